What follows belongs to an exercise in optimizing a design on an open flow for small area and a short achievable clock period; a production flow would make more cautious choices.
Where RTL was checked, it was by simulation tests only, not by an equivalence proof against the original.
Runs are listed by start time; runs that overlapped did not see each other's results, and the first one shown may already differ from the original design.
Some runs may be left out. An edit can pass the tests and still lose a function that they never use.
The RTL of runs 2 and 3 was laid out without a check of its function.

**flow/design.v**
```verilog
module fpu_adder
(
	input clk, rst,
	input [31:0] a,
	input [31:0] b,
	input sub,			 
	output [31:0] s
);
	wire exchange = ({1'b0, b[30:0]} > {1'b0, a[30:0]});
	wire [31:0] fp_large = exchange? b : a;
	wire [31:0] fp_small = exchange? a : b;
	wire fp_large_hidden_bit = |fp_large[30:23];
	wire fp_small_hidden_bit = |fp_small[30:23];
	wire [23:0] large_frac24 = {fp_large_hidden_bit,fp_large[22:0]};
	wire [23:0] small_frac24 = {fp_small_hidden_bit,fp_small[22:0]};
	wire [7:0] temp_exp = fp_large[30:23];
	wire sign = exchange? sub^b[31] : a[31];
	wire op_sub = sub^fp_large[31]^fp_small[31];
	wire fp_large_expo_is_ff = &fp_large[30:23];
	wire fp_small_expo_is_ff = &fp_small[30:23];
	wire fp_large_frac_is_00 = ~|fp_large[22:0];
	wire fp_small_frac_is_00 = ~|fp_small[22:0];
	wire fp_large_is_inf = fp_large_expo_is_ff & fp_large_frac_is_00;
	wire fp_small_is_inf = fp_small_expo_is_ff & fp_small_frac_is_00;
	wire fp_large_is_nan = fp_large_expo_is_ff & ~fp_large_frac_is_00;
	wire fp_small_is_nan = fp_small_expo_is_ff & ~fp_small_frac_is_00;
	wire s_is_inf = fp_large_is_inf | fp_small_is_inf;
	wire s_is_nan = fp_large_is_nan | fp_small_is_nan | ((sub^fp_small[31]^fp_large[31]) & fp_large_is_inf & fp_small_is_inf);
	wire [22:0] nan_frac = ({1'b0, a[22:0]} > {1'b0, b[22:0]}) ? {1'b1, a[21:0]} : {1'b1, b[21:0]};
	wire [22:0] inf_nan_frac = s_is_nan ? nan_frac : 23'h0;
	wire [7:0] exp_diff = fp_large[30:23] - fp_small[30:23];
	wire small_den_only = (fp_large[30:23] != 0) & (fp_small[30:23] == 0);
	wire [7:0] shift_amount = small_den_only ? exp_diff - 8'h1 : exp_diff;
	wire [49:0] small_frac50 = (shift_amount >= 26) ? {26'h0, small_frac24} : {small_frac24, 26'h0} >> shift_amount;
	wire [26:0] small_frac27 = {small_frac50[49:24], |small_frac50[23:0]};
	wire [27:0] aligned_large_frac = {1'b0, large_frac24, 3'b000};
	wire [27:0] aligned_small_frac = {1'b0, small_frac27};
	wire [27:0] cal_frac = op_sub ? aligned_large_frac - aligned_small_frac : aligned_large_frac + aligned_small_frac;
	wire [26:0] f4, f3, f2, f1, f0;
	wire [4:0] zeros;
	assign zeros[4] = ~|cal_frac[26:11];
	assign f4 = zeros[4] ? {cal_frac[10:0], 16'b0} : cal_frac[26:0];
	assign zeros[3] = ~|f4[26:19];
	assign f3 = zeros[3] ? {f4[18:0], 8'b0} : f4;
	assign zeros[2] = ~|f3[26:23];
	assign f2 = zeros[2] ? {f3[22:0], 4'b0} : f3;
	assign zeros[1] = ~|f2[26:25];
	assign f1 = zeros[1] ? {f2[24:0], 2'b0} : f2;
	assign zeros[0] = ~f1[26];
	assign f0 = zeros[0] ? {f1[25:0], 1'b0} : f1;
	reg [7:0] exp0;
	reg [26:0] frac0;
	always @(*) begin
		if (cal_frac[27]) begin  
			frac0 = cal_frac[27:1];  
			exp0 = temp_exp + 8'h1;
		end else begin
			if ((temp_exp > zeros) && (f0[26])) begin  
				exp0 = temp_exp - zeros;
				frac0 = f0;                
			end else begin                 
				exp0 = 0;
				if (temp_exp != 0)         
				frac0 = cal_frac[26:0] << (temp_exp - 8'h1);
				else frac0 = cal_frac[26:0]; 
			end
		end
	end
	wire frac_plus_1 = frac0[2] & (frac0[1] | frac0[0]) | frac0[2] & frac0[1] & frac0[0] & frac0[3] | (frac0[2] | frac0[1] | frac0[0]) & sign;
	wire [24:0] frac_round = {1'b0, frac0[26:3]} + frac_plus_1;
	wire [7:0] exponent = frac_round[24]? exp0 + 8'h1 : exp0;
	wire overflow = &exp0 | &exponent;
	reg [31:0] res;
	always @(posedge clk) begin
		if (rst) begin
			res <= 0;
		end else begin
			res <= final_result(overflow, sign, s_is_nan, s_is_inf, exponent, frac_round[22:0], inf_nan_frac);
		end
	end
	assign s = res;
	function [31:0] final_result;
		input overflow;
		input sign;
		input is_nan;
		input is_inf;
		input [7:0] exponent;
		input [22:0] fraction, inf_nan_frac;
		casex({overflow, sign, is_nan, is_inf})
			4'b1_x_0_x : final_result = {sign, 8'hff, 23'h000000};  
			4'b0_x_0_0 : final_result = {sign, exponent, fraction};  
			4'bx_x_1_x : final_result = {1'b1, 8'hff, inf_nan_frac};  
			4'bx_x_0_1 : final_result = {sign, 8'hff, inf_nan_frac};  
			default : final_result = {sign, 8'h00, 23'h000000};  
		endcase
	endfunction
endmodule
module pipelined_fpu_mul_eff
(
	input clk, rst,
	input [31:0] a, b,
	output [31:0] s
);
	wire a_expo_is_00 = ~|a[30:23];
	wire a_expo_is_ff = &a[30:23];
	wire a_frac_is_00 = ~|a[22:0];
	wire a_is_inf = a_expo_is_ff & a_frac_is_00;
	wire a_is_nan = a_expo_is_ff & ~a_frac_is_00;
	wire a_is_0 = a_expo_is_00 & a_frac_is_00;
	wire b_expo_is_00 = ~|b[30:23];
	wire b_expo_is_ff = &b[30:23];
	wire b_frac_is_00 = ~|b[22:0];
	wire b_is_inf = b_expo_is_ff & b_frac_is_00;
	wire b_is_nan = b_expo_is_ff & ~b_frac_is_00;
	wire b_is_0 = b_expo_is_00 & b_frac_is_00;
	wire [22:0] nan_frac = (a[21:0] > b[21:0]) ? {1'b1, a[21:0]} : {1'b1, b[21:0]};
	wire is_nan = a_is_nan | b_is_nan | (a_is_inf & b_is_0) | (b_is_inf & a_is_0);
	wire [23:0] a_frac24 = {~a_expo_is_00, a[22:0]};
	wire [23:0] b_frac24 = {~b_expo_is_00, b[22:0]};
	wire [35:0] pp1 = a_frac24 * b_frac24[11:0];
	reg sign_str, s_is_nan_str, s_is_inf_str;
	reg [9:0] exp10_str;
	reg [22:0] inf_nan_frac_str;
	reg [23:0] a_frac24_str;
	reg [11:0] b_frac24_msb_str;
	reg [35:0] pp1_str;
	always @(posedge clk) begin
		if (rst) begin
			sign_str <= 0;
			s_is_nan_str <= 0;
			s_is_inf_str <= 0;
			exp10_str <= 0;
			inf_nan_frac_str <= 0;
			a_frac24_str <= 0;
			b_frac24_msb_str <= 0;
			pp1_str <= 0;
		end else begin
			sign_str <= a[31] ^ b[31];
			s_is_nan_str <= is_nan;
			s_is_inf_str <= a_is_inf | b_is_inf;
			exp10_str <= {2'h0, a[30:23]} + {2'h0, b[30:23]} - 10'h7f + a_expo_is_00 + b_expo_is_00;
			inf_nan_frac_str <= is_nan ? nan_frac : 23'h0;
			a_frac24_str <= a_frac24;
			b_frac24_msb_str <= b_frac24[23:12];
			pp1_str <= pp1;
		end
	end
	wire [35:0] pp2 = a_frac24_str * b_frac24_msb_str;
	wire [87:0] full_z = pp1_str + {pp2, 12'h000};
	reg sign, s_is_nan, s_is_inf;
	reg [9:0] exp10;
	reg [22:0] inf_nan_frac;
	reg [47:8] z_sum, z_carry;
	reg [7:0] z_7_0;
	always @(posedge clk) begin
		if (rst) begin
			sign <= 0;
			s_is_nan <= 0;
			s_is_inf <= 0;
			exp10 <= 0;
			inf_nan_frac <= 0;
			z_carry <= 0;
			z_sum <= 0;
			z_7_0 <= 0;
		end else begin
			sign <= sign_str;
			s_is_nan <= s_is_nan_str;
			s_is_inf <= s_is_inf_str;
			exp10 <= exp10_str;
			inf_nan_frac <= inf_nan_frac_str;
			z_carry <= full_z[87:48];
			z_sum <= full_z[47:8];
			z_7_0 <= full_z[7:0];
		end
	end
	wire [47:8] z_47_8 = {1'b0, z_sum} + z_carry;
	wire [47:0] z = {z_47_8, z_7_0};
	wire [46:0] z5, z4, z3, z2, z1, z0;
	wire [5:0] zeros;
	assign zeros[5] = ~|z[46:15];
	assign z5 = zeros[5] ? {z[14:0], 32'b0} : z[46:0];
	assign zeros[4] = ~|z5[46:31];
	assign z4 = zeros[4] ? {z5[30:0], 16'b0} : z5;
	assign zeros[3] = ~|z4[46:39];
	assign z3 = zeros[3] ? {z4[38:0], 8'b0} : z4;
	assign zeros[2] = ~|z3[46:43];
	assign z2 = zeros[2] ? {z3[42:0], 4'b0} : z3;
	assign zeros[1] = ~|z2[46:45];
	assign z1 = zeros[1] ? {z2[44:0], 2'b0} : z2;
	assign zeros[0] = ~z1[46];
	assign z0 = zeros[0] ? {z1[45:0], 1'b0} : z1;
	reg [46:0] frac0;
	reg [9:0] exp0;
	always @(*) begin
		if (z[47]) begin
			exp0 = exp10 + 10'h1;
			frac0 = z[47:1];
		end else begin
			if (!exp10[9] && (exp10[8:0] > zeros) && z0[46]) begin
				exp0 = exp10 - zeros;
				frac0 = z0;
			end else begin
				exp0 = 0;
				if (!exp10[9] && (exp10 != 0))
					frac0 = z[46:0] << (exp10 - 10'h1);
				else
					frac0 = z[46:0] >> (10'h1 - exp10);
			end
		end
	end
	wire [26:0] frac = {frac0[46:21], |frac0[20:0]};
	wire frac_plus_1 = frac0[2] & (frac0[1] | frac0[0]) | frac0[2] & ~frac0[1] & ~frac0[0] & frac0[3];
	wire [24:0] frac_round = {1'b0, frac[26:3]} + frac_plus_1;
	wire [9:0] exp1 = frac_round[24] ? exp0 + 10'h1 : exp0;
	wire overflow = (exp0 >= 10'h0ff) | (exp1 >= 10'h0ff);
	reg [31:0] prod;
	always @(posedge clk) begin
		if (rst) begin
			prod <= 0;
		end else begin
			prod <= final_result(overflow, sign, s_is_inf, s_is_nan, exp1[7:0], frac_round[22:0], inf_nan_frac);
		end
	end 
	assign s = prod;
	function [31:0] final_result;
		input overflow;
		input sign, s_is_inf, s_is_nan;
		input [7:0] exponent;
		input [22:0] fraction, inf_nan_frac;
		casex({overflow, sign, s_is_nan, s_is_inf})
			4'b1_x_0_x : final_result = {sign, 8'hff, 23'h000000};
			4'b0_x_0_0 : final_result = {sign, exponent, fraction};
			4'bx_x_1_x : final_result = {1'b1, 8'hff, inf_nan_frac};
			4'bx_x_0_1 : final_result = {sign, 8'hff, inf_nan_frac};
			default : final_result = {sign, 8'h00, 23'h000000};
		endcase
	endfunction
endmodule
module complex_multiplier
(
	input clk, rst,
	input in_valid,
	input [31:0] x_real, x_imag, y_real, y_imag,
	output out_valid,
	output [31:0] xy_real, xy_imag
);
	wire [31:0] rr, ri, ir, ii;
	reg [3:0] valid_pipe;
	always @(posedge clk) begin
		if (rst)
			valid_pipe <= 4'b0;
		else
			valid_pipe <= {valid_pipe[2:0], in_valid};
	end
	assign out_valid = valid_pipe[3];
	pipelined_fpu_mul_eff mrr(
		.clk(clk),
		.rst(rst),
		.a(x_real),
		.b(y_real),
		.s(rr)
	);
	pipelined_fpu_mul_eff mri(
		.clk(clk),
		.rst(rst),
		.a(x_real),
		.b(y_imag),
		.s(ri)
	);
	pipelined_fpu_mul_eff mir(
		.clk(clk),
		.rst(rst),
		.a(x_imag),
		.b(y_real),
		.s(ir)
	);
	pipelined_fpu_mul_eff mii(
		.clk(clk),
		.rst(rst),
		.a(x_imag),
		.b(y_imag),
		.s(ii)
	);
	fpu_adder realpart(
		.clk(clk),
		.rst(rst),
		.a(rr),
		.b(ii),
		.sub(1'b1),
		.s(xy_real)
	);
	fpu_adder imagpart(
		.clk(clk),
		.rst(rst),
		.a(ri),
		.b(ir),
		.sub(1'b0),
		.s(xy_imag)
	);
endmodule
```
**flow/constraint.sdc**
```tcl
create_clock -name core_clock -period 21.0 [get_ports {clk}]
set_input_delay 4.2000 -clock core_clock [delete_from_list [all_inputs] [get_ports {clk}]]
set_output_delay 4.2000 -clock core_clock [all_outputs]
set_load 0.01 [all_outputs]
```
**flow/run.sh**
```bash
#!/bin/bash
# synth_recipe.tcl (not shown) runs the flow's synth.tcl, then flattens the netlist and writes it again
# the make line also repeats each setting of config.mk as NAME=value (left out here)
make -C /OpenROAD-flow-scripts/flow DESIGN_CONFIG=/design/flow/config.mk WORK_HOME=/design/flow/orfs CLKGATE_MAP_FILE= SYNTH_SCRIPT=/design/flow/synth_recipe.tcl finish
```
**flow/config.mk**
```make
export PLATFORM = sky130hd
export DESIGN_NAME = complex_multiplier
export DESIGN_NICKNAME = complex_multiplier
export VERILOG_FILES = /design/flow/design.v
export SDC_FILE = /design/flow/constraint.sdc
export NUM_CORES = 8
export LEC_CHECK = 0
export CAP_MARGIN = 20
export CORE_MARGIN = 2
export CORE_UTILIZATION = 40
export SLEW_MARGIN = 20
```
==> metrics.cfg, run 1 <==
[cts]
htree_num_levels = 3
hold_buffers = 0
cts_resized = 0
clk_pin_slew_ps = 60
cts_root_buf = clkbuf_16
cts_num_sinks = 896
ctsLongestPathBuffers = 4
cts_inserted_buffers = 115
clk_latency_ps = 960
cts_setup_buffers = 0
cts_tree = yes

[logic_synthesis]
ys_ff_latch = 896
yosys.area.top_type_share_pct = 20.92
netlist_area_mm2 = 0.1703
yosys.area_share.adder_pct = 29.56
syn_avg_cell_area_um2 = 7.605
postSynthCellCount = 22400
syn_nets = 25480
synth_compound_area_share_pct = 17.82
synth_top_family_by_area = adder cells
synth_edf_count = 0
synth-simple-area-share_pct = 21.51
ys_warn_count = 3
ys_types = 132
synthXorXnorAreaFrac_pct = 5.140
async_flop_share_pct = 0
synth.area.mux_share_pct = 6.406
synth.area.top_cells = fa_1, dfxtp_1, ha_1
synth_top_area_cell = fa_1
synth-seq-area-share_pct = 10.53
synth_flop_cell = dfxtp_1

[run_status]
status = finished clean

[setup_path]
crit_type = register to register
max_stage_delay_ps = 780
cp_common_cell = a21oi_1
cp_max_fo = 43
worstPathArrival_ps = 19550
cp_top_family = simple AND/OR/NAND/NOR gates
cp-start-kind = register
crit_buf_inv = 6
end_kind = register
slowest_stage = ha_2
cp.required_ps = 21800

[hold_path]
min_path_type = register to register

[finish]
final_common_cell = nand2_1
post-route-util_pct = 43.26
final_cell_mix = nand2_1, inv_1, nor2_1
fill_cells = 43550
drive_gt1_share_pct = 7.067
fin_nets = 24950
instances_no_fill = 27720
area_delta_synth_final_pct = 7.694

[global_route]
grt_pass1_wl_um = 1112000
grt_usage_pct = 34.35
first_global_vias = 161800
grt_start_max_net_pins = 157
grt_overflow_total = 0
antenna_found_initial = 60

[route]
drtAntennaViolNets = 0
wirelength_um = 761300
vias = 166700
drt-initial-drc-count = 18600
firstDrtPassIters = 8
drcViolationCount = 0
wl_per_cell_um = 27.46
viasPerCell = 6.014

[placed_design]
dp.final_hpwl_um = 592400
numPortBuffers = 195
place.gp.congestion = 1.019
place_inst = 27410

[timing]
max_slew_margin_pct = 13.54
min_period_ps = 18750
setup_viol = 0
finalSetupTns_ps = 0
whs_ps = 414.0
slew_violations = 0
fin_worst_skew_ps = 99.00
worst_pin_slew_ps = 1283
hold_violations = 0
rsz0062_at_grt = no
fin_crit_sh_pct = 89.27
timing.fmax_mhz = 53.35

[floorplanning]
die_h_um = 656.6
dieArea_mm2 = 0.4311
initial_core_util_pct = 40.17
die_w_um = 656.6
num_io_pins = 196
fp.coreArea_mm2 = 0.4240
rows = 239

[flow_run]
cap_violations = 0

synth_stat cells (426+ instances only):
cell / n
a21oi_1: 1381
and2_1: 682
clkbuf_1: 1261
dfxtp_1: 896
fa_1: 1780
ha_1: 1174
inv_1: 2458
mux2i_1: 662
nand2_1: 3016
nand3_1: 426
nor2_1: 1861
nor3_1: 532
o21ai_0: 993
xnor2_1: 661
final timing paths:
kind / start / end / slack, ps / depth (start not counted)
worst max-delay path: mii.prod[10]$_SDFF_PP0_ / realpart.res[22]$_SDFF_PP0_ / 2250 / 57
worst min-delay path: mrr.inf_nan_frac_str[6]$_SDFF_PP0_ / mrr.inf_nan_frac[6]$_SDFF_PP0_ / 410 / 1
worst max register to register: mii.prod[10]$_SDFF_PP0_ / realpart.res[22]$_SDFF_PP0_ / 2250 / 57
worst min register to register: mrr.inf_nan_frac_str[6]$_SDFF_PP0_ / mrr.inf_nan_frac[6]$_SDFF_PP0_ / 410 / 1
logic make-up (layout without fill, tap and decap cells):
family                     Yosys count  count (layout)
other                                0              98
buffers and inverters             4024            3586
xor gates and xnor gates           991             991
AOI/OAI and AO/OA                 4711            4711
DFF                                896             896
and+or+nand+nor                   7901            7901
adders and majority gates         2957            2957
muxes                              918             918
final cells by class:
cell class / count / area, um2 / share of cell area, %
well taps: 5663 / 7086 / 3.862
inverters: 2487 / 9335 / 5.089
diodes: 98 / 245.2 / 0.1337
clock buffers: 137 / 3134 / 1.708
repair buffers: 887 / 6865 / 3.742
multi-input cells: 17480 / 137700 / 75.07
flip-flops and latches: 896 / 18000 / 9.812
clock inverters: 75 / 1061 / 0.5784
stage by stage:
step,worst slack (ps),instance area [um2]
2_1_floorplan,4028,170300
3_3_place_gp,3021,178900
6_report,2254,183500
4_1_cts,2759,183200
3_5_place_dp,2798,179000
5_1_grt,1220,183400
flip-flops by register name (all words and copies together) (netlist names), 24 cells and up:
name	flops
imagpart.res	32
mii.a_frac24_str	24
mir.z_sum	40
mrr.pp1_str	36
mii.pp1_str	36
mri.z_sum	40
mii.z_sum	40
mir.prod	32
mri.a_frac24_str	24
mii.prod	32
mrr.prod	32
mri.pp1_str	36
mir.pp1_str	36
mrr.z_sum	40
realpart.res	32
mri.prod	32
layer usage:
metal	part of all wire (%)	global-route usage [%]
met1	41	45.19
met2	42	51.53
met3	9.6	7.407
met4	7.2	20.72
met5	0.028	0
Power of run 1 is left out: the tool's default activity adds up to more than one toggle a clock period on the data nets, which glitch-free logic cannot reach.
==> inputs of run 2 (changes only) <==
==> flow/design.v (replaced) <==
module fpu_adder
(
	input clk,
	input [31:0] a,
	input [31:0] b,
	input sub,			 
	output [31:0] s
);
	wire exchange = (b[30:0] > a[30:0]);
	wire [31:0] fp_large = exchange ? b : a;
	wire [31:0] fp_small = exchange ? a : b;
	wire [23:0] large_frac24 = {|fp_large[30:23], fp_large[22:0]};
	wire [23:0] small_frac24 = {|fp_small[30:23], fp_small[22:0]};
	wire [7:0] temp_exp = fp_large[30:23];
	wire sign = exchange ? sub ^ b[31] : a[31];
	wire op_sub = sub ^ a[31] ^ b[31];
	wire a_expo_is_ff = &a[30:23];
	wire b_expo_is_ff = &b[30:23];
	wire a_frac_is_00 = ~|a[22:0];
	wire b_frac_is_00 = ~|b[22:0];
	wire a_is_inf = a_expo_is_ff & a_frac_is_00;
	wire b_is_inf = b_expo_is_ff & b_frac_is_00;
	wire a_is_nan = a_expo_is_ff & ~a_frac_is_00;
	wire b_is_nan = b_expo_is_ff & ~b_frac_is_00;
	wire s_is_inf = a_is_inf | b_is_inf;
	wire s_is_nan = a_is_nan | b_is_nan | (op_sub & a_is_inf & b_is_inf);
	wire [21:0] nan_frac = (a[22:0] > b[22:0]) ? a[21:0] : b[21:0];
	wire [7:0] dab = a[30:23] - b[30:23];
	wire [7:0] dba = b[30:23] - a[30:23];
	wire [7:0] exp_diff = exchange ? dba : dab;
	wire small_den_only = (|fp_large[30:23]) & ~(|fp_small[30:23]);
	wire [7:0] shift_amount = exp_diff - small_den_only;
	wire [49:0] small_frac50 = (shift_amount >= 26) ? {26'h0, small_frac24} : {small_frac24, 26'h0} >> shift_amount;
	wire [26:0] small_frac27 = {small_frac50[49:24], |small_frac50[23:0]};
	wire [27:0] aligned_large_frac = {1'b0, large_frac24, 3'b000};
	wire [27:0] aligned_small_frac = {1'b0, small_frac27};
	wire [27:0] cal_frac = op_sub ? aligned_large_frac - aligned_small_frac : aligned_large_frac + aligned_small_frac;
	reg [27:0] cal_q;
	reg [7:0] te_q;
	reg sign_q, nan_q, inf_q;
	always @(posedge clk) begin
		cal_q <= {cal_frac[27:22], s_is_nan ? nan_frac : cal_frac[21:0]};
		te_q <= temp_exp;
		sign_q <= sign;
		nan_q <= s_is_nan;
		inf_q <= s_is_inf;
	end
	wire [4:0] zeros = lzc27(cal_q[26:0]);
	wire [7:0] lim = (te_q == 8'h0) ? 8'h0 : te_q - 8'h1;
	wire [4:0] sh = ({3'h0, zeros} < lim) ? zeros : lim[4:0];
	wire [26:0] f0 = cal_q[26:0] << sh;
	wire [26:0] frac0 = cal_q[27] ? cal_q[27:1] : f0;
	wire [7:0] exp0 = cal_q[27] ? te_q + 8'h1 : f0[26] ? te_q - sh : 8'h0;
	wire frac_plus_1 = frac0[2] & (frac0[1] | frac0[0]) | (frac0[2] | frac0[1] | frac0[0]) & sign_q;
	wire [24:0] frac_round = {1'b0, frac0[26:3]} + frac_plus_1;
	wire [7:0] exponent = frac_round[24] ? exp0 + 8'h1 : exp0;
	wire overflow = &exp0 | &exponent;
	reg [31:0] res;
	always @(posedge clk) begin
		if (nan_q)
			res <= {1'b1, 8'hff, 1'b1, cal_q[21:0]};
		else if (overflow | inf_q)
			res <= {sign_q, 8'hff, 23'h0};
		else
			res <= {sign_q, exponent, frac_round[22:0]};
	end
	assign s = res;
	function [4:0] lzc27;
		input [26:0] v;
		integer i;
		begin
			lzc27 = 5'd31;
			for (i = 0; i < 27; i = i + 1)
				if (v[i]) lzc27 = 26 - i;
		end
	endfunction
endmodule
module pipelined_fpu_mul_eff
(
	input clk,
	input [31:0] a, b,
	output [31:0] s
);
	wire [7:0] ea = a[30:23];
	wire [7:0] eb = b[30:23];
	wire a_expo_is_00 = ~|ea;
	wire b_expo_is_00 = ~|eb;
	wire a_expo_is_ff = &ea;
	wire b_expo_is_ff = &eb;
	wire a_frac_is_00 = ~|a[22:0];
	wire b_frac_is_00 = ~|b[22:0];
	wire a_is_inf = a_expo_is_ff & a_frac_is_00;
	wire a_is_nan = a_expo_is_ff & ~a_frac_is_00;
	wire a_is_0 = a_expo_is_00 & a_frac_is_00;
	wire b_is_inf = b_expo_is_ff & b_frac_is_00;
	wire b_is_nan = b_expo_is_ff & ~b_frac_is_00;
	wire b_is_0 = b_expo_is_00 & b_frac_is_00;
	wire is_nan = a_is_nan | b_is_nan | (a_is_inf & b_is_0) | (b_is_inf & a_is_0);
	wire is_inf = a_is_inf | b_is_inf;
	wire [21:0] nan_frac = (a[21:0] > b[21:0]) ? a[21:0] : b[21:0];
	wire [23:0] a_frac24 = {~a_expo_is_00, a[22:0]};
	wire [23:0] b_frac24 = {~b_expo_is_00, b[22:0]};
	wire [47:0] z;
	mant_mul24 mm(.x(a_frac24), .y(b_frac24), .z(z));
	wire [9:0] E = {2'h0, ea} + {2'h0, eb} - 10'h7f + a_expo_is_00 + b_expo_is_00;
	wire [4:0] lza = lzc24(a_frac24);
	wire [4:0] lzb = lzc24(b_frac24);
	wire [5:0] L = lza + lzb;
	wire signed [10:0] Es = {E[9], E};
	wire signed [10:0] Ls = {5'h0, L};
	wire signed [10:0] Em1 = Es - 11'sd1;
	wire signed [10:0] s0 = (Em1 < Ls) ? Em1 : Ls;
	wire signed [10:0] r0 = 11'sd46 - s0;
	wire [6:0] r = (r0 > 11'sd127) ? 7'd127 : r0[6:0];
	wire signed [10:0] EmL = Es - Ls;
	wire [8:0] Eb = (EmL < 11'sd1) ? 9'd1 : EmL[8:0];
	wire L0 = (L == 6'd0);
	wire fA1 = L0 & (E == 10'h3ff);
	wire fA2 = L0 & E[9] & (E != 10'h3ff);
	reg [47:0] z_q;
	reg [6:0] r_q;
	reg [8:0] Eb_q;
	reg fA1_q, fA2_q, sign_q, nan_q, inf_q;
	always @(posedge clk) begin
		z_q <= {z[47:22], is_nan ? nan_frac : z[21:0]};
		r_q <= r;
		Eb_q <= Eb;
		fA1_q <= fA1;
		fA2_q <= fA2;
		sign_q <= a[31] ^ b[31];
		nan_q <= is_nan;
		inf_q <= is_inf;
	end
	wire [93:0] zz = {z_q, 46'h0} >> r_q;
	wire [47:0] y = zz[47:0];
	wire zA = fA1_q & z_q[47];
	wire [46:0] frac0 = zA ? z_q[47:1] : y[47] ? y[47:1] : y[46:0];
	wire frac_plus_1 = frac0[2] & (frac0[1] | frac0[0] | frac0[3]);
	wire [24:0] frac_round = {1'b0, frac0[46:23]} + frac_plus_1;
	wire [9:0] exp0 = zA ? 10'h0 : (y[47] | y[46]) ? {1'b0, Eb_q} + y[47] : 10'h0;
	wire [9:0] exp1 = frac_round[24] ? exp0 + 10'h1 : exp0;
	wire overflow = (exp0 >= 10'h0ff) | (exp1 >= 10'h0ff) | (fA2_q & z_q[47]);
	reg [31:0] prod;
	always @(posedge clk) begin
		if (nan_q)
			prod <= {1'b1, 8'hff, 1'b1, z_q[21:0]};
		else if (overflow | inf_q)
			prod <= {sign_q, 8'hff, 23'h0};
		else
			prod <= {sign_q, exp1[7:0], frac_round[22:0]};
	end
	assign s = prod;
	function [4:0] lzc24;
		input [23:0] v;
		integer i;
		begin
			lzc24 = 5'd24;
			for (i = 0; i < 24; i = i + 1)
				if (v[i]) lzc24 = 23 - i;
		end
	endfunction
endmodule
module mant_mul24(input [23:0] x, input [23:0] y, output [47:0] z);
wire bo1;
wire bt2;
wire bn3;
wire pp4;
wire pp5;
wire pp6;
wire pp7;
wire pp8;
wire pp9;
wire pp10;
wire pp11;
wire pp12;
wire pp13;
wire pp14;
wire pp15;
wire pp16;
wire pp17;
wire pp18;
wire pp19;
wire pp20;
wire pp21;
wire pp22;
wire pp23;
wire pp24;
wire pp25;
wire pp26;
wire pp27;
wire pp28;
wire nn29;
wire bo30;
wire bt31;
wire bn32;
wire pp33;
wire pp34;
wire pp35;
wire pp36;
wire pp37;
wire pp38;
wire pp39;
wire pp40;
wire pp41;
wire pp42;
wire pp43;
wire pp44;
wire pp45;
wire pp46;
wire pp47;
wire pp48;
wire pp49;
wire pp50;
wire pp51;
wire pp52;
wire pp53;
wire pp54;
wire pp55;
wire pp56;
wire pp57;
wire nn58;
wire bo59;
wire bt60;
wire bn61;
wire pp62;
wire pp63;
wire pp64;
wire pp65;
wire pp66;
wire pp67;
wire pp68;
wire pp69;
wire pp70;
wire pp71;
wire pp72;
wire pp73;
wire pp74;
wire pp75;
wire pp76;
wire pp77;
wire pp78;
wire pp79;
wire pp80;
wire pp81;
wire pp82;
wire pp83;
wire pp84;
wire pp85;
wire pp86;
wire nn87;
wire bo88;
wire bt89;
wire bn90;
wire pp91;
wire pp92;
wire pp93;
wire pp94;
wire pp95;
wire pp96;
wire pp97;
wire pp98;
wire pp99;
wire pp100;
wire pp101;
wire pp102;
wire pp103;
wire pp104;
wire pp105;
wire pp106;
wire pp107;
wire pp108;
wire pp109;
wire pp110;
wire pp111;
wire pp112;
wire pp113;
wire pp114;
wire pp115;
wire nn116;
wire bo117;
wire bt118;
wire bn119;
wire pp120;
wire pp121;
wire pp122;
wire pp123;
wire pp124;
wire pp125;
wire pp126;
wire pp127;
wire pp128;
wire pp129;
wire pp130;
wire pp131;
wire pp132;
wire pp133;
wire pp134;
wire pp135;
wire pp136;
wire pp137;
wire pp138;
wire pp139;
wire pp140;
wire pp141;
wire pp142;
wire pp143;
wire pp144;
wire nn145;
wire bo146;
wire bt147;
wire bn148;
wire pp149;
wire pp150;
wire pp151;
wire pp152;
wire pp153;
wire pp154;
wire pp155;
wire pp156;
wire pp157;
wire pp158;
wire pp159;
wire pp160;
wire pp161;
wire pp162;
wire pp163;
wire pp164;
wire pp165;
wire pp166;
wire pp167;
wire pp168;
wire pp169;
wire pp170;
wire pp171;
wire pp172;
wire pp173;
wire nn174;
wire bo175;
wire bt176;
wire bn177;
wire pp178;
wire pp179;
wire pp180;
wire pp181;
wire pp182;
wire pp183;
wire pp184;
wire pp185;
wire pp186;
wire pp187;
wire pp188;
wire pp189;
wire pp190;
wire pp191;
wire pp192;
wire pp193;
wire pp194;
wire pp195;
wire pp196;
wire pp197;
wire pp198;
wire pp199;
wire pp200;
wire pp201;
wire pp202;
wire nn203;
wire bo204;
wire bt205;
wire bn206;
wire pp207;
wire pp208;
wire pp209;
wire pp210;
wire pp211;
wire pp212;
wire pp213;
wire pp214;
wire pp215;
wire pp216;
wire pp217;
wire pp218;
wire pp219;
wire pp220;
wire pp221;
wire pp222;
wire pp223;
wire pp224;
wire pp225;
wire pp226;
wire pp227;
wire pp228;
wire pp229;
wire pp230;
wire pp231;
wire nn232;
wire bo233;
wire bt234;
wire bn235;
wire pp236;
wire pp237;
wire pp238;
wire pp239;
wire pp240;
wire pp241;
wire pp242;
wire pp243;
wire pp244;
wire pp245;
wire pp246;
wire pp247;
wire pp248;
wire pp249;
wire pp250;
wire pp251;
wire pp252;
wire pp253;
wire pp254;
wire pp255;
wire pp256;
wire pp257;
wire pp258;
wire pp259;
wire pp260;
wire nn261;
wire bo262;
wire bt263;
wire bn264;
wire pp265;
wire pp266;
wire pp267;
wire pp268;
wire pp269;
wire pp270;
wire pp271;
wire pp272;
wire pp273;
wire pp274;
wire pp275;
wire pp276;
wire pp277;
wire pp278;
wire pp279;
wire pp280;
wire pp281;
wire pp282;
wire pp283;
wire pp284;
wire pp285;
wire pp286;
wire pp287;
wire pp288;
wire pp289;
wire nn290;
wire bo291;
wire bt292;
wire bn293;
wire pp294;
wire pp295;
wire pp296;
wire pp297;
wire pp298;
wire pp299;
wire pp300;
wire pp301;
wire pp302;
wire pp303;
wire pp304;
wire pp305;
wire pp306;
wire pp307;
wire pp308;
wire pp309;
wire pp310;
wire pp311;
wire pp312;
wire pp313;
wire pp314;
wire pp315;
wire pp316;
wire pp317;
wire pp318;
wire nn319;
wire bo320;
wire bt321;
wire bn322;
wire pp323;
wire pp324;
wire pp325;
wire pp326;
wire pp327;
wire pp328;
wire pp329;
wire pp330;
wire pp331;
wire pp332;
wire pp333;
wire pp334;
wire pp335;
wire pp336;
wire pp337;
wire pp338;
wire pp339;
wire pp340;
wire pp341;
wire pp342;
wire pp343;
wire pp344;
wire pp345;
wire pp346;
wire pp347;
wire nn348;
wire bo349;
wire bt350;
wire bn351;
wire pp352;
wire pp353;
wire pp354;
wire pp355;
wire pp356;
wire pp357;
wire pp358;
wire pp359;
wire pp360;
wire pp361;
wire pp362;
wire pp363;
wire pp364;
wire pp365;
wire pp366;
wire pp367;
wire pp368;
wire pp369;
wire pp370;
wire pp371;
wire pp372;
wire pp373;
wire pp374;
wire pp375;
wire s376;
wire c377;
wire s378;
wire c379;
wire s380;
wire c381;
wire s382;
wire c383;
wire s384;
wire c385;
wire s386;
wire c387;
wire s388;
wire c389;
wire s390;
wire c391;
wire s392;
wire c393;
wire s394;
wire c395;
wire s396;
wire c397;
wire s398;
wire c399;
wire s400;
wire c401;
wire s402;
wire c403;
wire s404;
wire c405;
wire s406;
wire c407;
wire s408;
wire c409;
wire s410;
wire c411;
wire s412;
wire c413;
wire s414;
wire c415;
wire s416;
wire c417;
wire s418;
wire c419;
wire s420;
wire c421;
wire s422;
wire c423;
wire s424;
wire c425;
wire s426;
wire c427;
wire s428;
wire c429;
wire s430;
wire c431;
wire s432;
wire c433;
wire s434;
wire c435;
wire s436;
wire c437;
wire s438;
wire c439;
wire s440;
wire c441;
wire s442;
wire c443;
wire s444;
wire c445;
wire s446;
wire c447;
wire s448;
wire c449;
wire s450;
wire c451;
wire s452;
wire c453;
wire s454;
wire c455;
wire s456;
wire c457;
wire s458;
wire c459;
wire s460;
wire c461;
wire s462;
wire c463;
wire s464;
wire c465;
wire s466;
wire c467;
wire s468;
wire c469;
wire s470;
wire c471;
wire s472;
wire c473;
wire s474;
wire c475;
wire s476;
wire c477;
wire s478;
wire c479;
wire s480;
wire c481;
wire s482;
wire c483;
wire s484;
wire c485;
wire s486;
wire c487;
wire s488;
wire c489;
wire s490;
wire c491;
wire s492;
wire c493;
wire s494;
wire c495;
wire s496;
wire c497;
wire s498;
wire c499;
wire s500;
wire c501;
wire s502;
wire c503;
wire s504;
wire c505;
wire s506;
wire c507;
wire s508;
wire c509;
wire s510;
wire c511;
wire s512;
wire c513;
wire s514;
wire c515;
wire s516;
wire c517;
wire s518;
wire c519;
wire s520;
wire c521;
wire s522;
wire c523;
wire s524;
wire c525;
wire s526;
wire c527;
wire s528;
wire c529;
wire s530;
wire c531;
wire s532;
wire c533;
wire s534;
wire c535;
wire s536;
wire c537;
wire s538;
wire c539;
wire s540;
wire c541;
wire s542;
wire c543;
wire s544;
wire c545;
wire s546;
wire c547;
wire s548;
wire c549;
wire s550;
wire c551;
wire s552;
wire c553;
wire s554;
wire c555;
wire s556;
wire c557;
wire s558;
wire c559;
wire s560;
wire c561;
wire s562;
wire c563;
wire s564;
wire c565;
wire s566;
wire c567;
wire s568;
wire c569;
wire s570;
wire c571;
wire s572;
wire c573;
wire s574;
wire c575;
wire s576;
wire c577;
wire s578;
wire c579;
wire s580;
wire c581;
wire s582;
wire c583;
wire s584;
wire c585;
wire s586;
wire c587;
wire s588;
wire c589;
wire s590;
wire c591;
wire s592;
wire c593;
wire s594;
wire c595;
wire s596;
wire c597;
wire s598;
wire c599;
wire s600;
wire c601;
wire s602;
wire c603;
wire s604;
wire c605;
wire s606;
wire c607;
wire s608;
wire c609;
wire s610;
wire c611;
wire s612;
wire c613;
wire s614;
wire c615;
wire s616;
wire c617;
wire s618;
wire c619;
wire s620;
wire c621;
wire s622;
wire c623;
wire s624;
wire c625;
wire s626;
wire c627;
wire s628;
wire c629;
wire s630;
wire c631;
wire s632;
wire c633;
wire s634;
wire c635;
wire s636;
wire c637;
wire s638;
wire c639;
wire s640;
wire c641;
wire s642;
wire c643;
wire s644;
wire c645;
wire s646;
wire c647;
wire s648;
wire c649;
wire s650;
wire c651;
wire s652;
wire c653;
wire s654;
wire c655;
wire s656;
wire c657;
wire s658;
wire c659;
wire s660;
wire c661;
wire s662;
wire c663;
wire s664;
wire c665;
wire s666;
wire c667;
wire s668;
wire c669;
wire s670;
wire c671;
wire s672;
wire c673;
wire s674;
wire c675;
wire s676;
wire c677;
wire s678;
wire c679;
wire s680;
wire c681;
wire s682;
wire c683;
wire s684;
wire c685;
wire s686;
wire c687;
wire s688;
wire c689;
wire s690;
wire c691;
wire s692;
wire c693;
wire s694;
wire c695;
wire s696;
wire c697;
wire s698;
wire c699;
wire s700;
wire c701;
wire s702;
wire c703;
wire s704;
wire c705;
wire s706;
wire c707;
wire s708;
wire c709;
wire s710;
wire c711;
wire s712;
wire c713;
wire s714;
wire c715;
wire s716;
wire c717;
wire s718;
wire c719;
wire s720;
wire c721;
wire s722;
wire c723;
wire s724;
wire c725;
wire s726;
wire c727;
wire s728;
wire c729;
wire s730;
wire c731;
wire s732;
wire c733;
wire s734;
wire c735;
wire s736;
wire c737;
wire s738;
wire c739;
wire s740;
wire c741;
wire s742;
wire c743;
wire s744;
wire c745;
wire s746;
wire c747;
wire s748;
wire c749;
wire s750;
wire c751;
wire s752;
wire c753;
wire s754;
wire c755;
wire s756;
wire c757;
wire s758;
wire c759;
wire s760;
wire c761;
wire s762;
wire c763;
wire s764;
wire c765;
wire s766;
wire c767;
wire s768;
wire c769;
wire s770;
wire c771;
wire s772;
wire c773;
wire s774;
wire c775;
wire s776;
wire c777;
wire s778;
wire c779;
wire s780;
wire c781;
wire s782;
wire c783;
wire s784;
wire c785;
wire s786;
wire c787;
wire s788;
wire c789;
wire s790;
wire c791;
wire s792;
wire c793;
wire s794;
wire c795;
wire s796;
wire c797;
wire s798;
wire c799;
wire s800;
wire c801;
wire s802;
wire c803;
wire s804;
wire c805;
wire s806;
wire c807;
wire s808;
wire c809;
wire s810;
wire c811;
wire s812;
wire c813;
wire s814;
wire c815;
wire s816;
wire c817;
wire s818;
wire c819;
wire s820;
wire c821;
wire s822;
wire c823;
wire s824;
wire c825;
wire s826;
wire c827;
wire s828;
wire c829;
wire s830;
wire c831;
wire s832;
wire c833;
wire s834;
wire c835;
wire s836;
wire c837;
wire s838;
wire c839;
wire s840;
wire c841;
wire s842;
wire c843;
wire s844;
wire c845;
wire s846;
wire c847;
wire s848;
wire c849;
wire s850;
wire c851;
wire s852;
wire c853;
wire s854;
wire c855;
wire s856;
wire c857;
wire s858;
wire c859;
wire s860;
wire c861;
wire s862;
wire c863;
wire s864;
wire c865;
wire s866;
wire c867;
wire s868;
wire c869;
wire s870;
wire c871;
wire s872;
wire c873;
wire s874;
wire c875;
wire s876;
wire c877;
wire s878;
wire c879;
wire s880;
wire c881;
wire s882;
wire c883;
wire s884;
wire c885;
wire s886;
wire c887;
wire s888;
wire c889;
wire s890;
wire c891;
wire s892;
wire c893;
wire s894;
wire c895;
wire s896;
wire c897;
wire s898;
wire c899;
wire s900;
wire c901;
wire s902;
wire c903;
wire s904;
wire c905;
wire s906;
wire c907;
wire s908;
wire c909;
wire s910;
wire c911;
wire s912;
wire c913;
wire s914;
wire c915;
wire s916;
wire c917;
wire s918;
wire c919;
wire s920;
wire c921;
wire s922;
wire c923;
wire s924;
wire c925;
wire s926;
wire c927;
wire s928;
wire c929;
wire s930;
wire c931;
wire s932;
wire c933;
wire s934;
wire c935;
wire s936;
wire c937;
wire s938;
wire c939;
wire s940;
wire c941;
wire s942;
wire c943;
wire s944;
wire c945;
wire s946;
wire c947;
wire s948;
wire c949;
wire s950;
wire c951;
wire s952;
wire c953;
wire s954;
wire c955;
wire s956;
wire c957;
wire s958;
wire c959;
wire s960;
wire c961;
wire s962;
wire c963;
wire s964;
wire c965;
wire s966;
wire c967;
assign bo1 = y[0] ^ 1'b0;
assign bt2 = (y[1] & ~y[0] & ~1'b0) | (~y[1] & y[0] & 1'b0);
assign bn3 = y[1];
assign pp4 = ((bo1 & x[0])) ^ bn3;
assign pp5 = ((bo1 & x[1]) | (bt2 & x[0])) ^ bn3;
assign pp6 = ((bo1 & x[2]) | (bt2 & x[1])) ^ bn3;
assign pp7 = ((bo1 & x[3]) | (bt2 & x[2])) ^ bn3;
assign pp8 = ((bo1 & x[4]) | (bt2 & x[3])) ^ bn3;
assign pp9 = ((bo1 & x[5]) | (bt2 & x[4])) ^ bn3;
assign pp10 = ((bo1 & x[6]) | (bt2 & x[5])) ^ bn3;
assign pp11 = ((bo1 & x[7]) | (bt2 & x[6])) ^ bn3;
assign pp12 = ((bo1 & x[8]) | (bt2 & x[7])) ^ bn3;
assign pp13 = ((bo1 & x[9]) | (bt2 & x[8])) ^ bn3;
assign pp14 = ((bo1 & x[10]) | (bt2 & x[9])) ^ bn3;
assign pp15 = ((bo1 & x[11]) | (bt2 & x[10])) ^ bn3;
assign pp16 = ((bo1 & x[12]) | (bt2 & x[11])) ^ bn3;
assign pp17 = ((bo1 & x[13]) | (bt2 & x[12])) ^ bn3;
assign pp18 = ((bo1 & x[14]) | (bt2 & x[13])) ^ bn3;
assign pp19 = ((bo1 & x[15]) | (bt2 & x[14])) ^ bn3;
assign pp20 = ((bo1 & x[16]) | (bt2 & x[15])) ^ bn3;
assign pp21 = ((bo1 & x[17]) | (bt2 & x[16])) ^ bn3;
assign pp22 = ((bo1 & x[18]) | (bt2 & x[17])) ^ bn3;
assign pp23 = ((bo1 & x[19]) | (bt2 & x[18])) ^ bn3;
assign pp24 = ((bo1 & x[20]) | (bt2 & x[19])) ^ bn3;
assign pp25 = ((bo1 & x[21]) | (bt2 & x[20])) ^ bn3;
assign pp26 = ((bo1 & x[22]) | (bt2 & x[21])) ^ bn3;
assign pp27 = ((bo1 & x[23]) | (bt2 & x[22])) ^ bn3;
assign pp28 = ((bt2 & x[23])) ^ bn3;
assign nn29 = ~bn3;
assign bo30 = y[2] ^ y[1];
assign bt31 = (y[3] & ~y[2] & ~y[1]) | (~y[3] & y[2] & y[1]);
assign bn32 = y[3];
assign pp33 = ((bo30 & x[0])) ^ bn32;
assign pp34 = ((bo30 & x[1]) | (bt31 & x[0])) ^ bn32;
assign pp35 = ((bo30 & x[2]) | (bt31 & x[1])) ^ bn32;
assign pp36 = ((bo30 & x[3]) | (bt31 & x[2])) ^ bn32;
assign pp37 = ((bo30 & x[4]) | (bt31 & x[3])) ^ bn32;
assign pp38 = ((bo30 & x[5]) | (bt31 & x[4])) ^ bn32;
assign pp39 = ((bo30 & x[6]) | (bt31 & x[5])) ^ bn32;
assign pp40 = ((bo30 & x[7]) | (bt31 & x[6])) ^ bn32;
assign pp41 = ((bo30 & x[8]) | (bt31 & x[7])) ^ bn32;
assign pp42 = ((bo30 & x[9]) | (bt31 & x[8])) ^ bn32;
assign pp43 = ((bo30 & x[10]) | (bt31 & x[9])) ^ bn32;
assign pp44 = ((bo30 & x[11]) | (bt31 & x[10])) ^ bn32;
assign pp45 = ((bo30 & x[12]) | (bt31 & x[11])) ^ bn32;
assign pp46 = ((bo30 & x[13]) | (bt31 & x[12])) ^ bn32;
assign pp47 = ((bo30 & x[14]) | (bt31 & x[13])) ^ bn32;
assign pp48 = ((bo30 & x[15]) | (bt31 & x[14])) ^ bn32;
assign pp49 = ((bo30 & x[16]) | (bt31 & x[15])) ^ bn32;
assign pp50 = ((bo30 & x[17]) | (bt31 & x[16])) ^ bn32;
assign pp51 = ((bo30 & x[18]) | (bt31 & x[17])) ^ bn32;
assign pp52 = ((bo30 & x[19]) | (bt31 & x[18])) ^ bn32;
assign pp53 = ((bo30 & x[20]) | (bt31 & x[19])) ^ bn32;
assign pp54 = ((bo30 & x[21]) | (bt31 & x[20])) ^ bn32;
assign pp55 = ((bo30 & x[22]) | (bt31 & x[21])) ^ bn32;
assign pp56 = ((bo30 & x[23]) | (bt31 & x[22])) ^ bn32;
assign pp57 = ((bt31 & x[23])) ^ bn32;
assign nn58 = ~bn32;
assign bo59 = y[4] ^ y[3];
assign bt60 = (y[5] & ~y[4] & ~y[3]) | (~y[5] & y[4] & y[3]);
assign bn61 = y[5];
assign pp62 = ((bo59 & x[0])) ^ bn61;
assign pp63 = ((bo59 & x[1]) | (bt60 & x[0])) ^ bn61;
assign pp64 = ((bo59 & x[2]) | (bt60 & x[1])) ^ bn61;
assign pp65 = ((bo59 & x[3]) | (bt60 & x[2])) ^ bn61;
assign pp66 = ((bo59 & x[4]) | (bt60 & x[3])) ^ bn61;
assign pp67 = ((bo59 & x[5]) | (bt60 & x[4])) ^ bn61;
assign pp68 = ((bo59 & x[6]) | (bt60 & x[5])) ^ bn61;
assign pp69 = ((bo59 & x[7]) | (bt60 & x[6])) ^ bn61;
assign pp70 = ((bo59 & x[8]) | (bt60 & x[7])) ^ bn61;
assign pp71 = ((bo59 & x[9]) | (bt60 & x[8])) ^ bn61;
assign pp72 = ((bo59 & x[10]) | (bt60 & x[9])) ^ bn61;
assign pp73 = ((bo59 & x[11]) | (bt60 & x[10])) ^ bn61;
assign pp74 = ((bo59 & x[12]) | (bt60 & x[11])) ^ bn61;
assign pp75 = ((bo59 & x[13]) | (bt60 & x[12])) ^ bn61;
assign pp76 = ((bo59 & x[14]) | (bt60 & x[13])) ^ bn61;
assign pp77 = ((bo59 & x[15]) | (bt60 & x[14])) ^ bn61;
assign pp78 = ((bo59 & x[16]) | (bt60 & x[15])) ^ bn61;
assign pp79 = ((bo59 & x[17]) | (bt60 & x[16])) ^ bn61;
assign pp80 = ((bo59 & x[18]) | (bt60 & x[17])) ^ bn61;
assign pp81 = ((bo59 & x[19]) | (bt60 & x[18])) ^ bn61;
assign pp82 = ((bo59 & x[20]) | (bt60 & x[19])) ^ bn61;
assign pp83 = ((bo59 & x[21]) | (bt60 & x[20])) ^ bn61;
assign pp84 = ((bo59 & x[22]) | (bt60 & x[21])) ^ bn61;
assign pp85 = ((bo59 & x[23]) | (bt60 & x[22])) ^ bn61;
assign pp86 = ((bt60 & x[23])) ^ bn61;
assign nn87 = ~bn61;
assign bo88 = y[6] ^ y[5];
assign bt89 = (y[7] & ~y[6] & ~y[5]) | (~y[7] & y[6] & y[5]);
assign bn90 = y[7];
assign pp91 = ((bo88 & x[0])) ^ bn90;
assign pp92 = ((bo88 & x[1]) | (bt89 & x[0])) ^ bn90;
assign pp93 = ((bo88 & x[2]) | (bt89 & x[1])) ^ bn90;
assign pp94 = ((bo88 & x[3]) | (bt89 & x[2])) ^ bn90;
assign pp95 = ((bo88 & x[4]) | (bt89 & x[3])) ^ bn90;
assign pp96 = ((bo88 & x[5]) | (bt89 & x[4])) ^ bn90;
assign pp97 = ((bo88 & x[6]) | (bt89 & x[5])) ^ bn90;
assign pp98 = ((bo88 & x[7]) | (bt89 & x[6])) ^ bn90;
assign pp99 = ((bo88 & x[8]) | (bt89 & x[7])) ^ bn90;
assign pp100 = ((bo88 & x[9]) | (bt89 & x[8])) ^ bn90;
assign pp101 = ((bo88 & x[10]) | (bt89 & x[9])) ^ bn90;
assign pp102 = ((bo88 & x[11]) | (bt89 & x[10])) ^ bn90;
assign pp103 = ((bo88 & x[12]) | (bt89 & x[11])) ^ bn90;
assign pp104 = ((bo88 & x[13]) | (bt89 & x[12])) ^ bn90;
assign pp105 = ((bo88 & x[14]) | (bt89 & x[13])) ^ bn90;
assign pp106 = ((bo88 & x[15]) | (bt89 & x[14])) ^ bn90;
assign pp107 = ((bo88 & x[16]) | (bt89 & x[15])) ^ bn90;
assign pp108 = ((bo88 & x[17]) | (bt89 & x[16])) ^ bn90;
assign pp109 = ((bo88 & x[18]) | (bt89 & x[17])) ^ bn90;
assign pp110 = ((bo88 & x[19]) | (bt89 & x[18])) ^ bn90;
assign pp111 = ((bo88 & x[20]) | (bt89 & x[19])) ^ bn90;
assign pp112 = ((bo88 & x[21]) | (bt89 & x[20])) ^ bn90;
assign pp113 = ((bo88 & x[22]) | (bt89 & x[21])) ^ bn90;
assign pp114 = ((bo88 & x[23]) | (bt89 & x[22])) ^ bn90;
assign pp115 = ((bt89 & x[23])) ^ bn90;
assign nn116 = ~bn90;
assign bo117 = y[8] ^ y[7];
assign bt118 = (y[9] & ~y[8] & ~y[7]) | (~y[9] & y[8] & y[7]);
assign bn119 = y[9];
assign pp120 = ((bo117 & x[0])) ^ bn119;
assign pp121 = ((bo117 & x[1]) | (bt118 & x[0])) ^ bn119;
assign pp122 = ((bo117 & x[2]) | (bt118 & x[1])) ^ bn119;
assign pp123 = ((bo117 & x[3]) | (bt118 & x[2])) ^ bn119;
assign pp124 = ((bo117 & x[4]) | (bt118 & x[3])) ^ bn119;
assign pp125 = ((bo117 & x[5]) | (bt118 & x[4])) ^ bn119;
assign pp126 = ((bo117 & x[6]) | (bt118 & x[5])) ^ bn119;
assign pp127 = ((bo117 & x[7]) | (bt118 & x[6])) ^ bn119;
assign pp128 = ((bo117 & x[8]) | (bt118 & x[7])) ^ bn119;
assign pp129 = ((bo117 & x[9]) | (bt118 & x[8])) ^ bn119;
assign pp130 = ((bo117 & x[10]) | (bt118 & x[9])) ^ bn119;
assign pp131 = ((bo117 & x[11]) | (bt118 & x[10])) ^ bn119;
assign pp132 = ((bo117 & x[12]) | (bt118 & x[11])) ^ bn119;
assign pp133 = ((bo117 & x[13]) | (bt118 & x[12])) ^ bn119;
assign pp134 = ((bo117 & x[14]) | (bt118 & x[13])) ^ bn119;
assign pp135 = ((bo117 & x[15]) | (bt118 & x[14])) ^ bn119;
assign pp136 = ((bo117 & x[16]) | (bt118 & x[15])) ^ bn119;
assign pp137 = ((bo117 & x[17]) | (bt118 & x[16])) ^ bn119;
assign pp138 = ((bo117 & x[18]) | (bt118 & x[17])) ^ bn119;
assign pp139 = ((bo117 & x[19]) | (bt118 & x[18])) ^ bn119;
assign pp140 = ((bo117 & x[20]) | (bt118 & x[19])) ^ bn119;
assign pp141 = ((bo117 & x[21]) | (bt118 & x[20])) ^ bn119;
assign pp142 = ((bo117 & x[22]) | (bt118 & x[21])) ^ bn119;
assign pp143 = ((bo117 & x[23]) | (bt118 & x[22])) ^ bn119;
assign pp144 = ((bt118 & x[23])) ^ bn119;
assign nn145 = ~bn119;
assign bo146 = y[10] ^ y[9];
assign bt147 = (y[11] & ~y[10] & ~y[9]) | (~y[11] & y[10] & y[9]);
assign bn148 = y[11];
assign pp149 = ((bo146 & x[0])) ^ bn148;
assign pp150 = ((bo146 & x[1]) | (bt147 & x[0])) ^ bn148;
assign pp151 = ((bo146 & x[2]) | (bt147 & x[1])) ^ bn148;
assign pp152 = ((bo146 & x[3]) | (bt147 & x[2])) ^ bn148;
assign pp153 = ((bo146 & x[4]) | (bt147 & x[3])) ^ bn148;
assign pp154 = ((bo146 & x[5]) | (bt147 & x[4])) ^ bn148;
assign pp155 = ((bo146 & x[6]) | (bt147 & x[5])) ^ bn148;
assign pp156 = ((bo146 & x[7]) | (bt147 & x[6])) ^ bn148;
assign pp157 = ((bo146 & x[8]) | (bt147 & x[7])) ^ bn148;
assign pp158 = ((bo146 & x[9]) | (bt147 & x[8])) ^ bn148;
assign pp159 = ((bo146 & x[10]) | (bt147 & x[9])) ^ bn148;
assign pp160 = ((bo146 & x[11]) | (bt147 & x[10])) ^ bn148;
assign pp161 = ((bo146 & x[12]) | (bt147 & x[11])) ^ bn148;
assign pp162 = ((bo146 & x[13]) | (bt147 & x[12])) ^ bn148;
assign pp163 = ((bo146 & x[14]) | (bt147 & x[13])) ^ bn148;
assign pp164 = ((bo146 & x[15]) | (bt147 & x[14])) ^ bn148;
assign pp165 = ((bo146 & x[16]) | (bt147 & x[15])) ^ bn148;
assign pp166 = ((bo146 & x[17]) | (bt147 & x[16])) ^ bn148;
assign pp167 = ((bo146 & x[18]) | (bt147 & x[17])) ^ bn148;
assign pp168 = ((bo146 & x[19]) | (bt147 & x[18])) ^ bn148;
assign pp169 = ((bo146 & x[20]) | (bt147 & x[19])) ^ bn148;
assign pp170 = ((bo146 & x[21]) | (bt147 & x[20])) ^ bn148;
assign pp171 = ((bo146 & x[22]) | (bt147 & x[21])) ^ bn148;
assign pp172 = ((bo146 & x[23]) | (bt147 & x[22])) ^ bn148;
assign pp173 = ((bt147 & x[23])) ^ bn148;
assign nn174 = ~bn148;
assign bo175 = y[12] ^ y[11];
assign bt176 = (y[13] & ~y[12] & ~y[11]) | (~y[13] & y[12] & y[11]);
assign bn177 = y[13];
assign pp178 = ((bo175 & x[0])) ^ bn177;
assign pp179 = ((bo175 & x[1]) | (bt176 & x[0])) ^ bn177;
assign pp180 = ((bo175 & x[2]) | (bt176 & x[1])) ^ bn177;
assign pp181 = ((bo175 & x[3]) | (bt176 & x[2])) ^ bn177;
assign pp182 = ((bo175 & x[4]) | (bt176 & x[3])) ^ bn177;
assign pp183 = ((bo175 & x[5]) | (bt176 & x[4])) ^ bn177;
assign pp184 = ((bo175 & x[6]) | (bt176 & x[5])) ^ bn177;
assign pp185 = ((bo175 & x[7]) | (bt176 & x[6])) ^ bn177;
assign pp186 = ((bo175 & x[8]) | (bt176 & x[7])) ^ bn177;
assign pp187 = ((bo175 & x[9]) | (bt176 & x[8])) ^ bn177;
assign pp188 = ((bo175 & x[10]) | (bt176 & x[9])) ^ bn177;
assign pp189 = ((bo175 & x[11]) | (bt176 & x[10])) ^ bn177;
assign pp190 = ((bo175 & x[12]) | (bt176 & x[11])) ^ bn177;
assign pp191 = ((bo175 & x[13]) | (bt176 & x[12])) ^ bn177;
assign pp192 = ((bo175 & x[14]) | (bt176 & x[13])) ^ bn177;
assign pp193 = ((bo175 & x[15]) | (bt176 & x[14])) ^ bn177;
assign pp194 = ((bo175 & x[16]) | (bt176 & x[15])) ^ bn177;
assign pp195 = ((bo175 & x[17]) | (bt176 & x[16])) ^ bn177;
assign pp196 = ((bo175 & x[18]) | (bt176 & x[17])) ^ bn177;
assign pp197 = ((bo175 & x[19]) | (bt176 & x[18])) ^ bn177;
assign pp198 = ((bo175 & x[20]) | (bt176 & x[19])) ^ bn177;
assign pp199 = ((bo175 & x[21]) | (bt176 & x[20])) ^ bn177;
assign pp200 = ((bo175 & x[22]) | (bt176 & x[21])) ^ bn177;
assign pp201 = ((bo175 & x[23]) | (bt176 & x[22])) ^ bn177;
assign pp202 = ((bt176 & x[23])) ^ bn177;
assign nn203 = ~bn177;
assign bo204 = y[14] ^ y[13];
assign bt205 = (y[15] & ~y[14] & ~y[13]) | (~y[15] & y[14] & y[13]);
assign bn206 = y[15];
assign pp207 = ((bo204 & x[0])) ^ bn206;
assign pp208 = ((bo204 & x[1]) | (bt205 & x[0])) ^ bn206;
assign pp209 = ((bo204 & x[2]) | (bt205 & x[1])) ^ bn206;
assign pp210 = ((bo204 & x[3]) | (bt205 & x[2])) ^ bn206;
assign pp211 = ((bo204 & x[4]) | (bt205 & x[3])) ^ bn206;
assign pp212 = ((bo204 & x[5]) | (bt205 & x[4])) ^ bn206;
assign pp213 = ((bo204 & x[6]) | (bt205 & x[5])) ^ bn206;
assign pp214 = ((bo204 & x[7]) | (bt205 & x[6])) ^ bn206;
assign pp215 = ((bo204 & x[8]) | (bt205 & x[7])) ^ bn206;
assign pp216 = ((bo204 & x[9]) | (bt205 & x[8])) ^ bn206;
assign pp217 = ((bo204 & x[10]) | (bt205 & x[9])) ^ bn206;
assign pp218 = ((bo204 & x[11]) | (bt205 & x[10])) ^ bn206;
assign pp219 = ((bo204 & x[12]) | (bt205 & x[11])) ^ bn206;
assign pp220 = ((bo204 & x[13]) | (bt205 & x[12])) ^ bn206;
assign pp221 = ((bo204 & x[14]) | (bt205 & x[13])) ^ bn206;
assign pp222 = ((bo204 & x[15]) | (bt205 & x[14])) ^ bn206;
assign pp223 = ((bo204 & x[16]) | (bt205 & x[15])) ^ bn206;
assign pp224 = ((bo204 & x[17]) | (bt205 & x[16])) ^ bn206;
assign pp225 = ((bo204 & x[18]) | (bt205 & x[17])) ^ bn206;
assign pp226 = ((bo204 & x[19]) | (bt205 & x[18])) ^ bn206;
assign pp227 = ((bo204 & x[20]) | (bt205 & x[19])) ^ bn206;
assign pp228 = ((bo204 & x[21]) | (bt205 & x[20])) ^ bn206;
assign pp229 = ((bo204 & x[22]) | (bt205 & x[21])) ^ bn206;
assign pp230 = ((bo204 & x[23]) | (bt205 & x[22])) ^ bn206;
assign pp231 = ((bt205 & x[23])) ^ bn206;
assign nn232 = ~bn206;
assign bo233 = y[16] ^ y[15];
assign bt234 = (y[17] & ~y[16] & ~y[15]) | (~y[17] & y[16] & y[15]);
assign bn235 = y[17];
assign pp236 = ((bo233 & x[0])) ^ bn235;
assign pp237 = ((bo233 & x[1]) | (bt234 & x[0])) ^ bn235;
assign pp238 = ((bo233 & x[2]) | (bt234 & x[1])) ^ bn235;
assign pp239 = ((bo233 & x[3]) | (bt234 & x[2])) ^ bn235;
assign pp240 = ((bo233 & x[4]) | (bt234 & x[3])) ^ bn235;
assign pp241 = ((bo233 & x[5]) | (bt234 & x[4])) ^ bn235;
assign pp242 = ((bo233 & x[6]) | (bt234 & x[5])) ^ bn235;
assign pp243 = ((bo233 & x[7]) | (bt234 & x[6])) ^ bn235;
assign pp244 = ((bo233 & x[8]) | (bt234 & x[7])) ^ bn235;
assign pp245 = ((bo233 & x[9]) | (bt234 & x[8])) ^ bn235;
assign pp246 = ((bo233 & x[10]) | (bt234 & x[9])) ^ bn235;
assign pp247 = ((bo233 & x[11]) | (bt234 & x[10])) ^ bn235;
assign pp248 = ((bo233 & x[12]) | (bt234 & x[11])) ^ bn235;
assign pp249 = ((bo233 & x[13]) | (bt234 & x[12])) ^ bn235;
assign pp250 = ((bo233 & x[14]) | (bt234 & x[13])) ^ bn235;
assign pp251 = ((bo233 & x[15]) | (bt234 & x[14])) ^ bn235;
assign pp252 = ((bo233 & x[16]) | (bt234 & x[15])) ^ bn235;
assign pp253 = ((bo233 & x[17]) | (bt234 & x[16])) ^ bn235;
assign pp254 = ((bo233 & x[18]) | (bt234 & x[17])) ^ bn235;
assign pp255 = ((bo233 & x[19]) | (bt234 & x[18])) ^ bn235;
assign pp256 = ((bo233 & x[20]) | (bt234 & x[19])) ^ bn235;
assign pp257 = ((bo233 & x[21]) | (bt234 & x[20])) ^ bn235;
assign pp258 = ((bo233 & x[22]) | (bt234 & x[21])) ^ bn235;
assign pp259 = ((bo233 & x[23]) | (bt234 & x[22])) ^ bn235;
assign pp260 = ((bt234 & x[23])) ^ bn235;
assign nn261 = ~bn235;
assign bo262 = y[18] ^ y[17];
assign bt263 = (y[19] & ~y[18] & ~y[17]) | (~y[19] & y[18] & y[17]);
assign bn264 = y[19];
assign pp265 = ((bo262 & x[0])) ^ bn264;
assign pp266 = ((bo262 & x[1]) | (bt263 & x[0])) ^ bn264;
assign pp267 = ((bo262 & x[2]) | (bt263 & x[1])) ^ bn264;
assign pp268 = ((bo262 & x[3]) | (bt263 & x[2])) ^ bn264;
assign pp269 = ((bo262 & x[4]) | (bt263 & x[3])) ^ bn264;
assign pp270 = ((bo262 & x[5]) | (bt263 & x[4])) ^ bn264;
assign pp271 = ((bo262 & x[6]) | (bt263 & x[5])) ^ bn264;
assign pp272 = ((bo262 & x[7]) | (bt263 & x[6])) ^ bn264;
assign pp273 = ((bo262 & x[8]) | (bt263 & x[7])) ^ bn264;
assign pp274 = ((bo262 & x[9]) | (bt263 & x[8])) ^ bn264;
assign pp275 = ((bo262 & x[10]) | (bt263 & x[9])) ^ bn264;
assign pp276 = ((bo262 & x[11]) | (bt263 & x[10])) ^ bn264;
assign pp277 = ((bo262 & x[12]) | (bt263 & x[11])) ^ bn264;
assign pp278 = ((bo262 & x[13]) | (bt263 & x[12])) ^ bn264;
assign pp279 = ((bo262 & x[14]) | (bt263 & x[13])) ^ bn264;
assign pp280 = ((bo262 & x[15]) | (bt263 & x[14])) ^ bn264;
assign pp281 = ((bo262 & x[16]) | (bt263 & x[15])) ^ bn264;
assign pp282 = ((bo262 & x[17]) | (bt263 & x[16])) ^ bn264;
assign pp283 = ((bo262 & x[18]) | (bt263 & x[17])) ^ bn264;
assign pp284 = ((bo262 & x[19]) | (bt263 & x[18])) ^ bn264;
assign pp285 = ((bo262 & x[20]) | (bt263 & x[19])) ^ bn264;
assign pp286 = ((bo262 & x[21]) | (bt263 & x[20])) ^ bn264;
assign pp287 = ((bo262 & x[22]) | (bt263 & x[21])) ^ bn264;
assign pp288 = ((bo262 & x[23]) | (bt263 & x[22])) ^ bn264;
assign pp289 = ((bt263 & x[23])) ^ bn264;
assign nn290 = ~bn264;
assign bo291 = y[20] ^ y[19];
assign bt292 = (y[21] & ~y[20] & ~y[19]) | (~y[21] & y[20] & y[19]);
assign bn293 = y[21];
assign pp294 = ((bo291 & x[0])) ^ bn293;
assign pp295 = ((bo291 & x[1]) | (bt292 & x[0])) ^ bn293;
assign pp296 = ((bo291 & x[2]) | (bt292 & x[1])) ^ bn293;
assign pp297 = ((bo291 & x[3]) | (bt292 & x[2])) ^ bn293;
assign pp298 = ((bo291 & x[4]) | (bt292 & x[3])) ^ bn293;
assign pp299 = ((bo291 & x[5]) | (bt292 & x[4])) ^ bn293;
assign pp300 = ((bo291 & x[6]) | (bt292 & x[5])) ^ bn293;
assign pp301 = ((bo291 & x[7]) | (bt292 & x[6])) ^ bn293;
assign pp302 = ((bo291 & x[8]) | (bt292 & x[7])) ^ bn293;
assign pp303 = ((bo291 & x[9]) | (bt292 & x[8])) ^ bn293;
assign pp304 = ((bo291 & x[10]) | (bt292 & x[9])) ^ bn293;
assign pp305 = ((bo291 & x[11]) | (bt292 & x[10])) ^ bn293;
assign pp306 = ((bo291 & x[12]) | (bt292 & x[11])) ^ bn293;
assign pp307 = ((bo291 & x[13]) | (bt292 & x[12])) ^ bn293;
assign pp308 = ((bo291 & x[14]) | (bt292 & x[13])) ^ bn293;
assign pp309 = ((bo291 & x[15]) | (bt292 & x[14])) ^ bn293;
assign pp310 = ((bo291 & x[16]) | (bt292 & x[15])) ^ bn293;
assign pp311 = ((bo291 & x[17]) | (bt292 & x[16])) ^ bn293;
assign pp312 = ((bo291 & x[18]) | (bt292 & x[17])) ^ bn293;
assign pp313 = ((bo291 & x[19]) | (bt292 & x[18])) ^ bn293;
assign pp314 = ((bo291 & x[20]) | (bt292 & x[19])) ^ bn293;
assign pp315 = ((bo291 & x[21]) | (bt292 & x[20])) ^ bn293;
assign pp316 = ((bo291 & x[22]) | (bt292 & x[21])) ^ bn293;
assign pp317 = ((bo291 & x[23]) | (bt292 & x[22])) ^ bn293;
assign pp318 = ((bt292 & x[23])) ^ bn293;
assign nn319 = ~bn293;
assign bo320 = y[22] ^ y[21];
assign bt321 = (y[23] & ~y[22] & ~y[21]) | (~y[23] & y[22] & y[21]);
assign bn322 = y[23];
assign pp323 = ((bo320 & x[0])) ^ bn322;
assign pp324 = ((bo320 & x[1]) | (bt321 & x[0])) ^ bn322;
assign pp325 = ((bo320 & x[2]) | (bt321 & x[1])) ^ bn322;
assign pp326 = ((bo320 & x[3]) | (bt321 & x[2])) ^ bn322;
assign pp327 = ((bo320 & x[4]) | (bt321 & x[3])) ^ bn322;
assign pp328 = ((bo320 & x[5]) | (bt321 & x[4])) ^ bn322;
assign pp329 = ((bo320 & x[6]) | (bt321 & x[5])) ^ bn322;
assign pp330 = ((bo320 & x[7]) | (bt321 & x[6])) ^ bn322;
assign pp331 = ((bo320 & x[8]) | (bt321 & x[7])) ^ bn322;
assign pp332 = ((bo320 & x[9]) | (bt321 & x[8])) ^ bn322;
assign pp333 = ((bo320 & x[10]) | (bt321 & x[9])) ^ bn322;
assign pp334 = ((bo320 & x[11]) | (bt321 & x[10])) ^ bn322;
assign pp335 = ((bo320 & x[12]) | (bt321 & x[11])) ^ bn322;
assign pp336 = ((bo320 & x[13]) | (bt321 & x[12])) ^ bn322;
assign pp337 = ((bo320 & x[14]) | (bt321 & x[13])) ^ bn322;
assign pp338 = ((bo320 & x[15]) | (bt321 & x[14])) ^ bn322;
assign pp339 = ((bo320 & x[16]) | (bt321 & x[15])) ^ bn322;
assign pp340 = ((bo320 & x[17]) | (bt321 & x[16])) ^ bn322;
assign pp341 = ((bo320 & x[18]) | (bt321 & x[17])) ^ bn322;
assign pp342 = ((bo320 & x[19]) | (bt321 & x[18])) ^ bn322;
assign pp343 = ((bo320 & x[20]) | (bt321 & x[19])) ^ bn322;
assign pp344 = ((bo320 & x[21]) | (bt321 & x[20])) ^ bn322;
assign pp345 = ((bo320 & x[22]) | (bt321 & x[21])) ^ bn322;
assign pp346 = ((bo320 & x[23]) | (bt321 & x[22])) ^ bn322;
assign pp347 = ((bt321 & x[23])) ^ bn322;
assign nn348 = ~bn322;
assign bo349 = 1'b0 ^ y[23];
assign bt350 = (1'b0 & ~1'b0 & ~y[23]) | (~1'b0 & 1'b0 & y[23]);
assign bn351 = 1'b0;
assign pp352 = (bo349 & x[0]);
assign pp353 = (bo349 & x[1]) | (bt350 & x[0]);
assign pp354 = (bo349 & x[2]) | (bt350 & x[1]);
assign pp355 = (bo349 & x[3]) | (bt350 & x[2]);
assign pp356 = (bo349 & x[4]) | (bt350 & x[3]);
assign pp357 = (bo349 & x[5]) | (bt350 & x[4]);
assign pp358 = (bo349 & x[6]) | (bt350 & x[5]);
assign pp359 = (bo349 & x[7]) | (bt350 & x[6]);
assign pp360 = (bo349 & x[8]) | (bt350 & x[7]);
assign pp361 = (bo349 & x[9]) | (bt350 & x[8]);
assign pp362 = (bo349 & x[10]) | (bt350 & x[9]);
assign pp363 = (bo349 & x[11]) | (bt350 & x[10]);
assign pp364 = (bo349 & x[12]) | (bt350 & x[11]);
assign pp365 = (bo349 & x[13]) | (bt350 & x[12]);
assign pp366 = (bo349 & x[14]) | (bt350 & x[13]);
assign pp367 = (bo349 & x[15]) | (bt350 & x[14]);
assign pp368 = (bo349 & x[16]) | (bt350 & x[15]);
assign pp369 = (bo349 & x[17]) | (bt350 & x[16]);
assign pp370 = (bo349 & x[18]) | (bt350 & x[17]);
assign pp371 = (bo349 & x[19]) | (bt350 & x[18]);
assign pp372 = (bo349 & x[20]) | (bt350 & x[19]);
assign pp373 = (bo349 & x[21]) | (bt350 & x[20]);
assign pp374 = (bo349 & x[22]) | (bt350 & x[21]);
assign pp375 = (bo349 & x[23]) | (bt350 & x[22]);
assign s376 = pp20 ^ pp47;
assign c377 = pp20 & pp47;
assign s378 = pp21 ^ pp48;
assign c379 = pp21 & pp48;
assign s380 = pp22 ^ pp49 ^ pp76;
assign c381 = (pp22 & pp49) | (pp22 & pp76) | (pp49 & pp76);
assign s382 = pp103 ^ pp130;
assign c383 = pp103 & pp130;
assign s384 = pp23 ^ pp50 ^ pp77;
assign c385 = (pp23 & pp50) | (pp23 & pp77) | (pp50 & pp77);
assign s386 = pp104 ^ pp131;
assign c387 = pp104 & pp131;
assign s388 = pp24 ^ pp51 ^ pp78;
assign c389 = (pp24 & pp51) | (pp24 & pp78) | (pp51 & pp78);
assign s390 = pp105 ^ pp132 ^ pp159;
assign c391 = (pp105 & pp132) | (pp105 & pp159) | (pp132 & pp159);
assign s392 = pp186 ^ pp213;
assign c393 = pp186 & pp213;
assign s394 = pp25 ^ pp52 ^ pp79;
assign c395 = (pp25 & pp52) | (pp25 & pp79) | (pp52 & pp79);
assign s396 = pp106 ^ pp133 ^ pp160;
assign c397 = (pp106 & pp133) | (pp106 & pp160) | (pp133 & pp160);
assign s398 = pp187 ^ pp214;
assign c399 = pp187 & pp214;
assign s400 = pp26 ^ pp53 ^ pp80;
assign c401 = (pp26 & pp53) | (pp26 & pp80) | (pp53 & pp80);
assign s402 = pp107 ^ pp134 ^ pp161;
assign c403 = (pp107 & pp134) | (pp107 & pp161) | (pp134 & pp161);
assign s404 = pp188 ^ pp215 ^ pp242;
assign c405 = (pp188 & pp215) | (pp188 & pp242) | (pp215 & pp242);
assign s406 = pp269 ^ pp296;
assign c407 = pp269 & pp296;
assign s408 = pp27 ^ pp54 ^ pp81;
assign c409 = (pp27 & pp54) | (pp27 & pp81) | (pp54 & pp81);
assign s410 = pp108 ^ pp135 ^ pp162;
assign c411 = (pp108 & pp135) | (pp108 & pp162) | (pp135 & pp162);
assign s412 = pp189 ^ pp216 ^ pp243;
assign c413 = (pp189 & pp216) | (pp189 & pp243) | (pp216 & pp243);
assign s414 = pp270 ^ pp297;
assign c415 = pp270 & pp297;
assign s416 = pp28 ^ pp55 ^ pp82;
assign c417 = (pp28 & pp55) | (pp28 & pp82) | (pp55 & pp82);
assign s418 = pp109 ^ pp136 ^ pp163;
assign c419 = (pp109 & pp136) | (pp109 & pp163) | (pp136 & pp163);
assign s420 = pp190 ^ pp217 ^ pp244;
assign c421 = (pp190 & pp217) | (pp190 & pp244) | (pp217 & pp244);
assign s422 = pp271 ^ pp298 ^ pp325;
assign c423 = (pp271 & pp298) | (pp271 & pp325) | (pp298 & pp325);
assign s424 = pp56 ^ pp83 ^ pp110;
assign c425 = (pp56 & pp83) | (pp56 & pp110) | (pp83 & pp110);
assign s426 = pp137 ^ pp164 ^ pp191;
assign c427 = (pp137 & pp164) | (pp137 & pp191) | (pp164 & pp191);
assign s428 = pp218 ^ pp245 ^ pp272;
assign c429 = (pp218 & pp245) | (pp218 & pp272) | (pp245 & pp272);
assign s430 = pp299 ^ pp326 ^ pp353;
assign c431 = (pp299 & pp326) | (pp299 & pp353) | (pp326 & pp353);
assign s432 = pp57 ^ pp84 ^ pp111;
assign c433 = (pp57 & pp84) | (pp57 & pp111) | (pp84 & pp111);
assign s434 = pp138 ^ pp165 ^ pp192;
assign c435 = (pp138 & pp165) | (pp138 & pp192) | (pp165 & pp192);
assign s436 = pp219 ^ pp246 ^ pp273;
assign c437 = (pp219 & pp246) | (pp219 & pp273) | (pp246 & pp273);
assign s438 = pp300 ^ pp327 ^ pp354;
assign c439 = (pp300 & pp327) | (pp300 & pp354) | (pp327 & pp354);
assign s440 = nn58 ^ pp85 ^ pp112;
assign c441 = (nn58 & pp85) | (nn58 & pp112) | (pp85 & pp112);
assign s442 = pp139 ^ pp166 ^ pp193;
assign c443 = (pp139 & pp166) | (pp139 & pp193) | (pp166 & pp193);
assign s444 = pp220 ^ pp247 ^ pp274;
assign c445 = (pp220 & pp247) | (pp220 & pp274) | (pp247 & pp274);
assign s446 = pp301 ^ pp328 ^ pp355;
assign c447 = (pp301 & pp328) | (pp301 & pp355) | (pp328 & pp355);
assign s448 = pp86 ^ pp113 ^ pp140;
assign c449 = (pp86 & pp113) | (pp86 & pp140) | (pp113 & pp140);
assign s450 = pp167 ^ pp194 ^ pp221;
assign c451 = (pp167 & pp194) | (pp167 & pp221) | (pp194 & pp221);
assign s452 = pp248 ^ pp275 ^ pp302;
assign c453 = (pp248 & pp275) | (pp248 & pp302) | (pp275 & pp302);
assign s454 = pp329 ^ pp356;
assign c455 = pp329 & pp356;
assign s456 = nn87 ^ pp114 ^ pp141;
assign c457 = (nn87 & pp114) | (nn87 & pp141) | (pp114 & pp141);
assign s458 = pp168 ^ pp195 ^ pp222;
assign c459 = (pp168 & pp195) | (pp168 & pp222) | (pp195 & pp222);
assign s460 = pp249 ^ pp276 ^ pp303;
assign c461 = (pp249 & pp276) | (pp249 & pp303) | (pp276 & pp303);
assign s462 = pp115 ^ pp142 ^ pp169;
assign c463 = (pp115 & pp142) | (pp115 & pp169) | (pp142 & pp169);
assign s464 = pp196 ^ pp223 ^ pp250;
assign c465 = (pp196 & pp223) | (pp196 & pp250) | (pp223 & pp250);
assign s466 = pp277 ^ pp304;
assign c467 = pp277 & pp304;
assign s468 = nn116 ^ pp143 ^ pp170;
assign c469 = (nn116 & pp143) | (nn116 & pp170) | (pp143 & pp170);
assign s470 = pp197 ^ pp224 ^ pp251;
assign c471 = (pp197 & pp224) | (pp197 & pp251) | (pp224 & pp251);
assign s472 = pp144 ^ pp171 ^ pp198;
assign c473 = (pp144 & pp171) | (pp144 & pp198) | (pp171 & pp198);
assign s474 = pp225 ^ pp252;
assign c475 = pp225 & pp252;
assign s476 = nn145 ^ pp172 ^ pp199;
assign c477 = (nn145 & pp172) | (nn145 & pp199) | (pp172 & pp199);
assign s478 = pp173 ^ pp200;
assign c479 = pp173 & pp200;
assign s480 = pp14 ^ pp41;
assign c481 = pp14 & pp41;
assign s482 = pp15 ^ pp42;
assign c483 = pp15 & pp42;
assign s484 = pp16 ^ pp43 ^ pp70;
assign c485 = (pp16 & pp43) | (pp16 & pp70) | (pp43 & pp70);
assign s486 = pp97 ^ pp124;
assign c487 = pp97 & pp124;
assign s488 = pp17 ^ pp44 ^ pp71;
assign c489 = (pp17 & pp44) | (pp17 & pp71) | (pp44 & pp71);
assign s490 = pp98 ^ pp125;
assign c491 = pp98 & pp125;
assign s492 = pp18 ^ pp45 ^ pp72;
assign c493 = (pp18 & pp45) | (pp18 & pp72) | (pp45 & pp72);
assign s494 = pp99 ^ pp126 ^ pp153;
assign c495 = (pp99 & pp126) | (pp99 & pp153) | (pp126 & pp153);
assign s496 = pp180 ^ pp207;
assign c497 = pp180 & pp207;
assign s498 = pp19 ^ pp46 ^ pp73;
assign c499 = (pp19 & pp46) | (pp19 & pp73) | (pp46 & pp73);
assign s500 = pp100 ^ pp127 ^ pp154;
assign c501 = (pp100 & pp127) | (pp100 & pp154) | (pp127 & pp154);
assign s502 = pp181 ^ pp208;
assign c503 = pp181 & pp208;
assign s504 = pp74 ^ pp101 ^ pp128;
assign c505 = (pp74 & pp101) | (pp74 & pp128) | (pp101 & pp128);
assign s506 = pp155 ^ pp182 ^ pp209;
assign c507 = (pp155 & pp182) | (pp155 & pp209) | (pp182 & pp209);
assign s508 = pp236 ^ bn235 ^ s376;
assign c509 = (pp236 & bn235) | (pp236 & s376) | (bn235 & s376);
assign s510 = pp75 ^ pp102 ^ pp129;
assign c511 = (pp75 & pp102) | (pp75 & pp129) | (pp102 & pp129);
assign s512 = pp156 ^ pp183 ^ pp210;
assign c513 = (pp156 & pp183) | (pp156 & pp210) | (pp183 & pp210);
assign s514 = pp237 ^ c377 ^ s378;
assign c515 = (pp237 & c377) | (pp237 & s378) | (c377 & s378);
assign s516 = pp157 ^ pp184 ^ pp211;
assign c517 = (pp157 & pp184) | (pp157 & pp211) | (pp184 & pp211);
assign s518 = pp238 ^ pp265 ^ bn264;
assign c519 = (pp238 & pp265) | (pp238 & bn264) | (pp265 & bn264);
assign s520 = c379 ^ s382 ^ s380;
assign c521 = (c379 & s382) | (c379 & s380) | (s382 & s380);
assign s522 = pp158 ^ pp185 ^ pp212;
assign c523 = (pp158 & pp185) | (pp158 & pp212) | (pp185 & pp212);
assign s524 = pp239 ^ pp266 ^ c383;
assign c525 = (pp239 & pp266) | (pp239 & c383) | (pp266 & c383);
assign s526 = s386 ^ c381 ^ s384;
assign c527 = (s386 & c381) | (s386 & s384) | (c381 & s384);
assign s528 = pp240 ^ pp267 ^ pp294;
assign c529 = (pp240 & pp267) | (pp240 & pp294) | (pp267 & pp294);
assign s530 = bn293 ^ c387 ^ s392;
assign c531 = (bn293 & c387) | (bn293 & s392) | (c387 & s392);
assign s532 = c385 ^ s388 ^ s390;
assign c533 = (c385 & s388) | (c385 & s390) | (s388 & s390);
assign s534 = pp241 ^ pp268 ^ pp295;
assign c535 = (pp241 & pp268) | (pp241 & pp295) | (pp268 & pp295);
assign s536 = c393 ^ s398 ^ c389;
assign c537 = (c393 & s398) | (c393 & c389) | (s398 & c389);
assign s538 = c391 ^ s394 ^ s396;
assign c539 = (c391 & s394) | (c391 & s396) | (s394 & s396);
assign s540 = pp323 ^ bn322 ^ c399;
assign c541 = (pp323 & bn322) | (pp323 & c399) | (bn322 & c399);
assign s542 = s406 ^ c395 ^ c397;
assign c543 = (s406 & c395) | (s406 & c397) | (c395 & c397);
assign s544 = s400 ^ s402 ^ s404;
assign c545 = (s400 & s402) | (s400 & s404) | (s402 & s404);
assign s546 = pp324 ^ c407 ^ s414;
assign c547 = (pp324 & c407) | (pp324 & s414) | (c407 & s414);
assign s548 = c401 ^ c403 ^ c405;
assign c549 = (c401 & c403) | (c401 & c405) | (c403 & c405);
assign s550 = s408 ^ s410 ^ s412;
assign c551 = (s408 & s410) | (s408 & s412) | (s410 & s412);
assign s552 = pp352 ^ c415 ^ c409;
assign c553 = (pp352 & c415) | (pp352 & c409) | (c415 & c409);
assign s554 = c411 ^ c413 ^ s416;
assign c555 = (c411 & c413) | (c411 & s416) | (c413 & s416);
assign s556 = s418 ^ s420 ^ s422;
assign c557 = (s418 & s420) | (s418 & s422) | (s420 & s422);
assign s558 = bn3 ^ c417 ^ c419;
assign c559 = (bn3 & c417) | (bn3 & c419) | (c417 & c419);
assign s560 = c421 ^ c423 ^ s424;
assign c561 = (c421 & c423) | (c421 & s424) | (c423 & s424);
assign s562 = s426 ^ s428 ^ s430;
assign c563 = (s426 & s428) | (s426 & s430) | (s428 & s430);
assign s564 = bn3 ^ c425 ^ c427;
assign c565 = (bn3 & c425) | (bn3 & c427) | (c425 & c427);
assign s566 = c429 ^ c431 ^ s432;
assign c567 = (c429 & c431) | (c429 & s432) | (c431 & s432);
assign s568 = s434 ^ s436 ^ s438;
assign c569 = (s434 & s436) | (s434 & s438) | (s436 & s438);
assign s570 = nn29 ^ c433 ^ c435;
assign c571 = (nn29 & c433) | (nn29 & c435) | (c433 & c435);
assign s572 = c437 ^ c439 ^ s440;
assign c573 = (c437 & c439) | (c437 & s440) | (c439 & s440);
assign s574 = s442 ^ s444 ^ s446;
assign c575 = (s442 & s444) | (s442 & s446) | (s444 & s446);
assign s576 = 1'b1 ^ s454 ^ c441;
assign c577 = (1'b1 & s454) | (1'b1 & c441) | (s454 & c441);
assign s578 = c443 ^ c445 ^ c447;
assign c579 = (c443 & c445) | (c443 & c447) | (c445 & c447);
assign s580 = s448 ^ s450 ^ s452;
assign c581 = (s448 & s450) | (s448 & s452) | (s450 & s452);
assign s582 = pp330 ^ pp357 ^ c455;
assign c583 = (pp330 & pp357) | (pp330 & c455) | (pp357 & c455);
assign s584 = c449 ^ c451 ^ c453;
assign c585 = (c449 & c451) | (c449 & c453) | (c451 & c453);
assign s586 = s456 ^ s458 ^ s460;
assign c587 = (s456 & s458) | (s456 & s460) | (s458 & s460);
assign s588 = pp331 ^ pp358 ^ 1'b1;
assign c589 = (pp331 & pp358) | (pp331 & 1'b1) | (pp358 & 1'b1);
assign s590 = s466 ^ c457 ^ c459;
assign c591 = (s466 & c457) | (s466 & c459) | (c457 & c459);
assign s592 = c461 ^ s462 ^ s464;
assign c593 = (c461 & s462) | (c461 & s464) | (s462 & s464);
assign s594 = pp278 ^ pp305 ^ pp332;
assign c595 = (pp278 & pp305) | (pp278 & pp332) | (pp305 & pp332);
assign s596 = pp359 ^ c467 ^ c463;
assign c597 = (pp359 & c467) | (pp359 & c463) | (c467 & c463);
assign s598 = c465 ^ s468 ^ s470;
assign c599 = (c465 & s468) | (c465 & s470) | (s468 & s470);
assign s600 = pp279 ^ pp306 ^ pp333;
assign c601 = (pp279 & pp306) | (pp279 & pp333) | (pp306 & pp333);
assign s602 = pp360 ^ 1'b1 ^ s474;
assign c603 = (pp360 & 1'b1) | (pp360 & s474) | (1'b1 & s474);
assign s604 = c469 ^ c471 ^ s472;
assign c605 = (c469 & c471) | (c469 & s472) | (c471 & s472);
assign s606 = pp226 ^ pp253 ^ pp280;
assign c607 = (pp226 & pp253) | (pp226 & pp280) | (pp253 & pp280);
assign s608 = pp307 ^ pp334 ^ pp361;
assign c609 = (pp307 & pp334) | (pp307 & pp361) | (pp334 & pp361);
assign s610 = c475 ^ c473 ^ s476;
assign c611 = (c475 & c473) | (c475 & s476) | (c473 & s476);
assign s612 = pp227 ^ pp254 ^ pp281;
assign c613 = (pp227 & pp254) | (pp227 & pp281) | (pp254 & pp281);
assign s614 = pp308 ^ pp335 ^ pp362;
assign c615 = (pp308 & pp335) | (pp308 & pp362) | (pp335 & pp362);
assign s616 = 1'b1 ^ s478 ^ c477;
assign c617 = (1'b1 & s478) | (1'b1 & c477) | (s478 & c477);
assign s618 = nn174 ^ pp201 ^ pp228;
assign c619 = (nn174 & pp201) | (nn174 & pp228) | (pp201 & pp228);
assign s620 = pp255 ^ pp282 ^ pp309;
assign c621 = (pp255 & pp282) | (pp255 & pp309) | (pp282 & pp309);
assign s622 = pp336 ^ pp363 ^ c479;
assign c623 = (pp336 & pp363) | (pp336 & c479) | (pp363 & c479);
assign s624 = pp202 ^ pp229 ^ pp256;
assign c625 = (pp202 & pp229) | (pp202 & pp256) | (pp229 & pp256);
assign s626 = pp283 ^ pp310 ^ pp337;
assign c627 = (pp283 & pp310) | (pp283 & pp337) | (pp310 & pp337);
assign s628 = pp364 ^ 1'b1;
assign c629 = pp364 & 1'b1;
assign s630 = nn203 ^ pp230 ^ pp257;
assign c631 = (nn203 & pp230) | (nn203 & pp257) | (pp230 & pp257);
assign s632 = pp284 ^ pp311 ^ pp338;
assign c633 = (pp284 & pp311) | (pp284 & pp338) | (pp311 & pp338);
assign s634 = pp231 ^ pp258 ^ pp285;
assign c635 = (pp231 & pp258) | (pp231 & pp285) | (pp258 & pp285);
assign s636 = pp312 ^ pp339;
assign c637 = pp312 & pp339;
assign s638 = nn232 ^ pp259 ^ pp286;
assign c639 = (nn232 & pp259) | (nn232 & pp286) | (pp259 & pp286);
assign s640 = pp260 ^ pp287;
assign c641 = pp260 & pp287;
assign s642 = pp10 ^ pp37;
assign c643 = pp10 & pp37;
assign s644 = pp11 ^ pp38;
assign c645 = pp11 & pp38;
assign s646 = pp12 ^ pp39 ^ pp66;
assign c647 = (pp12 & pp39) | (pp12 & pp66) | (pp39 & pp66);
assign s648 = pp93 ^ pp120;
assign c649 = pp93 & pp120;
assign s650 = pp13 ^ pp40 ^ pp67;
assign c651 = (pp13 & pp40) | (pp13 & pp67) | (pp40 & pp67);
assign s652 = pp94 ^ pp121;
assign c653 = pp94 & pp121;
assign s654 = pp68 ^ pp95 ^ pp122;
assign c655 = (pp68 & pp95) | (pp68 & pp122) | (pp95 & pp122);
assign s656 = pp149 ^ bn148 ^ s480;
assign c657 = (pp149 & bn148) | (pp149 & s480) | (bn148 & s480);
assign s658 = pp69 ^ pp96 ^ pp123;
assign c659 = (pp69 & pp96) | (pp69 & pp123) | (pp96 & pp123);
assign s660 = pp150 ^ c481 ^ s482;
assign c661 = (pp150 & c481) | (pp150 & s482) | (c481 & s482);
assign s662 = pp151 ^ pp178 ^ bn177;
assign c663 = (pp151 & pp178) | (pp151 & bn177) | (pp178 & bn177);
assign s664 = c483 ^ s486 ^ s484;
assign c665 = (c483 & s486) | (c483 & s484) | (s486 & s484);
assign s666 = pp152 ^ pp179 ^ c487;
assign c667 = (pp152 & pp179) | (pp152 & c487) | (pp179 & c487);
assign s668 = s490 ^ c485 ^ s488;
assign c669 = (s490 & c485) | (s490 & s488) | (c485 & s488);
assign s670 = bn206 ^ c491 ^ s496;
assign c671 = (bn206 & c491) | (bn206 & s496) | (c491 & s496);
assign s672 = c489 ^ s492 ^ s494;
assign c673 = (c489 & s492) | (c489 & s494) | (s492 & s494);
assign s674 = c497 ^ s502 ^ c493;
assign c675 = (c497 & s502) | (c497 & c493) | (s502 & c493);
assign s676 = c495 ^ s498 ^ s500;
assign c677 = (c495 & s498) | (c495 & s500) | (s498 & s500);
assign s678 = c503 ^ c499 ^ c501;
assign c679 = (c503 & c499) | (c503 & c501) | (c499 & c501);
assign s680 = s504 ^ s506 ^ s508;
assign c681 = (s504 & s506) | (s504 & s508) | (s506 & s508);
assign s682 = c505 ^ c507 ^ s510;
assign c683 = (c505 & c507) | (c505 & s510) | (c507 & s510);
assign s684 = s512 ^ c509 ^ s514;
assign c685 = (s512 & c509) | (s512 & s514) | (c509 & s514);
assign s686 = c511 ^ c513 ^ s516;
assign c687 = (c511 & c513) | (c511 & s516) | (c513 & s516);
assign s688 = s518 ^ c515 ^ s520;
assign c689 = (s518 & c515) | (s518 & s520) | (c515 & s520);
assign s690 = c517 ^ c519 ^ s522;
assign c691 = (c517 & c519) | (c517 & s522) | (c519 & s522);
assign s692 = s524 ^ c521 ^ s526;
assign c693 = (s524 & c521) | (s524 & s526) | (c521 & s526);
assign s694 = c523 ^ s528 ^ c525;
assign c695 = (c523 & s528) | (c523 & c525) | (s528 & c525);
assign s696 = s530 ^ c527 ^ s532;
assign c697 = (s530 & c527) | (s530 & s532) | (c527 & s532);
assign s698 = c529 ^ s534 ^ c531;
assign c699 = (c529 & s534) | (c529 & c531) | (s534 & c531);
assign s700 = c533 ^ s536 ^ s538;
assign c701 = (c533 & s536) | (c533 & s538) | (s536 & s538);
assign s702 = c535 ^ s540 ^ c537;
assign c703 = (c535 & s540) | (c535 & c537) | (s540 & c537);
assign s704 = c539 ^ s542 ^ s544;
assign c705 = (c539 & s542) | (c539 & s544) | (s542 & s544);
assign s706 = c541 ^ c543 ^ s546;
assign c707 = (c541 & c543) | (c541 & s546) | (c543 & s546);
assign s708 = c545 ^ s548 ^ s550;
assign c709 = (c545 & s548) | (c545 & s550) | (s548 & s550);
assign s710 = c547 ^ c549 ^ c551;
assign c711 = (c547 & c549) | (c547 & c551) | (c549 & c551);
assign s712 = s552 ^ s554 ^ s556;
assign c713 = (s552 & s554) | (s552 & s556) | (s554 & s556);
assign s714 = c553 ^ c555 ^ c557;
assign c715 = (c553 & c555) | (c553 & c557) | (c555 & c557);
assign s716 = s558 ^ s560 ^ s562;
assign c717 = (s558 & s560) | (s558 & s562) | (s560 & s562);
assign s718 = c559 ^ c561 ^ c563;
assign c719 = (c559 & c561) | (c559 & c563) | (c561 & c563);
assign s720 = s564 ^ s566 ^ s568;
assign c721 = (s564 & s566) | (s564 & s568) | (s566 & s568);
assign s722 = c565 ^ c567 ^ c569;
assign c723 = (c565 & c567) | (c565 & c569) | (c567 & c569);
assign s724 = s570 ^ s572 ^ s574;
assign c725 = (s570 & s572) | (s570 & s574) | (s572 & s574);
assign s726 = c571 ^ c573 ^ c575;
assign c727 = (c571 & c573) | (c571 & c575) | (c573 & c575);
assign s728 = s576 ^ s578 ^ s580;
assign c729 = (s576 & s578) | (s576 & s580) | (s578 & s580);
assign s730 = s582 ^ c577 ^ c579;
assign c731 = (s582 & c577) | (s582 & c579) | (c577 & c579);
assign s732 = c581 ^ s584 ^ s586;
assign c733 = (c581 & s584) | (c581 & s586) | (s584 & s586);
assign s734 = s588 ^ c583 ^ c585;
assign c735 = (s588 & c583) | (s588 & c585) | (c583 & c585);
assign s736 = c587 ^ s590 ^ s592;
assign c737 = (c587 & s590) | (c587 & s592) | (s590 & s592);
assign s738 = c589 ^ s594 ^ c591;
assign c739 = (c589 & s594) | (c589 & c591) | (s594 & c591);
assign s740 = c593 ^ s596 ^ s598;
assign c741 = (c593 & s596) | (c593 & s598) | (s596 & s598);
assign s742 = c595 ^ s600 ^ c597;
assign c743 = (c595 & s600) | (c595 & c597) | (s600 & c597);
assign s744 = s602 ^ c599 ^ s604;
assign c745 = (s602 & c599) | (s602 & s604) | (c599 & s604);
assign s746 = c601 ^ s606 ^ s608;
assign c747 = (c601 & s606) | (c601 & s608) | (s606 & s608);
assign s748 = c603 ^ c605 ^ s610;
assign c749 = (c603 & c605) | (c603 & s610) | (c605 & s610);
assign s750 = c607 ^ c609 ^ s612;
assign c751 = (c607 & c609) | (c607 & s612) | (c609 & s612);
assign s752 = s614 ^ c611 ^ s616;
assign c753 = (s614 & c611) | (s614 & s616) | (c611 & s616);
assign s754 = c613 ^ c615 ^ s618;
assign c755 = (c613 & c615) | (c613 & s618) | (c615 & s618);
assign s756 = s620 ^ s622 ^ c617;
assign c757 = (s620 & s622) | (s620 & c617) | (s622 & c617);
assign s758 = s628 ^ c619 ^ c621;
assign c759 = (s628 & c619) | (s628 & c621) | (c619 & c621);
assign s760 = s624 ^ s626 ^ c623;
assign c761 = (s624 & s626) | (s624 & c623) | (s626 & c623);
assign s762 = pp365 ^ c629 ^ c625;
assign c763 = (pp365 & c629) | (pp365 & c625) | (c629 & c625);
assign s764 = c627 ^ s630 ^ s632;
assign c765 = (c627 & s630) | (c627 & s632) | (s630 & s632);
assign s766 = pp366 ^ 1'b1 ^ s636;
assign c767 = (pp366 & 1'b1) | (pp366 & s636) | (1'b1 & s636);
assign s768 = c631 ^ c633 ^ s634;
assign c769 = (c631 & c633) | (c631 & s634) | (c633 & s634);
assign s770 = pp313 ^ pp340 ^ pp367;
assign c771 = (pp313 & pp340) | (pp313 & pp367) | (pp340 & pp367);
assign s772 = c637 ^ c635 ^ s638;
assign c773 = (c637 & c635) | (c637 & s638) | (c635 & s638);
assign s774 = pp314 ^ pp341 ^ pp368;
assign c775 = (pp314 & pp341) | (pp314 & pp368) | (pp341 & pp368);
assign s776 = 1'b1 ^ s640 ^ c639;
assign c777 = (1'b1 & s640) | (1'b1 & c639) | (s640 & c639);
assign s778 = nn261 ^ pp288 ^ pp315;
assign c779 = (nn261 & pp288) | (nn261 & pp315) | (pp288 & pp315);
assign s780 = pp342 ^ pp369 ^ c641;
assign c781 = (pp342 & pp369) | (pp342 & c641) | (pp369 & c641);
assign s782 = pp289 ^ pp316 ^ pp343;
assign c783 = (pp289 & pp316) | (pp289 & pp343) | (pp316 & pp343);
assign s784 = pp370 ^ 1'b1;
assign c785 = pp370 & 1'b1;
assign s786 = nn290 ^ pp317 ^ pp344;
assign c787 = (nn290 & pp317) | (nn290 & pp344) | (pp317 & pp344);
assign s788 = pp318 ^ pp345;
assign c789 = pp318 & pp345;
assign s790 = pp8 ^ pp35;
assign c791 = pp8 & pp35;
assign s792 = pp9 ^ pp36;
assign c793 = pp9 & pp36;
assign s794 = pp64 ^ pp91 ^ bn90;
assign c795 = (pp64 & pp91) | (pp64 & bn90) | (pp91 & bn90);
assign s796 = pp65 ^ pp92 ^ c643;
assign c797 = (pp65 & pp92) | (pp65 & c643) | (pp92 & c643);
assign s798 = bn119 ^ c645 ^ s648;
assign c799 = (bn119 & c645) | (bn119 & s648) | (c645 & s648);
assign s800 = c649 ^ s652 ^ c647;
assign c801 = (c649 & s652) | (c649 & c647) | (s652 & c647);
assign s802 = c653 ^ c651 ^ s654;
assign c803 = (c653 & c651) | (c653 & s654) | (c651 & s654);
assign s804 = c655 ^ s658 ^ c657;
assign c805 = (c655 & s658) | (c655 & c657) | (s658 & c657);
assign s806 = c659 ^ s662 ^ c661;
assign c807 = (c659 & s662) | (c659 & c661) | (s662 & c661);
assign s808 = c663 ^ s666 ^ c665;
assign c809 = (c663 & s666) | (c663 & c665) | (s666 & c665);
assign s810 = c667 ^ s670 ^ c669;
assign c811 = (c667 & s670) | (c667 & c669) | (s670 & c669);
assign s812 = c671 ^ c673 ^ s674;
assign c813 = (c671 & c673) | (c671 & s674) | (c673 & s674);
assign s814 = c675 ^ c677 ^ s678;
assign c815 = (c675 & c677) | (c675 & s678) | (c677 & s678);
assign s816 = c679 ^ s682 ^ c681;
assign c817 = (c679 & s682) | (c679 & c681) | (s682 & c681);
assign s818 = c683 ^ s686 ^ c685;
assign c819 = (c683 & s686) | (c683 & c685) | (s686 & c685);
assign s820 = c687 ^ s690 ^ c689;
assign c821 = (c687 & s690) | (c687 & c689) | (s690 & c689);
assign s822 = c691 ^ s694 ^ c693;
assign c823 = (c691 & s694) | (c691 & c693) | (s694 & c693);
assign s824 = c695 ^ s698 ^ c697;
assign c825 = (c695 & s698) | (c695 & c697) | (s698 & c697);
assign s826 = c699 ^ s702 ^ c701;
assign c827 = (c699 & s702) | (c699 & c701) | (s702 & c701);
assign s828 = c703 ^ s706 ^ c705;
assign c829 = (c703 & s706) | (c703 & c705) | (s706 & c705);
assign s830 = c707 ^ c709 ^ s710;
assign c831 = (c707 & c709) | (c707 & s710) | (c709 & s710);
assign s832 = c711 ^ c713 ^ s714;
assign c833 = (c711 & c713) | (c711 & s714) | (c713 & s714);
assign s834 = c715 ^ c717 ^ s718;
assign c835 = (c715 & c717) | (c715 & s718) | (c717 & s718);
assign s836 = c719 ^ c721 ^ s722;
assign c837 = (c719 & c721) | (c719 & s722) | (c721 & s722);
assign s838 = c723 ^ c725 ^ s726;
assign c839 = (c723 & c725) | (c723 & s726) | (c725 & s726);
assign s840 = c727 ^ s730 ^ c729;
assign c841 = (c727 & s730) | (c727 & c729) | (s730 & c729);
assign s842 = c731 ^ s734 ^ c733;
assign c843 = (c731 & s734) | (c731 & c733) | (s734 & c733);
assign s844 = c735 ^ s738 ^ c737;
assign c845 = (c735 & s738) | (c735 & c737) | (s738 & c737);
assign s846 = c739 ^ s742 ^ c741;
assign c847 = (c739 & s742) | (c739 & c741) | (s742 & c741);
assign s848 = s746 ^ c743 ^ c745;
assign c849 = (s746 & c743) | (s746 & c745) | (c743 & c745);
assign s850 = c747 ^ s750 ^ c749;
assign c851 = (c747 & s750) | (c747 & c749) | (s750 & c749);
assign s852 = c751 ^ s754 ^ c753;
assign c853 = (c751 & s754) | (c751 & c753) | (s754 & c753);
assign s854 = c755 ^ s758 ^ s760;
assign c855 = (c755 & s758) | (c755 & s760) | (s758 & s760);
assign s856 = c759 ^ s762 ^ s764;
assign c857 = (c759 & s762) | (c759 & s764) | (s762 & s764);
assign s858 = c763 ^ s766 ^ c765;
assign c859 = (c763 & s766) | (c763 & c765) | (s766 & c765);
assign s860 = s770 ^ c767 ^ c769;
assign c861 = (s770 & c767) | (s770 & c769) | (c767 & c769);
assign s862 = c771 ^ s774 ^ c773;
assign c863 = (c771 & s774) | (c771 & c773) | (s774 & c773);
assign s864 = c775 ^ s778 ^ s780;
assign c865 = (c775 & s778) | (c775 & s780) | (s778 & s780);
assign s866 = s784 ^ c779 ^ s782;
assign c867 = (s784 & c779) | (s784 & s782) | (c779 & s782);
assign s868 = pp371 ^ c785 ^ c783;
assign c869 = (pp371 & c785) | (pp371 & c783) | (c785 & c783);
assign s870 = pp372 ^ 1'b1 ^ s788;
assign c871 = (pp372 & 1'b1) | (pp372 & s788) | (1'b1 & s788);
assign s872 = nn319 ^ pp346 ^ pp373;
assign c873 = (nn319 & pp346) | (nn319 & pp373) | (pp346 & pp373);
assign s874 = pp347 ^ pp374;
assign c875 = pp347 & pp374;
assign s876 = pp6 ^ pp33;
assign c877 = pp6 & pp33;
assign s878 = pp7 ^ pp34;
assign c879 = pp7 & pp34;
assign s880 = pp62 ^ bn61 ^ s790;
assign c881 = (pp62 & bn61) | (pp62 & s790) | (bn61 & s790);
assign s882 = pp63 ^ c791 ^ s792;
assign c883 = (pp63 & c791) | (pp63 & s792) | (c791 & s792);
assign s884 = c793 ^ s642 ^ s794;
assign c885 = (c793 & s642) | (c793 & s794) | (s642 & s794);
assign s886 = s644 ^ c795 ^ s796;
assign c887 = (s644 & c795) | (s644 & s796) | (c795 & s796);
assign s888 = s646 ^ c797 ^ s798;
assign c889 = (s646 & c797) | (s646 & s798) | (c797 & s798);
assign s890 = s650 ^ c799 ^ s800;
assign c891 = (s650 & c799) | (s650 & s800) | (c799 & s800);
assign s892 = c801 ^ s656 ^ s802;
assign c893 = (c801 & s656) | (c801 & s802) | (s656 & s802);
assign s894 = s660 ^ c803 ^ s804;
assign c895 = (s660 & c803) | (s660 & s804) | (c803 & s804);
assign s896 = s664 ^ c805 ^ s806;
assign c897 = (s664 & c805) | (s664 & s806) | (c805 & s806);
assign s898 = s668 ^ c807 ^ s808;
assign c899 = (s668 & c807) | (s668 & s808) | (c807 & s808);
assign s900 = s672 ^ c809 ^ s810;
assign c901 = (s672 & c809) | (s672 & s810) | (c809 & s810);
assign s902 = s676 ^ c811 ^ s812;
assign c903 = (s676 & c811) | (s676 & s812) | (c811 & s812);
assign s904 = c813 ^ s680 ^ s814;
assign c905 = (c813 & s680) | (c813 & s814) | (s680 & s814);
assign s906 = c815 ^ s684 ^ s816;
assign c907 = (c815 & s684) | (c815 & s816) | (s684 & s816);
assign s908 = s688 ^ c817 ^ s818;
assign c909 = (s688 & c817) | (s688 & s818) | (c817 & s818);
assign s910 = s692 ^ c819 ^ s820;
assign c911 = (s692 & c819) | (s692 & s820) | (c819 & s820);
assign s912 = s696 ^ c821 ^ s822;
assign c913 = (s696 & c821) | (s696 & s822) | (c821 & s822);
assign s914 = s700 ^ c823 ^ s824;
assign c915 = (s700 & c823) | (s700 & s824) | (c823 & s824);
assign s916 = s704 ^ c825 ^ s826;
assign c917 = (s704 & c825) | (s704 & s826) | (c825 & s826);
assign s918 = s708 ^ c827 ^ s828;
assign c919 = (s708 & c827) | (s708 & s828) | (c827 & s828);
assign s920 = s712 ^ c829 ^ s830;
assign c921 = (s712 & c829) | (s712 & s830) | (c829 & s830);
assign s922 = s716 ^ c831 ^ s832;
assign c923 = (s716 & c831) | (s716 & s832) | (c831 & s832);
assign s924 = s720 ^ c833 ^ s834;
assign c925 = (s720 & c833) | (s720 & s834) | (c833 & s834);
assign s926 = s724 ^ c835 ^ s836;
assign c927 = (s724 & c835) | (s724 & s836) | (c835 & s836);
assign s928 = s728 ^ c837 ^ s838;
assign c929 = (s728 & c837) | (s728 & s838) | (c837 & s838);
assign s930 = s732 ^ c839 ^ s840;
assign c931 = (s732 & c839) | (s732 & s840) | (c839 & s840);
assign s932 = s736 ^ c841 ^ s842;
assign c933 = (s736 & c841) | (s736 & s842) | (c841 & s842);
assign s934 = s740 ^ c843 ^ s844;
assign c935 = (s740 & c843) | (s740 & s844) | (c843 & s844);
assign s936 = s744 ^ c845 ^ s846;
assign c937 = (s744 & c845) | (s744 & s846) | (c845 & s846);
assign s938 = s748 ^ c847 ^ s848;
assign c939 = (s748 & c847) | (s748 & s848) | (c847 & s848);
assign s940 = s752 ^ c849 ^ s850;
assign c941 = (s752 & c849) | (s752 & s850) | (c849 & s850);
assign s942 = s756 ^ c851 ^ s852;
assign c943 = (s756 & c851) | (s756 & s852) | (c851 & s852);
assign s944 = c757 ^ s854 ^ c853;
assign c945 = (c757 & s854) | (c757 & c853) | (s854 & c853);
assign s946 = c761 ^ s856 ^ c855;
assign c947 = (c761 & s856) | (c761 & c855) | (s856 & c855);
assign s948 = s768 ^ c857 ^ s858;
assign c949 = (s768 & c857) | (s768 & s858) | (c857 & s858);
assign s950 = s772 ^ c859 ^ s860;
assign c951 = (s772 & c859) | (s772 & s860) | (c859 & s860);
assign s952 = s776 ^ c861 ^ s862;
assign c953 = (s776 & c861) | (s776 & s862) | (c861 & s862);
assign s954 = c777 ^ s864 ^ c863;
assign c955 = (c777 & s864) | (c777 & c863) | (s864 & c863);
assign s956 = c781 ^ s866 ^ c865;
assign c957 = (c781 & s866) | (c781 & c865) | (s866 & c865);
assign s958 = s786 ^ c867 ^ s868;
assign c959 = (s786 & c867) | (s786 & s868) | (c867 & s868);
assign s960 = c787 ^ c869 ^ s870;
assign c961 = (c787 & c869) | (c787 & s870) | (c869 & s870);
assign s962 = c789 ^ s872 ^ c871;
assign c963 = (c789 & s872) | (c789 & c871) | (s872 & c871);
assign s964 = 1'b1 ^ s874 ^ c873;
assign c965 = (1'b1 & s874) | (1'b1 & c873) | (s874 & c873);
assign s966 = nn348 ^ pp375 ^ c875;
assign c967 = (nn348 & pp375) | (nn348 & c875) | (pp375 & c875);
wire [47:0] ra = {c965, c963, c961, c959, c957, c955, c953, c951, c949, c947, c945, c943, c941, c939, c937, c935, c933, c931, c929, c927, c925, c923, c921, c919, c917, c915, c913, c911, c909, c907, c905, c903, c901, c899, c897, c895, c893, c891, c889, c887, c885, c883, c881, c879, c877, s876, pp5, pp4};
wire [47:0] rb = {s966, s964, s962, s960, s958, s956, s954, s952, s950, s948, s946, s944, s942, s940, s938, s936, s934, s932, s930, s928, s926, s924, s922, s920, s918, s916, s914, s912, s910, s908, s906, s904, s902, s900, s898, s896, s894, s892, s890, s888, s886, s884, s882, s880, s878, bn32, 1'b0, bn3};
assign z = ra + rb;
endmodule
module complex_multiplier
(
	input clk, rst,
	input in_valid,
	input [31:0] x_real, x_imag, y_real, y_imag,
	output out_valid,
	output [31:0] xy_real, xy_imag
);
	reg [4:0] valid_pipe;
	always @(posedge clk) begin
		if (rst)
			valid_pipe <= 5'b0;
		else
			valid_pipe <= {valid_pipe[3:0], in_valid};
	end
	assign out_valid = valid_pipe[4];
	reg [31:0] xr, xi, yr, yi;
	always @(posedge clk) begin
		xr <= x_real;
		xi <= x_imag;
		yr <= y_real;
		yi <= y_imag;
	end
	wire [31:0] rr, ri, ir, ii;
	pipelined_fpu_mul_eff mrr(.clk(clk), .a(xr), .b(yr), .s(rr));
	pipelined_fpu_mul_eff mri(.clk(clk), .a(xr), .b(yi), .s(ri));
	pipelined_fpu_mul_eff mir(.clk(clk), .a(xi), .b(yr), .s(ir));
	pipelined_fpu_mul_eff mii(.clk(clk), .a(xi), .b(yi), .s(ii));
	fpu_adder realpart(.clk(clk), .a(rr), .b(ii), .sub(1'b1), .s(xy_real));
	fpu_adder imagpart(.clk(clk), .a(ri), .b(ir), .sub(1'b0), .s(xy_imag));
endmodule
--- a/flow/config.mk
+++ b/flow/config.mk
@@ -5,6 +5,7 @@
 export SDC_FILE = /design/flow/constraint.sdc
 export NUM_CORES = 8
 export LEC_CHECK = 0
+export ABC_AREA = 1
 export CAP_MARGIN = 20
 export CORE_MARGIN = 2
 export CORE_UTILIZATION = 40
==> metrics.cfg, run 2 <==
[cts]
clk_latency_ps = 880
hold_buffers = 0
ctsLongestPathBuffers = 4
cts_resized = 0
cts_inserted_buffers = 99
htree_num_levels = 3
clk_pin_slew_ps = 60
cts_setup_buffers = 0
cts_root_buf = clkbuf_16
cts_num_sinks = 679
cts_tree = yes

[placed_design]
dp_slack_ps = 12060
dp.final_hpwl_um = 413100
numPortBuffers = 195
place.gp.congestion = 1.045
place_inst = 21510

[logic_synthesis]
synthTopCellsByCount = nand2_1, inv_1, xor2_1
ys_types = 100
synth_top_area_cell = fa_1
ys_warn_count = 3
synth_edf_count = 0
syn_avg_cell_area_um2 = 6.886
async_flop_share_pct = 0
synth.area.top_cells = fa_1, dfxtp_1, xor2_1
synth_most_common_cell = nand2_1
postSynthCellCount = 17940
synth_flop_cell = dfxtp_1
ys_ff_latch = 679
netlist_area_mm2 = 0.1235
syn_nets = 19930
synth-seq-area-share_pct = 11.01
yosys.area.top_type_share_pct = 16.47

[timing]
fin_crit_sh_pct = 44.17
hold_violations = 0
setup_viol = 0
fin_worst_skew_ps = 115.6
max_slew_margin_pct = 20.03
worst_pin_slew_ps = 1191
slew_violations = 0
timing.fmax_mhz = 107.8
timing.final.ws_setup_ps = 11720
finalSetupTns_ps = 0
min_period_ps = 9276
rsz0062_at_grt = no

[finish]
fin_nets = 19480
drive_gt1_share_pct = 5.208
final_cell_mix = nand2_1, inv_1, xor2_1
area_delta_synth_final_pct = 7.146
final_common_cell = nand2_1
instances_no_fill = 21720

[hold_path]
min-delay-start = valid_pipe[3]$_SDFF_PP0_
min_path_type = register to register
hold_path_end = valid_pipe[4]$_SDFF_PP0_
hold_depth = 2

[setup_path]
slowest_stage = fa_1
r2r_start = yr[3]$_DFF_P_
crit_type = register to register
cp_common_cell = inv_1
worstPathArrival_ps = 10020
cp_max_fo = 32
cp_top_family = adder cells
crit_buf_inv = 9
cp.required_ps = 21740
cp-start-kind = register
max_stage_delay_ps = 550
regToRegEndpoint = mir.z_q[46]$_DFF_P_
reg2reg_depth = 38
end_kind = register
r2r_setup_slack_ps = 11720

[floorplanning]
rows = 204
die_w_um = 559.7
initial_core_util_pct = 40.09
fp.coreArea_mm2 = 0.3081
dieArea_mm2 = 0.3132
num_io_pins = 196
die_h_um = 559.7

[route]
drt-initial-drc-count = 14960
drcViolationCount = 0
wl_per_cell_um = 25.21
viasPerCell = 5.836
drtAntennaViolNets = 0
wirelength_um = 547500
vias = 126800
firstDrtPassIters = 6

[flow_run]
cap_violations = 0

[global_route]
grt_usage_pct = 33.65
antenna_found_initial = 49
grt_start_max_net_pins = 102
grt_overflow_total = 0
grt_pass1_wl_um = 800500
first_global_vias = 120000

[run_status]
status = finished clean

[run 2: cell count changes in the layout (fill, tap and decap cells not counted), sizes merged, moves of 541 or more]
cell / change
nand3: +541
nor2: -643
and2: -668
fa: -764
a21oi: -597
o22ai: +1130
xor2: +1145
[run 2: layer usage]
| layer | vias up | wire length [um] | share of wire, % | track usage, % |
|---|---|---|---|---|
| li1 | 57980 | - | - | - |
| met1 | 59860 | 223300 | 41 | 44.44 |
| met2 | 7359 | 224900 | 41 | 49.28 |
| met3 | 1550 | 62220 | 11 | 9.057 |
| met4 | 28 | 36790 | 6.7 | 19.05 |
| met5 | - | 226 | 0.041 | 0 |
[run 2: cell families after synthesis]
family                     count (synthesis)  synth area share (%)
xor gates and xnor gates                1618                 11.49
buffers and inverters                   3845                 12.19
adders and majority gates               1860                 25.02
DFF                                      679                 11.01
muxes                                    203                 1.647
and+or+nand+nor                         5905                 20.47
AOI/OAI and AO/OA                       3825                 18.18
[run 2: area by class of cell]
cell class                 count  area, um2
fill                       32340     175700
multi-input combinational  13410      95200
sequential                   679      13620
inverter                    2791      10510
tap                         4120       5155
timing repair buffer         508       4302
clock buffer                 121       2713
clock inverter                59      757.0
antenna                       31      77.57
[run 2: through the flow]
| step | hold WS [ps] | utilization (%) | cell area (um2) |
|---|---|---|---|
| detailed placement | 392.8 | 41.80 | 128800 |
| CTS | 407.8 | 42.93 | 132200 |
| global placement | 390.8 | 41.80 | 128800 |
| floorplan | 388.3 | - | 123500 |
| finish | 404.3 | 42.95 | 132300 |
| global route | 417.5 | 42.95 | 132300 |
[run 2: how the worst max path moves through the flow]
stage / start / endpoint / cells past startpoint
6_report: yr[3]$_DFF_P_ / mir.z_q[46]$_DFF_P_ / 38
5_1_grt: yr[0]$_DFF_P_ / mir.r_q[1]$_SDFF_PN1_ / 41
4_1_cts: mrr.prod[23]$_SDFF_PP1_ / realpart.cal_q[25]$_DFF_P_ / 45
3_5_place_dp: mrr.prod[23]$_SDFF_PP1_ / realpart.cal_q[25]$_DFF_P_ / 45
3_3_place_gp: mrr.prod[23]$_SDFF_PP1_ / realpart.cal_q[25]$_DFF_P_ / 45
2_1_floorplan: mii.prod[13]$_DFF_P_ / realpart.cal_q[26]$_DFF_P_ / 52
[run 2: worst min-delay path: cells and delay by family (launching register included)]
| family | cells | cell delay [ps] |
|---|---|---|
| DFF | 1 | 300 |
| and+or+nand+nor | 1 | 30 |
| buffers and inverters | 1 | 40 |
Power of run 2 is left out for the same reason.
==> inputs of run 3 (changes only) <==
--- a/flow/config.mk
+++ b/flow/config.mk
@@ -5,7 +5,7 @@
 export SDC_FILE = /design/flow/constraint.sdc
 export NUM_CORES = 8
 export LEC_CHECK = 0
-export ABC_AREA = 1
+export ABC_AREA = 0
 export CAP_MARGIN = 20
 export CORE_MARGIN = 2
 export CORE_UTILIZATION = 40
==> metrics.cfg, run 3 <==
[logic_synthesis]
ys_ff_latch = 679
async_flop_share_pct = 0
netlist_area_mm2 = 0.1482
syn_nets = 23050
synth_top_area_cell = fa_1
yosys.area.top_type_share_pct = 13.72
synth_flop_cell = dfxtp_1
synth_most_common_cell = a21oi_1
synth-seq-area-share_pct = 9.172
syn_avg_cell_area_um2 = 7.038
ys_types = 125
synthTopCellsByCount = a21oi_1, nand2_1, o21ai_0
postSynthCellCount = 21060
synth.area.top_cells = fa_1, dfxtp_1, a21oi_1
synth_edf_count = 0
ys_warn_count = 3

[floorplanning]
initial_core_util_pct = 40.18
die_h_um = 612.7
die_w_um = 612.7
dieArea_mm2 = 0.3754
num_io_pins = 196
rows = 223
fp.coreArea_mm2 = 0.3689

[timing]
hold_violations = 0
rsz0062_at_grt = no
setup_viol = 0
slew_violations = 0
finalSetupTns_ps = 0
timing.final.ws_setup_ps = 9717
timing.fmax_mhz = 88.63
min_period_ps = 11280
fin_worst_skew_ps = 80.49
worst_pin_slew_ps = 1261
fin_crit_sh_pct = 53.73
max_slew_margin_pct = 15.35

[placed_design]
dp.final_hpwl_um = 500700
dp_slack_ps = 9798
numPortBuffers = 195
place_inst = 24470
place.gp.congestion = 1.028

[global_route]
grt_start_max_net_pins = 167
grt_pass1_wl_um = 1026000
grt_overflow_total = 0
first_global_vias = 149000
antenna_found_initial = 50
grt_usage_pct = 36.16

[setup_path]
cp_top_family = compound AO/OA/AOI/OAI gates
cp-start-kind = register
worstPathArrival_ps = 12080
r2r_start = mii.prod[21]$_DFF_P_
r2r_setup_slack_ps = 9720
crit_buf_inv = 3
slowest_stage = nor4_2
cp.required_ps = 21790
end_kind = register
max_stage_delay_ps = 700
regToRegEndpoint = realpart.cal_q[26]$_DFF_P_
cp_common_cell = a21oi_1
crit_type = register to register
cp_max_fo = 51
reg2reg_depth = 48

[route]
drtAntennaViolNets = 0
wirelength_um = 709200
drcViolationCount = 0
viasPerCell = 6.633
wl_per_cell_um = 28.73
firstDrtPassIters = 12
drt-initial-drc-count = 23960
vias = 163700

[cts]
cts_tree = yes
cts_root_buf = clkbuf_16
clk_latency_ps = 890
cts_inserted_buffers = 93
hold_buffers = 0
cts_num_sinks = 679
cts_resized = 0
cts_setup_buffers = 0
htree_num_levels = 3
ctsLongestPathBuffers = 4
clk_pin_slew_ps = 70

[flow_run]
cap_violations = 0

[finish]
area_delta_synth_final_pct = 4.823
final-seq-area_mm2 = 0.01391
fill_cells = 38220
final_cell_mix = a21oi_1, nand2_1, o21ai_0
multi_input_area_mm2 = 0.1199
instances_no_fill = 24680
drive_gt1_share_pct = 6.679
post-route-util_pct = 42.12
final_common_cell = a21oi_1
fin_nets = 21610

[hold_path]
min-delay-start = valid_pipe[0]$_SDFF_PP0_
hold_path_end = valid_pipe[1]$_SDFF_PP0_
min_path_type = register to register
hold_depth = 1

[run_status]
status = finished clean

run 3: worst max path at each step:
stage          slack [ps]  cells past startpoint                  from                         end
3_5_place_dp         9800                     48  mii.prod[14]$_DFF_P_  realpart.cal_q[26]$_DFF_P_
5_1_grt              8630                     48  mii.prod[14]$_DFF_P_  realpart.cal_q[26]$_DFF_P_
6_report             9720                     48  mii.prod[21]$_DFF_P_  realpart.cal_q[26]$_DFF_P_
3_3_place_gp         9640                     48  mii.prod[14]$_DFF_P_  realpart.cal_q[26]$_DFF_P_
2_1_floorplan       10580                     54   mii.prod[5]$_DFF_P_  realpart.cal_q[26]$_DFF_P_
4_1_cts              9770                     48  mii.prod[14]$_DFF_P_  realpart.cal_q[26]$_DFF_P_
run 3: cells by family (layout without fill, tap and decap cells):
kind of cell / count (synthesis) / in the layout / synth area share [%]
adders and majority gates: 1914 / 1914 / 21.21
AOI/OAI and AO/OA: 7754 / 7754 / 32.34
muxes: 805 / 805 / 7.149
DFF: 679 / 679 / 9.172
buffers and inverters: 3927 / 2559 / 10.23
xor gates and xnor gates: 660 / 660 / 3.924
and+or+nand+nor: 5318 / 5318 / 15.98
other: 0 / 44 / 0
run 3: stage by stage:
stage | hold WS (ps) | area [um2]
after floorplan | 389.5 | 148200
after global placement | 416.0 | 152000
after detailed placement | 429.4 | 152000
after CTS | 443.8 | 155200
after global routing | 459.2 | 155300
final | 440.7 | 155300
run 3: layer usage:
metal  part of all wire, %  up-vias  GRT usage, %  wire length (um)
li1                      -    72020             -                 -
met1                    39    77680         47.33            278000
met2                    41    11280         52.61            290300
met3                    13     2699         11.27             93470
met4                   6.6       42         19.72             47020
met5                 0.065        -        0.1679               460
run 3: layout make-up:
cell class | instances | area share [%]
Tap cell | 4950 | 3.987
Timing Repair Buffer | 663 | 3.550
Inverter | 1728 | 4.183
Multi-Input combinational cell | 16450 | 77.20
Clock inverter | 57 | 0.4518
Sequential cell | 679 | 8.955
Clock buffer | 111 | 1.608
Antenna cell | 44 | 0.07088
Power of run 3 is left out for the same reason.
==> inputs of run 4 (changes only) <==
==> flow/design.v (replaced) <==
module fpu_adder
(
	input clk,
	input [31:0] a_d,		 
	input [31:0] b_d,
	input sub,			 
	output [31:0] s
);
	wire exchange_d = (b_d[30:0] > a_d[30:0]);
	wire [7:0] ea1 = {a_d[30:24], a_d[23] | ~|a_d[30:23]};
	wire [7:0] eb1 = {b_d[30:24], b_d[23] | ~|b_d[30:23]};
	wire [7:0] dab = ea1 - eb1;
	wire [7:0] dba = eb1 - ea1;
	wire [7:0] shift_amount_d = exchange_d ? dba : dab;
	wire nan_a_d = (a_d[22:0] > b_d[22:0]);
	reg [31:0] fp_large, fp_small;
	reg exchange, nan_small, big_shift;
	reg [4:0] sh5;
	always @(posedge clk) begin
		fp_large <= exchange_d ? b_d : a_d;
		fp_small <= exchange_d ? a_d : b_d;
		exchange <= exchange_d;
		nan_small <= ~(nan_a_d ^ exchange_d);
		big_shift <= (shift_amount_d >= 8'd26);
		sh5 <= shift_amount_d[4:0];
	end
	wire [23:0] large_frac24 = {|fp_large[30:23], fp_large[22:0]};
	wire [23:0] small_frac24 = {|fp_small[30:23], fp_small[22:0]};
	wire [7:0] temp_exp = fp_large[30:23];
	wire sign = fp_large[31] ^ (exchange & sub);
	wire op_sub = sub ^ fp_large[31] ^ fp_small[31];
	wire l_expo_is_ff = &fp_large[30:23];
	wire s_expo_is_ff = &fp_small[30:23];
	wire l_frac_is_00 = ~|fp_large[22:0];
	wire s_frac_is_00 = ~|fp_small[22:0];
	wire l_is_inf = l_expo_is_ff & l_frac_is_00;
	wire s_is_inf_ = s_expo_is_ff & s_frac_is_00;
	wire l_is_nan = l_expo_is_ff & ~l_frac_is_00;
	wire s_is_nan_ = s_expo_is_ff & ~s_frac_is_00;
	wire s_is_inf = l_is_inf | s_is_inf_;
	wire s_is_nan = l_is_nan | s_is_nan_ | (op_sub & l_is_inf & s_is_inf_);
	wire [21:0] nan_frac = nan_small ? fp_small[21:0] : fp_large[21:0];
	wire [25:0] small_hi = big_shift ? 26'h0 : {small_frac24, 2'b00} >> sh5;
	wire [23:0] below = big_shift ? 24'hffffff : ~(24'hffffff << (sh5 - 5'd2)) & {24{sh5 >= 5'd3}};
	wire sticky = |(small_frac24 & below);
	wire [27:0] aligned_large_frac = s_is_nan ? {2'b10, nan_frac, 4'h0} : {1'b0, large_frac24, 3'b000};
	wire [27:0] aligned_small_frac = s_is_nan ? 28'h0 : {1'b0, small_hi, sticky};
	wire [27:0] cal_frac = aligned_large_frac + (aligned_small_frac ^ {28{op_sub}}) + op_sub;
	reg [27:0] cal_q;
	reg [7:0] te_q;
	reg sign_q, nan_q, inf_q;
	always @(posedge clk) begin
		cal_q <= cal_frac;
		te_q <= temp_exp;
		sign_q <= sign;
		nan_q <= s_is_nan;
		inf_q <= s_is_inf;
	end
	wire [4:0] zeros = lzc27(cal_q[26:0]);
	wire [7:0] lim = (te_q == 8'h0) ? 8'h0 : te_q - 8'h1;
	wire [4:0] sh = ({3'h0, zeros} < lim) ? zeros : lim[4:0];
	wire [26:0] f0 = cal_q[26:0] << sh;
	wire [26:0] frac0 = cal_q[27] ? cal_q[27:1] : f0;
	wire [7:0] exp0 = cal_q[27] ? te_q + 8'h1 : f0[26] ? te_q - sh : 8'h0;
	wire frac_plus_1 = frac0[2] & (frac0[1] | frac0[0]) | (frac0[2] | frac0[1] | frac0[0]) & sign_q;
	reg [23:0] fh_q;
	reg [7:0] e0_q;
	reg p1_q, sign_q2, nan_q2, inf_q2;
	always @(posedge clk) begin
		fh_q <= frac0[26:3];
		p1_q <= frac_plus_1;
		e0_q <= exp0;
		sign_q2 <= sign_q;
		nan_q2 <= nan_q;
		inf_q2 <= inf_q;
	end
	wire [24:0] frac_round = {1'b0, fh_q} + p1_q;
	wire [7:0] exponent = frac_round[24] ? e0_q + 8'h1 : e0_q;
	wire overflow = &e0_q | &exponent;
	reg [31:0] res;
	always @(posedge clk) begin
		if (nan_q2)
			res <= {1'b1, 8'hff, 1'b1, frac_round[21:0]};
		else if (overflow | inf_q2)
			res <= {sign_q2, 8'hff, 23'h0};
		else
			res <= {sign_q2, exponent, frac_round[22:0]};
	end
	assign s = res;
	function [4:0] lzc27;
		input [26:0] v;
		integer i;
		begin
			lzc27 = 5'd31;
			for (i = 0; i < 27; i = i + 1)
				if (v[i]) lzc27 = 26 - i;
		end
	endfunction
endmodule
module pipelined_fpu_mul_eff
(
	input clk,
	input [31:0] a, b,
	input [12:0] b_one, b_two,
	output [31:0] s
);
	wire [7:0] ea = a[30:23];
	wire [7:0] eb = b[30:23];
	wire a_expo_is_00 = ~|ea;
	wire b_expo_is_00 = ~|eb;
	wire a_expo_is_ff = &ea;
	wire b_expo_is_ff = &eb;
	wire a_frac_is_00 = ~|a[22:0];
	wire b_frac_is_00 = ~|b[22:0];
	wire a_is_inf = a_expo_is_ff & a_frac_is_00;
	wire a_is_nan = a_expo_is_ff & ~a_frac_is_00;
	wire a_is_0 = a_expo_is_00 & a_frac_is_00;
	wire b_is_inf = b_expo_is_ff & b_frac_is_00;
	wire b_is_nan = b_expo_is_ff & ~b_frac_is_00;
	wire b_is_0 = b_expo_is_00 & b_frac_is_00;
	wire is_nan = a_is_nan | b_is_nan | (a_is_inf & b_is_0) | (b_is_inf & a_is_0);
	wire is_inf = a_is_inf | b_is_inf;
	wire [21:0] nan_frac = (a[21:0] > b[21:0]) ? a[21:0] : b[21:0];
	wire [23:0] a_frac24 = {~a_expo_is_00, a[22:0]};
	wire [23:0] b_frac24 = {~b_expo_is_00, b[22:0]};
	wire [12:0] b_neg = {1'b0, b_frac24[23], b_frac24[21], b_frac24[19], b_frac24[17], b_frac24[15],
		b_frac24[13], b_frac24[11], b_frac24[9], b_frac24[7], b_frac24[5], b_frac24[3], b_frac24[1]};
	wire [47:0] ra, rb;
	mant_mul24 mm(.x(a_frac24), .one(b_one), .two(b_two), .neg(b_neg), .ra(ra), .rb(rb));
	wire [8:0] S = {1'b0, ea[7:1], ea[0] | a_expo_is_00} + {1'b0, eb[7:1], eb[0] | b_expo_is_00};
	wire [5:0] lzs = lzc24(a_frac24) + lzc24(b_frac24);
	reg [47:0] ra_q, rb_q;
	reg [8:0] S_q;
	reg [5:0] lzs_q;
	reg sign_q, nan_q, inf_q;
	always @(posedge clk) begin
		ra_q <= {ra[47:22], is_nan ? nan_frac : ra[21:0]};
		rb_q <= {rb[47:22], is_nan ? 22'h0 : rb[21:0]};
		S_q <= S;
		lzs_q <= lzs;
		sign_q <= a[31] ^ b[31];
		nan_q <= is_nan;
		inf_q <= is_inf;
	end
	wire [47:0] z = ra_q + rb_q;
	wire [9:0] rA = 10'd535 - lzs_q;
	wire [9:0] rB = 10'd663 - S_q;
	wire [9:0] rM = (rA > rB) ? rA : rB;
	wire [6:0] r = ~rM[9] ? 7'd0 : (rM[8:7] != 2'b00) ? 7'd127 : rM[6:0];
	wire [9:0] EmL = {1'b0, S_q} + 10'd385 - lzs_q;
	wire [8:0] Eb = (EmL < 10'd513) ? 9'd1 : EmL[8:0];
	wire L0 = (lzs_q == 6'd0);
	wire fA1 = L0 & (S_q == 9'd126);
	wire fA2 = L0 & (S_q < 9'd126);
	reg [47:0] z_q;
	reg [6:0] r_q;
	reg [8:0] Eb_q;
	reg fA1_q, fA2_q, sign_q2, nan_q2, inf_q2;
	always @(posedge clk) begin
		z_q <= z;
		r_q <= r;
		Eb_q <= Eb;
		fA1_q <= fA1;
		fA2_q <= fA2;
		sign_q2 <= sign_q;
		nan_q2 <= nan_q;
		inf_q2 <= inf_q;
	end
	wire [70:0] zz = {z_q, 23'h0} >> r_q;
	wire [47:0] y = zz[47:0];
	wire zA = fA1_q & z_q[47];
	wire [46:0] frac0 = zA ? z_q[47:1] : y[47] ? y[47:1] : y[46:0];
	wire frac_plus_1 = frac0[2] & (frac0[1] | frac0[0] | frac0[3]);
	wire [9:0] exp0 = zA ? 10'h0 : (y[47] | y[46]) ? {1'b0, Eb_q} + y[47] : 10'h0;
	reg [23:0] fh_q;
	reg [9:0] e0_q;
	reg p1_q, sign_q3, nan_q3, inf_q3, ovfA_q3;
	always @(posedge clk) begin
		fh_q <= nan_q2 ? {2'b00, z_q[21:0]} : frac0[46:23];
		p1_q <= frac_plus_1 & ~nan_q2;
		e0_q <= exp0;
		sign_q3 <= sign_q2;
		nan_q3 <= nan_q2;
		inf_q3 <= inf_q2;
		ovfA_q3 <= fA2_q & z_q[47];
	end
	wire [24:0] frac_round = {1'b0, fh_q} + p1_q;
	wire [9:0] exp1 = frac_round[24] ? e0_q + 10'h1 : e0_q;
	wire overflow = (e0_q >= 10'h0ff) | (exp1 >= 10'h0ff) | ovfA_q3;
	reg [31:0] prod;
	always @(posedge clk) begin
		if (nan_q3)
			prod <= {1'b1, 8'hff, 1'b1, frac_round[21:0]};
		else if (overflow | inf_q3)
			prod <= {sign_q3, 8'hff, 23'h0};
		else
			prod <= {sign_q3, exp1[7:0], frac_round[22:0]};
	end
	assign s = prod;
	function [4:0] lzc24;
		input [23:0] v;
		reg [31:0] w;
		reg [15:0] z1;
		reg [15:0] c1;
		reg [7:0] z2;
		reg [15:0] c2;
		reg [3:0] z3;
		reg [11:0] c3;
		reg [1:0] z4;
		reg [7:0] c4;
		integer g;
		begin
			w = {v, 8'hff};
			for (g = 0; g < 16; g = g + 1) begin
				z1[g] = ~(w[2*g+1] | w[2*g]);
				c1[g] = ~w[2*g+1];
			end
			for (g = 0; g < 8; g = g + 1) begin
				z2[g] = z1[2*g+1] & z1[2*g];
				c2[2*g +: 2] = z1[2*g+1] ? {1'b1, c1[2*g]} : {1'b0, c1[2*g+1]};
			end
			for (g = 0; g < 4; g = g + 1) begin
				z3[g] = z2[2*g+1] & z2[2*g];
				c3[3*g +: 3] = z2[2*g+1] ? {1'b1, c2[2*(2*g) +: 2]} : {1'b0, c2[2*(2*g+1) +: 2]};
			end
			for (g = 0; g < 2; g = g + 1) begin
				z4[g] = z3[2*g+1] & z3[2*g];
				c4[4*g +: 4] = z3[2*g+1] ? {1'b1, c3[3*(2*g) +: 3]} : {1'b0, c3[3*(2*g+1) +: 3]};
			end
			lzc24 = z4[1] ? {1'b1, c4[3:0]} : {1'b0, c4[7:4]};
		end
	endfunction
endmodule
module mant_mul24(input [23:0] x, input [12:0] one, input [12:0] two, input [12:0] neg, output [47:0] ra, output [47:0] rb);
wire pp1;
wire pp2;
wire pp3;
wire pp4;
wire pp5;
wire pp6;
wire pp7;
wire pp8;
wire pp9;
wire pp10;
wire pp11;
wire pp12;
wire pp13;
wire pp14;
wire pp15;
wire pp16;
wire pp17;
wire pp18;
wire pp19;
wire pp20;
wire pp21;
wire pp22;
wire pp23;
wire pp24;
wire pp25;
wire nn26;
wire pp27;
wire pp28;
wire pp29;
wire pp30;
wire pp31;
wire pp32;
wire pp33;
wire pp34;
wire pp35;
wire pp36;
wire pp37;
wire pp38;
wire pp39;
wire pp40;
wire pp41;
wire pp42;
wire pp43;
wire pp44;
wire pp45;
wire pp46;
wire pp47;
wire pp48;
wire pp49;
wire pp50;
wire pp51;
wire nn52;
wire pp53;
wire pp54;
wire pp55;
wire pp56;
wire pp57;
wire pp58;
wire pp59;
wire pp60;
wire pp61;
wire pp62;
wire pp63;
wire pp64;
wire pp65;
wire pp66;
wire pp67;
wire pp68;
wire pp69;
wire pp70;
wire pp71;
wire pp72;
wire pp73;
wire pp74;
wire pp75;
wire pp76;
wire pp77;
wire nn78;
wire pp79;
wire pp80;
wire pp81;
wire pp82;
wire pp83;
wire pp84;
wire pp85;
wire pp86;
wire pp87;
wire pp88;
wire pp89;
wire pp90;
wire pp91;
wire pp92;
wire pp93;
wire pp94;
wire pp95;
wire pp96;
wire pp97;
wire pp98;
wire pp99;
wire pp100;
wire pp101;
wire pp102;
wire pp103;
wire nn104;
wire pp105;
wire pp106;
wire pp107;
wire pp108;
wire pp109;
wire pp110;
wire pp111;
wire pp112;
wire pp113;
wire pp114;
wire pp115;
wire pp116;
wire pp117;
wire pp118;
wire pp119;
wire pp120;
wire pp121;
wire pp122;
wire pp123;
wire pp124;
wire pp125;
wire pp126;
wire pp127;
wire pp128;
wire pp129;
wire nn130;
wire pp131;
wire pp132;
wire pp133;
wire pp134;
wire pp135;
wire pp136;
wire pp137;
wire pp138;
wire pp139;
wire pp140;
wire pp141;
wire pp142;
wire pp143;
wire pp144;
wire pp145;
wire pp146;
wire pp147;
wire pp148;
wire pp149;
wire pp150;
wire pp151;
wire pp152;
wire pp153;
wire pp154;
wire pp155;
wire nn156;
wire pp157;
wire pp158;
wire pp159;
wire pp160;
wire pp161;
wire pp162;
wire pp163;
wire pp164;
wire pp165;
wire pp166;
wire pp167;
wire pp168;
wire pp169;
wire pp170;
wire pp171;
wire pp172;
wire pp173;
wire pp174;
wire pp175;
wire pp176;
wire pp177;
wire pp178;
wire pp179;
wire pp180;
wire pp181;
wire nn182;
wire pp183;
wire pp184;
wire pp185;
wire pp186;
wire pp187;
wire pp188;
wire pp189;
wire pp190;
wire pp191;
wire pp192;
wire pp193;
wire pp194;
wire pp195;
wire pp196;
wire pp197;
wire pp198;
wire pp199;
wire pp200;
wire pp201;
wire pp202;
wire pp203;
wire pp204;
wire pp205;
wire pp206;
wire pp207;
wire nn208;
wire pp209;
wire pp210;
wire pp211;
wire pp212;
wire pp213;
wire pp214;
wire pp215;
wire pp216;
wire pp217;
wire pp218;
wire pp219;
wire pp220;
wire pp221;
wire pp222;
wire pp223;
wire pp224;
wire pp225;
wire pp226;
wire pp227;
wire pp228;
wire pp229;
wire pp230;
wire pp231;
wire pp232;
wire pp233;
wire nn234;
wire pp235;
wire pp236;
wire pp237;
wire pp238;
wire pp239;
wire pp240;
wire pp241;
wire pp242;
wire pp243;
wire pp244;
wire pp245;
wire pp246;
wire pp247;
wire pp248;
wire pp249;
wire pp250;
wire pp251;
wire pp252;
wire pp253;
wire pp254;
wire pp255;
wire pp256;
wire pp257;
wire pp258;
wire pp259;
wire nn260;
wire pp261;
wire pp262;
wire pp263;
wire pp264;
wire pp265;
wire pp266;
wire pp267;
wire pp268;
wire pp269;
wire pp270;
wire pp271;
wire pp272;
wire pp273;
wire pp274;
wire pp275;
wire pp276;
wire pp277;
wire pp278;
wire pp279;
wire pp280;
wire pp281;
wire pp282;
wire pp283;
wire pp284;
wire pp285;
wire nn286;
wire pp287;
wire pp288;
wire pp289;
wire pp290;
wire pp291;
wire pp292;
wire pp293;
wire pp294;
wire pp295;
wire pp296;
wire pp297;
wire pp298;
wire pp299;
wire pp300;
wire pp301;
wire pp302;
wire pp303;
wire pp304;
wire pp305;
wire pp306;
wire pp307;
wire pp308;
wire pp309;
wire pp310;
wire pp311;
wire nn312;
wire pp313;
wire pp314;
wire pp315;
wire pp316;
wire pp317;
wire pp318;
wire pp319;
wire pp320;
wire pp321;
wire pp322;
wire pp323;
wire pp324;
wire pp325;
wire pp326;
wire pp327;
wire pp328;
wire pp329;
wire pp330;
wire pp331;
wire pp332;
wire pp333;
wire pp334;
wire pp335;
wire pp336;
wire s337;
wire c338;
wire s339;
wire c340;
wire s341;
wire c342;
wire t343;
wire s344;
wire c345;
wire s346;
wire c347;
wire t348;
wire s349;
wire c350;
wire s351;
wire c352;
wire t353;
wire s354;
wire c355;
wire t356;
wire s357;
wire c358;
wire s359;
wire c360;
wire t361;
wire s362;
wire c363;
wire t364;
wire s365;
wire c366;
wire s367;
wire c368;
wire t369;
wire s370;
wire c371;
wire t372;
wire s373;
wire c374;
wire t375;
wire s376;
wire c377;
wire s378;
wire c379;
wire t380;
wire s381;
wire c382;
wire t383;
wire s384;
wire c385;
wire t386;
wire s387;
wire c388;
wire s389;
wire c390;
wire t391;
wire s392;
wire c393;
wire t394;
wire s395;
wire c396;
wire t397;
wire s398;
wire c399;
wire t400;
wire s401;
wire c402;
wire t403;
wire s404;
wire c405;
wire t406;
wire s407;
wire c408;
wire t409;
wire s410;
wire c411;
wire t412;
wire s413;
wire c414;
wire t415;
wire s416;
wire c417;
wire t418;
wire s419;
wire c420;
wire t421;
wire s422;
wire c423;
wire t424;
wire s425;
wire c426;
wire t427;
wire s428;
wire c429;
wire t430;
wire s431;
wire c432;
wire t433;
wire s434;
wire c435;
wire t436;
wire s437;
wire c438;
wire t439;
wire s440;
wire c441;
wire t442;
wire s443;
wire c444;
wire t445;
wire s446;
wire c447;
wire s448;
wire c449;
wire t450;
wire s451;
wire c452;
wire t453;
wire s454;
wire c455;
wire t456;
wire s457;
wire c458;
wire t459;
wire s460;
wire c461;
wire t462;
wire s463;
wire c464;
wire s465;
wire c466;
wire t467;
wire s468;
wire c469;
wire t470;
wire s471;
wire c472;
wire t473;
wire s474;
wire c475;
wire s476;
wire c477;
wire t478;
wire s479;
wire c480;
wire s481;
wire c482;
wire s483;
wire c484;
wire s485;
wire c486;
wire t487;
wire s488;
wire c489;
wire s490;
wire c491;
wire t492;
wire s493;
wire c494;
wire s495;
wire c496;
wire t497;
wire s498;
wire c499;
wire t500;
wire s501;
wire c502;
wire s503;
wire c504;
wire t505;
wire s506;
wire c507;
wire t508;
wire s509;
wire c510;
wire s511;
wire c512;
wire t513;
wire s514;
wire c515;
wire t516;
wire s517;
wire c518;
wire t519;
wire s520;
wire c521;
wire t522;
wire s523;
wire c524;
wire t525;
wire s526;
wire c527;
wire t528;
wire s529;
wire c530;
wire t531;
wire s532;
wire c533;
wire t534;
wire s535;
wire c536;
wire t537;
wire s538;
wire c539;
wire t540;
wire s541;
wire c542;
wire t543;
wire s544;
wire c545;
wire t546;
wire s547;
wire c548;
wire t549;
wire s550;
wire c551;
wire t552;
wire s553;
wire c554;
wire t555;
wire s556;
wire c557;
wire t558;
wire s559;
wire c560;
wire t561;
wire s562;
wire c563;
wire t564;
wire s565;
wire c566;
wire t567;
wire s568;
wire c569;
wire t570;
wire s571;
wire c572;
wire t573;
wire s574;
wire c575;
wire t576;
wire s577;
wire c578;
wire t579;
wire s580;
wire c581;
wire t582;
wire s583;
wire c584;
wire t585;
wire s586;
wire c587;
wire t588;
wire s589;
wire c590;
wire t591;
wire s592;
wire c593;
wire t594;
wire s595;
wire c596;
wire t597;
wire s598;
wire c599;
wire t600;
wire s601;
wire c602;
wire t603;
wire s604;
wire c605;
wire t606;
wire s607;
wire c608;
wire t609;
wire s610;
wire c611;
wire t612;
wire s613;
wire c614;
wire t615;
wire s616;
wire c617;
wire t618;
wire s619;
wire c620;
wire t621;
wire s622;
wire c623;
wire t624;
wire s625;
wire c626;
wire t627;
wire s628;
wire c629;
wire t630;
wire s631;
wire c632;
wire t633;
wire s634;
wire c635;
wire t636;
wire s637;
wire c638;
wire t639;
wire s640;
wire c641;
wire t642;
wire s643;
wire c644;
wire t645;
wire s646;
wire c647;
wire t648;
wire s649;
wire c650;
wire t651;
wire s652;
wire c653;
wire t654;
wire s655;
wire c656;
wire t657;
wire s658;
wire c659;
wire t660;
wire s661;
wire c662;
wire t663;
wire s664;
wire c665;
wire t666;
wire s667;
wire c668;
wire t669;
wire s670;
wire c671;
wire t672;
wire s673;
wire c674;
wire t675;
wire s676;
wire c677;
wire t678;
wire s679;
wire c680;
wire t681;
wire s682;
wire c683;
wire t684;
wire s685;
wire c686;
wire t687;
wire s688;
wire c689;
wire t690;
wire s691;
wire c692;
wire t693;
wire s694;
wire c695;
wire t696;
wire s697;
wire c698;
wire s699;
wire c700;
wire t701;
wire s702;
wire c703;
wire t704;
wire s705;
wire c706;
wire t707;
wire s708;
wire c709;
wire s710;
wire c711;
wire t712;
wire s713;
wire c714;
wire s715;
wire c716;
wire s717;
wire c718;
wire s719;
wire c720;
wire t721;
wire s722;
wire c723;
wire s724;
wire c725;
wire t726;
wire s727;
wire c728;
wire s729;
wire c730;
wire t731;
wire s732;
wire c733;
wire t734;
wire s735;
wire c736;
wire t737;
wire s738;
wire c739;
wire t740;
wire s741;
wire c742;
wire t743;
wire s744;
wire c745;
wire t746;
wire s747;
wire c748;
wire t749;
wire s750;
wire c751;
wire t752;
wire s753;
wire c754;
wire t755;
wire s756;
wire c757;
wire t758;
wire s759;
wire c760;
wire t761;
wire s762;
wire c763;
wire t764;
wire s765;
wire c766;
wire t767;
wire s768;
wire c769;
wire t770;
wire s771;
wire c772;
wire t773;
wire s774;
wire c775;
wire t776;
wire s777;
wire c778;
wire t779;
wire s780;
wire c781;
wire t782;
wire s783;
wire c784;
wire t785;
wire s786;
wire c787;
wire t788;
wire s789;
wire c790;
wire t791;
wire s792;
wire c793;
wire t794;
wire s795;
wire c796;
wire t797;
wire s798;
wire c799;
wire t800;
wire s801;
wire c802;
wire t803;
wire s804;
wire c805;
wire t806;
wire s807;
wire c808;
wire t809;
wire s810;
wire c811;
wire t812;
wire s813;
wire c814;
wire t815;
wire s816;
wire c817;
wire t818;
wire s819;
wire c820;
wire t821;
wire s822;
wire c823;
wire t824;
wire s825;
wire c826;
wire t827;
wire s828;
wire c829;
wire t830;
wire s831;
wire c832;
wire t833;
wire s834;
wire c835;
wire t836;
wire s837;
wire c838;
wire t839;
wire s840;
wire c841;
wire t842;
wire s843;
wire c844;
wire t845;
wire s846;
wire c847;
wire t848;
wire s849;
wire c850;
wire t851;
wire s852;
wire c853;
wire t854;
wire s855;
wire c856;
wire t857;
wire s858;
wire c859;
wire t860;
wire s861;
wire c862;
wire t863;
wire s864;
wire c865;
wire t866;
wire s867;
wire c868;
wire t869;
wire s870;
wire c871;
wire t872;
wire s873;
wire c874;
wire t875;
wire s876;
wire c877;
wire t878;
wire s879;
wire c880;
wire t881;
wire s882;
wire c883;
wire t884;
wire s885;
wire c886;
wire t887;
wire s888;
wire c889;
wire t890;
wire s891;
wire c892;
wire t893;
wire s894;
wire c895;
wire t896;
wire s897;
wire c898;
wire t899;
wire s900;
wire c901;
wire t902;
wire s903;
wire c904;
wire t905;
wire s906;
wire c907;
wire t908;
wire s909;
wire c910;
wire t911;
wire s912;
wire c913;
wire t914;
wire s915;
wire c916;
wire t917;
wire s918;
wire c919;
wire t920;
wire s921;
wire c922;
wire t923;
wire s924;
wire c925;
wire s926;
wire c927;
wire t928;
wire s929;
wire c930;
wire s931;
wire c932;
wire s933;
wire c934;
wire s935;
wire c936;
wire t937;
wire s938;
wire c939;
wire t940;
wire s941;
wire c942;
wire t943;
wire s944;
wire c945;
wire t946;
wire s947;
wire c948;
wire t949;
wire s950;
wire c951;
wire t952;
wire s953;
wire c954;
wire t955;
wire s956;
wire c957;
wire t958;
wire s959;
wire c960;
wire t961;
wire s962;
wire c963;
wire t964;
wire s965;
wire c966;
wire t967;
wire s968;
wire c969;
wire t970;
wire s971;
wire c972;
wire t973;
wire s974;
wire c975;
wire t976;
wire s977;
wire c978;
wire t979;
wire s980;
wire c981;
wire t982;
wire s983;
wire c984;
wire t985;
wire s986;
wire c987;
wire t988;
wire s989;
wire c990;
wire t991;
wire s992;
wire c993;
wire t994;
wire s995;
wire c996;
wire t997;
wire s998;
wire c999;
wire t1000;
wire s1001;
wire c1002;
wire t1003;
wire s1004;
wire c1005;
wire t1006;
wire s1007;
wire c1008;
wire t1009;
wire s1010;
wire c1011;
wire t1012;
wire s1013;
wire c1014;
wire t1015;
wire s1016;
wire c1017;
wire t1018;
wire s1019;
wire c1020;
wire t1021;
wire s1022;
wire c1023;
wire t1024;
wire s1025;
wire c1026;
wire t1027;
wire s1028;
wire c1029;
wire t1030;
wire s1031;
wire c1032;
wire t1033;
wire s1034;
wire c1035;
wire t1036;
wire s1037;
wire c1038;
wire t1039;
wire s1040;
wire c1041;
wire t1042;
wire s1043;
wire c1044;
wire t1045;
wire s1046;
wire c1047;
wire t1048;
wire s1049;
wire c1050;
wire t1051;
wire s1052;
wire c1053;
wire t1054;
wire s1055;
wire c1056;
wire s1057;
wire c1058;
wire s1059;
wire c1060;
wire s1061;
wire c1062;
wire t1063;
wire s1064;
wire c1065;
wire t1066;
wire s1067;
wire c1068;
wire t1069;
wire s1070;
wire c1071;
wire t1072;
wire s1073;
wire c1074;
wire t1075;
wire s1076;
wire c1077;
wire t1078;
wire s1079;
wire c1080;
wire t1081;
wire s1082;
wire c1083;
wire t1084;
wire s1085;
wire c1086;
wire t1087;
wire s1088;
wire c1089;
wire t1090;
wire s1091;
wire c1092;
wire t1093;
wire s1094;
wire c1095;
wire t1096;
wire s1097;
wire c1098;
wire t1099;
wire s1100;
wire c1101;
wire t1102;
wire s1103;
wire c1104;
wire t1105;
wire s1106;
wire c1107;
wire t1108;
wire s1109;
wire c1110;
wire t1111;
wire s1112;
wire c1113;
wire t1114;
wire s1115;
wire c1116;
wire t1117;
wire s1118;
wire c1119;
wire t1120;
wire s1121;
wire c1122;
wire t1123;
wire s1124;
wire c1125;
wire t1126;
wire s1127;
wire c1128;
wire t1129;
wire s1130;
wire c1131;
wire t1132;
wire s1133;
wire c1134;
wire t1135;
wire s1136;
wire c1137;
wire t1138;
wire s1139;
wire c1140;
wire t1141;
wire s1142;
wire c1143;
wire t1144;
wire s1145;
wire c1146;
wire t1147;
wire s1148;
wire c1149;
wire t1150;
wire s1151;
wire c1152;
wire t1153;
wire s1154;
wire c1155;
wire t1156;
wire s1157;
wire c1158;
wire t1159;
wire s1160;
wire c1161;
wire t1162;
wire s1163;
wire c1164;
wire t1165;
wire s1166;
wire c1167;
wire t1168;
wire s1169;
wire c1170;
wire t1171;
wire s1172;
wire c1173;
wire t1174;
wire s1175;
wire c1176;
wire t1177;
wire s1178;
wire c1179;
wire t1180;
wire s1181;
wire c1182;
wire t1183;
wire s1184;
wire c1185;
wire t1186;
wire s1187;
wire c1188;
wire t1189;
wire s1190;
wire c1191;
wire t1192;
assign pp1 = ((one[0] & x[0])) ^ neg[0];
assign pp2 = ((one[0] & x[1]) | (two[0] & x[0])) ^ neg[0];
assign pp3 = ((one[0] & x[2]) | (two[0] & x[1])) ^ neg[0];
assign pp4 = ((one[0] & x[3]) | (two[0] & x[2])) ^ neg[0];
assign pp5 = ((one[0] & x[4]) | (two[0] & x[3])) ^ neg[0];
assign pp6 = ((one[0] & x[5]) | (two[0] & x[4])) ^ neg[0];
assign pp7 = ((one[0] & x[6]) | (two[0] & x[5])) ^ neg[0];
assign pp8 = ((one[0] & x[7]) | (two[0] & x[6])) ^ neg[0];
assign pp9 = ((one[0] & x[8]) | (two[0] & x[7])) ^ neg[0];
assign pp10 = ((one[0] & x[9]) | (two[0] & x[8])) ^ neg[0];
assign pp11 = ((one[0] & x[10]) | (two[0] & x[9])) ^ neg[0];
assign pp12 = ((one[0] & x[11]) | (two[0] & x[10])) ^ neg[0];
assign pp13 = ((one[0] & x[12]) | (two[0] & x[11])) ^ neg[0];
assign pp14 = ((one[0] & x[13]) | (two[0] & x[12])) ^ neg[0];
assign pp15 = ((one[0] & x[14]) | (two[0] & x[13])) ^ neg[0];
assign pp16 = ((one[0] & x[15]) | (two[0] & x[14])) ^ neg[0];
assign pp17 = ((one[0] & x[16]) | (two[0] & x[15])) ^ neg[0];
assign pp18 = ((one[0] & x[17]) | (two[0] & x[16])) ^ neg[0];
assign pp19 = ((one[0] & x[18]) | (two[0] & x[17])) ^ neg[0];
assign pp20 = ((one[0] & x[19]) | (two[0] & x[18])) ^ neg[0];
assign pp21 = ((one[0] & x[20]) | (two[0] & x[19])) ^ neg[0];
assign pp22 = ((one[0] & x[21]) | (two[0] & x[20])) ^ neg[0];
assign pp23 = ((one[0] & x[22]) | (two[0] & x[21])) ^ neg[0];
assign pp24 = ((one[0] & x[23]) | (two[0] & x[22])) ^ neg[0];
assign pp25 = ((two[0] & x[23])) ^ neg[0];
assign nn26 = ~neg[0];
assign pp27 = ((one[1] & x[0])) ^ neg[1];
assign pp28 = ((one[1] & x[1]) | (two[1] & x[0])) ^ neg[1];
assign pp29 = ((one[1] & x[2]) | (two[1] & x[1])) ^ neg[1];
assign pp30 = ((one[1] & x[3]) | (two[1] & x[2])) ^ neg[1];
assign pp31 = ((one[1] & x[4]) | (two[1] & x[3])) ^ neg[1];
assign pp32 = ((one[1] & x[5]) | (two[1] & x[4])) ^ neg[1];
assign pp33 = ((one[1] & x[6]) | (two[1] & x[5])) ^ neg[1];
assign pp34 = ((one[1] & x[7]) | (two[1] & x[6])) ^ neg[1];
assign pp35 = ((one[1] & x[8]) | (two[1] & x[7])) ^ neg[1];
assign pp36 = ((one[1] & x[9]) | (two[1] & x[8])) ^ neg[1];
assign pp37 = ((one[1] & x[10]) | (two[1] & x[9])) ^ neg[1];
assign pp38 = ((one[1] & x[11]) | (two[1] & x[10])) ^ neg[1];
assign pp39 = ((one[1] & x[12]) | (two[1] & x[11])) ^ neg[1];
assign pp40 = ((one[1] & x[13]) | (two[1] & x[12])) ^ neg[1];
assign pp41 = ((one[1] & x[14]) | (two[1] & x[13])) ^ neg[1];
assign pp42 = ((one[1] & x[15]) | (two[1] & x[14])) ^ neg[1];
assign pp43 = ((one[1] & x[16]) | (two[1] & x[15])) ^ neg[1];
assign pp44 = ((one[1] & x[17]) | (two[1] & x[16])) ^ neg[1];
assign pp45 = ((one[1] & x[18]) | (two[1] & x[17])) ^ neg[1];
assign pp46 = ((one[1] & x[19]) | (two[1] & x[18])) ^ neg[1];
assign pp47 = ((one[1] & x[20]) | (two[1] & x[19])) ^ neg[1];
assign pp48 = ((one[1] & x[21]) | (two[1] & x[20])) ^ neg[1];
assign pp49 = ((one[1] & x[22]) | (two[1] & x[21])) ^ neg[1];
assign pp50 = ((one[1] & x[23]) | (two[1] & x[22])) ^ neg[1];
assign pp51 = ((two[1] & x[23])) ^ neg[1];
assign nn52 = ~neg[1];
assign pp53 = ((one[2] & x[0])) ^ neg[2];
assign pp54 = ((one[2] & x[1]) | (two[2] & x[0])) ^ neg[2];
assign pp55 = ((one[2] & x[2]) | (two[2] & x[1])) ^ neg[2];
assign pp56 = ((one[2] & x[3]) | (two[2] & x[2])) ^ neg[2];
assign pp57 = ((one[2] & x[4]) | (two[2] & x[3])) ^ neg[2];
assign pp58 = ((one[2] & x[5]) | (two[2] & x[4])) ^ neg[2];
assign pp59 = ((one[2] & x[6]) | (two[2] & x[5])) ^ neg[2];
assign pp60 = ((one[2] & x[7]) | (two[2] & x[6])) ^ neg[2];
assign pp61 = ((one[2] & x[8]) | (two[2] & x[7])) ^ neg[2];
assign pp62 = ((one[2] & x[9]) | (two[2] & x[8])) ^ neg[2];
assign pp63 = ((one[2] & x[10]) | (two[2] & x[9])) ^ neg[2];
assign pp64 = ((one[2] & x[11]) | (two[2] & x[10])) ^ neg[2];
assign pp65 = ((one[2] & x[12]) | (two[2] & x[11])) ^ neg[2];
assign pp66 = ((one[2] & x[13]) | (two[2] & x[12])) ^ neg[2];
assign pp67 = ((one[2] & x[14]) | (two[2] & x[13])) ^ neg[2];
assign pp68 = ((one[2] & x[15]) | (two[2] & x[14])) ^ neg[2];
assign pp69 = ((one[2] & x[16]) | (two[2] & x[15])) ^ neg[2];
assign pp70 = ((one[2] & x[17]) | (two[2] & x[16])) ^ neg[2];
assign pp71 = ((one[2] & x[18]) | (two[2] & x[17])) ^ neg[2];
assign pp72 = ((one[2] & x[19]) | (two[2] & x[18])) ^ neg[2];
assign pp73 = ((one[2] & x[20]) | (two[2] & x[19])) ^ neg[2];
assign pp74 = ((one[2] & x[21]) | (two[2] & x[20])) ^ neg[2];
assign pp75 = ((one[2] & x[22]) | (two[2] & x[21])) ^ neg[2];
assign pp76 = ((one[2] & x[23]) | (two[2] & x[22])) ^ neg[2];
assign pp77 = ((two[2] & x[23])) ^ neg[2];
assign nn78 = ~neg[2];
assign pp79 = ((one[3] & x[0])) ^ neg[3];
assign pp80 = ((one[3] & x[1]) | (two[3] & x[0])) ^ neg[3];
assign pp81 = ((one[3] & x[2]) | (two[3] & x[1])) ^ neg[3];
assign pp82 = ((one[3] & x[3]) | (two[3] & x[2])) ^ neg[3];
assign pp83 = ((one[3] & x[4]) | (two[3] & x[3])) ^ neg[3];
assign pp84 = ((one[3] & x[5]) | (two[3] & x[4])) ^ neg[3];
assign pp85 = ((one[3] & x[6]) | (two[3] & x[5])) ^ neg[3];
assign pp86 = ((one[3] & x[7]) | (two[3] & x[6])) ^ neg[3];
assign pp87 = ((one[3] & x[8]) | (two[3] & x[7])) ^ neg[3];
assign pp88 = ((one[3] & x[9]) | (two[3] & x[8])) ^ neg[3];
assign pp89 = ((one[3] & x[10]) | (two[3] & x[9])) ^ neg[3];
assign pp90 = ((one[3] & x[11]) | (two[3] & x[10])) ^ neg[3];
assign pp91 = ((one[3] & x[12]) | (two[3] & x[11])) ^ neg[3];
assign pp92 = ((one[3] & x[13]) | (two[3] & x[12])) ^ neg[3];
assign pp93 = ((one[3] & x[14]) | (two[3] & x[13])) ^ neg[3];
assign pp94 = ((one[3] & x[15]) | (two[3] & x[14])) ^ neg[3];
assign pp95 = ((one[3] & x[16]) | (two[3] & x[15])) ^ neg[3];
assign pp96 = ((one[3] & x[17]) | (two[3] & x[16])) ^ neg[3];
assign pp97 = ((one[3] & x[18]) | (two[3] & x[17])) ^ neg[3];
assign pp98 = ((one[3] & x[19]) | (two[3] & x[18])) ^ neg[3];
assign pp99 = ((one[3] & x[20]) | (two[3] & x[19])) ^ neg[3];
assign pp100 = ((one[3] & x[21]) | (two[3] & x[20])) ^ neg[3];
assign pp101 = ((one[3] & x[22]) | (two[3] & x[21])) ^ neg[3];
assign pp102 = ((one[3] & x[23]) | (two[3] & x[22])) ^ neg[3];
assign pp103 = ((two[3] & x[23])) ^ neg[3];
assign nn104 = ~neg[3];
assign pp105 = ((one[4] & x[0])) ^ neg[4];
assign pp106 = ((one[4] & x[1]) | (two[4] & x[0])) ^ neg[4];
assign pp107 = ((one[4] & x[2]) | (two[4] & x[1])) ^ neg[4];
assign pp108 = ((one[4] & x[3]) | (two[4] & x[2])) ^ neg[4];
assign pp109 = ((one[4] & x[4]) | (two[4] & x[3])) ^ neg[4];
assign pp110 = ((one[4] & x[5]) | (two[4] & x[4])) ^ neg[4];
assign pp111 = ((one[4] & x[6]) | (two[4] & x[5])) ^ neg[4];
assign pp112 = ((one[4] & x[7]) | (two[4] & x[6])) ^ neg[4];
assign pp113 = ((one[4] & x[8]) | (two[4] & x[7])) ^ neg[4];
assign pp114 = ((one[4] & x[9]) | (two[4] & x[8])) ^ neg[4];
assign pp115 = ((one[4] & x[10]) | (two[4] & x[9])) ^ neg[4];
assign pp116 = ((one[4] & x[11]) | (two[4] & x[10])) ^ neg[4];
assign pp117 = ((one[4] & x[12]) | (two[4] & x[11])) ^ neg[4];
assign pp118 = ((one[4] & x[13]) | (two[4] & x[12])) ^ neg[4];
assign pp119 = ((one[4] & x[14]) | (two[4] & x[13])) ^ neg[4];
assign pp120 = ((one[4] & x[15]) | (two[4] & x[14])) ^ neg[4];
assign pp121 = ((one[4] & x[16]) | (two[4] & x[15])) ^ neg[4];
assign pp122 = ((one[4] & x[17]) | (two[4] & x[16])) ^ neg[4];
assign pp123 = ((one[4] & x[18]) | (two[4] & x[17])) ^ neg[4];
assign pp124 = ((one[4] & x[19]) | (two[4] & x[18])) ^ neg[4];
assign pp125 = ((one[4] & x[20]) | (two[4] & x[19])) ^ neg[4];
assign pp126 = ((one[4] & x[21]) | (two[4] & x[20])) ^ neg[4];
assign pp127 = ((one[4] & x[22]) | (two[4] & x[21])) ^ neg[4];
assign pp128 = ((one[4] & x[23]) | (two[4] & x[22])) ^ neg[4];
assign pp129 = ((two[4] & x[23])) ^ neg[4];
assign nn130 = ~neg[4];
assign pp131 = ((one[5] & x[0])) ^ neg[5];
assign pp132 = ((one[5] & x[1]) | (two[5] & x[0])) ^ neg[5];
assign pp133 = ((one[5] & x[2]) | (two[5] & x[1])) ^ neg[5];
assign pp134 = ((one[5] & x[3]) | (two[5] & x[2])) ^ neg[5];
assign pp135 = ((one[5] & x[4]) | (two[5] & x[3])) ^ neg[5];
assign pp136 = ((one[5] & x[5]) | (two[5] & x[4])) ^ neg[5];
assign pp137 = ((one[5] & x[6]) | (two[5] & x[5])) ^ neg[5];
assign pp138 = ((one[5] & x[7]) | (two[5] & x[6])) ^ neg[5];
assign pp139 = ((one[5] & x[8]) | (two[5] & x[7])) ^ neg[5];
assign pp140 = ((one[5] & x[9]) | (two[5] & x[8])) ^ neg[5];
assign pp141 = ((one[5] & x[10]) | (two[5] & x[9])) ^ neg[5];
assign pp142 = ((one[5] & x[11]) | (two[5] & x[10])) ^ neg[5];
assign pp143 = ((one[5] & x[12]) | (two[5] & x[11])) ^ neg[5];
assign pp144 = ((one[5] & x[13]) | (two[5] & x[12])) ^ neg[5];
assign pp145 = ((one[5] & x[14]) | (two[5] & x[13])) ^ neg[5];
assign pp146 = ((one[5] & x[15]) | (two[5] & x[14])) ^ neg[5];
assign pp147 = ((one[5] & x[16]) | (two[5] & x[15])) ^ neg[5];
assign pp148 = ((one[5] & x[17]) | (two[5] & x[16])) ^ neg[5];
assign pp149 = ((one[5] & x[18]) | (two[5] & x[17])) ^ neg[5];
assign pp150 = ((one[5] & x[19]) | (two[5] & x[18])) ^ neg[5];
assign pp151 = ((one[5] & x[20]) | (two[5] & x[19])) ^ neg[5];
assign pp152 = ((one[5] & x[21]) | (two[5] & x[20])) ^ neg[5];
assign pp153 = ((one[5] & x[22]) | (two[5] & x[21])) ^ neg[5];
assign pp154 = ((one[5] & x[23]) | (two[5] & x[22])) ^ neg[5];
assign pp155 = ((two[5] & x[23])) ^ neg[5];
assign nn156 = ~neg[5];
assign pp157 = ((one[6] & x[0])) ^ neg[6];
assign pp158 = ((one[6] & x[1]) | (two[6] & x[0])) ^ neg[6];
assign pp159 = ((one[6] & x[2]) | (two[6] & x[1])) ^ neg[6];
assign pp160 = ((one[6] & x[3]) | (two[6] & x[2])) ^ neg[6];
assign pp161 = ((one[6] & x[4]) | (two[6] & x[3])) ^ neg[6];
assign pp162 = ((one[6] & x[5]) | (two[6] & x[4])) ^ neg[6];
assign pp163 = ((one[6] & x[6]) | (two[6] & x[5])) ^ neg[6];
assign pp164 = ((one[6] & x[7]) | (two[6] & x[6])) ^ neg[6];
assign pp165 = ((one[6] & x[8]) | (two[6] & x[7])) ^ neg[6];
assign pp166 = ((one[6] & x[9]) | (two[6] & x[8])) ^ neg[6];
assign pp167 = ((one[6] & x[10]) | (two[6] & x[9])) ^ neg[6];
assign pp168 = ((one[6] & x[11]) | (two[6] & x[10])) ^ neg[6];
assign pp169 = ((one[6] & x[12]) | (two[6] & x[11])) ^ neg[6];
assign pp170 = ((one[6] & x[13]) | (two[6] & x[12])) ^ neg[6];
assign pp171 = ((one[6] & x[14]) | (two[6] & x[13])) ^ neg[6];
assign pp172 = ((one[6] & x[15]) | (two[6] & x[14])) ^ neg[6];
assign pp173 = ((one[6] & x[16]) | (two[6] & x[15])) ^ neg[6];
assign pp174 = ((one[6] & x[17]) | (two[6] & x[16])) ^ neg[6];
assign pp175 = ((one[6] & x[18]) | (two[6] & x[17])) ^ neg[6];
assign pp176 = ((one[6] & x[19]) | (two[6] & x[18])) ^ neg[6];
assign pp177 = ((one[6] & x[20]) | (two[6] & x[19])) ^ neg[6];
assign pp178 = ((one[6] & x[21]) | (two[6] & x[20])) ^ neg[6];
assign pp179 = ((one[6] & x[22]) | (two[6] & x[21])) ^ neg[6];
assign pp180 = ((one[6] & x[23]) | (two[6] & x[22])) ^ neg[6];
assign pp181 = ((two[6] & x[23])) ^ neg[6];
assign nn182 = ~neg[6];
assign pp183 = ((one[7] & x[0])) ^ neg[7];
assign pp184 = ((one[7] & x[1]) | (two[7] & x[0])) ^ neg[7];
assign pp185 = ((one[7] & x[2]) | (two[7] & x[1])) ^ neg[7];
assign pp186 = ((one[7] & x[3]) | (two[7] & x[2])) ^ neg[7];
assign pp187 = ((one[7] & x[4]) | (two[7] & x[3])) ^ neg[7];
assign pp188 = ((one[7] & x[5]) | (two[7] & x[4])) ^ neg[7];
assign pp189 = ((one[7] & x[6]) | (two[7] & x[5])) ^ neg[7];
assign pp190 = ((one[7] & x[7]) | (two[7] & x[6])) ^ neg[7];
assign pp191 = ((one[7] & x[8]) | (two[7] & x[7])) ^ neg[7];
assign pp192 = ((one[7] & x[9]) | (two[7] & x[8])) ^ neg[7];
assign pp193 = ((one[7] & x[10]) | (two[7] & x[9])) ^ neg[7];
assign pp194 = ((one[7] & x[11]) | (two[7] & x[10])) ^ neg[7];
assign pp195 = ((one[7] & x[12]) | (two[7] & x[11])) ^ neg[7];
assign pp196 = ((one[7] & x[13]) | (two[7] & x[12])) ^ neg[7];
assign pp197 = ((one[7] & x[14]) | (two[7] & x[13])) ^ neg[7];
assign pp198 = ((one[7] & x[15]) | (two[7] & x[14])) ^ neg[7];
assign pp199 = ((one[7] & x[16]) | (two[7] & x[15])) ^ neg[7];
assign pp200 = ((one[7] & x[17]) | (two[7] & x[16])) ^ neg[7];
assign pp201 = ((one[7] & x[18]) | (two[7] & x[17])) ^ neg[7];
assign pp202 = ((one[7] & x[19]) | (two[7] & x[18])) ^ neg[7];
assign pp203 = ((one[7] & x[20]) | (two[7] & x[19])) ^ neg[7];
assign pp204 = ((one[7] & x[21]) | (two[7] & x[20])) ^ neg[7];
assign pp205 = ((one[7] & x[22]) | (two[7] & x[21])) ^ neg[7];
assign pp206 = ((one[7] & x[23]) | (two[7] & x[22])) ^ neg[7];
assign pp207 = ((two[7] & x[23])) ^ neg[7];
assign nn208 = ~neg[7];
assign pp209 = ((one[8] & x[0])) ^ neg[8];
assign pp210 = ((one[8] & x[1]) | (two[8] & x[0])) ^ neg[8];
assign pp211 = ((one[8] & x[2]) | (two[8] & x[1])) ^ neg[8];
assign pp212 = ((one[8] & x[3]) | (two[8] & x[2])) ^ neg[8];
assign pp213 = ((one[8] & x[4]) | (two[8] & x[3])) ^ neg[8];
assign pp214 = ((one[8] & x[5]) | (two[8] & x[4])) ^ neg[8];
assign pp215 = ((one[8] & x[6]) | (two[8] & x[5])) ^ neg[8];
assign pp216 = ((one[8] & x[7]) | (two[8] & x[6])) ^ neg[8];
assign pp217 = ((one[8] & x[8]) | (two[8] & x[7])) ^ neg[8];
assign pp218 = ((one[8] & x[9]) | (two[8] & x[8])) ^ neg[8];
assign pp219 = ((one[8] & x[10]) | (two[8] & x[9])) ^ neg[8];
assign pp220 = ((one[8] & x[11]) | (two[8] & x[10])) ^ neg[8];
assign pp221 = ((one[8] & x[12]) | (two[8] & x[11])) ^ neg[8];
assign pp222 = ((one[8] & x[13]) | (two[8] & x[12])) ^ neg[8];
assign pp223 = ((one[8] & x[14]) | (two[8] & x[13])) ^ neg[8];
assign pp224 = ((one[8] & x[15]) | (two[8] & x[14])) ^ neg[8];
assign pp225 = ((one[8] & x[16]) | (two[8] & x[15])) ^ neg[8];
assign pp226 = ((one[8] & x[17]) | (two[8] & x[16])) ^ neg[8];
assign pp227 = ((one[8] & x[18]) | (two[8] & x[17])) ^ neg[8];
assign pp228 = ((one[8] & x[19]) | (two[8] & x[18])) ^ neg[8];
assign pp229 = ((one[8] & x[20]) | (two[8] & x[19])) ^ neg[8];
assign pp230 = ((one[8] & x[21]) | (two[8] & x[20])) ^ neg[8];
assign pp231 = ((one[8] & x[22]) | (two[8] & x[21])) ^ neg[8];
assign pp232 = ((one[8] & x[23]) | (two[8] & x[22])) ^ neg[8];
assign pp233 = ((two[8] & x[23])) ^ neg[8];
assign nn234 = ~neg[8];
assign pp235 = ((one[9] & x[0])) ^ neg[9];
assign pp236 = ((one[9] & x[1]) | (two[9] & x[0])) ^ neg[9];
assign pp237 = ((one[9] & x[2]) | (two[9] & x[1])) ^ neg[9];
assign pp238 = ((one[9] & x[3]) | (two[9] & x[2])) ^ neg[9];
assign pp239 = ((one[9] & x[4]) | (two[9] & x[3])) ^ neg[9];
assign pp240 = ((one[9] & x[5]) | (two[9] & x[4])) ^ neg[9];
assign pp241 = ((one[9] & x[6]) | (two[9] & x[5])) ^ neg[9];
assign pp242 = ((one[9] & x[7]) | (two[9] & x[6])) ^ neg[9];
assign pp243 = ((one[9] & x[8]) | (two[9] & x[7])) ^ neg[9];
assign pp244 = ((one[9] & x[9]) | (two[9] & x[8])) ^ neg[9];
assign pp245 = ((one[9] & x[10]) | (two[9] & x[9])) ^ neg[9];
assign pp246 = ((one[9] & x[11]) | (two[9] & x[10])) ^ neg[9];
assign pp247 = ((one[9] & x[12]) | (two[9] & x[11])) ^ neg[9];
assign pp248 = ((one[9] & x[13]) | (two[9] & x[12])) ^ neg[9];
assign pp249 = ((one[9] & x[14]) | (two[9] & x[13])) ^ neg[9];
assign pp250 = ((one[9] & x[15]) | (two[9] & x[14])) ^ neg[9];
assign pp251 = ((one[9] & x[16]) | (two[9] & x[15])) ^ neg[9];
assign pp252 = ((one[9] & x[17]) | (two[9] & x[16])) ^ neg[9];
assign pp253 = ((one[9] & x[18]) | (two[9] & x[17])) ^ neg[9];
assign pp254 = ((one[9] & x[19]) | (two[9] & x[18])) ^ neg[9];
assign pp255 = ((one[9] & x[20]) | (two[9] & x[19])) ^ neg[9];
assign pp256 = ((one[9] & x[21]) | (two[9] & x[20])) ^ neg[9];
assign pp257 = ((one[9] & x[22]) | (two[9] & x[21])) ^ neg[9];
assign pp258 = ((one[9] & x[23]) | (two[9] & x[22])) ^ neg[9];
assign pp259 = ((two[9] & x[23])) ^ neg[9];
assign nn260 = ~neg[9];
assign pp261 = ((one[10] & x[0])) ^ neg[10];
assign pp262 = ((one[10] & x[1]) | (two[10] & x[0])) ^ neg[10];
assign pp263 = ((one[10] & x[2]) | (two[10] & x[1])) ^ neg[10];
assign pp264 = ((one[10] & x[3]) | (two[10] & x[2])) ^ neg[10];
assign pp265 = ((one[10] & x[4]) | (two[10] & x[3])) ^ neg[10];
assign pp266 = ((one[10] & x[5]) | (two[10] & x[4])) ^ neg[10];
assign pp267 = ((one[10] & x[6]) | (two[10] & x[5])) ^ neg[10];
assign pp268 = ((one[10] & x[7]) | (two[10] & x[6])) ^ neg[10];
assign pp269 = ((one[10] & x[8]) | (two[10] & x[7])) ^ neg[10];
assign pp270 = ((one[10] & x[9]) | (two[10] & x[8])) ^ neg[10];
assign pp271 = ((one[10] & x[10]) | (two[10] & x[9])) ^ neg[10];
assign pp272 = ((one[10] & x[11]) | (two[10] & x[10])) ^ neg[10];
assign pp273 = ((one[10] & x[12]) | (two[10] & x[11])) ^ neg[10];
assign pp274 = ((one[10] & x[13]) | (two[10] & x[12])) ^ neg[10];
assign pp275 = ((one[10] & x[14]) | (two[10] & x[13])) ^ neg[10];
assign pp276 = ((one[10] & x[15]) | (two[10] & x[14])) ^ neg[10];
assign pp277 = ((one[10] & x[16]) | (two[10] & x[15])) ^ neg[10];
assign pp278 = ((one[10] & x[17]) | (two[10] & x[16])) ^ neg[10];
assign pp279 = ((one[10] & x[18]) | (two[10] & x[17])) ^ neg[10];
assign pp280 = ((one[10] & x[19]) | (two[10] & x[18])) ^ neg[10];
assign pp281 = ((one[10] & x[20]) | (two[10] & x[19])) ^ neg[10];
assign pp282 = ((one[10] & x[21]) | (two[10] & x[20])) ^ neg[10];
assign pp283 = ((one[10] & x[22]) | (two[10] & x[21])) ^ neg[10];
assign pp284 = ((one[10] & x[23]) | (two[10] & x[22])) ^ neg[10];
assign pp285 = ((two[10] & x[23])) ^ neg[10];
assign nn286 = ~neg[10];
assign pp287 = ((one[11] & x[0])) ^ neg[11];
assign pp288 = ((one[11] & x[1]) | (two[11] & x[0])) ^ neg[11];
assign pp289 = ((one[11] & x[2]) | (two[11] & x[1])) ^ neg[11];
assign pp290 = ((one[11] & x[3]) | (two[11] & x[2])) ^ neg[11];
assign pp291 = ((one[11] & x[4]) | (two[11] & x[3])) ^ neg[11];
assign pp292 = ((one[11] & x[5]) | (two[11] & x[4])) ^ neg[11];
assign pp293 = ((one[11] & x[6]) | (two[11] & x[5])) ^ neg[11];
assign pp294 = ((one[11] & x[7]) | (two[11] & x[6])) ^ neg[11];
assign pp295 = ((one[11] & x[8]) | (two[11] & x[7])) ^ neg[11];
assign pp296 = ((one[11] & x[9]) | (two[11] & x[8])) ^ neg[11];
assign pp297 = ((one[11] & x[10]) | (two[11] & x[9])) ^ neg[11];
assign pp298 = ((one[11] & x[11]) | (two[11] & x[10])) ^ neg[11];
assign pp299 = ((one[11] & x[12]) | (two[11] & x[11])) ^ neg[11];
assign pp300 = ((one[11] & x[13]) | (two[11] & x[12])) ^ neg[11];
assign pp301 = ((one[11] & x[14]) | (two[11] & x[13])) ^ neg[11];
assign pp302 = ((one[11] & x[15]) | (two[11] & x[14])) ^ neg[11];
assign pp303 = ((one[11] & x[16]) | (two[11] & x[15])) ^ neg[11];
assign pp304 = ((one[11] & x[17]) | (two[11] & x[16])) ^ neg[11];
assign pp305 = ((one[11] & x[18]) | (two[11] & x[17])) ^ neg[11];
assign pp306 = ((one[11] & x[19]) | (two[11] & x[18])) ^ neg[11];
assign pp307 = ((one[11] & x[20]) | (two[11] & x[19])) ^ neg[11];
assign pp308 = ((one[11] & x[21]) | (two[11] & x[20])) ^ neg[11];
assign pp309 = ((one[11] & x[22]) | (two[11] & x[21])) ^ neg[11];
assign pp310 = ((one[11] & x[23]) | (two[11] & x[22])) ^ neg[11];
assign pp311 = ((two[11] & x[23])) ^ neg[11];
assign nn312 = ~neg[11];
assign pp313 = (one[12] & x[0]);
assign pp314 = (one[12] & x[1]) | (two[12] & x[0]);
assign pp315 = (one[12] & x[2]) | (two[12] & x[1]);
assign pp316 = (one[12] & x[3]) | (two[12] & x[2]);
assign pp317 = (one[12] & x[4]) | (two[12] & x[3]);
assign pp318 = (one[12] & x[5]) | (two[12] & x[4]);
assign pp319 = (one[12] & x[6]) | (two[12] & x[5]);
assign pp320 = (one[12] & x[7]) | (two[12] & x[6]);
assign pp321 = (one[12] & x[8]) | (two[12] & x[7]);
assign pp322 = (one[12] & x[9]) | (two[12] & x[8]);
assign pp323 = (one[12] & x[10]) | (two[12] & x[9]);
assign pp324 = (one[12] & x[11]) | (two[12] & x[10]);
assign pp325 = (one[12] & x[12]) | (two[12] & x[11]);
assign pp326 = (one[12] & x[13]) | (two[12] & x[12]);
assign pp327 = (one[12] & x[14]) | (two[12] & x[13]);
assign pp328 = (one[12] & x[15]) | (two[12] & x[14]);
assign pp329 = (one[12] & x[16]) | (two[12] & x[15]);
assign pp330 = (one[12] & x[17]) | (two[12] & x[16]);
assign pp331 = (one[12] & x[18]) | (two[12] & x[17]);
assign pp332 = (one[12] & x[19]) | (two[12] & x[18]);
assign pp333 = (one[12] & x[20]) | (two[12] & x[19]);
assign pp334 = (one[12] & x[21]) | (two[12] & x[20]);
assign pp335 = (one[12] & x[22]) | (two[12] & x[21]);
assign pp336 = (one[12] & x[23]) | (two[12] & x[22]);
assign s337 = pp17 ^ pp41;
assign c338 = pp17 & pp41;
assign s339 = pp18 ^ pp42;
assign c340 = pp18 & pp42;
assign t343 = pp19 ^ pp43;
assign s341 = t343 ^ pp67;
assign c342 = (pp19 & pp43) | (t343 & pp67);
assign s344 = pp91 ^ pp115;
assign c345 = pp91 & pp115;
assign t348 = pp20 ^ pp44;
assign s346 = t348 ^ pp68;
assign c347 = (pp20 & pp44) | (t348 & pp68);
assign s349 = pp92 ^ pp116;
assign c350 = pp92 & pp116;
assign t353 = pp21 ^ pp45;
assign s351 = t353 ^ pp69;
assign c352 = (pp21 & pp45) | (t353 & pp69);
assign t356 = pp93 ^ pp117;
assign s354 = t356 ^ pp141;
assign c355 = (pp93 & pp117) | (t356 & pp141);
assign s357 = pp165 ^ pp189;
assign c358 = pp165 & pp189;
assign t361 = pp22 ^ pp46;
assign s359 = t361 ^ pp70;
assign c360 = (pp22 & pp46) | (t361 & pp70);
assign t364 = pp94 ^ pp118;
assign s362 = t364 ^ pp142;
assign c363 = (pp94 & pp118) | (t364 & pp142);
assign s365 = pp166 ^ pp190;
assign c366 = pp166 & pp190;
assign t369 = pp23 ^ pp47;
assign s367 = t369 ^ pp71;
assign c368 = (pp23 & pp47) | (t369 & pp71);
assign t372 = pp95 ^ pp119;
assign s370 = t372 ^ pp143;
assign c371 = (pp95 & pp119) | (t372 & pp143);
assign t375 = pp167 ^ pp191;
assign s373 = t375 ^ pp215;
assign c374 = (pp167 & pp191) | (t375 & pp215);
assign s376 = pp239 ^ pp263;
assign c377 = pp239 & pp263;
assign t380 = pp24 ^ pp48;
assign s378 = t380 ^ pp72;
assign c379 = (pp24 & pp48) | (t380 & pp72);
assign t383 = pp96 ^ pp120;
assign s381 = t383 ^ pp144;
assign c382 = (pp96 & pp120) | (t383 & pp144);
assign t386 = pp168 ^ pp192;
assign s384 = t386 ^ pp216;
assign c385 = (pp168 & pp192) | (t386 & pp216);
assign s387 = pp240 ^ pp264;
assign c388 = pp240 & pp264;
assign t391 = pp25 ^ pp49;
assign s389 = t391 ^ pp73;
assign c390 = (pp25 & pp49) | (t391 & pp73);
assign t394 = pp97 ^ pp121;
assign s392 = t394 ^ pp145;
assign c393 = (pp97 & pp121) | (t394 & pp145);
assign t397 = pp169 ^ pp193;
assign s395 = t397 ^ pp217;
assign c396 = (pp169 & pp193) | (t397 & pp217);
assign t400 = pp241 ^ pp265;
assign s398 = t400 ^ pp289;
assign c399 = (pp241 & pp265) | (t400 & pp289);
assign t403 = pp50 ^ pp74;
assign s401 = t403 ^ pp98;
assign c402 = (pp50 & pp74) | (t403 & pp98);
assign t406 = pp122 ^ pp146;
assign s404 = t406 ^ pp170;
assign c405 = (pp122 & pp146) | (t406 & pp170);
assign t409 = pp194 ^ pp218;
assign s407 = t409 ^ pp242;
assign c408 = (pp194 & pp218) | (t409 & pp242);
assign t412 = pp266 ^ pp290;
assign s410 = t412 ^ pp314;
assign c411 = (pp266 & pp290) | (t412 & pp314);
assign t415 = pp51 ^ pp75;
assign s413 = t415 ^ pp99;
assign c414 = (pp51 & pp75) | (t415 & pp99);
assign t418 = pp123 ^ pp147;
assign s416 = t418 ^ pp171;
assign c417 = (pp123 & pp147) | (t418 & pp171);
assign t421 = pp195 ^ pp219;
assign s419 = t421 ^ pp243;
assign c420 = (pp195 & pp219) | (t421 & pp243);
assign t424 = pp267 ^ pp291;
assign s422 = t424 ^ pp315;
assign c423 = (pp267 & pp291) | (t424 & pp315);
assign t427 = nn52 ^ pp76;
assign s425 = t427 ^ pp100;
assign c426 = (nn52 & pp76) | (t427 & pp100);
assign t430 = pp124 ^ pp148;
assign s428 = t430 ^ pp172;
assign c429 = (pp124 & pp148) | (t430 & pp172);
assign t433 = pp196 ^ pp220;
assign s431 = t433 ^ pp244;
assign c432 = (pp196 & pp220) | (t433 & pp244);
assign t436 = pp268 ^ pp292;
assign s434 = t436 ^ pp316;
assign c435 = (pp268 & pp292) | (t436 & pp316);
assign t439 = pp77 ^ pp101;
assign s437 = t439 ^ pp125;
assign c438 = (pp77 & pp101) | (t439 & pp125);
assign t442 = pp149 ^ pp173;
assign s440 = t442 ^ pp197;
assign c441 = (pp149 & pp173) | (t442 & pp197);
assign t445 = pp221 ^ pp245;
assign s443 = t445 ^ pp269;
assign c444 = (pp221 & pp245) | (t445 & pp269);
assign s446 = pp293 ^ pp317;
assign c447 = pp293 & pp317;
assign t450 = nn78 ^ pp102;
assign s448 = t450 ^ pp126;
assign c449 = (nn78 & pp102) | (t450 & pp126);
assign t453 = pp150 ^ pp174;
assign s451 = t453 ^ pp198;
assign c452 = (pp150 & pp174) | (t453 & pp198);
assign t456 = pp222 ^ pp246;
assign s454 = t456 ^ pp270;
assign c455 = (pp222 & pp246) | (t456 & pp270);
assign t459 = pp103 ^ pp127;
assign s457 = t459 ^ pp151;
assign c458 = (pp103 & pp127) | (t459 & pp151);
assign t462 = pp175 ^ pp199;
assign s460 = t462 ^ pp223;
assign c461 = (pp175 & pp199) | (t462 & pp223);
assign s463 = pp247 ^ pp271;
assign c464 = pp247 & pp271;
assign t467 = nn104 ^ pp128;
assign s465 = t467 ^ pp152;
assign c466 = (nn104 & pp128) | (t467 & pp152);
assign t470 = pp176 ^ pp200;
assign s468 = t470 ^ pp224;
assign c469 = (pp176 & pp200) | (t470 & pp224);
assign t473 = pp129 ^ pp153;
assign s471 = t473 ^ pp177;
assign c472 = (pp129 & pp153) | (t473 & pp177);
assign s474 = pp201 ^ pp225;
assign c475 = pp201 & pp225;
assign t478 = nn130 ^ pp154;
assign s476 = t478 ^ pp178;
assign c477 = (nn130 & pp154) | (t478 & pp178);
assign s479 = pp155 ^ pp179;
assign c480 = pp155 & pp179;
assign s481 = pp11 ^ pp35;
assign c482 = pp11 & pp35;
assign s483 = pp12 ^ pp36;
assign c484 = pp12 & pp36;
assign t487 = pp13 ^ pp37;
assign s485 = t487 ^ pp61;
assign c486 = (pp13 & pp37) | (t487 & pp61);
assign s488 = pp85 ^ pp109;
assign c489 = pp85 & pp109;
assign t492 = pp14 ^ pp38;
assign s490 = t492 ^ pp62;
assign c491 = (pp14 & pp38) | (t492 & pp62);
assign s493 = pp86 ^ pp110;
assign c494 = pp86 & pp110;
assign t497 = pp15 ^ pp39;
assign s495 = t497 ^ pp63;
assign c496 = (pp15 & pp39) | (t497 & pp63);
assign t500 = pp87 ^ pp111;
assign s498 = t500 ^ pp135;
assign c499 = (pp87 & pp111) | (t500 & pp135);
assign s501 = pp159 ^ pp183;
assign c502 = pp159 & pp183;
assign t505 = pp16 ^ pp40;
assign s503 = t505 ^ pp64;
assign c504 = (pp16 & pp40) | (t505 & pp64);
assign t508 = pp88 ^ pp112;
assign s506 = t508 ^ pp136;
assign c507 = (pp88 & pp112) | (t508 & pp136);
assign s509 = pp160 ^ pp184;
assign c510 = pp160 & pp184;
assign t513 = pp65 ^ pp89;
assign s511 = t513 ^ pp113;
assign c512 = (pp65 & pp89) | (t513 & pp113);
assign t516 = pp137 ^ pp161;
assign s514 = t516 ^ pp185;
assign c515 = (pp137 & pp161) | (t516 & pp185);
assign t519 = pp209 ^ neg[8];
assign s517 = t519 ^ s337;
assign c518 = (pp209 & neg[8]) | (t519 & s337);
assign t522 = pp66 ^ pp90;
assign s520 = t522 ^ pp114;
assign c521 = (pp66 & pp90) | (t522 & pp114);
assign t525 = pp138 ^ pp162;
assign s523 = t525 ^ pp186;
assign c524 = (pp138 & pp162) | (t525 & pp186);
assign t528 = pp210 ^ c338;
assign s526 = t528 ^ s339;
assign c527 = (pp210 & c338) | (t528 & s339);
assign t531 = pp139 ^ pp163;
assign s529 = t531 ^ pp187;
assign c530 = (pp139 & pp163) | (t531 & pp187);
assign t534 = pp211 ^ pp235;
assign s532 = t534 ^ neg[9];
assign c533 = (pp211 & pp235) | (t534 & neg[9]);
assign t537 = c340 ^ s344;
assign s535 = t537 ^ s341;
assign c536 = (c340 & s344) | (t537 & s341);
assign t540 = pp140 ^ pp164;
assign s538 = t540 ^ pp188;
assign c539 = (pp140 & pp164) | (t540 & pp188);
assign t543 = pp212 ^ pp236;
assign s541 = t543 ^ c345;
assign c542 = (pp212 & pp236) | (t543 & c345);
assign t546 = s349 ^ c342;
assign s544 = t546 ^ s346;
assign c545 = (s349 & c342) | (t546 & s346);
assign t549 = pp213 ^ pp237;
assign s547 = t549 ^ pp261;
assign c548 = (pp213 & pp237) | (t549 & pp261);
assign t552 = neg[10] ^ c350;
assign s550 = t552 ^ s357;
assign c551 = (neg[10] & c350) | (t552 & s357);
assign t555 = c347 ^ s351;
assign s553 = t555 ^ s354;
assign c554 = (c347 & s351) | (t555 & s354);
assign t558 = pp214 ^ pp238;
assign s556 = t558 ^ pp262;
assign c557 = (pp214 & pp238) | (t558 & pp262);
assign t561 = c358 ^ s365;
assign s559 = t561 ^ c352;
assign c560 = (c358 & s365) | (t561 & c352);
assign t564 = c355 ^ s359;
assign s562 = t564 ^ s362;
assign c563 = (c355 & s359) | (t564 & s362);
assign t567 = pp287 ^ neg[11];
assign s565 = t567 ^ c366;
assign c566 = (pp287 & neg[11]) | (t567 & c366);
assign t570 = s376 ^ c360;
assign s568 = t570 ^ c363;
assign c569 = (s376 & c360) | (t570 & c363);
assign t573 = s367 ^ s370;
assign s571 = t573 ^ s373;
assign c572 = (s367 & s370) | (t573 & s373);
assign t576 = pp288 ^ c377;
assign s574 = t576 ^ s387;
assign c575 = (pp288 & c377) | (t576 & s387);
assign t579 = c368 ^ c371;
assign s577 = t579 ^ c374;
assign c578 = (c368 & c371) | (t579 & c374);
assign t582 = s378 ^ s381;
assign s580 = t582 ^ s384;
assign c581 = (s378 & s381) | (t582 & s384);
assign t585 = pp313 ^ c388;
assign s583 = t585 ^ c379;
assign c584 = (pp313 & c388) | (t585 & c379);
assign t588 = c382 ^ c385;
assign s586 = t588 ^ s389;
assign c587 = (c382 & c385) | (t588 & s389);
assign t591 = s392 ^ s395;
assign s589 = t591 ^ s398;
assign c590 = (s392 & s395) | (t591 & s398);
assign t594 = neg[0] ^ c390;
assign s592 = t594 ^ c393;
assign c593 = (neg[0] & c390) | (t594 & c393);
assign t597 = c396 ^ c399;
assign s595 = t597 ^ s401;
assign c596 = (c396 & c399) | (t597 & s401);
assign t600 = s404 ^ s407;
assign s598 = t600 ^ s410;
assign c599 = (s404 & s407) | (t600 & s410);
assign t603 = neg[0] ^ c402;
assign s601 = t603 ^ c405;
assign c602 = (neg[0] & c402) | (t603 & c405);
assign t606 = c408 ^ c411;
assign s604 = t606 ^ s413;
assign c605 = (c408 & c411) | (t606 & s413);
assign t609 = s416 ^ s419;
assign s607 = t609 ^ s422;
assign c608 = (s416 & s419) | (t609 & s422);
assign t612 = nn26 ^ c414;
assign s610 = t612 ^ c417;
assign c611 = (nn26 & c414) | (t612 & c417);
assign t615 = c420 ^ c423;
assign s613 = t615 ^ s425;
assign c614 = (c420 & c423) | (t615 & s425);
assign t618 = s428 ^ s431;
assign s616 = t618 ^ s434;
assign c617 = (s428 & s431) | (t618 & s434);
assign t621 = 1'b1 ^ s446;
assign s619 = t621 ^ c426;
assign c620 = (1'b1 & s446) | (t621 & c426);
assign t624 = c429 ^ c432;
assign s622 = t624 ^ c435;
assign c623 = (c429 & c432) | (t624 & c435);
assign t627 = s437 ^ s440;
assign s625 = t627 ^ s443;
assign c626 = (s437 & s440) | (t627 & s443);
assign t630 = pp294 ^ pp318;
assign s628 = t630 ^ c447;
assign c629 = (pp294 & pp318) | (t630 & c447);
assign t633 = c438 ^ c441;
assign s631 = t633 ^ c444;
assign c632 = (c438 & c441) | (t633 & c444);
assign t636 = s448 ^ s451;
assign s634 = t636 ^ s454;
assign c635 = (s448 & s451) | (t636 & s454);
assign t639 = pp295 ^ pp319;
assign s637 = t639 ^ 1'b1;
assign c638 = (pp295 & pp319) | (t639 & 1'b1);
assign t642 = s463 ^ c449;
assign s640 = t642 ^ c452;
assign c641 = (s463 & c449) | (t642 & c452);
assign t645 = c455 ^ s457;
assign s643 = t645 ^ s460;
assign c644 = (c455 & s457) | (t645 & s460);
assign t648 = pp248 ^ pp272;
assign s646 = t648 ^ pp296;
assign c647 = (pp248 & pp272) | (t648 & pp296);
assign t651 = pp320 ^ c464;
assign s649 = t651 ^ c458;
assign c650 = (pp320 & c464) | (t651 & c458);
assign t654 = c461 ^ s465;
assign s652 = t654 ^ s468;
assign c653 = (c461 & s465) | (t654 & s468);
assign t657 = pp249 ^ pp273;
assign s655 = t657 ^ pp297;
assign c656 = (pp249 & pp273) | (t657 & pp297);
assign t660 = pp321 ^ 1'b1;
assign s658 = t660 ^ s474;
assign c659 = (pp321 & 1'b1) | (t660 & s474);
assign t663 = c466 ^ c469;
assign s661 = t663 ^ s471;
assign c662 = (c466 & c469) | (t663 & s471);
assign t666 = pp202 ^ pp226;
assign s664 = t666 ^ pp250;
assign c665 = (pp202 & pp226) | (t666 & pp250);
assign t669 = pp274 ^ pp298;
assign s667 = t669 ^ pp322;
assign c668 = (pp274 & pp298) | (t669 & pp322);
assign t672 = c475 ^ c472;
assign s670 = t672 ^ s476;
assign c671 = (c475 & c472) | (t672 & s476);
assign t675 = pp203 ^ pp227;
assign s673 = t675 ^ pp251;
assign c674 = (pp203 & pp227) | (t675 & pp251);
assign t678 = pp275 ^ pp299;
assign s676 = t678 ^ pp323;
assign c677 = (pp275 & pp299) | (t678 & pp323);
assign t681 = 1'b1 ^ s479;
assign s679 = t681 ^ c477;
assign c680 = (1'b1 & s479) | (t681 & c477);
assign t684 = nn156 ^ pp180;
assign s682 = t684 ^ pp204;
assign c683 = (nn156 & pp180) | (t684 & pp204);
assign t687 = pp228 ^ pp252;
assign s685 = t687 ^ pp276;
assign c686 = (pp228 & pp252) | (t687 & pp276);
assign t690 = pp300 ^ pp324;
assign s688 = t690 ^ c480;
assign c689 = (pp300 & pp324) | (t690 & c480);
assign t693 = pp181 ^ pp205;
assign s691 = t693 ^ pp229;
assign c692 = (pp181 & pp205) | (t693 & pp229);
assign t696 = pp253 ^ pp277;
assign s694 = t696 ^ pp301;
assign c695 = (pp253 & pp277) | (t696 & pp301);
assign s697 = pp325 ^ 1'b1;
assign c698 = pp325 & 1'b1;
assign t701 = nn182 ^ pp206;
assign s699 = t701 ^ pp230;
assign c700 = (nn182 & pp206) | (t701 & pp230);
assign t704 = pp254 ^ pp278;
assign s702 = t704 ^ pp302;
assign c703 = (pp254 & pp278) | (t704 & pp302);
assign t707 = pp207 ^ pp231;
assign s705 = t707 ^ pp255;
assign c706 = (pp207 & pp231) | (t707 & pp255);
assign s708 = pp279 ^ pp303;
assign c709 = pp279 & pp303;
assign t712 = nn208 ^ pp232;
assign s710 = t712 ^ pp256;
assign c711 = (nn208 & pp232) | (t712 & pp256);
assign s713 = pp233 ^ pp257;
assign c714 = pp233 & pp257;
assign s715 = pp7 ^ pp31;
assign c716 = pp7 & pp31;
assign s717 = pp8 ^ pp32;
assign c718 = pp8 & pp32;
assign t721 = pp9 ^ pp33;
assign s719 = t721 ^ pp57;
assign c720 = (pp9 & pp33) | (t721 & pp57);
assign s722 = pp81 ^ pp105;
assign c723 = pp81 & pp105;
assign t726 = pp10 ^ pp34;
assign s724 = t726 ^ pp58;
assign c725 = (pp10 & pp34) | (t726 & pp58);
assign s727 = pp82 ^ pp106;
assign c728 = pp82 & pp106;
assign t731 = pp59 ^ pp83;
assign s729 = t731 ^ pp107;
assign c730 = (pp59 & pp83) | (t731 & pp107);
assign t734 = pp131 ^ neg[5];
assign s732 = t734 ^ s481;
assign c733 = (pp131 & neg[5]) | (t734 & s481);
assign t737 = pp60 ^ pp84;
assign s735 = t737 ^ pp108;
assign c736 = (pp60 & pp84) | (t737 & pp108);
assign t740 = pp132 ^ c482;
assign s738 = t740 ^ s483;
assign c739 = (pp132 & c482) | (t740 & s483);
assign t743 = pp133 ^ pp157;
assign s741 = t743 ^ neg[6];
assign c742 = (pp133 & pp157) | (t743 & neg[6]);
assign t746 = c484 ^ s488;
assign s744 = t746 ^ s485;
assign c745 = (c484 & s488) | (t746 & s485);
assign t749 = pp134 ^ pp158;
assign s747 = t749 ^ c489;
assign c748 = (pp134 & pp158) | (t749 & c489);
assign t752 = s493 ^ c486;
assign s750 = t752 ^ s490;
assign c751 = (s493 & c486) | (t752 & s490);
assign t755 = neg[7] ^ c494;
assign s753 = t755 ^ s501;
assign c754 = (neg[7] & c494) | (t755 & s501);
assign t758 = c491 ^ s495;
assign s756 = t758 ^ s498;
assign c757 = (c491 & s495) | (t758 & s498);
assign t761 = c502 ^ s509;
assign s759 = t761 ^ c496;
assign c760 = (c502 & s509) | (t761 & c496);
assign t764 = c499 ^ s503;
assign s762 = t764 ^ s506;
assign c763 = (c499 & s503) | (t764 & s506);
assign t767 = c510 ^ c504;
assign s765 = t767 ^ c507;
assign c766 = (c510 & c504) | (t767 & c507);
assign t770 = s511 ^ s514;
assign s768 = t770 ^ s517;
assign c769 = (s511 & s514) | (t770 & s517);
assign t773 = c512 ^ c515;
assign s771 = t773 ^ s520;
assign c772 = (c512 & c515) | (t773 & s520);
assign t776 = s523 ^ c518;
assign s774 = t776 ^ s526;
assign c775 = (s523 & c518) | (t776 & s526);
assign t779 = c521 ^ c524;
assign s777 = t779 ^ s529;
assign c778 = (c521 & c524) | (t779 & s529);
assign t782 = s532 ^ c527;
assign s780 = t782 ^ s535;
assign c781 = (s532 & c527) | (t782 & s535);
assign t785 = c530 ^ c533;
assign s783 = t785 ^ s538;
assign c784 = (c530 & c533) | (t785 & s538);
assign t788 = s541 ^ c536;
assign s786 = t788 ^ s544;
assign c787 = (s541 & c536) | (t788 & s544);
assign t791 = c539 ^ s547;
assign s789 = t791 ^ c542;
assign c790 = (c539 & s547) | (t791 & c542);
assign t794 = s550 ^ c545;
assign s792 = t794 ^ s553;
assign c793 = (s550 & c545) | (t794 & s553);
assign t797 = c548 ^ s556;
assign s795 = t797 ^ c551;
assign c796 = (c548 & s556) | (t797 & c551);
assign t800 = c554 ^ s559;
assign s798 = t800 ^ s562;
assign c799 = (c554 & s559) | (t800 & s562);
assign t803 = c557 ^ s565;
assign s801 = t803 ^ c560;
assign c802 = (c557 & s565) | (t803 & c560);
assign t806 = c563 ^ s568;
assign s804 = t806 ^ s571;
assign c805 = (c563 & s568) | (t806 & s571);
assign t809 = c566 ^ c569;
assign s807 = t809 ^ s574;
assign c808 = (c566 & c569) | (t809 & s574);
assign t812 = c572 ^ s577;
assign s810 = t812 ^ s580;
assign c811 = (c572 & s577) | (t812 & s580);
assign t815 = c575 ^ c578;
assign s813 = t815 ^ c581;
assign c814 = (c575 & c578) | (t815 & c581);
assign t818 = s583 ^ s586;
assign s816 = t818 ^ s589;
assign c817 = (s583 & s586) | (t818 & s589);
assign t821 = c584 ^ c587;
assign s819 = t821 ^ c590;
assign c820 = (c584 & c587) | (t821 & c590);
assign t824 = s592 ^ s595;
assign s822 = t824 ^ s598;
assign c823 = (s592 & s595) | (t824 & s598);
assign t827 = c593 ^ c596;
assign s825 = t827 ^ c599;
assign c826 = (c593 & c596) | (t827 & c599);
assign t830 = s601 ^ s604;
assign s828 = t830 ^ s607;
assign c829 = (s601 & s604) | (t830 & s607);
assign t833 = c602 ^ c605;
assign s831 = t833 ^ c608;
assign c832 = (c602 & c605) | (t833 & c608);
assign t836 = s610 ^ s613;
assign s834 = t836 ^ s616;
assign c835 = (s610 & s613) | (t836 & s616);
assign t839 = c611 ^ c614;
assign s837 = t839 ^ c617;
assign c838 = (c611 & c614) | (t839 & c617);
assign t842 = s619 ^ s622;
assign s840 = t842 ^ s625;
assign c841 = (s619 & s622) | (t842 & s625);
assign t845 = s628 ^ c620;
assign s843 = t845 ^ c623;
assign c844 = (s628 & c620) | (t845 & c623);
assign t848 = c626 ^ s631;
assign s846 = t848 ^ s634;
assign c847 = (c626 & s631) | (t848 & s634);
assign t851 = s637 ^ c629;
assign s849 = t851 ^ c632;
assign c850 = (s637 & c629) | (t851 & c632);
assign t854 = c635 ^ s640;
assign s852 = t854 ^ s643;
assign c853 = (c635 & s640) | (t854 & s643);
assign t857 = c638 ^ s646;
assign s855 = t857 ^ c641;
assign c856 = (c638 & s646) | (t857 & c641);
assign t860 = c644 ^ s649;
assign s858 = t860 ^ s652;
assign c859 = (c644 & s649) | (t860 & s652);
assign t863 = c647 ^ s655;
assign s861 = t863 ^ c650;
assign c862 = (c647 & s655) | (t863 & c650);
assign t866 = s658 ^ c653;
assign s864 = t866 ^ s661;
assign c865 = (s658 & c653) | (t866 & s661);
assign t869 = c656 ^ s664;
assign s867 = t869 ^ s667;
assign c868 = (c656 & s664) | (t869 & s667);
assign t872 = c659 ^ c662;
assign s870 = t872 ^ s670;
assign c871 = (c659 & c662) | (t872 & s670);
assign t875 = c665 ^ c668;
assign s873 = t875 ^ s673;
assign c874 = (c665 & c668) | (t875 & s673);
assign t878 = s676 ^ c671;
assign s876 = t878 ^ s679;
assign c877 = (s676 & c671) | (t878 & s679);
assign t881 = c674 ^ c677;
assign s879 = t881 ^ s682;
assign c880 = (c674 & c677) | (t881 & s682);
assign t884 = s685 ^ s688;
assign s882 = t884 ^ c680;
assign c883 = (s685 & s688) | (t884 & c680);
assign t887 = s697 ^ c683;
assign s885 = t887 ^ c686;
assign c886 = (s697 & c683) | (t887 & c686);
assign t890 = s691 ^ s694;
assign s888 = t890 ^ c689;
assign c889 = (s691 & s694) | (t890 & c689);
assign t893 = pp326 ^ c698;
assign s891 = t893 ^ c692;
assign c892 = (pp326 & c698) | (t893 & c692);
assign t896 = c695 ^ s699;
assign s894 = t896 ^ s702;
assign c895 = (c695 & s699) | (t896 & s702);
assign t899 = pp327 ^ 1'b1;
assign s897 = t899 ^ s708;
assign c898 = (pp327 & 1'b1) | (t899 & s708);
assign t902 = c700 ^ c703;
assign s900 = t902 ^ s705;
assign c901 = (c700 & c703) | (t902 & s705);
assign t905 = pp280 ^ pp304;
assign s903 = t905 ^ pp328;
assign c904 = (pp280 & pp304) | (t905 & pp328);
assign t908 = c709 ^ c706;
assign s906 = t908 ^ s710;
assign c907 = (c709 & c706) | (t908 & s710);
assign t911 = pp281 ^ pp305;
assign s909 = t911 ^ pp329;
assign c910 = (pp281 & pp305) | (t911 & pp329);
assign t914 = 1'b1 ^ s713;
assign s912 = t914 ^ c711;
assign c913 = (1'b1 & s713) | (t914 & c711);
assign t917 = nn234 ^ pp258;
assign s915 = t917 ^ pp282;
assign c916 = (nn234 & pp258) | (t917 & pp282);
assign t920 = pp306 ^ pp330;
assign s918 = t920 ^ c714;
assign c919 = (pp306 & pp330) | (t920 & c714);
assign t923 = pp259 ^ pp283;
assign s921 = t923 ^ pp307;
assign c922 = (pp259 & pp283) | (t923 & pp307);
assign s924 = pp331 ^ 1'b1;
assign c925 = pp331 & 1'b1;
assign t928 = nn260 ^ pp284;
assign s926 = t928 ^ pp308;
assign c927 = (nn260 & pp284) | (t928 & pp308);
assign s929 = pp285 ^ pp309;
assign c930 = pp285 & pp309;
assign s931 = pp5 ^ pp29;
assign c932 = pp5 & pp29;
assign s933 = pp6 ^ pp30;
assign c934 = pp6 & pp30;
assign t937 = pp55 ^ pp79;
assign s935 = t937 ^ neg[3];
assign c936 = (pp55 & pp79) | (t937 & neg[3]);
assign t940 = pp56 ^ pp80;
assign s938 = t940 ^ c716;
assign c939 = (pp56 & pp80) | (t940 & c716);
assign t943 = neg[4] ^ c718;
assign s941 = t943 ^ s722;
assign c942 = (neg[4] & c718) | (t943 & s722);
assign t946 = c723 ^ s727;
assign s944 = t946 ^ c720;
assign c945 = (c723 & s727) | (t946 & c720);
assign t949 = c728 ^ c725;
assign s947 = t949 ^ s729;
assign c948 = (c728 & c725) | (t949 & s729);
assign t952 = c730 ^ s735;
assign s950 = t952 ^ c733;
assign c951 = (c730 & s735) | (t952 & c733);
assign t955 = c736 ^ s741;
assign s953 = t955 ^ c739;
assign c954 = (c736 & s741) | (t955 & c739);
assign t958 = c742 ^ s747;
assign s956 = t958 ^ c745;
assign c957 = (c742 & s747) | (t958 & c745);
assign t961 = c748 ^ s753;
assign s959 = t961 ^ c751;
assign c960 = (c748 & s753) | (t961 & c751);
assign t964 = c754 ^ c757;
assign s962 = t964 ^ s759;
assign c963 = (c754 & c757) | (t964 & s759);
assign t967 = c760 ^ c763;
assign s965 = t967 ^ s765;
assign c966 = (c760 & c763) | (t967 & s765);
assign t970 = c766 ^ s771;
assign s968 = t970 ^ c769;
assign c969 = (c766 & s771) | (t970 & c769);
assign t973 = c772 ^ s777;
assign s971 = t973 ^ c775;
assign c972 = (c772 & s777) | (t973 & c775);
assign t976 = c778 ^ s783;
assign s974 = t976 ^ c781;
assign c975 = (c778 & s783) | (t976 & c781);
assign t979 = c784 ^ s789;
assign s977 = t979 ^ c787;
assign c978 = (c784 & s789) | (t979 & c787);
assign t982 = c790 ^ s795;
assign s980 = t982 ^ c793;
assign c981 = (c790 & s795) | (t982 & c793);
assign t985 = c796 ^ s801;
assign s983 = t985 ^ c799;
assign c984 = (c796 & s801) | (t985 & c799);
assign t988 = c802 ^ s807;
assign s986 = t988 ^ c805;
assign c987 = (c802 & s807) | (t988 & c805);
assign t991 = c808 ^ c811;
assign s989 = t991 ^ s813;
assign c990 = (c808 & c811) | (t991 & s813);
assign t994 = c814 ^ c817;
assign s992 = t994 ^ s819;
assign c993 = (c814 & c817) | (t994 & s819);
assign t997 = c820 ^ c823;
assign s995 = t997 ^ s825;
assign c996 = (c820 & c823) | (t997 & s825);
assign t1000 = c826 ^ c829;
assign s998 = t1000 ^ s831;
assign c999 = (c826 & c829) | (t1000 & s831);
assign t1003 = c832 ^ c835;
assign s1001 = t1003 ^ s837;
assign c1002 = (c832 & c835) | (t1003 & s837);
assign t1006 = c838 ^ s843;
assign s1004 = t1006 ^ c841;
assign c1005 = (c838 & s843) | (t1006 & c841);
assign t1009 = c844 ^ s849;
assign s1007 = t1009 ^ c847;
assign c1008 = (c844 & s849) | (t1009 & c847);
assign t1012 = c850 ^ s855;
assign s1010 = t1012 ^ c853;
assign c1011 = (c850 & s855) | (t1012 & c853);
assign t1015 = c856 ^ s861;
assign s1013 = t1015 ^ c859;
assign c1014 = (c856 & s861) | (t1015 & c859);
assign t1018 = s867 ^ c862;
assign s1016 = t1018 ^ c865;
assign c1017 = (s867 & c862) | (t1018 & c865);
assign t1021 = c868 ^ s873;
assign s1019 = t1021 ^ c871;
assign c1020 = (c868 & s873) | (t1021 & c871);
assign t1024 = c874 ^ s879;
assign s1022 = t1024 ^ c877;
assign c1023 = (c874 & s879) | (t1024 & c877);
assign t1027 = c880 ^ s885;
assign s1025 = t1027 ^ s888;
assign c1026 = (c880 & s885) | (t1027 & s888);
assign t1030 = c886 ^ s891;
assign s1028 = t1030 ^ s894;
assign c1029 = (c886 & s891) | (t1030 & s894);
assign t1033 = c892 ^ s897;
assign s1031 = t1033 ^ c895;
assign c1032 = (c892 & s897) | (t1033 & c895);
assign t1036 = s903 ^ c898;
assign s1034 = t1036 ^ c901;
assign c1035 = (s903 & c898) | (t1036 & c901);
assign t1039 = c904 ^ s909;
assign s1037 = t1039 ^ c907;
assign c1038 = (c904 & s909) | (t1039 & c907);
assign t1042 = c910 ^ s915;
assign s1040 = t1042 ^ s918;
assign c1041 = (c910 & s915) | (t1042 & s918);
assign t1045 = s924 ^ c916;
assign s1043 = t1045 ^ s921;
assign c1044 = (s924 & c916) | (t1045 & s921);
assign t1048 = pp332 ^ c925;
assign s1046 = t1048 ^ c922;
assign c1047 = (pp332 & c925) | (t1048 & c922);
assign t1051 = pp333 ^ 1'b1;
assign s1049 = t1051 ^ s929;
assign c1050 = (pp333 & 1'b1) | (t1051 & s929);
assign t1054 = nn286 ^ pp310;
assign s1052 = t1054 ^ pp334;
assign c1053 = (nn286 & pp310) | (t1054 & pp334);
assign s1055 = pp311 ^ pp335;
assign c1056 = pp311 & pp335;
assign s1057 = pp3 ^ pp27;
assign c1058 = pp3 & pp27;
assign s1059 = pp4 ^ pp28;
assign c1060 = pp4 & pp28;
assign t1063 = pp53 ^ neg[2];
assign s1061 = t1063 ^ s931;
assign c1062 = (pp53 & neg[2]) | (t1063 & s931);
assign t1066 = pp54 ^ c932;
assign s1064 = t1066 ^ s933;
assign c1065 = (pp54 & c932) | (t1066 & s933);
assign t1069 = c934 ^ s715;
assign s1067 = t1069 ^ s935;
assign c1068 = (c934 & s715) | (t1069 & s935);
assign t1072 = s717 ^ c936;
assign s1070 = t1072 ^ s938;
assign c1071 = (s717 & c936) | (t1072 & s938);
assign t1075 = s719 ^ c939;
assign s1073 = t1075 ^ s941;
assign c1074 = (s719 & c939) | (t1075 & s941);
assign t1078 = s724 ^ c942;
assign s1076 = t1078 ^ s944;
assign c1077 = (s724 & c942) | (t1078 & s944);
assign t1081 = c945 ^ s732;
assign s1079 = t1081 ^ s947;
assign c1080 = (c945 & s732) | (t1081 & s947);
assign t1084 = s738 ^ c948;
assign s1082 = t1084 ^ s950;
assign c1083 = (s738 & c948) | (t1084 & s950);
assign t1087 = s744 ^ c951;
assign s1085 = t1087 ^ s953;
assign c1086 = (s744 & c951) | (t1087 & s953);
assign t1090 = s750 ^ c954;
assign s1088 = t1090 ^ s956;
assign c1089 = (s750 & c954) | (t1090 & s956);
assign t1093 = s756 ^ c957;
assign s1091 = t1093 ^ s959;
assign c1092 = (s756 & c957) | (t1093 & s959);
assign t1096 = s762 ^ c960;
assign s1094 = t1096 ^ s962;
assign c1095 = (s762 & c960) | (t1096 & s962);
assign t1099 = c963 ^ s768;
assign s1097 = t1099 ^ s965;
assign c1098 = (c963 & s768) | (t1099 & s965);
assign t1102 = c966 ^ s774;
assign s1100 = t1102 ^ s968;
assign c1101 = (c966 & s774) | (t1102 & s968);
assign t1105 = s780 ^ c969;
assign s1103 = t1105 ^ s971;
assign c1104 = (s780 & c969) | (t1105 & s971);
assign t1108 = s786 ^ c972;
assign s1106 = t1108 ^ s974;
assign c1107 = (s786 & c972) | (t1108 & s974);
assign t1111 = s792 ^ c975;
assign s1109 = t1111 ^ s977;
assign c1110 = (s792 & c975) | (t1111 & s977);
assign t1114 = s798 ^ c978;
assign s1112 = t1114 ^ s980;
assign c1113 = (s798 & c978) | (t1114 & s980);
assign t1117 = s804 ^ c981;
assign s1115 = t1117 ^ s983;
assign c1116 = (s804 & c981) | (t1117 & s983);
assign t1120 = s810 ^ c984;
assign s1118 = t1120 ^ s986;
assign c1119 = (s810 & c984) | (t1120 & s986);
assign t1123 = s816 ^ c987;
assign s1121 = t1123 ^ s989;
assign c1122 = (s816 & c987) | (t1123 & s989);
assign t1126 = s822 ^ c990;
assign s1124 = t1126 ^ s992;
assign c1125 = (s822 & c990) | (t1126 & s992);
assign t1129 = s828 ^ c993;
assign s1127 = t1129 ^ s995;
assign c1128 = (s828 & c993) | (t1129 & s995);
assign t1132 = s834 ^ c996;
assign s1130 = t1132 ^ s998;
assign c1131 = (s834 & c996) | (t1132 & s998);
assign t1135 = s840 ^ c999;
assign s1133 = t1135 ^ s1001;
assign c1134 = (s840 & c999) | (t1135 & s1001);
assign t1138 = s846 ^ c1002;
assign s1136 = t1138 ^ s1004;
assign c1137 = (s846 & c1002) | (t1138 & s1004);
assign t1141 = s852 ^ c1005;
assign s1139 = t1141 ^ s1007;
assign c1140 = (s852 & c1005) | (t1141 & s1007);
assign t1144 = s858 ^ c1008;
assign s1142 = t1144 ^ s1010;
assign c1143 = (s858 & c1008) | (t1144 & s1010);
assign t1147 = s864 ^ c1011;
assign s1145 = t1147 ^ s1013;
assign c1146 = (s864 & c1011) | (t1147 & s1013);
assign t1150 = s870 ^ c1014;
assign s1148 = t1150 ^ s1016;
assign c1149 = (s870 & c1014) | (t1150 & s1016);
assign t1153 = s876 ^ c1017;
assign s1151 = t1153 ^ s1019;
assign c1152 = (s876 & c1017) | (t1153 & s1019);
assign t1156 = s882 ^ c1020;
assign s1154 = t1156 ^ s1022;
assign c1155 = (s882 & c1020) | (t1156 & s1022);
assign t1159 = c883 ^ s1025;
assign s1157 = t1159 ^ c1023;
assign c1158 = (c883 & s1025) | (t1159 & c1023);
assign t1162 = c889 ^ s1028;
assign s1160 = t1162 ^ c1026;
assign c1161 = (c889 & s1028) | (t1162 & c1026);
assign t1165 = s900 ^ c1029;
assign s1163 = t1165 ^ s1031;
assign c1164 = (s900 & c1029) | (t1165 & s1031);
assign t1168 = s906 ^ c1032;
assign s1166 = t1168 ^ s1034;
assign c1167 = (s906 & c1032) | (t1168 & s1034);
assign t1171 = s912 ^ c1035;
assign s1169 = t1171 ^ s1037;
assign c1170 = (s912 & c1035) | (t1171 & s1037);
assign t1174 = c913 ^ s1040;
assign s1172 = t1174 ^ c1038;
assign c1173 = (c913 & s1040) | (t1174 & c1038);
assign t1177 = c919 ^ s1043;
assign s1175 = t1177 ^ c1041;
assign c1176 = (c919 & s1043) | (t1177 & c1041);
assign t1180 = s926 ^ c1044;
assign s1178 = t1180 ^ s1046;
assign c1179 = (s926 & c1044) | (t1180 & s1046);
assign t1183 = c927 ^ c1047;
assign s1181 = t1183 ^ s1049;
assign c1182 = (c927 & c1047) | (t1183 & s1049);
assign t1186 = c930 ^ s1052;
assign s1184 = t1186 ^ c1050;
assign c1185 = (c930 & s1052) | (t1186 & c1050);
assign t1189 = 1'b1 ^ s1055;
assign s1187 = t1189 ^ c1053;
assign c1188 = (1'b1 & s1055) | (t1189 & c1053);
assign t1192 = nn312 ^ pp336;
assign s1190 = t1192 ^ c1056;
assign c1191 = (nn312 & pp336) | (t1192 & c1056);
assign ra = {c1188, c1185, c1182, c1179, c1176, c1173, c1170, c1167, c1164, c1161, c1158, c1155, c1152, c1149, c1146, c1143, c1140, c1137, c1134, c1131, c1128, c1125, c1122, c1119, c1116, c1113, c1110, c1107, c1104, c1101, c1098, c1095, c1092, c1089, c1086, c1083, c1080, c1077, c1074, c1071, c1068, c1065, c1062, c1060, c1058, s1057, pp2, pp1};
assign rb = {s1190, s1187, s1184, s1181, s1178, s1175, s1172, s1169, s1166, s1163, s1160, s1157, s1154, s1151, s1148, s1145, s1142, s1139, s1136, s1133, s1130, s1127, s1124, s1121, s1118, s1115, s1112, s1109, s1106, s1103, s1100, s1097, s1094, s1091, s1088, s1085, s1082, s1079, s1076, s1073, s1070, s1067, s1064, s1061, s1059, neg[1], 1'b0, neg[0]};
endmodule
module complex_multiplier
(
	input clk, rst,
	input in_valid,
	input [31:0] x_real, x_imag, y_real, y_imag,
	output out_valid,
	output [31:0] xy_real, xy_imag
);
	reg [8:0] valid_pipe;
	always @(posedge clk) begin
		if (rst)
			valid_pipe <= 9'b0;
		else
			valid_pipe <= {valid_pipe[7:0], in_valid};
	end
	assign out_valid = valid_pipe[8];
	reg [31:0] xr, xi, yr, yi;
	reg [12:0] yr_one, yr_two, yi_one, yi_two;
	always @(posedge clk) begin
		xr <= x_real;
		xi <= x_imag;
		yr <= y_real;
		yi <= y_imag;
		yr_one <= booth_one(y_real);
		yr_two <= booth_two(y_real);
		yi_one <= booth_one(y_imag);
		yi_two <= booth_two(y_imag);
	end
	wire [31:0] rr, ri, ir, ii;
	pipelined_fpu_mul_eff mrr(.clk(clk), .a(xr), .b(yr), .b_one(yr_one), .b_two(yr_two), .s(rr));
	pipelined_fpu_mul_eff mri(.clk(clk), .a(xr), .b(yi), .b_one(yi_one), .b_two(yi_two), .s(ri));
	pipelined_fpu_mul_eff mir(.clk(clk), .a(xi), .b(yr), .b_one(yr_one), .b_two(yr_two), .s(ir));
	pipelined_fpu_mul_eff mii(.clk(clk), .a(xi), .b(yi), .b_one(yi_one), .b_two(yi_two), .s(ii));
	fpu_adder realpart(.clk(clk), .a_d(rr), .b_d(ii), .sub(1'b1), .s(xy_real));
	fpu_adder imagpart(.clk(clk), .a_d(ri), .b_d(ir), .sub(1'b0), .s(xy_imag));
	function [25:0] booth_digits;
		input [31:0] f;
		reg [26:0] m;
		integer i;
		begin
			m = {2'b00, |f[30:23], f[22:0], 1'b0};
			for (i = 0; i < 13; i = i + 1) begin
				booth_digits[i] = m[2*i+1] ^ m[2*i];
				booth_digits[13+i] = (m[2*i+2] & ~m[2*i+1] & ~m[2*i]) | (~m[2*i+2] & m[2*i+1] & m[2*i]);
			end
		end
	endfunction
	function [12:0] booth_one;
		input [31:0] f;
		booth_one = booth_digits(f) >> 0;
	endfunction
	function [12:0] booth_two;
		input [31:0] f;
		booth_two = booth_digits(f) >> 13;
	endfunction
endmodule
--- a/flow/config.mk
+++ b/flow/config.mk
@@ -5,8 +5,8 @@
 export SDC_FILE = /design/flow/constraint.sdc
 export NUM_CORES = 8
 export LEC_CHECK = 0
-export ABC_AREA = 0
+export ABC_AREA = 1
 export CAP_MARGIN = 20
 export CORE_MARGIN = 2
-export CORE_UTILIZATION = 40
+export CORE_UTILIZATION = 55
 export SLEW_MARGIN = 20
==> metrics.cfg, run 4 <==
[logic_synthesis]
ys_types = 81
synth.area.top_cells = dfxtp_1, fa_1, xor2_1
synth_top_area_cell = dfxtp_1
async_flop_share_pct = 0
syn_avg_cell_area_um2 = 7.746
synthTopCellsByCount = nand2_1, inv_1, dfxtp_1
synth_flop_cell = dfxtp_1
postSynthCellCount = 17080
syn_nets = 19040
ys_ff_latch = 1554
synth_edf_count = 0
yosys.area.top_type_share_pct = 23.51
ys_warn_count = 3
netlist_area_mm2 = 0.1323
synth_most_common_cell = nand2_1
synth-seq-area-share_pct = 23.51

[timing]
slew_violations = 0
timing.fmax_mhz = 168.9
worst_pin_slew_ps = 1261
finalSetupTns_ps = 0
hold_violations = 0
fin_crit_sh_pct = 28.19
rsz0062_at_grt = no
min_period_ps = 5920
setup_viol = 0
fin_worst_skew_ps = 59.99
max_slew_margin_pct = 15.81

[floorplanning]
initial_core_util_pct = 55.16
dieArea_mm2 = 0.2445
rows = 180
fp.coreArea_mm2 = 0.2399
die_w_um = 494.5
die_h_um = 494.5
num_io_pins = 196

[route]
wirelength_um = 499100
drt-initial-drc-count = 13720
wl_per_cell_um = 24.84
firstDrtPassIters = 9
drcViolationCount = 0
viasPerCell = 6.054
vias = 121700
drtAntennaViolNets = 0

[placed_design]
place.gp.congestion = 1.018
place_area_mm2 = 0.1365
numPortBuffers = 195
dp.final_hpwl_um = 359500

[finish]
final_common_cell = nand2_1
fin_nets = 18680
fin_area_mm2 = 0.1427
area_delta_synth_final_pct = 7.832
post-route-util_pct = 59.48
final_cell_mix = nand2_1, inv_1, dfxtp_1
drive_gt1_share_pct = 4.975

[cts]
cts_inserted_buffers = 174
cts_root_buf = clkbuf_16
cts_tree = yes
cts_setup_buffers = 0
clk_latency_ps = 880
cts_num_sinks = 1554
cts_resized = 0
htree_num_levels = 4
clk_pin_slew_ps = 60
ctsLongestPathBuffers = 3
hold_buffers = 0

[setup_path]
cp-start-kind = register
crit_buf_inv = 1
max_stage_delay_ps = 540
r2r_setup_slack_ps = 15400
slowest_stage = clkdlybuf4s50_1
cp_top_family = buffers and inverters
critical_path.cell_chain = clkdlybuf4s50_1
cp_max_fo = 1
crit_type = register to output port
end_kind = output port
worstPathArrival_ps = 1720
cp.required_ps = 16800

[run_status]
status = finished clean

[hold_path]
min_path_type = register to register

[global_route]
grt_overflow_total = 0
first_global_vias = 115000
grt_start_max_net_pins = 94
grt_pass1_wl_um = 735800
grt_usage_pct = 39.93
antenna_found_initial = 63

[flow_run]
cap_violations = 0

==> run 4: layout make-up <==
type,instances,area [um2]
multi-input cells,12360,89280
diodes,46,115.1
repair buffers,464,3971
fillers,22620,97180
flip-flops and latches,1554,31130
clock inverters,100,1236
clock buffers,219,4816
inverters,2167,8137
well taps,3185,3985
==> run 4: final timing paths <==
check                         startpoint                         end  cells past startpoint
max reg2reg      imagpart.sh5[1]$_DFF_P_  imagpart.cal_q[22]$_DFF_P_                     27
min                   mii.inf_q2$_DFF_P_          mii.inf_q3$_DFF_P_                      0
max          realpart.res[28]$_SDFF_PP1_                 xy_real[28]                      1
min reg2reg           mii.inf_q2$_DFF_P_          mii.inf_q3$_DFF_P_                      0
==> run 4: through the flow <==
stage          hold slack [ps]  setup WS, ps  instances
2_1_floorplan            309.6         16190      17080
3_3_place_gp             310.7         14950      19730
3_5_place_dp             312.1         14980      19730
4_1_cts                  307.7         15010      20050
5_1_grt                  327.6         14850      20070
6_report                 318.7         15080      20100
==> run 4: kinds of logic (layout without fill, tap and decap cells) <==
kind of cell,Yosys count,after routing,synth area share [%]
muxes,101,101,0.7849
other,0,46,0
DFF,1554,1554,23.51
AOI/OAI and AO/OA,3880,3880,17.10
and+or+nand+nor,4836,4836,15.12
adders and majority gates,1830,1830,23.06
buffers and inverters,3166,2950,9.069
xor gates and xnor gates,1714,1714,11.36
==> run 4: metal layers <==
metal  vias up  GRT usage, %  wire, um
li1      55650             -         -
met1     57170         51.86    198200
met2      7152         58.16    207000
met3      1653         12.15     59070
met4        26         24.07     34670
met5         -             0       190
Power of run 4 is not shown: the default activity estimate is doubtful for this run.
==> inputs of run 5 (changes only) <==
--- a/flow/design.v
+++ b/flow/design.v
@@ -11,40 +11,49 @@
 	wire [7:0] eb1 = {b_d[30:24], b_d[23] | ~|b_d[30:23]};
 	wire [7:0] dab = ea1 - eb1;
 	wire [7:0] dba = eb1 - ea1;
-	wire [7:0] shift_amount_d = exchange_d ? dba : dab;
-	wire nan_a_d = (a_d[22:0] > b_d[22:0]);
+	wire [4:0] tza = tzc24({|a_d[30:23], a_d[22:0]});
+	wire [4:0] tzb = tzc24({|b_d[30:23], b_d[22:0]});
+	wire big_ab = (dab >= 8'd26);
+	wire big_ba = (dba >= 8'd26);
+	wire [5:0] shc_ab = big_ab ? 6'd26 : {1'b0, dab[4:0]};
+	wire [5:0] shc_ba = big_ba ? 6'd26 : {1'b0, dba[4:0]};
+	wire sticky_ab = ({1'b0, tzb} + 6'd3 <= shc_ab);
+	wire sticky_ba = ({1'b0, tza} + 6'd3 <= shc_ba);
+	wire big_shift_d = exchange_d ? big_ba : big_ab;
+	wire [4:0] sh5_d = exchange_d ? dba[4:0] : dab[4:0];
+	wire sticky_d = exchange_d ? sticky_ba : sticky_ab;
+	wire a_expo_is_ff = &a_d[30:23];
+	wire b_expo_is_ff = &b_d[30:23];
+	wire a_frac_is_00 = ~|a_d[22:0];
+	wire b_frac_is_00 = ~|b_d[22:0];
+	wire a_is_inf = a_expo_is_ff & a_frac_is_00;
+	wire b_is_inf = b_expo_is_ff & b_frac_is_00;
+	wire a_is_nan = a_expo_is_ff & ~a_frac_is_00;
+	wire b_is_nan = b_expo_is_ff & ~b_frac_is_00;
+	wire s_is_inf_d = a_is_inf | b_is_inf;
+	wire s_is_nan_d = a_is_nan | b_is_nan | ((sub ^ a_d[31] ^ b_d[31]) & a_is_inf & b_is_inf);
+	wire [21:0] nan_frac = (a_d[22:0] > b_d[22:0]) ? a_d[21:0] : b_d[21:0];
 	reg [31:0] fp_large, fp_small;
-	reg exchange, nan_small, big_shift;
+	reg exchange, big_shift, sticky, nan_q0, inf_q0;
 	reg [4:0] sh5;
 	always @(posedge clk) begin
-		fp_large <= exchange_d ? b_d : a_d;
-		fp_small <= exchange_d ? a_d : b_d;
+		fp_large <= s_is_nan_d ? {9'h0ff, 1'b0, nan_frac} : exchange_d ? b_d : a_d;
+		fp_small <= s_is_nan_d ? 32'h0 : exchange_d ? a_d : b_d;
 		exchange <= exchange_d;
-		nan_small <= ~(nan_a_d ^ exchange_d);
-		big_shift <= (shift_amount_d >= 8'd26);
-		sh5 <= shift_amount_d[4:0];
+		big_shift <= big_shift_d;
+		sh5 <= sh5_d;
+		sticky <= sticky_d & ~s_is_nan_d;
+		nan_q0 <= s_is_nan_d;
+		inf_q0 <= s_is_inf_d;
 	end
 	wire [23:0] large_frac24 = {|fp_large[30:23], fp_large[22:0]};
 	wire [23:0] small_frac24 = {|fp_small[30:23], fp_small[22:0]};
 	wire [7:0] temp_exp = fp_large[30:23];
 	wire sign = fp_large[31] ^ (exchange & sub);
 	wire op_sub = sub ^ fp_large[31] ^ fp_small[31];
-	wire l_expo_is_ff = &fp_large[30:23];
-	wire s_expo_is_ff = &fp_small[30:23];
-	wire l_frac_is_00 = ~|fp_large[22:0];
-	wire s_frac_is_00 = ~|fp_small[22:0];
-	wire l_is_inf = l_expo_is_ff & l_frac_is_00;
-	wire s_is_inf_ = s_expo_is_ff & s_frac_is_00;
-	wire l_is_nan = l_expo_is_ff & ~l_frac_is_00;
-	wire s_is_nan_ = s_expo_is_ff & ~s_frac_is_00;
-	wire s_is_inf = l_is_inf | s_is_inf_;
-	wire s_is_nan = l_is_nan | s_is_nan_ | (op_sub & l_is_inf & s_is_inf_);
-	wire [21:0] nan_frac = nan_small ? fp_small[21:0] : fp_large[21:0];
 	wire [25:0] small_hi = big_shift ? 26'h0 : {small_frac24, 2'b00} >> sh5;
-	wire [23:0] below = big_shift ? 24'hffffff : ~(24'hffffff << (sh5 - 5'd2)) & {24{sh5 >= 5'd3}};
-	wire sticky = |(small_frac24 & below);
-	wire [27:0] aligned_large_frac = s_is_nan ? {2'b10, nan_frac, 4'h0} : {1'b0, large_frac24, 3'b000};
-	wire [27:0] aligned_small_frac = s_is_nan ? 28'h0 : {1'b0, small_hi, sticky};
+	wire [27:0] aligned_large_frac = {1'b0, large_frac24, 3'b000};
+	wire [27:0] aligned_small_frac = {1'b0, small_hi, sticky};
 	wire [27:0] cal_frac = aligned_large_frac + (aligned_small_frac ^ {28{op_sub}}) + op_sub;
 	reg [27:0] cal_q;
 	reg [7:0] te_q;
@@ -53,8 +62,8 @@
 		cal_q <= cal_frac;
 		te_q <= temp_exp;
 		sign_q <= sign;
-		nan_q <= s_is_nan;
-		inf_q <= s_is_inf;
+		nan_q <= nan_q0;
+		inf_q <= inf_q0;
 	end
 	wire [4:0] zeros = lzc27(cal_q[26:0]);
 	wire [7:0] lim = (te_q == 8'h0) ? 8'h0 : te_q - 8'h1;
@@ -87,6 +96,39 @@
 			res <= {sign_q2, exponent, frac_round[22:0]};
 	end
 	assign s = res;
+	function [4:0] tzc24;
+		input [23:0] v;
+		reg [31:0] w;
+		reg [15:0] z1;
+		reg [15:0] c1;
+		reg [7:0] z2;
+		reg [15:0] c2;
+		reg [3:0] z3;
+		reg [11:0] c3;
+		reg [1:0] z4;
+		reg [7:0] c4;
+		integer g;
+		begin
+			w = {8'hff, v};
+			for (g = 0; g < 16; g = g + 1) begin
+				z1[g] = ~(w[2*g+1] | w[2*g]);
+				c1[g] = ~w[2*g];
+			end
+			for (g = 0; g < 8; g = g + 1) begin
+				z2[g] = z1[2*g+1] & z1[2*g];
+				c2[2*g +: 2] = z1[2*g] ? {1'b1, c1[2*g+1]} : {1'b0, c1[2*g]};
+			end
+			for (g = 0; g < 4; g = g + 1) begin
+				z3[g] = z2[2*g+1] & z2[2*g];
+				c3[3*g +: 3] = z2[2*g] ? {1'b1, c2[2*(2*g+1) +: 2]} : {1'b0, c2[2*(2*g) +: 2]};
+			end
+			for (g = 0; g < 2; g = g + 1) begin
+				z4[g] = z3[2*g+1] & z3[2*g];
+				c4[4*g +: 4] = z3[2*g] ? {1'b1, c3[3*(2*g+1) +: 3]} : {1'b0, c3[3*(2*g) +: 3]};
+			end
+			tzc24 = z4[0] ? {1'b1, c4[7:4]} : {1'b0, c4[3:0]};
+		end
+	endfunction
 	function [4:0] lzc27;
 		input [26:0] v;
 		integer i;
@@ -142,7 +184,8 @@
 		nan_q <= is_nan;
 		inf_q <= is_inf;
 	end
-	wire [47:0] z = ra_q + rb_q;
+	wire [47:0] z;
+	add48 cpa(.a(ra_q), .b(rb_q), .s(z));
 	wire [9:0] rA = 10'd535 - lzs_q;
 	wire [9:0] rB = 10'd663 - S_q;
 	wire [9:0] rM = (rA > rB) ? rA : rB;
@@ -2619,6 +2662,361 @@
 assign ra = {c1188, c1185, c1182, c1179, c1176, c1173, c1170, c1167, c1164, c1161, c1158, c1155, c1152, c1149, c1146, c1143, c1140, c1137, c1134, c1131, c1128, c1125, c1122, c1119, c1116, c1113, c1110, c1107, c1104, c1101, c1098, c1095, c1092, c1089, c1086, c1083, c1080, c1077, c1074, c1071, c1068, c1065, c1062, c1060, c1058, s1057, pp2, pp1};
 assign rb = {s1190, s1187, s1184, s1181, s1178, s1175, s1172, s1169, s1166, s1163, s1160, s1157, s1154, s1151, s1148, s1145, s1142, s1139, s1136, s1133, s1130, s1127, s1124, s1121, s1118, s1115, s1112, s1109, s1106, s1103, s1100, s1097, s1094, s1091, s1088, s1085, s1082, s1079, s1076, s1073, s1070, s1067, s1064, s1061, s1059, neg[1], 1'b0, neg[0]};
 endmodule
+module add48(input [47:0] a, input [47:0] b, output [47:0] s);
+wire ag0 = a[0] & b[0];
+wire ap0 = a[0] ^ b[0];
+wire ag1 = a[1] & b[1];
+wire ap1 = a[1] ^ b[1];
+wire ag2 = a[2] & b[2];
+wire ap2 = a[2] ^ b[2];
+wire ag3 = a[3] & b[3];
+wire ap3 = a[3] ^ b[3];
+wire ag4 = a[4] & b[4];
+wire ap4 = a[4] ^ b[4];
+wire ag5 = a[5] & b[5];
+wire ap5 = a[5] ^ b[5];
+wire ag6 = a[6] & b[6];
+wire ap6 = a[6] ^ b[6];
+wire ag7 = a[7] & b[7];
+wire ap7 = a[7] ^ b[7];
+wire ag8 = a[8] & b[8];
+wire ap8 = a[8] ^ b[8];
+wire ag9 = a[9] & b[9];
+wire ap9 = a[9] ^ b[9];
+wire ag10 = a[10] & b[10];
+wire ap10 = a[10] ^ b[10];
+wire ag11 = a[11] & b[11];
+wire ap11 = a[11] ^ b[11];
+wire ag12 = a[12] & b[12];
+wire ap12 = a[12] ^ b[12];
+wire ag13 = a[13] & b[13];
+wire ap13 = a[13] ^ b[13];
+wire ag14 = a[14] & b[14];
+wire ap14 = a[14] ^ b[14];
+wire ag15 = a[15] & b[15];
+wire ap15 = a[15] ^ b[15];
+wire ag16 = a[16] & b[16];
+wire ap16 = a[16] ^ b[16];
+wire ag17 = a[17] & b[17];
+wire ap17 = a[17] ^ b[17];
+wire ag18 = a[18] & b[18];
+wire ap18 = a[18] ^ b[18];
+wire ag19 = a[19] & b[19];
+wire ap19 = a[19] ^ b[19];
+wire ag20 = a[20] & b[20];
+wire ap20 = a[20] ^ b[20];
+wire ag21 = a[21] & b[21];
+wire ap21 = a[21] ^ b[21];
+wire ag22 = a[22] & b[22];
+wire ap22 = a[22] ^ b[22];
+wire ag23 = a[23] & b[23];
+wire ap23 = a[23] ^ b[23];
+wire ag24 = a[24] & b[24];
+wire ap24 = a[24] ^ b[24];
+wire ag25 = a[25] & b[25];
+wire ap25 = a[25] ^ b[25];
+wire ag26 = a[26] & b[26];
+wire ap26 = a[26] ^ b[26];
+wire ag27 = a[27] & b[27];
+wire ap27 = a[27] ^ b[27];
+wire ag28 = a[28] & b[28];
+wire ap28 = a[28] ^ b[28];
+wire ag29 = a[29] & b[29];
+wire ap29 = a[29] ^ b[29];
+wire ag30 = a[30] & b[30];
+wire ap30 = a[30] ^ b[30];
+wire ag31 = a[31] & b[31];
+wire ap31 = a[31] ^ b[31];
+wire ag32 = a[32] & b[32];
+wire ap32 = a[32] ^ b[32];
+wire ag33 = a[33] & b[33];
+wire ap33 = a[33] ^ b[33];
+wire ag34 = a[34] & b[34];
+wire ap34 = a[34] ^ b[34];
+wire ag35 = a[35] & b[35];
+wire ap35 = a[35] ^ b[35];
+wire ag36 = a[36] & b[36];
+wire ap36 = a[36] ^ b[36];
+wire ag37 = a[37] & b[37];
+wire ap37 = a[37] ^ b[37];
+wire ag38 = a[38] & b[38];
+wire ap38 = a[38] ^ b[38];
+wire ag39 = a[39] & b[39];
+wire ap39 = a[39] ^ b[39];
+wire ag40 = a[40] & b[40];
+wire ap40 = a[40] ^ b[40];
+wire ag41 = a[41] & b[41];
+wire ap41 = a[41] ^ b[41];
+wire ag42 = a[42] & b[42];
+wire ap42 = a[42] ^ b[42];
+wire ag43 = a[43] & b[43];
+wire ap43 = a[43] ^ b[43];
+wire ag44 = a[44] & b[44];
+wire ap44 = a[44] ^ b[44];
+wire ag45 = a[45] & b[45];
+wire ap45 = a[45] ^ b[45];
+wire ag46 = a[46] & b[46];
+wire ap46 = a[46] ^ b[46];
+wire ag47 = a[47] & b[47];
+wire ap47 = a[47] ^ b[47];
+wire aG1 = ag1 | (ap1 & ag0);
+wire aP1 = ap1 & ap0;
+wire aG2 = ag3 | (ap3 & ag2);
+wire aP2 = ap3 & ap2;
+wire aG3 = ag5 | (ap5 & ag4);
+wire aP3 = ap5 & ap4;
+wire aG4 = ag7 | (ap7 & ag6);
+wire aP4 = ap7 & ap6;
+wire aG5 = ag9 | (ap9 & ag8);
+wire aP5 = ap9 & ap8;
+wire aG6 = ag11 | (ap11 & ag10);
+wire aP6 = ap11 & ap10;
+wire aG7 = ag13 | (ap13 & ag12);
+wire aP7 = ap13 & ap12;
+wire aG8 = ag15 | (ap15 & ag14);
+wire aP8 = ap15 & ap14;
+wire aG9 = ag17 | (ap17 & ag16);
+wire aP9 = ap17 & ap16;
+wire aG10 = ag19 | (ap19 & ag18);
+wire aP10 = ap19 & ap18;
+wire aG11 = ag21 | (ap21 & ag20);
+wire aP11 = ap21 & ap20;
+wire aG12 = ag23 | (ap23 & ag22);
+wire aP12 = ap23 & ap22;
+wire aG13 = ag25 | (ap25 & ag24);
+wire aP13 = ap25 & ap24;
+wire aG14 = ag27 | (ap27 & ag26);
+wire aP14 = ap27 & ap26;
+wire aG15 = ag29 | (ap29 & ag28);
+wire aP15 = ap29 & ap28;
+wire aG16 = ag31 | (ap31 & ag30);
+wire aP16 = ap31 & ap30;
+wire aG17 = ag33 | (ap33 & ag32);
+wire aP17 = ap33 & ap32;
+wire aG18 = ag35 | (ap35 & ag34);
+wire aP18 = ap35 & ap34;
+wire aG19 = ag37 | (ap37 & ag36);
+wire aP19 = ap37 & ap36;
+wire aG20 = ag39 | (ap39 & ag38);
+wire aP20 = ap39 & ap38;
+wire aG21 = ag41 | (ap41 & ag40);
+wire aP21 = ap41 & ap40;
+wire aG22 = ag43 | (ap43 & ag42);
+wire aP22 = ap43 & ap42;
+wire aG23 = ag45 | (ap45 & ag44);
+wire aP23 = ap45 & ap44;
+wire aG24 = ag47 | (ap47 & ag46);
+wire aP24 = ap47 & ap46;
+wire aG25 = ag2 | (ap2 & aG1);
+wire aP25 = ap2 & aP1;
+wire aG26 = aG2 | (aP2 & aG1);
+wire aP26 = aP2 & aP1;
+wire aG27 = ag6 | (ap6 & aG3);
+wire aP27 = ap6 & aP3;
+wire aG28 = aG4 | (aP4 & aG3);
+wire aP28 = aP4 & aP3;
+wire aG29 = ag10 | (ap10 & aG5);
+wire aP29 = ap10 & aP5;
+wire aG30 = aG6 | (aP6 & aG5);
+wire aP30 = aP6 & aP5;
+wire aG31 = ag14 | (ap14 & aG7);
+wire aP31 = ap14 & aP7;
+wire aG32 = aG8 | (aP8 & aG7);
+wire aP32 = aP8 & aP7;
+wire aG33 = ag18 | (ap18 & aG9);
+wire aP33 = ap18 & aP9;
+wire aG34 = aG10 | (aP10 & aG9);
+wire aP34 = aP10 & aP9;
+wire aG35 = ag22 | (ap22 & aG11);
+wire aP35 = ap22 & aP11;
+wire aG36 = aG12 | (aP12 & aG11);
+wire aP36 = aP12 & aP11;
+wire aG37 = ag26 | (ap26 & aG13);
+wire aP37 = ap26 & aP13;
+wire aG38 = aG14 | (aP14 & aG13);
+wire aP38 = aP14 & aP13;
+wire aG39 = ag30 | (ap30 & aG15);
+wire aP39 = ap30 & aP15;
+wire aG40 = aG16 | (aP16 & aG15);
+wire aP40 = aP16 & aP15;
+wire aG41 = ag34 | (ap34 & aG17);
+wire aP41 = ap34 & aP17;
+wire aG42 = aG18 | (aP18 & aG17);
+wire aP42 = aP18 & aP17;
+wire aG43 = ag38 | (ap38 & aG19);
+wire aP43 = ap38 & aP19;
+wire aG44 = aG20 | (aP20 & aG19);
+wire aP44 = aP20 & aP19;
+wire aG45 = ag42 | (ap42 & aG21);
+wire aP45 = ap42 & aP21;
+wire aG46 = aG22 | (aP22 & aG21);
+wire aP46 = aP22 & aP21;
+wire aG47 = ag46 | (ap46 & aG23);
+wire aP47 = ap46 & aP23;
+wire aG48 = aG24 | (aP24 & aG23);
+wire aP48 = aP24 & aP23;
+wire aG49 = ag4 | (ap4 & aG26);
+wire aP49 = ap4 & aP26;
+wire aG50 = aG3 | (aP3 & aG26);
+wire aP50 = aP3 & aP26;
+wire aG51 = aG27 | (aP27 & aG26);
+wire aP51 = aP27 & aP26;
+wire aG52 = aG28 | (aP28 & aG26);
+wire aP52 = aP28 & aP26;
+wire aG53 = ag12 | (ap12 & aG30);
+wire aP53 = ap12 & aP30;
+wire aG54 = aG7 | (aP7 & aG30);
+wire aP54 = aP7 & aP30;
+wire aG55 = aG31 | (aP31 & aG30);
+wire aP55 = aP31 & aP30;
+wire aG56 = aG32 | (aP32 & aG30);
+wire aP56 = aP32 & aP30;
+wire aG57 = ag20 | (ap20 & aG34);
+wire aP57 = ap20 & aP34;
+wire aG58 = aG11 | (aP11 & aG34);
+wire aP58 = aP11 & aP34;
+wire aG59 = aG35 | (aP35 & aG34);
+wire aP59 = aP35 & aP34;
+wire aG60 = aG36 | (aP36 & aG34);
+wire aP60 = aP36 & aP34;
+wire aG61 = ag28 | (ap28 & aG38);
+wire aP61 = ap28 & aP38;
+wire aG62 = aG15 | (aP15 & aG38);
+wire aP62 = aP15 & aP38;
+wire aG63 = aG39 | (aP39 & aG38);
+wire aP63 = aP39 & aP38;
+wire aG64 = aG40 | (aP40 & aG38);
+wire aP64 = aP40 & aP38;
+wire aG65 = ag36 | (ap36 & aG42);
+wire aP65 = ap36 & aP42;
+wire aG66 = aG19 | (aP19 & aG42);
+wire aP66 = aP19 & aP42;
+wire aG67 = aG43 | (aP43 & aG42);
+wire aP67 = aP43 & aP42;
+wire aG68 = aG44 | (aP44 & aG42);
+wire aP68 = aP44 & aP42;
+wire aG69 = ag44 | (ap44 & aG46);
+wire aP69 = ap44 & aP46;
+wire aG70 = aG23 | (aP23 & aG46);
+wire aP70 = aP23 & aP46;
+wire aG71 = aG47 | (aP47 & aG46);
+wire aP71 = aP47 & aP46;
+wire aG72 = aG48 | (aP48 & aG46);
+wire aP72 = aP48 & aP46;
+wire aG73 = ag8 | (ap8 & aG52);
+wire aP73 = ap8 & aP52;
+wire aG74 = aG5 | (aP5 & aG52);
+wire aP74 = aP5 & aP52;
+wire aG75 = aG29 | (aP29 & aG52);
+wire aP75 = aP29 & aP52;
+wire aG76 = aG30 | (aP30 & aG52);
+wire aP76 = aP30 & aP52;
+wire aG77 = aG53 | (aP53 & aG52);
+wire aP77 = aP53 & aP52;
+wire aG78 = aG54 | (aP54 & aG52);
+wire aP78 = aP54 & aP52;
+wire aG79 = aG55 | (aP55 & aG52);
+wire aP79 = aP55 & aP52;
+wire aG80 = aG56 | (aP56 & aG52);
+wire aP80 = aP56 & aP52;
+wire aG81 = ag24 | (ap24 & aG60);
+wire aP81 = ap24 & aP60;
+wire aG82 = aG13 | (aP13 & aG60);
+wire aP82 = aP13 & aP60;
+wire aG83 = aG37 | (aP37 & aG60);
+wire aP83 = aP37 & aP60;
+wire aG84 = aG38 | (aP38 & aG60);
+wire aP84 = aP38 & aP60;
+wire aG85 = aG61 | (aP61 & aG60);
+wire aP85 = aP61 & aP60;
+wire aG86 = aG62 | (aP62 & aG60);
+wire aP86 = aP62 & aP60;
+wire aG87 = aG63 | (aP63 & aG60);
+wire aP87 = aP63 & aP60;
+wire aG88 = aG64 | (aP64 & aG60);
+wire aP88 = aP64 & aP60;
+wire aG89 = ag40 | (ap40 & aG68);
+wire aP89 = ap40 & aP68;
+wire aG90 = aG21 | (aP21 & aG68);
+wire aP90 = aP21 & aP68;
+wire aG91 = aG45 | (aP45 & aG68);
+wire aP91 = aP45 & aP68;
+wire aG92 = aG46 | (aP46 & aG68);
+wire aP92 = aP46 & aP68;
+wire aG93 = aG69 | (aP69 & aG68);
+wire aP93 = aP69 & aP68;
+wire aG94 = aG70 | (aP70 & aG68);
+wire aP94 = aP70 & aP68;
+wire aG95 = aG71 | (aP71 & aG68);
+wire aP95 = aP71 & aP68;
+wire aG96 = aG72 | (aP72 & aG68);
+wire aP96 = aP72 & aP68;
+wire aG97 = ag16 | (ap16 & aG80);
+wire aP97 = ap16 & aP80;
+wire aG98 = aG9 | (aP9 & aG80);
+wire aP98 = aP9 & aP80;
+wire aG99 = aG33 | (aP33 & aG80);
+wire aP99 = aP33 & aP80;
+wire aG100 = aG34 | (aP34 & aG80);
+wire aP100 = aP34 & aP80;
+wire aG101 = aG57 | (aP57 & aG80);
+wire aP101 = aP57 & aP80;
+wire aG102 = aG58 | (aP58 & aG80);
+wire aP102 = aP58 & aP80;
+wire aG103 = aG59 | (aP59 & aG80);
+wire aP103 = aP59 & aP80;
+wire aG104 = aG60 | (aP60 & aG80);
+wire aP104 = aP60 & aP80;
+wire aG105 = aG81 | (aP81 & aG80);
+wire aP105 = aP81 & aP80;
+wire aG106 = aG82 | (aP82 & aG80);
+wire aP106 = aP82 & aP80;
+wire aG107 = aG83 | (aP83 & aG80);
+wire aP107 = aP83 & aP80;
+wire aG108 = aG84 | (aP84 & aG80);
+wire aP108 = aP84 & aP80;
+wire aG109 = aG85 | (aP85 & aG80);
+wire aP109 = aP85 & aP80;
+wire aG110 = aG86 | (aP86 & aG80);
+wire aP110 = aP86 & aP80;
+wire aG111 = aG87 | (aP87 & aG80);
+wire aP111 = aP87 & aP80;
+wire aG112 = aG88 | (aP88 & aG80);
+wire aP112 = aP88 & aP80;
+wire aG113 = ag32 | (ap32 & aG112);
+wire aP113 = ap32 & aP112;
+wire aG114 = aG17 | (aP17 & aG112);
+wire aP114 = aP17 & aP112;
+wire aG115 = aG41 | (aP41 & aG112);
+wire aP115 = aP41 & aP112;
+wire aG116 = aG42 | (aP42 & aG112);
+wire aP116 = aP42 & aP112;
+wire aG117 = aG65 | (aP65 & aG112);
+wire aP117 = aP65 & aP112;
+wire aG118 = aG66 | (aP66 & aG112);
+wire aP118 = aP66 & aP112;
+wire aG119 = aG67 | (aP67 & aG112);
+wire aP119 = aP67 & aP112;
+wire aG120 = aG68 | (aP68 & aG112);
+wire aP120 = aP68 & aP112;
+wire aG121 = aG89 | (aP89 & aG112);
+wire aP121 = aP89 & aP112;
+wire aG122 = aG90 | (aP90 & aG112);
+wire aP122 = aP90 & aP112;
+wire aG123 = aG91 | (aP91 & aG112);
+wire aP123 = aP91 & aP112;
+wire aG124 = aG92 | (aP92 & aG112);
+wire aP124 = aP92 & aP112;
+wire aG125 = aG93 | (aP93 & aG112);
+wire aP125 = aP93 & aP112;
+wire aG126 = aG94 | (aP94 & aG112);
+wire aP126 = aP94 & aP112;
+wire aG127 = aG95 | (aP95 & aG112);
+wire aP127 = aP95 & aP112;
+wire aG128 = aG96 | (aP96 & aG112);
+wire aP128 = aP96 & aP112;
+assign s = {(ap47 ^ aG127), (ap46 ^ aG126), (ap45 ^ aG125), (ap44 ^ aG124), (ap43 ^ aG123), (ap42 ^ aG122), (ap41 ^ aG121), (ap40 ^ aG120), (ap39 ^ aG119), (ap38 ^ aG118), (ap37 ^ aG117), (ap36 ^ aG116), (ap35 ^ aG115), (ap34 ^ aG114), (ap33 ^ aG113), (ap32 ^ aG112), (ap31 ^ aG111), (ap30 ^ aG110), (ap29 ^ aG109), (ap28 ^ aG108), (ap27 ^ aG107), (ap26 ^ aG106), (ap25 ^ aG105), (ap24 ^ aG104), (ap23 ^ aG103), (ap22 ^ aG102), (ap21 ^ aG101), (ap20 ^ aG100), (ap19 ^ aG99), (ap18 ^ aG98), (ap17 ^ aG97), (ap16 ^ aG80), (ap15 ^ aG79), (ap14 ^ aG78), (ap13 ^ aG77), (ap12 ^ aG76), (ap11 ^ aG75), (ap10 ^ aG74), (ap9 ^ aG73), (ap8 ^ aG52), (ap7 ^ aG51), (ap6 ^ aG50), (ap5 ^ aG49), (ap4 ^ aG26), (ap3 ^ aG25), (ap2 ^ aG1), (ap1 ^ ag0), ap0};
+endmodule
 module complex_multiplier
 (
 	input clk, rst,
==> flow/flow/run.sh (new file) <==
#!/bin/bash
# Layout flow: the standard layout (standard.sh, unchanged synthesis and
# ORFS steps), except that the buffers ORFS puts on the input and output ports
# at global placement are sky130_fd_sc_hd__buf_4 rather than the buffer it
# picks by default (sky130_fd_sc_hd__clkdlybuf4s50_1, a slow delay cell).
# make's full output goes to standard.log here; each ORFS step keeps its own
# log under orfs/logs/.
set -euo pipefail
bash standard.sh "BUFFER_PORTS_ARGS=-buffer_cell sky130_fd_sc_hd__buf_4" finish > standard.log 2>&1
==> flow/standard.sh (new file) <==
#!/bin/bash
# synth_recipe.tcl (not shown) runs the flow's synth.tcl, then flattens the netlist and writes it again
# the make line also repeats each setting of config.mk as NAME=value (left out here)
make -C /OpenROAD-flow-scripts/flow DESIGN_CONFIG=/design/flow/config.mk WORK_HOME=/design/flow/orfs CLKGATE_MAP_FILE= SYNTH_SCRIPT=/design/flow/synth_recipe.tcl "${@:-finish}"
removed: flow/run.sh
==> metrics.cfg, run 5 <==
[run_status]
status = finished clean

[logic_synthesis]
postSynthCellCount = 16960
ys_types = 84
synth_edf_count = 0
ys_ff_latch = 1558
synth_flop_cell = dfxtp_1
ys_warn_count = 3
synthTopCellsByCount = nand2_1, inv_1, dfxtp_1
synth.area.top_cells = dfxtp_1, fa_1, xor2_1
synth_compound_area_share_pct = 16.78
synth-seq-area-share_pct = 23.54
synth_most_common_cell = nand2_1
synth.area.mux_share_pct = 0.9567
synth-simple-area-share_pct = 14.67
syn_avg_cell_area_um2 = 7.811
yosys.area_share.adder_pct = 23.46
synth_top_family_by_area = adder cells
synthXorXnorAreaFrac_pct = 11.16
netlist_area_mm2 = 0.1325
syn_nets = 18960
yosys.area.top_type_share_pct = 23.54
synth_top_area_cell = dfxtp_1
async_flop_share_pct = 0

[global_route]
first_global_vias = 116100
grt_pass1_wl_um = 747400
grt_start_max_net_pins = 85
antenna_found_initial = 46
grt_usage_pct = 40.55
grt_overflow_total = 0

[setup_path]
crit_buf_inv = 1
slowest_stage = dfxtp_1
crit_type = register to output port
cp_top_family = flip-flops
cp.required_ps = 16800
worstPathArrival_ps = 1290
cp-start-kind = register
end_kind = output port
r2r_start = xr[28]$_DFF_P_
max_stage_delay_ps = 300
critical_path.cell_chain = buf_4
setup.worst_path.start = realpart.res[28]$_SDFF_PP1_
cp_max_fo = 1

[timing]
fin_worst_skew_ps = 51.45
setup_viol = 0
worst_pin_slew_ps = 1294
timing.fmax_mhz = 182.2
min_period_ps = 5489
hold_violations = 0
max_slew_margin_pct = 13.09
slew_violations = 0
fin_crit_sh_pct = 26.14
finalSetupTns_ps = 0
rsz0062_at_grt = no

[finish]
multi_input_area_mm2 = 0.08890
fin_nets = 18590
fill_cells = 22630
area_delta_synth_final_pct = 7.476
final_cell_mix = nand2_1, inv_1, dfxtp_1
final_common_cell = nand2_1
final-seq-area_mm2 = 0.03121
post-route-util_pct = 59.31
drive_gt1_share_pct = 6.426

[cts]
htree_num_levels = 4
clk_pin_slew_ps = 60
cts_setup_buffers = 0
hold_buffers = 0
cts_root_buf = clkbuf_16
cts_resized = 0
cts_num_sinks = 1558
clk_latency_ps = 870
cts_tree = yes
cts_inserted_buffers = 175
ctsLongestPathBuffers = 3

[route]
wl_per_cell_um = 25.36
vias = 121300
viasPerCell = 6.081
drt-initial-drc-count = 14260
drtAntennaViolNets = 0
wirelength_um = 506100
firstDrtPassIters = 9
drcViolationCount = 0

[floorplanning]
dieArea_mm2 = 0.2448
die_h_um = 494.8
rows = 180
initial_core_util_pct = 55.19
die_w_um = 494.8
fp.coreArea_mm2 = 0.2401
num_io_pins = 196

[hold_path]
min_path_type = register to register
min-delay-start = mrr.nan_q$_DFF_P_

[placed_design]
place.gp.congestion = 1.008
numPortBuffers = 195
dp.final_hpwl_um = 360600

[flow_run]
cap_violations = 0

run 5: metal layers:
metal / part of all wire, % / up-vias / GRT usage, %
li1: - / 55040 / -
met1: 40 / 56880 / 52.88
met2: 41 / 7447 / 59.15
met3: 12 / 1963 / 12.67
met4: 6.9 / 20 / 23.18
met5: 0.062 / - / 0.1957
run 5: cell type report:
type                    count  area share (%)
multi-input cells       12120           62.43
flip-flops and latches   1558           21.92
inverters                2269           5.982
clock buffers             227           3.439
well taps                3185           2.799
repair buffers            470           2.492
clock inverters            97          0.8936
diodes                     25         0.04393
run 5: final timing paths:
check                    endpoint  slack [ps]  cells past startpoint
min            mrr.nan_q2$_DFF_P_         320                      0
max reg2reg  mri.rb_q[27]$_DFF_P_       15780                     11
min reg2reg    mrr.nan_q2$_DFF_P_         320                      0
max                   xy_real[28]       15510                      1
run 5: per-stage QoR:
| stage | hold slack, ps | cells | setup slack [ps] | area (um2) |
|---|---|---|---|---|
| 2_1_floorplan | 309.6 | 16960 | 16190 | 132500 |
| 3_3_place_gp | 310.4 | 19600 | 15280 | 136100 |
| 3_5_place_dp | 312.1 | 19610 | 15360 | 136100 |
| 4_1_cts | 311.9 | 19930 | 15460 | 142300 |
| 5_1_grt | 320.4 | 19940 | 15430 | 142300 |
| 6_report | 317.3 | 19950 | 15510 | 142400 |
run 5: cell families after synthesis:
kind of cell	Yosys count
adder cells (fa/ha/maj)	1864
flip-flops	1558
multiplexers	124
XOR/XNOR	1688
AND/OR/NAND/NOR	4639
buffers and inverters	3281
AO/OA/AOI/OAI	3808
Power of run 5 is not shown: the default activity estimate is doubtful for this run.
==> inputs of run 6 (changes only) <==
--- a/flow/design.v
+++ b/flow/design.v
@@ -33,24 +33,28 @@
 	wire s_is_inf_d = a_is_inf | b_is_inf;
 	wire s_is_nan_d = a_is_nan | b_is_nan | ((sub ^ a_d[31] ^ b_d[31]) & a_is_inf & b_is_inf);
 	wire [21:0] nan_frac = (a_d[22:0] > b_d[22:0]) ? a_d[21:0] : b_d[21:0];
-	reg [31:0] fp_large, fp_small;
-	reg exchange, big_shift, sticky, nan_q0, inf_q0;
+	wire [31:0] large_d = exchange_d ? b_d : a_d;
+	wire [31:0] small_d = exchange_d ? a_d : b_d;
+	reg sign, op_sub, s_hid;
+	reg [7:0] temp_exp;
+	reg [22:0] l_frac, s_frac;
+	reg big_shift, sticky, nan_q0, inf_q0;
 	reg [4:0] sh5;
 	always @(posedge clk) begin
-		fp_large <= s_is_nan_d ? {9'h0ff, 1'b0, nan_frac} : exchange_d ? b_d : a_d;
-		fp_small <= s_is_nan_d ? 32'h0 : exchange_d ? a_d : b_d;
-		exchange <= exchange_d;
+		sign <= exchange_d ? sub ^ b_d[31] : a_d[31];
+		op_sub <= sub ^ a_d[31] ^ b_d[31];
+		temp_exp <= s_is_nan_d ? 8'hff : large_d[30:23];
+		l_frac <= s_is_nan_d ? {1'b0, nan_frac} : large_d[22:0];
+		s_hid <= ~s_is_nan_d & (|small_d[30:23]);
+		s_frac <= s_is_nan_d ? 23'h0 : small_d[22:0];
 		big_shift <= big_shift_d;
 		sh5 <= sh5_d;
 		sticky <= sticky_d & ~s_is_nan_d;
 		nan_q0 <= s_is_nan_d;
 		inf_q0 <= s_is_inf_d;
 	end
-	wire [23:0] large_frac24 = {|fp_large[30:23], fp_large[22:0]};
-	wire [23:0] small_frac24 = {|fp_small[30:23], fp_small[22:0]};
-	wire [7:0] temp_exp = fp_large[30:23];
-	wire sign = fp_large[31] ^ (exchange & sub);
-	wire op_sub = sub ^ fp_large[31] ^ fp_small[31];
+	wire [23:0] large_frac24 = {|temp_exp, l_frac};
+	wire [23:0] small_frac24 = {s_hid, s_frac};
 	wire [25:0] small_hi = big_shift ? 26'h0 : {small_frac24, 2'b00} >> sh5;
 	wire [27:0] aligned_large_frac = {1'b0, large_frac24, 3'b000};
 	wire [27:0] aligned_small_frac = {1'b0, small_hi, sticky};
@@ -143,13 +147,14 @@
 (
 	input clk,
 	input [31:0] a, b,
+	input a_h, b_h,			 
 	input [12:0] b_one, b_two,
 	output [31:0] s
 );
 	wire [7:0] ea = a[30:23];
 	wire [7:0] eb = b[30:23];
-	wire a_expo_is_00 = ~|ea;
-	wire b_expo_is_00 = ~|eb;
+	wire a_expo_is_00 = ~a_h;
+	wire b_expo_is_00 = ~b_h;
 	wire a_expo_is_ff = &ea;
 	wire b_expo_is_ff = &eb;
 	wire a_frac_is_00 = ~|a[22:0];
@@ -214,9 +219,9 @@
 	wire zA = fA1_q & z_q[47];
 	wire [46:0] frac0 = zA ? z_q[47:1] : y[47] ? y[47:1] : y[46:0];
 	wire frac_plus_1 = frac0[2] & (frac0[1] | frac0[0] | frac0[3]);
-	wire [9:0] exp0 = zA ? 10'h0 : (y[47] | y[46]) ? {1'b0, Eb_q} + y[47] : 10'h0;
+	wire [8:0] exp0 = zA ? 9'h0 : (y[47] | y[46]) ? Eb_q + y[47] : 9'h0;
 	reg [23:0] fh_q;
-	reg [9:0] e0_q;
+	reg [8:0] e0_q;
 	reg p1_q, sign_q3, nan_q3, inf_q3, ovfA_q3;
 	always @(posedge clk) begin
 		fh_q <= nan_q2 ? {2'b00, z_q[21:0]} : frac0[46:23];
@@ -228,8 +233,8 @@
 		ovfA_q3 <= fA2_q & z_q[47];
 	end
 	wire [24:0] frac_round = {1'b0, fh_q} + p1_q;
-	wire [9:0] exp1 = frac_round[24] ? e0_q + 10'h1 : e0_q;
-	wire overflow = (e0_q >= 10'h0ff) | (exp1 >= 10'h0ff) | ovfA_q3;
+	wire [8:0] exp1 = frac_round[24] ? e0_q + 9'h1 : e0_q;
+	wire overflow = (e0_q >= 9'h0ff) | (exp1 >= 9'h0ff) | ovfA_q3;
 	reg [31:0] prod;
 	always @(posedge clk) begin
 		if (nan_q3)
@@ -3034,22 +3039,27 @@
 	end
 	assign out_valid = valid_pipe[8];
 	reg [31:0] xr, xi, yr, yi;
+	reg xr_h, xi_h, yr_h, yi_h;		 
 	reg [12:0] yr_one, yr_two, yi_one, yi_two;
 	always @(posedge clk) begin
 		xr <= x_real;
 		xi <= x_imag;
 		yr <= y_real;
 		yi <= y_imag;
+		xr_h <= |x_real[30:23];
+		xi_h <= |x_imag[30:23];
+		yr_h <= |y_real[30:23];
+		yi_h <= |y_imag[30:23];
 		yr_one <= booth_one(y_real);
 		yr_two <= booth_two(y_real);
 		yi_one <= booth_one(y_imag);
 		yi_two <= booth_two(y_imag);
 	end
 	wire [31:0] rr, ri, ir, ii;
-	pipelined_fpu_mul_eff mrr(.clk(clk), .a(xr), .b(yr), .b_one(yr_one), .b_two(yr_two), .s(rr));
-	pipelined_fpu_mul_eff mri(.clk(clk), .a(xr), .b(yi), .b_one(yi_one), .b_two(yi_two), .s(ri));
-	pipelined_fpu_mul_eff mir(.clk(clk), .a(xi), .b(yr), .b_one(yr_one), .b_two(yr_two), .s(ir));
-	pipelined_fpu_mul_eff mii(.clk(clk), .a(xi), .b(yi), .b_one(yi_one), .b_two(yi_two), .s(ii));
+	pipelined_fpu_mul_eff mrr(.clk(clk), .a(xr), .a_h(xr_h), .b(yr), .b_h(yr_h), .b_one(yr_one), .b_two(yr_two), .s(rr));
+	pipelined_fpu_mul_eff mri(.clk(clk), .a(xr), .a_h(xr_h), .b(yi), .b_h(yi_h), .b_one(yi_one), .b_two(yi_two), .s(ri));
+	pipelined_fpu_mul_eff mir(.clk(clk), .a(xi), .a_h(xi_h), .b(yr), .b_h(yr_h), .b_one(yr_one), .b_two(yr_two), .s(ir));
+	pipelined_fpu_mul_eff mii(.clk(clk), .a(xi), .a_h(xi_h), .b(yi), .b_h(yi_h), .b_one(yi_one), .b_two(yi_two), .s(ii));
 	fpu_adder realpart(.clk(clk), .a_d(rr), .b_d(ii), .sub(1'b1), .s(xy_real));
 	fpu_adder imagpart(.clk(clk), .a_d(ri), .b_d(ir), .sub(1'b0), .s(xy_imag));
 	function [25:0] booth_digits;
==> metrics.cfg, run 6 <==
[floorplanning]
num_io_pins = 196
dieArea_mm2 = 0.2428
fp.coreArea_mm2 = 0.2376
die_w_um = 492.7
die_h_um = 492.7
initial_core_util_pct = 55.28
rows = 179

[logic_synthesis]
synth_most_common_cell = nand2_1
synth_top_area_cell = dfxtp_1
syn_avg_cell_area_um2 = 7.795
synth_flop_cell = dfxtp_1
ys_warn_count = 3
async_flop_share_pct = 0
syn_nets = 18850
synth_edf_count = 0
netlist_area_mm2 = 0.1314
postSynthCellCount = 16850
ys_types = 80
synthTopCellsByCount = nand2_1, inv_1, xor2_1
ys_ff_latch = 1541
synth-seq-area-share_pct = 23.49
synth.area.top_cells = dfxtp_1, fa_1, xor2_1
yosys.area.top_type_share_pct = 23.49

[route]
wirelength_um = 488600
drcViolationCount = 0
viasPerCell = 5.988
vias = 119000
wl_per_cell_um = 24.59
firstDrtPassIters = 7
drtAntennaViolNets = 0
drt-initial-drc-count = 14230

[timing]
slew_violations = 0
worst_pin_slew_ps = 1342
min_period_ps = 5499
rsz0062_at_grt = no
fin_crit_sh_pct = 26.19
hold_violations = 0
finalSetupTns_ps = 0
fin_worst_skew_ps = 54.14
max_slew_margin_pct = 10.21
timing.fmax_mhz = 181.9
setup_viol = 0

[setup_path]
cp_top_family = flip-flops
r2r_start = xi[17]$_DFF_P_
reg2reg_depth = 10
end_kind = output port
crit_type = register to output port
slowest_stage = dfxtp_1
worstPathArrival_ps = 1300
crit_buf_inv = 1
critical_path.cell_chain = buf_4
cp_max_fo = 1
cp.required_ps = 16800
max_stage_delay_ps = 300
regToRegEndpoint = mii.rb_q[19]$_SDFF_PN0_
cp-start-kind = register
r2r_setup_slack_ps = 15700

[hold_path]
min_path_type = register to register
min-delay-start = mii.nan_q$_DFF_P_
hold_path_end = mii.nan_q2$_DFF_P_
hold_depth = 0

[cts]
cts_root_buf = clkbuf_16
hold_buffers = 0
clk_pin_slew_ps = 70
cts_setup_buffers = 0
cts_resized = 0
cts_num_sinks = 1541
cts_tree = yes
clk_latency_ps = 860
htree_num_levels = 4
cts_inserted_buffers = 174
ctsLongestPathBuffers = 3

[global_route]
grt_start_max_net_pins = 116
first_global_vias = 112200
grt_pass1_wl_um = 722100
grt_usage_pct = 39.32
antenna_found_initial = 31
grt_overflow_total = 0

[run_status]
status = finished clean

[placed_design]
numPortBuffers = 195
place.gp.congestion = 1.034
dp.final_hpwl_um = 355000

[finish]
final_cell_mix = nand2_1, inv_1, xor2_1
area_delta_synth_final_pct = 7.759
drive_gt1_share_pct = 6.329
final_common_cell = nand2_1
fin_nets = 18520

[flow_run]
cap_violations = 0

## run 6: cell count changes in the layout (fill, tap and decap cells not counted), sizes merged, moves of 10 or more
| cell | delta |
|---|---|
| nor4 | +13 |
| xor2 | +39 |
| inv | -12 |
| o21ai | -57 |
| a21oi | +18 |
| xnor2 | -36 |
| o21bai | -10 |
| a31oi | +14 |
| dfxtp | -17 |
| nor3 | -16 |
| nand2 | +37 |
| nor2 | -56 |
## run 6: per-stage QoR
stage	instance area (um2)	util, %	hold slack, ps	instances	worst slack (ps)
floorplan	131400	-	309.6	16850	16190
global placement	135200	56.89	309.6	19510	15010
detailed placement	135200	56.90	312.1	19510	15050
CTS	141400	59.52	316.6	19840	15430
global route	141500	59.54	322.7	19850	15430
finish	141600	59.57	319.2	19870	15500
## run 6: worst max path at each step
stage                                     start                  to  slack [ps]  cells past startpoint
finish                 imagpart.res[17]$_DFF_P_         xy_imag[17]       15500                      1
global route        imagpart.res[22]$_SDFF_PP1_         xy_imag[22]       15430                      1
CTS                 imagpart.res[22]$_SDFF_PP1_         xy_imag[22]       15430                      1
detailed placement                   y_imag[24]  yi_two[11]$_DFF_P_       15050                      4
global placement                     y_imag[24]  yi_two[11]$_DFF_P_       15010                      5
floorplan                            y_imag[24]  yi_two[11]$_DFF_P_       16190                      3
## run 6: layout make-up
class	count	area (um2)
Antenna cell	34	85.08
Timing Repair Buffer	476	3573
Clock inverter	94	1309
Multi-Input combinational cell	12060	88300
Tap cell	3167	3963
Clock buffer	229	4932
Sequential cell	1541	30880
Inverter	2265	8513
Fill cell	22410	96080
## run 6: layer usage
metal	GRT usage [%]	share of wire, %	vias to the layer above
met1	52.56	40	55870
met2	56.57	41	6810
met4	23.56	6.9	22
li1	-	-	54780
met3	10.68	12	1489
met5	0.5088	0.034	-
## run 6: logic make-up after synthesis
group | after synthesis | synth area share [%]
simple gates | 4602 | 14.56
xor+xnor | 1691 | 11.27
mux | 121 | 0.9401
fa+ha+maj | 1868 | 23.70
flops | 1541 | 23.49
buf+inv | 3247 | 9.363
compound gates | 3782 | 16.68
Power of run 6 is not shown: the default activity estimate is doubtful for this run.
==> inputs of run 7 (changes only) <==
--- a/flow/config.mk
+++ b/flow/config.mk
@@ -8,5 +8,5 @@
 export ABC_AREA = 1
 export CAP_MARGIN = 20
 export CORE_MARGIN = 2
-export CORE_UTILIZATION = 55
+export CORE_UTILIZATION = 70
 export SLEW_MARGIN = 20
==> metrics.cfg, run 7 <==
[global_route]
grt_start_max_net_pins = 115
grt_usage_pct = 61.79
grt_overflow_total = 152
antenna_found_initial = 85

[cts]
cts_resized = 0
hold_buffers = 0
cts_setup_buffers = 0
cts_num_sinks = 1541
cts_root_buf = clkbuf_16
htree_num_levels = 4
ctsLongestPathBuffers = 3
cts_inserted_buffers = 166

[logic_synthesis]
synth_most_common_cell = nand2_1
synth.area.top_cells = dfxtp_1, fa_1, xor2_1
synth_edf_count = 0
ys_types = 80
synthTopCellsByCount = nand2_1, inv_1, xor2_1
synth_top_area_cell = dfxtp_1
ys_warn_count = 3
synth_flop_cell = dfxtp_1
yosys.area.top_type_share_pct = 23.49
syn_nets = 18850
postSynthCellCount = 16850
ys_ff_latch = 1541
netlist_area_mm2 = 0.1314
synth-seq-area-share_pct = 23.49
syn_avg_cell_area_um2 = 7.795
async_flop_share_pct = 0

[placed_design]
numPortBuffers = 195
dp.final_hpwl_um = 368700
place.gp.congestion = 1.075

[floorplanning]
die_w_um = 437.2
rows = 158
num_io_pins = 196
die_h_um = 437.2
initial_core_util_pct = 70.61

[run_status]
status = aborted with a tool error
firstError = [ERROR GRT-0232] Routing congestion too high. Check the congestion heatmap in the GUI.
lastStage = 5_1_grt

==> run 7: worst max path at each step <==
stage                     slack, ps                 end                     from  cells past startpoint
after global placement        14920  yr_two[11]$_DFF_P_               y_real[28]                      4
after floorplan               16190  yi_two[11]$_DFF_P_               y_imag[24]                      3
after detailed placement      14870  yr_two[11]$_DFF_P_               y_real[28]                      5
after CTS                     15460          xy_imag[7]  imagpart.res[7]$_DFF_P_                      1
==> run 7: kinds of logic after synthesis <==
logic type	after synthesis	share of synthesized area, %
xor gates and xnor gates	1691	11.27
adders and majority gates	1868	23.70
DFF	1541	23.49
and+or+nand+nor	4602	14.56
muxes	121	0.9401
buffers and inverters	3247	9.363
AOI/OAI and AO/OA	3782	16.68
==> run 7: metrics by stage <==
step	hold slack (ps)	area (um2)	setup slack, ps	util [%]	std cells
floorplan	309.6	131400	16190	-	16850
global placement	310.0	134100	14920	72.09	18800
detailed placement	312.1	134100	14870	72.10	18800
CTS	310.0	140000	15460	75.24	19110
==> run 7: layer usage <==
| metal | GRT usage, % | GRT overflow |
|---|---|---|
| met2 | 79.00 | 79 |
| met3 | 42.61 | 11 |
| met5 | 26.23 | 2 |
| met1 | 67.37 | 15 |
| met4 | 49.69 | 45 |
==> inputs of run 8 (changes only) <==
--- a/flow/config.mk
+++ b/flow/config.mk
@@ -8,5 +8,5 @@
 export ABC_AREA = 1
 export CAP_MARGIN = 20
 export CORE_MARGIN = 2
-export CORE_UTILIZATION = 70
+export CORE_UTILIZATION = 62
 export SLEW_MARGIN = 20
==> metrics.cfg, run 8 <==
[cts]
clk_latency_ps = 850
cts_resized = 0
cts_inserted_buffers = 169
htree_num_levels = 4
ctsLongestPathBuffers = 3
cts_root_buf = clkbuf_16
hold_buffers = 0
cts_tree = yes
cts_setup_buffers = 0
cts_num_sinks = 1541
clk_pin_slew_ps = 70

[hold_path]
min_path_type = register to register
min-delay-start = imagpart.inf_q0$_DFF_P_

[finish]
fin_nets = 18500
fill_cells = 18180
final_cell_mix = nand2_1, inv_1, xor2_1
area_delta_synth_final_pct = 7.115
final_common_cell = nand2_1
drive_gt1_share_pct = 6.072
instances_no_fill = 19490

[setup_path]
cp.required_ps = 16800
r2r_start = xi[12]$_DFF_P_
worstPathArrival_ps = 1300
cp-start-kind = register
r2r_setup_slack_ps = 15860
cp_top_family = flip-flops
slowest_stage = dfxtp_1
max_stage_delay_ps = 310
crit_type = register to output port
crit_buf_inv = 1
setup.worst_path.start = realpart.res[12]$_DFF_P_
critical_path.cell_chain = buf_4
cp_max_fo = 1
end_kind = output port

[logic_synthesis]
synth_edf_count = 0
synth_most_common_cell = nand2_1
yosys.area.top_type_share_pct = 23.49
synth_flop_cell = dfxtp_1
ys_ff_latch = 1541
synth_top_area_cell = dfxtp_1
ys_types = 80
synth-seq-area-share_pct = 23.49
ys_warn_count = 3
syn_nets = 18850
async_flop_share_pct = 0
netlist_area_mm2 = 0.1314
postSynthCellCount = 16850
synthTopCellsByCount = nand2_1, inv_1, xor2_1
synth.area.top_cells = dfxtp_1, fa_1, xor2_1
syn_avg_cell_area_um2 = 7.795

[timing]
min_period_ps = 5502
rsz0062_at_grt = no
hold_violations = 0
slew_violations = 0
max_slew_margin_pct = 8.308
fin_crit_sh_pct = 26.20
timing.fmax_mhz = 181.7
worst_pin_slew_ps = 1366
setup_viol = 0
finalSetupTns_ps = 0
timing.final.ws_setup_ps = 15500
fin_worst_skew_ps = 61.59

[route]
wirelength_um = 476400
drcViolationCount = 0
viasPerCell = 6.239
drtAntennaViolNets = 0
vias = 121600
drt-initial-drc-count = 16440
wl_per_cell_um = 24.45
firstDrtPassIters = 10

[global_route]
first_global_vias = 115200
antenna_found_initial = 49
grt_overflow_total = 0
grt_usage_pct = 43.27
grt_start_max_net_pins = 116
grt_pass1_wl_um = 711700

[placed_design]
dp.final_hpwl_um = 343100
place.gp.congestion = 1.080
place_inst = 19130
numPortBuffers = 195
dp_slack_ps = 15030

[floorplanning]
die_h_um = 464.3
fp.coreArea_mm2 = 0.2100
initial_core_util_pct = 62.55
rows = 168
num_io_pins = 196
dieArea_mm2 = 0.2156
die_w_um = 464.3

[run_status]
status = finished clean

[flow_run]
cap_violations = 0

[run 8: cell counts after synthesis]
No cell type changed its count.
[run 8: per-stage QoR]
stage | utilization, % | area, um2 | hold slack [ps]
finish | 67.00 | 140700 | 321.7
global route | 66.96 | 140600 | 329.2
CTS | 66.91 | 140500 | 322.3
detailed placement | 64.09 | 134600 | 312.1
global placement | 64.09 | 134600 | 309.5
floorplan | - | 131400 | 309.6
[run 8: metal layers]
layer / GRT usage [%] / up-vias / routed length, um
met5: 0.4456 / - / 460
met1: 55.34 / 56320 / 180000
met4: 29.12 / 34 / 39390
met2: 61.18 / 8316 / 191500
li1: - / 54750 / -
met3: 15.28 / 2163 / 65040
[run 8: area by class of cell]
cell class | instances | area, um2 | share of cell area (%)
antenna | 48 | 120.1 | 0.08537
clock buffer | 221 | 4767 | 3.388
clock inverter | 81 | 1152 | 0.8190
inverter | 2265 | 8507 | 6.046
multi-input combinational | 12060 | 88250 | 62.72
sequential | 1541 | 30880 | 21.94
tap | 2805 | 3510 | 2.494
timing repair buffer | 463 | 3518 | 2.501
[run 8: cells by family after synthesis]
group | after synthesis | synth area share (%)
AO/OA/AOI/OAI | 3782 | 16.68
buffers and inverters | 3247 | 9.363
flip-flops | 1541 | 23.49
XOR/XNOR | 1691 | 11.27
multiplexers | 121 | 0.9401
adder cells (fa/ha/maj) | 1868 | 23.70
AND/OR/NAND/NOR | 4602 | 14.56
[run 8: final timing paths]
kind / end / cells after the start
worst min register to register: imagpart.inf_q$_DFF_P_ / 0
worst max-delay path: xy_real[12] / 1
worst min-delay path: imagpart.inf_q$_DFF_P_ / 0
worst max register to register: mii.lzs_q[5]$_DFF_P_ / 17
Power of run 8 is not shown: the default activity estimate is doubtful for this run.
==> inputs of run 9 (changes only) <==
--- a/flow/config.mk
+++ b/flow/config.mk
@@ -8,5 +8,7 @@
 export ABC_AREA = 1
 export CAP_MARGIN = 20
 export CORE_MARGIN = 2
-export CORE_UTILIZATION = 62
+export CORE_UTILIZATION = 55
+export CTS_CLUSTER_DIAMETER = 200
+export CTS_CLUSTER_SIZE = 18
 export SLEW_MARGIN = 20
==> metrics.cfg, run 9 <==
[route]
viasPerCell = 6.021
wirelength_um = 486500
drcViolationCount = 0
vias = 118400
firstDrtPassIters = 9
drt-initial-drc-count = 14130
wl_per_cell_um = 24.75
drtAntennaViolNets = 0

[timing]
fin_crit_sh_pct = 25.88
fin_worst_skew_ps = 53.17
setup_viol = 0
whs_ps = 314.2
min_period_ps = 5434
max_slew_margin_pct = 12.18
worst_pin_slew_ps = 1313
rsz0062_at_grt = no
finalSetupTns_ps = 0
timing.fmax_mhz = 184.0
slew_violations = 0
hold_violations = 0

[logic_synthesis]
async_flop_share_pct = 0
ys_types = 80
synth_top_area_cell = dfxtp_1
ys_warn_count = 3
syn_nets = 18850
synth_flop_cell = dfxtp_1
synth.area.top_cells = dfxtp_1, fa_1, xor2_1
synth-seq-area-share_pct = 23.49
postSynthCellCount = 16850
synth_most_common_cell = nand2_1
ys_ff_latch = 1541
synthTopCellsByCount = nand2_1, inv_1, xor2_1
netlist_area_mm2 = 0.1314
yosys.area.top_type_share_pct = 23.49
synth_edf_count = 0
syn_avg_cell_area_um2 = 7.795

[cts]
cts_root_buf = clkbuf_16
ctsLongestPathBuffers = 3
clk_pin_slew_ps = 90
cts_setup_buffers = 0
cts_inserted_buffers = 95
cts_resized = 0
clk_latency_ps = 810
htree_num_levels = 3
cts_num_sinks = 1541
cts_tree = yes
hold_buffers = 0

[setup_path]
crit_buf_inv = 1
cp.required_ps = 16800
cp_max_fo = 1
cp_top_family = flip-flops
slowest_stage = dfxtp_1
critical_path.cell_chain = buf_4
crit_type = register to output port
worstPathArrival_ps = 1230
max_stage_delay_ps = 300
end_kind = output port
cp-start-kind = register

[global_route]
grt_overflow_total = 0
antenna_found_initial = 36
first_global_vias = 111200
grt_pass1_wl_um = 718100
grt_start_max_net_pins = 116
grt_usage_pct = 39.12

[flow_run]
cap_violations = 0

[run_status]
status = finished clean

[finish]
post-route-util_pct = 58.02
fill_cells = 22810
final_cell_mix = nand2_1, inv_1, xor2_1
fin_area_mm2 = 0.1379
area_delta_synth_final_pct = 4.962
fin_nets = 18440
drive_gt1_share_pct = 5.191
final_common_cell = nand2_1

[floorplanning]
die_h_um = 492.7
num_io_pins = 196
rows = 179
initial_core_util_pct = 55.28
die_w_um = 492.7
fp.coreArea_mm2 = 0.2376
dieArea_mm2 = 0.2428

[placed_design]
place_area_mm2 = 0.1352
numPortBuffers = 195
place.gp.congestion = 1.034
dp.final_hpwl_um = 355000

[hold_path]
min_path_type = register to register

==> run 9: cell counts after synthesis <==
No cell type changed its count.
==> run 9: stage by stage <==
stage                     instances  setup slack (ps)
after CTS                     19620             15490
after global routing          19630             15480
final                         19660             15570
after floorplan               16850             16190
after detailed placement      19510             15050
after global placement        19510             15010
==> run 9: path summary, 6_finish.rpt <==
path	startpoint	endpoint	slack, ps	cells after the start
setup reg to reg	xi[17]$_DFF_P_	mii.rb_q[19]$_SDFF_PN0_	15700	10
setup / recovery	imagpart.res[3]$_DFF_P_	xy_imag[3]	15570	1
hold reg to reg	mri.nan_q$_DFF_P_	mri.nan_q2$_DFF_P_	310	0
hold / removal	mri.nan_q$_DFF_P_	mri.nan_q2$_DFF_P_	310	0
==> run 9: cell families after synthesis <==
| family | Yosys count | synth area share (%) |
|---|---|---|
| XOR/XNOR | 1691 | 11.27 |
| AND/OR/NAND/NOR | 4602 | 14.56 |
| multiplexers | 121 | 0.9401 |
| flip-flops | 1541 | 23.49 |
| buffers and inverters | 3247 | 9.363 |
| adder cells (fa/ha/maj) | 1868 | 23.70 |
| AO/OA/AOI/OAI | 3782 | 16.68 |
==> run 9: worst register-to-register path: cells and delay by family, from the launching register on <==
kind            cells  cell delay [ps]
fa+ha+maj           5             2500
buf+inv             2             1320
flops               1              880
compound gates      1              220
xor+xnor            1              200
simple gates        1               40
==> run 9: layout make-up <==
class | instances | area (um2) | share of cell area [%]
sequential | 1541 | 30880 | 22.39
timing repair buffer | 476 | 3573 | 2.592
tap | 3167 | 3963 | 2.874
clock buffer | 99 | 2414 | 1.751
multi-input combinational | 12060 | 88300 | 64.04
inverter | 2265 | 8514 | 6.175
clock inverter | 7 | 141.4 | 0.1025
antenna | 39 | 97.59 | 0.07078
==> run 9: layer usage <==
| layer | GRT usage, % | vias up | share of wire (%) |
|---|---|---|---|
| met1 | 52.30 | 55660 | 40 |
| met4 | 23.51 | 16 | 7.0 |
| li1 | - | 54480 | - |
| met3 | 10.33 | 1477 | 12 |
| met5 | 0 | - | 0.025 |
| met2 | 56.50 | 6724 | 41 |
Power of run 9 is not shown: the default activity estimate is doubtful for this run.
==> inputs of run 10 (changes only) <==
--- a/flow/design.v
+++ b/flow/design.v
@@ -181,16 +181,17 @@
 	reg [5:0] lzs_q;
 	reg sign_q, nan_q, inf_q;
 	always @(posedge clk) begin
-		ra_q <= {ra[47:22], is_nan ? nan_frac : ra[21:0]};
-		rb_q <= {rb[47:22], is_nan ? 22'h0 : rb[21:0]};
+		ra_q <= ~{ra[47:22], is_nan ? nan_frac : ra[21:0]};
+		rb_q <= ~{rb[47:22], is_nan ? 22'h0 : rb[21:0]};
 		S_q <= S;
 		lzs_q <= lzs;
 		sign_q <= a[31] ^ b[31];
 		nan_q <= is_nan;
 		inf_q <= is_inf;
 	end
-	wire [47:0] z;
-	add48 cpa(.a(ra_q), .b(rb_q), .s(z));
+	wire [47:0] nz;
+	add48 cpa(.a(ra_q), .b(rb_q), .s(nz));
+	wire [47:0] z = ~nz;
 	wire [9:0] rA = 10'd535 - lzs_q;
 	wire [9:0] rB = 10'd663 - S_q;
 	wire [9:0] rM = (rA > rB) ? rA : rB;
@@ -2667,7 +2668,7 @@
 assign ra = {c1188, c1185, c1182, c1179, c1176, c1173, c1170, c1167, c1164, c1161, c1158, c1155, c1152, c1149, c1146, c1143, c1140, c1137, c1134, c1131, c1128, c1125, c1122, c1119, c1116, c1113, c1110, c1107, c1104, c1101, c1098, c1095, c1092, c1089, c1086, c1083, c1080, c1077, c1074, c1071, c1068, c1065, c1062, c1060, c1058, s1057, pp2, pp1};
 assign rb = {s1190, s1187, s1184, s1181, s1178, s1175, s1172, s1169, s1166, s1163, s1160, s1157, s1154, s1151, s1148, s1145, s1142, s1139, s1136, s1133, s1130, s1127, s1124, s1121, s1118, s1115, s1112, s1109, s1106, s1103, s1100, s1097, s1094, s1091, s1088, s1085, s1082, s1079, s1076, s1073, s1070, s1067, s1064, s1061, s1059, neg[1], 1'b0, neg[0]};
 endmodule
-module add48(input [47:0] a, input [47:0] b, output [47:0] s);
+module add48(input [47:0] a, input [47:0] b, output [47:0] s);   
 wire ag0 = a[0] & b[0];
 wire ap0 = a[0] ^ b[0];
 wire ag1 = a[1] & b[1];
@@ -3020,7 +3021,7 @@
 wire aP127 = aP95 & aP112;
 wire aG128 = aG96 | (aP96 & aG112);
 wire aP128 = aP96 & aP112;
-assign s = {(ap47 ^ aG127), (ap46 ^ aG126), (ap45 ^ aG125), (ap44 ^ aG124), (ap43 ^ aG123), (ap42 ^ aG122), (ap41 ^ aG121), (ap40 ^ aG120), (ap39 ^ aG119), (ap38 ^ aG118), (ap37 ^ aG117), (ap36 ^ aG116), (ap35 ^ aG115), (ap34 ^ aG114), (ap33 ^ aG113), (ap32 ^ aG112), (ap31 ^ aG111), (ap30 ^ aG110), (ap29 ^ aG109), (ap28 ^ aG108), (ap27 ^ aG107), (ap26 ^ aG106), (ap25 ^ aG105), (ap24 ^ aG104), (ap23 ^ aG103), (ap22 ^ aG102), (ap21 ^ aG101), (ap20 ^ aG100), (ap19 ^ aG99), (ap18 ^ aG98), (ap17 ^ aG97), (ap16 ^ aG80), (ap15 ^ aG79), (ap14 ^ aG78), (ap13 ^ aG77), (ap12 ^ aG76), (ap11 ^ aG75), (ap10 ^ aG74), (ap9 ^ aG73), (ap8 ^ aG52), (ap7 ^ aG51), (ap6 ^ aG50), (ap5 ^ aG49), (ap4 ^ aG26), (ap3 ^ aG25), (ap2 ^ aG1), (ap1 ^ ag0), ap0};
+assign s = {(ap47 ^ (aG127 | aP127)), (ap46 ^ (aG126 | aP126)), (ap45 ^ (aG125 | aP125)), (ap44 ^ (aG124 | aP124)), (ap43 ^ (aG123 | aP123)), (ap42 ^ (aG122 | aP122)), (ap41 ^ (aG121 | aP121)), (ap40 ^ (aG120 | aP120)), (ap39 ^ (aG119 | aP119)), (ap38 ^ (aG118 | aP118)), (ap37 ^ (aG117 | aP117)), (ap36 ^ (aG116 | aP116)), (ap35 ^ (aG115 | aP115)), (ap34 ^ (aG114 | aP114)), (ap33 ^ (aG113 | aP113)), (ap32 ^ (aG112 | aP112)), (ap31 ^ (aG111 | aP111)), (ap30 ^ (aG110 | aP110)), (ap29 ^ (aG109 | aP109)), (ap28 ^ (aG108 | aP108)), (ap27 ^ (aG107 | aP107)), (ap26 ^ (aG106 | aP106)), (ap25 ^ (aG105 | aP105)), (ap24 ^ (aG104 | aP104)), (ap23 ^ (aG103 | aP103)), (ap22 ^ (aG102 | aP102)), (ap21 ^ (aG101 | aP101)), (ap20 ^ (aG100 | aP100)), (ap19 ^ (aG99 | aP99)), (ap18 ^ (aG98 | aP98)), (ap17 ^ (aG97 | aP97)), (ap16 ^ (aG80 | aP80)), (ap15 ^ (aG79 | aP79)), (ap14 ^ (aG78 | aP78)), (ap13 ^ (aG77 | aP77)), (ap12 ^ (aG76 | aP76)), (ap11 ^ (aG75 | aP75)), (ap10 ^ (aG74 | aP74)), (ap9 ^ (aG73 | aP73)), (ap8 ^ (aG52 | aP52)), (ap7 ^ (aG51 | aP51)), (ap6 ^ (aG50 | aP50)), (ap5 ^ (aG49 | aP49)), (ap4 ^ (aG26 | aP26)), (ap3 ^ (aG25 | aP25)), (ap2 ^ (aG1 | aP1)), (ap1 ^ (ag0 | ap0)), ~ap0};
 endmodule
 module complex_multiplier
 (
==> metrics.cfg, run 10 <==
[run_status]
status = finished clean

[logic_synthesis]
synth.area.top_cells = dfxtp_1, fa_1, xor2_1
syn_nets = 18730
syn_avg_cell_area_um2 = 7.829
ys_warn_count = 3
yosys.area.top_type_share_pct = 23.53
synth_flop_cell = dfxtp_1
synthTopCellsByCount = nand2_1, inv_1, xor2_1
synth_edf_count = 0
synth-seq-area-share_pct = 23.53
async_flop_share_pct = 0
synth_most_common_cell = nand2_1
ys_ff_latch = 1541
synth_top_area_cell = dfxtp_1
postSynthCellCount = 16750
ys_types = 85
netlist_area_mm2 = 0.1311

[finish]
final-seq-area_mm2 = 0.03087
drive_gt1_share_pct = 5.217
area_delta_synth_final_pct = 4.594
fin_nets = 18270
multi_input_area_mm2 = 0.08899
fin_area_mm2 = 0.1371
final_common_cell = nand2_1
fill_cells = 21810
final_cell_mix = nand2_1, inv_1, xor2_1

[placed_design]
dp.final_hpwl_um = 375600
dp_slack_ps = 15420
place.gp.congestion = 1.008
place_area_mm2 = 0.1345
numPortBuffers = 195

[timing]
fin_worst_skew_ps = 97.03
whs_ps = 327.2
fin_crit_sh_pct = 26.56
min_period_ps = 5578
hold_violations = 0
rsz0062_at_grt = no
setup_viol = 0
max_slew_margin_pct = 18.57
slew_violations = 0
worst_pin_slew_ps = 1220
timing.fmax_mhz = 179.3
finalSetupTns_ps = 0
timing.final.ws_setup_ps = 15420

[floorplanning]
die_h_um = 492.3
dieArea_mm2 = 0.2423
fp.coreArea_mm2 = 0.2374
num_io_pins = 196
rows = 179
die_w_um = 492.3
initial_core_util_pct = 55.23

[cts]
cts_num_sinks = 1541
cts_resized = 0
hold_buffers = 0
cts_root_buf = clkbuf_16
clk_pin_slew_ps = 90
htree_num_levels = 3
clk_latency_ps = 870
cts_setup_buffers = 0
ctsLongestPathBuffers = 3
cts_inserted_buffers = 95
cts_tree = yes

[global_route]
grt_pass1_wl_um = 760400
grt_start_max_net_pins = 114
grt_overflow_total = 0
grt_usage_pct = 41.25
antenna_found_initial = 47
first_global_vias = 121800

[hold_path]
min-delay-start = mii.inf_q$_DFF_P_
min_path_type = register to register

[route]
viasPerCell = 6.367
dr_wl_met3_um = 71490
firstDrtPassIters = 9
dr_wl_met2_um = 209700
wirelength_um = 516200
drt-initial-drc-count = 15930
wl_per_cell_um = 26.49
met1_length_um = 195500
drtAntennaViolNets = 0
drcViolationCount = 0
highest_layer = met5
vias = 124100

[setup_path]
cp_common_cell = a21oi_1
setup.worst_path.start = yi[7]$_DFF_P_
r2r_start = yi[7]$_DFF_P_
slowest_stage = inv_1
critical_path.cell_chain = buf_4, inv_2, buf_4, ha_1, a21oi_1, nor2_1, a211oi_1, a211oi_1, a2111oi_0, o21ai_0, a21oi_1, o221ai_1, nand2_1, inv_1, o21ai_0, a21oi_1, a21oi_1
cp-start-kind = register
worstPathArrival_ps = 6310
cp.required_ps = 21730
max_stage_delay_ps = 620
end_kind = register
cp_max_fo = 31
crit_type = register to register

[flow_run]
cap_violations = 0

-- run 10: cell types whose count changed after synthesis, sizes merged, moves of 15 or more --
cell    before   now
nor4        72    90
nor2      1087   989
fa        1034  1014
o21ai     1350  1384
o211ai     146   120
inv       2244  1934
a21o        19    46
nand2     2509  2601
or2         40    97
clkinv      21    45
xnor2      116   133
o22ai     1185  1170
nand3      591   685
-- run 10: metal layers --
layer	up-vias	global-route usage, %
met3	2523	15.60
met2	8646	59.50
met4	34	25.18
met1	58420	52.07
li1	54460	-
met5	-	0.2544
-- run 10: worst paths after layout --
path	endpoint	slack (ps)	cells after the start
worst min register to register	mii.inf_q2$_DFF_P_	330	0
worst max register to register	mri.ra_q[10]$_DFF_P_	15420	17
worst min-delay path	mii.inf_q2$_DFF_P_	330	0
worst max-delay path	mri.ra_q[10]$_DFF_P_	15420	17
-- run 10: cell families after synthesis --
group                      count (synthesis)  synth area share (%)
AOI/OAI and AO/OA                       3798                 16.79
xor gates and xnor gates                1697                 11.34
adders and majority gates               1848                 23.44
buffers and inverters                   2967                 8.625
DFF                                     1541                 23.53
muxes                                    114                0.8894
and+or+nand+nor                         4782                 15.39
-- run 10: through the flow --
step           instances  utilization [%]
2_1_floorplan      16750                -
3_3_place_gp       19350            56.63
3_5_place_dp       19350            56.65
4_1_cts            19460            57.72
5_1_grt            19470            57.74
6_report           19490            57.77
-- run 10: area by class of cell --
cell class,instances,share of cell area [%]
antenna,29,0.05292
clock buffer,99,1.775
clock inverter,5,0.07390
inverter,1979,5.422
multi-input combinational,12240,64.89
sequential,1541,22.51
tap,3167,2.889
timing repair buffer,430,2.383
-- run 10: critical path, delay by kind of cell, from the launching register on --
kind	cells	cell delay (ps)
AOI/OAI and AO/OA	10	2160
buffers and inverters	4	2030
and+or+nand+nor	2	580
adders and majority gates	1	350
DFF	1	310
Power of run 10 is not shown: the default activity estimate is doubtful for this run.
==> inputs of run 11 (changes only) <==
--- a/flow/design.v
+++ b/flow/design.v
@@ -167,7 +167,7 @@
 	wire b_is_0 = b_expo_is_00 & b_frac_is_00;
 	wire is_nan = a_is_nan | b_is_nan | (a_is_inf & b_is_0) | (b_is_inf & a_is_0);
 	wire is_inf = a_is_inf | b_is_inf;
-	wire [21:0] nan_frac = (a[21:0] > b[21:0]) ? a[21:0] : b[21:0];
+	wire nan_a = (a[21:0] > b[21:0]);
 	wire [23:0] a_frac24 = {~a_expo_is_00, a[22:0]};
 	wire [23:0] b_frac24 = {~b_expo_is_00, b[22:0]};
 	wire [12:0] b_neg = {1'b0, b_frac24[23], b_frac24[21], b_frac24[19], b_frac24[17], b_frac24[15],
@@ -179,10 +179,11 @@
 	reg [47:0] ra_q, rb_q;
 	reg [8:0] S_q;
 	reg [5:0] lzs_q;
-	reg sign_q, nan_q, inf_q;
+	reg sign_q, nan_q, inf_q, nan_a_q;
 	always @(posedge clk) begin
-		ra_q <= ~{ra[47:22], is_nan ? nan_frac : ra[21:0]};
-		rb_q <= ~{rb[47:22], is_nan ? 22'h0 : rb[21:0]};
+		ra_q <= ~{ra[47:22], is_nan ? a[21:0] : ra[21:0]};
+		rb_q <= ~{rb[47:22], is_nan ? b[21:0] : rb[21:0]};
+		nan_a_q <= nan_a;
 		S_q <= S;
 		lzs_q <= lzs;
 		sign_q <= a[31] ^ b[31];
@@ -206,7 +207,7 @@
 	reg [8:0] Eb_q;
 	reg fA1_q, fA2_q, sign_q2, nan_q2, inf_q2;
 	always @(posedge clk) begin
-		z_q <= z;
+		z_q <= {z[47:22], ~(nan_q ? (nan_a_q ? ra_q[21:0] : rb_q[21:0]) : nz[21:0])};
 		r_q <= r;
 		Eb_q <= Eb;
 		fA1_q <= fA1;
==> flow/flow/run.sh (replaced) <==
#!/bin/bash
# Layout flow: the standard layout (standard.sh: unchanged synthesis and
# ORFS steps, the design's SDC and clock period) with two ORFS settings given
# to make on its command line:
#  - BUFFER_PORTS_ARGS: the buffers ORFS puts on the input and output ports at
#    global placement are sky130_fd_sc_hd__buf_4 rather than the buffer it
#    picks by default (sky130_fd_sc_hd__clkdlybuf4s50_1, a slow delay cell);
#  - SETUP_SLACK_MARGIN: ORFS's repair_timing steps (after CTS and after global
#    routing) aim for 15.65 ns of setup slack instead of 0, so they also size
#    and buffer the slowest register-to-register paths (the clock period and
#    constraints are unchanged).
# make's full output goes to standard.log here; each ORFS step keeps its own
# log under orfs/logs/.
set -euo pipefail
bash standard.sh \
  "BUFFER_PORTS_ARGS=-buffer_cell sky130_fd_sc_hd__buf_4" \
  "SETUP_SLACK_MARGIN=15.65" \
  finish > standard.log 2>&1
--- a/flow/config.mk
+++ b/flow/config.mk
@@ -8,7 +8,7 @@
 export ABC_AREA = 1
 export CAP_MARGIN = 20
 export CORE_MARGIN = 2
-export CORE_UTILIZATION = 55
+export CORE_UTILIZATION = 62
 export CTS_CLUSTER_DIAMETER = 200
 export CTS_CLUSTER_SIZE = 18
 export SLEW_MARGIN = 20
==> metrics.cfg, run 11 <==
[logic_synthesis]
async_flop_share_pct = 0
syn_avg_cell_area_um2 = 7.737
syn_nets = 19090
postSynthCellCount = 17110
synth_top_family_by_area = adder cells
synthXorXnorAreaFrac_pct = 10.98
ys_types = 78
synth.area.top_cells = dfxtp_1, fa_1, xor2_1
synth-seq-area-share_pct = 23.43
netlist_area_mm2 = 0.1324
synth_most_common_cell = nand2_1
synth.area.mux_share_pct = 0.8962
synth_compound_area_share_pct = 17.23
synth_top_area_cell = dfxtp_1
yosys.area.top_type_share_pct = 23.43
ys_ff_latch = 1549
yosys.area_share.adder_pct = 23.26
synth_edf_count = 0
synthTopCellsByCount = nand2_1, inv_1, dfxtp_1
ys_warn_count = 3
synth-simple-area-share_pct = 15.48
synth_flop_cell = dfxtp_1

[floorplanning]
num_io_pins = 196
die_w_um = 466.0
rows = 169
initial_core_util_pct = 62.41
fp.coreArea_mm2 = 0.2121
dieArea_mm2 = 0.2172
die_h_um = 466.0

[timing]
hold_violations = 0
worst_pin_slew_ps = 1317
slew_violations = 0
fin_worst_skew_ps = 58.07
fin_crit_sh_pct = 25.89
timing.final.ws_setup_ps = 15560
timing.fmax_mhz = 183.9
max_slew_margin_pct = 12.05
min_period_ps = 5437
rsz0062_at_grt = yes
setup_viol = 0
finalSetupTns_ps = 0

[setup_path]
cp.required_ps = 16800
crit_buf_inv = 1
slowest_stage = dfxtp_2
cp_top_family = flip-flops
cp-start-kind = register
cp_max_fo = 1
critical_path.cell_chain = buf_6
worstPathArrival_ps = 1240
crit_type = register to output port
max_stage_delay_ps = 330
end_kind = output port

[finish]
area_delta_synth_final_pct = 4.511
drive_gt1_share_pct = 5.215
final_cell_mix = nand2_1, inv_1, xor2_1
fin_nets = 18620
final_common_cell = nand2_1
post-route-util_pct = 65.22

[placed_design]
dp.final_hpwl_um = 355000
dp_slack_ps = 15450
numPortBuffers = 195
place.gp.congestion = 1.068

[global_route]
grt_start_max_net_pins = 94
grt_overflow_total = 0
grt_usage_pct = 44.01
antenna_found_initial = 36
grt_pass1_wl_um = 727300
first_global_vias = 116600

[cts]
cts_root_buf = clkbuf_16
clk_pin_slew_ps = 90
cts_num_sinks = 1549
cts_tree = yes
clk_latency_ps = 830
htree_num_levels = 3
cts_inserted_buffers = 96
hold_buffers = 0
cts_setup_buffers = 0
ctsLongestPathBuffers = 3

[route]
firstDrtPassIters = 10
vias = 124000
wirelength_um = 490900
drtAntennaViolNets = 0
drt-initial-drc-count = 16250
viasPerCell = 6.365
wl_per_cell_um = 25.19
drcViolationCount = 0

[hold_path]
min_path_type = register to register

[flow_run]
cap_violations = 0

[run_status]
status = finished clean

==> run 11: cell types whose count changed in the layout (fill, tap and decap cells not counted), moves of 56 or more <==
cell	change
nand2_1	+227
buf_6	+65
nor2_1	+56
o21ai_0	+134
dfxtp_1	-56
dfxtp_2	+64
==> run 11: cell type report <==
| class | count | area (um2) |
|---|---|---|
| inverters | 2012 | 7579 |
| diodes | 21 | 52.55 |
| multi-input cells | 12530 | 89820 |
| fillers | 18890 | 73760 |
| clock inverters | 6 | 135.1 |
| well taps | 2821 | 3530 |
| flip-flops and latches | 1549 | 31110 |
| repair inverters | 3 | 20.02 |
| clock buffers | 101 | 2474 |
| repair buffers | 442 | 3602 |
==> run 11: cells by family (layout without fill, tap and decap cells) <==
family                     after synthesis  count (layout)
AOI/OAI and AO/OA                     3953            3953
muxes                                  116             116
DFF                                   1549            1549
other                                    0              21
and+or+nand+nor                       4951            4951
buffers and inverters                 3026            2564
adders and majority gates             1852            1852
xor gates and xnor gates              1660            1660
==> run 11: timing repair <==
item	in CTS	in global routing
setup endpoints to repair	71	114
gates cloned	0	3
resized for setup	108	32
==> run 11: stage by stage <==
step	std cells	area (um2)	hold WS, ps
final	19490	138300	329.1
after floorplan	17110	132400	309.6
after global placement	19350	135200	310.8
after global routing	19470	138300	339.8
after CTS	19460	138200	329.2
after detailed placement	19360	135300	312.1
==> run 11: final timing paths <==
| path | depth (start not counted) | slack, ps | from | endpoint |
|---|---|---|---|---|
| setup / recovery | 1 | 15560 | valid_pipe[8]$_SDFF_PP0_ | out_valid |
| setup reg to reg | 13 | 15610 | xi[12]$_DFF_P_ | mii.ra_q[19]$_DFF_P_ |
| hold reg to reg | 0 | 330 | realpart.inf_q0$_DFF_P_ | realpart.inf_q$_DFF_P_ |
| hold / removal | 0 | 330 | realpart.inf_q0$_DFF_P_ | realpart.inf_q$_DFF_P_ |
==> run 11: per-layer routing <==
layer	wire length (um)	up-vias	track usage (%)
met5	284	-	0.2635
met4	37650	25	26.22
met3	70240	2285	16.72
met2	195200	8597	62.21
met1	187500	57520	56.84
li1	-	55620	-
Power of run 11 is not shown: the default activity estimate is doubtful for this run.
==> inputs of run 12 (changes only) <==
--- a/flow/design.v
+++ b/flow/design.v
@@ -3042,7 +3042,7 @@
 	assign out_valid = valid_pipe[8];
 	reg [31:0] xr, xi, yr, yi;
 	reg xr_h, xi_h, yr_h, yi_h;		 
-	reg [12:0] yr_one, yr_two, yi_one, yi_two;
+	wire [12:0] yr_one, yr_two, yi_one, yi_two;
 	always @(posedge clk) begin
 		xr <= x_real;
 		xi <= x_imag;
@@ -3052,11 +3052,11 @@
 		xi_h <= |x_imag[30:23];
 		yr_h <= |y_real[30:23];
 		yi_h <= |y_imag[30:23];
-		yr_one <= booth_one(y_real);
-		yr_two <= booth_two(y_real);
-		yi_one <= booth_one(y_imag);
-		yi_two <= booth_two(y_imag);
 	end
+	assign yr_one = booth_one({yr_h, yr[22:0]});
+	assign yr_two = booth_two({yr_h, yr[22:0]});
+	assign yi_one = booth_one({yi_h, yi[22:0]});
+	assign yi_two = booth_two({yi_h, yi[22:0]});
 	wire [31:0] rr, ri, ir, ii;
 	pipelined_fpu_mul_eff mrr(.clk(clk), .a(xr), .a_h(xr_h), .b(yr), .b_h(yr_h), .b_one(yr_one), .b_two(yr_two), .s(rr));
 	pipelined_fpu_mul_eff mri(.clk(clk), .a(xr), .a_h(xr_h), .b(yi), .b_h(yi_h), .b_one(yi_one), .b_two(yi_two), .s(ri));
@@ -3065,11 +3065,11 @@
 	fpu_adder realpart(.clk(clk), .a_d(rr), .b_d(ii), .sub(1'b1), .s(xy_real));
 	fpu_adder imagpart(.clk(clk), .a_d(ri), .b_d(ir), .sub(1'b0), .s(xy_imag));
 	function [25:0] booth_digits;
-		input [31:0] f;
+		input [23:0] f;
 		reg [26:0] m;
 		integer i;
 		begin
-			m = {2'b00, |f[30:23], f[22:0], 1'b0};
+			m = {2'b00, f, 1'b0};
 			for (i = 0; i < 13; i = i + 1) begin
 				booth_digits[i] = m[2*i+1] ^ m[2*i];
 				booth_digits[13+i] = (m[2*i+2] & ~m[2*i+1] & ~m[2*i]) | (~m[2*i+2] & m[2*i+1] & m[2*i]);
@@ -3077,11 +3077,11 @@
 		end
 	endfunction
 	function [12:0] booth_one;
-		input [31:0] f;
+		input [23:0] f;
 		booth_one = booth_digits(f) >> 0;
 	endfunction
 	function [12:0] booth_two;
-		input [31:0] f;
+		input [23:0] f;
 		booth_two = booth_digits(f) >> 13;
 	endfunction
 endmodule
==> metrics.cfg, run 12 <==
[route]
viasPerCell = 6.411
firstDrtPassIters = 10
drt-initial-drc-count = 17080
vias = 124500
drcViolationCount = 0
wl_per_cell_um = 25.47
wirelength_um = 494700
drtAntennaViolNets = 0

[setup_path]
regToRegEndpoint = mrr.ra_q[18]$_DFF_P_
cp_max_fo = 24
end_kind = register
cp-start-kind = register
r2r_setup_slack_ps = 15450
crit_type = register to register
worstPathArrival_ps = 6090
reg2reg_depth = 11
r2r_start = yr[8]$_DFF_P_
cp.required_ps = 21530

[finish]
final_cell_mix = nand2_1, inv_1, o21ai_0
fin_area_mm2 = 0.1377
instances_no_fill = 19420
fill_cells = 18550
area_delta_synth_final_pct = 4.759
drive_gt1_share_pct = 5.620
final_common_cell = nand2_1
fin_nets = 18580

[floorplanning]
rows = 168
initial_core_util_pct = 62.51
die_w_um = 464.4
num_io_pins = 196
dieArea_mm2 = 0.2156
fp.coreArea_mm2 = 0.2102
die_h_um = 464.4

[global_route]
grt_start_max_net_pins = 119
grt_usage_pct = 44.63
antenna_found_initial = 48
grt_pass1_wl_um = 733800
first_global_vias = 117700
grt_overflow_total = 0

[logic_synthesis]
synth_most_common_cell = nand2_1
synth.area.top_cells = dfxtp_1, fa_1, xor2_1
synth-seq-area-share_pct = 22.90
yosys.area.top_type_share_pct = 22.90
synth_top_family_by_area = adder cells
syn_nets = 19060
ys_ff_latch = 1503
syn_avg_cell_area_um2 = 7.693
synthXorXnorAreaFrac_pct = 10.76
ys_warn_count = 3
synth_top_area_cell = dfxtp_1
async_flop_share_pct = 0
synthTopCellsByCount = nand2_1, inv_1, o21ai_0
synth_edf_count = 0
ys_types = 83
netlist_area_mm2 = 0.1314
synth-simple-area-share_pct = 15.76
synth_flop_cell = dfxtp_1
yosys.area_share.adder_pct = 23.43
synth_compound_area_share_pct = 17.65
postSynthCellCount = 17080
synth.area.mux_share_pct = 0.7561

[timing]
min_period_ps = 5554
finalSetupTns_ps = 0
worst_pin_slew_ps = 1281
slew_violations = 0
hold_violations = 0
timing.final.ws_setup_ps = 15450
timing.fmax_mhz = 180.1
fin_worst_skew_ps = 88.91
rsz0062_at_grt = yes
setup_viol = 0
fin_crit_sh_pct = 26.45
max_slew_margin_pct = 14.50

[placed_design]
place_area_mm2 = 0.1344
place.gp.congestion = 1.049
numPortBuffers = 195
place_inst = 19280
dp_slack_ps = 15660
dp.final_hpwl_um = 356600

[cts]
cts_inserted_buffers = 93
hold_buffers = 0
cts_root_buf = clkbuf_16
clk_pin_slew_ps = 90
ctsLongestPathBuffers = 3
clk_latency_ps = 850
cts_num_sinks = 1503
cts_tree = yes
htree_num_levels = 3

[flow_run]
cap_violations = 0

[run_status]
status = finished clean

[hold_path]
hold_depth = 0
hold_path_end = imagpart.nan_q$_DFF_P_
min_path_type = register to register
min-delay-start = imagpart.nan_q0$_DFF_P_

## run 12: cell count changes after synthesis, moves of 16 or more
| cell | change |
|---|---|
| clkbuf_1 | +151 |
| xnor2_1 | +16 |
| o21ai_0 | +34 |
| xor2_1 | -64 |
| inv_2 | -42 |
| a31oi_1 | -16 |
| mux2_2 | -18 |
| nor2_1 | +56 |
| buf_1 | -113 |
| dfxtp_1 | -46 |
| inv_1 | -17 |
| a21oi_1 | +34 |
| nand2_1 | -42 |
| nor4_1 | -25 |
## run 12: metrics by stage
step	util (%)	hold slack, ps
2_1_floorplan	-	309.6
3_3_place_gp	63.95	310.0
3_5_place_dp	63.95	312.1
4_1_cts	65.28	329.5
5_1_grt	65.47	333.4
6_report	65.49	328.4
## run 12: repair_timing
item	in CTS	in global routing
resized for setup	101	66
setup endpoints to repair	66	242
pin swaps	0	6
cloned	0	10
buffers inserted	0	7
## run 12: worst max-delay path by stage
stage,start,end,slack [ps],cells past startpoint
final,yr[8]$_DFF_P_,mrr.ra_q[18]$_DFF_P_,15450,11
after global routing,imagpart.res[31]$_SDFF_PP1_,xy_imag[31],15510,1
after CTS,imagpart.res[31]$_SDFF_PP1_,xy_imag[31],15510,1
after detailed placement,xr[8]$_DFF_P_,mrr.ra_q[18]$_DFF_P_,15660,10
after global placement,xr[8]$_DFF_P_,mrr.ra_q[18]$_DFF_P_,15720,10
after floorplan,x_imag[24],xi_h$_DFF_P_,16370,2
## run 12: cell type report
cell class	count	area [um2]	share of cell area, %
inverter	1955	7391	5.369
timing repair buffer	461	3786	2.751
sequential	1503	30200	21.94
multi-input combinational	12580	90200	65.53
clock inverter	7	142.6	0.1036
clock buffer	96	2360	1.714
timing repair inverter	4	22.52	0.01636
tap	2805	3510	2.550
antenna	18	45.04	0.03272
## run 12: cells by family (layout without fill, tap and decap cells)
kind of cell / Yosys count / in the layout
AOI/OAI and AO/OA: 4025 / 4031
xor gates and xnor gates: 1613 / 1613
adders and majority gates: 1852 / 1852
buffers and inverters: 3009 / 2523
DFF: 1503 / 1503
muxes: 99 / 99
other: 0 / 18
and+or+nand+nor: 4980 / 4980
## run 12: per-layer routing
layer | vias to the layer above | GRT usage (%) | wire length (um)
met5 | - | 0.4011 | 551
met4 | 42 | 27.97 | 40660
met3 | 2671 | 16.97 | 70870
met2 | 8960 | 63.14 | 197100
met1 | 57300 | 57.05 | 185500
li1 | 55550 | - | -
## run 12: worst max-delay path: stages (launching register included)
cell,delay (ps)
dfxtp_1,880
nor2_1,310
a21oi_4,520
buf_4,480
o22ai_1,150
xor2_1,210
fa_1,530
fa_1,400
fa_1,570
fa_1,460
nand2_1,290
o21ai_1,430
Power of run 12 is not shown: the default activity estimate is doubtful for this run.
==> inputs of run 13 (changes only) <==
--- a/flow/design.v
+++ b/flow/design.v
@@ -148,6 +148,9 @@
 	input clk,
 	input [31:0] a, b,
 	input a_h, b_h,			 
+	input a_nan, a_inf, a_0,	 
+	input b_nan, b_inf, b_0,
+	input [4:0] a_lz, b_lz,		 
 	input [12:0] b_one, b_two,
 	output [31:0] s
 );
@@ -155,18 +158,8 @@
 	wire [7:0] eb = b[30:23];
 	wire a_expo_is_00 = ~a_h;
 	wire b_expo_is_00 = ~b_h;
-	wire a_expo_is_ff = &ea;
-	wire b_expo_is_ff = &eb;
-	wire a_frac_is_00 = ~|a[22:0];
-	wire b_frac_is_00 = ~|b[22:0];
-	wire a_is_inf = a_expo_is_ff & a_frac_is_00;
-	wire a_is_nan = a_expo_is_ff & ~a_frac_is_00;
-	wire a_is_0 = a_expo_is_00 & a_frac_is_00;
-	wire b_is_inf = b_expo_is_ff & b_frac_is_00;
-	wire b_is_nan = b_expo_is_ff & ~b_frac_is_00;
-	wire b_is_0 = b_expo_is_00 & b_frac_is_00;
-	wire is_nan = a_is_nan | b_is_nan | (a_is_inf & b_is_0) | (b_is_inf & a_is_0);
-	wire is_inf = a_is_inf | b_is_inf;
+	wire is_nan = a_nan | b_nan | (a_inf & b_0) | (b_inf & a_0);
+	wire is_inf = a_inf | b_inf;
 	wire nan_a = (a[21:0] > b[21:0]);
 	wire [23:0] a_frac24 = {~a_expo_is_00, a[22:0]};
 	wire [23:0] b_frac24 = {~b_expo_is_00, b[22:0]};
@@ -175,14 +168,14 @@
 	wire [47:0] ra, rb;
 	mant_mul24 mm(.x(a_frac24), .one(b_one), .two(b_two), .neg(b_neg), .ra(ra), .rb(rb));
 	wire [8:0] S = {1'b0, ea[7:1], ea[0] | a_expo_is_00} + {1'b0, eb[7:1], eb[0] | b_expo_is_00};
-	wire [5:0] lzs = lzc24(a_frac24) + lzc24(b_frac24);
+	wire [5:0] lzs = a_lz + b_lz;
 	reg [47:0] ra_q, rb_q;
 	reg [8:0] S_q;
 	reg [5:0] lzs_q;
 	reg sign_q, nan_q, inf_q, nan_a_q;
 	always @(posedge clk) begin
-		ra_q <= ~{ra[47:22], is_nan ? a[21:0] : ra[21:0]};
-		rb_q <= ~{rb[47:22], is_nan ? b[21:0] : rb[21:0]};
+		ra_q <= ~{is_nan ? a[21:0] : ra[47:26], ra[25:0]};
+		rb_q <= ~{is_nan ? b[21:0] : rb[47:26], rb[25:0]};
 		nan_a_q <= nan_a;
 		S_q <= S;
 		lzs_q <= lzs;
@@ -207,7 +200,7 @@
 	reg [8:0] Eb_q;
 	reg fA1_q, fA2_q, sign_q2, nan_q2, inf_q2;
 	always @(posedge clk) begin
-		z_q <= {z[47:22], ~(nan_q ? (nan_a_q ? ra_q[21:0] : rb_q[21:0]) : nz[21:0])};
+		z_q <= {z[47:22], ~(nan_q ? (nan_a_q ? ra_q[47:26] : rb_q[47:26]) : nz[21:0])};
 		r_q <= r;
 		Eb_q <= Eb;
 		fA1_q <= fA1;
@@ -247,39 +240,6 @@
 			prod <= {sign_q3, exp1[7:0], frac_round[22:0]};
 	end
 	assign s = prod;
-	function [4:0] lzc24;
-		input [23:0] v;
-		reg [31:0] w;
-		reg [15:0] z1;
-		reg [15:0] c1;
-		reg [7:0] z2;
-		reg [15:0] c2;
-		reg [3:0] z3;
-		reg [11:0] c3;
-		reg [1:0] z4;
-		reg [7:0] c4;
-		integer g;
-		begin
-			w = {v, 8'hff};
-			for (g = 0; g < 16; g = g + 1) begin
-				z1[g] = ~(w[2*g+1] | w[2*g]);
-				c1[g] = ~w[2*g+1];
-			end
-			for (g = 0; g < 8; g = g + 1) begin
-				z2[g] = z1[2*g+1] & z1[2*g];
-				c2[2*g +: 2] = z1[2*g+1] ? {1'b1, c1[2*g]} : {1'b0, c1[2*g+1]};
-			end
-			for (g = 0; g < 4; g = g + 1) begin
-				z3[g] = z2[2*g+1] & z2[2*g];
-				c3[3*g +: 3] = z2[2*g+1] ? {1'b1, c2[2*(2*g) +: 2]} : {1'b0, c2[2*(2*g+1) +: 2]};
-			end
-			for (g = 0; g < 2; g = g + 1) begin
-				z4[g] = z3[2*g+1] & z3[2*g];
-				c4[4*g +: 4] = z3[2*g+1] ? {1'b1, c3[3*(2*g) +: 3]} : {1'b0, c3[3*(2*g+1) +: 3]};
-			end
-			lzc24 = z4[1] ? {1'b1, c4[3:0]} : {1'b0, c4[7:4]};
-		end
-	endfunction
 endmodule
 module mant_mul24(input [23:0] x, input [12:0] one, input [12:0] two, input [12:0] neg, output [47:0] ra, output [47:0] rb);
 wire pp1;
@@ -3041,8 +3001,12 @@
 	end
 	assign out_valid = valid_pipe[8];
 	reg [31:0] xr, xi, yr, yi;
-	reg xr_h, xi_h, yr_h, yi_h;		 
-	wire [12:0] yr_one, yr_two, yi_one, yi_two;
+	reg xr_h, xi_h, yr_h, yi_h;
+	reg xr_nan, xi_nan, yr_nan, yi_nan;
+	reg xr_inf, xi_inf, yr_inf, yi_inf;
+	reg xr_0, xi_0, yr_0, yi_0;
+	reg [4:0] xr_lz, xi_lz, yr_lz, yi_lz;
+	reg [12:0] yr_one, yr_two, yi_one, yi_two;	 
 	always @(posedge clk) begin
 		xr <= x_real;
 		xi <= x_imag;
@@ -3052,18 +3016,77 @@
 		xi_h <= |x_imag[30:23];
 		yr_h <= |y_real[30:23];
 		yi_h <= |y_imag[30:23];
+		yr_one <= booth_one({|y_real[30:23], y_real[22:0]});
+		yr_two <= booth_two({|y_real[30:23], y_real[22:0]});
+		yi_one <= booth_one({|y_imag[30:23], y_imag[22:0]});
+		yi_two <= booth_two({|y_imag[30:23], y_imag[22:0]});
+		{xr_nan, xr_inf, xr_0, xr_lz} <= classify(x_real);
+		{xi_nan, xi_inf, xi_0, xi_lz} <= classify(x_imag);
+		{yr_nan, yr_inf, yr_0, yr_lz} <= classify(y_real);
+		{yi_nan, yi_inf, yi_0, yi_lz} <= classify(y_imag);
 	end
-	assign yr_one = booth_one({yr_h, yr[22:0]});
-	assign yr_two = booth_two({yr_h, yr[22:0]});
-	assign yi_one = booth_one({yi_h, yi[22:0]});
-	assign yi_two = booth_two({yi_h, yi[22:0]});
 	wire [31:0] rr, ri, ir, ii;
-	pipelined_fpu_mul_eff mrr(.clk(clk), .a(xr), .a_h(xr_h), .b(yr), .b_h(yr_h), .b_one(yr_one), .b_two(yr_two), .s(rr));
-	pipelined_fpu_mul_eff mri(.clk(clk), .a(xr), .a_h(xr_h), .b(yi), .b_h(yi_h), .b_one(yi_one), .b_two(yi_two), .s(ri));
-	pipelined_fpu_mul_eff mir(.clk(clk), .a(xi), .a_h(xi_h), .b(yr), .b_h(yr_h), .b_one(yr_one), .b_two(yr_two), .s(ir));
-	pipelined_fpu_mul_eff mii(.clk(clk), .a(xi), .a_h(xi_h), .b(yi), .b_h(yi_h), .b_one(yi_one), .b_two(yi_two), .s(ii));
+	pipelined_fpu_mul_eff mrr(.clk(clk),
+		.a_nan(xr_nan), .a_inf(xr_inf), .a_0(xr_0), .a_lz(xr_lz),
+		.b_nan(yr_nan), .b_inf(yr_inf), .b_0(yr_0), .b_lz(yr_lz),
+		.a(xr), .a_h(xr_h), .b(yr), .b_h(yr_h), .b_one(yr_one), .b_two(yr_two), .s(rr));
+	pipelined_fpu_mul_eff mri(.clk(clk),
+		.a_nan(xr_nan), .a_inf(xr_inf), .a_0(xr_0), .a_lz(xr_lz),
+		.b_nan(yi_nan), .b_inf(yi_inf), .b_0(yi_0), .b_lz(yi_lz),
+		.a(xr), .a_h(xr_h), .b(yi), .b_h(yi_h), .b_one(yi_one), .b_two(yi_two), .s(ri));
+	pipelined_fpu_mul_eff mir(.clk(clk),
+		.a_nan(xi_nan), .a_inf(xi_inf), .a_0(xi_0), .a_lz(xi_lz),
+		.b_nan(yr_nan), .b_inf(yr_inf), .b_0(yr_0), .b_lz(yr_lz),
+		.a(xi), .a_h(xi_h), .b(yr), .b_h(yr_h), .b_one(yr_one), .b_two(yr_two), .s(ir));
+	pipelined_fpu_mul_eff mii(.clk(clk),
+		.a_nan(xi_nan), .a_inf(xi_inf), .a_0(xi_0), .a_lz(xi_lz),
+		.b_nan(yi_nan), .b_inf(yi_inf), .b_0(yi_0), .b_lz(yi_lz),
+		.a(xi), .a_h(xi_h), .b(yi), .b_h(yi_h), .b_one(yi_one), .b_two(yi_two), .s(ii));
 	fpu_adder realpart(.clk(clk), .a_d(rr), .b_d(ii), .sub(1'b1), .s(xy_real));
 	fpu_adder imagpart(.clk(clk), .a_d(ri), .b_d(ir), .sub(1'b0), .s(xy_imag));
+	function [7:0] classify;
+		input [31:0] f;
+		reg e00, eff, f00;
+		begin
+			e00 = ~|f[30:23];
+			eff = &f[30:23];
+			f00 = ~|f[22:0];
+			classify = {eff & ~f00, eff & f00, e00 & f00, lzc24({~e00, f[22:0]})};
+		end
+	endfunction
+	function [4:0] lzc24;
+		input [23:0] v;
+		reg [31:0] w;
+		reg [15:0] z1;
+		reg [15:0] c1;
+		reg [7:0] z2;
+		reg [15:0] c2;
+		reg [3:0] z3;
+		reg [11:0] c3;
+		reg [1:0] z4;
+		reg [7:0] c4;
+		integer g;
+		begin
+			w = {v, 8'hff};
+			for (g = 0; g < 16; g = g + 1) begin
+				z1[g] = ~(w[2*g+1] | w[2*g]);
+				c1[g] = ~w[2*g+1];
+			end
+			for (g = 0; g < 8; g = g + 1) begin
+				z2[g] = z1[2*g+1] & z1[2*g];
+				c2[2*g +: 2] = z1[2*g+1] ? {1'b1, c1[2*g]} : {1'b0, c1[2*g+1]};
+			end
+			for (g = 0; g < 4; g = g + 1) begin
+				z3[g] = z2[2*g+1] & z2[2*g];
+				c3[3*g +: 3] = z2[2*g+1] ? {1'b1, c2[2*(2*g) +: 2]} : {1'b0, c2[2*(2*g+1) +: 2]};
+			end
+			for (g = 0; g < 2; g = g + 1) begin
+				z4[g] = z3[2*g+1] & z3[2*g];
+				c4[4*g +: 4] = z3[2*g+1] ? {1'b1, c3[3*(2*g) +: 3]} : {1'b0, c3[3*(2*g+1) +: 3]};
+			end
+			lzc24 = z4[1] ? {1'b1, c4[3:0]} : {1'b0, c4[7:4]};
+		end
+	endfunction
 	function [25:0] booth_digits;
 		input [23:0] f;
 		reg [26:0] m;
--- a/flow/flow/run.sh
+++ b/flow/flow/run.sh
@@ -6,7 +6,7 @@
 #    global placement are sky130_fd_sc_hd__buf_4 rather than the buffer it
 #    picks by default (sky130_fd_sc_hd__clkdlybuf4s50_1, a slow delay cell);
 #  - SETUP_SLACK_MARGIN: ORFS's repair_timing steps (after CTS and after global
-#    routing) aim for 15.65 ns of setup slack instead of 0, so they also size
+#    routing) aim for 15.8 ns of setup slack instead of 0, so they also size
 #    and buffer the slowest register-to-register paths (the clock period and
 #    constraints are unchanged).
 # make's full output goes to standard.log here; each ORFS step keeps its own
@@ -14,5 +14,5 @@
 set -euo pipefail
 bash standard.sh \
   "BUFFER_PORTS_ARGS=-buffer_cell sky130_fd_sc_hd__buf_4" \
-  "SETUP_SLACK_MARGIN=15.65" \
+  "SETUP_SLACK_MARGIN=15.8" \
   finish > standard.log 2>&1
==> metrics.cfg, run 13 <==
[setup_path]
slowest_stage = dfxtp_2
critical_path.cell_chain = buf_6
cp_max_fo = 1
cp.required_ps = 16800
setup.worst_path.start = imagpart.res[7]$_DFF_P_
max_stage_delay_ps = 330
cp-start-kind = register
r2r_setup_slack_ps = 15700
end_kind = output port
cp_top_family = flip-flops
r2r_start = xi[19]$_DFF_P_
crit_buf_inv = 1
crit_type = register to output port
worstPathArrival_ps = 1230

[floorplanning]
die_w_um = 467.5
die_h_um = 467.5
num_io_pins = 196
dieArea_mm2 = 0.2186
initial_core_util_pct = 62.20
fp.coreArea_mm2 = 0.2142
rows = 170

[placed_design]
place.gp.congestion = 1.055
numPortBuffers = 195
dp.final_hpwl_um = 374600

[cts]
cts_num_sinks = 1571
ctsLongestPathBuffers = 3
cts_root_buf = clkbuf_16
htree_num_levels = 3
hold_buffers = 0
clk_pin_slew_ps = 80
cts_tree = yes
cts_inserted_buffers = 97
clk_latency_ps = 830

[route]
drtAntennaViolNets = 0
drt-initial-drc-count = 16280
viasPerCell = 6.372
wirelength_um = 513000
wl_per_cell_um = 26.11
drcViolationCount = 0
firstDrtPassIters = 12
vias = 125200

[logic_synthesis]
synth_most_common_cell = nand2_1
syn_nets = 19200
synth_edf_count = 0
synth_top_area_cell = dfxtp_1
async_flop_share_pct = 0
synth_flop_cell = dfxtp_1
ys_warn_count = 3
synth.area.top_cells = dfxtp_1, fa_1, xor2_1
ys_ff_latch = 1571
syn_avg_cell_area_um2 = 7.735
yosys.area.top_type_share_pct = 23.61
ys_types = 81
postSynthCellCount = 17220
netlist_area_mm2 = 0.1332
synth-seq-area-share_pct = 23.61
synthTopCellsByCount = nand2_1, inv_1, dfxtp_1

[timing]
min_period_ps = 5430
fin_crit_sh_pct = 25.86
hold_violations = 0
finalSetupTns_ps = 0
max_slew_margin_pct = 14.31
timing.fmax_mhz = 184.2
whs_ps = 329.1
worst_pin_slew_ps = 1285
rsz0062_at_grt = yes
setup_viol = 0
fin_worst_skew_ps = 64.73
slew_violations = 0

[finish]
area_delta_synth_final_pct = 4.769
fin_nets = 18760
final_cell_mix = nand2_1, inv_1, xor2_1
final_common_cell = nand2_1
drive_gt1_share_pct = 5.664

[global_route]
antenna_found_initial = 29
grt_start_max_net_pins = 106
grt_usage_pct = 45.85
grt_pass1_wl_um = 751600
grt_overflow_total = 0
first_global_vias = 117500

[hold_path]
min_path_type = register to register
min-delay-start = imagpart.nan_q$_DFF_P_

[flow_run]
cap_violations = 0

[run_status]
status = finished clean

==> run 13: cell types whose count changed after synthesis, moves of 18 or more <==
cell | previous run | this run
xnor2_1 | 141 | 121
nor2_1 | 1092 | 1121
dfxtp_1 | 1503 | 1571
buf_1 | 163 | 289
inv_1 | 1890 | 1950
inv_2 | 41 | 79
nand3_1 | 623 | 657
o21ai_0 | 1520 | 1372
clkbuf_1 | 836 | 661
nor4_1 | 66 | 88
a31oi_1 | 70 | 88
a21oi_1 | 759 | 813
xor2_1 | 1471 | 1538
o22ai_1 | 1185 | 1163
==> run 13: path summary, 6_finish.rpt <==
path	cells after the start	to
min	0	imagpart.nan_q2$_DFF_P_
max reg2reg	12	mir.ra_q[31]$_DFF_P_
min reg2reg	0	imagpart.nan_q2$_DFF_P_
max	1	xy_imag[7]
==> run 13: layout make-up <==
type	count	area [um2]
multi-input combinational	12600	90350
timing repair buffer	466	3766
inverter	2044	7726
antenna	19	47.55
clock inverter	8	132.6
timing repair inverter	2	10.01
tap	2838	3551
fill	19100	74620
sequential	1571	31550
clock buffer	99	2435
==> run 13: routing by layer <==
| metal | vias up | track usage (%) | routed length, um |
|---|---|---|---|
| met4 | 24 | 30.07 | 41590 |
| li1 | 56030 | - | - |
| met1 | 57850 | 56.91 | 188600 |
| met3 | 2270 | 18.33 | 76380 |
| met2 | 9015 | 65.49 | 206100 |
| met5 | - | 1.010 | 372 |
==> run 13: timing repair <==
action / CTS / global route
gates resized for setup: 115 / 40
gates cloned: 0 / 2
hold endpoints to repair: 0 / 0
buffers inserted: 0 / 2
pin swaps: 0 / 0
endpoints found under the setup margin: 101 / 145
==> run 13: cells by family (layout without fill, tap and decap cells) <==
kind of cell	after synthesis	in the layout	synth area share (%)
muxes	95	95	0.7175
and+or+nand+nor	5058	5058	15.80
AOI/OAI and AO/OA	3940	3940	17.14
adders and majority gates	1848	1848	23.07
buffers and inverters	3051	2619	8.750
xor gates and xnor gates	1660	1660	10.92
other	0	19	0
DFF	1571	1571	23.61
==> run 13: per-stage QoR <==
stage / setup WS, ps / instances / cell area, um2 / utilization [%]
after floorplan: 15670 / 17220 / 133400 / -
after global placement: 14580 / 19520 / 136500 / 63.72
after detailed placement: 14610 / 19520 / 136500 / 63.73
after CTS: 15530 / 19620 / 139400 / 65.07
after global routing: 15540 / 19640 / 139500 / 65.15
final: 15570 / 19650 / 139600 / 65.16
Power of run 13 is not shown: the default activity estimate is doubtful for this run.
==> inputs of run 14 (changes only) <==
--- a/flow/flow/run.sh
+++ b/flow/flow/run.sh
@@ -6,7 +6,7 @@
 #    global placement are sky130_fd_sc_hd__buf_4 rather than the buffer it
 #    picks by default (sky130_fd_sc_hd__clkdlybuf4s50_1, a slow delay cell);
 #  - SETUP_SLACK_MARGIN: ORFS's repair_timing steps (after CTS and after global
-#    routing) aim for 15.8 ns of setup slack instead of 0, so they also size
+#    routing) aim for 15.65 ns of setup slack instead of 0, so they also size
 #    and buffer the slowest register-to-register paths (the clock period and
 #    constraints are unchanged).
 # make's full output goes to standard.log here; each ORFS step keeps its own
@@ -14,5 +14,5 @@
 set -euo pipefail
 bash standard.sh \
   "BUFFER_PORTS_ARGS=-buffer_cell sky130_fd_sc_hd__buf_4" \
-  "SETUP_SLACK_MARGIN=15.8" \
+  "SETUP_SLACK_MARGIN=15.65" \
   finish > standard.log 2>&1
--- a/flow/config.mk
+++ b/flow/config.mk
@@ -8,7 +8,7 @@
 export ABC_AREA = 1
 export CAP_MARGIN = 20
 export CORE_MARGIN = 2
-export CORE_UTILIZATION = 62
-export CTS_CLUSTER_DIAMETER = 200
-export CTS_CLUSTER_SIZE = 18
+export CORE_UTILIZATION = 55
+export CTS_CLUSTER_DIAMETER = 150
+export CTS_CLUSTER_SIZE = 16
 export SLEW_MARGIN = 20
==> metrics.cfg, run 14 <==
[global_route]
grt_pass1_wl_um = 767200
first_global_vias = 116500
grt_start_max_net_pins = 121
grt_overflow_total = 0
grt_usage_pct = 41.84
antenna_found_initial = 27

[placed_design]
place_area_mm2 = 0.1369
place.gp.congestion = 1.030
numPortBuffers = 195
dp.final_hpwl_um = 387000

[cts]
cts_root_buf = clkbuf_16
cts_num_sinks = 1571
cts_setup_buffers = 0
htree_num_levels = 3
cts_inserted_buffers = 108
ctsLongestPathBuffers = 3
clk_pin_slew_ps = 80
clk_latency_ps = 840
cts_tree = yes

[logic_synthesis]
ys_types = 81
synth-seq-area-share_pct = 23.61
synth_top_area_cell = dfxtp_1
yosys.area.top_type_share_pct = 23.61
synth_flop_cell = dfxtp_1
synth_edf_count = 0
syn_avg_cell_area_um2 = 7.735
syn_nets = 19200
postSynthCellCount = 17220
synth.area.top_cells = dfxtp_1, fa_1, xor2_1
netlist_area_mm2 = 0.1332
ys_warn_count = 3
synth_most_common_cell = nand2_1
synthTopCellsByCount = nand2_1, inv_1, dfxtp_1
async_flop_share_pct = 0
ys_ff_latch = 1571

[floorplanning]
rows = 180
num_io_pins = 196
fp.coreArea_mm2 = 0.2408
dieArea_mm2 = 0.2462
die_h_um = 496.2
initial_core_util_pct = 55.34
die_w_um = 496.2

[setup_path]
crit_type = register to output port
r2r_start = xi[18]$_DFF_P_
crit_buf_inv = 1
end_kind = output port
cp-start-kind = register
max_stage_delay_ps = 320
r2r_setup_slack_ps = 15600
cp_top_family = flip-flops
worstPathArrival_ps = 1270
cp.required_ps = 16800
critical_path.cell_chain = buf_6
regToRegEndpoint = mii.rb_q[34]$_DFF_P_
cp_max_fo = 1
slowest_stage = dfxtp_2
reg2reg_depth = 12

[hold_path]
hold_depth = 0
min_path_type = register to register
hold_path_end = mrr.inf_q3$_DFF_P_
min-delay-start = mrr.inf_q2$_DFF_P_

[timing]
hold_violations = 0
fin_worst_skew_ps = 66.19
max_slew_margin_pct = 17.53
rsz0062_at_grt = yes
setup_viol = 0
min_period_ps = 5470
slew_violations = 0
timing.fmax_mhz = 182.8
worst_pin_slew_ps = 1224
finalSetupTns_ps = 0
whs_ps = 299.2
fin_crit_sh_pct = 26.05

[route]
wirelength_um = 528300
wl_per_cell_um = 26.39
dr_wl_met3_um = 68700
highest_layer = met5
drt-initial-drc-count = 15580
met1_length_um = 205400
vias = 123600
dr_wl_met2_um = 215000
drtAntennaViolNets = 0
viasPerCell = 6.174
drcViolationCount = 0
firstDrtPassIters = 11

[finish]
post-route-util_pct = 58.25
final_common_cell = nand2_1
final_cell_mix = nand2_1, inv_1, xor2_1
area_delta_synth_final_pct = 5.266
drive_gt1_share_pct = 5.646
fin_nets = 18780
fin_area_mm2 = 0.1402

[run_status]
status = finished clean

[flow_run]
cap_violations = 0

-- run 14: cell types whose count changed in the layout (fill, tap and decap cells not counted), sizes merged --
cell and change:
inv +6, clkbuf +12, clkinvlp -9, buf +6, diode +4, bufinv +1
-- run 14: cell families (layout without fill, tap and decap cells) --
kind of cell | after synthesis | in the layout | synth area share [%]
buffers and inverters | 3051 | 2635 | 8.750
xor gates and xnor gates | 1660 | 1660 | 10.92
adders and majority gates | 1848 | 1848 | 23.07
AOI/OAI and AO/OA | 3940 | 3940 | 17.14
and+or+nand+nor | 5058 | 5058 | 15.80
DFF | 1571 | 1571 | 23.61
muxes | 95 | 95 | 0.7175
other | 0 | 23 | 0
-- run 14: worst max path at each step --
| stage | slack, ps | cells past startpoint | start | to |
|---|---|---|---|---|
| 2_1_floorplan | 15620 | 10 | x_real[19] | xr_lz[2]$_DFF_P_ |
| 5_1_grt | 15480 | 1 | realpart.res[31]$_SDFF_PP1_ | xy_real[31] |
| 4_1_cts | 15470 | 1 | realpart.res[22]$_SDFF_PP1_ | xy_real[22] |
| 6_report | 15530 | 1 | realpart.res[22]$_SDFF_PP1_ | xy_real[22] |
| 3_5_place_dp | 14450 | 8 | y_imag[3] | yi_lz[3]$_DFF_P_ |
| 3_3_place_gp | 14460 | 9 | y_imag[3] | yi_nan$_DFF_P_ |
-- run 14: layout make-up --
type / instances / area [um2]
Tap cell: 3185 / 3985
Multi-Input combinational cell: 12600 / 90220
Clock inverter: 8 / 173.9
Clock buffer: 111 / 2735
Sequential cell: 1571 / 31550
Timing Repair Buffer: 472 / 3815
Fill cell: 22870 / 100500
Inverter: 2044 / 7701
Antenna cell: 23 / 57.56
-- run 14: layer usage --
layer | track usage, % | vias to the layer above
li1 | - | 56080
met1 | 53.83 | 57950
met2 | 60.39 | 7744
met3 | 14.33 | 1773
met4 | 25.16 | 16
met5 | 0.4440 | -
-- run 14: stage by stage --
stage | instances | worst slack (ps)
final | 20020 | 15530
after global routing | 20000 | 15480
after CTS | 19990 | 15470
after detailed placement | 19870 | 14450
after global placement | 19870 | 14460
after floorplan | 17220 | 15620
-- run 14: what timing repair did --
action,in CTS,in global routing
setup endpoints to repair,69,89
resized for setup,117,22
hold buffers,0,0
Power of run 14 is not shown: the default activity estimate is doubtful for this run.
==> inputs of run 15 (changes only) <==
--- a/flow/design.v
+++ b/flow/design.v
@@ -148,9 +148,6 @@
 	input clk,
 	input [31:0] a, b,
 	input a_h, b_h,			 
-	input a_nan, a_inf, a_0,	 
-	input b_nan, b_inf, b_0,
-	input [4:0] a_lz, b_lz,		 
 	input [12:0] b_one, b_two,
 	output [31:0] s
 );
@@ -158,8 +155,18 @@
 	wire [7:0] eb = b[30:23];
 	wire a_expo_is_00 = ~a_h;
 	wire b_expo_is_00 = ~b_h;
-	wire is_nan = a_nan | b_nan | (a_inf & b_0) | (b_inf & a_0);
-	wire is_inf = a_inf | b_inf;
+	wire a_expo_is_ff = &ea;
+	wire b_expo_is_ff = &eb;
+	wire a_frac_is_00 = ~|a[22:0];
+	wire b_frac_is_00 = ~|b[22:0];
+	wire a_is_inf = a_expo_is_ff & a_frac_is_00;
+	wire a_is_nan = a_expo_is_ff & ~a_frac_is_00;
+	wire a_is_0 = a_expo_is_00 & a_frac_is_00;
+	wire b_is_inf = b_expo_is_ff & b_frac_is_00;
+	wire b_is_nan = b_expo_is_ff & ~b_frac_is_00;
+	wire b_is_0 = b_expo_is_00 & b_frac_is_00;
+	wire is_nan = a_is_nan | b_is_nan | (a_is_inf & b_is_0) | (b_is_inf & a_is_0);
+	wire is_inf = a_is_inf | b_is_inf;
 	wire nan_a = (a[21:0] > b[21:0]);
 	wire [23:0] a_frac24 = {~a_expo_is_00, a[22:0]};
 	wire [23:0] b_frac24 = {~b_expo_is_00, b[22:0]};
@@ -168,7 +175,7 @@
 	wire [47:0] ra, rb;
 	mant_mul24 mm(.x(a_frac24), .one(b_one), .two(b_two), .neg(b_neg), .ra(ra), .rb(rb));
 	wire [8:0] S = {1'b0, ea[7:1], ea[0] | a_expo_is_00} + {1'b0, eb[7:1], eb[0] | b_expo_is_00};
-	wire [5:0] lzs = a_lz + b_lz;
+	wire [5:0] lzs = lzc24(a_frac24) + lzc24(b_frac24);
 	reg [47:0] ra_q, rb_q;
 	reg [8:0] S_q;
 	reg [5:0] lzs_q;
@@ -240,6 +247,39 @@
 			prod <= {sign_q3, exp1[7:0], frac_round[22:0]};
 	end
 	assign s = prod;
+	function [4:0] lzc24;
+		input [23:0] v;
+		reg [31:0] w;
+		reg [15:0] z1;
+		reg [15:0] c1;
+		reg [7:0] z2;
+		reg [15:0] c2;
+		reg [3:0] z3;
+		reg [11:0] c3;
+		reg [1:0] z4;
+		reg [7:0] c4;
+		integer g;
+		begin
+			w = {v, 8'hff};
+			for (g = 0; g < 16; g = g + 1) begin
+				z1[g] = ~(w[2*g+1] | w[2*g]);
+				c1[g] = ~w[2*g+1];
+			end
+			for (g = 0; g < 8; g = g + 1) begin
+				z2[g] = z1[2*g+1] & z1[2*g];
+				c2[2*g +: 2] = z1[2*g+1] ? {1'b1, c1[2*g]} : {1'b0, c1[2*g+1]};
+			end
+			for (g = 0; g < 4; g = g + 1) begin
+				z3[g] = z2[2*g+1] & z2[2*g];
+				c3[3*g +: 3] = z2[2*g+1] ? {1'b1, c2[2*(2*g) +: 2]} : {1'b0, c2[2*(2*g+1) +: 2]};
+			end
+			for (g = 0; g < 2; g = g + 1) begin
+				z4[g] = z3[2*g+1] & z3[2*g];
+				c4[4*g +: 4] = z3[2*g+1] ? {1'b1, c3[3*(2*g) +: 3]} : {1'b0, c3[3*(2*g+1) +: 3]};
+			end
+			lzc24 = z4[1] ? {1'b1, c4[3:0]} : {1'b0, c4[7:4]};
+		end
+	endfunction
 endmodule
 module mant_mul24(input [23:0] x, input [12:0] one, input [12:0] two, input [12:0] neg, output [47:0] ra, output [47:0] rb);
 wire pp1;
@@ -3001,12 +3041,8 @@
 	end
 	assign out_valid = valid_pipe[8];
 	reg [31:0] xr, xi, yr, yi;
-	reg xr_h, xi_h, yr_h, yi_h;
-	reg xr_nan, xi_nan, yr_nan, yi_nan;
-	reg xr_inf, xi_inf, yr_inf, yi_inf;
-	reg xr_0, xi_0, yr_0, yi_0;
-	reg [4:0] xr_lz, xi_lz, yr_lz, yi_lz;
-	reg [12:0] yr_one, yr_two, yi_one, yi_two;	 
+	reg xr_h, xi_h, yr_h, yi_h;		 
+	reg [12:0] yr_one, yr_two, yi_one, yi_two;
 	always @(posedge clk) begin
 		xr <= x_real;
 		xi <= x_imag;
@@ -3016,83 +3052,24 @@
 		xi_h <= |x_imag[30:23];
 		yr_h <= |y_real[30:23];
 		yi_h <= |y_imag[30:23];
-		yr_one <= booth_one({|y_real[30:23], y_real[22:0]});
-		yr_two <= booth_two({|y_real[30:23], y_real[22:0]});
-		yi_one <= booth_one({|y_imag[30:23], y_imag[22:0]});
-		yi_two <= booth_two({|y_imag[30:23], y_imag[22:0]});
-		{xr_nan, xr_inf, xr_0, xr_lz} <= classify(x_real);
-		{xi_nan, xi_inf, xi_0, xi_lz} <= classify(x_imag);
-		{yr_nan, yr_inf, yr_0, yr_lz} <= classify(y_real);
-		{yi_nan, yi_inf, yi_0, yi_lz} <= classify(y_imag);
+		yr_one <= booth_one(y_real);
+		yr_two <= booth_two(y_real);
+		yi_one <= booth_one(y_imag);
+		yi_two <= booth_two(y_imag);
 	end
 	wire [31:0] rr, ri, ir, ii;
-	pipelined_fpu_mul_eff mrr(.clk(clk),
-		.a_nan(xr_nan), .a_inf(xr_inf), .a_0(xr_0), .a_lz(xr_lz),
-		.b_nan(yr_nan), .b_inf(yr_inf), .b_0(yr_0), .b_lz(yr_lz),
-		.a(xr), .a_h(xr_h), .b(yr), .b_h(yr_h), .b_one(yr_one), .b_two(yr_two), .s(rr));
-	pipelined_fpu_mul_eff mri(.clk(clk),
-		.a_nan(xr_nan), .a_inf(xr_inf), .a_0(xr_0), .a_lz(xr_lz),
-		.b_nan(yi_nan), .b_inf(yi_inf), .b_0(yi_0), .b_lz(yi_lz),
-		.a(xr), .a_h(xr_h), .b(yi), .b_h(yi_h), .b_one(yi_one), .b_two(yi_two), .s(ri));
-	pipelined_fpu_mul_eff mir(.clk(clk),
-		.a_nan(xi_nan), .a_inf(xi_inf), .a_0(xi_0), .a_lz(xi_lz),
-		.b_nan(yr_nan), .b_inf(yr_inf), .b_0(yr_0), .b_lz(yr_lz),
-		.a(xi), .a_h(xi_h), .b(yr), .b_h(yr_h), .b_one(yr_one), .b_two(yr_two), .s(ir));
-	pipelined_fpu_mul_eff mii(.clk(clk),
-		.a_nan(xi_nan), .a_inf(xi_inf), .a_0(xi_0), .a_lz(xi_lz),
-		.b_nan(yi_nan), .b_inf(yi_inf), .b_0(yi_0), .b_lz(yi_lz),
-		.a(xi), .a_h(xi_h), .b(yi), .b_h(yi_h), .b_one(yi_one), .b_two(yi_two), .s(ii));
+	pipelined_fpu_mul_eff mrr(.clk(clk), .a(xr), .a_h(xr_h), .b(yr), .b_h(yr_h), .b_one(yr_one), .b_two(yr_two), .s(rr));
+	pipelined_fpu_mul_eff mri(.clk(clk), .a(xr), .a_h(xr_h), .b(yi), .b_h(yi_h), .b_one(yi_one), .b_two(yi_two), .s(ri));
+	pipelined_fpu_mul_eff mir(.clk(clk), .a(xi), .a_h(xi_h), .b(yr), .b_h(yr_h), .b_one(yr_one), .b_two(yr_two), .s(ir));
+	pipelined_fpu_mul_eff mii(.clk(clk), .a(xi), .a_h(xi_h), .b(yi), .b_h(yi_h), .b_one(yi_one), .b_two(yi_two), .s(ii));
 	fpu_adder realpart(.clk(clk), .a_d(rr), .b_d(ii), .sub(1'b1), .s(xy_real));
 	fpu_adder imagpart(.clk(clk), .a_d(ri), .b_d(ir), .sub(1'b0), .s(xy_imag));
-	function [7:0] classify;
-		input [31:0] f;
-		reg e00, eff, f00;
-		begin
-			e00 = ~|f[30:23];
-			eff = &f[30:23];
-			f00 = ~|f[22:0];
-			classify = {eff & ~f00, eff & f00, e00 & f00, lzc24({~e00, f[22:0]})};
-		end
-	endfunction
-	function [4:0] lzc24;
-		input [23:0] v;
-		reg [31:0] w;
-		reg [15:0] z1;
-		reg [15:0] c1;
-		reg [7:0] z2;
-		reg [15:0] c2;
-		reg [3:0] z3;
-		reg [11:0] c3;
-		reg [1:0] z4;
-		reg [7:0] c4;
-		integer g;
-		begin
-			w = {v, 8'hff};
-			for (g = 0; g < 16; g = g + 1) begin
-				z1[g] = ~(w[2*g+1] | w[2*g]);
-				c1[g] = ~w[2*g+1];
-			end
-			for (g = 0; g < 8; g = g + 1) begin
-				z2[g] = z1[2*g+1] & z1[2*g];
-				c2[2*g +: 2] = z1[2*g+1] ? {1'b1, c1[2*g]} : {1'b0, c1[2*g+1]};
-			end
-			for (g = 0; g < 4; g = g + 1) begin
-				z3[g] = z2[2*g+1] & z2[2*g];
-				c3[3*g +: 3] = z2[2*g+1] ? {1'b1, c2[2*(2*g) +: 2]} : {1'b0, c2[2*(2*g+1) +: 2]};
-			end
-			for (g = 0; g < 2; g = g + 1) begin
-				z4[g] = z3[2*g+1] & z3[2*g];
-				c4[4*g +: 4] = z3[2*g+1] ? {1'b1, c3[3*(2*g) +: 3]} : {1'b0, c3[3*(2*g+1) +: 3]};
-			end
-			lzc24 = z4[1] ? {1'b1, c4[3:0]} : {1'b0, c4[7:4]};
-		end
-	endfunction
 	function [25:0] booth_digits;
-		input [23:0] f;
+		input [31:0] f;
 		reg [26:0] m;
 		integer i;
 		begin
-			m = {2'b00, f, 1'b0};
+			m = {2'b00, |f[30:23], f[22:0], 1'b0};
 			for (i = 0; i < 13; i = i + 1) begin
 				booth_digits[i] = m[2*i+1] ^ m[2*i];
 				booth_digits[13+i] = (m[2*i+2] & ~m[2*i+1] & ~m[2*i]) | (~m[2*i+2] & m[2*i+1] & m[2*i]);
@@ -3100,11 +3077,11 @@
 		end
 	endfunction
 	function [12:0] booth_one;
-		input [23:0] f;
+		input [31:0] f;
 		booth_one = booth_digits(f) >> 0;
 	endfunction
 	function [12:0] booth_two;
-		input [23:0] f;
+		input [31:0] f;
 		booth_two = booth_digits(f) >> 13;
 	endfunction
 endmodule
==> metrics.cfg, run 15 <==
[logic_synthesis]
synth.area.top_cells = dfxtp_1, fa_1, xor2_1
syn_nets = 19080
synth_flop_cell = dfxtp_1
async_flop_share_pct = 0
synthTopCellsByCount = nand2_1, inv_1, dfxtp_1, xor2_1, o21ai_0
yosys.area.top_type_share_pct = 23.28
ys_warn_count = 3
syn_avg_cell_area_um2 = 7.751
ys_types = 81
netlist_area_mm2 = 0.1325
synth_most_common_cell = nand2_1
synth_top_area_cell = dfxtp_1
postSynthCellCount = 17100
synth-seq-area-share_pct = 23.28
ys_ff_latch = 1541
synth_edf_count = 0

[timing]
max_slew_margin_pct = 16.28
timing.final.ws_setup_ps = 15540
finalSetupTns_ps = 0
timing.fmax_mhz = 183.0
fin_crit_sh_pct = 26.01
rsz0062_at_grt = yes
hold_violations = 0
slew_violations = 0
worst_pin_slew_ps = 1256
min_period_ps = 5463
fin_worst_skew_ps = 75.15
setup_viol = 0

[cts]
htree_num_levels = 3
ctsLongestPathBuffers = 3
clk_latency_ps = 850
cts_root_buf = clkbuf_16
cts_num_sinks = 1541
hold_buffers = 0
clk_pin_slew_ps = 90
cts_inserted_buffers = 107
cts_tree = yes
cts_setup_buffers = 0

[global_route]
grt_overflow_total = 0
first_global_vias = 115100
grt_pass1_wl_um = 743300
grt_start_max_net_pins = 115
antenna_found_initial = 15
grt_usage_pct = 40.24

[placed_design]
dp_slack_ps = 15410
dp.final_hpwl_um = 372400
place.gp.congestion = 1.015
place_inst = 19710
numPortBuffers = 195

[finish]
area_delta_synth_final_pct = 5.068
drive_gt1_share_pct = 5.947
fin_nets = 18620
instances_no_fill = 19850
multi_input_area_mm2 = 0.09007
final-seq-area_mm2 = 0.03096
fill_cells = 22780
final_cell_mix = nand2_1, inv_1, xor2_1
post-route-util_pct = 57.99
final_common_cell = nand2_1

[setup_path]
crit_type = register to output port
cp_max_fo = 1
cp.required_ps = 16800
crit_buf_inv = 1
slowest_stage = dfxtp_2
worstPathArrival_ps = 1260
cp_top_family = flip-flops
r2r_setup_slack_ps = 15760
cp-start-kind = register
max_stage_delay_ps = 330
critical_path.cell_chain = buf_6
end_kind = output port

[route]
drt-initial-drc-count = 14550
drcViolationCount = 0
viasPerCell = 6.132
firstDrtPassIters = 7
wl_per_cell_um = 25.53
drtAntennaViolNets = 0
wirelength_um = 506600
vias = 121700

[floorplanning]
initial_core_util_pct = 55.20
die_w_um = 494.9
dieArea_mm2 = 0.2449
num_io_pins = 196
die_h_um = 494.9
rows = 180
fp.coreArea_mm2 = 0.2401

[hold_path]
min_path_type = register to register

[flow_run]
cap_violations = 0

[run_status]
status = finished clean

==> run 15: cell types whose count changed after synthesis, moves of 15 or more <==
cell      change
clkbuf_1     +35
buf_1        -16
dfxtp_1      -30
nor2_1       -36
a21oi_1      -67
nand2_1      -58
nor4_1       -16
nand3_1      -18
xnor2_1      -15
o21ai_0      +30
mux2_2       +58
==> run 15: area by class of cell <==
cell class / instances / share of cell area (%)
flip-flops and latches: 1541 / 22.23
clock buffers: 110 / 1.946
inverters: 2045 / 5.524
repair buffers: 446 / 2.594
repair inverters: 1 / 0.005392
multi-input cells: 12500 / 64.69
diodes: 12 / 0.02157
clock inverters: 10 / 0.1267
well taps: 3185 / 2.862
==> run 15: repair_timing <==
item | CTS | global route
gates resized for setup | 109 | 27
cloned | 0 | 1
pin swaps | 0 | 0
setup endpoints to repair | 65 | 123
==> run 15: metrics by stage <==
stage               instance area (um2)  hold WS, ps
floorplan                        132500        309.6
finish                           139200        328.4
global route                     139200        334.3
CTS                              139100        327.3
detailed placement               135900        312.1
global placement                 135900        311.3
==> run 15: worst paths after layout <==
kind                                    start  cells past startpoint                   end
setup reg to reg                 xr_h$_DFF_P_                     11  mri.rb_q[31]$_DFF_P_
hold / removal            mrr.sign_q2$_DFF_P_                      0   mrr.sign_q3$_DFF_P_
setup / recovery  realpart.res[22]$_SDFF_PP1_                      1           xy_real[22]
hold reg to reg           mrr.sign_q2$_DFF_P_                      0   mrr.sign_q3$_DFF_P_
==> run 15: layer usage <==
metal / global-route usage, % / up-vias / routed length [um]
met5: 0 / - / 105
met4: 22.50 / 14 / 34210
met3: 13.00 / 1724 / 63560
met2: 58.39 / 7399 / 206900
met1: 52.68 / 56960 / 201900
li1: - / 55590 / -
==> run 15: worst reg2reg max path, delay by kind of cell, from the launching register on <==
family / cells / cell delay (ps)
multiplexers: 1 / 260
AO/OA/AOI/OAI: 1 / 270
buffers and inverters: 3 / 1580
XOR/XNOR: 1 / 200
adder cells (fa/ha/maj): 5 / 2460
flip-flops: 1 / 330
==> run 15: kinds of logic after synthesis <==
logic type / Yosys count / share of synthesized area, %
and+or+nand+nor: 4933 / 15.50
DFF: 1541 / 23.28
muxes: 157 / 1.244
AOI/OAI and AO/OA: 3910 / 17.13
adders and majority gates: 1848 / 23.19
buffers and inverters: 3060 / 8.776
xor gates and xnor gates: 1647 / 10.89
Power of run 15 is not shown: the default activity estimate is doubtful for this run.
==> inputs of run 16 (changes only) <==
==> flow/flow/run.sh (replaced) <==
#!/bin/bash
# Layout flow: the standard layout (standard.sh, unchanged synthesis and
# ORFS steps), except that the buffers ORFS puts on the input and output ports
# at global placement are sky130_fd_sc_hd__buf_4 rather than the buffer it
# picks by default (sky130_fd_sc_hd__clkdlybuf4s50_1, a slow delay cell).
# make's full output goes to standard.log here; each ORFS step keeps its own
# log under orfs/logs/.
set -euo pipefail
bash standard.sh "BUFFER_PORTS_ARGS=-buffer_cell sky130_fd_sc_hd__buf_4" finish > standard.log 2>&1
--- a/flow/config.mk
+++ b/flow/config.mk
@@ -9,6 +9,6 @@
 export CAP_MARGIN = 20
 export CORE_MARGIN = 2
 export CORE_UTILIZATION = 55
-export CTS_CLUSTER_DIAMETER = 150
-export CTS_CLUSTER_SIZE = 16
+export CTS_CLUSTER_DIAMETER = 200
+export CTS_CLUSTER_SIZE = 18
 export SLEW_MARGIN = 20
==> metrics.cfg, run 16 <==
[setup_path]
slowest_stage = dfxtp_1
reg2reg_depth = 11
regToRegEndpoint = mir.rb_q[29]$_DFF_P_
crit_buf_inv = 1
cp.required_ps = 16800
max_stage_delay_ps = 340
cp_max_fo = 1
critical_path.cell_chain = buf_4
end_kind = output port
cp-start-kind = register
r2r_setup_slack_ps = 15550
worstPathArrival_ps = 1260
r2r_start = xi[8]$_DFF_P_
setup.worst_path.start = realpart.res[5]$_DFF_P_
cp_top_family = flip-flops
crit_type = register to output port

[flow_run]
cap_violations = 0

[logic_synthesis]
async_flop_share_pct = 0
syn_nets = 19080
synthTopCellsByCount = nand2_1, inv_1, dfxtp_1, xor2_1, o21ai_0
syn_avg_cell_area_um2 = 7.751
netlist_area_mm2 = 0.1325
synth-seq-area-share_pct = 23.28
postSynthCellCount = 17100
ys_types = 81
ys_warn_count = 3
synth_top_area_cell = dfxtp_1
ys_ff_latch = 1541
synth_most_common_cell = nand2_1
synth_edf_count = 0
synth.area.top_cells = dfxtp_1, fa_1, xor2_1
synth_flop_cell = dfxtp_1
yosys.area.top_type_share_pct = 23.28

[placed_design]
place.gp.congestion = 1.015
numPortBuffers = 195
dp.final_hpwl_um = 372400

[floorplanning]
initial_core_util_pct = 55.20
die_w_um = 494.9
dieArea_mm2 = 0.2449
die_h_um = 494.9
fp.coreArea_mm2 = 0.2401
num_io_pins = 196
rows = 180

[timing]
finalSetupTns_ps = 0
timing.fmax_mhz = 183.2
setup_viol = 0
worst_pin_slew_ps = 1246
slew_violations = 0
min_period_ps = 5458
hold_violations = 0
fin_crit_sh_pct = 25.99
rsz0062_at_grt = no
max_slew_margin_pct = 16.84
fin_worst_skew_ps = 69.85

[cts]
ctsLongestPathBuffers = 3
cts_setup_buffers = 0
htree_num_levels = 3
cts_resized = 0
cts_inserted_buffers = 95
clk_latency_ps = 820
cts_tree = yes
cts_root_buf = clkbuf_16
hold_buffers = 0
cts_num_sinks = 1541
clk_pin_slew_ps = 80

[route]
drtAntennaViolNets = 0
drcViolationCount = 0
vias = 121300
wl_per_cell_um = 25.50
firstDrtPassIters = 6
viasPerCell = 6.121
drt-initial-drc-count = 13870
wirelength_um = 505600

[global_route]
antenna_found_initial = 16
grt_overflow_total = 0
grt_usage_pct = 40.17
first_global_vias = 114800
grt_pass1_wl_um = 742000
grt_start_max_net_pins = 115

[finish]
fin_nets = 18600
area_delta_synth_final_pct = 4.530
final_cell_mix = nand2_1, inv_1, xor2_1
final_common_cell = nand2_1
drive_gt1_share_pct = 5.436

[hold_path]
hold_path_end = imagpart.te_q[0]$_DFF_P_
min_path_type = register to register
min-delay-start = imagpart.temp_exp[0]$_SDFF_PN1_
hold_depth = 0

[run_status]
status = finished clean

==> run 16: routing by layer <==
layer | vias to the layer above | global-route usage (%) | share of wire (%)
met5 | - | 0 | 0.019
met4 | 14 | 22.01 | 6.6
met3 | 1735 | 13.04 | 13
met2 | 7330 | 58.33 | 41
met1 | 56690 | 52.70 | 40
li1 | 55570 | - | -
==> run 16: layout make-up <==
class / instances / area [um2]
antenna: 9 / 22.52
clock buffer: 97 / 2385
clock inverter: 7 / 153.9
fill: 22920 / 101600
inverter: 2045 / 7676
multi-input combinational: 12500 / 90060
sequential: 1541 / 30880
tap: 3185 / 3985
timing repair buffer: 446 / 3361
==> run 16: per-stage QoR <==
step	cells	utilization [%]	hold WS (ps)	setup WS [ps]	cell area, um2
2_1_floorplan	17100	-	309.6	16190	132500
3_3_place_gp	19710	56.62	311.3	15370	135900
3_5_place_dp	19710	56.62	312.1	15410	135900
4_1_cts	19820	57.68	296.5	15480	138500
5_1_grt	19820	57.69	309.5	15250	138500
6_report	19830	57.70	306.6	15540	138500
==> run 16: logic make-up after synthesis <==
group                      Yosys count  share of synthesized area (%)
DFF                               1541                          23.28
and+or+nand+nor                   4933                          15.50
muxes                              157                          1.244
adders and majority gates         1848                          23.19
buffers and inverters             3060                          8.776
AOI/OAI and AO/OA                 3910                          17.13
xor gates and xnor gates          1647                          10.89
==> run 16: how the worst max path moves through the flow <==
stage	endpoint	slack (ps)	cells past startpoint
after floorplan	yi_two[11]$_DFF_P_	16190	3
after global placement	yi_two[11]$_DFF_P_	15370	5
after detailed placement	yr_two[11]$_DFF_P_	15410	5
after CTS	xy_imag[16]	15480	1
after global routing	realpart.e0_q[6]$_DFF_P_	15250	26
final	xy_real[5]	15540	1
Power of run 16 is not shown: the default activity estimate is doubtful for this run.
==> inputs of run 17 (changes only) <==
==> flow/flow/run.sh (replaced) <==
#!/bin/bash
# Layout flow: the standard layout (standard.sh: unchanged synthesis and
# ORFS steps, the design's SDC and clock period) with two ORFS settings given
# to make on its command line:
#  - BUFFER_PORTS_ARGS: the buffers ORFS puts on the input and output ports at
#    global placement are sky130_fd_sc_hd__buf_4 rather than the buffer it
#    picks by default (sky130_fd_sc_hd__clkdlybuf4s50_1, a slow delay cell);
#  - SETUP_SLACK_MARGIN: ORFS's repair_timing steps (after CTS and after global
#    routing) aim for 15.65 ns of setup slack instead of 0, so they also size
#    and buffer the slowest register-to-register paths (the clock period and
#    constraints are unchanged).
# make's full output goes to standard.log here; each ORFS step keeps its own
# log under orfs/logs/.
set -euo pipefail
bash standard.sh \
  "BUFFER_PORTS_ARGS=-buffer_cell sky130_fd_sc_hd__buf_4" \
  "SETUP_SLACK_MARGIN=15.65" \
  finish > standard.log 2>&1
==> metrics.cfg, run 17 <==
[logic_synthesis]
synthTopCellsByCount = nand2_1, inv_1, dfxtp_1, xor2_1, o21ai_0
synth_top_area_cell = dfxtp_1
syn_nets = 19080
synth_most_common_cell = nand2_1
yosys.area.top_type_share_pct = 23.28
synth_flop_cell = dfxtp_1
synth.area.top_cells = dfxtp_1, fa_1, xor2_1
netlist_area_mm2 = 0.1325
async_flop_share_pct = 0
postSynthCellCount = 17100
ys_ff_latch = 1541
ys_types = 81
syn_avg_cell_area_um2 = 7.751
synth_edf_count = 0
synth-seq-area-share_pct = 23.28
ys_warn_count = 3

[cts]
cts_root_buf = clkbuf_16
cts_tree = yes
htree_num_levels = 3
cts_inserted_buffers = 95
ctsLongestPathBuffers = 3
cts_setup_buffers = 0
clk_latency_ps = 820
cts_num_sinks = 1541
clk_pin_slew_ps = 80

[floorplanning]
rows = 180
die_h_um = 494.9
dieArea_mm2 = 0.2449
initial_core_util_pct = 55.20
num_io_pins = 196
fp.coreArea_mm2 = 0.2401
die_w_um = 494.9

[finish]
fin_nets = 18600
final_cell_mix = nand2_1, inv_1, xor2_1
instances_no_fill = 19830
final-seq-area_mm2 = 0.03096
fill_cells = 22830
area_delta_synth_final_pct = 4.784
final_common_cell = nand2_1
drive_gt1_share_pct = 5.857
multi_input_area_mm2 = 0.09007

[setup_path]
reg2reg_depth = 11
cp_top_family = flip-flops
max_stage_delay_ps = 330
cp.required_ps = 16800
critical_path.cell_chain = buf_6
slowest_stage = dfxtp_2
cp_max_fo = 1
crit_type = register to output port
worstPathArrival_ps = 1240
cp-start-kind = register
end_kind = output port
crit_buf_inv = 1
path_depth = 1

[global_route]
use_met3_pct = 13.02
grt_pass1_wl_um = 742200
grt_usage_pct = 40.18
grt_busiest_layer = met2
grt_start_max_net_pins = 115
grt_overflow_total = 0
gr-usage-met1_pct = 52.71
grt_use_met2_pct = 58.36
antenna_found_initial = 16
first_global_vias = 114900

[timing]
fin_worst_skew_ps = 69.53
timing.fmax_mhz = 183.7
finalSetupTns_ps = 0
slew_violations = 0
min_period_ps = 5445
max_slew_margin_pct = 17.20
fin_crit_sh_pct = 25.93
rsz0062_at_grt = yes
setup_viol = 0
hold_violations = 0
worst_pin_slew_ps = 1240

[placed_design]
dp.final_hpwl_um = 372400
numPortBuffers = 195
place_inst = 19710
place.gp.congestion = 1.015

[route]
wirelength_um = 505800
firstDrtPassIters = 7
drcViolationCount = 0
viasPerCell = 6.125
vias = 121400
drt-initial-drc-count = 14210
drtAntennaViolNets = 0
wl_per_cell_um = 25.51

[hold_path]
hold_depth = 0
min_path_type = register to register

[run_status]
status = finished clean

[flow_run]
cap_violations = 0

-- run 17: cell counts after synthesis --
No cell type changed its count.
-- run 17: layer usage --
metal | share of wire, % | vias up
met5 | 0.025 | -
met4 | 6.6 | 18
met3 | 13 | 1700
met2 | 41 | 7289
met1 | 40 | 56870
li1 | - | 55570
-- run 17: cells by family after synthesis --
kind of cell	synth area share (%)
adder cells (fa/ha/maj)	23.19
multiplexers	1.244
AND/OR/NAND/NOR	15.50
buffers and inverters	8.776
AO/OA/AOI/OAI	17.13
flip-flops	23.28
XOR/XNOR	10.89
-- run 17: worst paths after layout --
| path | startpoint | endpoint | slack, ps |
|---|---|---|---|
| setup / recovery | imagpart.res[16]$_DFF_P_ | xy_imag[16] | 15560 |
| hold / removal | imagpart.temp_exp[0]$_SDFF_PN1_ | imagpart.te_q[0]$_DFF_P_ | 310 |
| setup reg to reg | xr_h$_DFF_P_ | mri.rb_q[34]$_DFF_P_ | 15740 |
| hold reg to reg | imagpart.temp_exp[0]$_SDFF_PN1_ | imagpart.te_q[0]$_DFF_P_ | 310 |
-- run 17: metrics by stage --
stage          hold slack (ps)  utilization (%)  instance area (um2)  setup WS [ps]
3_5_place_dp             312.1            56.62               135900          15410
5_1_grt                  309.5            57.83               138800          15510
2_1_floorplan            309.6                -               132500          16190
6_report                 306.3            57.84               138900          15560
4_1_cts                  296.5            57.80               138800          15490
3_3_place_gp             311.3            56.62               135900          15370
-- run 17: cell type report --
type | count | share of cell area, %
diodes | 11 | 0.01982
clock buffers | 97 | 1.717
well taps | 3185 | 2.870
repair inverters | 1 | 0.005406
repair buffers | 445 | 2.582
flip-flops and latches | 1541 | 22.29
multi-input cells | 12500 | 64.86
clock inverters | 7 | 0.1108
inverters | 2045 | 5.539
-- run 17: timing repair --
item,4_1_cts,5_1_grt
pin swaps,0,0
gates cloned,0,1
gates resized for setup,110,26
hold buffers,0,0
endpoints found under the setup margin,65,116
Power of run 17 is not shown: the default activity estimate is doubtful for this run.
==> inputs of run 18 (changes only) <==
==> flow/design.v: back to that of run 6 <==
==> metrics.cfg, run 18 <==
[floorplanning]
dieArea_mm2 = 0.2428
initial_core_util_pct = 55.28
rows = 179
die_h_um = 492.7
num_io_pins = 196
fp.coreArea_mm2 = 0.2376
die_w_um = 492.7

[setup_path]
cp-start-kind = register
cp.required_ps = 16800
slowest_stage = dfxtp_2
crit_type = register to output port
worstPathArrival_ps = 1220
critical_path.cell_chain = buf_6
end_kind = output port
cp_max_fo = 1
max_stage_delay_ps = 320
cp_top_family = flip-flops
crit_buf_inv = 1

[logic_synthesis]
syn_avg_cell_area_um2 = 7.795
ys_ff_latch = 1541
synth_edf_count = 0
synth_flop_cell = dfxtp_1
synthTopCellsByCount = nand2_1, inv_1, xor2_1
synth_most_common_cell = nand2_1
ys_types = 80
postSynthCellCount = 16850
ys_warn_count = 3
syn_nets = 18850
netlist_area_mm2 = 0.1314
synth-seq-area-share_pct = 23.49
synth.area.top_cells = dfxtp_1, fa_1, xor2_1
yosys.area.top_type_share_pct = 23.49
synth_top_area_cell = dfxtp_1
async_flop_share_pct = 0

[finish]
multi_input_area_mm2 = 0.08830
final_cell_mix = nand2_1, inv_1, xor2_1
drive_gt1_share_pct = 5.537
final-seq-area_mm2 = 0.03094
post-route-util_pct = 58.17
final_common_cell = nand2_1
fin_nets = 18440
fill_cells = 22740
area_delta_synth_final_pct = 5.223

[route]
wirelength_um = 486500
vias = 118700
drtAntennaViolNets = 0
drt-initial-drc-count = 14180
drcViolationCount = 0
firstDrtPassIters = 7
wl_per_cell_um = 24.74
viasPerCell = 6.035

[timing]
timing.fmax_mhz = 184.5
fin_crit_sh_pct = 25.80
rsz0062_at_grt = yes
fin_worst_skew_ps = 51.12
min_period_ps = 5419
max_slew_margin_pct = 14.72
hold_violations = 0
finalSetupTns_ps = 0
slew_violations = 0
setup_viol = 0
worst_pin_slew_ps = 1275

[cts]
hold_buffers = 0
ctsLongestPathBuffers = 3
cts_inserted_buffers = 95
htree_num_levels = 3
cts_setup_buffers = 0
clk_latency_ps = 810
clk_pin_slew_ps = 90
cts_root_buf = clkbuf_16
cts_tree = yes
cts_resized = 100
cts_num_sinks = 1541

[global_route]
antenna_found_initial = 36
grt_usage_pct = 39.12
grt_pass1_wl_um = 718300
grt_overflow_total = 0
grt_start_max_net_pins = 116
first_global_vias = 111300

[placed_design]
place.gp.congestion = 1.034
dp.final_hpwl_um = 355000
numPortBuffers = 195

[run_status]
status = finished clean

[hold_path]
min_path_type = register to register

[flow_run]
cap_violations = 0

## run 18: changes by cell type after synthesis, sizes merged, moves of 36 or more
| cell | delta |
|---|---|
| inv | +214 |
| mux2 | -43 |
| nand2 | -211 |
| nand3 | -49 |
| o211ai | +38 |
| o21ai | -81 |
| or2 | -36 |
## run 18: metrics by stage
| stage | cell area (um2) | cells | setup slack (ps) | hold WS [ps] |
|---|---|---|---|---|
| 2_1_floorplan | 131400 | 16850 | 16190 | 309.6 |
| 3_3_place_gp | 135200 | 19510 | 15010 | 309.6 |
| 3_5_place_dp | 135200 | 19510 | 15050 | 312.1 |
| 4_1_cts | 138000 | 19620 | 15510 | 298.7 |
| 5_1_grt | 138100 | 19630 | 15540 | 318.8 |
| 6_report | 138200 | 19670 | 15580 | 317.4 |
## run 18: path summary, 6_finish.rpt
check                                             start                 endpoint  slack (ps)  cells past startpoint
worst min-delay path                  mri.nan_q$_DFF_P_       mri.nan_q2$_DFF_P_         320                      0
worst max-delay path            imagpart.res[3]$_DFF_P_               xy_imag[3]       15580                      1
worst min register to register        mri.nan_q$_DFF_P_       mri.nan_q2$_DFF_P_         320                      0
worst max register to register           xi[17]$_DFF_P_  mii.rb_q[19]$_SDFF_PN0_       15750                     10
## run 18: layout make-up
type / count / share of cell area, %
inverter: 2265 / 6.163
multi-input combinational: 12060 / 63.88
clock inverter: 7 / 0.1023
antenna: 48 / 0.08690
clock buffer: 99 / 1.746
timing repair buffer: 476 / 2.762
sequential: 1541 / 22.39
tap: 3167 / 2.867
## run 18: routing by layer
| layer | track usage, % | share of wire, % | up-vias | wire [um] |
|---|---|---|---|---|
| li1 | - | - | 54440 | - |
| met3 | 10.34 | 12 | 1450 | 56860 |
| met1 | 52.30 | 40 | 55900 | 194800 |
| met5 | 0 | 0.058 | - | 282 |
| met4 | 23.55 | 6.9 | 18 | 33440 |
| met2 | 56.49 | 41 | 6882 | 201200 |
## run 18: cell families after synthesis
family                   Yosys count  synth area share (%)
XOR/XNOR                        1691                 11.27
flip-flops                      1541                 23.49
buffers and inverters           3247                 9.363
adder cells (fa/ha/maj)         1868                 23.70
multiplexers                     121                0.9401
AND/OR/NAND/NOR                 4602                 14.56
AO/OA/AOI/OAI                   3782                 16.68
## run 18: worst reg2reg max path: cells and delay by family (launching register included)
family	cells	cell delay, ps
AO/OA/AOI/OAI	1	210
XOR/XNOR	1	190
adder cells (fa/ha/maj)	5	2500
buffers and inverters	2	1290
flip-flops	1	870
AND/OR/NAND/NOR	1	40
Power of run 18 is not shown: the default activity estimate is doubtful for this run.

-- what the ideal ports hide --
How much do the figures lean on ideal ports? The routed layouts below were timed once more, with nothing changed but the port constraints.
Step 1 assumes that a clkbuf_16 drives the clock port and a buf_2 every other input.
Step 2 also shifts input and output timing later by t, the mid clock arrival at the registers, as if the neighbouring blocks saw the same clock.
Slacks: ideal ports / drivers / drivers and shift; pairs: ideal ports / drivers.
run | shift t [ns] | setup WS [ns] | worst setup path at the end
run 1 | 1.027 | 2.254 / 2.254 / 2.254 | register to register
run 2 | 0.928 | 11.724 / 11.724 / 11.724 | register to register
run 3 | 0.972 | 9.717 / 9.717 / 9.717 | register to register
run 4 | 0.959 | 15.080 / 14.973 / 14.949 | input to register
run 5 | 0.956 | 15.511 / 15.403 / 15.262 | input to register
run 6 | 0.943 | 15.501 / 15.395 / 15.079 | input to register
run 8 | 0.931 | 15.497 / 15.394 / 15.021 | input to register
run 9 | 0.892 | 15.566 / 15.461 / 14.998 | input to register
run 10 | 0.928 | 15.422 / 15.422 / 15.422 | register to register
run 11 | 0.905 | 15.563 / 15.459 / 15.501 | input to register
run 12 | 0.917 | 15.446 / 15.446 / 15.446 | register to register
run 13 | 0.904 | 15.570 / 15.460 / 15.089 | input to register
run 14 | 0.916 | 15.530 / 15.421 / 14.858 | input to register
run 15 | 0.922 | 15.537 / 15.432 / 15.337 | input to register
run 16 | 0.900 | 15.542 / 15.428 / 15.325 | input to register
run 17 | 0.891 | 15.555 / 15.449 / 15.297 | input to register
run 18 | 0.894 | 15.581 / 15.475 / 14.992 | input to register
After both steps setup and hold are still met in every run listed. For run 14, which loses most, drivers alone change the setup slack by -0.109 ns; drivers and shift together by -0.672 ns.
